What follows belongs to an exercise in optimizing a design on an open flow for small area, a short achievable clock period and few clock cycles per item; a production flow would make more cautious choices.
At most, simulation tests tie the RTL to the original design; equivalence was not proved.
Order is by start time. A run may have started before the one above it ended, and the first run may already hold edits.
Not every run is shown, and edits may drop behaviour that the tests do not exercise.
No functional check of the RTL was part of runs 8 to 11, 19, 20, 22, 23, 25, 28, 30 to 32 and 39.
The clock port is modelled as an ideal driver; clocking choices that lean on that would not hold on a real chip.
No activity file was given, so power comes from the tool's default toggle rates.

==> flow/design.v <==
`default_nettype none
module wb_slave_register #(
    parameter ADDR_WIDTH = 16,
    parameter DATA_WIDTH = 32,
    parameter GRANULE = 8,
    parameter REGISTER_NUM = 16,
    parameter SEL_WIDTH = DATA_WIDTH / GRANULE
) (
    input wire rst_i,
    input wire clk_i,
    input wire [ADDR_WIDTH-1:0] adr_i,
    input wire [DATA_WIDTH-1:0] dat_i,
    output reg [DATA_WIDTH-1:0] dat_o,
    input wire [SEL_WIDTH-1:0] sel_i,
    input wire we_i,
    input wire stb_i,
    output wire ack_o,
    output wire err_o,
    input wire cyc_i
);
    localparam [1:0] STATE_IDLE = 2'd0;
    localparam [1:0] STATE_PROCESS = 2'd1;
    localparam [1:0] STATE_WAIT_FOR_PHASE_END = 2'd2;
    reg [DATA_WIDTH-1:0] register_value [0:REGISTER_NUM-1];
    reg [ADDR_WIDTH-1:0] r_adr_i;
    reg [DATA_WIDTH-1:0] r_dat_i;
    reg [SEL_WIDTH-1:0] r_sel_i;
    reg r_we_i;
    reg ack;
    reg err;
    reg [1:0] state;
    integer i;
    always @(posedge clk_i) begin
        if (rst_i) begin
            state <= STATE_IDLE;
            ack <= 1'h0;
            err <= 1'h0;
            for (i = 0; i < REGISTER_NUM; i = i + 1) begin
                register_value[i] <= {DATA_WIDTH{1'h0}};
            end
        end else begin
            case (state)
                STATE_IDLE: begin
                    if (stb_i) begin
                        state <= STATE_PROCESS;
                        r_sel_i <= sel_i;
                        r_adr_i <= adr_i;
                        r_we_i <= we_i;
                        ack <= 1'h0;
                        err <= 1'h0;
                        if (we_i) begin
                            r_dat_i <= dat_i;
                        end
                    end
                end
                STATE_PROCESS: begin
                    if (r_adr_i >= REGISTER_NUM) begin
                        err <= 1'h1;
                        ack <= 1'h0;
                    end else begin
                        for (i = 0; i < SEL_WIDTH; i = i + 1) begin
                            if (r_sel_i[i]) begin
                                if (r_we_i) begin
                                    register_value[r_adr_i][i*GRANULE+:GRANULE] <= r_dat_i[i*GRANULE+:GRANULE];
                                end else begin
                                    dat_o[i*GRANULE+:GRANULE] <= register_value[r_adr_i][i*GRANULE+:GRANULE];
                                end
                            end
                        end
                        ack <= 1'h1;
                        err <= 1'h0;
                    end
                    state <= STATE_WAIT_FOR_PHASE_END;
                end
                STATE_WAIT_FOR_PHASE_END: begin
                    if (~stb_i) begin
                        state <= STATE_IDLE;
                        ack <= 1'h0;
                        err <= 1'h0;
                    end
                end
                default: ;
            endcase
        end
    end
    assign ack_o = ack;
    assign err_o = err;
endmodule
==> flow/run.sh <==
#!/bin/bash
# synth_recipe.tcl (not shown) runs the flow's synth.tcl, then flattens the netlist and writes it again
# the make line also repeats each setting of config.mk as NAME=value (left out here)
make -C /OpenROAD-flow-scripts/flow DESIGN_CONFIG=/design/flow/config.mk WORK_HOME=/design/flow/orfs CLKGATE_MAP_FILE= SYNTH_SCRIPT=/design/flow/synth_recipe.tcl finish
==> flow/config.mk <==
export PLATFORM = sky130hd
export DESIGN_NAME = wb_slave_register
export DESIGN_NICKNAME = wb_slave_register
export VERILOG_FILES = /design/flow/design.v
export SDC_FILE = /design/flow/constraint.sdc
export NUM_CORES = 4
export LEC_CHECK = 0
export CAP_MARGIN = 20
export CORE_MARGIN = 2
export CORE_UTILIZATION = 40
export SLEW_MARGIN = 20
==> flow/constraint.sdc <==
create_clock -name core_clock -period 5.0 [get_ports {clk_i}]
set_input_delay 1.0000 -clock core_clock [delete_from_list [all_inputs] [get_ports {clk_i}]]
set_output_delay 1.0000 -clock core_clock [all_outputs]
set_load 0.01 [all_outputs]
==> results of run 1 <==
[worst paths after layout]
path | from | end | slack, ns | cells after the start
max | state[1] | register_value[2][6] | 1.46 | 6
max reg2reg | state[1] | register_value[2][6] | 1.46 | 6
min | err | err | 0.51 | 2
min reg2reg | err | err | 0.51 | 2
[flip-flops by register name, indices dropped and copies added (netlist names), named ones only]
name / cells
err: 1
r_sel_i: 4
r_adr_i: 16
r_dat_i: 32
register_value: 512
state: 2
r_we_i: 1
dat_o: 32
ack: 1
[layout make-up]
type / count / area, sq um
Fill cell: 5552 / 35200
Sequential cell: 605 / 18100
Multi-Input combinational cell: 931 / 8110
Clock buffer: 92 / 1830
Timing Repair Buffer: 119 / 1170
Tap cell: 864 / 1080
Clock inverter: 22 / 231
Inverter: 3 / 11.3
[critical path: stages (launching register included)]
cell and delay, ns:
dfxtp_1 0.34, inv_1 0.09, ha_1 0.24, nor2b_1 0.54
nand2_1 0.76, nor3_2 0.76, or2_1 0.46
[cells in the mapped netlist (2+ instances only)]
| library cell | n |
|---|---|
| edfxtp_1 | 597 |
| and2_1 | 514 |
| mux4_2 | 128 |
| clkbuf_1 | 70 |
| a22oi_1 | 64 |
| or2_2 | 46 |
| nand2_1 | 45 |
| nor3_2 | 43 |
| buf_2 | 20 |
| nor2_1 | 19 |
| or2_1 | 18 |
| nand3_1 | 11 |
| nor3_1 | 10 |
| dfxtp_1 | 8 |
| nor2b_1 | 8 |
| ha_1 | 4 |
| mux2_2 | 4 |
| inv_1 | 3 |
| nor4_4 | 3 |
| a211oi_1 | 2 |
| a21oi_1 | 2 |
| buf_1 | 2 |
| nand2b_1 | 2 |
| nand4_1 | 2 |
[power breakdown]
group / switching [mW] / total, mW / internal (mW) / leakage [nW]
sequential: 0.231 / 6.02 / 5.79 / 6.13
combinational: 0.694 / 1.26 / 0.570 / 3.56
clock: 1.91 / 4.72 / 2.81 / 1.01
[kinds of logic (layout without fill, tap and decap cells)]
| logic type | count (synthesis) | count (layout) | share of synthesized area [%] |
|---|---|---|---|
| AND/OR/NAND/NOR | 726 | 726 | 17.3 |
| AO/OA/AOI/OAI | 68 | 68 | 1.90 |
| flip-flops | 605 | 605 | 68.1 |
| adder cells (fa/ha/maj) | 4 | 4 | 0.189 |
| buffers and inverters | 95 | 236 | 1.44 |
| multiplexers | 133 | 133 | 11.1 |
[routing by layer]
metal	vias up	wire length [microns]	GRT usage (%)	part of all wire [%]
met5	-	41	0	0.066
met4	6	1470	5.95	2.4
li1	6306	-	-	-
met3	113	3660	3.24	5.9
met2	372	31500	31.8	51
met1	7064	25700	24.1	41
[metrics by stage]
step	hold WS (ns)	instance area [sq um]	std cells	power (mW)	utilization, %
2_1_floorplan	0.491	26500	1631	6.90	-
3_5_place_dp	0.507	28500	2522	7.42	43.3
5_1_grt	0.537	30500	2636	12.4	46.4
4_1_cts	0.520	30500	2636	12.1	46.4
3_3_place_gp	0.491	28400	2521	7.38	43.2
6_report	0.511	30500	2636	12.0	46.4
==> results.sh, run 1 <==
export IMPL_clk_pin_slew_ns=0.06
export IMPL_post_drt_wl_per_cell_microns=23.7
export IMPL_cts_path_max_buffers=3
export IMPL_ys_flop_type="edfxtp_1"
export IMPL_numPortBuffers=89
export IMPL_diodes=0
export IMPL_synth_area_leaders="edfxtp_1, and2_1, mux4_2"
export IMPL_fin_ws_ns=1.46
export IMPL_vias=13861
export IMPL_final_hold_violation_count=0
export IMPL_num_rows=94
export IMPL_grt_max_degree=71
export IMPL_antenna_found_initial=3
export IMPL_syn_avg_cell_area_sq_um=16.3
export IMPL_max_vdd_ir_drop_v=0.000250
export IMPL_synthArstFlopShare_pct=0
export IMPL_firstDrtPassIters=7
export IMPL_die_height_microns=262
export IMPL_drtAntennaViolNets=0
export IMPL_area_delta_synth_final_pct=15.0
export IMPL_design_core_area_sq_um=65700
export IMPL_clockRootBuffer="clkbuf_16"
export IMPL_max_freq_mhz=283
export IMPL_fin_crit_sh_pct=70.7
export IMPL_cts_hold_buffers=0
export IMPL_path_class="reg2reg"
export IMPL_cts_tree="yes"
export IMPL_syn_inst=1631
export IMPL_syn_num_nets=1692
export IMPL_cts_inserted_buffers=66
export IMPL_numClockSinks=605
export IMPL_dr_first_iter_drc_count=1110
export IMPL_initial_core_util_pct=40.4
export IMPL_htree_levels=3
export IMPL_worst_pin_slew_ns=1.12
export IMPL_synth_top_area_share_pct=67.5
export IMPL_place_gp_congestion=0.767
export IMPL_ios=91
export IMPL_worst_clock_skew_ns=0.0198
export IMPL_power_density_nw_per_um2=393
export IMPL_drc=0
export IMPL_grt_pass1_wl_microns=91400
export IMPL_maxCapViolations=0
export IMPL_preCtsSetupSlack_ns=1.11
export IMPL_tns_ns=0
export IMPL_fin_nets=1787
export IMPL_dpl_hpwl_microns=39100
export IMPL_fin_crit_ns=3.54
export IMPL_final_common_cell="edfxtp_1"
export IMPL_cp_max_fo=17
export IMPL_slew_violations=0
export IMPL_gr_total_overflow=0
export IMPL_synthesis_area_sq_um=26500
export IMPL_critPathCaptureType="register"
export IMPL_synth_edf_count=597
export IMPL_via_per_inst=5.26
export IMPL_startpoint_type="register"
export IMPL_slew_headroom_pct=24.7
export IMPL_cts_resized=0
export IMPL_yosys_warnings=1
export IMPL_synth_top_cell_by_area="edfxtp_1"
export IMPL_yosysSeqAreaShare_pct=68.1
export IMPL_min_path_type="reg2reg"
export IMPL_setup_viol=0
export IMPL_cts_setup_buffers=0
export IMPL_outcome="complete, no violations"
export IMPL_synth_seq_cells=605
export IMPL_wirelength_microns=62400
export IMPL_layout_common_cells="edfxtp_1, and2_1, mux4_2"
export IMPL_rsz0062_at_grt="no"
export IMPL_insertion_delay_ns=0.59
export IMPL_cp_data_arrival_time_ns=3.77
export IMPL_drive_gt1_share_pct=19.7
export IMPL_die_x_microns=262
export IMPL_dieArea_sq_um=68400
export IMPL_ys_types=30
export IMPL_first_global_vias=14633
export IMPL_cp_data_required_time_ns=5.24
export IMPL_grt_use_total_pct=18.6
export IMPL_p_leak_nw=10.7
Testbench counts, summed over its fixed seeds: cycles 19,192, items 4,800.
==> run 2, diff against run 1 <==
==> flow/design.v (replaced) <==
`default_nettype none
module wb_slave_register #(
    parameter ADDR_WIDTH = 16,
    parameter DATA_WIDTH = 32,
    parameter GRANULE = 8,
    parameter REGISTER_NUM = 16,
    parameter SEL_WIDTH = DATA_WIDTH / GRANULE
) (
    input wire rst_i,
    input wire clk_i,
    input wire [ADDR_WIDTH-1:0] adr_i,
    input wire [DATA_WIDTH-1:0] dat_i,
    output reg [DATA_WIDTH-1:0] dat_o,
    input wire [SEL_WIDTH-1:0] sel_i,
    input wire we_i,
    input wire stb_i,
    output wire ack_o,
    output wire err_o,
    input wire cyc_i
);
    reg [DATA_WIDTH-1:0] register_value [0:REGISTER_NUM-1];
    wire in_range = (adr_i < REGISTER_NUM);
    wire [3:0] idx = adr_i[3:0];
    assign ack_o = stb_i & in_range;
    assign err_o = stb_i & ~in_range;
    wire wr = stb_i & we_i & in_range;
    wire [DATA_WIDTH-1:0] wdata = dat_i & {DATA_WIDTH{~rst_i}};
    integer i, b;
    always @(posedge clk_i) begin
        for (i = 0; i < REGISTER_NUM; i = i + 1) begin
            for (b = 0; b < SEL_WIDTH; b = b + 1) begin
                if (rst_i | (wr & (idx == i) & sel_i[b])) begin
                    register_value[i][b*GRANULE+:GRANULE] <= wdata[b*GRANULE+:GRANULE];
                end
            end
        end
    end
    always @(*) begin
        dat_o = register_value[idx];
    end
endmodule
==> run 2 against run 1 <==
Fmax is 26% lower. Synthesized cell count shrank 21%. Global-route usage grew 6.4 points. Largest power group unchanged. Setup slack got worse by 1.2 ns. Critical path type is now in2out. Sequential power down 14%. Core utilization up 1.7 points. Final cell count down 16%. Highest routed layer is now met4.
==> results.sh, run 2 <==
export IMPL_area_delta_synth_final_pct=19.1
export IMPL_regMostFlops="register_value"
export IMPL_startpoint_type="input pin"
export IMPL_die_height_microns=231
export IMPL_syn_avg_cell_area_sq_um=16.0
export IMPL_initial_core_util_pct=40.4
export IMPL_numPortBuffers=89
export IMPL_critPathCaptureType="output port"
export IMPL_via_per_inst=6.02
export IMPL_maxCapViolations=0
export IMPL_htree_levels=2
export IMPL_dr_first_iter_drc_count=2012
export IMPL_total_power_mw=9.80
export IMPL_post_synth_top_count_cell="edfxtp_1"
export IMPL_fin_area_sq_um=24700
export IMPL_dieArea_sq_um=53600
export IMPL_grt_max_degree=97
export IMPL_synth_mux_area_share_pct=4.10
export IMPL_largest_reg_flops=512
export IMPL_synthArstFlopShare_pct=0
export IMPL_synth_top_cell_by_area="edfxtp_1"
export IMPL_tns_ns=0
export IMPL_netlist_top_cells_count="edfxtp_1, a22oi_1, nand2_1, o21bai_1, mux2i_1"
export IMPL_outcome="complete, no violations"
export IMPL_final_cells=2215
export IMPL_cp_data_arrival_time_ns=3.78
export IMPL_max_vdd_ir_drop_v=0.000231
export IMPL_cp_max_fo=28
export IMPL_cts_resized=0
export IMPL_ys_flop_type="edfxtp_1"
export IMPL_place_gp_congestion=0.891
export IMPL_synth_top_family_by_area="compound AO/OA/AOI/OAI gates"
export IMPL_cts_tree="yes"
export IMPL_synthSimpleGateAreaFrac_pct=5.18
export IMPL_whs_path_depth=2
export IMPL_worst_pin_slew_ns=1.13
export IMPL_ios=91
export IMPL_setup_viol=0
export IMPL_syn_inst=1292
export IMPL_dpl_hpwl_microns=43000
export IMPL_vias=13334
export IMPL_slew_headroom_pct=24.5
export IMPL_cts_path_max_buffers=3
export IMPL_cp_data_required_time_ns=4.00
export IMPL_die_x_microns=231
export IMPL_grt_use_total_pct=25.0
export IMPL_drive_gt1_share_pct=17.5
export IMPL_num_rows=83
export IMPL_synth_area_leaders="edfxtp_1, a22oi_1, mux2i_1"
export IMPL_rsz0062_at_grt="no"
export IMPL_synth_seq_cells=512
export IMPL_synth_xor_area_share_pct=0
export IMPL_synth_adder_area_share_pct=0
export IMPL_fin_crit_ns=4.78
export IMPL_synth_top_area_share_pct=74.3
export IMPL_yosys_warnings=2
export IMPL_numClockSinks=512
export IMPL_holdWs_ns=1.17
export IMPL_synth_compound_area_share_pct=13.8
export IMPL_fin_nets=1553
export IMPL_drtAntennaViolNets=0
export IMPL_firstDrtPassIters=6
export IMPL_synthesis_area_sq_um=20700
export IMPL_clk_pin_slew_ns=0.06
export IMPL_drc=0
export IMPL_synth_edf_count=512
export IMPL_postPlaceCellArea_sq_um=23100
export IMPL_design_core_area_sq_um=51200
export IMPL_final_hold_violation_count=0
export IMPL_yosysSeqAreaShare_pct=74.3
export IMPL_path_class="in2out"
export IMPL_syn_num_nets=1349
export IMPL_slew_violations=0
export IMPL_clockRootBuffer="clkbuf_16"
export IMPL_fin_crit_sh_pct=95.6
export IMPL_max_freq_mhz=209
export IMPL_ys_types=63
export IMPL_grt_pass1_wl_microns=93800
export IMPL_reg_top3="register_value (512)"
export IMPL_final_common_cell="edfxtp_1"
export IMPL_preCtsSetupSlack_ns=0.223
export IMPL_cts_setup_buffers=0
export IMPL_p_leak_nw=8.27
export IMPL_fin_util_pct=48.2
export IMPL_hold_end="register_value[4][8]"
export IMPL_gr_total_overflow=0
export IMPL_antenna_found_initial=1
export IMPL_first_global_vias=12768
export IMPL_placedCellCount=2121
export IMPL_wirelength_microns=67400
export IMPL_layout_common_cells="edfxtp_1, buf_4, clkdlybuf4s50_1"
export IMPL_cts_hold_buffers=0
export IMPL_post_drt_wl_per_cell_microns=30.4
export IMPL_cts_inserted_buffers=52
export IMPL_fin_ws_ns=0.218
export IMPL_hp_start="dat_i[8]"
export IMPL_min_path_type="in2reg"
export IMPL_power_density_nw_per_um2=397
[run 2: cell count changes in the layout (fill, tap and decap cells not counted), sizes merged, moves of 49 or more]
| cell | before | now |
|---|---|---|
| and2 | 514 | 6 |
| buf | 31 | 156 |
| mux4 | 128 | 4 |
| edfxtp | 597 | 512 |
| o21bai | 0 | 64 |
| or2 | 64 | 2 |
| mux2i | 1 | 50 |
[run 2: where the power goes]
group          switching (mW)  leakage, nW  internal (mW)
clock                    1.58        0.755           2.04
sequential             0.0847         4.93           5.10
combinational           0.616         2.58          0.377
[run 2: metal layers]
metal	GRT usage (%)	part of all wire, %	up-vias	wire length (microns)
li1	-	-	5622	-
met2	38.8	46	852	30700
met1	33.7	39	6695	26200
met5	0	0	-	0
met4	10.8	4.4	0	2950
met3	5.81	11	165	7600
[run 2: how the worst max path moves through the flow]
stage,from,endpoint,depth (start not counted)
after CTS,adr_i[0],dat_o[22],10
final,adr_i[0],dat_o[22],10
after global routing,adr_i[0],dat_o[22],10
after floorplan,adr_i[3],dat_o[23],7
after global placement,adr_i[0],dat_o[22],10
after detailed placement,adr_i[0],dat_o[22],10
[run 2: worst max-delay path: stages]
cell             delay (ns)
buf_4                  0.38
buf_4                  0.40
nor2_2                 0.06
buf_4                  0.24
a22oi_1                0.20
o22ai_1                0.11
a2111oi_0              0.57
buf_4                  0.22
a21oi_1                0.08
clkdlybuf4s50_1        0.49
[run 2: logic make-up after synthesis]
kind of cell | after synthesis
buffers and inverters | 96
AOI/OAI and AO/OA | 387
and+or+nand+nor | 220
DFF | 512
muxes | 77
[run 2: layout make-up]
| cell class | instances | area [sq um] |
|---|---|---|
| Timing Repair Buffer | 240 | 2050 |
| Antenna cell | 1 | 2.50 |
| Fill cell | 4385 | 26500 |
| Sequential cell | 512 | 15400 |
| Tap cell | 680 | 851 |
| Multi-Input combinational cell | 684 | 4810 |
| Clock inverter | 25 | 169 |
| Inverter | 6 | 25.0 |
| Clock buffer | 67 | 1380 |
Testbench counts for the RTL of run 2, summed over its fixed seeds: cycles 9,592, items 4,800.
==> run 3, diff against run 2 <==
--- a/flow/design.v
+++ b/flow/design.v
@@ -19,10 +19,10 @@
     input wire cyc_i
 );
     reg [DATA_WIDTH-1:0] register_value [0:REGISTER_NUM-1];
+    reg ack;
+    reg err;
     wire in_range = (adr_i < REGISTER_NUM);
     wire [3:0] idx = adr_i[3:0];
-    assign ack_o = stb_i & in_range;
-    assign err_o = stb_i & ~in_range;
     wire wr = stb_i & we_i & in_range;
     wire [DATA_WIDTH-1:0] wdata = dat_i & {DATA_WIDTH{~rst_i}};
     integer i, b;
@@ -35,7 +35,18 @@
             end
         end
     end
-    always @(*) begin
-        dat_o = register_value[idx];
+    always @(posedge clk_i) begin
+        if (rst_i) begin
+            ack <= 1'b0;
+            err <= 1'b0;
+        end else begin
+            ack <= stb_i & in_range & ~ack;
+            err <= stb_i & ~in_range & ~err;
+        end
     end
+    always @(posedge clk_i) begin
+        dat_o <= register_value[idx];
+    end
+    assign ack_o = ack;
+    assign err_o = err;
 endmodule
==> run 3 against run 2 <==
Still clean. Hold slack worse by 0.74 ns. Power up 11%. Sequential cell count up 34. Sequential share of layout area about the same. Design area up 4.4%. Global-route usage down 2.8 points. Core utilization down 0.22 points. Count of clock-buffer cells in the layout up 15. Combinational power down 9.0%. Non-clock buffer count down 51. Critical path type is now in2reg. Highest routed layer unchanged.
==> results.sh, run 3 <==
export IMPL_outcome="complete, no violations"
export IMPL_synth_seq_cells=546
export IMPL_final_hold_violation_count=0
export IMPL_fin_crit_ns=3.32
export IMPL_post_drt_wl_per_cell_microns=27.5
export IMPL_setup_viol=0
export IMPL_grt_use_total_pct=22.2
export IMPL_maxCapViolations=0
export IMPL_synth_top_cell_by_area="edfxtp_1"
export IMPL_die_height_microns=237
export IMPL_htree_levels=2
export IMPL_slew_violations=0
export IMPL_r2r_end="dat_o[29]"
export IMPL_cts_hold_buffers=0
export IMPL_dieArea_sq_um=56100
export IMPL_fin_nets=1591
export IMPL_fin_crit_sh_pct=66.4
export IMPL_final_common_cell="edfxtp_1"
export IMPL_internal_power_mw=8.41
export IMPL_max_vdd_ir_drop_v=0.000273
export IMPL_synth_top_area_share_pct=70.9
export IMPL_startpoint_type="input pin"
export IMPL_post_synth_top_count_cell="edfxtp_1"
export IMPL_ios=91
export IMPL_cts_tree="yes"
export IMPL_tns_ns=0
export IMPL_worst_clock_skew_ns=0.0150
export IMPL_place_gp_congestion=0.806
export IMPL_wirelength_microns=62700
export IMPL_path_class="in2reg"
export IMPL_initial_core_util_pct=40.4
export IMPL_reg2reg_from="register_value[9][29]"
export IMPL_reg_top3="register_value (512), dat_o (32)"
export IMPL_gr_total_overflow=0
export IMPL_num_rows=85
export IMPL_crit_buf_inv=1
export IMPL_regMostFlops="register_value"
export IMPL_worst_r2r_cell_count=4
export IMPL_yosys_warnings=2
export IMPL_cp_data_required_time_ns=5.23
export IMPL_seqPwrFrac_pct=50.9
export IMPL_p_clk_share_pct=40.7
export IMPL_antenna_found_initial=1
export IMPL_numPortBuffers=89
export IMPL_cp_max_fo=16
export IMPL_netlist_top_cells_count="edfxtp_1, a22o_1, clkbuf_1, o21bai_1, nand2_1"
export IMPL_syn_inst=1396
export IMPL_grt_pass1_wl_microns=89200
export IMPL_worstPathCellList="clkdlybuf4s50_1 > or4_4 > nor4_4 > nand2_2 > o21bai_2"
export IMPL_drtAntennaViolNets=0
export IMPL_critPathSlowestCell="o21bai_2"
export IMPL_drc=0
export IMPL_slew_headroom_pct=22.5
export IMPL_clockRootBuffer="clkbuf_16"
export IMPL_max_freq_mhz=301
export IMPL_cts_resized=0
export IMPL_critPathCaptureType="register"
export IMPL_dr_first_iter_drc_count=1517
export IMPL_rsz0062_at_grt="no"
export IMPL_synthesis_area_sq_um=21700
export IMPL_via_per_inst=5.87
export IMPL_first_global_vias=13151
export IMPL_yosysSeqAreaShare_pct=74.1
export IMPL_power_frac_comb_pct=8.3
export IMPL_grt_max_degree=98
export IMPL_layout_common_cells="edfxtp_1, buf_4, clkdlybuf4s50_1"
export IMPL_clk_pin_slew_ns=0.06
export IMPL_synth_edf_count=512
export IMPL_largest_reg_flops=512
export IMPL_cts_setup_buffers=0
export IMPL_firstDrtPassIters=6
export IMPL_cp_depth=5
export IMPL_area_delta_synth_final_pct=18.8
export IMPL_min_path_type="reg2reg"
export IMPL_netSwitchingPower_mw=2.42
export IMPL_ys_flop_type="edfxtp_1"
export IMPL_total_power_mw=10.8
export IMPL_drive_gt1_share_pct=16.2
export IMPL_die_x_microns=237
export IMPL_whs_path_depth=1
export IMPL_design_core_area_sq_um=53700
export IMPL_numClockSinks=546
export IMPL_insertion_delay_ns=0.61
export IMPL_vias=13379
export IMPL_critPathLaunch="adr_i[7]"
export IMPL_synthArstFlopShare_pct=0
export IMPL_cp_data_arrival_time_ns=3.55
export IMPL_ys_types=61
export IMPL_synth_area_leaders="edfxtp_1, a22o_1, dfxtp_1"
export IMPL_crit_end="register_value[0][28]"
export IMPL_cp_top_family="simple AND/OR/NAND/NOR gates"
export IMPL_cts_inserted_buffers=58
export IMPL_syn_avg_cell_area_sq_um=15.5
export IMPL_rrSetupSlack_ns=3.39
export IMPL_dpl_hpwl_microns=39000
export IMPL_power_density_nw_per_um2=421
export IMPL_worst_pin_slew_ns=1.16
export IMPL_critPathMaxStageDelay_ns=0.67
export IMPL_cts_path_max_buffers=3
export IMPL_syn_num_nets=1453
export IMPL_p_leak_nw=8.69
export IMPL_switching_share_pct=22.3
[run 3: cell count changes after synthesis, moves of 24 or more]
cell,before,now
clkbuf_1,26,66
mux2i_1,50,15
a2111oi_0,1,25
a22o_1,20,80
dfxtp_1,0,34
nand3b_1,1,48
a22oi_1,77,30
[run 3: logic make-up after synthesis]
family / Yosys count / share of synthesized area [%]
muxes: 18 / 0.848
buffers and inverters: 124 / 2.49
AOI/OAI and AO/OA: 404 / 14.1
and+or+nand+nor: 304 / 8.47
DFF: 546 / 74.1
[run 3: worst reg2reg max path, delay by kind of cell, from the launching register on]
kind	cells	cell delay [ns]
flip-flops	1	0.35
AND/OR/NAND/NOR	1	0.19
AO/OA/AOI/OAI	3	0.92
[run 3: per-layer routing]
layer / global-route usage (%) / share of wire, %
met1: 29.8 / 42
met2: 36.0 / 47
met3: 3.39 / 7.5
met4: 9.47 / 4.2
met5: 0 / 0
[run 3: per-stage QoR]
step | cell area [sq um] | hold slack, ns | util, % | instances | worst slack [ns]
2_1_floorplan | 21700 | 0.429 | - | 1396 | 1.91
3_3_place_gp | 23700 | 0.410 | 44.2 | 2170 | 1.07
3_5_place_dp | 23700 | 0.417 | 44.2 | 2170 | 1.09
4_1_cts | 25700 | 0.431 | 47.9 | 2278 | 1.72
5_1_grt | 25700 | 0.451 | 47.9 | 2278 | 1.64
6_report | 25700 | 0.429 | 47.9 | 2279 | 1.68
[run 3: final cells by class]
class | count | area [sq um]
inverters | 13 | 48.8
multi-input cells | 726 | 5140
clock inverters | 26 | 335
flip-flops and latches | 546 | 16100
diodes | 1 | 2.50
clock buffers | 82 | 1640
well taps | 696 | 871
repair buffers | 189 | 1650
fillers | 4573 | 28000
[run 3: worst min-delay path by stage]
stage | slack (ns) | end | start
2_1_floorplan | 0.43 | dat_o[25] | register_value[0][25]
3_3_place_gp | 0.41 | err | err
3_5_place_dp | 0.42 | ack | ack
4_1_cts | 0.43 | ack | ack
5_1_grt | 0.45 | err | err
6_report | 0.43 | err | err
[run 3: power by group through the flow]
stage	clock [mW]	sequential (mW)	combinational, mW
global route	4.66	5.55	0.957
detailed placement	0	5.61	0.901
global placement	0	5.60	0.891
CTS	4.48	5.52	0.905
finish	4.41	5.52	0.904
floorplan	0	5.60	0.432
Testbench counts for the RTL of run 3, summed over its fixed seeds: cycles 14,392, items 4,800.
==> run 4, diff against run 3 <==
--- a/flow/design.v
+++ b/flow/design.v
@@ -19,10 +19,10 @@
     input wire cyc_i
 );
     reg [DATA_WIDTH-1:0] register_value [0:REGISTER_NUM-1];
-    reg ack;
-    reg err;
     wire in_range = (adr_i < REGISTER_NUM);
     wire [3:0] idx = adr_i[3:0];
+    assign ack_o = stb_i & in_range;
+    assign err_o = stb_i & ~in_range;
     wire wr = stb_i & we_i & in_range;
     wire [DATA_WIDTH-1:0] wdata = dat_i & {DATA_WIDTH{~rst_i}};
     integer i, b;
@@ -35,18 +35,7 @@
             end
         end
     end
-    always @(posedge clk_i) begin
-        if (rst_i) begin
-            ack <= 1'b0;
-            err <= 1'b0;
-        end else begin
-            ack <= stb_i & in_range & ~ack;
-            err <= stb_i & ~in_range & ~err;
-        end
+    always @(*) begin
+        dat_o = register_value[idx];
     end
-    always @(posedge clk_i) begin
-        dat_o <= register_value[idx];
-    end
-    assign ack_o = ack;
-    assign err_o = err;
 endmodule
--- a/flow/config.mk
+++ b/flow/config.mk
@@ -7,5 +7,6 @@
 export LEC_CHECK = 0
 export CAP_MARGIN = 20
 export CORE_MARGIN = 2
-export CORE_UTILIZATION = 40
+export CORE_UTILIZATION = 60
+export SETUP_SLACK_MARGIN = 2.0
 export SLEW_MARGIN = 20
==> run 4 against run 3 <==
Still clean on timing, DRC and antenna. Synthesized cell count decreased by 7.4%. Core utilization grew 32 points. Critical path type is now in2out. Final cell count decreased by 6.2%. Largest cell class unchanged. Hold slack better by 0.83 ns.
==> results.sh, run 4 <==
export IMPL_outcome="complete, no violations"
export IMPL_max_freq_mhz=268
export IMPL_yosys_warnings=2
export IMPL_htree_levels=2
export IMPL_fin_nets=1706
export IMPL_p_leak_nw=9.75
export IMPL_startpoint_type="input pin"
export IMPL_ys_types=63
export IMPL_die_x_microns=190
export IMPL_grt_pass1_wl_microns=101000
export IMPL_cts_inserted_buffers=50
export IMPL_grt_use_total_pct=40.7
export IMPL_gr_total_overflow=0
export IMPL_ios=91
export IMPL_area_delta_synth_final_pct=32.9
export IMPL_num_rows=68
export IMPL_place_gp_congestion=0.898
export IMPL_drive_gt1_share_pct=35.7
export IMPL_drtAntennaViolNets=0
export IMPL_tns_ns=0
export IMPL_met1_usage_pct=55.1
export IMPL_rsz0062_at_grt="yes"
export IMPL_post_drt_wl_per_cell_microns=34.5
export IMPL_final_common_cell="edfxtp_1"
export IMPL_synth_area_leaders="edfxtp_1, a22oi_1, mux2i_1"
export IMPL_firstDrtPassIters=6
export IMPL_dieArea_sq_um=36000
export IMPL_via_per_inst=6.94
export IMPL_cts_hold_buffers=0
export IMPL_grt_use_met3_pct=12.3
export IMPL_die_height_microns=190
export IMPL_worst_pin_slew_ns=1.16
export IMPL_slew_headroom_pct=22.8
export IMPL_cp_data_arrival_time_ns=2.73
export IMPL_numPortBuffers=89
export IMPL_final_cells=2138
export IMPL_yosysSeqAreaShare_pct=74.3
export IMPL_ys_flop_type="edfxtp_1"
export IMPL_fin_ws_ns=1.27
export IMPL_vias=14829
export IMPL_maxCapViolations=0
export IMPL_seqPwrFrac_pct=51.5
export IMPL_synth_top_area_share_pct=74.3
export IMPL_total_power_mw=10.1
export IMPL_fin_crit_sh_pct=74.7
export IMPL_cts_path_max_buffers=3
export IMPL_slew_violations=0
export IMPL_clk_pin_slew_ns=0.07
export IMPL_netSwitchingPower_mw=2.39
export IMPL_numClockSinks=512
export IMPL_busiest_layer="met2"
export IMPL_initial_core_util_pct=60.4
export IMPL_layout_common_cells="edfxtp_1, buf_4, o21bai_1"
export IMPL_met2_usage_pct=61.2
export IMPL_reg_top3="register_value (512)"
export IMPL_synth_top_cell_by_area="edfxtp_1"
export IMPL_grt_max_degree=54
export IMPL_syn_inst=1292
export IMPL_final_hold_violation_count=0
export IMPL_diodes=0
export IMPL_cp_data_required_time_ns=4.00
export IMPL_cp_max_fo=7
export IMPL_path_class="in2out"
export IMPL_netlist_top_cells_count="edfxtp_1, a22oi_1, nand2_1, o21bai_1, mux2i_1"
export IMPL_largest_reg_flops=512
export IMPL_synth_edf_count=512
export IMPL_regMostFlops="register_value"
export IMPL_post_synth_top_count_cell="edfxtp_1"
export IMPL_first_global_vias=14056
export IMPL_power_frac_comb_pct=12.7
export IMPL_switching_share_pct=23.6
export IMPL_cts_tree="yes"
export IMPL_power_density_nw_per_um2=368
export IMPL_wirelength_microns=73800
export IMPL_min_path_type="in2reg"
export IMPL_syn_avg_cell_area_sq_um=16.0
export IMPL_preCtsSetupSlack_ns=0.366
export IMPL_syn_num_nets=1349
export IMPL_p_clk_share_pct=35.8
export IMPL_dpl_hpwl_microns=41500
export IMPL_max_vdd_ir_drop_v=0.000332
export IMPL_setup_viol=0
export IMPL_placedCellCount=1884
export IMPL_drc=0
export IMPL_internal_power_mw=7.73
export IMPL_fin_crit_ns=3.73
export IMPL_antenna_found_initial=1
export IMPL_synthArstFlopShare_pct=0
export IMPL_dr_first_iter_drc_count=2679
export IMPL_critPathCaptureType="output port"
export IMPL_clockRootBuffer="clkbuf_16"
export IMPL_synthesis_area_sq_um=20700
export IMPL_design_core_area_sq_um=34300
export IMPL_synth_seq_cells=512
run 4: cell count changes after synthesis, moves of 24 or more:
cell       delta
nand3b_1     -47
a2111oi_0    -24
clkbuf_1     -40
mux2i_1      +35
a22oi_1      +47
a22o_1       -60
dfxtp_1      -34
run 4: worst max-delay path, cell delays in order:
cell	delay, ns
buf_16	0.13
nor2b_4	0.16
buf_12	0.13
a22o_1	0.20
a222oi_1	0.42
o221ai_1	0.27
o22a_1	0.25
buf_2	0.15
run 4: cell families (layout without fill, tap and decap cells):
kind of cell,after synthesis,count (layout),synth area share (%)
AOI/OAI and AO/OA,387,387,13.8
and+or+nand+nor,220,222,5.18
muxes,77,77,4.10
DFF,512,512,74.3
buffers and inverters,96,485,2.67
run 4: cell type report:
cell class	count	area (sq um)
inverters	6	37.5
flip-flops and latches	512	15400
clock buffers	63	1360
fillers	1812	6780
well taps	455	569
clock inverters	23	178
repair buffers	393	4200
multi-input cells	686	5780
run 4: worst paths after layout:
check | from | endpoint | depth (start not counted)
worst min-delay path | rst_i | register_value[1][29] | 2
worst max-delay path | adr_i[3] | dat_o[23] | 8
run 4: layer usage:
metal / routed length, microns / vias up
met2: 33400 / 1294
met4: 3910 / 4
met5: 76 / -
met3: 10700 / 238
met1: 25800 / 7332
li1: - / 5961
run 4: power by group through the flow:
stage	Clock (mW)	Sequential (mW)	Combinational, mW
6_report	3.62	5.21	1.28
5_1_grt	3.78	5.23	1.31
4_1_cts	3.61	5.20	1.17
3_5_place_dp	0	5.28	0.987
3_3_place_gp	0	5.26	0.980
2_1_floorplan	0	5.25	0.538
run 4: metrics by stage:
stage	util, %	hold slack (ns)	instance area [sq um]
finish	80.2	1.26	27500
global route	80.2	1.28	27500
CTS	78.2	1.24	26800
detailed placement	67.0	1.85	23000
global placement	67.0	1.84	23000
floorplan	-	1.42	21200
run 4: timing repair:
action,CTS,global route
buffers inserted,117,36
cloned,13,2
endpoints found under the setup margin,37,34
resized for setup,345,103
hold endpoints to repair,0,0
pin swaps,83,56
Testbench counts for the RTL of run 4, summed over its fixed seeds: cycles 9,592, items 4,800.
==> run 5, diff against run 4 <==
--- a/flow/design.v
+++ b/flow/design.v
@@ -19,10 +19,10 @@
     input wire cyc_i
 );
     reg [DATA_WIDTH-1:0] register_value [0:REGISTER_NUM-1];
+    reg ack;
+    reg err;
     wire in_range = (adr_i < REGISTER_NUM);
     wire [3:0] idx = adr_i[3:0];
-    assign ack_o = stb_i & in_range;
-    assign err_o = stb_i & ~in_range;
     wire wr = stb_i & we_i & in_range;
     wire [DATA_WIDTH-1:0] wdata = dat_i & {DATA_WIDTH{~rst_i}};
     integer i, b;
@@ -35,7 +35,18 @@
             end
         end
     end
-    always @(*) begin
-        dat_o = register_value[idx];
+    always @(posedge clk_i) begin
+        if (rst_i) begin
+            ack <= 1'b0;
+            err <= 1'b0;
+        end else begin
+            ack <= stb_i & in_range & ~ack;
+            err <= stb_i & ~in_range & ~err;
+        end
     end
+    always @(posedge clk_i) begin
+        dat_o <= register_value[idx];
+    end
+    assign ack_o = ack;
+    assign err_o = err;
 endmodule
--- a/flow/config.mk
+++ b/flow/config.mk
@@ -8,5 +8,5 @@
 export CAP_MARGIN = 20
 export CORE_MARGIN = 2
 export CORE_UTILIZATION = 60
-export SETUP_SLACK_MARGIN = 2.0
+export SETUP_SLACK_MARGIN = 2.5
 export SLEW_MARGIN = 20
==> run 5 against run 4 <==
Sequential cell count increased by 34. First-iteration DRC count decreased by 45%. Largest cell class unchanged. Non-clock buffer count decreased by 187. Clock power increased by 8.0%. Wire length decreased by 20%.
==> results.sh, run 5 <==
export IMPL_synth_adder_area_share_pct=0
export IMPL_grt_use_met3_pct=4.56
export IMPL_busiest_layer="met2"
export IMPL_fin_crit_sh_pct=51.2
export IMPL_synth_compound_area_share_pct=14.1
export IMPL_final_cells=2053
export IMPL_setup_viol=0
export IMPL_cp_top_family="simple AND/OR/NAND/NOR gates"
export IMPL_gr_total_overflow=0
export IMPL_worst_clock_skew_ns=0.0152
export IMPL_synthArstFlopShare_pct=0
export IMPL_cts_inserted_buffers=53
export IMPL_fin_area_sq_um=26400
export IMPL_firstDrtPassIters=8
export IMPL_maxCapViolations=0
export IMPL_fin_crit_ns=2.56
export IMPL_synth_mux_area_share_pct=0.848
export IMPL_max_freq_mhz=391
export IMPL_yosys_warnings=2
export IMPL_reg_top3="register_value (512), dat_o (32)"
export IMPL_crit_buf_inv=4
export IMPL_vias=13564
export IMPL_worst_pin_slew_ns=1.18
export IMPL_place_gp_congestion=0.838
export IMPL_p_leak_nw=9.03
export IMPL_synthSimpleGateAreaFrac_pct=8.47
export IMPL_synth_seq_cells=546
export IMPL_met2_usage_pct=48.3
export IMPL_fillCellCount=2260
export IMPL_rsz0062_at_grt="yes"
export IMPL_ios=91
export IMPL_regMostFlops="register_value"
export IMPL_final_common_cell="edfxtp_1"
export IMPL_power_density_nw_per_um2=394
export IMPL_post_synth_top_count_cell="edfxtp_1"
export IMPL_preCtsSetupSlack_ns=0.794
export IMPL_area_delta_synth_final_pct=21.8
export IMPL_die_x_microns=194
export IMPL_total_power_mw=10.4
export IMPL_insertion_delay_ns=0.61
export IMPL_fin_ws_ns=2.44
export IMPL_slew_headroom_pct=21.2
export IMPL_critPathMaxStageDelay_ns=0.54
export IMPL_wirelength_microns=59000
export IMPL_ys_types=61
export IMPL_min_path_type="reg2reg"
export IMPL_tns_ns=0
export IMPL_design_core_area_sq_um=35600
export IMPL_seqPwrFrac_pct=53.0
export IMPL_outcome="complete, no violations"
export IMPL_drc=0
export IMPL_met1_usage_pct=44.9
export IMPL_grt_use_total_pct=31.2
export IMPL_post_drt_wl_per_cell_microns=28.8
export IMPL_num_rows=69
export IMPL_grt_pass1_wl_microns=86100
export IMPL_initial_core_util_pct=60.9
export IMPL_area_sequential_sq_um=16100
export IMPL_max_vdd_ir_drop_v=0.000300
export IMPL_critPathCaptureType="register"
export IMPL_critPathSlowestCell="or4_4"
export IMPL_placedCellCount=1904
export IMPL_yosysSeqAreaShare_pct=74.1
export IMPL_syn_num_nets=1453
export IMPL_internal_power_mw=8.09
export IMPL_netSwitchingPower_mw=2.31
export IMPL_cp_data_required_time_ns=5.31
export IMPL_dieArea_sq_um=37700
export IMPL_worstPathCellList="clkbuf_2 > or4_4 > nor4_4 > buf_12 > nand2_8 > buf_12 > o21bai_1 > buf_4"
export IMPL_cp_max_fo=8
export IMPL_holdWs_ns=0.409
export IMPL_cts_tree="yes"
export IMPL_fin_util_pct=74.3
export IMPL_grt_max_degree=72
export IMPL_clk_pin_slew_ns=0.06
export IMPL_largest_reg_flops=512
export IMPL_switching_share_pct=22.2
export IMPL_antenna_found_initial=0
export IMPL_rrSetupSlack_ns=3.37
export IMPL_synth_top_area_share_pct=70.9
export IMPL_cts_path_max_buffers=3
export IMPL_drtAntennaViolNets=0
export IMPL_fin_nets=1605
export IMPL_via_per_inst=6.61
export IMPL_die_height_microns=194
export IMPL_cpMostUsedCell="buf_12"
export IMPL_ys_flop_type="edfxtp_1"
export IMPL_cp_data_arrival_time_ns=2.87
export IMPL_syn_avg_cell_area_sq_um=15.5
export IMPL_synth_top_family_by_area="compound AO/OA/AOI/OAI gates"
export IMPL_synth_area_leaders="edfxtp_1, a22o_1, dfxtp_1"
export IMPL_multiInputGateArea_sq_um=5840
export IMPL_layout_common_cells="edfxtp_1, a22o_1, buf_4"
export IMPL_synthesis_area_sq_um=21700
export IMPL_clockRootBuffer="clkbuf_16"
export IMPL_synth_top_cell_by_area="edfxtp_1"
export IMPL_final_hold_violation_count=0
export IMPL_power_frac_comb_pct=9.3
export IMPL_synth_edf_count=512
export IMPL_numClockSinks=546
export IMPL_first_global_vias=13282
export IMPL_p_clk_share_pct=37.6
export IMPL_numPortBuffers=89
export IMPL_diodes=0
export IMPL_drive_gt1_share_pct=20.7
export IMPL_syn_inst=1396
export IMPL_postPlaceCellArea_sq_um=23600
export IMPL_htree_levels=2
export IMPL_startpoint_type="input pin"
export IMPL_slew_violations=0
export IMPL_path_class="in2reg"
export IMPL_dpl_hpwl_microns=36200
export IMPL_dr_first_iter_drc_count=1467
export IMPL_netlist_top_cells_count="edfxtp_1, a22o_1, clkbuf_1, o21bai_1, nand2_1"
export IMPL_synth_xor_area_share_pct=0
[run 5: cell types whose count changed after synthesis, moves of 15 or more]
cell       delta
mux2i_1      -35
a22oi_1      -47
o22ai_1      -22
nor2_1       -19
a21o_1       +16
and2_1       +15
a22o_1       +60
a21oi_1      +16
clkbuf_1     +40
a2111oi_0    +24
dfxtp_1      +34
nand3b_1     +47
nand3_1      +15
or3b_2       +19
[run 5: area by class of cell]
cell class,instances,share of cell area (%)
sequential,546,60.8
multi-input combinational,728,22.1
timing repair buffer,206,8.27
clock buffer,76,5.74
tap,461,2.18
clock inverter,23,0.720
inverter,13,0.185
[run 5: kinds of logic after synthesis]
| logic type | after synthesis |
|---|---|
| flip-flops | 546 |
| AO/OA/AOI/OAI | 404 |
| multiplexers | 18 |
| buffers and inverters | 124 |
| AND/OR/NAND/NOR | 304 |
[run 5: metal layers]
layer  share of wire (%)  routed length, microns
met1                  41                   24000
met2                  47                   27500
met3                 8.5                    5010
met4                 4.3                    2540
met5                   0                       0
[run 5: path summary, 6_finish.rpt]
check | from | endpoint | cells past startpoint
worst max-delay path | adr_i[11] | register_value[13][13] | 8
worst min-delay path | err | err | 1
worst max register to register | register_value[14][15] | dat_o[15] | 3
worst min register to register | err | err | 1
[run 5: timing repair]
item / in CTS / in global routing
resized for setup: 96 / 26
endpoints found under the hold margin: 0 / 0
setup buffers: 34 / 14
cloned: 2 / 0
endpoints found under the setup margin: 544 / 449
hold buffers: 0 / 0
pin swaps: 23 / 22
[run 5: power by group through the flow]
stage / Combinational, mW / Sequential (mW) / Clock [mW]
2_1_floorplan: 0.458 / 5.60 / 0
3_3_place_gp: 0.867 / 5.60 / 0
3_5_place_dp: 0.878 / 5.61 / 0
4_1_cts: 0.929 / 5.52 / 3.94
5_1_grt: 1.02 / 5.55 / 4.10
6_report: 0.971 / 5.52 / 3.91
Testbench counts for the RTL of run 5, summed over its fixed seeds: cycles 14,392, items 4,800.
==> run 6, diff against run 5 <==
--- a/flow/config.mk
+++ b/flow/config.mk
@@ -8,5 +8,5 @@
 export CAP_MARGIN = 20
 export CORE_MARGIN = 2
 export CORE_UTILIZATION = 60
-export SETUP_SLACK_MARGIN = 2.5
+export SETUP_SLACK_MARGIN = 3.0
 export SLEW_MARGIN = 20
==> run 6 against run 5 <==
Still clean. Non-clock buffer count rose by 57. Power rose by 4.9%. Core utilization rose by 5.7 points. Synthesized cell count did not move. Sequential cell count did not move. Global-route usage rose by 3.5 points. Register-to-register slack improved by 0.09 ns. Fmax fell by 3.6%. Sequential share of layout area fell by 4.2 points. Wire length rose by 15%. Combinational power rose by 19%. Setup slack got worse by 0.096 ns. Critical endpoint is now register_value[13][2]. Largest power group unchanged.
==> results.sh, run 6 <==
export IMPL_cts_path_max_buffers=3
export IMPL_critPathLaunch="adr_i[5]"
export IMPL_die_x_microns=194
export IMPL_p_leak_nw=9.96
export IMPL_cp_data_arrival_time_ns=2.94
export IMPL_fin_crit_sh_pct=53.1
export IMPL_insertion_delay_ns=0.61
export IMPL_min_path_type="reg2reg"
export IMPL_numClockSinks=546
export IMPL_fillCellCount=1869
export IMPL_layout_common_cells="edfxtp_1, a22o_1, o21bai_4, buf_4, clkbuf_16"
export IMPL_final_hold_violation_count=0
export IMPL_cp_depth=8
export IMPL_worst_pin_slew_ns=0.837
export IMPL_synth_xor_area_share_pct=0
export IMPL_slew_headroom_pct=43.9
export IMPL_drive_gt1_share_pct=32.5
export IMPL_rrSetupSlack_ns=3.46
export IMPL_final_cells=2115
export IMPL_synth_seq_cells=546
export IMPL_dpl_hpwl_microns=35600
export IMPL_yosysSeqAreaShare_pct=74.1
export IMPL_critPathSlowestCell="or4_4"
export IMPL_ys_types=61
export IMPL_tns_ns=0
export IMPL_vias=14490
export IMPL_final_common_cell="edfxtp_1"
export IMPL_gr_total_overflow=0
export IMPL_fin_util_pct=79.9
export IMPL_worst_clock_skew_ns=0.0192
export IMPL_regMostFlops="register_value"
export IMPL_synth_top_cell_by_area="edfxtp_1"
export IMPL_path_class="in2reg"
export IMPL_synthArstFlopShare_pct=0
export IMPL_reg_top3="register_value (512), dat_o (32)"
export IMPL_total_power_mw=10.9
export IMPL_synth_adder_area_share_pct=0
export IMPL_cp_max_fo=8
export IMPL_power_density_nw_per_um2=384
export IMPL_maxCapViolations=0
export IMPL_worstPathCellList="buf_6 > or4_4 > nor4_4 > buf_6 > buf_12 > nand2_8 > o21bai_1 > buf_4"
export IMPL_num_rows=69
export IMPL_cp_top_family="simple AND/OR/NAND/NOR gates"
export IMPL_cpMostUsedCell="buf_6"
export IMPL_synth_top_family_by_area="compound AO/OA/AOI/OAI gates"
export IMPL_design_core_area_sq_um=35600
export IMPL_synthesis_area_sq_um=21700
export IMPL_numPortBuffers=89
export IMPL_fin_area_sq_um=28400
export IMPL_antenna_found_initial=1
export IMPL_ys_flop_type="edfxtp_1"
export IMPL_wirelength_microns=67700
export IMPL_grt_max_degree=67
export IMPL_outcome="complete, no violations"
export IMPL_dr_first_iter_drc_count=2114
export IMPL_htree_levels=2
export IMPL_cts_inserted_buffers=53
export IMPL_area_delta_synth_final_pct=31.1
export IMPL_critPathCaptureType="register"
export IMPL_syn_avg_cell_area_sq_um=15.5
export IMPL_max_vdd_ir_drop_v=0.000388
export IMPL_fin_nets=1666
export IMPL_cp_data_required_time_ns=5.29
export IMPL_setup_viol=0
export IMPL_first_global_vias=13999
export IMPL_drc=0
export IMPL_r2r_end="dat_o[5]"
export IMPL_synth_edf_count=512
export IMPL_post_drt_wl_per_cell_microns=32.0
export IMPL_grt_use_total_pct=34.7
export IMPL_rsz0062_at_grt="yes"
export IMPL_place_gp_congestion=0.829
export IMPL_yosys_warnings=2
export IMPL_synth_mux_area_share_pct=0.848
export IMPL_placedCellCount=1889
export IMPL_critPathMaxStageDelay_ns=0.55
export IMPL_synth_top_area_share_pct=70.9
export IMPL_largest_reg_flops=512
export IMPL_diodes=0
export IMPL_crit_end="register_value[13][2]"
export IMPL_slew_violations=0
export IMPL_clk_pin_slew_ns=0.06
export IMPL_holdWs_ns=0.411
export IMPL_crit_buf_inv=4
export IMPL_clockRootBuffer="clkbuf_16"
export IMPL_worst_r2r_cell_count=3
export IMPL_syn_num_nets=1453
export IMPL_via_per_inst=6.85
export IMPL_grt_pass1_wl_microns=94500
export IMPL_netlist_top_cells_count="edfxtp_1, a22o_1, clkbuf_1, o21bai_1, nand2_1"
export IMPL_ios=91
export IMPL_drtAntennaViolNets=0
export IMPL_reg2reg_from="register_value[14][5]"
export IMPL_startpoint_type="input pin"
export IMPL_initial_core_util_pct=60.9
export IMPL_max_freq_mhz=376
export IMPL_dieArea_sq_um=37700
export IMPL_synth_compound_area_share_pct=14.1
export IMPL_cts_tree="yes"
export IMPL_postPlaceCellArea_sq_um=23800
export IMPL_preCtsSetupSlack_ns=0.808
export IMPL_synthSimpleGateAreaFrac_pct=8.47
export IMPL_fin_ws_ns=2.34
export IMPL_synth_area_leaders="edfxtp_1, a22o_1, dfxtp_1"
export IMPL_firstDrtPassIters=7
export IMPL_die_height_microns=194
export IMPL_fin_crit_ns=2.66
export IMPL_post_synth_top_count_cell="edfxtp_1"
export IMPL_syn_inst=1396
-- run 6: cell counts after synthesis --
Identical to the previous run, type by type.
-- run 6: per-layer routing --
metal | global-route usage [%] | vias to the layer above | routed length [microns] | share of wire (%)
met3 | 6.66 | 228 | 6930 | 10
met4 | 16.3 | 0 | 3520 | 5.2
met2 | 56.5 | 1016 | 32800 | 48
met5 | 0 | - | 0 | 0
met1 | 45.6 | 7215 | 24500 | 36
li1 | - | 6031 | - | -
-- run 6: final cells by class --
cell class	count	area [sq um]	share of cell area [%]
repair buffers	263	3330	11.7
multi-input cells	732	6560	23.1
clock inverters	29	353	1.24
flip-flops and latches	546	16100	56.5
inverters	13	48.8	0.172
well taps	461	577	2.03
clock buffers	71	1490	5.23
-- run 6: kinds of logic (layout without fill, tap and decap cells) --
group | after synthesis | in the layout
flops | 546 | 546
compound gates | 404 | 404
simple gates | 304 | 310
buf+inv | 124 | 376
mux | 18 | 18
-- run 6: worst register-to-register path, delay by kind of cell (launching register included) --
| kind | cells | cell delay (ns) |
|---|---|---|
| flip-flops | 1 | 0.36 |
| AO/OA/AOI/OAI | 3 | 1.02 |
-- run 6: how the worst min path moves through the flow --
| stage | start | endpoint | slack [ns] | cells after the start |
|---|---|---|---|---|
| after global routing | ack | ack | 0.43 | 1 |
| final | err | err | 0.41 | 1 |
| after floorplan | register_value[0][25] | dat_o[25] | 0.43 | 1 |
| after global placement | ack | ack | 0.41 | 1 |
| after CTS | err | err | 0.41 | 1 |
| after detailed placement | err | err | 0.41 | 1 |
-- run 6: power by group --
group	switching [mW]	total, mW	leakage, nW	internal (mW)
logic	0.646	1.16	3.83	0.519
clock network	1.71	4.21	0.909	2.50
registers	0.113	5.54	5.22	5.42
-- run 6: what timing repair did --
| action | 4_1_cts | 5_1_grt |
|---|---|---|
| hold buffers | 0 | 0 |
| setup buffers | 91 | 18 |
| gates cloned | 14 | 3 |
| setup endpoints to repair | 959 | 766 |
| resized for setup | 367 | 83 |
| endpoints found under the hold margin | 0 | 0 |
| pin swaps | 90 | 59 |
==> run 7, diff against run 6 <==
--- a/flow/design.v
+++ b/flow/design.v
@@ -19,10 +19,10 @@
     input wire cyc_i
 );
     reg [DATA_WIDTH-1:0] register_value [0:REGISTER_NUM-1];
-    reg ack;
-    reg err;
     wire in_range = (adr_i < REGISTER_NUM);
     wire [3:0] idx = adr_i[3:0];
+    assign ack_o = stb_i & in_range;
+    assign err_o = stb_i & ~in_range;
     wire wr = stb_i & we_i & in_range;
     wire [DATA_WIDTH-1:0] wdata = dat_i & {DATA_WIDTH{~rst_i}};
     integer i, b;
@@ -35,18 +35,7 @@
             end
         end
     end
-    always @(posedge clk_i) begin
-        if (rst_i) begin
-            ack <= 1'b0;
-            err <= 1'b0;
-        end else begin
-            ack <= stb_i & in_range & ~ack;
-            err <= stb_i & ~in_range & ~err;
-        end
+    always @(*) begin
+        dat_o = register_value[idx];
     end
-    always @(posedge clk_i) begin
-        dat_o <= register_value[idx];
-    end
-    assign ack_o = ack;
-    assign err_o = err;
 endmodule
--- a/flow/config.mk
+++ b/flow/config.mk
@@ -5,8 +5,9 @@
 export SDC_FILE = /design/flow/constraint.sdc
 export NUM_CORES = 4
 export LEC_CHECK = 0
+export ABC_CLOCK_PERIOD_IN_PS = 1000
 export CAP_MARGIN = 20
 export CORE_MARGIN = 2
 export CORE_UTILIZATION = 60
-export SETUP_SLACK_MARGIN = 3.0
+export SETUP_SLACK_MARGIN = 2.0
 export SLEW_MARGIN = 20
==> run 7 against run 6 <==
Highest routed layer is now met5. Via count up 2.3%. Largest power group unchanged. Still clean on timing, DRC and antenna. Design area fell by 3.2%. First-iteration DRC count rose by 27%.
==> results.sh, run 7 <==
export IMPL_outcome="complete, no violations"
export IMPL_synth_seq_cells=512
export IMPL_numClockSinks=512
export IMPL_cp_data_arrival_time_ns=2.73
export IMPL_critPathCaptureType="output port"
export IMPL_numPortBuffers=89
export IMPL_place_gp_congestion=0.898
export IMPL_fillCellCount=1812
export IMPL_post_synth_top_count_cell="edfxtp_1"
export IMPL_syn_inst=1292
export IMPL_synth_edf_count=512
export IMPL_rsz0062_at_grt="yes"
export IMPL_worst_pin_slew_ns=1.16
export IMPL_htree_levels=2
export IMPL_clockRootBuffer="clkbuf_16"
export IMPL_first_global_vias=14056
export IMPL_grt_pass1_wl_microns=101000
export IMPL_diodes=0
export IMPL_antenna_found_initial=1
export IMPL_cts_path_max_buffers=3
export IMPL_preCtsSetupSlack_ns=0.366
export IMPL_cts_tree="yes"
export IMPL_area_sequential_sq_um=15400
export IMPL_synth_top_area_share_pct=74.3
export IMPL_slew_headroom_pct=22.8
export IMPL_min_path_type="in2reg"
export IMPL_maxCapViolations=0
export IMPL_drtAntennaViolNets=0
export IMPL_fin_crit_sh_pct=74.7
export IMPL_grt_max_degree=54
export IMPL_power_density_nw_per_um2=368
export IMPL_slew_violations=0
export IMPL_drc=0
export IMPL_wirelength_microns=73800
export IMPL_area_delta_synth_final_pct=32.9
export IMPL_die_height_microns=190
export IMPL_ios=91
export IMPL_post_drt_wl_per_cell_microns=34.5
export IMPL_largest_reg_flops=512
export IMPL_clk_pin_slew_ns=0.07
export IMPL_final_common_cell="edfxtp_1"
export IMPL_fin_crit_ns=3.73
export IMPL_drive_gt1_share_pct=35.7
export IMPL_max_vdd_ir_drop_v=0.000332
export IMPL_syn_avg_cell_area_sq_um=16.0
export IMPL_dpl_hpwl_microns=41500
export IMPL_via_per_inst=6.94
export IMPL_regMostFlops="register_value"
export IMPL_p_leak_nw=9.75
export IMPL_fin_nets=1706
export IMPL_cp_max_fo=7
export IMPL_synthesis_area_sq_um=20700
export IMPL_critPathSlowestCell="a222oi_1"
export IMPL_netlist_top_cells_count="edfxtp_1, a22oi_1, nand2_1, o21bai_1, mux2i_1"
export IMPL_cp_data_required_time_ns=4.00
export IMPL_grt_use_total_pct=40.7
export IMPL_yosys_warnings=2
export IMPL_die_x_microns=190
export IMPL_holdWs_ns=1.26
export IMPL_syn_num_nets=1349
export IMPL_fin_ws_ns=1.27
export IMPL_whs_path_depth=2
export IMPL_synth_area_leaders="edfxtp_1, a22oi_1, mux2i_1"
export IMPL_layout_common_cells="edfxtp_1, buf_4, o21bai_1"
export IMPL_synth_top_cell_by_area="edfxtp_1"
export IMPL_num_rows=68
export IMPL_max_freq_mhz=268
export IMPL_setup_viol=0
export IMPL_ys_flop_type="edfxtp_1"
export IMPL_critPathMaxStageDelay_ns=0.42
export IMPL_startpoint_type="input pin"
export IMPL_dr_first_iter_drc_count=2679
export IMPL_path_class="in2out"
export IMPL_worstPathCellList="buf_16 > nor2b_4 > buf_12 > a22o_1 > a222oi_1 > o221ai_1 > o22a_1 > buf_2"
export IMPL_dieArea_sq_um=36000
export IMPL_firstDrtPassIters=6
export IMPL_multiInputGateArea_sq_um=5780
export IMPL_cts_inserted_buffers=50
export IMPL_vias=14829
export IMPL_ys_types=63
export IMPL_synthArstFlopShare_pct=0
export IMPL_gr_total_overflow=0
export IMPL_yosysSeqAreaShare_pct=74.3
export IMPL_reg_top3="register_value (512)"
export IMPL_design_core_area_sq_um=34300
export IMPL_initial_core_util_pct=60.4
export IMPL_final_hold_violation_count=0
export IMPL_tns_ns=0
-- run 7: cell count changes after synthesis, moves of 22 or more --
cell | before | now
clkbuf_1 | 66 | 26
a2111oi_0 | 25 | 1
dfxtp_1 | 34 | 0
a22o_1 | 80 | 20
a22oi_1 | 30 | 77
mux2i_1 | 15 | 50
o22ai_1 | 6 | 28
nand3b_1 | 48 | 1
-- run 7: worst paths after layout --
path     start               endpoint
min      rst_i  register_value[1][29]
max   adr_i[3]              dat_o[23]
-- run 7: timing repair --
| item | 4_1_cts | 5_1_grt |
|---|---|---|
| endpoints found under the hold margin | 0 | 0 |
| pin swaps | 83 | 56 |
| gates cloned | 13 | 2 |
| endpoints found under the setup margin | 37 | 34 |
| hold buffers | 0 | 0 |
| resized for setup | 345 | 103 |
| buffers inserted | 117 | 36 |
-- run 7: critical path: cells and delay by family --
family / cells / cell delay [ns]
buffers and inverters: 3 / 0.41
AND/OR/NAND/NOR: 1 / 0.16
AO/OA/AOI/OAI: 4 / 1.14
-- run 7: cell type report --
cell class,instances,share of cell area (%)
Clock buffer,63,4.96
Sequential cell,512,55.9
Timing Repair Buffer,393,15.3
Multi-Input combinational cell,686,21.0
Inverter,6,0.136
Tap cell,455,2.07
Clock inverter,23,0.646
-- run 7: routing by layer --
layer,track usage [%],vias up,wire [microns]
li1,-,5961,-
met1,55.1,7332,25800
met2,61.2,1294,33400
met3,12.3,238,10700
met4,19.4,4,3910
met5,0,-,76
-- run 7: per-stage QoR --
step	cell area [sq um]	util, %	total power [mW]	std cells
2_1_floorplan	21200	-	5.79	1292
3_3_place_gp	23000	67.0	6.24	1884
3_5_place_dp	23000	67.0	6.27	1884
4_1_cts	26800	78.2	9.98	2100
5_1_grt	27500	80.2	10.3	2138
6_report	27500	80.2	10.1	2138
-- run 7: cell families after synthesis --
group | count (synthesis) | synth area share (%)
compound gates | 387 | 13.8
buf+inv | 96 | 2.67
flops | 512 | 74.3
mux | 77 | 4.10
simple gates | 220 | 5.18
-- run 7: where the power goes --
group / internal, mW / leakage (nW) / switching (mW) / total, mW
sequential: 5.11 / 4.93 / 0.106 / 5.21
combinational: 0.553 / 4.06 / 0.729 / 1.28
clock: 2.07 / 0.756 / 1.56 / 3.62
Testbench counts for the RTL of run 7, summed over its fixed seeds: cycles 9,592, items 4,800.
==> run 8, diff against run 7 <==
--- a/flow/design.v
+++ b/flow/design.v
@@ -19,11 +19,11 @@
     input wire cyc_i
 );
     reg [DATA_WIDTH-1:0] register_value [0:REGISTER_NUM-1];
+    reg ack;
+    reg err;
     wire in_range = (adr_i < REGISTER_NUM);
     wire [3:0] idx = adr_i[3:0];
-    assign ack_o = stb_i & in_range;
-    assign err_o = stb_i & ~in_range;
-    wire wr = stb_i & we_i & in_range;
+    wire wr = ack & we_i;
     wire [DATA_WIDTH-1:0] wdata = dat_i & {DATA_WIDTH{~rst_i}};
     integer i, b;
     always @(posedge clk_i) begin
@@ -35,7 +35,18 @@
             end
         end
     end
-    always @(*) begin
-        dat_o = register_value[idx];
+    always @(posedge clk_i) begin
+        if (rst_i) begin
+            ack <= 1'b0;
+            err <= 1'b0;
+        end else begin
+            ack <= stb_i & in_range & ~ack;
+            err <= stb_i & ~in_range & ~err;
+        end
     end
+    always @(posedge clk_i) begin
+        dat_o <= register_value[idx];
+    end
+    assign ack_o = ack;
+    assign err_o = err;
 endmodule
--- a/flow/config.mk
+++ b/flow/config.mk
@@ -9,5 +9,5 @@
 export CAP_MARGIN = 20
 export CORE_MARGIN = 2
 export CORE_UTILIZATION = 60
-export SETUP_SLACK_MARGIN = 2.0
+export SETUP_SLACK_MARGIN = 2.5
 export SLEW_MARGIN = 20
==> run 8 against run 7 <==
First-iteration DRC count is 48% lower. Synthesized cell count rose by 5.7%. Count of clock-buffer cells in the layout rose by 13. Setup slack better by 1.2 ns. Sequential share of layout area up 8.4 points. Clock power is 5.8% higher. Core utilization is 10 points lower. Global-route usage down 11 points. Critical path type is now in2reg. Largest cell class unchanged.
==> results.sh, run 8 <==
export IMPL_cts_inserted_buffers=51
export IMPL_max_vdd_ir_drop_v=0.000297
export IMPL_fin_nets=1506
export IMPL_cts_tree="yes"
export IMPL_post_synth_top_count_cell="edfxtp_1"
export IMPL_slew_headroom_pct=25.0
export IMPL_firstDrtPassIters=5
export IMPL_synth_top_cell_by_area="edfxtp_1"
export IMPL_drive_gt1_share_pct=14.7
export IMPL_grt_pass1_wl_microns=82700
export IMPL_grt_max_degree=98
export IMPL_power_density_nw_per_um2=410
export IMPL_maxCapViolations=0
export IMPL_clockRootBuffer="clkbuf_16"
export IMPL_ys_flop_type="edfxtp_1"
export IMPL_fin_crit_sh_pct=49.8
export IMPL_busiest_layer="met2"
export IMPL_drtAntennaViolNets=0
export IMPL_fin_ws_ns=2.51
export IMPL_die_height_microns=194
export IMPL_dpl_hpwl_microns=33900
export IMPL_cp_data_arrival_time_ns=2.69
export IMPL_dieArea_sq_um=37700
export IMPL_final_common_cell="edfxtp_1"
export IMPL_reg_top3="register_value (512), dat_o (32)"
export IMPL_grt_use_total_pct=30.0
export IMPL_final_hold_violation_count=0
export IMPL_crit_buf_inv=1
export IMPL_slew_violations=0
export IMPL_rsz0062_at_grt="yes"
export IMPL_insertion_delay_ns=0.57
export IMPL_cp_top_family="buffers and inverters"
export IMPL_met2_usage_pct=46.5
export IMPL_first_global_vias=12686
export IMPL_synth_area_leaders="edfxtp_1, dfxtp_1, a22oi_1"
export IMPL_placedCellCount=1844
export IMPL_postPlaceCellArea_sq_um=22900
export IMPL_met1_usage_pct=42.8
export IMPL_preCtsSetupSlack_ns=1.16
export IMPL_gr_total_overflow=0
export IMPL_ys_types=67
export IMPL_antenna_found_initial=0
export IMPL_cp_data_required_time_ns=5.21
export IMPL_numPortBuffers=89
export IMPL_synth_edf_count=512
export IMPL_grt_use_met3_pct=6.58
export IMPL_htree_levels=2
export IMPL_initial_core_util_pct=61.1
export IMPL_cts_hold_buffers=0
export IMPL_syn_inst=1365
export IMPL_via_per_inst=6.65
export IMPL_p_leak_nw=8.62
export IMPL_diodes=0
export IMPL_layout_common_cells="edfxtp_1, a22oi_1, clkdlybuf4s50_1"
export IMPL_dr_first_iter_drc_count=1405
export IMPL_clk_pin_slew_ns=0.06
export IMPL_design_core_area_sq_um=35600
export IMPL_drc=0
export IMPL_worstPathCellList="clkdlybuf4s50_1 > and3_1 > a21o_1"
export IMPL_setup_viol=0
export IMPL_synthArstFlopShare_pct=0
export IMPL_synth_top_area_share_pct=70.8
export IMPL_netlist_top_cells_count="edfxtp_1, a22oi_1, a22o_1, buf_2, a21oi_1"
export IMPL_worst_pin_slew_ns=1.12
export IMPL_area_delta_synth_final_pct=15.0
export IMPL_cts_path_max_buffers=3
export IMPL_cp_max_fo=11
export IMPL_syn_num_nets=1422
export IMPL_min_path_type="reg2reg"
export IMPL_ios=91
export IMPL_final_cells=1952
export IMPL_startpoint_type="input pin"
export IMPL_path_class="in2reg"
export IMPL_place_gp_congestion=0.822
export IMPL_wirelength_microns=56800
export IMPL_numClockSinks=546
export IMPL_fin_crit_ns=2.49
export IMPL_max_freq_mhz=402
export IMPL_largest_reg_flops=512
export IMPL_vias=12986
export IMPL_outcome="complete, no violations"
export IMPL_synthesis_area_sq_um=21700
export IMPL_synth_seq_cells=546
export IMPL_critPathMaxStageDelay_ns=0.71
export IMPL_critPathSlowestCell="clkdlybuf4s50_1"
export IMPL_regMostFlops="register_value"
export IMPL_fin_area_sq_um=25000
export IMPL_total_power_mw=10.2
export IMPL_holdWs_ns=0.445
export IMPL_tns_ns=0
export IMPL_yosysSeqAreaShare_pct=73.9
export IMPL_critPathCaptureType="register"
export IMPL_die_x_microns=194
export IMPL_yosys_warnings=2
export IMPL_post_drt_wl_per_cell_microns=29.1
export IMPL_worst_clock_skew_ns=0.0121
export IMPL_fin_util_pct=70.2
export IMPL_syn_avg_cell_area_sq_um=15.9
export IMPL_num_rows=69
-- run 8: changes by cell type after synthesis, sizes merged, moves of 34 or more --
cell / before / now
a21o: 2 / 44
a22o: 20 / 54
dfxtp: 0 / 34
nand2: 65 / 22
nand3b: 1 / 45
o21bai: 64 / 20
-- run 8: cells by family after synthesis --
kind of cell	synth area share (%)
simple gates	7.58
flops	73.9
compound gates	13.6
buf+inv	3.24
mux	1.66
-- run 8: path summary, 6_finish.rpt --
path	end	start	slack (ns)	cells past startpoint
setup / recovery	register_value[7][16]	we_i	2.51	3
hold / removal	err	err	0.45	1
setup reg to reg	register_value[7][16]	ack	3.29	2
hold reg to reg	err	err	0.45	1
-- run 8: timing repair --
action	in CTS	in global routing
setup buffers	11	0
resized for setup	61	27
endpoints found under the setup margin	490	194
pin swaps	2	0
gates cloned	2	0
-- run 8: cell type report --
cell class,instances,area [sq um]
multi-input cells,692,5230
well taps,461,577
inverters,18,67.6
flip-flops and latches,546,16100
repair buffers,140,1380
clock inverters,19,164
fillers,2400,10600
clock buffers,76,1500
-- run 8: where the power goes --
group / internal, mW / switching [mW]
sequential: 5.42 / 0.101
clock: 2.23 / 1.60
combinational: 0.341 / 0.548
total: 7.99 / 2.25
-- run 8: layer usage --
metal  wire length [microns]  vias to the layer above
li1                        -                     5681
met1                   23000                     6519
met2                   26300                      686
met3                    5810                      100
met4                    1650                        0
met5                       0                        -
==> run 9, diff against run 8 <==
--- a/flow/config.mk
+++ b/flow/config.mk
@@ -9,5 +9,5 @@
 export CAP_MARGIN = 20
 export CORE_MARGIN = 2
 export CORE_UTILIZATION = 60
-export SETUP_SLACK_MARGIN = 2.5
+export SETUP_SLACK_MARGIN = 2.8
 export SLEW_MARGIN = 20
==> run 9 against run 8 <==
Largest power group unchanged. Wire length increased by 2.8%. Sequential share of layout area decreased by 2.3 points. Still clean on timing, DRC and antenna. Critical endpoint is now dat_o[15]. Register-to-register slack improved by 0.07 ns. Synthesized cell count unchanged. Hold slack got worse by 0.022 ns. Count of clock-buffer cells in the layout increased by 4.
==> results.sh, run 9 <==
export IMPL_ios=91
export IMPL_worstPathCellList="buf_16 > nor2_4 > buf_4 > a22o_1 > a2111oi_2 > a31oi_2"
export IMPL_min_path_type="reg2reg"
export IMPL_synth_top_area_share_pct=70.8
export IMPL_clk_pin_slew_ns=0.06
export IMPL_synthesis_area_sq_um=21700
export IMPL_max_vdd_ir_drop_v=0.000362
export IMPL_rsz0062_at_grt="yes"
export IMPL_htree_levels=2
export IMPL_synth_seq_cells=546
export IMPL_r2r_end="register_value[15][9]"
export IMPL_cp_max_fo=52
export IMPL_worst_r2r_cell_count=3
export IMPL_reg2reg_from="ack"
export IMPL_place_gp_congestion=0.824
export IMPL_post_drt_wl_per_cell_microns=29.8
export IMPL_netlist_top_cells_count="edfxtp_1, a22oi_1, a22o_1, buf_2, a21oi_1"
export IMPL_fin_nets=1518
export IMPL_outcome="complete, no violations"
export IMPL_numPortBuffers=89
export IMPL_maxCapViolations=0
export IMPL_final_common_cell="edfxtp_1"
export IMPL_crit_end="dat_o[15]"
export IMPL_post_synth_top_count_cell="edfxtp_1"
export IMPL_dr_first_iter_drc_count=1510
export IMPL_regMostFlops="register_value"
export IMPL_synthArstFlopShare_pct=0
export IMPL_fin_crit_sh_pct=44.5
export IMPL_critPathMaxStageDelay_ns=0.46
export IMPL_rrSetupSlack_ns=3.36
export IMPL_cts_path_max_buffers=3
export IMPL_p_leak_nw=8.92
export IMPL_dieArea_sq_um=37700
export IMPL_drtAntennaViolNets=0
export IMPL_synth_top_cell_by_area="edfxtp_1"
export IMPL_cts_inserted_buffers=53
export IMPL_total_power_mw=10.2
export IMPL_max_freq_mhz=450
export IMPL_die_x_microns=194
export IMPL_numClockSinks=546
export IMPL_gr_total_overflow=0
export IMPL_slew_violations=0
export IMPL_num_rows=69
export IMPL_drc=0
export IMPL_cts_tree="yes"
export IMPL_first_global_vias=13221
export IMPL_syn_avg_cell_area_sq_um=15.9
export IMPL_fin_crit_ns=2.22
export IMPL_firstDrtPassIters=5
export IMPL_worst_clock_skew_ns=0.0120
export IMPL_synth_edf_count=512
export IMPL_final_hold_violation_count=0
export IMPL_reg_top3="register_value (512), dat_o (32)"
export IMPL_insertion_delay_ns=0.59
export IMPL_drive_gt1_share_pct=20.6
export IMPL_wirelength_microns=58400
export IMPL_yosysSeqAreaShare_pct=73.9
export IMPL_power_density_nw_per_um2=395
export IMPL_whs_path_depth=1
export IMPL_clockRootBuffer="clkbuf_16"
export IMPL_critPathCaptureType="register"
export IMPL_tns_ns=0
export IMPL_grt_max_degree=82
export IMPL_diodes=0
export IMPL_vias=13185
export IMPL_initial_core_util_pct=61.1
export IMPL_holdWs_ns=0.423
export IMPL_fillCellCount=2248
export IMPL_via_per_inst=6.72
export IMPL_dpl_hpwl_microns=33400
export IMPL_critPathLaunch="adr_i[1]"
export IMPL_path_class="in2reg"
export IMPL_antenna_found_initial=0
export IMPL_largest_reg_flops=512
export IMPL_cp_data_arrival_time_ns=2.69
export IMPL_ys_types=67
export IMPL_area_delta_synth_final_pct=19.3
export IMPL_grt_pass1_wl_microns=85200
export IMPL_yosys_warnings=2
export IMPL_startpoint_type="input pin"
export IMPL_fin_area_sq_um=25900
export IMPL_synth_area_leaders="edfxtp_1, dfxtp_1, a22oi_1"
export IMPL_die_height_microns=194
export IMPL_syn_num_nets=1422
export IMPL_fin_ws_ns=2.78
export IMPL_slew_headroom_pct=25.4
export IMPL_syn_inst=1365
export IMPL_setup_viol=0
export IMPL_preCtsSetupSlack_ns=1.29
export IMPL_design_core_area_sq_um=35600
export IMPL_layout_common_cells="edfxtp_1, a22oi_1, a22o_1"
export IMPL_critPathSlowestCell="nor2_4"
export IMPL_cts_hold_buffers=0
export IMPL_ys_flop_type="edfxtp_1"
export IMPL_worst_pin_slew_ns=1.12
export IMPL_cp_data_required_time_ns=5.47
export IMPL_grt_use_total_pct=31.0
export IMPL_postPlaceCellArea_sq_um=23400
run 9: cell counts after synthesis:
No cell type changed its count.
run 9: per-layer routing:
metal	up-vias	global-route usage, %	routed length [microns]
li1	5699	-	-
met1	6678	44.1	23800
met2	693	48.3	27400
met3	115	6.24	5430
met4	0	11.2	1720
met5	-	0	0
run 9: power breakdown:
| part | switching, mW | internal [mW] | total, mW | leakage [nW] |
|---|---|---|---|---|
| combinational | 0.573 | 0.376 | 0.949 | 2.90 |
| clock | 1.63 | 2.16 | 3.78 | 0.798 |
| sequential | 0.0987 | 5.42 | 5.52 | 5.22 |
| total | 2.30 | 7.95 | 10.2 | 8.92 |
run 9: cell type report:
| cell class | instances | area [sq um] | area share, % |
|---|---|---|---|
| Clock buffer | 80 | 1540 | 5.93 |
| Clock inverter | 14 | 93.8 | 0.362 |
| Timing Repair Buffer | 151 | 1670 | 6.43 |
| Sequential cell | 546 | 16100 | 62.0 |
| Inverter | 18 | 67.6 | 0.261 |
| Multi-Input combinational cell | 691 | 5910 | 22.8 |
| Tap cell | 461 | 577 | 2.23 |
run 9: metrics by stage:
step	std cells	util [%]
2_1_floorplan	1365	-
3_3_place_gp	1826	65.9
3_5_place_dp	1826	65.9
4_1_cts	1954	72.2
5_1_grt	1961	72.9
6_report	1961	72.9
run 9: cell families (layout without fill, tap and decap cells):
family	count (synthesis)	count (layout)	share of synthesized area, %
compound gates	395	395	13.6
mux	35	35	1.66
buf+inv	129	263	3.24
simple gates	260	261	7.58
flops	546	546	73.9
run 9: worst min path at each step:
| stage | startpoint | endpoint | slack, ns |
|---|---|---|---|
| final | err | err | 0.42 |
| after global routing | err | err | 0.45 |
| after CTS | err | err | 0.43 |
| after detailed placement | err | err | 0.42 |
| after global placement | err | err | 0.41 |
| after floorplan | register_value[0][11] | dat_o[11] | 0.44 |
run 9: worst max-delay path: cells and delay by family:
kind | cells | cell delay [ns]
AOI/OAI and AO/OA | 3 | 0.63
buffers and inverters | 2 | 0.56
and+or+nand+nor | 1 | 0.46
run 9: repair_timing:
action / CTS / global route
resized for setup: 109 / 34
pin swaps: 9 / 7
buffers inserted: 30 / 7
setup endpoints to repair: 722 / 452
gates cloned: 4 / 0
==> run 10, diff against run 9 <==
--- a/flow/config.mk
+++ b/flow/config.mk
@@ -5,9 +5,8 @@
 export SDC_FILE = /design/flow/constraint.sdc
 export NUM_CORES = 4
 export LEC_CHECK = 0
-export ABC_CLOCK_PERIOD_IN_PS = 1000
 export CAP_MARGIN = 20
 export CORE_MARGIN = 2
 export CORE_UTILIZATION = 60
-export SETUP_SLACK_MARGIN = 2.8
+export SETUP_SLACK_MARGIN = 3.2
 export SLEW_MARGIN = 20
==> run 10 against run 9 <==
Still clean on timing, DRC and antenna. Setup slack better by 0.13 ns. Sequential share of layout area is 7.3 points lower. Wire length is 30% higher. Critical path depth is 5 lower. Design area is 14% higher. Largest cell class unchanged. Largest power group unchanged.
==> results.sh, run 10 <==
export IMPL_fin_ws_ns=2.90
export IMPL_internal_power_mw=8.26
export IMPL_rsz0062_at_grt="yes"
export IMPL_slew_violations=0
export IMPL_drive_gt1_share_pct=37.6
export IMPL_dieArea_sq_um=37700
export IMPL_numClockSinks=546
export IMPL_synth_edf_count=512
export IMPL_synthArstFlopShare_pct=0
export IMPL_wl_met2_microns=34800
export IMPL_clk_pin_slew_ns=0.07
export IMPL_syn_inst=1365
export IMPL_htree_levels=2
export IMPL_vias=15351
export IMPL_synth_area_leaders="edfxtp_1, dfxtp_1, a22oi_1"
export IMPL_die_x_microns=194
export IMPL_syn_num_nets=1422
export IMPL_crit_buf_inv=1
export IMPL_insertion_delay_ns=0.62
export IMPL_synth_seq_cells=546
export IMPL_die_height_microns=194
export IMPL_grt_max_degree=51
export IMPL_syn_avg_cell_area_sq_um=15.9
export IMPL_startpoint_type="register"
export IMPL_gr_total_overflow=0
export IMPL_fin_crit_ns=2.10
export IMPL_min_path_type="reg2reg"
export IMPL_worstPathCellList="buf_6"
export IMPL_layout_common_cells="edfxtp_1, buf_4, a22oi_1"
export IMPL_tns_ns=0
export IMPL_yosys_warnings=2
export IMPL_path_class="reg2out"
export IMPL_place_gp_congestion=0.805
export IMPL_post_synth_top_count_cell="edfxtp_1"
export IMPL_final_hold_violation_count=0
export IMPL_grt_pass1_wl_microns=102000
export IMPL_cp_data_arrival_time_ns=1.10
export IMPL_ys_types=67
export IMPL_critPathSlowestCell="dfxtp_2"
export IMPL_numPortBuffers=89
export IMPL_fin_crit_sh_pct=41.9
export IMPL_area_delta_synth_final_pct=35.5
export IMPL_postPlaceCellArea_sq_um=23700
export IMPL_p_clk_share_pct=36.5
export IMPL_synthesis_area_sq_um=21700
export IMPL_preCtsSetupSlack_ns=1.37
export IMPL_power_frac_comb_pct=12.4
export IMPL_wl_met3_microns=10500
export IMPL_cp_data_required_time_ns=4.00
export IMPL_reg_top3="register_value (512), dat_o (32)"
export IMPL_critPathMaxStageDelay_ns=0.36
export IMPL_ys_flop_type="edfxtp_1"
export IMPL_wl_met1_microns=26000
export IMPL_netSwitchingPower_mw=2.61
export IMPL_yosysSeqAreaShare_pct=73.9
export IMPL_outcome="complete, no violations"
export IMPL_largest_reg_flops=512
export IMPL_clockRootBuffer="clkbuf_16"
export IMPL_num_rows=69
export IMPL_final_common_cell="edfxtp_1"
export IMPL_design_core_area_sq_um=35600
export IMPL_critPathCaptureType="output port"
export IMPL_setup_viol=0
export IMPL_fin_nets=1685
export IMPL_wirelength_microns=76000
export IMPL_cts_tree="yes"
export IMPL_seqPwrFrac_pct=51.1
export IMPL_post_drt_wl_per_cell_microns=35.7
export IMPL_via_per_inst=7.20
export IMPL_synth_top_area_share_pct=70.8
export IMPL_ios=91
export IMPL_dr_first_iter_drc_count=2109
export IMPL_max_vdd_ir_drop_v=0.000344
export IMPL_worst_pin_slew_ns=0.792
export IMPL_slew_headroom_pct=47.0
export IMPL_firstDrtPassIters=6
export IMPL_synth_top_cell_by_area="edfxtp_1"
export IMPL_worst_clock_skew_ns=0.0228
export IMPL_total_power_mw=10.9
export IMPL_cp_top_family="flip-flops"
export IMPL_antenna_found_initial=2
export IMPL_maxCapViolations=0
export IMPL_switching_share_pct=24.0
export IMPL_cts_path_max_buffers=3
export IMPL_drtAntennaViolNets=0
export IMPL_dpl_hpwl_microns=33700
export IMPL_diodes=0
export IMPL_cts_inserted_buffers=54
export IMPL_netlist_top_cells_count="edfxtp_1, a22oi_1, a22o_1, buf_2, a21oi_1"
export IMPL_fin_area_sq_um=29400
export IMPL_top_layer="met5"
export IMPL_first_global_vias=14725
export IMPL_fin_util_pct=82.8
export IMPL_p_leak_nw=10.4
export IMPL_fillCellCount=1697
export IMPL_cp_max_fo=1
export IMPL_max_freq_mhz=477
export IMPL_regMostFlops="register_value"
export IMPL_drc=0
export IMPL_initial_core_util_pct=61.1
export IMPL_grt_use_total_pct=38.1
export IMPL_power_density_nw_per_um2=369
## run 10: cell types whose count changed in the layout (fill, tap and decap cells not counted), sizes merged, moves of 2 or more
cell,change
and2,+2
buf,+183
bufbuf,+5
clkbuf,-6
clkdlybuf4s15,-7
clkdlybuf4s50,-4
clkinv,+7
dlygate4sd2,-20
inv,+3
nand2b,+3
## run 10: final timing paths
kind,end,start,slack (ns),depth (start not counted)
setup / recovery,dat_o[15],dat_o[15],2.90,1
hold / removal,err,err,0.42,1
setup reg to reg,dat_o[1],register_value[15][1],3.37,4
hold reg to reg,err,err,0.42,1
## run 10: metrics by stage
stage,hold slack [ns],cells
2_1_floorplan,0.439,1365
3_3_place_gp,0.412,1828
3_5_place_dp,0.420,1828
4_1_cts,0.419,2094
5_1_grt,0.430,2132
6_report,0.421,2132
## run 10: cell families (layout without fill, tap and decap cells)
| logic type | Yosys count | in the layout | share of synthesized area [%] |
|---|---|---|---|
| and+or+nand+nor | 260 | 271 | 7.58 |
| muxes | 35 | 35 | 1.66 |
| DFF | 546 | 546 | 73.9 |
| buffers and inverters | 129 | 424 | 3.24 |
| AOI/OAI and AO/OA | 395 | 395 | 13.6 |
## run 10: area by class of cell
type / count / area [sq um] / area share [%]
timing repair buffer: 307 / 4160 / 14.1
tap: 461 / 577 / 1.96
clock buffer: 74 / 1520 / 5.16
multi-input combinational: 701 / 6850 / 23.3
inverter: 18 / 67.6 / 0.230
clock inverter: 25 / 183 / 0.621
sequential: 546 / 16100 / 54.6
## run 10: timing repair
item                                    4_1_cts  5_1_grt
hold buffers                                  0        0
gates cloned                                 33        6
endpoints found under the setup margin      878      590
buffers inserted                            134       32
pin swaps                                   106       87
resized for setup                           392      110
## run 10: layer usage
metal,vias up,global-route usage [%]
met4,2,20.7
met2,1346,59.0
li1,6082,-
met5,-,0
met3,324,10.3
met1,7597,49.3
## run 10: power by group through the flow
stage                     logic [mW]  clock network [mW]  registers (mW)
after floorplan                0.541                   0            5.60
after global placement         0.886                   0            5.59
after detailed placement       0.899                   0            5.61
after CTS                       1.20                3.90            5.52
after global routing            1.38                4.13            5.58
final                           1.35                3.96            5.55
==> run 11, diff against run 10 <==
--- a/flow/config.mk
+++ b/flow/config.mk
@@ -8,5 +8,5 @@
 export CAP_MARGIN = 20
 export CORE_MARGIN = 2
 export CORE_UTILIZATION = 60
-export SETUP_SLACK_MARGIN = 3.2
+export SETUP_SLACK_MARGIN = 3.0
 export SLEW_MARGIN = 20
==> run 11 against run 10 <==
Design area fell by 9.2%. Critical endpoint unchanged. Clock skew fell by 0.0014 ns. Final cell count fell by 6.2%. Largest power group unchanged. Register-to-register slack improved by 0.04 ns. Largest cell class unchanged.
==> results.sh, run 11 <==
export IMPL_first_global_vias=13524
export IMPL_antenna_found_initial=1
export IMPL_numClockSinks=546
export IMPL_layout_common_cells="edfxtp_1, a22oi_1, clkbuf_16"
export IMPL_cp_max_fo=1
export IMPL_drc=0
export IMPL_crit_buf_inv=1
export IMPL_worstPathCellList="buf_6"
export IMPL_synth_compound_area_share_pct=13.6
export IMPL_grt_max_degree=42
export IMPL_drtAntennaViolNets=0
export IMPL_wl_met3_microns=5790
export IMPL_fin_crit_ns=2.10
export IMPL_p_clk_share_pct=36.7
export IMPL_regMostFlops="register_value"
export IMPL_largest_reg_flops=512
export IMPL_initial_core_util_pct=61.1
export IMPL_yosysSeqAreaShare_pct=73.9
export IMPL_min_path_type="reg2reg"
export IMPL_critPathSlowestCell="dfxtp_4"
export IMPL_dieArea_sq_um=37700
export IMPL_ys_flop_type="edfxtp_1"
export IMPL_fillCellCount=2139
export IMPL_switching_share_pct=22.6
export IMPL_synthesis_area_sq_um=21700
export IMPL_syn_avg_cell_area_sq_um=15.9
export IMPL_reg_top3="register_value (512), dat_o (32)"
export IMPL_slew_headroom_pct=33.4
export IMPL_wl_met1_microns=24400
export IMPL_synth_seq_cells=546
export IMPL_clk_pin_slew_ns=0.06
export IMPL_syn_inst=1365
export IMPL_synth_top_cell_by_area="edfxtp_1"
export IMPL_insertion_delay_ns=0.61
export IMPL_num_rows=69
export IMPL_place_gp_congestion=0.799
export IMPL_slew_violations=0
export IMPL_cp_data_required_time_ns=4.00
export IMPL_ys_types=67
export IMPL_synth_top_area_share_pct=70.8
export IMPL_top_layer="met4"
export IMPL_synth_adder_area_share_pct=0
export IMPL_die_height_microns=194
export IMPL_power_density_nw_per_um2=388
export IMPL_yosys_warnings=2
export IMPL_clockRootBuffer="clkbuf_16"
export IMPL_ios=91
export IMPL_cts_path_max_buffers=3
export IMPL_path_class="reg2out"
export IMPL_grt_pass1_wl_microns=88700
export IMPL_final_common_cell="edfxtp_1"
export IMPL_fin_nets=1550
export IMPL_dr_first_iter_drc_count=1865
export IMPL_netlist_top_cells_count="edfxtp_1, a22oi_1, a22o_1, buf_2, a21oi_1"
export IMPL_grt_use_total_pct=32.5
export IMPL_die_x_microns=194
export IMPL_worst_pin_slew_ns=0.998
export IMPL_htree_levels=2
export IMPL_diodes=0
export IMPL_critPathMaxStageDelay_ns=0.39
export IMPL_cts_hold_buffers=0
export IMPL_vias=13560
export IMPL_syn_num_nets=1422
export IMPL_max_vdd_ir_drop_v=0.000308
export IMPL_setup_viol=0
export IMPL_startpoint_type="register"
export IMPL_internal_power_mw=8.04
export IMPL_postPlaceCellArea_sq_um=23600
export IMPL_gr_total_overflow=0
export IMPL_cts_tree="yes"
export IMPL_drive_gt1_share_pct=26.1
export IMPL_dpl_hpwl_microns=33400
export IMPL_critPathCaptureType="output port"
export IMPL_post_drt_wl_per_cell_microns=31.0
export IMPL_wirelength_microns=61900
export IMPL_synth_edf_count=512
export IMPL_outcome="complete, no violations"
export IMPL_synthSimpleGateAreaFrac_pct=7.58
export IMPL_fin_crit_sh_pct=42.1
export IMPL_post_synth_top_count_cell="edfxtp_1"
export IMPL_wl_met2_microns=29200
export IMPL_synthArstFlopShare_pct=0
export IMPL_synth_area_leaders="edfxtp_1, dfxtp_1, a22oi_1"
export IMPL_maxCapViolations=0
export IMPL_power_frac_comb_pct=10.0
export IMPL_p_leak_nw=9.26
export IMPL_synth_mux_area_share_pct=1.66
export IMPL_design_core_area_sq_um=35600
export IMPL_seqPwrFrac_pct=53.3
export IMPL_preCtsSetupSlack_ns=1.38
export IMPL_synth_xor_area_share_pct=0
export IMPL_synth_top_family_by_area="compound AO/OA/AOI/OAI gates"
export IMPL_cts_inserted_buffers=53
export IMPL_cp_data_arrival_time_ns=1.10
export IMPL_rsz0062_at_grt="yes"
export IMPL_max_freq_mhz=475
export IMPL_firstDrtPassIters=5
export IMPL_final_hold_violation_count=0
export IMPL_worst_clock_skew_ns=0.0213
export IMPL_fin_area_sq_um=26700
export IMPL_area_delta_synth_final_pct=23.1
export IMPL_netSwitchingPower_mw=2.35
export IMPL_fin_ws_ns=2.90
export IMPL_numPortBuffers=89
export IMPL_via_per_inst=6.78
export IMPL_tns_ns=0
export IMPL_cp_top_family="flip-flops"
## run 11: cell counts after synthesis
No cell type changed its count.
## run 11: metrics by stage
| step | hold WS [ns] | total power [mW] | util [%] | instances |
|---|---|---|---|---|
| 4_1_cts | 0.416 | 10.3 | 74.1 | 1982 |
| 2_1_floorplan | 0.439 | 6.14 | - | 1365 |
| 3_5_place_dp | 0.409 | 6.50 | 66.3 | 1829 |
| 6_report | 0.413 | 10.4 | 75.2 | 1999 |
| 5_1_grt | 0.428 | 10.7 | 75.2 | 1999 |
| 3_3_place_gp | 0.412 | 6.47 | 66.3 | 1829 |
## run 11: power groups by stage
stage                     registers [mW]  clock network (mW)  logic (mW)
after floorplan                     5.60                   0       0.535
after global placement              5.60                   0       0.874
after detailed placement            5.61                   0       0.889
after CTS                           5.52                3.82       0.988
after global routing                5.56                4.02        1.09
final                               5.53                3.81        1.04
## run 11: what timing repair did
action,4_1_cts,5_1_grt
hold endpoints to repair,0,0
setup buffers,43,13
gates resized for setup,261,43
gates cloned,10,4
endpoints found under the setup margin,796,406
pin swaps,22,16
## run 11: cell families after synthesis
logic type / count (synthesis)
compound gates: 395
mux: 35
simple gates: 260
buf+inv: 129
flops: 546
## run 11: path summary, 6_finish.rpt
path / startpoint / end / slack (ns) / cells past startpoint
setup / recovery: dat_o[15] / dat_o[15] / 2.90 / 1
hold / removal: err / err / 0.41 / 1
setup reg to reg: ack / register_value[10][18] / 3.41 / 3
hold reg to reg: err / err / 0.41 / 1
## run 11: routing by layer
layer	up-vias	track usage [%]
met3	150	5.71
li1	5786	-
met4	0	13.4
met5	-	0
met1	6848	45.9
met2	776	50.9
## run 11: final cells by class
class / instances / area, sq um / area share (%)
sequential: 546 / 16100 / 60.2
multi-input combinational: 694 / 6070 / 22.7
timing repair buffer: 180 / 2290 / 8.57
clock buffer: 79 / 1500 / 5.60
tap: 461 / 577 / 2.16
clock inverter: 21 / 150 / 0.562
inverter: 18 / 67.6 / 0.253
## run 11: worst register-to-register path: stages (launching register included)
cell      delay [ns]
dfxtp_4         0.35
buf_4           0.23
nand3_2         0.29
o21bai_4        0.40
==> run 12, diff against run 11 <==
--- a/flow/design.v
+++ b/flow/design.v
@@ -44,8 +44,19 @@
             err <= stb_i & ~in_range & ~err;
         end
     end
+    wire [REGISTER_NUM-1:0] rsel;
+    reg [DATA_WIDTH-1:0] rdata;
+    genvar g;
+    generate for (g = 0; g < REGISTER_NUM; g = g + 1) begin : dec
+        assign rsel[g] = (idx == g);
+    end endgenerate
+    always @(*) begin
+        rdata = {DATA_WIDTH{1'b0}};
+        for (i = 0; i < REGISTER_NUM; i = i + 1)
+            rdata = rdata | (register_value[i] & {DATA_WIDTH{rsel[i]}});
+    end
     always @(posedge clk_i) begin
-        dat_o <= register_value[idx];
+        dat_o <= rdata;
     end
     assign ack_o = ack;
     assign err_o = err;
--- a/flow/config.mk
+++ b/flow/config.mk
@@ -8,5 +8,5 @@
 export CAP_MARGIN = 20
 export CORE_MARGIN = 2
 export CORE_UTILIZATION = 60
-export SETUP_SLACK_MARGIN = 3.0
+export SETUP_SLACK_MARGIN = 2.9
 export SLEW_MARGIN = 20
==> run 12 against run 11 <==
Sequential cell count unchanged. Sequential power about the same. First-iteration DRC count decreased by 22%. Power decreased by 2.9%. Synthesized cell count decreased by 11%. Count of clock-buffer cells in the layout increased by 7. Via count decreased by 9.7%. Final cell count decreased by 9.6%. Critical endpoint is now register_value[0][23]. Highest routed layer unchanged.
==> results.sh, run 12 <==
export IMPL_outcome="complete, no violations"
export IMPL_maxCapViolations=0
export IMPL_syn_num_nets=1269
export IMPL_max_freq_mhz=472
export IMPL_synth_edf_count=512
export IMPL_cp_data_required_time_ns=5.25
export IMPL_synthArstFlopShare_pct=0
export IMPL_power_density_nw_per_um2=406
export IMPL_syn_avg_cell_area_sq_um=16.9
export IMPL_cts_inserted_buffers=52
export IMPL_fin_ws_ns=2.88
export IMPL_fin_util_pct=73.8
export IMPL_ios=91
export IMPL_htree_levels=2
export IMPL_post_synth_top_count_cell="edfxtp_1"
export IMPL_numClockSinks=546
export IMPL_p_leak_nw=8.41
export IMPL_cp_max_fo=13
export IMPL_place_gp_congestion=0.766
export IMPL_insertion_delay_ns=0.59
export IMPL_first_global_vias=12078
export IMPL_gr_total_overflow=0
export IMPL_worstPathCellList="dlygate4sd2_1 > buf_12 > buf_4 > nor4_4 > a21o_2"
export IMPL_synth_top_cell_by_area="edfxtp_1"
export IMPL_clockRootBuffer="clkbuf_16"
export IMPL_dieArea_sq_um=35700
export IMPL_fin_crit_ns=2.12
export IMPL_critPathSlowestCell="a21o_2"
export IMPL_dr_first_iter_drc_count=1447
export IMPL_crit_buf_inv=3
export IMPL_critPathMaxStageDelay_ns=0.42
export IMPL_diodes=0
export IMPL_worst_clock_skew_ns=0.00903
export IMPL_via_per_inst=6.77
export IMPL_min_path_type="reg2reg"
export IMPL_synthesis_area_sq_um=20500
export IMPL_path_class="in2reg"
export IMPL_layout_common_cells="edfxtp_1, a22oi_1, o22ai_1"
export IMPL_yosys_warnings=2
export IMPL_ys_types=28
export IMPL_drtAntennaViolNets=0
export IMPL_cts_path_max_buffers=3
export IMPL_largest_reg_flops=512
export IMPL_synth_top_area_share_pct=75.0
export IMPL_post_drt_wl_per_cell_microns=29.6
export IMPL_slew_headroom_pct=30.9
export IMPL_synth_seq_cells=546
export IMPL_drive_gt1_share_pct=28.7
export IMPL_tns_ns=0
export IMPL_startpoint_type="input pin"
export IMPL_cp_data_arrival_time_ns=2.37
export IMPL_ys_flop_type="edfxtp_1"
export IMPL_firstDrtPassIters=5
export IMPL_synth_area_leaders="edfxtp_1, a22oi_1, a221oi_1"
export IMPL_vias=12239
export IMPL_setup_viol=0
export IMPL_fin_nets=1376
export IMPL_rsz0062_at_grt="yes"
export IMPL_numPortBuffers=89
export IMPL_cp_top_family="buffers and inverters"
export IMPL_antenna_found_initial=0
export IMPL_max_vdd_ir_drop_v=0.000352
export IMPL_reg_top3="register_value (512), dat_o (32)"
export IMPL_design_core_area_sq_um=33600
export IMPL_grt_use_total_pct=30.5
export IMPL_fin_crit_sh_pct=42.4
export IMPL_netlist_top_cells_count="edfxtp_1, a22oi_1, a221oi_1, o22ai_1, clkbuf_1"
export IMPL_grt_pass1_wl_microns=78500
export IMPL_total_power_mw=10.1
export IMPL_regMostFlops="register_value"
export IMPL_die_height_microns=189
export IMPL_grt_max_degree=98
export IMPL_critPathCaptureType="register"
export IMPL_wirelength_microns=53500
export IMPL_num_rows=67
export IMPL_preCtsSetupSlack_ns=1.22
export IMPL_final_hold_violation_count=0
export IMPL_drc=0
export IMPL_yosysSeqAreaShare_pct=78.3
export IMPL_slew_violations=0
export IMPL_area_delta_synth_final_pct=21.1
export IMPL_syn_inst=1212
export IMPL_worst_pin_slew_ns=1.03
export IMPL_final_common_cell="edfxtp_1"
export IMPL_cts_tree="yes"
export IMPL_clk_pin_slew_ns=0.06
export IMPL_holdWs_ns=0.410
export IMPL_dpl_hpwl_microns=28600
export IMPL_die_x_microns=189
export IMPL_initial_core_util_pct=61.0
## run 12: cell types whose count changed in the layout (fill, tap and decap cells not counted), sizes merged, moves of 19 or more
| cell | before | now |
|---|---|---|
| mux2i | 26 | 0 |
| a31oi | 24 | 0 |
| a211o | 9 | 32 |
| nand3b | 45 | 0 |
| a22o | 54 | 0 |
| or3b | 19 | 0 |
| o22ai | 26 | 64 |
| buf | 121 | 97 |
| a21oi | 51 | 32 |
| nand3 | 27 | 5 |
| nand2 | 23 | 4 |
| a22oi | 85 | 160 |
| a221oi | 17 | 96 |
## run 12: logic make-up after synthesis
| kind of cell | after synthesis | share of synthesized area [%] |
|---|---|---|
| buf+inv | 103 | 2.31 |
| flops | 546 | 78.3 |
| simple gates | 115 | 2.94 |
| compound gates | 448 | 16.4 |
## run 12: cell type report
class	instances	area, sq um
clock inverters	9	45.0
flip-flops and latches	546	16100
multi-input cells	568	5150
fillers	2059	8790
clock buffers	86	1540
well taps	448	561
repair buffers	151	1470
## run 12: final timing paths
check / start / to / slack (ns) / depth (start not counted)
max: adr_i[2] / register_value[0][23] / 2.88 / 5
max reg2reg: ack / register_value[12][11] / 3.36 / 3
min: err / err / 0.41 / 1
min reg2reg: err / err / 0.41 / 1
## run 12: through the flow
| stage | area, sq um | cells |
|---|---|---|
| 2_1_floorplan | 21400 | 1212 |
| 3_3_place_gp | 22600 | 1678 |
| 3_5_place_dp | 22600 | 1678 |
| 4_1_cts | 24700 | 1808 |
| 5_1_grt | 24800 | 1808 |
| 6_report | 24800 | 1808 |
## run 12: timing repair
item	in CTS	in global routing
endpoints found under the hold margin	0	0
setup buffers	28	0
setup endpoints to repair	866	357
pin swaps	11	2
hold buffers	0	0
gates cloned	7	0
resized for setup	272	27
## run 12: power breakdown
group / switching, mW / internal [mW] / leakage (nW) / total, mW
clock: 1.59 / 2.09 / 0.775 / 3.68
combinational: 0.539 / 0.325 / 2.41 / 0.864
sequential: 0.120 / 5.42 / 5.22 / 5.54
total: 2.25 / 7.83 / 8.41 / 10.1
## run 12: routing by layer
layer,vias up,routed length (microns),global-route usage [%]
li1,5289,-,-
met1,6281,22100,43.9
met2,568,25700,48.5
met3,101,4210,5.18
met4,0,1510,9.53
met5,-,0,0
Testbench counts for the RTL of run 12, summed over its fixed seeds: cycles 14,392, items 4,800.
==> run 13, diff against run 12 <==
--- a/flow/config.mk
+++ b/flow/config.mk
@@ -8,5 +8,8 @@
 export CAP_MARGIN = 20
 export CORE_MARGIN = 2
 export CORE_UTILIZATION = 60
+export CTS_BUF_LIST = sky130_fd_sc_hd__clkbuf_8
+export CTS_CLUSTER_DIAMETER = 60
+export CTS_CLUSTER_SIZE = 16
 export SETUP_SLACK_MARGIN = 2.9
 export SLEW_MARGIN = 20
==> run 13 against run 12 <==
Highest routed layer unchanged. Setup slack got worse by 0.031 ns. Hold slack improved by 0.0052 ns. Still clean. Combinational power is 2% lower. Design area is 4.3% lower. Core utilization is 3.1 points lower. Clock power decreased by 42%. Area after synthesis unchanged.
==> results.sh, run 13 <==
export IMPL_path_class="in2reg"
export IMPL_yosysSeqAreaShare_pct=78.3
export IMPL_rsz0062_at_grt="yes"
export IMPL_initial_core_util_pct=61.0
export IMPL_synthArstFlopShare_pct=0
export IMPL_insertion_delay_ns=0.58
export IMPL_fin_area_sq_um=23800
export IMPL_cp_data_required_time_ns=5.24
export IMPL_slew_violations=0
export IMPL_numClockSinks=546
export IMPL_fin_crit_sh_pct=43.0
export IMPL_outcome="complete, no violations"
export IMPL_cts_inserted_buffers=40
export IMPL_min_path_type="reg2reg"
export IMPL_worst_pin_slew_ns=1.11
export IMPL_final_hold_violation_count=0
export IMPL_dpl_hpwl_microns=28600
export IMPL_max_vdd_ir_drop_v=0.000342
export IMPL_final_common_cell="edfxtp_1"
export IMPL_cts_tree="yes"
export IMPL_synth_edf_count=512
export IMPL_synth_top_cell_by_area="edfxtp_1"
export IMPL_worst_clock_skew_ns=0.0175
export IMPL_drtAntennaViolNets=0
export IMPL_cts_path_max_buffers=3
export IMPL_area_delta_synth_final_pct=16.0
export IMPL_place_gp_congestion=0.766
export IMPL_p_leak_nw=8.04
export IMPL_numPortBuffers=89
export IMPL_post_drt_wl_per_cell_microns=29.6
export IMPL_vias=12025
export IMPL_cp_max_fo=13
export IMPL_yosys_warnings=2
export IMPL_power_density_nw_per_um2=359
export IMPL_total_power_mw=8.52
export IMPL_dr_first_iter_drc_count=1494
export IMPL_fillCellCount=2202
export IMPL_num_rows=67
export IMPL_wirelength_microns=52800
export IMPL_design_core_area_sq_um=33600
export IMPL_firstDrtPassIters=5
export IMPL_antenna_found_initial=0
export IMPL_netlist_top_cells_count="edfxtp_1, a22oi_1, a221oi_1, o22ai_1, clkbuf_1"
export IMPL_synthesis_area_sq_um=20500
export IMPL_ios=91
export IMPL_via_per_inst=6.75
export IMPL_grt_pass1_wl_microns=77000
export IMPL_cp_data_arrival_time_ns=2.39
export IMPL_syn_inst=1212
export IMPL_synth_seq_cells=546
export IMPL_diodes=0
export IMPL_gr_total_overflow=0
export IMPL_post_synth_top_count_cell="edfxtp_1"
export IMPL_startpoint_type="input pin"
export IMPL_synth_top_area_share_pct=75.0
export IMPL_dieArea_sq_um=35700
export IMPL_ys_types=28
export IMPL_max_freq_mhz=465
export IMPL_reg_top3="register_value (512), dat_o (32)"
export IMPL_drive_gt1_share_pct=27.2
export IMPL_clockRootBuffer="clkbuf_8"
export IMPL_syn_num_nets=1269
export IMPL_postPlaceCellArea_sq_um=22600
export IMPL_tns_ns=0
export IMPL_fin_crit_ns=2.15
export IMPL_regMostFlops="register_value"
export IMPL_fin_util_pct=70.7
export IMPL_grt_use_total_pct=29.9
export IMPL_cts_hold_buffers=0
export IMPL_clk_pin_slew_ns=0.09
export IMPL_syn_avg_cell_area_sq_um=16.9
export IMPL_fin_nets=1361
export IMPL_slew_headroom_pct=26.0
export IMPL_critPathCaptureType="register"
export IMPL_drc=0
export IMPL_largest_reg_flops=512
export IMPL_htree_levels=2
export IMPL_die_x_microns=189
export IMPL_first_global_vias=11787
export IMPL_die_height_microns=189
export IMPL_ys_flop_type="edfxtp_1"
export IMPL_setup_viol=0
export IMPL_layout_common_cells="edfxtp_1, a22oi_1, o22ai_1"
export IMPL_synth_area_leaders="edfxtp_1, a22oi_1, a221oi_1"
export IMPL_maxCapViolations=0
export IMPL_grt_max_degree=98
-- run 13: cells by family (layout without fill, tap and decap cells) --
group | after synthesis | count (layout) | synth area share [%]
DFF | 546 | 546 | 78.3
and+or+nand+nor | 115 | 120 | 2.94
AOI/OAI and AO/OA | 448 | 448 | 16.4
buffers and inverters | 103 | 219 | 2.31
-- run 13: area by class of cell --
type	count	area (sq um)	area share [%]
timing repair buffer	148	1390	5.84
sequential	546	16100	67.6
tap	448	561	2.36
clock buffer	42	578	2.43
multi-input combinational	568	5060	21.3
clock inverter	29	113	0.474
-- run 13: what timing repair did --
action,CTS,global route
resized for setup,257,25
setup buffers,25,0
pin swaps,10,1
endpoints found under the setup margin,858,255
gates cloned,7,0
-- run 13: worst max-delay path, stage by stage --
cell and delay (ns):
dlygate4sd2_1 0.26, buf_12 0.15, nand2b_4 0.16, nor2_1 0.37, a21o_2 0.43
-- run 13: power breakdown --
group	switching, mW	leakage [nW]	internal, mW	total (mW)
clock network	1.36	0.452	0.787	2.14
logic	0.535	2.36	0.315	0.850
registers	0.118	5.22	5.41	5.53
total	2.01	8.04	6.51	8.52
-- run 13: final timing paths --
check / cells past startpoint / to / start / slack (ns)
worst max-delay path: 5 / register_value[9][7] / adr_i[2] / 2.85
worst min-delay path: 1 / err / err / 0.41
worst min register to register: 1 / err / err / 0.41
worst max register to register: 3 / register_value[0][17] / ack / 3.37
-- run 13: stage by stage --
step,hold slack (ns),setup WS [ns],std cells
after floorplan,0.465,2.76,1212
after global placement,0.406,1.21,1678
after detailed placement,0.426,1.22,1678
after CTS,0.417,2.84,1781
after global routing,0.438,2.87,1781
final,0.415,2.85,1781
-- run 13: routing by layer --
layer / global-route usage, % / wire length [microns] / up-vias
met2: 48.9 / 25700 / 586
li1: - / - / 5221
met4: 7.63 / 1270 / 0
met1: 42.3 / 21400 / 6154
met3: 5.18 / 4480 / 64
met5: 0 / 0 / -
==> run 14, diff against run 13 <==
--- a/flow/config.mk
+++ b/flow/config.mk
@@ -8,8 +8,8 @@
 export CAP_MARGIN = 20
 export CORE_MARGIN = 2
 export CORE_UTILIZATION = 60
-export CTS_BUF_LIST = sky130_fd_sc_hd__clkbuf_8
-export CTS_CLUSTER_DIAMETER = 60
-export CTS_CLUSTER_SIZE = 16
+export CTS_BUF_LIST = sky130_fd_sc_hd__clkbuf_4 sky130_fd_sc_hd__clkbuf_8
+export CTS_CLUSTER_DIAMETER = 50
+export CTS_CLUSTER_SIZE = 12
 export SETUP_SLACK_MARGIN = 2.9
 export SLEW_MARGIN = 20
==> run 14 against run 13 <==
Clock power up 24%. First-iteration DRC count down 6.5%. Register-to-register slack worse by 0.07 ns. Via count up 0.23%. Synthesized cell count unchanged. Sequential power about the same. Critical path type unchanged. Largest power group unchanged. Highest routed layer unchanged.
==> results.sh, run 14 <==
export IMPL_outcome="complete, no violations"
export IMPL_diodes=0
export IMPL_p_leak_nw=8.26
export IMPL_cp_data_required_time_ns=5.29
export IMPL_synth_adder_area_share_pct=0
export IMPL_place_gp_congestion=0.766
export IMPL_vias=12053
export IMPL_synth_top_cell_by_area="edfxtp_1"
export IMPL_max_vdd_ir_drop_v=0.000293
export IMPL_clk_pin_slew_ns=0.07
export IMPL_total_power_mw=9.08
export IMPL_yosys_warnings=2
export IMPL_cts_tree="yes"
export IMPL_rsz0062_at_grt="yes"
export IMPL_tns_ns=0
export IMPL_syn_num_nets=1269
export IMPL_design_core_area_sq_um=33600
export IMPL_dr_first_iter_drc_count=1397
export IMPL_cp_data_arrival_time_ns=2.39
export IMPL_setup_viol=0
export IMPL_cts_hold_buffers=0
export IMPL_critPathCaptureType="register"
export IMPL_drive_gt1_share_pct=30.5
export IMPL_netlist_top_cells_count="edfxtp_1, a22oi_1, a221oi_1, o22ai_1, clkbuf_1"
export IMPL_cts_path_max_buffers=3
export IMPL_initial_core_util_pct=61.0
export IMPL_post_synth_top_count_cell="edfxtp_1"
export IMPL_regMostFlops="register_value"
export IMPL_synth_edf_count=512
export IMPL_clockRootBuffer="clkbuf_8"
export IMPL_maxCapViolations=0
export IMPL_wl_met1_microns=21400
export IMPL_cp_max_fo=11
export IMPL_die_x_microns=189
export IMPL_post_drt_wl_per_cell_microns=29.2
export IMPL_synthArstFlopShare_pct=0
export IMPL_synthesis_area_sq_um=20500
export IMPL_via_per_inst=6.66
export IMPL_fin_crit_sh_pct=42.1
export IMPL_synth_top_area_share_pct=75.0
export IMPL_final_common_cell="edfxtp_1"
export IMPL_dieArea_sq_um=35700
export IMPL_reg_top3="register_value (512), dat_o (32)"
export IMPL_syn_inst=1212
export IMPL_gr_total_overflow=0
export IMPL_insertion_delay_ns=0.64
export IMPL_syn_avg_cell_area_sq_um=16.9
export IMPL_slew_headroom_pct=26.7
export IMPL_startpoint_type="input pin"
export IMPL_worstPathCellList="clkdlybuf4s50_1 > and3_2 > a21o_2"
export IMPL_synth_seq_cells=546
export IMPL_grt_pass1_wl_microns=77400
export IMPL_top_layer="met4"
export IMPL_fin_nets=1382
export IMPL_critPathMaxStageDelay_ns=0.56
export IMPL_yosysSeqAreaShare_pct=78.3
export IMPL_firstDrtPassIters=5
export IMPL_dpl_hpwl_microns=28600
export IMPL_wirelength_microns=52900
export IMPL_placedCellCount=1678
export IMPL_synth_xor_area_share_pct=0
export IMPL_holdWs_ns=0.427
export IMPL_synth_mux_area_share_pct=0
export IMPL_drtAntennaViolNets=0
export IMPL_synth_area_leaders="edfxtp_1, a22oi_1, a221oi_1"
export IMPL_antenna_found_initial=0
export IMPL_grt_use_total_pct=30.2
export IMPL_fin_util_pct=72.7
export IMPL_ys_flop_type="edfxtp_1"
export IMPL_critPathSlowestCell="clkdlybuf4s50_1"
export IMPL_die_height_microns=189
export IMPL_worst_clock_skew_ns=0.0220
export IMPL_fillCellCount=2103
export IMPL_slew_violations=0
export IMPL_wl_met3_microns=4410
export IMPL_drc=0
export IMPL_synthSimpleGateAreaFrac_pct=2.94
export IMPL_ys_types=28
export IMPL_final_cells=1810
export IMPL_numClockSinks=546
export IMPL_first_global_vias=11976
export IMPL_power_density_nw_per_um2=372
export IMPL_max_freq_mhz=476
export IMPL_synth_top_family_by_area="compound AO/OA/AOI/OAI gates"
export IMPL_synth_compound_area_share_pct=16.4
export IMPL_fin_crit_ns=2.10
export IMPL_grt_max_degree=98
export IMPL_num_rows=67
export IMPL_ios=91
export IMPL_numPortBuffers=89
export IMPL_htree_levels=2
export IMPL_area_delta_synth_final_pct=19.2
export IMPL_min_path_type="reg2reg"
export IMPL_path_class="in2reg"
export IMPL_layout_common_cells="edfxtp_1, a22oi_1, o22ai_1"
export IMPL_cts_inserted_buffers=51
export IMPL_wl_met2_microns=25700
export IMPL_worst_pin_slew_ns=1.10
export IMPL_largest_reg_flops=512
export IMPL_final_hold_violation_count=0
## run 14: cell counts after synthesis
No cell type changed its count.
## run 14: cell type report
class	instances	area (sq um)	share of cell area [%]
sequential	546	16100	65.9
multi-input combinational	567	5060	20.7
timing repair buffer	159	1720	7.04
clock buffer	88	992	4.06
tap	448	561	2.29
clock inverter	2	8.76	0.0359
## run 14: per-layer routing
metal / GRT usage (%) / vias to the layer above
li1: - / 5271
met1: 42.7 / 6130
met2: 48.4 / 575
met3: 5.35 / 77
met4: 10.2 / 0
met5: 0 / -
## run 14: path summary, 6_finish.rpt
| kind | start | endpoint | slack (ns) | cells past startpoint |
|---|---|---|---|---|
| setup / recovery | sel_i[0] | register_value[6][5] | 2.90 | 3 |
| hold / removal | err | err | 0.43 | 1 |
| setup reg to reg | ack | register_value[6][5] | 3.30 | 3 |
| hold reg to reg | err | err | 0.43 | 1 |
## run 14: timing repair
| action | CTS | global route |
|---|---|---|
| setup buffers | 24 | 11 |
| resized for setup | 264 | 45 |
| gates cloned | 7 | 0 |
| pin swaps | 8 | 9 |
| endpoints found under the setup margin | 683 | 316 |
## run 14: logic make-up (layout without fill, tap and decap cells)
logic type      count (synthesis)  count (layout)
buf+inv                       103             249
simple gates                  115             119
compound gates                448             448
flops                         546             546
## run 14: power breakdown
part	internal (mW)	switching (mW)	total, mW
Sequential	5.42	0.122	5.54
Combinational	0.358	0.534	0.892
Clock	1.24	1.41	2.65
Total	7.01	2.07	9.08
## run 14: critical path, delay by kind of cell
kind                   cells  cell delay [ns]
AOI/OAI and AO/OA          1             0.43
and+or+nand+nor            1             0.39
buffers and inverters      1             0.56
## run 14: through the flow
step                setup WS (ns)  instance area, sq um
finish                       2.90                 24400
global route                 2.87                 24400
CTS                          2.85                 24100
detailed placement           1.22                 22600
global placement             1.21                 22600
floorplan                    2.76                 21400
==> run 15, diff against run 14 <==
--- a/flow/config.mk
+++ b/flow/config.mk
@@ -11,5 +11,5 @@
 export CTS_BUF_LIST = sky130_fd_sc_hd__clkbuf_4 sky130_fd_sc_hd__clkbuf_8
 export CTS_CLUSTER_DIAMETER = 50
 export CTS_CLUSTER_SIZE = 12
-export SETUP_SLACK_MARGIN = 2.9
+export SETUP_SLACK_MARGIN = 3.05
 export SLEW_MARGIN = 20
==> run 15 against run 14 <==
Sequential power barely moved. Global-route usage fell by 0.90 points. Wire length fell by 1.7%. Count of clock-buffer cells in the layout rose by 5. Die area did not move. Critical path depth fell by 2. Register-to-register slack improved by 0.13 ns. Hold slack got worse by 0.0034 ns. Non-clock buffer count fell by 8.
==> results.sh, run 15 <==
export IMPL_firstDrtPassIters=5
export IMPL_ys_flop_type="edfxtp_1"
export IMPL_numClockSinks=546
export IMPL_design_core_area_sq_um=33600
export IMPL_grt_pass1_wl_microns=76300
export IMPL_regMostFlops="register_value"
export IMPL_final_hold_violation_count=0
export IMPL_max_freq_mhz=484
export IMPL_clockRootBuffer="clkbuf_8"
export IMPL_outcome="complete, no violations"
export IMPL_fin_ws_ns=2.93
export IMPL_numPortBuffers=89
export IMPL_p_leak_nw=8.24
export IMPL_fillCellCount=2090
export IMPL_cts_tree="yes"
export IMPL_max_vdd_ir_drop_v=0.000296
export IMPL_cts_inserted_buffers=52
export IMPL_num_rows=67
export IMPL_insertion_delay_ns=0.61
export IMPL_area_delta_synth_final_pct=19.5
export IMPL_cp_data_arrival_time_ns=1.07
export IMPL_path_class="reg2out"
export IMPL_vias=12056
export IMPL_syn_avg_cell_area_sq_um=16.9
export IMPL_fin_crit_sh_pct=41.3
export IMPL_ios=91
export IMPL_synthesis_area_sq_um=20500
export IMPL_critPathCaptureType="output port"
export IMPL_rrSetupSlack_ns=3.43
export IMPL_cp_data_required_time_ns=4.00
export IMPL_diodes=0
export IMPL_initial_core_util_pct=61.0
export IMPL_critPathMaxStageDelay_ns=0.35
export IMPL_rsz0062_at_grt="yes"
export IMPL_via_per_inst=6.66
export IMPL_min_path_type="reg2reg"
export IMPL_wirelength_microns=52000
export IMPL_tns_ns=0
export IMPL_worst_clock_skew_ns=0.0274
export IMPL_place_gp_congestion=0.800
export IMPL_reg_top3="register_value (512), dat_o (32)"
export IMPL_drtAntennaViolNets=0
export IMPL_holdWs_ns=0.423
export IMPL_antenna_found_initial=0
export IMPL_fin_nets=1376
export IMPL_synth_top_cell_by_area="edfxtp_1"
export IMPL_dieArea_sq_um=35700
export IMPL_area_sequential_sq_um=16100
export IMPL_final_cells=1809
export IMPL_crit_buf_inv=1
export IMPL_cts_hold_buffers=0
export IMPL_critPathSlowestCell="dfxtp_4"
export IMPL_dpl_hpwl_microns=28500
export IMPL_die_x_microns=189
export IMPL_fin_crit_ns=2.07
export IMPL_power_density_nw_per_um2=373
export IMPL_drc=0
export IMPL_htree_levels=2
export IMPL_setup_viol=0
export IMPL_synth_seq_cells=546
export IMPL_synth_area_leaders="edfxtp_1, a22oi_1, a221oi_1"
export IMPL_drive_gt1_share_pct=30.3
export IMPL_startpoint_type="register"
export IMPL_yosys_warnings=2
export IMPL_layout_common_cells="edfxtp_1, a22oi_1, o22ai_1"
export IMPL_multiInputGateArea_sq_um=5200
export IMPL_syn_inst=1212
export IMPL_preCtsSetupSlack_ns=1.04
export IMPL_post_drt_wl_per_cell_microns=28.8
export IMPL_dr_first_iter_drc_count=1319
export IMPL_gr_total_overflow=0
export IMPL_die_height_microns=189
export IMPL_synthArstFlopShare_pct=0
export IMPL_cp_top_family="flip-flops"
export IMPL_worst_pin_slew_ns=0.717
export IMPL_final_common_cell="edfxtp_1"
export IMPL_grt_max_degree=68
export IMPL_synth_edf_count=512
export IMPL_largest_reg_flops=512
export IMPL_slew_violations=0
export IMPL_slew_headroom_pct=52.0
export IMPL_netlist_top_cells_count="edfxtp_1, a22oi_1, a221oi_1, o22ai_1, clkbuf_1"
export IMPL_placedCellCount=1675
export IMPL_cts_path_max_buffers=3
export IMPL_maxCapViolations=0
export IMPL_grt_use_total_pct=29.3
export IMPL_yosysSeqAreaShare_pct=78.3
export IMPL_first_global_vias=11889
export IMPL_worstPathCellList="buf_6"
export IMPL_cp_max_fo=2
export IMPL_syn_num_nets=1269
export IMPL_total_power_mw=9.13
export IMPL_ys_types=28
export IMPL_post_synth_top_count_cell="edfxtp_1"
export IMPL_clk_pin_slew_ns=0.08
export IMPL_synth_top_area_share_pct=75.0
[run 15: cell counts after synthesis]
No cell type changed its count.
[run 15: final cells by class]
type | count | area share (%)
Sequential cell | 546 | 65.6
Tap cell | 448 | 2.29
Clock inverter | 3 | 0.0869
Multi-Input combinational cell | 568 | 21.3
Clock buffer | 93 | 4.23
Timing Repair Buffer | 151 | 6.50
[run 15: report_power, final]
group | total [mW] | internal [mW] | switching [mW] | leakage [nW]
logic | 0.876 | 0.346 | 0.530 | 2.43
clock network | 2.73 | 1.30 | 1.43 | 0.582
registers | 5.53 | 5.41 | 0.116 | 5.22
total | 9.13 | 7.06 | 2.07 | 8.24
[run 15: worst paths after layout]
check	depth (start not counted)	startpoint	endpoint
worst max-delay path	1	ack	ack_o
worst min-delay path	1	err	err
worst max register to register	3	ack	register_value[10][28]
worst min register to register	1	err	err
[run 15: what timing repair did]
| action | CTS | global route |
|---|---|---|
| setup endpoints to repair | 861 | 597 |
| setup buffers | 21 | 12 |
| gates resized for setup | 271 | 65 |
| gates cloned | 5 | 0 |
| pin swaps | 13 | 13 |
[run 15: kinds of logic after synthesis]
| kind of cell | synth area share (%) |
|---|---|
| buffers and inverters | 2.31 |
| AND/OR/NAND/NOR | 2.94 |
| AO/OA/AOI/OAI | 16.4 |
| flip-flops | 78.3 |
[run 15: metal layers]
layer,track usage (%),part of all wire [%],vias to the layer above,wire length [microns]
met4,9.74,3.0,2,1580
li1,-,-,5274,-
met1,41.9,41,6131,21500
met5,0,0.092,-,48
met2,46.6,48,545,25100
met3,4.99,7.3,104,3790
[run 15: through the flow]
stage | instance area, sq um | utilization [%]
floorplan | 21400 | -
global placement | 22500 | 67.0
detailed placement | 22500 | 67.0
CTS | 24000 | 71.5
global route | 24500 | 72.8
finish | 24500 | 72.8
==> run 16, diff against run 15 <==
--- a/flow/config.mk
+++ b/flow/config.mk
@@ -8,8 +8,8 @@
 export CAP_MARGIN = 20
 export CORE_MARGIN = 2
 export CORE_UTILIZATION = 60
-export CTS_BUF_LIST = sky130_fd_sc_hd__clkbuf_4 sky130_fd_sc_hd__clkbuf_8
-export CTS_CLUSTER_DIAMETER = 50
-export CTS_CLUSTER_SIZE = 12
+export CTS_BUF_LIST = sky130_fd_sc_hd__clkbuf_8
+export CTS_CLUSTER_DIAMETER = 60
+export CTS_CLUSTER_SIZE = 16
 export SETUP_SLACK_MARGIN = 3.05
 export SLEW_MARGIN = 20
==> run 16 against run 15 <==
Setup slack gained 0.023 ns. Via count grew 1.3%. Final cell count is essentially flat. Hold slack is essentially flat. Synthesized cell count is the same. Sequential share of layout area shrank 0.54 points. Register-to-register slack is essentially flat. Critical path type unchanged. Highest routed layer is now met4. Wire length grew 3.9%. Critical path depth is the same.
==> results.sh, run 16 <==
export IMPL_outcome="complete, no violations"
export IMPL_rsz0062_at_grt="yes"
export IMPL_crit_buf_inv=1
export IMPL_slew_headroom_pct=49.2
export IMPL_ys_types=28
export IMPL_power_density_nw_per_um2=348
export IMPL_yosys_warnings=2
export IMPL_cts_path_max_buffers=3
export IMPL_design_core_area_sq_um=33600
export IMPL_drive_gt1_share_pct=29.1
export IMPL_insertion_delay_ns=0.59
export IMPL_fin_ws_ns=2.96
export IMPL_area_delta_synth_final_pct=20.5
export IMPL_cp_data_arrival_time_ns=1.04
export IMPL_synth_edf_count=512
export IMPL_grt_pass1_wl_microns=76300
export IMPL_placedCellCount=1675
export IMPL_dr_first_iter_drc_count=1334
export IMPL_met1_usage_pct=41.6
export IMPL_layout_common_cells="edfxtp_1, a22oi_1, o22ai_1"
export IMPL_cp_max_fo=2
export IMPL_synth_seq_cells=546
export IMPL_synth_top_area_share_pct=75.0
export IMPL_clockRootBuffer="clkbuf_8"
export IMPL_busiest_layer="met2"
export IMPL_critPathMaxStageDelay_ns=0.36
export IMPL_synthesis_area_sq_um=20500
export IMPL_grt_max_degree=68
export IMPL_vias=12212
export IMPL_startpoint_type="register"
export IMPL_initial_core_util_pct=61.0
export IMPL_die_x_microns=189
export IMPL_met2_usage_pct=47.1
export IMPL_final_cells=1808
export IMPL_regMostFlops="register_value"
export IMPL_grt_use_met3_pct=5.42
export IMPL_syn_inst=1212
export IMPL_cts_hold_buffers=0
export IMPL_numPortBuffers=89
export IMPL_tns_ns=0
export IMPL_synth_top_cell_by_area="edfxtp_1"
export IMPL_htree_levels=2
export IMPL_preCtsSetupSlack_ns=1.04
export IMPL_firstDrtPassIters=6
export IMPL_final_hold_violation_count=0
export IMPL_worst_pin_slew_ns=0.758
export IMPL_max_vdd_ir_drop_v=0.000252
export IMPL_fin_crit_sh_pct=40.8
export IMPL_cp_top_family="flip-flops"
export IMPL_cts_tree="yes"
export IMPL_place_gp_congestion=0.800
export IMPL_p_leak_nw=8.33
export IMPL_yosysSeqAreaShare_pct=78.3
export IMPL_ios=91
export IMPL_maxCapViolations=0
export IMPL_post_synth_top_count_cell="edfxtp_1"
export IMPL_post_drt_wl_per_cell_microns=29.9
export IMPL_largest_reg_flops=512
export IMPL_cts_inserted_buffers=40
export IMPL_syn_avg_cell_area_sq_um=16.9
export IMPL_slew_violations=0
export IMPL_num_rows=67
export IMPL_clk_pin_slew_ns=0.09
export IMPL_drtAntennaViolNets=0
export IMPL_drc=0
export IMPL_syn_num_nets=1269
export IMPL_critPathSlowestCell="dfxtp_4"
export IMPL_grt_use_total_pct=29.4
export IMPL_reg_top3="register_value (512), dat_o (32)"
export IMPL_max_freq_mhz=490
export IMPL_gr_total_overflow=0
export IMPL_die_height_microns=189
export IMPL_cp_data_required_time_ns=4.00
export IMPL_via_per_inst=6.75
export IMPL_fin_nets=1387
export IMPL_setup_viol=0
export IMPL_numClockSinks=546
export IMPL_path_class="reg2out"
export IMPL_synthArstFlopShare_pct=0
export IMPL_antenna_found_initial=1
export IMPL_min_path_type="reg2reg"
export IMPL_ys_flop_type="edfxtp_1"
export IMPL_dieArea_sq_um=35700
export IMPL_fin_crit_ns=2.04
export IMPL_wirelength_microns=54000
export IMPL_worst_clock_skew_ns=0.0227
export IMPL_dpl_hpwl_microns=28500
export IMPL_critPathCaptureType="output port"
export IMPL_netlist_top_cells_count="edfxtp_1, a22oi_1, a221oi_1, o22ai_1, clkbuf_1"
export IMPL_fillCellCount=2025
export IMPL_final_common_cell="edfxtp_1"
export IMPL_worstPathCellList="buf_6"
export IMPL_synth_area_leaders="edfxtp_1, a22oi_1, a221oi_1"
export IMPL_first_global_vias=11813
==> run 16: kinds of logic after synthesis <==
kind of cell / after synthesis / share of synthesized area [%]
AOI/OAI and AO/OA: 448 / 16.4
and+or+nand+nor: 115 / 2.94
buffers and inverters: 103 / 2.31
DFF: 546 / 78.3
==> run 16: stage by stage <==
step                utilization (%)  instance area (sq um)  power, mW  hold WS (ns)
floorplan                         -                  21400       6.07         0.465
global placement               67.0                  22500       6.40         0.407
detailed placement             67.0                  22500       6.43         0.423
CTS                            71.3                  24000       8.53         0.426
global route                   73.5                  24700       8.87         0.440
finish                         73.5                  24700       8.60         0.423
==> run 16: path summary, 6_finish.rpt <==
| kind | from | end | slack, ns | cells past startpoint |
|---|---|---|---|---|
| hold / removal | err | err | 0.42 | 1 |
| hold reg to reg | err | err | 0.42 | 1 |
| setup reg to reg | ack | register_value[12][24] | 3.42 | 3 |
| setup / recovery | ack | ack_o | 2.96 | 1 |
==> run 16: layout make-up <==
| cell class | instances | area [sq um] | area share, % |
|---|---|---|---|
| timing repair buffer | 171 | 1920 | 7.79 |
| clock buffer | 42 | 578 | 2.34 |
| clock inverter | 29 | 113 | 0.456 |
| multi-input combinational | 571 | 5440 | 22.0 |
| sequential | 546 | 16100 | 65.1 |
| tap | 448 | 561 | 2.27 |
| antenna | 1 | 2.50 | 0.0101 |
==> run 16: timing repair <==
action,4_1_cts,5_1_grt
cloned,6,8
buffers inserted,29,18
pin swaps,15,8
gates resized for setup,306,63
setup endpoints to repair,989,378
==> run 16: where the power goes <==
group	leakage, nW	switching [mW]	internal (mW)	total, mW
Clock	0.452	1.35	0.787	2.13
Sequential	5.22	0.123	5.41	5.53
Combinational	2.65	0.554	0.378	0.932
==> run 16: per-layer routing <==
| layer | vias to the layer above | wire [microns] |
|---|---|---|
| li1 | 5291 | - |
| met1 | 6268 | 21900 |
| met2 | 555 | 26200 |
| met3 | 98 | 4320 |
| met4 | 0 | 1640 |
| met5 | - | 0 |
==> run 17, diff against run 16 <==
--- a/flow/config.mk
+++ b/flow/config.mk
@@ -7,7 +7,7 @@
 export LEC_CHECK = 0
 export CAP_MARGIN = 20
 export CORE_MARGIN = 2
-export CORE_UTILIZATION = 60
+export CORE_UTILIZATION = 75
 export CTS_BUF_LIST = sky130_fd_sc_hd__clkbuf_8
 export CTS_CLUSTER_DIAMETER = 60
 export CTS_CLUSTER_SIZE = 16
==> run 17 against run 16 <==
Register-to-register slack lost 0.11 ns. Sequential power grew 0.9%. Count of clock-buffer cells in the layout shrank 1. Critical endpoint unchanged. Fmax shrank 2.0%. Final cell count shrank 7.0%. Wire length grew 1.3%. Hold slack gained 0.00073 ns. Sequential share of layout area grew 1.3 points. Critical path type unchanged. Still clean. Core utilization grew 17 points. Critical path depth is the same. Die area shrank 20%. First-iteration DRC count grew 61%.
==> results.sh, run 17 <==
export IMPL_insertion_delay_ns=0.60
export IMPL_netlist_top_cells_count="edfxtp_1, a22oi_1, a221oi_1, o22ai_1, clkbuf_1"
export IMPL_num_rows=60
export IMPL_yosys_warnings=2
export IMPL_regMostFlops="register_value"
export IMPL_grt_pass1_wl_microns=71900
export IMPL_synth_edf_count=512
export IMPL_die_x_microns=169
export IMPL_layout_common_cells="edfxtp_1, a22oi_1, o22ai_1"
export IMPL_netSwitchingPower_mw=2.12
export IMPL_vias=12957
export IMPL_gr_total_overflow=0
export IMPL_power_frac_comb_pct=10.4
export IMPL_synth_xor_area_share_pct=0
export IMPL_hold_end="err"
export IMPL_drc=0
export IMPL_worst_pin_slew_ns=0.784
export IMPL_clk_pin_slew_ns=0.11
export IMPL_antenna_found_initial=0
export IMPL_reg_top3="register_value (512), dat_o (32)"
export IMPL_final_common_cell="edfxtp_1"
export IMPL_synth_adder_area_share_pct=0
export IMPL_fin_area_sq_um=24200
export IMPL_crit_buf_inv=1
export IMPL_synth_seq_cells=546
export IMPL_outcome="complete, no violations"
export IMPL_first_global_vias=12233
export IMPL_synth_mux_area_share_pct=0
export IMPL_postPlaceCellArea_sq_um=22400
export IMPL_cts_tree="yes"
export IMPL_wirelength_microns=54800
export IMPL_grt_max_degree=73
export IMPL_critPathCaptureType="output port"
export IMPL_diodes=0
export IMPL_synthesis_area_sq_um=20500
export IMPL_hp_start="err"
export IMPL_synth_top_cell_by_area="edfxtp_1"
export IMPL_largest_reg_flops=512
export IMPL_slew_headroom_pct=47.5
export IMPL_syn_avg_cell_area_sq_um=16.9
export IMPL_synth_top_family_by_area="compound AO/OA/AOI/OAI gates"
export IMPL_rsz0062_at_grt="yes"
export IMPL_seqPwrFrac_pct=64.3
export IMPL_drtAntennaViolNets=0
export IMPL_startpoint_type="register"
export IMPL_cts_inserted_buffers=40
export IMPL_final_hold_violation_count=0
export IMPL_yosysSeqAreaShare_pct=78.3
export IMPL_htree_levels=2
export IMPL_path_class="reg2out"
export IMPL_place_gp_congestion=0.826
export IMPL_clockRootBuffer="clkbuf_8"
export IMPL_drive_gt1_share_pct=29.6
export IMPL_power_density_nw_per_um2=358
export IMPL_post_synth_top_count_cell="edfxtp_1"
export IMPL_cts_hold_buffers=0
export IMPL_area_delta_synth_final_pct=18.1
export IMPL_worst_clock_skew_ns=0.0386
export IMPL_ys_flop_type="edfxtp_1"
export IMPL_fin_crit_sh_pct=41.7
export IMPL_ys_types=28
export IMPL_synthSimpleGateAreaFrac_pct=2.94
export IMPL_design_core_area_sq_um=26900
export IMPL_initial_core_util_pct=76.3
export IMPL_fin_nets=1367
export IMPL_max_vdd_ir_drop_v=0.000332
export IMPL_tns_ns=0
export IMPL_whs_path_depth=1
export IMPL_synth_compound_area_share_pct=16.4
export IMPL_rrSetupSlack_ns=3.31
export IMPL_via_per_inst=7.71
export IMPL_r2r_end="register_value[6][31]"
export IMPL_cp_top_family="flip-flops"
export IMPL_dpl_hpwl_microns=29000
export IMPL_grt_use_total_pct=33.8
export IMPL_critPathMaxStageDelay_ns=0.36
export IMPL_max_freq_mhz=480
export IMPL_maxCapViolations=0
export IMPL_slew_violations=0
export IMPL_reg2reg_from="ack"
export IMPL_fin_crit_ns=2.08
export IMPL_cp_max_fo=2
export IMPL_setup_viol=0
export IMPL_numPortBuffers=89
export IMPL_numClockSinks=546
export IMPL_synthArstFlopShare_pct=0
export IMPL_syn_inst=1212
export IMPL_dieArea_sq_um=28700
export IMPL_critPathSlowestCell="dfxtp_4"
export IMPL_p_clk_share_pct=25.3
export IMPL_fin_util_pct=90.1
export IMPL_die_height_microns=169
export IMPL_p_leak_nw=8.17
export IMPL_switching_share_pct=24.4
export IMPL_syn_num_nets=1269
export IMPL_min_path_type="reg2reg"
export IMPL_dr_first_iter_drc_count=2149
export IMPL_firstDrtPassIters=6
export IMPL_internal_power_mw=6.55
export IMPL_ios=91
export IMPL_worst_r2r_cell_count=3
export IMPL_synth_top_area_share_pct=75.0
export IMPL_worstPathCellList="buf_6"
export IMPL_synth_area_leaders="edfxtp_1, a22oi_1, a221oi_1"
export IMPL_cp_data_arrival_time_ns=1.08
export IMPL_cts_path_max_buffers=3
export IMPL_post_drt_wl_per_cell_microns=32.6
export IMPL_cp_data_required_time_ns=4.00
run 17: cell counts after synthesis:
Identical to the previous run, type by type.
run 17: cell families (layout without fill, tap and decap cells):
logic type             Yosys count  in the layout
flip-flops                     546            546
AO/OA/AOI/OAI                  448            448
AND/OR/NAND/NOR                115            119
buffers and inverters          103            227
run 17: final cells by class:
class | count | area, sq um
Timing Repair Buffer | 155 | 1600
Tap cell | 341 | 427
Fill cell | 938 | 2670
Sequential cell | 546 | 16100
Multi-Input combinational cell | 567 | 5400
Clock buffer | 41 | 564
Clock inverter | 31 | 136
run 17: power by group through the flow:
stage | Combinational [mW] | Sequential [mW] | Clock (mW)
detailed placement | 0.781 | 5.63 | 0
global placement | 0.755 | 5.60 | 0
finish | 0.902 | 5.58 | 2.19
global route | 0.940 | 5.59 | 2.32
CTS | 0.791 | 5.54 | 2.13
floorplan | 0.461 | 5.61 | 0
run 17: routing by layer:
metal / track usage (%) / up-vias / share of wire (%)
met1: 47.5 / 6416 / 35
li1: - / 5242 / -
met3: 5.88 / 191 / 11
met4: 10.0 / 0 / 3.7
met2: 56.1 / 1108 / 50
met5: 0 / - / 0
run 17: how the worst max path moves through the flow:
| stage | start | endpoint | depth (start not counted) |
|---|---|---|---|
| floorplan | adr_i[2] | register_value[11][16] | 4 |
| global placement | adr_i[2] | dat_o[17] | 6 |
| detailed placement | adr_i[2] | dat_o[25] | 6 |
| CTS | rst_i | register_value[13][21] | 3 |
| global route | ack | ack_o | 1 |
| finish | ack | ack_o | 1 |
run 17: per-stage QoR:
| stage | hold WS (ns) | power, mW | setup slack [ns] | std cells |
|---|---|---|---|---|
| finish | 0.424 | 8.67 | 2.92 | 1681 |
| floorplan | 0.465 | 6.07 | 2.86 | 1212 |
| global placement | 0.407 | 6.36 | 1.29 | 1570 |
| global route | 0.441 | 8.86 | 2.90 | 1681 |
| detailed placement | 0.414 | 6.41 | 1.18 | 1570 |
| CTS | 0.423 | 8.46 | 2.84 | 1654 |
run 17: what timing repair did:
| item | 4_1_cts | 5_1_grt |
|---|---|---|
| endpoints found under the setup margin | 1074 | 812 |
| buffers inserted | 9 | 19 |
| gates cloned | 3 | 7 |
| resized for setup | 271 | 104 |
| pin swaps | 5 | 11 |
==> run 18, diff against run 17 <==
==> flow/flow/run.sh (new file) <==
#!/bin/bash
# The standard layout, with the port buffers that buffer_ports inserts made
# from the smallest plain buffer instead of the delay buffer it picks by
# default; the resizer upsizes the ones on critical paths as usual.
set -euo pipefail
export BUFFER_PORTS_ARGS="-buffer_cell sky130_fd_sc_hd__buf_1"
bash standard.sh finish > standard_flow.log 2>&1
==> flow/standard.sh (new file) <==
#!/bin/bash
# synth_recipe.tcl (not shown) runs the flow's synth.tcl, then flattens the netlist and writes it again
# the make line also repeats each setting of config.mk as NAME=value (left out here)
make -C /OpenROAD-flow-scripts/flow DESIGN_CONFIG=/design/flow/config.mk WORK_HOME=/design/flow/orfs CLKGATE_MAP_FILE= SYNTH_SCRIPT=/design/flow/synth_recipe.tcl "${@:-finish}"
--- a/flow/config.mk
+++ b/flow/config.mk
@@ -7,7 +7,7 @@
 export LEC_CHECK = 0
 export CAP_MARGIN = 20
 export CORE_MARGIN = 2
-export CORE_UTILIZATION = 75
+export CORE_UTILIZATION = 60
 export CTS_BUF_LIST = sky130_fd_sc_hd__clkbuf_8
 export CTS_CLUSTER_DIAMETER = 60
 export CTS_CLUSTER_SIZE = 16
removed: flow/run.sh
==> run 18 against run 17 <==
Wire length increased by 11%. Critical path depth grew 9. Area after synthesis is the same. Synthesized cell count unchanged. Sequential share of layout area is 3.6 points lower. Sequential cell count unchanged. Via count rose by 0.38%. Count of clock-buffer cells in the layout increased by 2. Critical path type is now in2reg. Highest routed layer is now met5.
==> results.sh, run 18 <==
export IMPL_gr_total_overflow=0
export IMPL_slew_violations=0
export IMPL_place_gp_congestion=0.791
export IMPL_tns_ns=0
export IMPL_cp_data_required_time_ns=5.45
export IMPL_crit_buf_inv=6
export IMPL_drtAntennaViolNets=0
export IMPL_cts_inserted_buffers=40
export IMPL_synthArstFlopShare_pct=0
export IMPL_synth_area_leaders="edfxtp_1, a22oi_1, a221oi_1"
export IMPL_holdWs_ns=0.422
export IMPL_largest_reg_flops=512
export IMPL_netlist_top_cells_count="edfxtp_1, a22oi_1, a221oi_1, o22ai_1, clkbuf_1"
export IMPL_p_leak_nw=8.70
export IMPL_dpl_hpwl_microns=28400
export IMPL_antenna_found_initial=1
export IMPL_rsz0062_at_grt="yes"
export IMPL_fin_nets=1436
export IMPL_max_freq_mhz=473
export IMPL_grt_max_degree=60
export IMPL_clk_pin_slew_ns=0.09
export IMPL_layout_common_cells="edfxtp_1, a22oi_1, buf_4"
export IMPL_drc=0
export IMPL_ys_flop_type="edfxtp_1"
export IMPL_post_synth_top_count_cell="edfxtp_1"
export IMPL_design_core_area_sq_um=33600
export IMPL_reg2reg_from="ack"
export IMPL_cp_max_fo=8
export IMPL_numClockSinks=546
export IMPL_cp_top_family="buffers and inverters"
export IMPL_dieArea_sq_um=35700
export IMPL_diodes=0
export IMPL_critPathSlowestCell="a211o_1"
export IMPL_synth_edf_count=512
export IMPL_final_common_cell="edfxtp_1"
export IMPL_final_hold_violation_count=0
export IMPL_fin_crit_sh_pct=42.3
export IMPL_grt_pass1_wl_microns=82500
export IMPL_startpoint_type="input pin"
export IMPL_fin_crit_ns=2.12
export IMPL_grt_use_total_pct=32.5
export IMPL_via_per_inst=7.01
export IMPL_total_power_mw=8.84
export IMPL_clockRootBuffer="clkbuf_8"
export IMPL_regMostFlops="register_value"
export IMPL_fillCellCount=1909
export IMPL_drive_gt1_share_pct=35.5
export IMPL_critPathCaptureType="register"
export IMPL_area_delta_synth_final_pct=24.8
export IMPL_critPathMaxStageDelay_ns=0.32
export IMPL_synth_seq_cells=546
export IMPL_synth_top_area_share_pct=75.0
export IMPL_synth_top_cell_by_area="edfxtp_1"
export IMPL_htree_levels=2
export IMPL_first_global_vias=12171
export IMPL_area_sequential_sq_um=16100
export IMPL_cts_hold_buffers=0
export IMPL_syn_inst=1212
export IMPL_initial_core_util_pct=61.0
export IMPL_ios=91
export IMPL_critPathLaunch="adr_i[3]"
export IMPL_yosys_warnings=2
export IMPL_cts_path_max_buffers=3
export IMPL_max_vdd_ir_drop_v=0.000291
export IMPL_synthesis_area_sq_um=20500
export IMPL_syn_num_nets=1269
export IMPL_ys_types=28
export IMPL_hp_start="err"
export IMPL_min_path_type="reg2reg"
export IMPL_syn_avg_cell_area_sq_um=16.9
export IMPL_power_density_nw_per_um2=346
export IMPL_cp_data_arrival_time_ns=2.57
export IMPL_slew_headroom_pct=32.5
export IMPL_outcome="complete, no violations"
export IMPL_maxCapViolations=0
export IMPL_wirelength_microns=60700
export IMPL_post_drt_wl_per_cell_microns=32.7
export IMPL_insertion_delay_ns=0.59
export IMPL_vias=13006
export IMPL_cts_tree="yes"
export IMPL_reg_top3="register_value (512), dat_o (32)"
export IMPL_die_x_microns=189
export IMPL_worst_clock_skew_ns=0.0236
export IMPL_yosysSeqAreaShare_pct=78.3
export IMPL_path_class="in2reg"
export IMPL_num_rows=67
export IMPL_cpMostUsedCell="buf_12"
export IMPL_die_height_microns=189
export IMPL_numPortBuffers=89
export IMPL_worstPathCellList="buf_12 > buf_12 > buf_12 > nor2b_4 > buf_8 > buf_12 > buf_16 > a221oi_2 > nor2_1 > a211o_1"
export IMPL_firstDrtPassIters=7
export IMPL_multiInputGateArea_sq_um=5770
export IMPL_fin_util_pct=76.1
export IMPL_setup_viol=0
export IMPL_worst_pin_slew_ns=1.01
export IMPL_dr_first_iter_drc_count=1643
## run 18: cell counts after synthesis
No cell type changed its count.
## run 18: path summary, 6_finish.rpt
check | to | slack, ns | depth (start not counted)
setup reg to reg | register_value[3][18] | 3.32 | 3
hold reg to reg | err | 0.42 | 1
hold / removal | err | 0.42 | 1
setup / recovery | dat_o[24] | 2.88 | 10
## run 18: metrics by stage
stage	cells	cell area [sq um]	worst slack, ns
floorplan	1212	21400	2.86
global placement	1673	22000	1.56
detailed placement	1673	22000	1.56
CTS	1815	24400	2.94
global route	1855	25600	2.88
finish	1855	25600	2.88
## run 18: worst reg2reg max path: stages (launching register included)
cell and delay, ns:
dfxtp_4 0.36, buf_4 0.20, and3_2 0.42, a21o_2 0.37
## run 18: cell type report
| cell class | instances | share of cell area (%) |
|---|---|---|
| clock buffer | 43 | 2.31 |
| clock inverter | 27 | 0.514 |
| multi-input combinational | 570 | 22.6 |
| sequential | 546 | 62.8 |
| tap | 448 | 2.19 |
| timing repair buffer | 221 | 9.57 |
## run 18: timing repair
action,CTS,global route
gates resized for setup,224,106
cloned,25,9
endpoints found under the setup margin,1076,510
pin swaps,43,34
setup buffers,47,31
## run 18: cell families after synthesis
logic type             share of synthesized area (%)
AOI/OAI and AO/OA                               16.4
DFF                                             78.3
and+or+nand+nor                                 2.94
buffers and inverters                           2.31
## run 18: power by group
group	switching, mW	leakage [nW]	internal [mW]
clock network	1.39	0.457	0.853
logic	0.622	3.03	0.428
registers	0.137	5.22	5.41
## run 18: per-layer routing
| layer | part of all wire (%) | vias up | track usage [%] |
|---|---|---|---|
| li1 | - | 5389 | - |
| met1 | 39 | 6658 | 47.5 |
| met2 | 47 | 844 | 50.1 |
| met3 | 10 | 113 | 6.44 |
| met4 | 2.9 | 2 | 10.3 |
| met5 | 0.023 | - | 0 |
==> run 19, diff against run 18 <==
--- a/flow/design.v
+++ b/flow/design.v
@@ -23,13 +23,25 @@
     reg err;
     wire in_range = (adr_i < REGISTER_NUM);
     wire [3:0] idx = adr_i[3:0];
+    wire [REGISTER_NUM-1:0] rsel;
+    genvar g, gb;
+    generate for (g = 0; g < REGISTER_NUM; g = g + 1) begin : dec
+        assign rsel[g] = (idx == g);
+    end endgenerate
     wire wr = ack & we_i;
+    wire [REGISTER_NUM-1:0] wrow = rsel & {REGISTER_NUM{wr}};
+    wire [SEL_WIDTH-1:0] lane_en [0:REGISTER_NUM-1];
+    generate for (g = 0; g < REGISTER_NUM; g = g + 1) begin : wen
+        for (gb = 0; gb < SEL_WIDTH; gb = gb + 1) begin : lane
+            wbr_a21o u_en (.a1(wrow[g]), .a2(sel_i[gb]), .b1(rst_i), .y(lane_en[g][gb]));
+        end
+    end endgenerate
     wire [DATA_WIDTH-1:0] wdata = dat_i & {DATA_WIDTH{~rst_i}};
     integer i, b;
     always @(posedge clk_i) begin
         for (i = 0; i < REGISTER_NUM; i = i + 1) begin
             for (b = 0; b < SEL_WIDTH; b = b + 1) begin
-                if (rst_i | (wr & (idx == i) & sel_i[b])) begin
+                if (lane_en[i][b]) begin
                     register_value[i][b*GRANULE+:GRANULE] <= wdata[b*GRANULE+:GRANULE];
                 end
             end
@@ -44,20 +56,43 @@
             err <= stb_i & ~in_range & ~err;
         end
     end
-    wire [REGISTER_NUM-1:0] rsel;
-    reg [DATA_WIDTH-1:0] rdata;
-    genvar g;
-    generate for (g = 0; g < REGISTER_NUM; g = g + 1) begin : dec
-        assign rsel[g] = (idx == g);
+    wire [DATA_WIDTH-1:0] rdata;
+    generate for (gb = 0; gb < DATA_WIDTH; gb = gb + 1) begin : rmux
+        wire [5:0] t;
+        for (g = 0; g < 5; g = g + 1) begin : grp
+            wbr_aoi222 u_t (
+                .a1(register_value[3*g][gb]),   .a2(rsel[3*g]),
+                .b1(register_value[3*g+1][gb]), .b2(rsel[3*g+1]),
+                .c1(register_value[3*g+2][gb]), .c2(rsel[3*g+2]),
+                .y(t[g]));
+        end
+        wbr_nand2 u_t5 (.a(register_value[15][gb]), .b(rsel[15]), .y(t[5]));
+        wire n0, n1;
+        wbr_nand3 u_n0 (.a(t[0]), .b(t[1]), .c(t[2]), .y(n0));
+        wbr_nand3 u_n1 (.a(t[3]), .b(t[4]), .c(t[5]), .y(n1));
+        wbr_or2 u_o (.a(n0), .b(n1), .y(rdata[gb]));
     end endgenerate
-    always @(*) begin
-        rdata = {DATA_WIDTH{1'b0}};
-        for (i = 0; i < REGISTER_NUM; i = i + 1)
-            rdata = rdata | (register_value[i] & {DATA_WIDTH{rsel[i]}});
-    end
     always @(posedge clk_i) begin
         dat_o <= rdata;
     end
     assign ack_o = ack;
     assign err_o = err;
 endmodule
+module wbr_aoi222 (
+    input wire a1, input wire a2, input wire b1, input wire b2,
+    input wire c1, input wire c2, output wire y
+);
+    assign y = ~((a1 & a2) | (b1 & b2) | (c1 & c2));
+endmodule
+module wbr_nand2 (input wire a, input wire b, output wire y);
+    assign y = ~(a & b);
+endmodule
+module wbr_nand3 (input wire a, input wire b, input wire c, output wire y);
+    assign y = ~(a & b & c);
+endmodule
+module wbr_or2 (input wire a, input wire b, output wire y);
+    assign y = a | b;
+endmodule
+module wbr_a21o (input wire a1, input wire a2, input wire b1, output wire y);
+    assign y = (a1 & a2) | b1;
+endmodule
==> flow/run.sh (new file) <==
#!/bin/bash
# synth_recipe.tcl (not shown) runs the flow's synth.tcl, then flattens the netlist and writes it again
# the make line also repeats each setting of config.mk as NAME=value (left out here)
make -C /OpenROAD-flow-scripts/flow DESIGN_CONFIG=/design/flow/config.mk WORK_HOME=/design/flow/orfs CLKGATE_MAP_FILE= SYNTH_SCRIPT=/design/flow/synth_recipe.tcl finish
--- a/flow/config.mk
+++ b/flow/config.mk
@@ -13,3 +13,5 @@
 export CTS_CLUSTER_SIZE = 16
 export SETUP_SLACK_MARGIN = 3.05
 export SLEW_MARGIN = 20
+export SYNTH_HIERARCHICAL = 1
+export SYNTH_MINIMUM_KEEP_SIZE = 0
removed: flow/flow/run.sh
removed: flow/standard.sh
==> run 19 against run 18 <==
Count of clock-buffer cells in the layout is 2 lower. Critical path type unchanged. Die area is 5.8% lower. Setup slack worse by 0.064 ns. Wire length is 14% lower. Area after synthesis is 6.0% lower. Still clean. Hold slack better by 0.10 ns. Highest routed layer is now met4.
==> results.sh, run 19 <==
export IMPL_drtAntennaViolNets=0
export IMPL_design_core_area_sq_um=31600
export IMPL_antenna_found_initial=1
export IMPL_slew_headroom_pct=40.7
export IMPL_post_drt_wl_per_cell_microns=31.6
export IMPL_worstPathCellList="buf_12 > or2_4 > buf_6 > nor3_4 > buf_6 > buf_12 > a222oi_1 > nand3_1 > or2_1"
export IMPL_multiInputGateArea_sq_um=4110
export IMPL_critPathCaptureType="register"
export IMPL_rsz0062_at_grt="yes"
export IMPL_gr_total_overflow=0
export IMPL_crit_buf_inv=4
export IMPL_outcome="complete, no violations"
export IMPL_max_vdd_ir_drop_v=0.000272
export IMPL_synth_seq_cells=546
export IMPL_num_rows=65
export IMPL_via_per_inst=6.92
export IMPL_startpoint_type="input pin"
export IMPL_yosys_warnings=9
export IMPL_regMostFlops="register_value"
export IMPL_setup_viol=0
export IMPL_synth_top_cell_by_area="edfxtp_1"
export IMPL_synth_top_area_share_pct=79.8
export IMPL_drive_gt1_share_pct=28.4
export IMPL_cts_path_max_buffers=3
export IMPL_yosysSeqAreaShare_pct=83.3
export IMPL_ios=91
export IMPL_fin_crit_sh_pct=43.6
export IMPL_seqPwrFrac_pct=66.2
export IMPL_max_freq_mhz=459
export IMPL_dpl_hpwl_microns=26100
export IMPL_synth_edf_count=512
export IMPL_synthesis_area_sq_um=19300
export IMPL_die_x_microns=183
export IMPL_post_synth_top_count_cell="edfxtp_1"
export IMPL_cts_hold_buffers=0
export IMPL_numClockSinks=546
export IMPL_die_height_microns=183
export IMPL_cts_inserted_buffers=40
export IMPL_clockRootBuffer="clkbuf_8"
export IMPL_fin_nets=1290
export IMPL_whs_path_depth=2
export IMPL_internal_power_mw=6.48
export IMPL_synth_area_leaders="edfxtp_1, a222oi_1, dfxtp_1"
export IMPL_syn_inst=988
export IMPL_path_class="in2reg"
export IMPL_numPortBuffers=89
export IMPL_p_leak_nw=8.22
export IMPL_netlist_top_cells_count="edfxtp_1, a222oi_1, a21o_1, nand3_1"
export IMPL_layout_common_cells="edfxtp_1, a222oi_1, nand3_1"
export IMPL_clk_pin_slew_ns=0.10
export IMPL_switching_share_pct=22.3
export IMPL_area_delta_synth_final_pct=22.7
export IMPL_area_sequential_sq_um=16100
export IMPL_worst_r2r_cell_count=4
export IMPL_cp_data_arrival_time_ns=2.65
export IMPL_syn_num_nets=1045
export IMPL_fillCellCount=1866
export IMPL_insertion_delay_ns=0.58
export IMPL_critPathLaunch="adr_i[2]"
export IMPL_slew_violations=0
export IMPL_wirelength_microns=52500
export IMPL_worst_clock_skew_ns=0.0173
export IMPL_drc=0
export IMPL_rrSetupSlack_ns=3.13
export IMPL_critPathMaxStageDelay_ns=0.45
export IMPL_total_power_mw=8.34
export IMPL_firstDrtPassIters=7
export IMPL_first_global_vias=10962
export IMPL_final_common_cell="edfxtp_1"
export IMPL_vias=11501
export IMPL_dr_first_iter_drc_count=2205
export IMPL_grt_pass1_wl_microns=72600
export IMPL_cp_max_fo=6
export IMPL_tns_ns=0
export IMPL_cp_data_required_time_ns=5.47
export IMPL_power_frac_comb_pct=8.6
export IMPL_hold_end="err"
export IMPL_power_density_nw_per_um2=352
export IMPL_syn_avg_cell_area_sq_um=19.5
export IMPL_largest_reg_flops=512
export IMPL_cts_tree="yes"
export IMPL_cp_top_family="simple AND/OR/NAND/NOR gates"
export IMPL_fin_crit_ns=2.18
export IMPL_grt_max_degree=61
export IMPL_place_gp_congestion=0.813
export IMPL_final_hold_violation_count=0
export IMPL_critPathSlowestCell="a222oi_1"
export IMPL_p_clk_share_pct=25.2
export IMPL_ys_flop_type="edfxtp_1"
export IMPL_htree_levels=2
export IMPL_ys_types=23
export IMPL_grt_use_total_pct=30.4
export IMPL_worst_pin_slew_ns=0.887
export IMPL_dieArea_sq_um=33600
export IMPL_reg2reg_from="ack"
export IMPL_min_path_type="reg2reg"
export IMPL_hp_start="err"
export IMPL_initial_core_util_pct=61.1
export IMPL_netSwitchingPower_mw=1.86
export IMPL_maxCapViolations=0
export IMPL_synthArstFlopShare_pct=0
export IMPL_reg_top3="register_value (512), dat_o (32)"
export IMPL_r2r_end="register_value[0][3]"
## run 19: changes by cell type in the layout (fill, tap and decap cells not counted), sizes merged, moves of 30 or more
cell	before	now
a22oi	160	0
clkdlybuf4s50	0	45
o22ai	64	0
nand2	4	34
a221oi	96	0
a222oi	0	160
a211o	32	0
nand3	5	64
a21oi	32	0
buf	208	150
## run 19: worst min-delay path: cells and delay by family, from the launching register on
kind | cells | cell delay [ns]
AOI/OAI and AO/OA | 1 | 0.04
DFF | 1 | 0.35
and+or+nand+nor | 1 | 0.10
## run 19: power groups by stage
stage | clock network [mW] | logic, mW | registers (mW)
CTS | 2.13 | 0.675 | 5.51
finish | 2.10 | 0.717 | 5.52
floorplan | 0 | 0.270 | 5.61
global placement | 0 | 0.596 | 5.60
global route | 2.27 | 0.752 | 5.55
detailed placement | 0 | 0.604 | 5.62
## run 19: how the worst max path moves through the flow
stage | end | slack, ns | cells after the start
6_report | dat_o[9] | 2.82 | 9
3_5_place_dp | dat_o[24] | 1.21 | 7
2_1_floorplan | dat_o[0] | 2.59 | 6
5_1_grt | dat_o[17] | 2.84 | 10
4_1_cts | dat_o[21] | 2.94 | 1
3_3_place_gp | dat_o[29] | 1.20 | 7
## run 19: per-stage QoR
| stage | hold slack [ns] | worst slack (ns) | util (%) | instance area, sq um | cells |
|---|---|---|---|---|---|
| 2_1_floorplan | 0.512 | 2.59 | - | 19700 | 988 |
| 3_3_place_gp | 0.493 | 1.20 | 67.1 | 21200 | 1490 |
| 3_5_place_dp | 0.509 | 1.21 | 67.1 | 21200 | 1490 |
| 4_1_cts | 0.517 | 2.94 | 73.7 | 23300 | 1647 |
| 5_1_grt | 0.547 | 2.84 | 75.0 | 23700 | 1662 |
| 6_report | 0.522 | 2.82 | 75.0 | 23700 | 1662 |
## run 19: modules after synthesis (local to each module, per instance)
module             cells inside  copies in the design  flip-flops and latches
wbr_a21o                      1                    64                       0
wbr_nand3                     1                    64                       0
wbr_aoi222                    1                   160                       0
wbr_or2                       1                    32                       0
wbr_nand2                     1                    32                       0
wb_slave_register           636                     1                     546
## run 19: area by class of cell
| class | instances | area share (%) |
|---|---|---|
| antenna | 1 | 0.0106 |
| clock buffer | 41 | 2.39 |
| clock inverter | 27 | 0.460 |
| multi-input combinational | 442 | 17.4 |
| sequential | 546 | 68.0 |
| tap | 402 | 2.13 |
| timing repair buffer | 203 | 9.68 |
## run 19: per-layer routing
layer  share of wire (%)  vias to the layer above  GRT usage, %
li1                    -                     4819             -
met1                  39                     5829          44.0
met2                  46                      725          47.2
met3                  10                      128          5.06
met4                 4.3                        0          11.9
met5                   0                        -             0
## run 19: cell families (layout without fill, tap and decap cells)
logic type | Yosys count | after routing | share of synthesized area, %
buf+inv | 8 | 271 | 0.195
other cells | 0 | 1 | 0
simple gates | 209 | 217 | 5.66
compound gates | 225 | 225 | 10.8
flops | 546 | 546 | 83.3
## run 19: what timing repair did
item,CTS,global route
gates resized for setup,354,51
setup buffers,76,11
gates cloned,13,3
endpoints found under the setup margin,927,363
pin swaps,61,37
==> run 20, diff against run 19 <==
--- a/flow/design.v
+++ b/flow/design.v
@@ -25,9 +25,7 @@
     wire [3:0] idx = adr_i[3:0];
     wire [REGISTER_NUM-1:0] rsel;
     genvar g, gb;
-    generate for (g = 0; g < REGISTER_NUM; g = g + 1) begin : dec
-        assign rsel[g] = (idx == g);
-    end endgenerate
+    wbr_dec4 u_dec (.a(idx), .y(rsel));
     wire wr = ack & we_i;
     wire [REGISTER_NUM-1:0] wrow = rsel & {REGISTER_NUM{wr}};
     wire [SEL_WIDTH-1:0] lane_en [0:REGISTER_NUM-1];
@@ -78,6 +76,12 @@
     assign ack_o = ack;
     assign err_o = err;
 endmodule
+module wbr_dec4 (input wire [3:0] a, output wire [15:0] y);
+    genvar k;
+    generate for (k = 0; k < 16; k = k + 1) begin : d
+        assign y[k] = (a == k);
+    end endgenerate
+endmodule
 module wbr_aoi222 (
     input wire a1, input wire a2, input wire b1, input wire b2,
     input wire c1, input wire c2, output wire y
==> run 20 against run 19 <==
Area after synthesis is 0.82% higher. Via count down 0.37%. Setup slack improved by 0.087 ns. Critical path depth fell by 5. Die area rose by 0.80%. Clock skew up 0.00066 ns. Largest power group unchanged.
==> results.sh, run 20 <==
export IMPL_final_common_cell="edfxtp_1"
export IMPL_synth_top_cell_by_area="edfxtp_1"
export IMPL_final_hold_violation_count=0
export IMPL_drc=0
export IMPL_antenna_found_initial=1
export IMPL_yosysSeqAreaShare_pct=82.6
export IMPL_die_height_microns=184
export IMPL_initial_core_util_pct=61.3
export IMPL_fillCellCount=1891
export IMPL_post_drt_wl_per_cell_microns=32.7
export IMPL_synthesis_area_sq_um=19400
export IMPL_dpl_hpwl_microns=25400
export IMPL_yosys_warnings=9
export IMPL_reg_top3="register_value (512), dat_o (32)"
export IMPL_critPathCaptureType="register"
export IMPL_startpoint_type="input pin"
export IMPL_regMostFlops="register_value"
export IMPL_netlist_top_cells_count="edfxtp_1, a222oi_1, a21o_1, nand3_1, dfxtp_1"
export IMPL_reg2reg_from="ack"
export IMPL_cts_hold_buffers=0
export IMPL_syn_num_nets=1035
export IMPL_synth_area_leaders="edfxtp_1, a222oi_1, dfxtp_1"
export IMPL_fin_crit_ns=2.09
export IMPL_slew_headroom_pct=48.8
export IMPL_fin_crit_sh_pct=41.9
export IMPL_vias=11459
export IMPL_numClockSinks=546
export IMPL_die_x_microns=184
export IMPL_post_synth_top_count_cell="edfxtp_1"
export IMPL_cp_max_fo=8
export IMPL_ys_types=23
export IMPL_hp_start="err"
export IMPL_outcome="complete, no violations"
export IMPL_path_class="in2reg"
export IMPL_setup_viol=0
export IMPL_layout_common_cells="edfxtp_1, a222oi_1, nand3_1"
export IMPL_via_per_inst=7.02
export IMPL_dieArea_sq_um=33800
export IMPL_postPlaceCellArea_sq_um=21200
export IMPL_critPathLaunch="adr_i[3]"
export IMPL_slew_violations=0
export IMPL_cp_data_arrival_time_ns=2.36
export IMPL_largest_reg_flops=512
export IMPL_worst_clock_skew_ns=0.0179
export IMPL_syn_inst=978
export IMPL_gr_total_overflow=0
export IMPL_fin_area_sq_um=23500
export IMPL_power_density_nw_per_um2=356
export IMPL_synth_edf_count=512
export IMPL_insertion_delay_ns=0.59
export IMPL_grt_pass1_wl_microns=75100
export IMPL_dr_first_iter_drc_count=2200
export IMPL_numPortBuffers=89
export IMPL_area_sequential_sq_um=16100
export IMPL_worst_r2r_cell_count=3
export IMPL_maxCapViolations=0
export IMPL_rsz0062_at_grt="yes"
export IMPL_synth_seq_cells=546
export IMPL_drive_gt1_share_pct=26.3
export IMPL_synthArstFlopShare_pct=0
export IMPL_cts_path_max_buffers=3
export IMPL_design_core_area_sq_um=31700
export IMPL_ios=91
export IMPL_whs_path_depth=2
export IMPL_ys_flop_type="edfxtp_1"
export IMPL_clk_pin_slew_ns=0.09
export IMPL_area_delta_synth_final_pct=21.1
export IMPL_clockRootBuffer="clkbuf_8"
export IMPL_cts_inserted_buffers=40
export IMPL_r2r_end="register_value[7][22]"
export IMPL_drtAntennaViolNets=0
export IMPL_final_cells=1632
export IMPL_first_global_vias=10989
export IMPL_cts_tree="yes"
export IMPL_cp_data_required_time_ns=5.27
export IMPL_placedCellCount=1476
export IMPL_synth_top_area_share_pct=79.1
export IMPL_min_path_type="reg2reg"
export IMPL_max_vdd_ir_drop_v=0.000280
export IMPL_syn_avg_cell_area_sq_um=19.9
export IMPL_htree_levels=2
export IMPL_hold_end="err"
export IMPL_firstDrtPassIters=9
export IMPL_max_freq_mhz=478
export IMPL_worst_pin_slew_ns=0.768
export IMPL_grt_max_degree=62
export IMPL_multiInputGateArea_sq_um=3930
export IMPL_p_leak_nw=8.26
export IMPL_rrSetupSlack_ns=3.28
export IMPL_num_rows=65
export IMPL_place_gp_congestion=0.741
export IMPL_tns_ns=0
export IMPL_fin_nets=1260
export IMPL_grt_use_total_pct=31.6
export IMPL_wirelength_microns=53400
-- run 20: cell types whose count changed in the layout (fill, tap and decap cells not counted), moves of 9 or more --
cell / delta
nor2_4: -34
a21o_4: -15
and3_4: +10
buf_16: +14
buf_4: -18
buf_12: -11
buf_6: -11
and4bb_4: +9
a21o_2: +12
-- run 20: critical path, cell delays in order --
cell and delay [ns]:
buf_16 0.12, nor4b_4 0.61, and3_4 0.38, a21o_4 0.25
-- run 20: timing repair --
item,in CTS,in global routing
gates resized for setup,326,40
gates cloned,24,2
setup endpoints to repair,955,293
pin swaps,50,28
buffers inserted,51,10
-- run 20: worst max-delay path by stage --
stage,cells after the start,end
finish,4,register_value[2][0]
global route,4,register_value[2][0]
CTS,1,ack_o
detailed placement,5,register_value[5][29]
global placement,5,register_value[5][29]
floorplan,4,register_value[4][0]
-- run 20: area by class of cell --
cell class              instances  area share [%]
diodes                          1          0.0106
repair buffers                186            9.87
clock inverters                24           0.399
flip-flops and latches        546            68.3
well taps                     402            2.14
multi-input cells             429            16.7
clock buffers                  44            2.57
-- run 20: stage by stage --
step / setup WS, ns / util, % / hold WS (ns) / total power [mW]
finish: 2.91 / 74.2 / 0.504 / 8.37
global placement: 1.15 / 66.9 / 0.488 / 6.19
CTS: 2.95 / 73.5 / 0.508 / 8.35
detailed placement: 1.13 / 66.9 / 0.497 / 6.21
floorplan: 2.09 / - / 0.512 / 5.88
global route: 2.91 / 74.2 / 0.539 / 8.62
-- run 20: layer usage --
metal	vias up	part of all wire [%]	GRT usage (%)
li1	4794	-	-
met1	5819	39	46.0
met2	746	46	47.9
met3	100	11	7.27
met4	0	2.9	10.8
met5	-	0	0
-- run 20: Yosys stat by module (local to each module, per instance) --
module | cells | copies in the design | area, sq um
wbr_dec4 | 20 | 1 | 277
wbr_or2 | 1 | 32 | 6.26
wbr_aoi222 | 1 | 160 | 10.0
wbr_nand2 | 1 | 32 | 3.75
wbr_a21o | 1 | 64 | 7.51
wb_slave_register | 606 | 1 | 16400
wbr_nand3 | 1 | 64 | 5.00
-- run 20: cell families after synthesis --
| family | share of synthesized area, % |
|---|---|
| flip-flops | 82.6 |
| AND/OR/NAND/NOR | 6.27 |
| buffers and inverters | 0.348 |
| AO/OA/AOI/OAI | 10.7 |
-- run 20: power by group --
| part | internal (mW) | switching (mW) | total (mW) |
|---|---|---|---|
| Clock | 0.813 | 1.34 | 2.16 |
| Sequential | 5.41 | 0.103 | 5.52 |
| Combinational | 0.291 | 0.410 | 0.701 |
==> run 21, diff against run 20 <==
==> flow/design.v (replaced) <==
`default_nettype none
module wb_slave_register #(
    parameter ADDR_WIDTH = 16,
    parameter DATA_WIDTH = 32,
    parameter GRANULE = 8,
    parameter REGISTER_NUM = 16,
    parameter SEL_WIDTH = DATA_WIDTH / GRANULE
) (
    input wire rst_i,
    input wire clk_i,
    input wire [ADDR_WIDTH-1:0] adr_i,
    input wire [DATA_WIDTH-1:0] dat_i,
    output reg [DATA_WIDTH-1:0] dat_o,
    input wire [SEL_WIDTH-1:0] sel_i,
    input wire we_i,
    input wire stb_i,
    output wire ack_o,
    output wire err_o,
    input wire cyc_i
);
    reg [DATA_WIDTH-1:0] register_value [0:REGISTER_NUM-1];
    reg ack;
    reg err;
    wire in_range = (adr_i < REGISTER_NUM);
    wire [3:0] idx = adr_i[3:0];
    wire wr = ack & we_i;
    wire [DATA_WIDTH-1:0] wdata = dat_i & {DATA_WIDTH{~rst_i}};
    integer i, b;
    always @(posedge clk_i) begin
        for (i = 0; i < REGISTER_NUM; i = i + 1) begin
            for (b = 0; b < SEL_WIDTH; b = b + 1) begin
                if (rst_i | (wr & (idx == i) & sel_i[b])) begin
                    register_value[i][b*GRANULE+:GRANULE] <= wdata[b*GRANULE+:GRANULE];
                end
            end
        end
    end
    always @(posedge clk_i) begin
        if (rst_i) begin
            ack <= 1'b0;
            err <= 1'b0;
        end else begin
            ack <= stb_i & in_range & ~ack;
            err <= stb_i & ~in_range & ~err;
        end
    end
    wire [REGISTER_NUM-1:0] rsel;
    reg [DATA_WIDTH-1:0] rdata;
    genvar g;
    generate for (g = 0; g < REGISTER_NUM; g = g + 1) begin : dec
        assign rsel[g] = (idx == g);
    end endgenerate
    always @(*) begin
        rdata = {DATA_WIDTH{1'b0}};
        for (i = 0; i < REGISTER_NUM; i = i + 1)
            rdata = rdata | (register_value[i] & {DATA_WIDTH{rsel[i]}});
    end
    always @(posedge clk_i) begin
        dat_o <= rdata;
    end
    assign ack_o = ack;
    assign err_o = err;
endmodule
==> flow/config.mk (replaced) <==
export PLATFORM = sky130hd
export DESIGN_NAME = wb_slave_register
export DESIGN_NICKNAME = wb_slave_register
export VERILOG_FILES = /design/flow/design.v
export SDC_FILE = /design/flow/constraint.sdc
export NUM_CORES = 4
export LEC_CHECK = 0
export CAP_MARGIN = 20
export CORE_MARGIN = 2
export CORE_UTILIZATION = 60
export CTS_BUF_LIST = sky130_fd_sc_hd__clkbuf_16
export CTS_CLUSTER_DIAMETER = 80
export CTS_CLUSTER_SIZE = 32
export SETUP_SLACK_MARGIN = 3.05
export SLEW_MARGIN = 20
==> run 21 against run 20 <==
Count of clock-buffer cells in the layout fell by 21. Synthesized cell count rose by 24%. Clock power rose by 6%. Global-route usage fell by 2.5 points. Non-clock buffer count fell by 20. Register-to-register slack improved by 0.11 ns. Critical path depth fell by 3. Sequential share of layout area fell by 3.0 points. Via count rose by 6.6%. Combinational power rose by 32%. Die area rose by 5.4%. Sequential power barely moved. Critical path type is now reg2out.
==> results.sh, run 21 <==
export IMPL_power_density_nw_per_um2=355
export IMPL_post_synth_top_count_cell="edfxtp_1"
export IMPL_path_class="reg2out"
export IMPL_max_freq_mhz=487
export IMPL_antenna_found_initial=0
export IMPL_first_global_vias=11695
export IMPL_dieArea_sq_um=35700
export IMPL_setup_viol=0
export IMPL_synth_top_cell_by_area="edfxtp_1"
export IMPL_cp_top_family="flip-flops"
export IMPL_die_height_microns=189
export IMPL_final_hold_violation_count=0
export IMPL_slew_headroom_pct=50.8
export IMPL_largest_reg_flops=512
export IMPL_placedCellCount=1675
export IMPL_final_common_cell="edfxtp_1"
export IMPL_critPathSlowestCell="dfxtp_4"
export IMPL_cts_path_max_buffers=3
export IMPL_fin_ws_ns=2.95
export IMPL_syn_inst=1212
export IMPL_fin_crit_ns=2.05
export IMPL_synth_seq_cells=546
export IMPL_via_per_inst=6.90
export IMPL_netlist_top_cells_count="edfxtp_1, a22oi_1, a221oi_1, o22ai_1, clkbuf_1"
export IMPL_reg_top3="register_value (512), dat_o (32)"
export IMPL_gr_total_overflow=0
export IMPL_grt_use_total_pct=29.1
export IMPL_htree_levels=1
export IMPL_drtAntennaViolNets=0
export IMPL_layout_common_cells="edfxtp_1, a22oi_1, o22ai_1"
export IMPL_syn_avg_cell_area_sq_um=16.9
export IMPL_clockRootBuffer="clkbuf_16"
export IMPL_worst_clock_skew_ns=0.0357
export IMPL_min_path_type="reg2reg"
export IMPL_vias=12218
export IMPL_clk_pin_slew_ns=0.11
export IMPL_insertion_delay_ns=0.57
export IMPL_numClockSinks=546
export IMPL_rsz0062_at_grt="yes"
export IMPL_numPortBuffers=89
export IMPL_yosys_warnings=2
export IMPL_wirelength_microns=53600
export IMPL_synthesis_area_sq_um=20500
export IMPL_outcome="complete, no violations"
export IMPL_hp_start="err"
export IMPL_cts_inserted_buffers=22
export IMPL_final_cells=1772
export IMPL_num_rows=67
export IMPL_cp_data_required_time_ns=4.00
export IMPL_die_x_microns=189
export IMPL_critPathMaxStageDelay_ns=0.37
export IMPL_synth_edf_count=512
export IMPL_ys_types=28
export IMPL_cp_data_arrival_time_ns=1.05
export IMPL_syn_num_nets=1269
export IMPL_post_drt_wl_per_cell_microns=30.2
export IMPL_ios=91
export IMPL_preCtsSetupSlack_ns=1.04
export IMPL_worstPathCellList="buf_6"
export IMPL_dr_first_iter_drc_count=1458
export IMPL_p_leak_nw=8.23
export IMPL_fin_crit_sh_pct=41.1
export IMPL_fin_util_pct=73.2
export IMPL_dpl_hpwl_microns=28500
export IMPL_synth_top_area_share_pct=75.0
export IMPL_design_core_area_sq_um=33600
export IMPL_holdWs_ns=0.427
export IMPL_drc=0
export IMPL_max_vdd_ir_drop_v=0.000356
export IMPL_ys_flop_type="edfxtp_1"
export IMPL_synthArstFlopShare_pct=0
export IMPL_grt_pass1_wl_microns=76000
export IMPL_diodes=0
export IMPL_startpoint_type="register"
export IMPL_rrSetupSlack_ns=3.39
export IMPL_firstDrtPassIters=7
export IMPL_crit_buf_inv=1
export IMPL_worst_pin_slew_ns=0.734
export IMPL_cts_hold_buffers=0
export IMPL_reg2reg_from="ack"
export IMPL_cts_tree="yes"
export IMPL_maxCapViolations=0
export IMPL_slew_violations=0
export IMPL_area_delta_synth_final_pct=20.1
export IMPL_place_gp_congestion=0.800
export IMPL_synth_area_leaders="edfxtp_1, a22oi_1, a221oi_1"
export IMPL_tns_ns=0
export IMPL_grt_max_degree=68
export IMPL_cp_max_fo=2
export IMPL_drive_gt1_share_pct=28.6
export IMPL_critPathCaptureType="output port"
export IMPL_fin_nets=1365
export IMPL_initial_core_util_pct=61.0
export IMPL_regMostFlops="register_value"
export IMPL_yosysSeqAreaShare_pct=78.3
export IMPL_critPathLaunch="ack"
-- run 21: changes by cell type in the layout (fill, tap and decap cells not counted), sizes merged, moves of 21 or more --
| cell | delta |
|---|---|
| a211o | +32 |
| a21oi | +32 |
| clkbuf | -21 |
| nor2 | +38 |
| a222oi | -160 |
| buf | -21 |
| nand2 | -28 |
| nand3 | -59 |
| o22ai | +64 |
| a22oi | +160 |
| or2 | -24 |
| a221oi | +96 |
-- run 21: path summary, 6_finish.rpt --
| kind | endpoint | cells past startpoint |
|---|---|---|
| max | ack_o | 1 |
| min | err | 1 |
| max reg2reg | register_value[6][10] | 3 |
| min reg2reg | err | 1 |
-- run 21: what timing repair did --
action	4_1_cts	5_1_grt
gates cloned	6	9
setup buffers	30	12
pin swaps	17	8
gates resized for setup	310	64
endpoints found under the setup margin	1008	360
-- run 21: cells by family (layout without fill, tap and decap cells) --
group / after synthesis / after routing / synth area share, %
buf+inv: 103 / 206 / 2.31
simple gates: 115 / 124 / 2.94
compound gates: 448 / 448 / 16.4
flops: 546 / 546 / 78.3
-- run 21: cell type report --
type                    instances  area [sq um]
flip-flops and latches        546         16100
fillers                      2030          8990
multi-input cells             572          5410
repair buffers                166          1860
clock buffers                  23           576
well taps                     448           561
clock inverters                17           139
-- run 21: power breakdown --
part | switching (mW) | internal, mW | total (mW)
Combinational | 0.550 | 0.373 | 0.923
Clock | 1.35 | 0.925 | 2.28
Sequential | 0.121 | 5.41 | 5.53
Total | 2.02 | 6.71 | 8.73
-- run 21: metal layers --
layer	up-vias	GRT usage [%]	routed length, microns	part of all wire [%]
met3	94	4.53	4320	8.1
met4	0	7.96	1580	2.9
met5	-	0	0	0
met1	6264	41.6	21600	40
li1	5247	-	-	-
met2	613	47.4	26100	49
-- run 21: stage by stage --
step                      total power, mW  cell area (sq um)
after CTS                            8.68              24000
after detailed placement             6.43              22500
after floorplan                      6.07              21400
after global routing                 8.98              24600
after global placement               6.40              22500
final                                8.73              24600
Testbench counts for the RTL of run 21, summed over its fixed seeds: cycles 14,392, items 4,800.
==> run 22, diff against run 21 <==
--- a/flow/design.v
+++ b/flow/design.v
@@ -23,13 +23,24 @@
     reg err;
     wire in_range = (adr_i < REGISTER_NUM);
     wire [3:0] idx = adr_i[3:0];
+    wire [REGISTER_NUM-1:0] rsel;
+    genvar g, gb;
+    wbr_dec4 u_dec (.a(idx), .y(rsel));
     wire wr = ack & we_i;
+    wire [REGISTER_NUM-1:0] wrow;
+    wbr_wdec4 u_wdec (.a(idx), .en(wr), .y(wrow));
+    wire [SEL_WIDTH-1:0] lane_en [0:REGISTER_NUM-1];
+    generate for (g = 0; g < REGISTER_NUM; g = g + 1) begin : wen
+        for (gb = 0; gb < SEL_WIDTH; gb = gb + 1) begin : lane
+            wbr_a21o u_en (.a1(wrow[g]), .a2(sel_i[gb]), .b1(rst_i), .y(lane_en[g][gb]));
+        end
+    end endgenerate
     wire [DATA_WIDTH-1:0] wdata = dat_i & {DATA_WIDTH{~rst_i}};
     integer i, b;
     always @(posedge clk_i) begin
         for (i = 0; i < REGISTER_NUM; i = i + 1) begin
             for (b = 0; b < SEL_WIDTH; b = b + 1) begin
-                if (rst_i | (wr & (idx == i) & sel_i[b])) begin
+                if (lane_en[i][b]) begin
                     register_value[i][b*GRANULE+:GRANULE] <= wdata[b*GRANULE+:GRANULE];
                 end
             end
@@ -44,20 +55,55 @@
             err <= stb_i & ~in_range & ~err;
         end
     end
-    wire [REGISTER_NUM-1:0] rsel;
-    reg [DATA_WIDTH-1:0] rdata;
-    genvar g;
-    generate for (g = 0; g < REGISTER_NUM; g = g + 1) begin : dec
-        assign rsel[g] = (idx == g);
+    wire [DATA_WIDTH-1:0] rdata;
+    generate for (gb = 0; gb < DATA_WIDTH; gb = gb + 1) begin : rmux
+        wire [5:0] t;
+        for (g = 0; g < 5; g = g + 1) begin : grp
+            wbr_aoi222 u_t (
+                .a1(register_value[3*g][gb]),   .a2(rsel[3*g]),
+                .b1(register_value[3*g+1][gb]), .b2(rsel[3*g+1]),
+                .c1(register_value[3*g+2][gb]), .c2(rsel[3*g+2]),
+                .y(t[g]));
+        end
+        wbr_nand2 u_t5 (.a(register_value[15][gb]), .b(rsel[15]), .y(t[5]));
+        wire n0, n1;
+        wbr_nand3 u_n0 (.a(t[0]), .b(t[1]), .c(t[2]), .y(n0));
+        wbr_nand3 u_n1 (.a(t[3]), .b(t[4]), .c(t[5]), .y(n1));
+        wbr_or2 u_o (.a(n0), .b(n1), .y(rdata[gb]));
     end endgenerate
-    always @(*) begin
-        rdata = {DATA_WIDTH{1'b0}};
-        for (i = 0; i < REGISTER_NUM; i = i + 1)
-            rdata = rdata | (register_value[i] & {DATA_WIDTH{rsel[i]}});
-    end
     always @(posedge clk_i) begin
         dat_o <= rdata;
     end
     assign ack_o = ack;
     assign err_o = err;
 endmodule
+module wbr_dec4 (input wire [3:0] a, output wire [15:0] y);
+    genvar k;
+    generate for (k = 0; k < 16; k = k + 1) begin : d
+        assign y[k] = (a == k);
+    end endgenerate
+endmodule
+module wbr_wdec4 (input wire [3:0] a, input wire en, output wire [15:0] y);
+    genvar k;
+    generate for (k = 0; k < 16; k = k + 1) begin : d
+        assign y[k] = en & (a == k);
+    end endgenerate
+endmodule
+module wbr_aoi222 (
+    input wire a1, input wire a2, input wire b1, input wire b2,
+    input wire c1, input wire c2, output wire y
+);
+    assign y = ~((a1 & a2) | (b1 & b2) | (c1 & c2));
+endmodule
+module wbr_nand2 (input wire a, input wire b, output wire y);
+    assign y = ~(a & b);
+endmodule
+module wbr_nand3 (input wire a, input wire b, input wire c, output wire y);
+    assign y = ~(a & b & c);
+endmodule
+module wbr_or2 (input wire a, input wire b, output wire y);
+    assign y = a | b;
+endmodule
+module wbr_a21o (input wire a1, input wire a2, input wire b1, output wire y);
+    assign y = (a1 & a2) | b1;
+endmodule
--- a/flow/config.mk
+++ b/flow/config.mk
@@ -8,8 +8,10 @@
 export CAP_MARGIN = 20
 export CORE_MARGIN = 2
 export CORE_UTILIZATION = 60
-export CTS_BUF_LIST = sky130_fd_sc_hd__clkbuf_16
-export CTS_CLUSTER_DIAMETER = 80
-export CTS_CLUSTER_SIZE = 32
+export CTS_BUF_LIST = sky130_fd_sc_hd__clkbuf_8
+export CTS_CLUSTER_DIAMETER = 60
+export CTS_CLUSTER_SIZE = 16
 export SETUP_SLACK_MARGIN = 3.05
 export SLEW_MARGIN = 20
+export SYNTH_HIERARCHICAL = 1
+export SYNTH_MINIMUM_KEEP_SIZE = 0
==> run 22 against run 21 <==
Die area down 5.0%. Via count down 10%. Register-to-register slack worse by 0.34 ns. Critical endpoint is now dat_o[31]. Highest routed layer unchanged.
==> results.sh, run 22 <==
export IMPL_worst_r2r_cell_count=7
export IMPL_synthArstFlopShare_pct=0
export IMPL_fin_crit_ns=2.15
export IMPL_post_drt_wl_per_cell_microns=29.0
export IMPL_drive_gt1_share_pct=26.7
export IMPL_cts_inserted_buffers=40
export IMPL_outcome="complete, no violations"
export IMPL_min_path_type="reg2reg"
export IMPL_tns_ns=0
export IMPL_rrSetupSlack_ns=3.05
export IMPL_worst_clock_skew_ns=0.0187
export IMPL_via_per_inst=6.71
export IMPL_reg2reg_from="ack"
export IMPL_synthesis_area_sq_um=19400
export IMPL_grt_max_degree=56
export IMPL_worst_pin_slew_ns=0.874
export IMPL_slew_violations=0
export IMPL_cts_tree="yes"
export IMPL_synth_compound_area_share_pct=10.7
export IMPL_dieArea_sq_um=33900
export IMPL_drc=0
export IMPL_vias=10984
export IMPL_critPathCaptureType="register"
export IMPL_fin_nets=1261
export IMPL_cp_data_arrival_time_ns=2.62
export IMPL_fin_crit_sh_pct=43.0
export IMPL_wirelength_microns=47400
export IMPL_cts_path_max_buffers=3
export IMPL_netlist_top_cells_count="edfxtp_1, a222oi_1, nand3_1, a21o_1, dfxtp_1"
export IMPL_synthSimpleGateAreaFrac_pct=6.39
export IMPL_final_common_cell="edfxtp_1"
export IMPL_startpoint_type="input pin"
export IMPL_syn_avg_cell_area_sq_um=19.8
export IMPL_maxCapViolations=0
export IMPL_largest_reg_flops=512
export IMPL_synth_top_area_share_pct=79.1
export IMPL_grt_pass1_wl_microns=68800
export IMPL_layout_common_cells="edfxtp_1, a222oi_1, nand3_1"
export IMPL_fillCellCount=1854
export IMPL_final_hold_violation_count=0
export IMPL_placedCellCount=1491
export IMPL_numPortBuffers=89
export IMPL_syn_num_nets=1041
export IMPL_regMostFlops="register_value"
export IMPL_slew_headroom_pct=41.8
export IMPL_hold_end="dat_o[1]"
export IMPL_whs_path_depth=3
export IMPL_max_vdd_ir_drop_v=0.000334
export IMPL_htree_levels=2
export IMPL_yosysSeqAreaShare_pct=82.6
export IMPL_initial_core_util_pct=61.3
export IMPL_antenna_found_initial=1
export IMPL_insertion_delay_ns=0.58
export IMPL_dpl_hpwl_microns=26300
export IMPL_die_x_microns=184
export IMPL_total_power_mw=8.35
export IMPL_firstDrtPassIters=9
export IMPL_final_cells=1637
export IMPL_synth_edf_count=512
export IMPL_setup_viol=0
export IMPL_max_freq_mhz=466
export IMPL_synth_adder_area_share_pct=0
export IMPL_synth_top_family_by_area="compound AO/OA/AOI/OAI gates"
export IMPL_multiInputGateArea_sq_um=4100
export IMPL_numClockSinks=546
export IMPL_path_class="in2reg"
export IMPL_drtAntennaViolNets=0
export IMPL_synth_mux_area_share_pct=0
export IMPL_area_sequential_sq_um=16100
export IMPL_ys_flop_type="edfxtp_1"
export IMPL_r2r_end="register_value[11][30]"
export IMPL_grt_use_total_pct=28.3
export IMPL_place_gp_congestion=0.739
export IMPL_syn_inst=984
export IMPL_ios=91
export IMPL_clockRootBuffer="clkbuf_8"
export IMPL_yosys_warnings=9
export IMPL_ys_types=28
export IMPL_synth_xor_area_share_pct=0
export IMPL_design_core_area_sq_um=31700
export IMPL_gr_total_overflow=0
export IMPL_synth_seq_cells=546
export IMPL_rsz0062_at_grt="yes"
export IMPL_synth_top_cell_by_area="edfxtp_1"
export IMPL_reg_top3="register_value (512), dat_o (32)"
export IMPL_p_leak_nw=8.19
export IMPL_area_delta_synth_final_pct=21.0
export IMPL_die_height_microns=184
export IMPL_num_rows=65
export IMPL_cp_max_fo=7
export IMPL_hp_start="register_value[15][1]"
export IMPL_post_synth_top_count_cell="edfxtp_1"
export IMPL_dr_first_iter_drc_count=1649
export IMPL_clk_pin_slew_ns=0.10
export IMPL_first_global_vias=10742
export IMPL_cp_data_required_time_ns=5.47
export IMPL_synth_area_leaders="edfxtp_1, a222oi_1, dfxtp_1"
export IMPL_power_density_nw_per_um2=355
run 22: changes by cell type in the layout (fill, tap and decap cells not counted), sizes merged, moves of 23 or more:
| cell | previous run | this run |
|---|---|---|
| a222oi | 0 | 160 |
| a21oi | 32 | 0 |
| nand2 | 4 | 33 |
| or2 | 8 | 32 |
| buf | 111 | 134 |
| a22oi | 160 | 0 |
| o22ai | 64 | 0 |
| a211o | 32 | 0 |
| a221oi | 96 | 0 |
| nand3 | 5 | 65 |
| nor2 | 38 | 12 |
run 22: metrics by stage:
| step | cell area (sq um) | setup slack [ns] | util, % | hold WS [ns] |
|---|---|---|---|---|
| final | 23500 | 2.85 | 74.2 | 0.536 |
| after global routing | 23500 | 2.79 | 74.2 | 0.563 |
| after CTS | 23300 | 2.92 | 73.4 | 0.508 |
| after detailed placement | 21500 | 0.919 | 67.8 | 0.506 |
| after global placement | 21500 | 1.01 | 67.8 | 0.499 |
| after floorplan | 20000 | 2.49 | - | 0.510 |
run 22: final cells by class:
cell class | count | share of cell area [%]
diodes | 1 | 0.0106
well taps | 402 | 2.14
repair buffers | 183 | 9.04
flip-flops and latches | 546 | 68.4
clock inverters | 31 | 0.628
clock buffers | 41 | 2.40
multi-input cells | 433 | 17.4
run 22: cell families after synthesis:
logic type,count (synthesis)
AND/OR/NAND/NOR,206
AO/OA/AOI/OAI,225
buffers and inverters,7
flip-flops,546
run 22: Yosys stat by module (local to each module, per instance):
| module | cell area, sq um | cells inside | times used | flip-flops and latches |
|---|---|---|---|---|
| wbr_a21o | 7.51 | 1 | 64 | 0 |
| wbr_aoi222 | 10.0 | 1 | 160 | 0 |
| wbr_nand2 | 3.75 | 1 | 32 | 0 |
| wb_slave_register | 16300 | 589 | 1 | 546 |
| wbr_dec4 | 277 | 20 | 1 | 0 |
| wbr_nand3 | 5.00 | 1 | 64 | 0 |
| wbr_wdec4 | 118 | 23 | 1 | 0 |
| wbr_or2 | 6.26 | 1 | 32 | 0 |
run 22: report_power, final:
part	total, mW	internal [mW]	switching (mW)
clock network	2.15	0.825	1.32
registers	5.52	5.42	0.107
logic	0.682	0.291	0.391
run 22: per-layer routing:
layer	up-vias	GRT usage (%)	routed length, microns
li1	4789	-	-
met1	5586	40.2	19200
met2	519	46.7	23200
met3	90	3.27	3480
met4	0	9.09	1520
met5	-	0	0
run 22: timing repair:
| action | 4_1_cts | 5_1_grt |
|---|---|---|
| cloned | 11 | 0 |
| endpoints found under the setup margin | 914 | 393 |
| setup buffers | 52 | 10 |
| hold buffers | 0 | 0 |
| pin swaps | 66 | 49 |
| resized for setup | 315 | 52 |
run 22: worst max-delay path: stages:
cell and delay [ns]:
buf_12 0.09, buf_8 0.10, and4bb_4 0.23, buf_6 0.13, buf_12 0.12, buf_16 0.13
a222oi_1 0.38, nand3_1 0.17, or2_1 0.25
run 22: worst max-delay path by stage:
| stage | cells past startpoint | start | slack [ns] | endpoint |
|---|---|---|---|---|
| final | 9 | adr_i[3] | 2.85 | dat_o[31] |
| after global routing | 9 | adr_i[3] | 2.79 | dat_o[31] |
| after CTS | 6 | adr_i[2] | 2.92 | dat_o[5] |
| after detailed placement | 6 | adr_i[2] | 0.92 | dat_o[5] |
| after global placement | 6 | adr_i[2] | 1.01 | dat_o[5] |
| after floorplan | 5 | adr_i[2] | 2.49 | dat_o[10] |
==> run 23, diff against run 22 <==
--- a/flow/design.v
+++ b/flow/design.v
@@ -27,8 +27,7 @@
     genvar g, gb;
     wbr_dec4 u_dec (.a(idx), .y(rsel));
     wire wr = ack & we_i;
-    wire [REGISTER_NUM-1:0] wrow;
-    wbr_wdec4 u_wdec (.a(idx), .en(wr), .y(wrow));
+    wire [REGISTER_NUM-1:0] wrow = rsel & {REGISTER_NUM{wr}};
     wire [SEL_WIDTH-1:0] lane_en [0:REGISTER_NUM-1];
     generate for (g = 0; g < REGISTER_NUM; g = g + 1) begin : wen
         for (gb = 0; gb < SEL_WIDTH; gb = gb + 1) begin : lane
@@ -83,12 +82,6 @@
         assign y[k] = (a == k);
     end endgenerate
 endmodule
-module wbr_wdec4 (input wire [3:0] a, input wire en, output wire [15:0] y);
-    genvar k;
-    generate for (k = 0; k < 16; k = k + 1) begin : d
-        assign y[k] = en & (a == k);
-    end endgenerate
-endmodule
 module wbr_aoi222 (
     input wire a1, input wire a2, input wire b1, input wire b2,
     input wire c1, input wire c2, output wire y
==> flow/flow/run.sh (new file) <==
#!/bin/bash
# The standard layout, with one change after clock tree synthesis: the tree's
# root buffer, which drives only the few buffers of the tree's first level,
# is removed and the clock port drives those buffers directly. Every
# register's clock still goes through the same number of buffers of the
# tree, so the skew between registers is unchanged.
set -euo pipefail
res=orfs/results/${FLOW_PLATFORM}/wb_slave_register/base
bash standard.sh cts > flow_1_to_cts.log 2>&1
openroad -no_init -exit flow/unroot.tcl > flow_2_unroot.log 2>&1
bash standard.sh finish > flow_3_to_finish.log 2>&1
==> flow/flow/unroot.tcl (new file) <==
set odb_file orfs/results/$::env(FLOW_PLATFORM)/wb_slave_register/base/4_cts.odb
read_db $odb_file
set block [ord::get_db_block]
set clk_net [$block findNet clk_i]
set loads [$clk_net getITerms]
if {[llength $loads] != 1} {
  puts "clk_i drives [llength $loads] cell pins; nothing changed"
  exit 0
}
set root [[lindex $loads 0] getInst]
set master [[$root getMaster] getName]
if {![string match "sky130_fd_sc_hd__clkbuf_*" $master]} {
  puts "clk_i drives $master; nothing changed"
  exit 0
}
set out_net [[$root findITerm X] getNet]
set sinks {}
foreach it [$out_net getITerms] {
  if {[$it getInst] != $root} { lappend sinks $it }
}
if {[llength $sinks] > 4} {
  puts "root buffer drives [llength $sinks] pins; nothing changed"
  exit 0
}
puts "removing [$root getName] ($master), moving [llength $sinks] pins to clk_i"
foreach it $sinks {
  $it disconnect
  $it connect $clk_net
  puts "  [[$it getInst] getName]/[[$it getMTerm] getName]"
}
[$root findITerm A] disconnect
odb::dbInst_destroy $root
odb::dbNet_destroy $out_net
write_db $odb_file
puts "done"
==> flow/standard.sh (new file) <==
#!/bin/bash
# synth_recipe.tcl (not shown) runs the flow's synth.tcl, then flattens the netlist and writes it again
# the make line also repeats each setting of config.mk as NAME=value (left out here)
make -C /OpenROAD-flow-scripts/flow DESIGN_CONFIG=/design/flow/config.mk WORK_HOME=/design/flow/orfs CLKGATE_MAP_FILE= SYNTH_SCRIPT=/design/flow/synth_recipe.tcl "${@:-finish}"
removed: flow/run.sh
==> run 23 against run 22 <==
Wire length rose by 13%. Die area barely moved. Sequential share of layout area fell by 0.46 points. Still clean.
==> results.sh, run 23 <==
export IMPL_dr_first_iter_drc_count=2149
export IMPL_first_global_vias=10991
export IMPL_maxCapViolations=0
export IMPL_startpoint_type="input pin"
export IMPL_initial_core_util_pct=61.3
export IMPL_fin_crit_sh_pct=46.6
export IMPL_netlist_top_cells_count="edfxtp_1, a222oi_1, a21o_1, nand3_1, dfxtp_1"
export IMPL_antenna_found_initial=1
export IMPL_grt_use_total_pct=31.5
export IMPL_layout_common_cells="edfxtp_1, a222oi_1, nand3_1"
export IMPL_dieArea_sq_um=33800
export IMPL_insertion_delay_ns=0.41
export IMPL_synthArstFlopShare_pct=0
export IMPL_setup_viol=0
export IMPL_largest_reg_flops=512
export IMPL_final_cells=1634
export IMPL_slew_headroom_pct=54.0
export IMPL_ys_types=23
export IMPL_cts_tree="yes"
export IMPL_die_height_microns=184
export IMPL_drive_gt1_share_pct=26.5
export IMPL_fin_util_pct=74.6
export IMPL_worst_r2r_cell_count=3
export IMPL_synth_top_area_share_pct=79.1
export IMPL_path_class="in2reg"
export IMPL_hold_end="err"
export IMPL_power_frac_comb_pct=8.5
export IMPL_p_clk_share_pct=25.3
export IMPL_dpl_hpwl_microns=25400
export IMPL_reg2reg_from="register_value[0][19]"
export IMPL_via_per_inst=7.04
export IMPL_fin_nets=1262
export IMPL_die_x_microns=184
export IMPL_postPlaceCellArea_sq_um=21200
export IMPL_whs_path_depth=2
export IMPL_yosysSeqAreaShare_pct=82.6
export IMPL_fin_area_sq_um=23700
export IMPL_synthesis_area_sq_um=19400
export IMPL_slew_violations=0
export IMPL_htree_levels=2
export IMPL_final_hold_violation_count=0
export IMPL_syn_avg_cell_area_sq_um=19.9
export IMPL_switching_share_pct=22.0
export IMPL_synth_seq_cells=546
export IMPL_grt_pass1_wl_microns=75100
export IMPL_numClockSinks=546
export IMPL_cp_data_required_time_ns=5.30
export IMPL_rsz0062_at_grt="yes"
export IMPL_yosys_warnings=9
export IMPL_place_gp_congestion=0.741
export IMPL_drtAntennaViolNets=0
export IMPL_cts_hold_buffers=0
export IMPL_final_common_cell="edfxtp_1"
export IMPL_worst_clock_skew_ns=0.0184
export IMPL_internal_power_mw=6.50
export IMPL_post_synth_top_count_cell="edfxtp_1"
export IMPL_worst_pin_slew_ns=0.687
export IMPL_max_vdd_ir_drop_v=0.000282
export IMPL_area_delta_synth_final_pct=21.8
export IMPL_ios=91
export IMPL_gr_total_overflow=0
export IMPL_reg_top3="register_value (512), dat_o (32)"
export IMPL_hp_start="err"
export IMPL_cts_inserted_buffers=40
export IMPL_numPortBuffers=89
export IMPL_clockRootBuffer="clkbuf_8"
export IMPL_cp_max_fo=7
export IMPL_critPathCaptureType="register"
export IMPL_netSwitchingPower_mw=1.83
export IMPL_syn_inst=978
export IMPL_total_power_mw=8.33
export IMPL_cp_data_arrival_time_ns=2.63
export IMPL_vias=11505
export IMPL_num_rows=65
export IMPL_outcome="complete, no violations"
export IMPL_ys_flop_type="edfxtp_1"
export IMPL_placedCellCount=1476
export IMPL_power_density_nw_per_um2=352
export IMPL_synth_top_cell_by_area="edfxtp_1"
export IMPL_post_drt_wl_per_cell_microns=32.9
export IMPL_seqPwrFrac_pct=66.2
export IMPL_tns_ns=0
export IMPL_max_freq_mhz=429
export IMPL_fin_crit_ns=2.33
export IMPL_cts_path_max_buffers=3
export IMPL_grt_max_degree=62
export IMPL_p_leak_nw=8.30
export IMPL_regMostFlops="register_value"
export IMPL_rrSetupSlack_ns=3.39
export IMPL_clk_pin_slew_ns=0.10
export IMPL_firstDrtPassIters=8
export IMPL_wirelength_microns=53700
export IMPL_syn_num_nets=1035
export IMPL_synth_area_leaders="edfxtp_1, a222oi_1, dfxtp_1"
export IMPL_min_path_type="reg2reg"
export IMPL_drc=0
export IMPL_r2r_end="dat_o[19]"
export IMPL_synth_edf_count=512
export IMPL_design_core_area_sq_um=31700
## run 23: changes by cell type after synthesis, sizes merged, moves of 2 or more
cell / delta
and3: +16
clkbuf: +2
nand2b: -2
nand3b: -2
nor2: -12
nor3: -4
## run 23: how the worst max path moves through the flow
stage                        start                     to  slack [ns]
after floorplan           adr_i[3]   register_value[4][0]        2.09
after global placement    adr_i[0]  register_value[5][29]        1.15
after detailed placement  adr_i[0]  register_value[5][29]        1.13
after CTS                      ack                  ack_o        2.95
after global routing      adr_i[3]   register_value[2][0]        2.73
final                     adr_i[3]              dat_o[22]        2.67
## run 23: per-module statistics from Yosys (local to each module, per instance)
module,cells,copies in the design,flops+latches
wbr_a21o,1,64,0
wbr_nand2,1,32,0
wbr_dec4,20,1,0
wbr_aoi222,1,160,0
wb_slave_register,606,1,546
wbr_or2,1,32,0
wbr_nand3,1,64,0
## run 23: cell families after synthesis
logic type	synth area share, %
buffers and inverters	0.348
AOI/OAI and AO/OA	10.7
DFF	82.6
and+or+nand+nor	6.27
## run 23: metrics by stage
step	setup slack, ns	hold slack, ns
CTS	2.95	0.508
global route	2.73	0.539
global placement	1.15	0.488
floorplan	2.09	0.512
detailed placement	1.13	0.497
finish	2.67	0.504
## run 23: routing by layer
layer / global-route usage [%] / wire (microns) / part of all wire (%)
met4: 10.8 / 1770 / 3.3
met1: 46.0 / 20600 / 38
met3: 6.97 / 6410 / 12
met5: 0 / 0 / 0
met2: 47.9 / 25000 / 46
## run 23: what timing repair did
item,CTS,global route
setup buffers,51,13
gates cloned,24,2
setup endpoints to repair,955,769
pin swaps,50,33
gates resized for setup,326,68
## run 23: area by class of cell
class | count | area (sq um)
Clock buffer | 43 | 592
Antenna cell | 1 | 2.50
Fill cell | 1861 | 8060
Timing Repair Buffer | 189 | 2310
Tap cell | 402 | 503
Clock inverter | 24 | 93.8
Multi-Input combinational cell | 429 | 4100
Sequential cell | 546 | 16100
## run 23: critical path, stage by stage
cell and delay [ns]:
buf_16 0.10, and4bb_4 0.25, buf_12 0.14, buf_12 0.13, buf_4 0.13, a222oi_1 0.45, nand3_1 0.19, or2_1 0.24
## run 23: power groups by stage
stage          clock [mW]  combinational (mW)  sequential (mW)
3_3_place_gp            0               0.594             5.60
6_report             2.11               0.708             5.51
3_5_place_dp            0               0.599             5.62
4_1_cts              2.17               0.669             5.51
2_1_floorplan           0               0.271             5.61
5_1_grt              2.29               0.743             5.55
==> run 24, diff against run 23 <==
==> flow/design.v (replaced) <==
`default_nettype none
module wb_slave_register #(
    parameter ADDR_WIDTH = 16,
    parameter DATA_WIDTH = 32,
    parameter GRANULE = 8,
    parameter REGISTER_NUM = 16,
    parameter SEL_WIDTH = DATA_WIDTH / GRANULE
) (
    input wire rst_i,
    input wire clk_i,
    input wire [ADDR_WIDTH-1:0] adr_i,
    input wire [DATA_WIDTH-1:0] dat_i,
    output reg [DATA_WIDTH-1:0] dat_o,
    input wire [SEL_WIDTH-1:0] sel_i,
    input wire we_i,
    input wire stb_i,
    output wire ack_o,
    output wire err_o,
    input wire cyc_i
);
    reg [DATA_WIDTH-1:0] register_value [0:REGISTER_NUM-1];
    reg ack;
    reg err;
    wire in_range = (adr_i < REGISTER_NUM);
    wire [3:0] idx = adr_i[3:0];
    wire wr = ack & we_i;
    wire [DATA_WIDTH-1:0] wdata = dat_i & {DATA_WIDTH{~rst_i}};
    integer i, b;
    always @(posedge clk_i) begin
        for (i = 0; i < REGISTER_NUM; i = i + 1) begin
            for (b = 0; b < SEL_WIDTH; b = b + 1) begin
                if (rst_i | (wr & (idx == i) & sel_i[b])) begin
                    register_value[i][b*GRANULE+:GRANULE] <= wdata[b*GRANULE+:GRANULE];
                end
            end
        end
    end
    always @(posedge clk_i) begin
        if (rst_i) begin
            ack <= 1'b0;
            err <= 1'b0;
        end else begin
            ack <= stb_i & in_range & ~ack;
            err <= stb_i & ~in_range & ~err;
        end
    end
    wire [REGISTER_NUM-1:0] rsel;
    reg [DATA_WIDTH-1:0] rdata;
    genvar g;
    generate for (g = 0; g < REGISTER_NUM; g = g + 1) begin : dec
        assign rsel[g] = (idx == g);
    end endgenerate
    always @(*) begin
        rdata = {DATA_WIDTH{1'b0}};
        for (i = 0; i < REGISTER_NUM; i = i + 1)
            rdata = rdata | (register_value[i] & {DATA_WIDTH{rsel[i]}});
    end
    always @(posedge clk_i) begin
        dat_o <= rdata;
    end
    assign ack_o = ack;
    assign err_o = err;
endmodule
--- a/flow/config.mk
+++ b/flow/config.mk
@@ -13,5 +13,3 @@
 export CTS_CLUSTER_SIZE = 16
 export SETUP_SLACK_MARGIN = 3.05
 export SLEW_MARGIN = 20
-export SYNTH_HIERARCHICAL = 1
-export SYNTH_MINIMUM_KEEP_SIZE = 0
==> run 24 against run 23 <==
Still clean. Fmax is 9.8% higher. Critical path depth stayed put. Non-clock buffer count is 50 higher. Power is 5.7% higher. Global-route usage is 2.3 points lower. Wire length is 17% higher. Area after synthesis is 5.5% higher. Combinational power is about 60% higher. Critical endpoint is now dat_o[26]. Largest cell class unchanged. Largest power group unchanged.
==> results.sh, run 24 <==
export IMPL_outcome="complete, no violations"
export IMPL_holdWs_ns=0.427
export IMPL_initial_core_util_pct=61.0
export IMPL_grt_use_met3_pct=5.20
export IMPL_fin_area_sq_um=26500
export IMPL_antenna_found_initial=0
export IMPL_ios=91
export IMPL_fin_crit_sh_pct=42.4
export IMPL_synthesis_area_sq_um=20500
export IMPL_met1_usage_pct=41.8
export IMPL_rrSetupSlack_ns=3.39
export IMPL_synth_area_leaders="edfxtp_1, a22oi_1, a221oi_1"
export IMPL_cts_inserted_buffers=40
export IMPL_area_sequential_sq_um=16100
export IMPL_gr_total_overflow=0
export IMPL_layout_common_cells="edfxtp_1, a22oi_1, a221oi_2"
export IMPL_setup_viol=0
export IMPL_multiInputGateArea_sq_um=6180
export IMPL_firstDrtPassIters=6
export IMPL_num_rows=67
export IMPL_numPortBuffers=89
export IMPL_busiest_layer="met2"
export IMPL_dr_first_iter_drc_count=1697
export IMPL_ys_types=28
export IMPL_grt_max_degree=68
export IMPL_fin_nets=1454
export IMPL_syn_num_nets=1269
export IMPL_path_class="in2reg"
export IMPL_slew_headroom_pct=50.5
export IMPL_syn_avg_cell_area_sq_um=16.9
export IMPL_die_height_microns=189
export IMPL_diodes=0
export IMPL_cts_tree="yes"
export IMPL_yosysSeqAreaShare_pct=78.3
export IMPL_syn_inst=1212
export IMPL_drive_gt1_share_pct=38.4
export IMPL_grt_pass1_wl_microns=76200
export IMPL_cp_data_arrival_time_ns=2.46
export IMPL_critPathCaptureType="register"
export IMPL_preCtsSetupSlack_ns=1.04
export IMPL_yosys_warnings=2
export IMPL_wirelength_microns=62600
export IMPL_synth_top_area_share_pct=75.0
export IMPL_synthArstFlopShare_pct=0
export IMPL_maxCapViolations=0
export IMPL_worst_clock_skew_ns=0.0250
export IMPL_netlist_top_cells_count="edfxtp_1, a22oi_1, a221oi_1, o22ai_1, clkbuf_1"
export IMPL_regMostFlops="register_value"
export IMPL_area_delta_synth_final_pct=29.4
export IMPL_largest_reg_flops=512
export IMPL_min_path_type="reg2reg"
export IMPL_power_density_nw_per_um2=332
export IMPL_via_per_inst=7.06
export IMPL_cts_hold_buffers=0
export IMPL_dieArea_sq_um=35700
export IMPL_final_common_cell="edfxtp_1"
export IMPL_clk_pin_slew_ns=0.10
export IMPL_max_vdd_ir_drop_v=0.000253
export IMPL_synth_edf_count=512
export IMPL_cp_data_required_time_ns=5.34
export IMPL_clockRootBuffer="clkbuf_8"
export IMPL_htree_levels=2
export IMPL_rsz0062_at_grt="yes"
export IMPL_drc=0
export IMPL_final_hold_violation_count=0
export IMPL_max_freq_mhz=471
export IMPL_worst_pin_slew_ns=0.738
export IMPL_p_leak_nw=9.09
export IMPL_postPlaceCellArea_sq_um=22500
export IMPL_tns_ns=0
export IMPL_cp_max_fo=22
export IMPL_numClockSinks=546
export IMPL_place_gp_congestion=0.800
export IMPL_synth_top_cell_by_area="edfxtp_1"
export IMPL_cts_path_max_buffers=3
export IMPL_insertion_delay_ns=0.42
export IMPL_post_synth_top_count_cell="edfxtp_1"
export IMPL_reg_top3="register_value (512), dat_o (32)"
export IMPL_vias=13231
export IMPL_ys_flop_type="edfxtp_1"
export IMPL_dpl_hpwl_microns=28500
export IMPL_startpoint_type="input pin"
export IMPL_first_global_vias=11811
export IMPL_post_drt_wl_per_cell_microns=33.4
export IMPL_fillCellCount=1721
export IMPL_drtAntennaViolNets=0
export IMPL_met2_usage_pct=46.8
export IMPL_die_x_microns=189
export IMPL_synth_seq_cells=546
export IMPL_grt_use_total_pct=29.2
export IMPL_fin_util_pct=78.9
export IMPL_slew_violations=0
export IMPL_fin_ws_ns=2.88
export IMPL_fin_crit_ns=2.12
export IMPL_design_core_area_sq_um=33600
[run 24: layout make-up]
type	count	share of cell area, %
timing repair buffer	239	11.5
clock buffer	41	2.13
clock inverter	29	0.425
tap	448	2.11
sequential	546	60.6
multi-input combinational	571	23.3
[run 24: kinds of logic (layout without fill, tap and decap cells)]
kind of cell / Yosys count / after routing / synth area share, %
DFF: 546 / 546 / 78.3
AOI/OAI and AO/OA: 448 / 448 / 16.4
buffers and inverters: 103 / 309 / 2.31
and+or+nand+nor: 115 / 123 / 2.94
[run 24: critical path: stages]
cell,delay [ns]
buf_12,0.12
buf_12,0.13
buf_4,0.13
nor2b_2,0.21
buf_8,0.26
a22oi_1,0.11
o22ai_1,0.29
a211o_1,0.19
[run 24: power breakdown]
part,leakage [nW],switching [mW],internal [mW]
Clock,0.445,1.34,0.770
Combinational,3.42,0.645,0.481
Sequential,5.22,0.152,5.41
Total,9.09,2.14,6.67
[run 24: per-layer routing]
layer | share of wire (%) | vias to the layer above
li1 | - | 5427
met2 | 48 | 847
met3 | 9.4 | 153
met1 | 38 | 6804
met5 | 0 | -
met4 | 3.8 | 0
[run 24: path summary, 6_finish.rpt]
kind                            depth (start not counted)     start               endpoint
worst min-delay path                                    1       err                    err
worst max register to register                          3       ack  register_value[3][13]
worst max-delay path                                    8  adr_i[3]              dat_o[26]
worst min register to register                          1       err                    err
[run 24: timing repair]
action | CTS | global route
setup endpoints to repair | 989 | 778
gates resized for setup | 306 | 237
hold endpoints to repair | 0 | 0
buffers inserted | 29 | 59
pin swaps | 15 | 74
gates cloned | 6 | 35
[run 24: per-stage QoR]
step	instances	total power, mW
final	1874	8.81
after global routing	1874	9.04
after CTS	1781	8.53
after detailed placement	1675	6.43
after global placement	1675	6.40
after floorplan	1212	6.07
Testbench counts for the RTL of run 24, summed over its fixed seeds: cycles 14,392, items 4,800.
==> run 25, diff against run 24 <==
--- a/flow/design.v
+++ b/flow/design.v
@@ -23,13 +23,28 @@
     reg err;
     wire in_range = (adr_i < REGISTER_NUM);
     wire [3:0] idx = adr_i[3:0];
-    wire wr = ack & we_i;
+    wire [REGISTER_NUM-1:0] rsel;
+    genvar g, gb;
+    wbr_dec4 u_dec (.a(idx), .y(rsel));
+    reg [REGISTER_NUM-1:0] wrow;
+    wire wr_first = ~rst_i & stb_i & we_i & in_range & ~ack;
+    wire [REGISTER_NUM-1:0] wrow_d;
+    wbr_wdec4 u_wdec (.a(idx), .en(wr_first), .y(wrow_d));
+    always @(posedge clk_i) begin
+        wrow <= wrow_d;
+    end
+    wire [SEL_WIDTH-1:0] lane_en [0:REGISTER_NUM-1];
+    generate for (g = 0; g < REGISTER_NUM; g = g + 1) begin : wen
+        for (gb = 0; gb < SEL_WIDTH; gb = gb + 1) begin : lane
+            wbr_a21o u_en (.a1(wrow[g]), .a2(sel_i[gb]), .b1(rst_i), .y(lane_en[g][gb]));
+        end
+    end endgenerate
     wire [DATA_WIDTH-1:0] wdata = dat_i & {DATA_WIDTH{~rst_i}};
     integer i, b;
     always @(posedge clk_i) begin
         for (i = 0; i < REGISTER_NUM; i = i + 1) begin
             for (b = 0; b < SEL_WIDTH; b = b + 1) begin
-                if (rst_i | (wr & (idx == i) & sel_i[b])) begin
+                if (lane_en[i][b]) begin
                     register_value[i][b*GRANULE+:GRANULE] <= wdata[b*GRANULE+:GRANULE];
                 end
             end
@@ -44,20 +59,41 @@
             err <= stb_i & ~in_range & ~err;
         end
     end
-    wire [REGISTER_NUM-1:0] rsel;
-    reg [DATA_WIDTH-1:0] rdata;
-    genvar g;
-    generate for (g = 0; g < REGISTER_NUM; g = g + 1) begin : dec
-        assign rsel[g] = (idx == g);
+    wire [DATA_WIDTH-1:0] rdata;
+    generate for (gb = 0; gb < DATA_WIDTH; gb = gb + 1) begin : rmux
+        wire [REGISTER_NUM-1:0] col;
+        for (g = 0; g < REGISTER_NUM; g = g + 1) begin : c
+            assign col[g] = register_value[g][gb];
+        end
+        wire lo, hi;
+        wbr_mux8 u_lo (.d(col[7:0]), .s(rsel[7:0]), .y(lo));
+        wbr_mux8 u_hi (.d(col[15:8]), .s(rsel[15:8]), .y(hi));
+        wbr_or2 u_o (.a(lo), .b(hi), .y(rdata[gb]));
     end endgenerate
-    always @(*) begin
-        rdata = {DATA_WIDTH{1'b0}};
-        for (i = 0; i < REGISTER_NUM; i = i + 1)
-            rdata = rdata | (register_value[i] & {DATA_WIDTH{rsel[i]}});
-    end
     always @(posedge clk_i) begin
         dat_o <= rdata;
     end
     assign ack_o = ack;
     assign err_o = err;
 endmodule
+module wbr_dec4 (input wire [3:0] a, output wire [15:0] y);
+    genvar k;
+    generate for (k = 0; k < 16; k = k + 1) begin : d
+        assign y[k] = (a == k);
+    end endgenerate
+endmodule
+module wbr_wdec4 (input wire [3:0] a, input wire en, output wire [15:0] y);
+    genvar k;
+    generate for (k = 0; k < 16; k = k + 1) begin : d
+        assign y[k] = en & (a == k);
+    end endgenerate
+endmodule
+module wbr_mux8 (input wire [7:0] d, input wire [7:0] s, output wire y);
+    assign y = |(d & s);
+endmodule
+module wbr_or2 (input wire a, input wire b, output wire y);
+    assign y = a | b;
+endmodule
+module wbr_a21o (input wire a1, input wire a2, input wire b1, output wire y);
+    assign y = (a1 & a2) | b1;
+endmodule
==> flow/run.sh (new file) <==
#!/bin/bash
# synth_recipe.tcl (not shown) runs the flow's synth.tcl, then flattens the netlist and writes it again
# the make line also repeats each setting of config.mk as NAME=value (left out here)
make -C /OpenROAD-flow-scripts/flow DESIGN_CONFIG=/design/flow/config.mk WORK_HOME=/design/flow/orfs CLKGATE_MAP_FILE= SYNTH_SCRIPT=/design/flow/synth_recipe.tcl finish
--- a/flow/config.mk
+++ b/flow/config.mk
@@ -13,3 +13,5 @@
 export CTS_CLUSTER_SIZE = 16
 export SETUP_SLACK_MARGIN = 3.05
 export SLEW_MARGIN = 20
+export SYNTH_HIERARCHICAL = 1
+export SYNTH_MINIMUM_KEEP_SIZE = 0
removed: flow/flow/run.sh
removed: flow/flow/unroot.tcl
removed: flow/standard.sh
==> run 25 against run 24 <==
Clock power grew 5%. Still clean. Core utilization fell by 9.3 points. Non-clock buffer count decreased by 111. Combinational power fell by 47%. Largest cell class unchanged. Sequential share of layout area up 11 points. Synthesized cell count fell by 12%. Power decreased by 3.8%. Area after synthesis is 2.1% lower.
==> results.sh, run 25 <==
export IMPL_antenna_found_initial=4
export IMPL_drive_gt1_share_pct=20.4
export IMPL_via_per_inst=6.42
export IMPL_min_path_type="reg2reg"
export IMPL_num_rows=66
export IMPL_die_height_microns=187
export IMPL_syn_num_nets=1122
export IMPL_layout_common_cells="edfxtp_1, a22oi_1, nand4_1"
export IMPL_numPortBuffers=89
export IMPL_path_class="reg2out"
export IMPL_post_synth_top_count_cell="edfxtp_1"
export IMPL_power_density_nw_per_um2=371
export IMPL_reg_top3="register_value (512), dat_o (32), wrow (16)"
export IMPL_wirelength_microns=47800
export IMPL_htree_levels=2
export IMPL_max_vdd_ir_drop_v=0.000276
export IMPL_holdWs_ns=0.548
export IMPL_cts_path_max_buffers=3
export IMPL_dpl_hpwl_microns=26200
export IMPL_multiInputGateArea_sq_um=3870
export IMPL_cts_tree="yes"
export IMPL_die_x_microns=187
export IMPL_synth_edf_count=512
export IMPL_gr_total_overflow=0
export IMPL_cts_hold_buffers=0
export IMPL_numClockSinks=562
export IMPL_fin_crit_ns=2.09
export IMPL_critPathCaptureType="output port"
export IMPL_worstPathCellList="buf_6"
export IMPL_area_delta_synth_final_pct=13.6
export IMPL_maxCapViolations=0
export IMPL_area_sequential_sq_um=16400
export IMPL_regMostFlops="register_value"
export IMPL_clk_pin_slew_ns=0.10
export IMPL_ys_types=29
export IMPL_outcome="complete, no violations"
export IMPL_vias=10935
export IMPL_firstDrtPassIters=7
export IMPL_ys_flop_type="edfxtp_1"
export IMPL_design_core_area_sq_um=32800
export IMPL_fillCellCount=2227
export IMPL_yosysSeqAreaShare_pct=81.6
export IMPL_max_freq_mhz=477
export IMPL_grt_pass1_wl_microns=68200
export IMPL_synthesis_area_sq_um=20100
export IMPL_dieArea_sq_um=34900
export IMPL_final_common_cell="edfxtp_1"
export IMPL_dr_first_iter_drc_count=1068
export IMPL_synth_seq_cells=562
export IMPL_crit_buf_inv=1
export IMPL_insertion_delay_ns=0.60
export IMPL_fin_ws_ns=2.91
export IMPL_worst_pin_slew_ns=0.694
export IMPL_fin_nets=1287
export IMPL_cp_top_family="flip-flops"
export IMPL_critPathMaxStageDelay_ns=0.38
export IMPL_final_hold_violation_count=0
export IMPL_synth_top_area_share_pct=76.6
export IMPL_total_power_mw=8.47
export IMPL_grt_use_total_pct=27.0
export IMPL_slew_violations=0
export IMPL_slew_headroom_pct=53.5
export IMPL_grt_max_degree=57
export IMPL_startpoint_type="register"
export IMPL_setup_viol=0
export IMPL_cp_max_fo=3
export IMPL_synth_area_leaders="edfxtp_1, a22oi_1, dfxtp_1"
export IMPL_cts_inserted_buffers=41
export IMPL_ios=91
export IMPL_worst_clock_skew_ns=0.0259
export IMPL_preCtsSetupSlack_ns=1.10
export IMPL_place_gp_congestion=0.768
export IMPL_synth_top_cell_by_area="edfxtp_1"
export IMPL_netlist_top_cells_count="edfxtp_1, a22oi_1, a21o_1, nand4_1, dfxtp_1"
export IMPL_critPathSlowestCell="dfxtp_4"
export IMPL_synthArstFlopShare_pct=0
export IMPL_post_drt_wl_per_cell_microns=28.1
export IMPL_syn_inst=1065
export IMPL_drc=0
export IMPL_clockRootBuffer="clkbuf_8"
export IMPL_initial_core_util_pct=61.2
export IMPL_cp_data_required_time_ns=4.00
export IMPL_p_leak_nw=7.79
export IMPL_tns_ns=0
export IMPL_fin_crit_sh_pct=41.9
export IMPL_syn_avg_cell_area_sq_um=18.9
export IMPL_drtAntennaViolNets=0
export IMPL_rsz0062_at_grt="yes"
export IMPL_largest_reg_flops=512
export IMPL_first_global_vias=10584
export IMPL_cp_data_arrival_time_ns=1.09
export IMPL_yosys_warnings=9
export IMPL_fin_util_pct=69.6
run 25: cell count changes after synthesis, sizes merged, moves of 44 or more:
| cell | delta |
|---|---|
| a221oi | -96 |
| a22oi | +96 |
| buf | -44 |
| clkbuf | -52 |
| nand4 | +63 |
| o22ai | -64 |
run 25: cell type report:
cell class | instances | share of cell area, %
Timing Repair Buffer | 128 | 5.53
Antenna cell | 1 | 0.0110
Multi-Input combinational cell | 497 | 17.0
Tap cell | 442 | 2.42
Clock buffer | 44 | 2.65
Clock inverter | 30 | 0.532
Sequential cell | 562 | 71.9
run 25: cell families after synthesis:
logic type / count (synthesis) / share of synthesized area [%]
AND/OR/NAND/NOR: 175 / 6.14
AO/OA/AOI/OAI: 321 / 12.0
buffers and inverters: 7 / 0.280
flip-flops: 562 / 81.6
run 25: worst paths after layout:
| kind | start | endpoint | slack [ns] | depth (start not counted) |
|---|---|---|---|---|
| setup / recovery | ack | ack_o | 2.91 | 1 |
| hold / removal | err | err | 0.55 | 2 |
| setup reg to reg | ack | wrow[0] | 3.08 | 4 |
| hold reg to reg | err | err | 0.55 | 2 |
run 25: routing by layer:
layer  wire length [microns]  track usage [%]
met3                    3830             4.33
met5                       0                0
met1                   20100             39.0
met4                    1140             7.45
met2                   22700             43.4
run 25: what timing repair did:
action                                  CTS  global route
resized for setup                       307            57
buffers inserted                          6             8
pin swaps                                 7             6
gates cloned                              2             2
endpoints found under the setup margin  977           472
run 25: stage by stage:
step	cells	instance area [sq um]
after floorplan	1065	20100
after global placement	1611	21700
after detailed placement	1611	21700
after CTS	1693	22500
after global routing	1704	22800
final	1704	22800
run 25: power by group:
group | leakage, nW | internal [mW] | switching, mW
sequential | 5.35 | 5.54 | 0.103
clock | 0.467 | 0.823 | 1.40
combinational | 1.97 | 0.225 | 0.375
total | 7.79 | 6.59 | 1.88
run 25: Yosys stat by module, one instance, submodules excluded:
module	cell area, sq um	flip-flops and latches
wb_slave_register	16700	562
wbr_dec4	277	0
wbr_wdec4	118	0
wbr_mux8	36.3	0
wbr_a21o	7.51	0
wbr_or2	6.26	0
==> run 26, diff against run 25 <==
--- a/flow/design.v
+++ b/flow/design.v
@@ -26,13 +26,9 @@
     wire [REGISTER_NUM-1:0] rsel;
     genvar g, gb;
     wbr_dec4 u_dec (.a(idx), .y(rsel));
-    reg [REGISTER_NUM-1:0] wrow;
-    wire wr_first = ~rst_i & stb_i & we_i & in_range & ~ack;
-    wire [REGISTER_NUM-1:0] wrow_d;
-    wbr_wdec4 u_wdec (.a(idx), .en(wr_first), .y(wrow_d));
-    always @(posedge clk_i) begin
-        wrow <= wrow_d;
-    end
+    wire wr = ack & we_i;
+    wire [REGISTER_NUM-1:0] wrow;
+    wbr_wdec4 u_wdec (.a(idx), .en(wr), .y(wrow));
     wire [SEL_WIDTH-1:0] lane_en [0:REGISTER_NUM-1];
     generate for (g = 0; g < REGISTER_NUM; g = g + 1) begin : wen
         for (gb = 0; gb < SEL_WIDTH; gb = gb + 1) begin : lane
==> run 26 against run 25 <==
Still clean on timing, DRC and antenna. Sequential cell count shrank 16. Critical path depth is the same. Fmax grew 1.9%. Core utilization grew 2.0 points. Via count shrank 0.56%. Clock skew grew 0.0020 ns. Area after synthesis shrank 1.7%. Sequential power shrank 2%. Synthesized cell count shrank 1.6%. Die area shrank 1.7%. Count of clock-buffer cells in the layout shrank 1.
==> results.sh, run 26 <==
export IMPL_outcome="complete, no violations"
export IMPL_synth_top_area_share_pct=77.9
export IMPL_post_synth_top_count_cell="edfxtp_1"
export IMPL_synth_area_leaders="edfxtp_1, a22oi_1, dfxtp_1"
export IMPL_design_core_area_sq_um=32500
export IMPL_worst_pin_slew_ns=0.693
export IMPL_layout_common_cells="edfxtp_1, a22oi_1, nand4_1"
export IMPL_diodes=0
export IMPL_clk_pin_slew_ns=0.10
export IMPL_cts_path_max_buffers=3
export IMPL_firstDrtPassIters=5
export IMPL_die_x_microns=185
export IMPL_setup_viol=0
export IMPL_slew_violations=0
export IMPL_synthArstFlopShare_pct=0
export IMPL_power_frac_comb_pct=7.5
export IMPL_synth_compound_area_share_pct=12.2
export IMPL_cp_data_arrival_time_ns=1.06
export IMPL_die_height_microns=185
export IMPL_critPathCaptureType="output port"
export IMPL_initial_core_util_pct=60.8
export IMPL_netlist_top_cells_count="edfxtp_1, a22oi_1, a21o_1, nand4_1, dfxtp_1"
export IMPL_yosysSeqAreaShare_pct=81.4
export IMPL_cp_top_family="flip-flops"
export IMPL_synthSimpleGateAreaFrac_pct=6.10
export IMPL_drtAntennaViolNets=0
export IMPL_seqPwrFrac_pct=66.8
export IMPL_reg_top3="register_value (512), dat_o (32)"
export IMPL_fillCellCount=2050
export IMPL_min_path_type="reg2reg"
export IMPL_critPathLaunch="ack"
export IMPL_fin_crit_sh_pct=41.1
export IMPL_synth_edf_count=512
export IMPL_worst_clock_skew_ns=0.0279
export IMPL_gr_total_overflow=0
export IMPL_p_leak_nw=7.76
export IMPL_cp_max_fo=3
export IMPL_wirelength_microns=45900
export IMPL_synth_top_cell_by_area="edfxtp_1"
export IMPL_largest_reg_flops=512
export IMPL_dr_first_iter_drc_count=1156
export IMPL_area_delta_synth_final_pct=17.8
export IMPL_netSwitchingPower_mw=1.82
export IMPL_cts_hold_buffers=0
export IMPL_htree_levels=2
export IMPL_drive_gt1_share_pct=24.6
export IMPL_cp_data_required_time_ns=4.00
export IMPL_switching_share_pct=21.9
export IMPL_synthesis_area_sq_um=19700
export IMPL_p_clk_share_pct=25.7
export IMPL_place_gp_congestion=0.755
export IMPL_startpoint_type="register"
export IMPL_syn_inst=1048
export IMPL_hp_start="err"
export IMPL_max_vdd_ir_drop_v=0.000254
export IMPL_fin_nets=1289
export IMPL_vias=10874
export IMPL_synth_mux_area_share_pct=0
export IMPL_crit_buf_inv=1
export IMPL_grt_max_degree=64
export IMPL_synth_adder_area_share_pct=0
export IMPL_yosys_warnings=9
export IMPL_worstPathCellList="buf_6"
export IMPL_post_drt_wl_per_cell_microns=27.0
export IMPL_syn_num_nets=1105
export IMPL_numPortBuffers=89
export IMPL_dpl_hpwl_microns=25200
export IMPL_fin_crit_ns=2.06
export IMPL_max_freq_mhz=486
export IMPL_power_density_nw_per_um2=356
export IMPL_placedCellCount=1595
export IMPL_synth_seq_cells=546
export IMPL_fin_util_pct=71.6
export IMPL_reg2reg_from="ack"
export IMPL_antenna_found_initial=0
export IMPL_first_global_vias=10471
export IMPL_drc=0
export IMPL_syn_avg_cell_area_sq_um=18.8
export IMPL_synth_xor_area_share_pct=0
export IMPL_cts_tree="yes"
export IMPL_ys_types=29
export IMPL_insertion_delay_ns=0.58
export IMPL_final_common_cell="edfxtp_1"
export IMPL_dieArea_sq_um=34300
export IMPL_final_cells=1700
export IMPL_tns_ns=0
export IMPL_ys_flop_type="edfxtp_1"
export IMPL_num_rows=66
export IMPL_synth_top_family_by_area="compound AO/OA/AOI/OAI gates"
export IMPL_critPathSlowestCell="dfxtp_2"
export IMPL_slew_headroom_pct=53.6
export IMPL_rsz0062_at_grt="yes"
export IMPL_holdWs_ns=0.523
export IMPL_regMostFlops="register_value"
export IMPL_via_per_inst=6.40
export IMPL_internal_power_mw=6.45
export IMPL_cts_inserted_buffers=40
export IMPL_critPathMaxStageDelay_ns=0.37
export IMPL_clockRootBuffer="clkbuf_8"
export IMPL_maxCapViolations=0
export IMPL_numClockSinks=546
export IMPL_path_class="reg2out"
export IMPL_grt_use_total_pct=26.7
export IMPL_grt_pass1_wl_microns=65800
export IMPL_final_hold_violation_count=0
export IMPL_ios=91
run 26: cell count changes after synthesis, moves of 2 or more:
cell,change
dfxtp_1,-16
nor2b_1,-2
buf_2,+3
nor4_2,-2
and2b_1,+2
nor4_1,+3
or4_4,-2
clkbuf_1,-3
run 26: power by group through the flow:
stage	Combinational, mW	Sequential [mW]	Clock, mW
finish	0.622	5.52	2.13
global route	0.666	5.55	2.31
CTS	0.600	5.51	2.15
detailed placement	0.612	5.62	0
global placement	0.603	5.60	0
floorplan	0.276	5.61	0
run 26: cell families after synthesis:
kind of cell           count (synthesis)
buffers and inverters                  7
AO/OA/AOI/OAI                        321
flip-flops                           546
AND/OR/NAND/NOR                      174
run 26: final timing paths:
check / to / slack [ns] / cells after the start
hold reg to reg: err / 0.52 / 2
setup reg to reg: register_value[0][0] / 3.10 / 5
hold / removal: err / 0.52 / 2
setup / recovery: ack_o / 2.94 / 1
run 26: Yosys stat by module (local to each module, per instance):
module,copies in the design,cells
wb_slave_register,1,589
wbr_dec4,1,20
wbr_wdec4,1,23
wbr_mux8,64,5
wbr_a21o,64,1
wbr_or2,32,1
run 26: routing by layer:
layer	global-route usage [%]	share of wire (%)	vias up	wire (microns)
met5	0	0	-	0
met4	8.79	3.3	0	1510
met3	3.42	6.2	87	2830
met2	42.7	48	409	22000
met1	38.7	43	5550	19500
li1	-	-	4828	-
run 26: per-stage QoR:
step | area, sq um | power [mW] | setup WS, ns
floorplan | 20300 | 5.89 | 2.49
global placement | 21900 | 6.20 | 1.27
detailed placement | 21900 | 6.23 | 1.21
CTS | 22900 | 8.26 | 2.92
global route | 23200 | 8.53 | 2.90
finish | 23200 | 8.27 | 2.94
run 26: tightest hold or removal path, cell delays in order, from the launching register on:
cell	delay, ns
dfxtp_2	0.35
or3b_1	0.11
a31oi_1	0.04
run 26: final cells by class:
class / instances / area (sq um) / share of cell area, %
clock buffer: 43 / 592 / 2.55
clock inverter: 25 / 100 / 0.431
multi-input combinational: 496 / 4450 / 19.1
sequential: 546 / 16100 / 69.2
tap: 442 / 553 / 2.38
timing repair buffer: 148 / 1470 / 6.33
run 26: timing repair:
item                       in CTS  in global routing
gates resized for setup       255                 67
setup endpoints to repair     914                415
pin swaps                      14                  6
setup buffers                  27                  6
gates cloned                    2                  2
Testbench counts for the RTL of run 26, summed over its fixed seeds: cycles 14,392, items 4,800.
==> run 27, diff against run 26 <==
--- a/flow/config.mk
+++ b/flow/config.mk
@@ -9,8 +9,8 @@
 export CORE_MARGIN = 2
 export CORE_UTILIZATION = 60
 export CTS_BUF_LIST = sky130_fd_sc_hd__clkbuf_8
-export CTS_CLUSTER_DIAMETER = 60
-export CTS_CLUSTER_SIZE = 16
+export CTS_CLUSTER_DIAMETER = 70
+export CTS_CLUSTER_SIZE = 20
 export SETUP_SLACK_MARGIN = 3.05
 export SLEW_MARGIN = 20
 export SYNTH_HIERARCHICAL = 1
==> run 27 against run 26 <==
Largest power group unchanged. Combinational power decreased by 0.6%. Wire length decreased by 1.1%. Area after synthesis unchanged. Sequential share of layout area increased by 0.26 points. Power decreased by 1.2%. Sequential cell count unchanged. Count of clock-buffer cells in the layout decreased by 5. Largest cell class unchanged. Still clean on timing, DRC and antenna. First-iteration DRC count decreased by 13%.
==> results.sh, run 27 <==
export IMPL_cp_data_required_time_ns=4.00
export IMPL_die_height_microns=185
export IMPL_largest_reg_flops=512
export IMPL_max_vdd_ir_drop_v=0.000325
export IMPL_slew_violations=0
export IMPL_syn_avg_cell_area_sq_um=18.8
export IMPL_diodes=0
export IMPL_crit_end="ack_o"
export IMPL_grt_use_total_pct=26.5
export IMPL_gr_total_overflow=0
export IMPL_syn_inst=1048
export IMPL_cp_max_fo=3
export IMPL_worst_clock_skew_ns=0.0312
export IMPL_yosys_warnings=9
export IMPL_crit_buf_inv=1
export IMPL_rsz0062_at_grt="yes"
export IMPL_startpoint_type="register"
export IMPL_cp_data_arrival_time_ns=1.04
export IMPL_cts_inserted_buffers=34
export IMPL_synthArstFlopShare_pct=0
export IMPL_final_common_cell="edfxtp_1"
export IMPL_fin_area_sq_um=23100
export IMPL_numPortBuffers=89
export IMPL_numClockSinks=546
export IMPL_clk_pin_slew_ns=0.12
export IMPL_critPathLaunch="ack"
export IMPL_tns_ns=0
export IMPL_initial_core_util_pct=60.8
export IMPL_fin_nets=1277
export IMPL_placedCellCount=1595
export IMPL_insertion_delay_ns=0.56
export IMPL_maxCapViolations=0
export IMPL_ios=91
export IMPL_grt_pass1_wl_microns=65300
export IMPL_cp_depth=1
export IMPL_dieArea_sq_um=34300
export IMPL_wirelength_microns=45400
export IMPL_worstPathCellList="buf_6"
export IMPL_ys_types=29
export IMPL_p_leak_nw=7.69
export IMPL_drive_gt1_share_pct=24.4
export IMPL_syn_num_nets=1105
export IMPL_dr_first_iter_drc_count=1008
export IMPL_outcome="complete, no violations"
export IMPL_post_synth_top_count_cell="edfxtp_1"
export IMPL_fin_crit_ns=2.04
export IMPL_cp_top_family="flip-flops"
export IMPL_yosysSeqAreaShare_pct=81.4
export IMPL_critPathCaptureType="output port"
export IMPL_regMostFlops="register_value"
export IMPL_vias=10768
export IMPL_die_x_microns=185
export IMPL_worst_r2r_cell_count=7
export IMPL_area_delta_synth_final_pct=17.3
export IMPL_slew_headroom_pct=40.6
export IMPL_synth_seq_cells=546
export IMPL_path_class="reg2out"
export IMPL_grt_max_degree=64
export IMPL_drc=0
export IMPL_first_global_vias=10351
export IMPL_critPathSlowestCell="dfxtp_2"
export IMPL_layout_common_cells="edfxtp_1, a22oi_1, nand4_1"
export IMPL_min_path_type="reg2reg"
export IMPL_dpl_hpwl_microns=25200
export IMPL_via_per_inst=6.38
export IMPL_r2r_end="register_value[11][17]"
export IMPL_power_density_nw_per_um2=353
export IMPL_place_gp_congestion=0.755
export IMPL_synth_edf_count=512
export IMPL_design_core_area_sq_um=32500
export IMPL_synth_top_cell_by_area="edfxtp_1"
export IMPL_max_freq_mhz=489
export IMPL_num_rows=66
export IMPL_drtAntennaViolNets=0
export IMPL_reg2reg_from="ack"
export IMPL_cts_path_max_buffers=3
export IMPL_synth_area_leaders="edfxtp_1, a22oi_1, dfxtp_1"
export IMPL_rrSetupSlack_ns=3.09
export IMPL_whs_path_depth=2
export IMPL_firstDrtPassIters=5
export IMPL_final_hold_violation_count=0
export IMPL_critPathMaxStageDelay_ns=0.38
export IMPL_final_cells=1687
export IMPL_setup_viol=0
export IMPL_synthesis_area_sq_um=19700
export IMPL_total_power_mw=8.17
export IMPL_worst_pin_slew_ns=0.891
export IMPL_fin_crit_sh_pct=40.9
export IMPL_antenna_found_initial=0
export IMPL_htree_levels=2
export IMPL_post_drt_wl_per_cell_microns=26.9
export IMPL_synth_top_area_share_pct=77.9
export IMPL_postPlaceCellArea_sq_um=21900
export IMPL_cts_tree="yes"
export IMPL_reg_top3="register_value (512), dat_o (32)"
export IMPL_clockRootBuffer="clkbuf_8"
export IMPL_ys_flop_type="edfxtp_1"
export IMPL_netlist_top_cells_count="edfxtp_1, a22oi_1, a21o_1, nand4_1, dfxtp_1"
-- run 27: cell counts after synthesis --
Identical to the previous run, type by type.
-- run 27: cell families (layout without fill, tap and decap cells) --
logic type             after synthesis  after routing  synth area share (%)
DFF                                546            546                  81.4
AOI/OAI and AO/OA                  321            321                  12.2
and+or+nand+nor                    174            175                  6.10
buffers and inverters                7            203                 0.304
-- run 27: how the worst min path moves through the flow --
stage                               from       end  slack, ns
CTS                                  err       err       0.52
detailed placement                   err       err       0.50
finish                               err       err       0.53
floorplan           register_value[6][0]  dat_o[0]       0.52
global route                         err       err       0.55
global placement                     err       err       0.49
-- run 27: worst reg2reg max path, delay by kind of cell (launching register included) --
| kind | cells | cell delay [ns] |
|---|---|---|
| buffers and inverters | 3 | 0.47 |
| DFF | 1 | 0.38 |
| and+or+nand+nor | 3 | 0.55 |
| AOI/OAI and AO/OA | 1 | 0.20 |
-- run 27: final cells by class --
cell class / count / area, sq um
Timing Repair Buffer: 142 / 1410
Clock buffer: 38 / 523
Tap cell: 442 / 553
Multi-Input combinational cell: 496 / 4480
Sequential cell: 546 / 16100
Clock inverter: 23 / 114
Fill cell: 2056 / 9310
-- run 27: per-module statistics from Yosys, one instance, submodules excluded --
module             cells inside  copies in the design
wbr_mux8                      5                    64
wbr_dec4                     20                     1
wbr_wdec4                    23                     1
wbr_or2                       1                    32
wbr_a21o                      1                    64
wb_slave_register           589                     1
-- run 27: repair_timing --
action / 4_1_cts / 5_1_grt
hold buffers: 0 / 0
gates cloned: 2 / 0
gates resized for setup: 251 / 70
setup buffers: 24 / 5
hold endpoints to repair: 0 / 0
endpoints found under the setup margin: 914 / 414
pin swaps: 13 / 8
-- run 27: metrics by stage --
stage	hold WS (ns)	util, %	setup slack (ns)
3_5_place_dp	0.499	67.4	1.21
6_report	0.525	71.3	2.96
2_1_floorplan	0.519	-	2.49
5_1_grt	0.548	71.3	2.90
4_1_cts	0.515	70.3	2.92
3_3_place_gp	0.491	67.4	1.27
-- run 27: layer usage --
metal	routed length, microns	vias to the layer above	track usage, %
met2	22000	407	42.6
met3	2930	65	3.58
met1	19300	5489	38.5
met4	1170	0	7.97
li1	-	4807	-
met5	0	-	0
-- run 27: power breakdown --
| part | total [mW] | internal, mW | switching (mW) |
|---|---|---|---|
| Combinational | 0.618 | 0.239 | 0.379 |
| Clock | 2.03 | 0.726 | 1.31 |
| Sequential | 5.52 | 5.41 | 0.107 |
==> run 28, diff against run 27 <==
--- a/flow/design.v
+++ b/flow/design.v
@@ -26,9 +26,13 @@
     wire [REGISTER_NUM-1:0] rsel;
     genvar g, gb;
     wbr_dec4 u_dec (.a(idx), .y(rsel));
-    wire wr = ack & we_i;
-    wire [REGISTER_NUM-1:0] wrow;
-    wbr_wdec4 u_wdec (.a(idx), .en(wr), .y(wrow));
+    reg [REGISTER_NUM-1:0] wrow;
+    wire wr_first = ~rst_i & stb_i & we_i & in_range & ~ack;
+    wire [REGISTER_NUM-1:0] wrow_d;
+    wbr_wdec4 u_wdec (.a(idx), .en(wr_first), .y(wrow_d));
+    always @(posedge clk_i) begin
+        wrow <= wrow_d;
+    end
     wire [SEL_WIDTH-1:0] lane_en [0:REGISTER_NUM-1];
     generate for (g = 0; g < REGISTER_NUM; g = g + 1) begin : wen
         for (gb = 0; gb < SEL_WIDTH; gb = gb + 1) begin : lane
==> flow/flow/run.sh (new file) <==
#!/bin/bash
# The standard layout, with one change after clock tree synthesis: the tree's
# root buffer, which drives only the few buffers of the tree's first level,
# is removed and the clock port drives those buffers directly. Every
# register's clock still goes through the same number of buffers of the
# tree, so the skew between registers is unchanged.
set -euo pipefail
res=orfs/results/${FLOW_PLATFORM}/wb_slave_register/base
bash standard.sh cts > flow_1_to_cts.log 2>&1
openroad -no_init -exit flow/unroot.tcl > flow_2_unroot.log 2>&1
bash standard.sh finish > flow_3_to_finish.log 2>&1
==> flow/flow/unroot.tcl (new file) <==
set odb_file orfs/results/$::env(FLOW_PLATFORM)/wb_slave_register/base/4_cts.odb
read_db $odb_file
set block [ord::get_db_block]
set clk_net [$block findNet clk_i]
set loads [$clk_net getITerms]
if {[llength $loads] != 1} {
  puts "clk_i drives [llength $loads] cell pins; nothing changed"
  exit 0
}
set root [[lindex $loads 0] getInst]
set master [[$root getMaster] getName]
if {![string match "sky130_fd_sc_hd__clkbuf_*" $master]} {
  puts "clk_i drives $master; nothing changed"
  exit 0
}
set out_net [[$root findITerm X] getNet]
set sinks {}
foreach it [$out_net getITerms] {
  if {[$it getInst] != $root} { lappend sinks $it }
}
if {[llength $sinks] > 4} {
  puts "root buffer drives [llength $sinks] pins; nothing changed"
  exit 0
}
puts "removing [$root getName] ($master), moving [llength $sinks] pins to clk_i"
foreach it $sinks {
  $it disconnect
  $it connect $clk_net
  puts "  [[$it getInst] getName]/[[$it getMTerm] getName]"
}
[$root findITerm A] disconnect
odb::dbInst_destroy $root
odb::dbNet_destroy $out_net
write_db $odb_file
puts "done"
==> flow/standard.sh (new file) <==
#!/bin/bash
# synth_recipe.tcl (not shown) runs the flow's synth.tcl, then flattens the netlist and writes it again
# the make line also repeats each setting of config.mk as NAME=value (left out here)
make -C /OpenROAD-flow-scripts/flow DESIGN_CONFIG=/design/flow/config.mk WORK_HOME=/design/flow/orfs CLKGATE_MAP_FILE= SYNTH_SCRIPT=/design/flow/synth_recipe.tcl "${@:-finish}"
--- a/flow/config.mk
+++ b/flow/config.mk
@@ -9,9 +9,9 @@
 export CORE_MARGIN = 2
 export CORE_UTILIZATION = 60
 export CTS_BUF_LIST = sky130_fd_sc_hd__clkbuf_8
-export CTS_CLUSTER_DIAMETER = 70
-export CTS_CLUSTER_SIZE = 20
-export SETUP_SLACK_MARGIN = 3.05
+export CTS_CLUSTER_DIAMETER = 60
+export CTS_CLUSTER_SIZE = 16
+export SETUP_SLACK_MARGIN = 3.15
 export SLEW_MARGIN = 20
 export SYNTH_HIERARCHICAL = 1
 export SYNTH_MINIMUM_KEEP_SIZE = 0
removed: flow/run.sh
==> run 28 against run 27 <==
Core utilization rose by 1.7 points. Combinational power rose by 7.6%. Synthesized cell count rose by 1.6%. Critical endpoint is now wrow[8]. Largest power group unchanged.
==> results.sh, run 28 <==
export IMPL_synth_seq_cells=562
export IMPL_worst_pin_slew_ns=0.495
export IMPL_critPathCaptureType="register"
export IMPL_ys_flop_type="edfxtp_1"
export IMPL_holdWs_ns=0.520
export IMPL_antenna_found_initial=0
export IMPL_synth_edf_count=512
export IMPL_wirelength_microns=48200
export IMPL_clk_pin_slew_ns=0.09
export IMPL_num_rows=66
export IMPL_slew_violations=0
export IMPL_fin_util_pct=73.0
export IMPL_netlist_top_cells_count="edfxtp_1, a22oi_1, a21o_1, nand4_1, dfxtp_1"
export IMPL_grt_pass1_wl_microns=67600
export IMPL_syn_inst=1065
export IMPL_whs_path_depth=2
export IMPL_final_common_cell="edfxtp_1"
export IMPL_drc=0
export IMPL_firstDrtPassIters=5
export IMPL_grt_max_degree=68
export IMPL_ys_types=29
export IMPL_worst_r2r_cell_count=7
export IMPL_cts_hold_buffers=0
export IMPL_preCtsSetupSlack_ns=1.01
export IMPL_initial_core_util_pct=61.2
export IMPL_dr_first_iter_drc_count=1281
export IMPL_path_class="in2reg"
export IMPL_max_freq_mhz=437
export IMPL_synthArstFlopShare_pct=0
export IMPL_final_hold_violation_count=0
export IMPL_slew_headroom_pct=67.0
export IMPL_post_synth_top_count_cell="edfxtp_1"
export IMPL_grt_use_total_pct=26.2
export IMPL_critPathMaxStageDelay_ns=0.53
export IMPL_insertion_delay_ns=0.40
export IMPL_first_global_vias=10648
export IMPL_yosys_warnings=9
export IMPL_yosysSeqAreaShare_pct=81.6
export IMPL_die_height_microns=187
export IMPL_synth_top_cell_by_area="edfxtp_1"
export IMPL_power_density_nw_per_um2=352
export IMPL_fin_ws_ns=2.71
export IMPL_ios=91
export IMPL_outcome="complete, no violations"
export IMPL_fin_crit_sh_pct=45.7
export IMPL_critPathSlowestCell="or4_4"
export IMPL_crit_buf_inv=3
export IMPL_clockRootBuffer="clkbuf_8"
export IMPL_hold_end="err"
export IMPL_cp_data_arrival_time_ns=2.60
export IMPL_cp_top_family="simple AND/OR/NAND/NOR gates"
export IMPL_cts_path_max_buffers=3
export IMPL_numPortBuffers=89
export IMPL_design_core_area_sq_um=32800
export IMPL_synth_area_leaders="edfxtp_1, a22oi_1, dfxtp_1"
export IMPL_syn_num_nets=1122
export IMPL_regMostFlops="register_value"
export IMPL_tns_ns=0
export IMPL_dieArea_sq_um=34900
export IMPL_fin_nets=1321
export IMPL_vias=11232
export IMPL_synth_top_area_share_pct=76.6
export IMPL_syn_avg_cell_area_sq_um=18.9
export IMPL_cpMostUsedCell="buf_4"
export IMPL_worst_clock_skew_ns=0.0230
export IMPL_fin_crit_ns=2.29
export IMPL_critPathLaunch="adr_i[10]"
export IMPL_place_gp_congestion=0.866
export IMPL_drive_gt1_share_pct=28.0
export IMPL_dpl_hpwl_microns=26100
export IMPL_cts_tree="yes"
export IMPL_max_vdd_ir_drop_v=0.000270
export IMPL_post_drt_wl_per_cell_microns=27.8
export IMPL_maxCapViolations=0
export IMPL_largest_reg_flops=512
export IMPL_rsz0062_at_grt="yes"
export IMPL_startpoint_type="input pin"
export IMPL_cp_max_fo=4
export IMPL_drtAntennaViolNets=0
export IMPL_fillCellCount=2032
export IMPL_gr_total_overflow=0
export IMPL_layout_common_cells="edfxtp_1, a22oi_1, a22oi_2, nand4_1, clkbuf_8"
export IMPL_synthesis_area_sq_um=20100
export IMPL_via_per_inst=6.47
export IMPL_diodes=0
export IMPL_hp_start="err"
export IMPL_worstPathCellList="buf_2 > or4_4 > nor4_4 > buf_4 > buf_4 > nand3b_1 > nor3_2"
export IMPL_cp_data_required_time_ns=5.32
export IMPL_area_delta_synth_final_pct=19.2
export IMPL_r2r_end="wrow[8]"
export IMPL_cts_inserted_buffers=41
export IMPL_rrSetupSlack_ns=3.00
export IMPL_min_path_type="reg2reg"
export IMPL_numClockSinks=562
export IMPL_reg_top3="register_value (512), dat_o (32), wrow (16)"
export IMPL_p_leak_nw=8.20
export IMPL_htree_levels=2
export IMPL_die_x_microns=187
export IMPL_reg2reg_from="ack"
export IMPL_setup_viol=0
## run 28: metrics by stage
stage               power [mW]  instances  area, sq um
floorplan                 6.00       1065        20200
global placement          6.30       1610        21700
detailed placement        6.33       1610        21700
global route              8.70       1735        23900
finish                    8.42       1735        23900
CTS                       8.41       1708        22900
## run 28: timing repair
action                                  4_1_cts  5_1_grt
pin swaps                                    26       66
gates resized for setup                     301      204
gates cloned                                  7        8
endpoints found under the setup margin      898     1098
setup buffers                                19       20
## run 28: worst max path at each step
stage	end	depth (start not counted)
2_1_floorplan	dat_o[0]	5
3_3_place_gp	dat_o[29]	6
3_5_place_dp	dat_o[29]	6
4_1_cts	wrow[0]	6
5_1_grt	wrow[8]	7
6_report	wrow[8]	7
## run 28: cell families after synthesis
logic type	count (synthesis)	synth area share (%)
compound gates	321	12.0
buf+inv	7	0.280
flops	562	81.6
simple gates	175	6.14
## run 28: final cells by class
cell class,instances,area (sq um),share of cell area [%]
Sequential cell,562,16400,68.5
Clock inverter,31,129,0.539
Multi-Input combinational cell,498,4470,18.7
Timing Repair Buffer,162,1830,7.63
Clock buffer,40,551,2.30
Tap cell,442,553,2.31
## run 28: metal layers
metal	wire length, microns	share of wire [%]	GRT usage [%]
met3	3540	7.3	3.58
met1	20700	43	39.8
met2	22800	47	40.9
met5	0	0	0
met4	1160	2.4	6.26
## run 28: worst reg2reg max path, stage by stage (launching register included)
cell      delay [ns]
dfxtp_2         0.34
buf_4           0.13
or4bb_4         0.54
nor4_4          0.21
buf_4           0.18
buf_4           0.13
nand3b_1        0.20
nor3_2          0.19
## run 28: modules after synthesis (local to each module, per instance)
module             cells inside  flops+latches  times used
wb_slave_register           606            562           1
wbr_dec4                     20              0           1
wbr_wdec4                    23              0           1
wbr_mux8                      5              0          64
wbr_a21o                      1              0          64
wbr_or2                       1              0          32
## run 28: where the power goes
part | switching (mW) | total (mW) | internal [mW]
registers | 0.117 | 5.66 | 5.54
clock network | 1.34 | 2.10 | 0.760
logic | 0.392 | 0.665 | 0.273
total | 1.85 | 8.42 | 6.58
==> run 29, diff against run 28 <==
--- a/flow/design.v
+++ b/flow/design.v
@@ -26,13 +26,9 @@
     wire [REGISTER_NUM-1:0] rsel;
     genvar g, gb;
     wbr_dec4 u_dec (.a(idx), .y(rsel));
-    reg [REGISTER_NUM-1:0] wrow;
-    wire wr_first = ~rst_i & stb_i & we_i & in_range & ~ack;
-    wire [REGISTER_NUM-1:0] wrow_d;
-    wbr_wdec4 u_wdec (.a(idx), .en(wr_first), .y(wrow_d));
-    always @(posedge clk_i) begin
-        wrow <= wrow_d;
-    end
+    wire wr = ack & we_i;
+    wire [REGISTER_NUM-1:0] wrow;
+    wbr_wdec4 u_wdec (.a(idx), .en(wr), .y(wrow));
     wire [SEL_WIDTH-1:0] lane_en [0:REGISTER_NUM-1];
     generate for (g = 0; g < REGISTER_NUM; g = g + 1) begin : wen
         for (gb = 0; gb < SEL_WIDTH; gb = gb + 1) begin : lane
==> run 29 against run 28 <==
Die area fell by 1.7%. Design area increased by 4.0%. Synthesized cell count decreased by 1.6%. Critical path type unchanged. Largest power group unchanged.
==> results.sh, run 29 <==
export IMPL_vias=11612
export IMPL_final_common_cell="edfxtp_1"
export IMPL_firstDrtPassIters=5
export IMPL_regMostFlops="register_value"
export IMPL_fin_nets=1337
export IMPL_syn_avg_cell_area_sq_um=18.8
export IMPL_htree_levels=2
export IMPL_dr_first_iter_drc_count=1156
export IMPL_worst_pin_slew_ns=0.586
export IMPL_synth_top_family_by_area="compound AO/OA/AOI/OAI gates"
export IMPL_synth_edf_count=512
export IMPL_wirelength_microns=52300
export IMPL_ys_types=29
export IMPL_min_path_type="reg2reg"
export IMPL_startpoint_type="input pin"
export IMPL_cts_hold_buffers=0
export IMPL_yosys_warnings=9
export IMPL_numPortBuffers=89
export IMPL_p_leak_nw=8.35
export IMPL_cp_data_required_time_ns=5.10
export IMPL_area_delta_synth_final_pct=26.2
export IMPL_post_drt_wl_per_cell_microns=29.9
export IMPL_final_cells=1750
export IMPL_via_per_inst=6.64
export IMPL_synth_mux_area_share_pct=0
export IMPL_synthArstFlopShare_pct=0
export IMPL_diodes=0
export IMPL_power_density_nw_per_um2=336
export IMPL_netlist_top_cells_count="edfxtp_1, a22oi_1, a21o_1, nand4_1, dfxtp_1"
export IMPL_drtAntennaViolNets=0
export IMPL_ys_flop_type="edfxtp_1"
export IMPL_layout_common_cells="edfxtp_1, a22oi_1, a22oi_2"
export IMPL_holdWs_ns=0.515
export IMPL_tns_ns=0
export IMPL_numClockSinks=546
export IMPL_maxCapViolations=0
export IMPL_fillCellCount=1847
export IMPL_ios=91
export IMPL_path_class="in2reg"
export IMPL_largest_reg_flops=512
export IMPL_cts_tree="yes"
export IMPL_cp_max_fo=8
export IMPL_die_x_microns=185
export IMPL_first_global_vias=10777
export IMPL_worst_clock_skew_ns=0.0331
export IMPL_syn_inst=1048
export IMPL_slew_headroom_pct=60.9
export IMPL_synthSimpleGateAreaFrac_pct=6.10
export IMPL_clockRootBuffer="clkbuf_8"
export IMPL_synth_top_cell_by_area="edfxtp_1"
export IMPL_synth_xor_area_share_pct=0
export IMPL_drc=0
export IMPL_fin_crit_sh_pct=43.6
export IMPL_syn_num_nets=1105
export IMPL_cp_data_arrival_time_ns=2.28
export IMPL_insertion_delay_ns=0.42
export IMPL_multiInputGateArea_sq_um=5130
export IMPL_die_height_microns=185
export IMPL_num_rows=66
export IMPL_grt_max_degree=42
export IMPL_synthesis_area_sq_um=19700
export IMPL_place_gp_congestion=0.770
export IMPL_max_vdd_ir_drop_v=0.000281
export IMPL_synth_seq_cells=546
export IMPL_rsz0062_at_grt="yes"
export IMPL_cts_inserted_buffers=40
export IMPL_antenna_found_initial=0
export IMPL_initial_core_util_pct=60.8
export IMPL_area_sequential_sq_um=16100
export IMPL_post_synth_top_count_cell="edfxtp_1"
export IMPL_outcome="complete, no violations"
export IMPL_yosysSeqAreaShare_pct=81.4
export IMPL_clk_pin_slew_ns=0.09
export IMPL_design_core_area_sq_um=32500
export IMPL_gr_total_overflow=0
export IMPL_fin_crit_ns=2.18
export IMPL_max_freq_mhz=459
export IMPL_critPathCaptureType="register"
export IMPL_placedCellCount=1595
export IMPL_slew_violations=0
export IMPL_dieArea_sq_um=34300
export IMPL_reg_top3="register_value (512), dat_o (32)"
export IMPL_grt_use_total_pct=27.2
export IMPL_synth_top_area_share_pct=77.9
export IMPL_synth_compound_area_share_pct=12.2
export IMPL_drive_gt1_share_pct=35.0
export IMPL_synth_adder_area_share_pct=0
export IMPL_cts_path_max_buffers=3
export IMPL_synth_area_leaders="edfxtp_1, a22oi_1, dfxtp_1"
export IMPL_final_hold_violation_count=0
export IMPL_grt_pass1_wl_microns=66900
export IMPL_setup_viol=0
export IMPL_dpl_hpwl_microns=25000
run 29: changes by cell type in the layout (fill, tap and decap cells not counted), sizes merged, moves of 3 or more:
| cell | before | now |
|---|---|---|
| buf | 115 | 133 |
| dfxtp | 50 | 34 |
| clkdlybuf4s50 | 32 | 45 |
| inv | 30 | 23 |
| clkbuf | 53 | 56 |
| or4 | 3 | 0 |
run 29: cells by family after synthesis:
logic type,count (synthesis)
AO/OA/AOI/OAI,321
buffers and inverters,7
flip-flops,546
AND/OR/NAND/NOR,174
run 29: critical path, stage by stage:
cell and delay [ns]:
buf_6 0.06, and2_4 0.17, or3b_4 0.42, nor3_4 0.34
a21o_4 0.27
run 29: path summary, 6_finish.rpt:
kind / startpoint / slack, ns / cells after the start / end
setup / recovery: we_i / 2.82 / 5 / register_value[0][18]
hold / removal: err / 0.52 / 2 / err
setup reg to reg: ack / 2.99 / 5 / register_value[0][18]
hold reg to reg: err / 0.52 / 2 / err
run 29: metal layers:
metal / track usage, % / part of all wire, % / vias up
li1: - / - / 4949
met1: 38.5 / 40 / 5916
met2: 44.2 / 48 / 616
met3: 4.03 / 8.0 / 131
met4: 8.98 / 4.3 / 0
met5: 0 / 0 / -
run 29: metrics by stage:
step	instance area (sq um)	power (mW)	worst slack, ns	util (%)
floorplan	20400	5.89	2.49	-
global placement	21900	6.20	1.33	67.6
detailed placement	21900	6.23	1.39	67.6
CTS	23400	8.30	2.93	72.1
global route	24900	8.63	2.82	76.7
finish	24900	8.37	2.82	76.7
run 29: what timing repair did:
item,CTS,global route
buffers inserted,35,24
pin swaps,37,67
gates resized for setup,292,199
gates cloned,8,19
setup endpoints to repair,770,1002
run 29: layout make-up:
| class | instances | area share [%] |
|---|---|---|
| Multi-Input combinational cell | 497 | 20.6 |
| Clock inverter | 28 | 0.483 |
| Clock buffer | 41 | 2.27 |
| Tap cell | 442 | 2.22 |
| Sequential cell | 546 | 64.6 |
| Timing Repair Buffer | 196 | 9.84 |
run 29: per-module statistics from Yosys, one instance, submodules excluded:
module,flops+latches,cells inside,copies in the design,cell area [sq um]
wbr_or2,0,1,32,6.26
wb_slave_register,546,589,1,16300
wbr_wdec4,0,23,1,118
wbr_a21o,0,1,64,7.51
wbr_mux8,0,5,64,36.3
wbr_dec4,0,20,1,277
run 29: power breakdown:
group / internal [mW] / switching (mW)
Sequential: 5.42 / 0.128
Clock: 0.772 / 1.31
Combinational: 0.313 / 0.425
Testbench counts for the RTL of run 29, summed over its fixed seeds: cycles 14,392, items 4,800.
==> run 30, diff against run 29 <==
--- a/flow/design.v
+++ b/flow/design.v
@@ -21,14 +21,26 @@
     reg [DATA_WIDTH-1:0] register_value [0:REGISTER_NUM-1];
     reg ack;
     reg err;
-    wire in_range = (adr_i < REGISTER_NUM);
+    wire [2:0] hi_zero;
+    wbr_nor4 u_z0 (.a(adr_i[4]),  .b(adr_i[5]),  .c(adr_i[6]),  .d(adr_i[7]),  .y(hi_zero[0]));
+    wbr_nor4 u_z1 (.a(adr_i[8]),  .b(adr_i[9]),  .c(adr_i[10]), .d(adr_i[11]), .y(hi_zero[1]));
+    wbr_nor4 u_z2 (.a(adr_i[12]), .b(adr_i[13]), .c(adr_i[14]), .d(adr_i[15]), .y(hi_zero[2]));
+    wire in_range = &hi_zero;
     wire [3:0] idx = adr_i[3:0];
     wire [REGISTER_NUM-1:0] rsel;
     genvar g, gb;
     wbr_dec4 u_dec (.a(idx), .y(rsel));
-    wire wr = ack & we_i;
-    wire [REGISTER_NUM-1:0] wrow;
-    wbr_wdec4 u_wdec (.a(idx), .en(wr), .y(wrow));
+    reg [REGISTER_NUM-1:0] wrow;
+    wire wr_first = ~rst_i & stb_i & we_i & in_range & ~ack;
+    wire [REGISTER_NUM-1:0] wsel;
+    wire [REGISTER_NUM-1:0] wrow_d;
+    wbr_dec4 u_wdec (.a(idx), .y(wsel));
+    generate for (g = 0; g < REGISTER_NUM; g = g + 1) begin : wq
+        wbr_and2 u_w (.a(wsel[g]), .b(wr_first), .y(wrow_d[g]));
+    end endgenerate
+    always @(posedge clk_i) begin
+        wrow <= wrow_d;
+    end
     wire [SEL_WIDTH-1:0] lane_en [0:REGISTER_NUM-1];
     generate for (g = 0; g < REGISTER_NUM; g = g + 1) begin : wen
         for (gb = 0; gb < SEL_WIDTH; gb = gb + 1) begin : lane
@@ -78,11 +90,11 @@
         assign y[k] = (a == k);
     end endgenerate
 endmodule
-module wbr_wdec4 (input wire [3:0] a, input wire en, output wire [15:0] y);
-    genvar k;
-    generate for (k = 0; k < 16; k = k + 1) begin : d
-        assign y[k] = en & (a == k);
-    end endgenerate
+module wbr_nor4 (input wire a, input wire b, input wire c, input wire d, output wire y);
+    assign y = ~(a | b | c | d);
+endmodule
+module wbr_and2 (input wire a, input wire b, output wire y);
+    assign y = a & b;
 endmodule
 module wbr_mux8 (input wire [7:0] d, input wire [7:0] s, output wire y);
     assign y = |(d & s);
==> flow/run.sh (new file) <==
#!/bin/bash
# synth_recipe.tcl (not shown) runs the flow's synth.tcl, then flattens the netlist and writes it again
# the make line also repeats each setting of config.mk as NAME=value (left out here)
make -C /OpenROAD-flow-scripts/flow DESIGN_CONFIG=/design/flow/config.mk WORK_HOME=/design/flow/orfs CLKGATE_MAP_FILE= SYNTH_SCRIPT=/design/flow/synth_recipe.tcl finish
--- a/flow/config.mk
+++ b/flow/config.mk
@@ -11,7 +11,7 @@
 export CTS_BUF_LIST = sky130_fd_sc_hd__clkbuf_8
 export CTS_CLUSTER_DIAMETER = 60
 export CTS_CLUSTER_SIZE = 16
-export SETUP_SLACK_MARGIN = 3.15
+export SETUP_SLACK_MARGIN = 3.05
 export SLEW_MARGIN = 20
 export SYNTH_HIERARCHICAL = 1
 export SYNTH_MINIMUM_KEEP_SIZE = 0
removed: flow/flow/run.sh
removed: flow/flow/unroot.tcl
removed: flow/standard.sh
==> run 30 against run 29 <==
Setup slack better by 0.11 ns. Sequential power up 2%. Wire length down 8.0%. Global-route usage down 0.14 points. Sequential cell count up 16. Critical path type is now reg2out. Critical endpoint is now ack_o. Largest cell class unchanged. Highest routed layer unchanged.
==> results.sh, run 30 <==
export IMPL_yosysSeqAreaShare_pct=80.5
export IMPL_netlist_top_cells_count="edfxtp_1, a22oi_1, a21o_1, nand4_1, dfxtp_1"
export IMPL_rrSetupSlack_ns=3.69
export IMPL_post_synth_top_count_cell="edfxtp_1"
export IMPL_yosys_warnings=9
export IMPL_diodes=0
export IMPL_ys_types=22
export IMPL_setup_viol=0
export IMPL_fin_crit_ns=2.07
export IMPL_synthSimpleGateAreaFrac_pct=7.11
export IMPL_cp_data_arrival_time_ns=1.07
export IMPL_die_x_microns=188
export IMPL_r2r_end="register_value[2][28]"
export IMPL_wl_met3_microns=4210
export IMPL_wirelength_microns=48100
export IMPL_maxCapViolations=0
export IMPL_grt_pass1_wl_microns=69200
export IMPL_layout_common_cells="edfxtp_1, a22oi_1, nand4_1"
export IMPL_cts_hold_buffers=0
export IMPL_hp_start="err"
export IMPL_rsz0062_at_grt="yes"
export IMPL_reg2reg_from="wrow[2]"
export IMPL_ios=91
export IMPL_grt_use_total_pct=27.1
export IMPL_cp_max_fo=2
export IMPL_power_density_nw_per_um2=362
export IMPL_insertion_delay_ns=0.62
export IMPL_antenna_found_initial=0
export IMPL_cp_depth=1
export IMPL_max_vdd_ir_drop_v=0.000337
export IMPL_crit_buf_inv=1
export IMPL_syn_avg_cell_area_sq_um=18.9
export IMPL_fillCellCount=2138
export IMPL_via_per_inst=6.45
export IMPL_wl_met2_microns=23300
export IMPL_regMostFlops="register_value"
export IMPL_holdWs_ns=0.521
export IMPL_numClockSinks=562
export IMPL_cp_data_required_time_ns=4.00
export IMPL_final_common_cell="edfxtp_1"
export IMPL_critPathSlowestCell="dfxtp_4"
export IMPL_slew_headroom_pct=33.8
export IMPL_worst_r2r_cell_count=1
export IMPL_outcome="complete, no violations"
export IMPL_startpoint_type="register"
export IMPL_final_hold_violation_count=0
export IMPL_drtAntennaViolNets=0
export IMPL_num_rows=67
export IMPL_fin_area_sq_um=23500
export IMPL_synth_edf_count=512
export IMPL_firstDrtPassIters=5
export IMPL_cts_tree="yes"
export IMPL_largest_reg_flops=512
export IMPL_fin_nets=1305
export IMPL_gr_total_overflow=0
export IMPL_p_leak_nw=8.03
export IMPL_cts_path_max_buffers=3
export IMPL_synth_seq_cells=562
export IMPL_synthesis_area_sq_um=20300
export IMPL_final_cells=1726
export IMPL_die_height_microns=188
export IMPL_synth_top_cell_by_area="edfxtp_1"
export IMPL_syn_inst=1078
export IMPL_synth_top_family_by_area="compound AO/OA/AOI/OAI gates"
export IMPL_ys_flop_type="edfxtp_1"
export IMPL_wl_met1_microns=19900
export IMPL_clockRootBuffer="clkbuf_8"
export IMPL_max_freq_mhz=484
export IMPL_first_global_vias=10728
export IMPL_design_core_area_sq_um=33400
export IMPL_hold_end="err"
export IMPL_initial_core_util_pct=60.8
export IMPL_slew_violations=0
export IMPL_syn_num_nets=1135
export IMPL_reg_top3="register_value (512), dat_o (32), wrow (16)"
export IMPL_preCtsSetupSlack_ns=1.42
export IMPL_dieArea_sq_um=35400
export IMPL_dpl_hpwl_microns=25600
export IMPL_htree_levels=2
export IMPL_vias=11139
export IMPL_min_path_type="reg2reg"
export IMPL_worst_pin_slew_ns=0.992
export IMPL_grt_max_degree=98
export IMPL_critPathMaxStageDelay_ns=0.36
export IMPL_postPlaceCellArea_sq_um=21900
export IMPL_area_delta_synth_final_pct=15.8
export IMPL_fin_crit_sh_pct=41.4
export IMPL_synthArstFlopShare_pct=0
export IMPL_worstPathCellList="buf_6"
export IMPL_synth_top_area_share_pct=75.6
export IMPL_synth_adder_area_share_pct=0
export IMPL_synth_mux_area_share_pct=0
export IMPL_placedCellCount=1627
export IMPL_whs_path_depth=2
export IMPL_path_class="reg2out"
export IMPL_drc=0
export IMPL_place_gp_congestion=0.742
export IMPL_post_drt_wl_per_cell_microns=27.9
export IMPL_synth_compound_area_share_pct=11.8
export IMPL_top_layer="met4"
export IMPL_numPortBuffers=89
export IMPL_tns_ns=0
export IMPL_worst_clock_skew_ns=0.0310
export IMPL_cts_inserted_buffers=41
export IMPL_synth_area_leaders="edfxtp_1, a22oi_1, dfxtp_1"
export IMPL_multiInputGateArea_sq_um=4200
export IMPL_synth_xor_area_share_pct=0
export IMPL_cp_top_family="flip-flops"
export IMPL_critPathCaptureType="output port"
export IMPL_drive_gt1_share_pct=21.7
export IMPL_fin_ws_ns=2.93
export IMPL_fin_util_pct=70.4
export IMPL_area_sequential_sq_um=16400
export IMPL_total_power_mw=8.52
export IMPL_clk_pin_slew_ns=0.09
export IMPL_dr_first_iter_drc_count=993
[run 30: cell types whose count changed in the layout (fill, tap and decap cells not counted), moves of 19 or more]
| cell | change |
|---|---|
| buf_6 | -30 |
| a22oi_1 | +93 |
| dfxtp_1 | +19 |
| a22oi_2 | -93 |
| a21o_4 | -63 |
| nor2b_4 | -26 |
| a21o_2 | +51 |
| nor2b_2 | +26 |
[run 30: repair_timing]
action | CTS | global route
resized for setup | 319 | 44
cloned | 12 | 2
buffers inserted | 8 | 4
endpoints found under the setup margin | 1082 | 318
pin swaps | 15 | 13
[run 30: per-module statistics from Yosys, one instance, submodules excluded]
module,area [sq um],times used
wb_slave_register,16600,1
wbr_dec4,277,2
wbr_mux8,36.3,64
wbr_nor4,12.5,3
wbr_a21o,7.51,64
wbr_and2,6.26,16
wbr_or2,6.26,32
[run 30: how the worst max path moves through the flow]
stage,startpoint,endpoint,slack [ns]
after detailed placement,adr_i[1],dat_o[19],1.42
after global placement,adr_i[1],dat_o[19],1.41
after floorplan,adr_i[1],dat_o[0],2.49
after CTS,ack,ack_o,2.91
final,ack,ack_o,2.93
after global routing,ack,ack_o,2.89
[run 30: cell type report]
cell class,instances,area share [%]
Timing Repair Buffer,138,7.04
Clock buffer,43,2.51
Multi-Input combinational cell,504,17.8
Inverter,1,0.0159
Clock inverter,30,0.616
Tap cell,448,2.38
Sequential cell,562,69.6
[run 30: kinds of logic after synthesis]
group           after synthesis
compound gates              320
buf+inv                      12
flops                       562
simple gates                184
[run 30: per-layer routing]
metal | GRT usage [%] | up-vias
li1 | - | 4918
met5 | 0 | -
met4 | 6.18 | 0
met3 | 4.34 | 62
met1 | 39.8 | 5667
met2 | 43.6 | 492
[run 30: where the power goes]
group	switching [mW]	internal, mW
clock network	1.38	0.857
registers	0.103	5.54
logic	0.388	0.245
total	1.87	6.64
==> run 31, diff against run 30 <==
==> flow/flow/run.sh (new file) <==
#!/bin/bash
# The standard layout, with one change after clock tree synthesis: the tree's
# root buffer, which drives only the few buffers of the tree's first level,
# is removed and the clock port drives those buffers directly. Every
# register's clock still goes through the same number of buffers of the
# tree, so the skew between registers is unchanged.
set -euo pipefail
res=orfs/results/${FLOW_PLATFORM}/wb_slave_register/base
bash standard.sh cts > flow_1_to_cts.log 2>&1
openroad -no_init -exit flow/unroot.tcl > flow_2_unroot.log 2>&1
bash standard.sh finish > flow_3_to_finish.log 2>&1
==> flow/flow/unroot.tcl (new file) <==
set odb_file orfs/results/$::env(FLOW_PLATFORM)/wb_slave_register/base/4_cts.odb
read_db $odb_file
set block [ord::get_db_block]
set clk_net [$block findNet clk_i]
set loads [$clk_net getITerms]
if {[llength $loads] != 1} {
  puts "clk_i drives [llength $loads] cell pins; nothing changed"
  exit 0
}
set root [[lindex $loads 0] getInst]
set master [[$root getMaster] getName]
if {![string match "sky130_fd_sc_hd__clkbuf_*" $master]} {
  puts "clk_i drives $master; nothing changed"
  exit 0
}
set out_net [[$root findITerm X] getNet]
set sinks {}
foreach it [$out_net getITerms] {
  if {[$it getInst] != $root} { lappend sinks $it }
}
if {[llength $sinks] > 4} {
  puts "root buffer drives [llength $sinks] pins; nothing changed"
  exit 0
}
puts "removing [$root getName] ($master), moving [llength $sinks] pins to clk_i"
foreach it $sinks {
  $it disconnect
  $it connect $clk_net
  puts "  [[$it getInst] getName]/[[$it getMTerm] getName]"
}
[$root findITerm A] disconnect
odb::dbInst_destroy $root
odb::dbNet_destroy $out_net
write_db $odb_file
puts "done"
==> flow/standard.sh (new file) <==
#!/bin/bash
# synth_recipe.tcl (not shown) runs the flow's synth.tcl, then flattens the netlist and writes it again
# the make line also repeats each setting of config.mk as NAME=value (left out here)
make -C /OpenROAD-flow-scripts/flow DESIGN_CONFIG=/design/flow/config.mk WORK_HOME=/design/flow/orfs CLKGATE_MAP_FILE= SYNTH_SCRIPT=/design/flow/synth_recipe.tcl "${@:-finish}"
--- a/flow/config.mk
+++ b/flow/config.mk
@@ -11,7 +11,7 @@
 export CTS_BUF_LIST = sky130_fd_sc_hd__clkbuf_8
 export CTS_CLUSTER_DIAMETER = 60
 export CTS_CLUSTER_SIZE = 16
-export SETUP_SLACK_MARGIN = 3.05
+export SETUP_SLACK_MARGIN = 3.15
 export SLEW_MARGIN = 20
 export SYNTH_HIERARCHICAL = 1
 export SYNTH_MINIMUM_KEEP_SIZE = 0
removed: flow/run.sh
==> run 31 against run 30 <==
Largest power group unchanged. Area after synthesis did not move. Global-route usage fell by 0.13 points. First-iteration DRC count rose by 16%. Clock power fell by 5%. Die area did not move. Combinational power rose by 11%. Hold slack got worse by 0.086 ns. Critical path type is now in2reg. Still clean. Wire length rose by 6.6%.
==> results.sh, run 31 <==
export IMPL_outcome="complete, no violations"
export IMPL_max_vdd_ir_drop_v=0.000259
export IMPL_fin_crit_sh_pct=40.4
export IMPL_postPlaceCellArea_sq_um=22000
export IMPL_regMostFlops="register_value"
export IMPL_cts_path_max_buffers=3
export IMPL_first_global_vias=10932
export IMPL_min_path_type="reg2reg"
export IMPL_drtAntennaViolNets=0
export IMPL_switching_share_pct=22.2
export IMPL_worstPathCellList="buf_16 > buf_12 > and4b_4 > buf_12 > a22oi_2 > nand4_1 > or2_1"
export IMPL_yosys_warnings=9
export IMPL_whs_path_depth=1
export IMPL_largest_reg_flops=512
export IMPL_worst_clock_skew_ns=0.0177
export IMPL_vias=11516
export IMPL_crit_buf_inv=3
export IMPL_synth_seq_cells=562
export IMPL_synth_area_leaders="edfxtp_1, a22oi_1, dfxtp_1"
export IMPL_drive_gt1_share_pct=27.0
export IMPL_slew_violations=0
export IMPL_netlist_top_cells_count="edfxtp_1, a22oi_1, a21o_1, nand4_1, dfxtp_1"
export IMPL_final_hold_violation_count=0
export IMPL_clockRootBuffer="clkbuf_8"
export IMPL_tns_ns=0
export IMPL_cpMostUsedCell="buf_12"
export IMPL_die_height_microns=188
export IMPL_dieArea_sq_um=35400
export IMPL_layout_common_cells="edfxtp_1, a22oi_1, a22oi_2"
export IMPL_critPathMaxStageDelay_ns=0.27
export IMPL_fin_area_sq_um=24300
export IMPL_via_per_inst=6.57
export IMPL_rsz0062_at_grt="yes"
export IMPL_drc=0
export IMPL_worst_r2r_cell_count=1
export IMPL_ys_flop_type="edfxtp_1"
export IMPL_cts_tree="yes"
export IMPL_die_x_microns=188
export IMPL_dr_first_iter_drc_count=1152
export IMPL_insertion_delay_ns=0.40
export IMPL_grt_use_total_pct=27.0
export IMPL_antenna_found_initial=1
export IMPL_internal_power_mw=6.60
export IMPL_syn_inst=1078
export IMPL_yosysSeqAreaShare_pct=80.5
export IMPL_place_gp_congestion=0.756
export IMPL_cts_hold_buffers=0
export IMPL_cts_inserted_buffers=41
export IMPL_netSwitchingPower_mw=1.89
export IMPL_cp_data_required_time_ns=5.28
export IMPL_p_clk_share_pct=25.0
export IMPL_max_freq_mhz=495
export IMPL_worst_pin_slew_ns=0.573
export IMPL_synthArstFlopShare_pct=0
export IMPL_slew_headroom_pct=61.8
export IMPL_grt_pass1_wl_microns=69300
export IMPL_fillCellCount=2039
export IMPL_seqPwrFrac_pct=66.8
export IMPL_diodes=0
export IMPL_initial_core_util_pct=60.8
export IMPL_setup_viol=0
export IMPL_critPathSlowestCell="and4b_4"
export IMPL_cp_top_family="simple AND/OR/NAND/NOR gates"
export IMPL_path_class="in2reg"
export IMPL_ios=91
export IMPL_post_synth_top_count_cell="edfxtp_1"
export IMPL_numClockSinks=562
export IMPL_fin_crit_ns=2.02
export IMPL_p_leak_nw=8.44
export IMPL_area_delta_synth_final_pct=19.7
export IMPL_syn_avg_cell_area_sq_um=18.9
export IMPL_fin_util_pct=72.7
export IMPL_cp_max_fo=8
export IMPL_num_rows=67
export IMPL_design_core_area_sq_um=33400
export IMPL_reg_top3="register_value (512), dat_o (32), wrow (16)"
export IMPL_synth_edf_count=512
export IMPL_area_sequential_sq_um=16400
export IMPL_power_density_nw_per_um2=349
export IMPL_fin_nets=1333
export IMPL_syn_num_nets=1135
export IMPL_clk_pin_slew_ns=0.10
export IMPL_dpl_hpwl_microns=26600
export IMPL_critPathCaptureType="register"
export IMPL_startpoint_type="input pin"
export IMPL_post_drt_wl_per_cell_microns=29.3
export IMPL_synth_top_cell_by_area="edfxtp_1"
export IMPL_ys_types=22
export IMPL_power_frac_comb_pct=8.3
export IMPL_gr_total_overflow=0
export IMPL_maxCapViolations=0
export IMPL_cp_depth=7
export IMPL_firstDrtPassIters=5
export IMPL_cp_data_arrival_time_ns=2.31
export IMPL_htree_levels=2
export IMPL_wirelength_microns=51300
export IMPL_synthesis_area_sq_um=20300
export IMPL_synth_top_area_share_pct=75.6
export IMPL_numPortBuffers=89
export IMPL_grt_max_degree=66
export IMPL_final_common_cell="edfxtp_1"
export IMPL_multiInputGateArea_sq_um=4620
-- run 31: cell counts after synthesis --
No cell type changed its count.
-- run 31: kinds of logic after synthesis --
group	after synthesis	synth area share, %
AO/OA/AOI/OAI	320	11.8
flip-flops	562	80.5
buffers and inverters	12	0.535
AND/OR/NAND/NOR	184	7.11
-- run 31: worst paths after layout --
kind	from	to	slack, ns
worst min register to register	err	err	0.44
worst max-delay path	adr_i[2]	dat_o[0]	2.98
worst min-delay path	err	err	0.44
worst max register to register	wrow[10]	register_value[10][9]	3.58
-- run 31: cell type report --
type                    count  share of cell area, %
inverters                   1                 0.0154
clock buffers              40                   2.26
flip-flops and latches    562                   67.4
clock inverters            32                  0.525
repair buffers            166                   8.54
well taps                 448                   2.30
multi-input cells         505                   19.0
-- run 31: timing repair --
action | 4_1_cts | 5_1_grt
cloned | 10 | 14
endpoints found under the setup margin | 770 | 1072
pin swaps | 22 | 54
gates resized for setup | 300 | 179
setup buffers | 10 | 20
-- run 31: layer usage --
| metal | wire, microns | track usage [%] | up-vias |
|---|---|---|---|
| li1 | - | - | 4972 |
| met4 | 1450 | 9.87 | 2 |
| met3 | 4070 | 4.42 | 89 |
| met2 | 24900 | 42.5 | 539 |
| met1 | 20900 | 38.7 | 5914 |
| met5 | 17 | 0 | - |
-- run 31: power groups by stage --
| stage | Clock (mW) | Sequential (mW) | Combinational [mW] |
|---|---|---|---|
| CTS | 2.20 | 5.65 | 0.612 |
| detailed placement | 0 | 5.75 | 0.600 |
| floorplan | 0 | 5.74 | 0.272 |
| global placement | 0 | 5.73 | 0.593 |
| global route | 2.31 | 5.70 | 0.742 |
| finish | 2.12 | 5.66 | 0.701 |
-- run 31: Yosys stat by module, one instance, submodules excluded --
module / area [sq um] / flops+latches / copies in the design
wbr_dec4: 277 / 0 / 2
wbr_mux8: 36.3 / 0 / 64
wbr_nor4: 12.5 / 0 / 3
wbr_and2: 6.26 / 0 / 16
wbr_or2: 6.26 / 0 / 32
wb_slave_register: 16600 / 562 / 1
wbr_a21o: 7.51 / 0 / 64
-- run 31: metrics by stage --
step | power [mW] | hold WS (ns) | worst slack, ns | std cells
final | 8.48 | 0.435 | 2.98 | 1754
after floorplan | 6.01 | 0.465 | 2.49 | 1078
after CTS | 8.45 | 0.432 | 2.94 | 1721
after global placement | 6.32 | 0.410 | 1.19 | 1628
after global routing | 8.75 | 0.457 | 2.97 | 1754
after detailed placement | 6.35 | 0.423 | 1.15 | 1628
==> run 32, diff against run 31 <==
--- a/flow/design.v
+++ b/flow/design.v
@@ -73,10 +73,10 @@
         for (g = 0; g < REGISTER_NUM; g = g + 1) begin : c
             assign col[g] = register_value[g][gb];
         end
-        wire lo, hi;
-        wbr_mux8 u_lo (.d(col[7:0]), .s(rsel[7:0]), .y(lo));
-        wbr_mux8 u_hi (.d(col[15:8]), .s(rsel[15:8]), .y(hi));
-        wbr_or2 u_o (.a(lo), .b(hi), .y(rdata[gb]));
+        wire lo_n, hi_n;
+        wbr_mux8n u_lo (.d(col[7:0]), .s(rsel[7:0]), .y(lo_n));
+        wbr_mux8n u_hi (.d(col[15:8]), .s(rsel[15:8]), .y(hi_n));
+        wbr_nand2 u_o (.a(lo_n), .b(hi_n), .y(rdata[gb]));
     end endgenerate
     always @(posedge clk_i) begin
         dat_o <= rdata;
@@ -96,11 +96,11 @@
 module wbr_and2 (input wire a, input wire b, output wire y);
     assign y = a & b;
 endmodule
-module wbr_mux8 (input wire [7:0] d, input wire [7:0] s, output wire y);
-    assign y = |(d & s);
+module wbr_mux8n (input wire [7:0] d, input wire [7:0] s, output wire y);
+    assign y = ~|(d & s);
 endmodule
-module wbr_or2 (input wire a, input wire b, output wire y);
-    assign y = a | b;
+module wbr_nand2 (input wire a, input wire b, output wire y);
+    assign y = ~(a & b);
 endmodule
 module wbr_a21o (input wire a1, input wire a2, input wire b1, output wire y);
     assign y = (a1 & a2) | b1;
==> flow/flow/run.sh (replaced) <==
#!/bin/bash
# The standard layout, with one change at the end of clock tree synthesis
# (flow/post_cts.tcl, run through ORFS's POST_CTS_TCL hook): the tree's root
# buffer, which drives only the few buffers of the tree's first level, is
# removed and the clock port drives those buffers directly; timing is then
# repaired again as the CTS step does. Every register's clock still goes
# through the same number of buffers, so the skew between registers is
# unchanged.
set -euo pipefail
export POST_CTS_TCL="$PWD/flow/post_cts.tcl"
bash standard.sh finish > flow_standard.log 2>&1
==> flow/flow/post_cts.tcl (new file) <==
set block [ord::get_db_block]
set clk_net [$block findNet clk_i]
set loads [$clk_net getITerms]
set root ""
if {[llength $loads] == 1} {
  set root [[lindex $loads 0] getInst]
  if {![string match "sky130_fd_sc_hd__clkbuf_*" [[$root getMaster] getName]]} {
    set root ""
  }
}
if {$root != ""} {
  set out_net [[$root findITerm X] getNet]
  set sinks {}
  foreach it [$out_net getITerms] {
    if {[$it getInst] != $root} { lappend sinks $it }
  }
  if {[llength $sinks] <= 4} {
    puts "post_cts: removing [$root getName], moving [llength $sinks] pins to clk_i"
    foreach it $sinks {
      $it disconnect
      $it connect $clk_net
    }
    [$root findITerm A] disconnect
    odb::dbInst_destroy $root
    odb::dbNet_destroy $out_net
    estimate_parasitics -placement
    repair_timing_helper
    detailed_placement
    check_placement -verbose
  } else {
    puts "post_cts: root buffer drives [llength $sinks] pins; nothing changed"
  }
} else {
  puts "post_cts: clock port does not drive a single clock buffer; nothing changed"
}
removed: flow/flow/unroot.tcl
==> run 32 against run 31 <==
Core utilization is 1.7 points higher. Sequential cell count stayed put. Synthesized cell count stayed put. Setup slack worse by 0.015 ns. Global-route usage is 1.0 points higher. Sequential share of layout area is 1.6 points lower. Critical path depth is 2 higher. Critical path type unchanged. Critical endpoint is now dat_o[18]. Highest routed layer is now met4.
==> results.sh, run 32 <==
export IMPL_outcome="complete, no violations"
export IMPL_numClockSinks=562
export IMPL_cts_tree="yes"
export IMPL_insertion_delay_ns=0.42
export IMPL_critPathMaxStageDelay_ns=0.27
export IMPL_yosys_warnings=9
export IMPL_hp_start="err"
export IMPL_critPathCaptureType="register"
export IMPL_dieArea_sq_um=35500
export IMPL_holdWs_ns=0.443
export IMPL_fin_util_pct=74.4
export IMPL_clk_pin_slew_ns=0.10
export IMPL_numPortBuffers=89
export IMPL_path_class="in2reg"
export IMPL_syn_num_nets=1135
export IMPL_synthArstFlopShare_pct=0
export IMPL_cp_top_family="buffers and inverters"
export IMPL_syn_avg_cell_area_sq_um=18.9
export IMPL_design_core_area_sq_um=33500
export IMPL_diodes=0
export IMPL_total_power_mw=8.60
export IMPL_setup_viol=0
export IMPL_min_path_type="reg2reg"
export IMPL_critPathLaunch="adr_i[3]"
export IMPL_tns_ns=0
export IMPL_ys_flop_type="edfxtp_1"
export IMPL_initial_core_util_pct=60.9
export IMPL_firstDrtPassIters=5
export IMPL_p_leak_nw=8.52
export IMPL_synth_top_cell_by_area="edfxtp_1"
export IMPL_fin_crit_ns=2.04
export IMPL_area_delta_synth_final_pct=22.2
export IMPL_crit_buf_inv=5
export IMPL_drtAntennaViolNets=0
export IMPL_final_common_cell="edfxtp_1"
export IMPL_cp_max_fo=8
export IMPL_yosysSeqAreaShare_pct=80.2
export IMPL_wl_met3_microns=3480
export IMPL_wirelength_microns=51200
export IMPL_power_density_nw_per_um2=345
export IMPL_post_drt_wl_per_cell_microns=28.6
export IMPL_slew_headroom_pct=60.6
export IMPL_startpoint_type="input pin"
export IMPL_gr_total_overflow=0
export IMPL_netlist_top_cells_count="edfxtp_1, a22oi_1, and4_1, a21o_1, dfxtp_1"
export IMPL_max_freq_mhz=491
export IMPL_fin_nets=1367
export IMPL_wl_met1_microns=20500
export IMPL_worstPathCellList="buf_16 > buf_12 > nor4b_4 > buf_6 > buf_12 > buf_12 > a22oi_2 > and4_4 > nand2_1"
export IMPL_hold_end="err"
export IMPL_layout_common_cells="edfxtp_1, a22oi_1, a22oi_2"
export IMPL_grt_max_degree=38
export IMPL_synth_top_area_share_pct=75.3
export IMPL_dr_first_iter_drc_count=1025
export IMPL_wl_met2_microns=25800
export IMPL_fin_crit_sh_pct=40.7
export IMPL_drive_gt1_share_pct=31.0
export IMPL_place_gp_congestion=0.792
export IMPL_worst_pin_slew_ns=0.588
export IMPL_synth_area_leaders="edfxtp_1, a22oi_1, dfxtp_1"
export IMPL_antenna_found_initial=0
export IMPL_via_per_inst=6.45
export IMPL_top_layer="met4"
export IMPL_drc=0
export IMPL_reg2reg_from="ack"
export IMPL_grt_use_total_pct=28.0
export IMPL_worst_r2r_cell_count=6
export IMPL_cp_data_required_time_ns=5.34
export IMPL_synth_edf_count=512
export IMPL_die_height_microns=188
export IMPL_r2r_end="wrow[12]"
export IMPL_first_global_vias=11362
export IMPL_num_rows=67
export IMPL_maxCapViolations=0
export IMPL_rsz0062_at_grt="yes"
export IMPL_dpl_hpwl_microns=27300
export IMPL_worst_clock_skew_ns=0.0335
export IMPL_critPathSlowestCell="nor4b_4"
export IMPL_max_vdd_ir_drop_v=0.000282
export IMPL_die_x_microns=188
export IMPL_vias=11541
export IMPL_post_synth_top_count_cell="edfxtp_1"
export IMPL_reg_top3="register_value (512), dat_o (32), wrow (16)"
export IMPL_rrSetupSlack_ns=3.62
export IMPL_regMostFlops="register_value"
export IMPL_synthesis_area_sq_um=20400
export IMPL_ys_types=21
export IMPL_final_hold_violation_count=0
export IMPL_syn_inst=1078
export IMPL_largest_reg_flops=512
export IMPL_grt_pass1_wl_microns=72000
export IMPL_whs_path_depth=1
export IMPL_slew_violations=0
export IMPL_cpMostUsedCell="buf_12"
export IMPL_ios=91
export IMPL_synth_seq_cells=562
export IMPL_cp_data_arrival_time_ns=2.38
==> run 32: cells by family after synthesis <==
kind of cell	Yosys count	share of synthesized area (%)
buf+inv	12	0.533
compound gates	320	11.8
flops	562	80.2
simple gates	184	7.48
==> run 32: Yosys stat by module (local to each module, per instance) <==
module	copies in the design	area, sq um
wb_slave_register	1	16600
wbr_a21o	64	7.51
wbr_and2	16	6.26
wbr_dec4	2	277
wbr_mux8n	64	38.8
wbr_nand2	32	3.75
wbr_nor4	3	12.5
==> run 32: worst max-delay path by stage <==
stage	end	slack (ns)	cells after the start
global placement	dat_o[29]	1.22	6
detailed placement	dat_o[29]	1.19	6
global route	dat_o[18]	2.93	9
floorplan	dat_o[0]	2.44	5
finish	dat_o[18]	2.96	9
==> run 32: per-layer routing <==
metal  vias up  track usage (%)
li1       5033                -
met5         -                0
met4         0             8.86
met1      5914             37.7
met3        96             4.28
met2       498             47.5
==> run 32: power breakdown <==
| group | switching, mW | internal, mW |
|---|---|---|
| clock network | 1.36 | 0.841 |
| logic | 0.412 | 0.322 |
| registers | 0.120 | 5.54 |
| total | 1.89 | 6.71 |
==> run 32: metrics by stage <==
stage	worst slack, ns	cell area (sq um)	cells
floorplan	2.44	20500	1078
global placement	1.22	22100	1635
detailed placement	1.19	22100	1635
global route	2.93	24900	1788
finish	2.96	24900	1788
==> run 32: area by class of cell <==
class / count / area [sq um]
Sequential cell: 562 / 16400
Fill cell: 1976 / 8590
Multi-Input combinational cell: 505 / 4650
Timing Repair Buffer: 200 / 2610
Clock buffer: 42 / 578
Tap cell: 448 / 561
Clock inverter: 30 / 148
Inverter: 1 / 3.75
==> run 33, diff against run 32 <==
--- a/flow/design.v
+++ b/flow/design.v
@@ -21,26 +21,14 @@
     reg [DATA_WIDTH-1:0] register_value [0:REGISTER_NUM-1];
     reg ack;
     reg err;
-    wire [2:0] hi_zero;
-    wbr_nor4 u_z0 (.a(adr_i[4]),  .b(adr_i[5]),  .c(adr_i[6]),  .d(adr_i[7]),  .y(hi_zero[0]));
-    wbr_nor4 u_z1 (.a(adr_i[8]),  .b(adr_i[9]),  .c(adr_i[10]), .d(adr_i[11]), .y(hi_zero[1]));
-    wbr_nor4 u_z2 (.a(adr_i[12]), .b(adr_i[13]), .c(adr_i[14]), .d(adr_i[15]), .y(hi_zero[2]));
-    wire in_range = &hi_zero;
+    wire in_range = (adr_i < REGISTER_NUM);
     wire [3:0] idx = adr_i[3:0];
     wire [REGISTER_NUM-1:0] rsel;
     genvar g, gb;
     wbr_dec4 u_dec (.a(idx), .y(rsel));
-    reg [REGISTER_NUM-1:0] wrow;
-    wire wr_first = ~rst_i & stb_i & we_i & in_range & ~ack;
-    wire [REGISTER_NUM-1:0] wsel;
-    wire [REGISTER_NUM-1:0] wrow_d;
-    wbr_dec4 u_wdec (.a(idx), .y(wsel));
-    generate for (g = 0; g < REGISTER_NUM; g = g + 1) begin : wq
-        wbr_and2 u_w (.a(wsel[g]), .b(wr_first), .y(wrow_d[g]));
-    end endgenerate
-    always @(posedge clk_i) begin
-        wrow <= wrow_d;
-    end
+    wire wr = ack & we_i;
+    wire [REGISTER_NUM-1:0] wrow;
+    wbr_wdec4 u_wdec (.a(idx), .en(wr), .y(wrow));
     wire [SEL_WIDTH-1:0] lane_en [0:REGISTER_NUM-1];
     generate for (g = 0; g < REGISTER_NUM; g = g + 1) begin : wen
         for (gb = 0; gb < SEL_WIDTH; gb = gb + 1) begin : lane
@@ -90,11 +78,11 @@
         assign y[k] = (a == k);
     end endgenerate
 endmodule
-module wbr_nor4 (input wire a, input wire b, input wire c, input wire d, output wire y);
-    assign y = ~(a | b | c | d);
-endmodule
-module wbr_and2 (input wire a, input wire b, output wire y);
-    assign y = a & b;
+module wbr_wdec4 (input wire [3:0] a, input wire en, output wire [15:0] y);
+    genvar k;
+    generate for (k = 0; k < 16; k = k + 1) begin : d
+        assign y[k] = en & (a == k);
+    end endgenerate
 endmodule
 module wbr_mux8n (input wire [7:0] d, input wire [7:0] s, output wire y);
     assign y = ~|(d & s);
==> flow/run.sh (new file) <==
#!/bin/bash
# synth_recipe.tcl (not shown) runs the flow's synth.tcl, then flattens the netlist and writes it again
# the make line also repeats each setting of config.mk as NAME=value (left out here)
make -C /OpenROAD-flow-scripts/flow DESIGN_CONFIG=/design/flow/config.mk WORK_HOME=/design/flow/orfs CLKGATE_MAP_FILE= SYNTH_SCRIPT=/design/flow/synth_recipe.tcl finish
--- a/flow/config.mk
+++ b/flow/config.mk
@@ -11,7 +11,7 @@
 export CTS_BUF_LIST = sky130_fd_sc_hd__clkbuf_8
 export CTS_CLUSTER_DIAMETER = 60
 export CTS_CLUSTER_SIZE = 16
-export SETUP_SLACK_MARGIN = 3.15
+export SETUP_SLACK_MARGIN = 3.05
 export SLEW_MARGIN = 20
 export SYNTH_HIERARCHICAL = 1
 export SYNTH_MINIMUM_KEEP_SIZE = 0
removed: flow/flow/run.sh
removed: flow/flow/post_cts.tcl
removed: flow/standard.sh
==> run 33 against run 32 <==
Still clean. Combinational power decreased by 16%. Final cell count decreased by 5.3%. Via count down 7.1%. Critical path type is now reg2out. Critical endpoint is now dat_o[22].
==> results.sh, run 33 <==
export IMPL_drc=0
export IMPL_firstDrtPassIters=5
export IMPL_first_global_vias=10669
export IMPL_path_class="reg2out"
export IMPL_synth_top_cell_by_area="edfxtp_1"
export IMPL_fin_ws_ns=2.96
export IMPL_slew_violations=0
export IMPL_r2r_end="register_value[1][2]"
export IMPL_final_common_cell="edfxtp_1"
export IMPL_hp_start="err"
export IMPL_holdWs_ns=0.509
export IMPL_startpoint_type="register"
export IMPL_dpl_hpwl_microns=27100
export IMPL_fin_util_pct=70.8
export IMPL_regMostFlops="register_value"
export IMPL_design_core_area_sq_um=32500
export IMPL_antenna_found_initial=2
export IMPL_drive_gt1_share_pct=22.0
export IMPL_via_per_inst=6.33
export IMPL_worstPathCellList="buf_6"
export IMPL_critPathMaxStageDelay_ns=0.34
export IMPL_top_layer="met4"
export IMPL_max_freq_mhz=491
export IMPL_insertion_delay_ns=0.58
export IMPL_dieArea_sq_um=34500
export IMPL_outcome="complete, no violations"
export IMPL_gr_total_overflow=0
export IMPL_grt_pass1_wl_microns=66400
export IMPL_reg2reg_from="ack"
export IMPL_slew_headroom_pct=40.9
export IMPL_die_height_microns=186
export IMPL_grt_use_total_pct=26.7
export IMPL_largest_reg_flops=512
export IMPL_ios=91
export IMPL_whs_path_depth=2
export IMPL_wl_met1_microns=18500
export IMPL_numPortBuffers=89
export IMPL_grt_max_degree=71
export IMPL_vias=10719
export IMPL_post_synth_top_count_cell="edfxtp_1"
export IMPL_min_path_type="reg2reg"
export IMPL_wl_met3_microns=2930
export IMPL_die_x_microns=186
export IMPL_synth_area_leaders="edfxtp_1, a22oi_1, dfxtp_1"
export IMPL_initial_core_util_pct=60.9
export IMPL_yosys_warnings=9
export IMPL_post_drt_wl_per_cell_microns=26.6
export IMPL_total_power_mw=8.24
export IMPL_critPathCaptureType="output port"
export IMPL_area_delta_synth_final_pct=16.2
export IMPL_syn_num_nets=1105
export IMPL_crit_buf_inv=1
export IMPL_tns_ns=0
export IMPL_ys_types=27
export IMPL_critPathSlowestCell="dfxtp_2"
export IMPL_preCtsSetupSlack_ns=1.33
export IMPL_yosysSeqAreaShare_pct=81.1
export IMPL_layout_common_cells="edfxtp_1, a22oi_1, and4_1"
export IMPL_dr_first_iter_drc_count=1021
export IMPL_clk_pin_slew_ns=0.10
export IMPL_synth_top_area_share_pct=77.6
export IMPL_synth_edf_count=512
export IMPL_hold_end="err"
export IMPL_htree_levels=2
export IMPL_fin_nets=1276
export IMPL_num_rows=66
export IMPL_setup_viol=0
export IMPL_synth_seq_cells=546
export IMPL_numClockSinks=546
export IMPL_rrSetupSlack_ns=3.04
export IMPL_syn_inst=1048
export IMPL_drtAntennaViolNets=0
export IMPL_worst_clock_skew_ns=0.0245
export IMPL_power_density_nw_per_um2=358
export IMPL_cp_max_fo=1
export IMPL_wl_met2_microns=22700
export IMPL_cts_tree="yes"
export IMPL_ys_flop_type="edfxtp_1"
export IMPL_worst_pin_slew_ns=0.887
export IMPL_cp_top_family="flip-flops"
export IMPL_netlist_top_cells_count="edfxtp_1, a22oi_1, and4_1, a21o_1, dfxtp_1"
export IMPL_reg_top3="register_value (512), dat_o (32)"
export IMPL_clockRootBuffer="clkbuf_8"
export IMPL_worst_r2r_cell_count=6
export IMPL_wirelength_microns=45000
export IMPL_maxCapViolations=0
export IMPL_fin_crit_ns=2.04
export IMPL_cp_data_arrival_time_ns=1.04
export IMPL_cp_data_required_time_ns=4.00
export IMPL_synthesis_area_sq_um=19800
export IMPL_cts_inserted_buffers=40
export IMPL_p_leak_nw=7.53
export IMPL_synthArstFlopShare_pct=0
export IMPL_final_hold_violation_count=0
export IMPL_rsz0062_at_grt="yes"
export IMPL_syn_avg_cell_area_sq_um=18.9
export IMPL_place_gp_congestion=0.761
export IMPL_max_vdd_ir_drop_v=0.000307
export IMPL_fin_crit_sh_pct=40.7
export IMPL_cts_path_max_buffers=3
## run 33: cell count changes in the layout (fill, tap and decap cells not counted), sizes merged, moves of 6 or more
cell,change
and2,-15
clkdlybuf4s50,+13
nor2,+12
dfxtp,-16
clkbuf,-7
and4bb,-6
buf,-65
## run 33: layer usage
| layer | track usage, % | vias to the layer above |
|---|---|---|
| li1 | - | 4809 |
| met1 | 37.0 | 5439 |
| met2 | 45.3 | 401 |
| met3 | 3.38 | 70 |
| met4 | 7.21 | 0 |
| met5 | 0 | - |
## run 33: through the flow
stage          cells  instance area, sq um
2_1_floorplan   1048                 20400
3_3_place_gp    1605                 22000
3_5_place_dp    1605                 22000
4_1_cts         1692                 22900
5_1_grt         1694                 23000
6_report        1694                 23000
## run 33: cell families after synthesis
| logic type | synth area share, % |
|---|---|
| flip-flops | 81.1 |
| buffers and inverters | 0.303 |
| AND/OR/NAND/NOR | 6.47 |
| AO/OA/AOI/OAI | 12.2 |
## run 33: worst max-delay path by stage
stage               startpoint                    end  slack [ns]  cells past startpoint
global placement      adr_i[2]              dat_o[28]        1.37                      7
detailed placement    adr_i[2]  register_value[8][10]        1.33                      5
CTS                  dat_o[22]              dat_o[22]        2.93                      1
global route         dat_o[16]              dat_o[16]        2.92                      1
finish               dat_o[22]              dat_o[22]        2.96                      1
floorplan             adr_i[2]               dat_o[0]        2.44                      5
## run 33: power by group
part	internal, mW	leakage (nW)	switching (mW)
registers	5.42	5.22	0.104
clock network	0.777	0.452	1.33
logic	0.241	1.86	0.374
total	6.43	7.53	1.81
## run 33: area by class of cell
class | count | area [sq um]
Sequential cell | 546 | 16100
Fill cell | 2120 | 9510
Multi-Input combinational cell | 496 | 4390
Timing Repair Buffer | 135 | 1290
Clock buffer | 41 | 564
Tap cell | 442 | 553
Clock inverter | 32 | 138
Antenna cell | 2 | 5.00
## run 33: worst reg2reg max path, delay by kind of cell (launching register included)
family | cells | cell delay (ns)
AO/OA/AOI/OAI | 1 | 0.26
AND/OR/NAND/NOR | 3 | 0.80
flip-flops | 1 | 0.35
buffers and inverters | 2 | 0.24
## run 33: Yosys stat by module (local to each module, per instance)
module             flops+latches  times used
wb_slave_register            546           1
wbr_a21o                       0          64
wbr_dec4                       0           1
wbr_mux8n                      0          64
wbr_nand2                      0          32
wbr_wdec4                      0           1
## run 33: timing repair
action	in CTS	in global routing
endpoints found under the setup margin	1090	458
hold buffers	0	0
resized for setup	239	51
pin swaps	6	6
setup buffers	13	0
gates cloned	1	0
Testbench counts for the RTL of run 33, summed over its fixed seeds: cycles 14,392, items 4,800.
==> run 34, diff against run 33 <==
--- a/flow/config.mk
+++ b/flow/config.mk
@@ -11,7 +11,7 @@
 export CTS_BUF_LIST = sky130_fd_sc_hd__clkbuf_8
 export CTS_CLUSTER_DIAMETER = 60
 export CTS_CLUSTER_SIZE = 16
-export SETUP_SLACK_MARGIN = 3.05
+export SETUP_SLACK_MARGIN = 2.98
 export SLEW_MARGIN = 20
 export SYNTH_HIERARCHICAL = 1
 export SYNTH_MINIMUM_KEEP_SIZE = 0
==> run 34 against run 33 <==
Clock skew rose by 0.0024 ns. Hold slack got worse by 0.0056 ns. Wire length rose by 0.59%. First-iteration DRC count rose by 17%. Design area rose by 0.39%. Global-route usage rose by 0.13 points. Via count rose by 0.31%. Setup slack improved by 0.011 ns. Critical path type unchanged. Largest cell class unchanged.
==> results.sh, run 34 <==
export IMPL_outcome="complete, no violations"
export IMPL_die_x_microns=186
export IMPL_ys_types=27
export IMPL_tns_ns=0
export IMPL_htree_levels=2
export IMPL_ys_flop_type="edfxtp_1"
export IMPL_place_gp_congestion=0.752
export IMPL_cts_hold_buffers=0
export IMPL_num_rows=66
export IMPL_netSwitchingPower_mw=1.79
export IMPL_critPathCaptureType="output port"
export IMPL_worst_pin_slew_ns=0.944
export IMPL_insertion_delay_ns=0.58
export IMPL_setup_viol=0
export IMPL_numPortBuffers=89
export IMPL_cp_max_fo=1
export IMPL_grt_max_degree=53
export IMPL_design_core_area_sq_um=32500
export IMPL_rsz0062_at_grt="yes"
export IMPL_regMostFlops="register_value"
export IMPL_cts_inserted_buffers=40
export IMPL_synth_top_cell_by_area="edfxtp_1"
export IMPL_fin_nets=1280
export IMPL_ios=91
export IMPL_clk_pin_slew_ns=0.10
export IMPL_syn_num_nets=1105
export IMPL_largest_reg_flops=512
export IMPL_final_hold_violation_count=0
export IMPL_cp_data_arrival_time_ns=1.03
export IMPL_worst_clock_skew_ns=0.0269
export IMPL_area_delta_synth_final_pct=16.7
export IMPL_p_leak_nw=7.56
export IMPL_yosys_warnings=9
export IMPL_drc=0
export IMPL_max_freq_mhz=494
export IMPL_post_drt_wl_per_cell_microns=26.8
export IMPL_synthArstFlopShare_pct=0
export IMPL_firstDrtPassIters=5
export IMPL_syn_inst=1048
export IMPL_maxCapViolations=0
export IMPL_critPathSlowestCell="dfxtp_1"
export IMPL_yosysSeqAreaShare_pct=81.1
export IMPL_grt_use_total_pct=26.8
export IMPL_worst_r2r_cell_count=6
export IMPL_drive_gt1_share_pct=22.3
export IMPL_die_height_microns=186
export IMPL_post_synth_top_count_cell="edfxtp_1"
export IMPL_dieArea_sq_um=34500
export IMPL_dpl_hpwl_microns=26000
export IMPL_synth_seq_cells=546
export IMPL_fin_crit_sh_pct=40.5
export IMPL_cts_path_max_buffers=3
export IMPL_slew_violations=0
export IMPL_first_global_vias=10359
export IMPL_min_path_type="reg2reg"
export IMPL_synth_top_area_share_pct=77.6
export IMPL_antenna_found_initial=0
export IMPL_initial_core_util_pct=60.9
export IMPL_final_common_cell="edfxtp_1"
export IMPL_netlist_top_cells_count="edfxtp_1, a22oi_1, and4_1, a21o_1, dfxtp_1"
export IMPL_fillCellCount=2092
export IMPL_internal_power_mw=6.53
export IMPL_via_per_inst=6.36
export IMPL_grt_pass1_wl_microns=66000
export IMPL_synth_edf_count=512
export IMPL_dr_first_iter_drc_count=1193
export IMPL_cp_top_family="flip-flops"
export IMPL_numClockSinks=546
export IMPL_reg_top3="register_value (512), dat_o (32)"
export IMPL_max_vdd_ir_drop_v=0.000237
export IMPL_diodes=0
export IMPL_whs_path_depth=2
export IMPL_cts_tree="yes"
export IMPL_crit_buf_inv=1
export IMPL_startpoint_type="register"
export IMPL_total_power_mw=8.31
export IMPL_slew_headroom_pct=37.0
export IMPL_drtAntennaViolNets=0
export IMPL_power_frac_comb_pct=7.4
export IMPL_wirelength_microns=45300
export IMPL_clockRootBuffer="clkbuf_8"
export IMPL_critPathMaxStageDelay_ns=0.32
export IMPL_power_density_nw_per_um2=360
export IMPL_layout_common_cells="edfxtp_1, a22oi_1, and4_1"
export IMPL_worstPathCellList="buf_2"
export IMPL_synthesis_area_sq_um=19800
export IMPL_switching_share_pct=21.5
export IMPL_p_clk_share_pct=26.3
export IMPL_path_class="reg2out"
export IMPL_seqPwrFrac_pct=66.4
export IMPL_syn_avg_cell_area_sq_um=18.9
export IMPL_synth_area_leaders="edfxtp_1, a22oi_1, dfxtp_1"
export IMPL_gr_total_overflow=0
export IMPL_cp_depth=1
export IMPL_vias=10752
export IMPL_fin_crit_ns=2.03
export IMPL_cp_data_required_time_ns=4.00
run 34: layout make-up:
cell class	instances	area, sq um	area share [%]
clock buffer	41	564	2.44
clock inverter	27	155	0.671
multi-input combinational	496	4370	18.9
sequential	546	16100	69.5
tap	442	553	2.39
timing repair buffer	139	1400	6.04
run 34: metal layers:
layer | track usage, % | vias up | part of all wire, %
li1 | - | 4814 | -
met4 | 7.12 | 0 | 2.0
met3 | 3.60 | 55 | 7.4
met2 | 42.2 | 448 | 48
met5 | 0 | - | 0
met1 | 40.1 | 5435 | 42
run 34: cells by family (layout without fill, tap and decap cells):
kind of cell    count (synthesis)  after routing  synth area share (%)
simple gates                  174            175                  6.47
buf+inv                         7            207                 0.303
flops                         546            546                  81.1
compound gates                321            321                  12.2
run 34: worst paths after layout:
kind | start | to | slack, ns
worst max-delay path | dat_o[7] | dat_o[7] | 2.97
worst min-delay path | err | err | 0.50
worst max register to register | ack | register_value[3][18] | 3.05
worst min register to register | err | err | 0.50
run 34: worst min-delay path: stages (launching register included):
cell	delay, ns
dfxtp_2	0.34
or3b_1	0.10
a31oi_1	0.03
run 34: power by group through the flow:
stage | combinational [mW] | sequential, mW | clock [mW]
after global placement | 0.599 | 5.60 | 0
after floorplan | 0.271 | 5.61 | 0
after global routing | 0.660 | 5.55 | 2.38
final | 0.613 | 5.52 | 2.18
after CTS | 0.606 | 5.52 | 2.23
after detailed placement | 0.606 | 5.62 | 0
run 34: modules after synthesis, one instance, submodules excluded:
module	flip-flops and latches	cells inside	copies in the design	area (sq um)
wbr_mux8n	0	5	64	38.8
wbr_nand2	0	1	32	3.75
wbr_a21o	0	1	64	7.51
wb_slave_register	546	589	1	16300
wbr_dec4	0	20	1	277
wbr_wdec4	0	23	1	118
run 34: through the flow:
stage	utilization, %	hold slack, ns	setup slack, ns	instances	instance area, sq um
after floorplan	-	0.544	2.44	1048	20300
after global placement	67.2	0.486	1.19	1595	21900
after detailed placement	67.2	0.495	1.15	1595	21900
after CTS	70.7	0.508	2.94	1690	23000
after global routing	71.0	0.542	2.93	1691	23100
final	71.0	0.504	2.97	1691	23100
run 34: repair_timing:
| item | CTS | global route |
|---|---|---|
| endpoints found under the setup margin | 874 | 458 |
| cloned | 5 | 0 |
| gates resized for setup | 272 | 34 |
| pin swaps | 13 | 3 |
| setup buffers | 22 | 1 |
==> run 35, diff against run 34 <==
--- a/flow/design.v
+++ b/flow/design.v
@@ -21,14 +21,32 @@
     reg [DATA_WIDTH-1:0] register_value [0:REGISTER_NUM-1];
     reg ack;
     reg err;
-    wire in_range = (adr_i < REGISTER_NUM);
+    wire [2:0] hi_zero;
+    wbr_nor4 u_z0 (.a(adr_i[4]),  .b(adr_i[5]),  .c(adr_i[6]),  .d(adr_i[7]),  .y(hi_zero[0]));
+    wbr_nor4 u_z1 (.a(adr_i[8]),  .b(adr_i[9]),  .c(adr_i[10]), .d(adr_i[11]), .y(hi_zero[1]));
+    wbr_nor4 u_z2 (.a(adr_i[12]), .b(adr_i[13]), .c(adr_i[14]), .d(adr_i[15]), .y(hi_zero[2]));
+    wire in_range = &hi_zero;
     wire [3:0] idx = adr_i[3:0];
-    wire [REGISTER_NUM-1:0] rsel;
-    genvar g, gb;
-    wbr_dec4 u_dec (.a(idx), .y(rsel));
-    wire wr = ack & we_i;
-    wire [REGISTER_NUM-1:0] wrow;
-    wbr_wdec4 u_wdec (.a(idx), .en(wr), .y(wrow));
+    genvar g, gb, gq;
+    wire [3:0] pre_lo, pre_hi;
+    wbr_dec2 u_pre_lo (.a(idx[1:0]), .y(pre_lo));
+    wbr_dec2 u_pre_hi (.a(idx[3:2]), .y(pre_hi));
+    wire [REGISTER_NUM-1:0] rsel [0:3];
+    generate for (gq = 0; gq < 4; gq = gq + 1) begin : rdec
+        for (g = 0; g < REGISTER_NUM; g = g + 1) begin : line
+            wbr_and2 u_s (.a(pre_lo[g % 4]), .b(pre_hi[g / 4]), .y(rsel[gq][g]));
+        end
+    end endgenerate
+    reg [REGISTER_NUM-1:0] wrow;
+    wire wr_first = ~rst_i & stb_i & we_i & in_range & ~ack;
+    wire [REGISTER_NUM-1:0] wrow_d;
+    wire [REGISTER_NUM-1:0] wsel = rsel[0];
+    generate for (g = 0; g < REGISTER_NUM; g = g + 1) begin : wq
+        wbr_and2 u_w (.a(wsel[g]), .b(wr_first), .y(wrow_d[g]));
+    end endgenerate
+    always @(posedge clk_i) begin
+        wrow <= wrow_d;
+    end
     wire [SEL_WIDTH-1:0] lane_en [0:REGISTER_NUM-1];
     generate for (g = 0; g < REGISTER_NUM; g = g + 1) begin : wen
         for (gb = 0; gb < SEL_WIDTH; gb = gb + 1) begin : lane
@@ -62,8 +80,8 @@
             assign col[g] = register_value[g][gb];
         end
         wire lo_n, hi_n;
-        wbr_mux8n u_lo (.d(col[7:0]), .s(rsel[7:0]), .y(lo_n));
-        wbr_mux8n u_hi (.d(col[15:8]), .s(rsel[15:8]), .y(hi_n));
+        wbr_mux8n u_lo (.d(col[7:0]), .s(rsel[gb / 8][7:0]), .y(lo_n));
+        wbr_mux8n u_hi (.d(col[15:8]), .s(rsel[gb / 8][15:8]), .y(hi_n));
         wbr_nand2 u_o (.a(lo_n), .b(hi_n), .y(rdata[gb]));
     end endgenerate
     always @(posedge clk_i) begin
@@ -72,17 +90,17 @@
     assign ack_o = ack;
     assign err_o = err;
 endmodule
-module wbr_dec4 (input wire [3:0] a, output wire [15:0] y);
-    genvar k;
-    generate for (k = 0; k < 16; k = k + 1) begin : d
-        assign y[k] = (a == k);
-    end endgenerate
+module wbr_dec2 (input wire [1:0] a, output wire [3:0] y);
+    assign y[0] = (a == 2'd0);
+    assign y[1] = (a == 2'd1);
+    assign y[2] = (a == 2'd2);
+    assign y[3] = (a == 2'd3);
 endmodule
-module wbr_wdec4 (input wire [3:0] a, input wire en, output wire [15:0] y);
-    genvar k;
-    generate for (k = 0; k < 16; k = k + 1) begin : d
-        assign y[k] = en & (a == k);
-    end endgenerate
+module wbr_nor4 (input wire a, input wire b, input wire c, input wire d, output wire y);
+    assign y = ~(a | b | c | d);
+endmodule
+module wbr_and2 (input wire a, input wire b, output wire y);
+    assign y = a & b;
 endmodule
 module wbr_mux8n (input wire [7:0] d, input wire [7:0] s, output wire y);
     assign y = ~|(d & s);
==> flow/flow/run.sh (new file) <==
#!/bin/bash
# The standard layout, with one change at the end of clock tree synthesis
# (flow/post_cts.tcl, run through ORFS's POST_CTS_TCL hook): the tree's root
# buffer, which drives only the few buffers of the tree's first level, is
# removed and the clock port drives those buffers directly; timing is then
# repaired again as the CTS step does. Every register's clock still goes
# through the same number of buffers, so the skew between registers is
# unchanged.
set -euo pipefail
export POST_CTS_TCL="$PWD/flow/post_cts.tcl"
bash standard.sh finish > flow_standard.log 2>&1
==> flow/flow/post_cts.tcl (new file) <==
set block [ord::get_db_block]
set clk_net [$block findNet clk_i]
set loads [$clk_net getITerms]
set root ""
if {[llength $loads] == 1} {
  set root [[lindex $loads 0] getInst]
  if {![string match "sky130_fd_sc_hd__clkbuf_*" [[$root getMaster] getName]]} {
    set root ""
  }
}
if {$root != ""} {
  set out_net [[$root findITerm X] getNet]
  set sinks {}
  foreach it [$out_net getITerms] {
    if {[$it getInst] != $root} { lappend sinks $it }
  }
  if {[llength $sinks] <= 4} {
    puts "post_cts: removing [$root getName], moving [llength $sinks] pins to clk_i"
    foreach it $sinks {
      $it disconnect
      $it connect $clk_net
    }
    [$root findITerm A] disconnect
    odb::dbInst_destroy $root
    odb::dbNet_destroy $out_net
    estimate_parasitics -placement
    repair_timing_helper
    detailed_placement
    check_placement -verbose
  } else {
    puts "post_cts: root buffer drives [llength $sinks] pins; nothing changed"
  }
} else {
  puts "post_cts: clock port does not drive a single clock buffer; nothing changed"
}
==> flow/standard.sh (new file) <==
#!/bin/bash
# synth_recipe.tcl (not shown) runs the flow's synth.tcl, then flattens the netlist and writes it again
# the make line also repeats each setting of config.mk as NAME=value (left out here)
make -C /OpenROAD-flow-scripts/flow DESIGN_CONFIG=/design/flow/config.mk WORK_HOME=/design/flow/orfs CLKGATE_MAP_FILE= SYNTH_SCRIPT=/design/flow/synth_recipe.tcl "${@:-finish}"
--- a/flow/config.mk
+++ b/flow/config.mk
@@ -11,7 +11,7 @@
 export CTS_BUF_LIST = sky130_fd_sc_hd__clkbuf_8
 export CTS_CLUSTER_DIAMETER = 60
 export CTS_CLUSTER_SIZE = 16
-export SETUP_SLACK_MARGIN = 2.98
+export SETUP_SLACK_MARGIN = 3.15
 export SLEW_MARGIN = 20
 export SYNTH_HIERARCHICAL = 1
 export SYNTH_MINIMUM_KEEP_SIZE = 0
removed: flow/run.sh
==> run 35 against run 34 <==
Still clean on timing, DRC and antenna. Synthesized cell count rose by 5.9%. Global-route usage fell by 1.8 points. Wire length fell by 2.0%. Combinational power rose by 6.5%. Final cell count rose by 3.8%. Critical endpoint is now wrow[6]. Largest cell class unchanged. Highest routed layer unchanged.
==> results.sh, run 35 <==
export IMPL_netSwitchingPower_mw=1.87
export IMPL_layout_common_cells="edfxtp_1, a22oi_1, a22oi_2"
export IMPL_max_vdd_ir_drop_v=0.000308
export IMPL_holdWs_ns=0.515
export IMPL_design_core_area_sq_um=33400
export IMPL_die_x_microns=188
export IMPL_num_rows=67
export IMPL_grt_max_degree=61
export IMPL_numPortBuffers=89
export IMPL_yosys_warnings=9
export IMPL_area_delta_synth_final_pct=18.2
export IMPL_synth_top_area_share_pct=75.7
export IMPL_power_density_nw_per_um2=355
export IMPL_cp_max_fo=8
export IMPL_outcome="complete, no violations"
export IMPL_dieArea_sq_um=35300
export IMPL_p_clk_share_pct=25.8
export IMPL_critPathCaptureType="register"
export IMPL_place_gp_congestion=0.785
export IMPL_syn_avg_cell_area_sq_um=18.3
export IMPL_drive_gt1_share_pct=32.1
export IMPL_post_synth_top_count_cell="edfxtp_1"
export IMPL_dr_first_iter_drc_count=875
export IMPL_worst_r2r_cell_count=6
export IMPL_maxCapViolations=0
export IMPL_power_frac_comb_pct=7.7
export IMPL_fin_nets=1332
export IMPL_rrSetupSlack_ns=3.63
export IMPL_synth_area_leaders="edfxtp_1, a22oi_1, dfxtp_1"
export IMPL_rsz0062_at_grt="yes"
export IMPL_reg_top3="register_value (512), dat_o (32), wrow (16)"
export IMPL_worst_pin_slew_ns=0.586
export IMPL_reg2reg_from="ack"
export IMPL_syn_inst=1110
export IMPL_regMostFlops="register_value"
export IMPL_synth_top_cell_by_area="edfxtp_1"
export IMPL_wirelength_microns=44400
export IMPL_diodes=0
export IMPL_post_drt_wl_per_cell_microns=25.3
export IMPL_yosysSeqAreaShare_pct=80.6
export IMPL_synthesis_area_sq_um=20300
export IMPL_internal_power_mw=6.65
export IMPL_largest_reg_flops=512
export IMPL_grt_pass1_wl_microns=66700
export IMPL_ys_flop_type="edfxtp_1"
export IMPL_fin_crit_sh_pct=38.8
export IMPL_tns_ns=0
export IMPL_critPathLaunch="adr_i[15]"
export IMPL_slew_violations=0
export IMPL_switching_share_pct=22.0
export IMPL_min_path_type="reg2reg"
export IMPL_startpoint_type="input pin"
export IMPL_clk_pin_slew_ns=0.09
export IMPL_crit_end="wrow[6]"
export IMPL_final_hold_violation_count=0
export IMPL_numClockSinks=562
export IMPL_fillCellCount=2129
export IMPL_path_class="in2reg"
export IMPL_r2r_end="wrow[6]"
export IMPL_gr_total_overflow=0
export IMPL_syn_num_nets=1167
export IMPL_vias=10976
export IMPL_drc=0
export IMPL_p_leak_nw=8.09
export IMPL_drtAntennaViolNets=0
export IMPL_fin_util_pct=71.8
export IMPL_synth_seq_cells=562
export IMPL_max_freq_mhz=515
export IMPL_synthArstFlopShare_pct=0
export IMPL_cts_tree="yes"
export IMPL_insertion_delay_ns=0.43
export IMPL_slew_headroom_pct=60.8
export IMPL_fin_crit_ns=1.94
export IMPL_dpl_hpwl_microns=28100
export IMPL_synth_edf_count=512
export IMPL_seqPwrFrac_pct=66.5
export IMPL_via_per_inst=6.25
export IMPL_ios=91
export IMPL_setup_viol=0
export IMPL_die_height_microns=188
export IMPL_antenna_found_initial=0
export IMPL_ys_types=19
export IMPL_worst_clock_skew_ns=0.0408
export IMPL_cp_data_arrival_time_ns=2.28
export IMPL_first_global_vias=11128
export IMPL_final_common_cell="edfxtp_1"
export IMPL_netlist_top_cells_count="edfxtp_1, a22oi_1, and2_1, a21o_1, and4_1"
export IMPL_firstDrtPassIters=5
export IMPL_grt_use_total_pct=25.0
export IMPL_initial_core_util_pct=60.7
export IMPL_cp_data_required_time_ns=5.34
run 35: layer usage:
layer	share of wire, %	track usage, %
met1	43	35.8
met2	49	41.4
met3	6.4	4.02
met4	1.7	5.03
met5	0	0
run 35: worst min path at each step:
| stage | startpoint | to | slack, ns | cells after the start |
|---|---|---|---|---|
| 2_1_floorplan | err | err | 0.46 | 1 |
| 3_3_place_gp | err | err | 0.42 | 1 |
| 3_5_place_dp | err | err | 0.41 | 1 |
| 5_1_grt | err | err | 0.52 | 2 |
| 6_report | err | err | 0.52 | 2 |
run 35: power groups by stage:
stage | logic (mW) | registers [mW] | clock network (mW)
2_1_floorplan | 0.266 | 5.74 | 0
3_5_place_dp | 0.586 | 5.75 | 0
5_1_grt | 0.698 | 5.70 | 2.40
6_report | 0.653 | 5.67 | 2.20
3_3_place_gp | 0.576 | 5.73 | 0
run 35: through the flow:
stage	instance area (sq um)	setup slack (ns)	total power [mW]	instances
finish	24000	3.06	8.53	1756
global route	24000	3.04	8.81	1756
detailed placement	22000	1.90	6.33	1645
global placement	22000	1.92	6.31	1645
floorplan	20600	3.04	6.01	1110
run 35: final cells by class:
class                   instances  area, sq um  area share (%)
flip-flops and latches        562        16400            68.3
repair buffers                119         1240            5.16
multi-input cells             551         5070            21.1
well taps                     448          561            2.34
clock buffers                  42          578            2.41
inverters                       1         3.75          0.0156
clock inverters                33          159           0.662
run 35: kinds of logic (layout without fill, tap and decap cells):
family                 count (synthesis)  after routing  share of synthesized area [%]
AOI/OAI and AO/OA                    320            320                           11.8
buffers and inverters                  4            195                         0.0924
DFF                                  562            562                           80.6
and+or+nand+nor                      224            231                           7.47
run 35: critical path: stages:
cell and delay, ns:
buf_6 0.09, nor4_4 0.28, nand3_2 0.16, nor4_4 0.20, buf_4 0.19, buf_6 0.10
buf_12 0.11, and2_4 0.14
run 35: Yosys stat by module (local to each module, per instance):
module,flops+latches,cell area [sq um]
wb_slave_register,562,16600
wbr_a21o,0,7.51
wbr_and2,0,6.26
wbr_dec2,0,26.3
wbr_mux8n,0,38.8
wbr_nand2,0,3.75
wbr_nor4,0,12.5
Testbench counts for the RTL of run 35, summed over its fixed seeds: cycles 14,392, items 4,800.
==> run 36, diff against run 35 <==
--- a/flow/design.v
+++ b/flow/design.v
@@ -38,7 +38,7 @@
         end
     end endgenerate
     reg [REGISTER_NUM-1:0] wrow;
-    wire wr_first = ~rst_i & stb_i & we_i & in_range & ~ack;
+    wire wr_first = ~rst_i & stb_i & we_i & ~ack;
     wire [REGISTER_NUM-1:0] wrow_d;
     wire [REGISTER_NUM-1:0] wsel = rsel[0];
     generate for (g = 0; g < REGISTER_NUM; g = g + 1) begin : wq
@@ -47,10 +47,14 @@
     always @(posedge clk_i) begin
         wrow <= wrow_d;
     end
+    wire [REGISTER_NUM-1:0] wrow_ok;
+    generate for (g = 0; g < REGISTER_NUM; g = g + 1) begin : wok
+        wbr_and2 u_k (.a(wrow[g]), .b(ack), .y(wrow_ok[g]));
+    end endgenerate
     wire [SEL_WIDTH-1:0] lane_en [0:REGISTER_NUM-1];
     generate for (g = 0; g < REGISTER_NUM; g = g + 1) begin : wen
         for (gb = 0; gb < SEL_WIDTH; gb = gb + 1) begin : lane
-            wbr_a21o u_en (.a1(wrow[g]), .a2(sel_i[gb]), .b1(rst_i), .y(lane_en[g][gb]));
+            wbr_a21o u_en (.a1(wrow_ok[g]), .a2(sel_i[gb]), .b1(rst_i), .y(lane_en[g][gb]));
         end
     end endgenerate
     wire [DATA_WIDTH-1:0] wdata = dat_i & {DATA_WIDTH{~rst_i}};
==> flow/run.sh (new file) <==
#!/bin/bash
# synth_recipe.tcl (not shown) runs the flow's synth.tcl, then flattens the netlist and writes it again
# the make line also repeats each setting of config.mk as NAME=value (left out here)
make -C /OpenROAD-flow-scripts/flow DESIGN_CONFIG=/design/flow/config.mk WORK_HOME=/design/flow/orfs CLKGATE_MAP_FILE= SYNTH_SCRIPT=/design/flow/synth_recipe.tcl finish
--- a/flow/config.mk
+++ b/flow/config.mk
@@ -11,7 +11,7 @@
 export CTS_BUF_LIST = sky130_fd_sc_hd__clkbuf_8
 export CTS_CLUSTER_DIAMETER = 60
 export CTS_CLUSTER_SIZE = 16
-export SETUP_SLACK_MARGIN = 3.15
+export SETUP_SLACK_MARGIN = 3.05
 export SLEW_MARGIN = 20
 export SYNTH_HIERARCHICAL = 1
 export SYNTH_MINIMUM_KEEP_SIZE = 0
removed: flow/flow/run.sh
removed: flow/flow/post_cts.tcl
removed: flow/standard.sh
==> run 36 against run 35 <==
Clock skew shrank 0.017 ns. Hold slack improved by 0.084 ns. Sequential power about the same.
==> results.sh, run 36 <==
export IMPL_outcome="complete, no violations"
export IMPL_synth_area_leaders="edfxtp_1, a22oi_1, dfxtp_1"
export IMPL_setup_viol=0
export IMPL_slew_violations=0
export IMPL_synthArstFlopShare_pct=0
export IMPL_post_synth_top_count_cell="edfxtp_1"
export IMPL_syn_inst=1125
export IMPL_crit_end="ack_o"
export IMPL_numClockSinks=562
export IMPL_place_gp_congestion=0.765
export IMPL_largest_reg_flops=512
export IMPL_p_clk_share_pct=27.2
export IMPL_ys_types=19
export IMPL_startpoint_type="register"
export IMPL_syn_avg_cell_area_sq_um=18.2
export IMPL_dr_first_iter_drc_count=829
export IMPL_rrSetupSlack_ns=3.08
export IMPL_regMostFlops="register_value"
export IMPL_drive_gt1_share_pct=18.1
export IMPL_final_hold_violation_count=0
export IMPL_synth_edf_count=512
export IMPL_max_vdd_ir_drop_v=0.000287
export IMPL_layout_common_cells="edfxtp_1, a22oi_1, and4_1"
export IMPL_grt_use_total_pct=25.0
export IMPL_initial_core_util_pct=60.9
export IMPL_max_freq_mhz=466
export IMPL_synth_seq_cells=562
export IMPL_ys_flop_type="edfxtp_1"
export IMPL_fin_crit_sh_pct=43.0
export IMPL_netSwitchingPower_mw=1.84
export IMPL_rsz0062_at_grt="yes"
export IMPL_cp_data_arrival_time_ns=1.15
export IMPL_synth_top_cell_by_area="edfxtp_1"
export IMPL_switching_share_pct=21.5
export IMPL_reg_top3="register_value (512), dat_o (32), wrow (16)"
export IMPL_tns_ns=0
export IMPL_final_common_cell="edfxtp_1"
export IMPL_fin_nets=1332
export IMPL_firstDrtPassIters=5
export IMPL_fin_ws_ns=2.85
export IMPL_numPortBuffers=89
export IMPL_power_density_nw_per_um2=371
export IMPL_synth_top_area_share_pct=75.3
export IMPL_die_x_microns=188
export IMPL_antenna_found_initial=1
export IMPL_slew_headroom_pct=48.2
export IMPL_via_per_inst=6.19
export IMPL_internal_power_mw=6.73
export IMPL_insertion_delay_ns=0.57
export IMPL_cp_data_required_time_ns=4.00
export IMPL_cp_max_fo=2
export IMPL_reg2reg_from="ack"
export IMPL_multiInputGateArea_sq_um=4340
export IMPL_cts_path_max_buffers=3
export IMPL_worst_r2r_cell_count=4
export IMPL_seqPwrFrac_pct=65.9
export IMPL_worst_clock_skew_ns=0.0240
export IMPL_min_path_type="reg2reg"
export IMPL_design_core_area_sq_um=33500
export IMPL_first_global_vias=10890
export IMPL_cts_tree="yes"
export IMPL_dieArea_sq_um=35500
export IMPL_preCtsSetupSlack_ns=1.74
export IMPL_power_frac_comb_pct=6.8
export IMPL_netlist_top_cells_count="edfxtp_1, a22oi_1, and2_1, a21o_1, and4_1"
export IMPL_r2r_end="register_value[6][12]"
export IMPL_area_sequential_sq_um=16400
export IMPL_area_delta_synth_final_pct=13.2
export IMPL_yosys_warnings=9
export IMPL_die_height_microns=188
export IMPL_maxCapViolations=0
export IMPL_fin_crit_ns=2.15
export IMPL_num_rows=67
export IMPL_synthesis_area_sq_um=20400
export IMPL_diodes=0
export IMPL_htree_levels=2
export IMPL_cts_inserted_buffers=42
export IMPL_grt_pass1_wl_microns=66700
export IMPL_fillCellCount=2274
export IMPL_syn_num_nets=1182
export IMPL_drc=0
export IMPL_grt_max_degree=76
export IMPL_p_leak_nw=7.82
export IMPL_ios=91
export IMPL_critPathLaunch="ack"
export IMPL_vias=10866
export IMPL_clockRootBuffer="clkbuf_8"
export IMPL_post_drt_wl_per_cell_microns=25.0
export IMPL_yosysSeqAreaShare_pct=80.2
export IMPL_path_class="reg2out"
export IMPL_gr_total_overflow=0
export IMPL_wirelength_microns=43900
export IMPL_drtAntennaViolNets=0
export IMPL_clk_pin_slew_ns=0.10
export IMPL_critPathCaptureType="output port"
export IMPL_worst_pin_slew_ns=0.774
export IMPL_dpl_hpwl_microns=28200
run 36: final cells by class:
cell class / instances / area share, %
clock buffers: 46 / 2.74
flip-flops and latches: 562 / 70.9
multi-input cells: 564 / 18.8
clock inverters: 31 / 0.774
repair buffers: 105 / 4.36
well taps: 448 / 2.42
run 36: per-layer routing:
metal	share of wire [%]	global-route usage, %
met5	0	0
met1	42	34.9
met4	1.3	4.12
met2	50	42.7
met3	6.3	4.10
run 36: stage by stage:
stage / area (sq um) / utilization, % / hold WS, ns / total power [mW] / instances
floorplan: 20500 / - / 0.559 / 6.00 / 1125
global placement: 21900 / 65.4 / 0.586 / 6.30 / 1663
detailed placement: 21900 / 65.4 / 0.579 / 6.33 / 1663
CTS: 23000 / 68.7 / 0.602 / 8.62 / 1755
global route: 23100 / 69.0 / 0.640 / 8.89 / 1756
finish: 23100 / 69.0 / 0.599 / 8.58 / 1756
run 36: per-module statistics from Yosys (local to each module, per instance), excerpt:
module | area, sq um | copies in the design | cells inside | flip-flops and latches
wbr_nor4 | 12.5 | 3 | 1 | 0
wbr_dec2 | 26.3 | 2 | 4 | 0
wbr_mux8n | 38.8 | 64 | 5 | 0
wbr_a21o | 7.51 | 64 | 1 | 0
wbr_and2 | 6.26 | 96 | 1 | 0
wbr_nand2 | 3.75 | 32 | 1 | 0
run 36: cells by family (layout without fill, tap and decap cells):
logic type / after synthesis / in the layout / synth area share (%)
DFF: 562 / 562 / 80.2
AOI/OAI and AO/OA: 320 / 320 / 11.8
and+or+nand+nor: 240 / 244 / 7.94
buffers and inverters: 3 / 182 / 0.104
run 36: worst max-delay path: stages (launching register included):
cell     delay [ns]
dfxtp_2        0.34
buf_8          0.12
buf_6          0.11
run 36: power by group through the flow:
stage,clock network [mW],logic (mW),registers (mW)
floorplan,0,0.252,5.74
global placement,0,0.563,5.73
detailed placement,0,0.573,5.75
CTS,2.40,0.569,5.65
global route,2.56,0.632,5.69
finish,2.34,0.585,5.65
run 36: repair_timing:
item,CTS,global route
setup endpoints to repair,1010,256
resized for setup,266,37
hold buffers,0,0
pin swaps,8,0
gates cloned,4,0
setup buffers,11,1
run 36: how the worst min path moves through the flow:
stage | start | to | slack, ns | cells past startpoint
floorplan | register_value[9][0] | dat_o[0] | 0.56 | 3
global placement | register_value[9][25] | dat_o[25] | 0.59 | 3
detailed placement | register_value[9][25] | dat_o[25] | 0.58 | 3
CTS | register_value[9][25] | dat_o[25] | 0.60 | 3
global route | err | err | 0.64 | 2
finish | register_value[9][25] | dat_o[25] | 0.60 | 3
Testbench counts for the RTL of run 36, summed over its fixed seeds: cycles 14,392, items 4,800.
==> run 37, diff against run 36 <==
==> flow/flow/run.sh (new file) <==
#!/bin/bash
# The standard layout, with one change at the end of clock tree synthesis
# (flow/post_cts.tcl, run through ORFS's POST_CTS_TCL hook): the tree's root
# buffer, which drives only the few buffers of the tree's first level, is
# removed and the clock port drives those buffers directly; timing is then
# repaired again as the CTS step does. Every register's clock still goes
# through the same number of buffers, so the skew between registers is
# unchanged.
set -euo pipefail
export POST_CTS_TCL="$PWD/flow/post_cts.tcl"
bash standard.sh finish > flow_standard.log 2>&1
==> flow/flow/post_cts.tcl (new file) <==
set block [ord::get_db_block]
set clk_net [$block findNet clk_i]
set loads [$clk_net getITerms]
set root ""
if {[llength $loads] == 1} {
  set root [[lindex $loads 0] getInst]
  if {![string match "sky130_fd_sc_hd__clkbuf_*" [[$root getMaster] getName]]} {
    set root ""
  }
}
if {$root != ""} {
  set out_net [[$root findITerm X] getNet]
  set sinks {}
  foreach it [$out_net getITerms] {
    if {[$it getInst] != $root} { lappend sinks $it }
  }
  if {[llength $sinks] <= 4} {
    puts "post_cts: removing [$root getName], moving [llength $sinks] pins to clk_i"
    foreach it $sinks {
      $it disconnect
      $it connect $clk_net
    }
    [$root findITerm A] disconnect
    odb::dbInst_destroy $root
    odb::dbNet_destroy $out_net
    estimate_parasitics -placement
    repair_timing_helper
    detailed_placement
    check_placement -verbose
  } else {
    puts "post_cts: root buffer drives [llength $sinks] pins; nothing changed"
  }
} else {
  puts "post_cts: clock port does not drive a single clock buffer; nothing changed"
}
==> flow/standard.sh (new file) <==
#!/bin/bash
# synth_recipe.tcl (not shown) runs the flow's synth.tcl, then flattens the netlist and writes it again
# the make line also repeats each setting of config.mk as NAME=value (left out here)
make -C /OpenROAD-flow-scripts/flow DESIGN_CONFIG=/design/flow/config.mk WORK_HOME=/design/flow/orfs CLKGATE_MAP_FILE= SYNTH_SCRIPT=/design/flow/synth_recipe.tcl "${@:-finish}"
--- a/flow/config.mk
+++ b/flow/config.mk
@@ -11,7 +11,7 @@
 export CTS_BUF_LIST = sky130_fd_sc_hd__clkbuf_8
 export CTS_CLUSTER_DIAMETER = 60
 export CTS_CLUSTER_SIZE = 16
-export SETUP_SLACK_MARGIN = 3.05
+export SETUP_SLACK_MARGIN = 3.15
 export SLEW_MARGIN = 20
 export SYNTH_HIERARCHICAL = 1
 export SYNTH_MINIMUM_KEEP_SIZE = 0
removed: flow/run.sh
==> run 37 against run 36 <==
Core utilization up 2.3 points. Critical path depth up 6. First-iteration DRC count up 6.9%. Setup slack better by 0.23 ns. Area after synthesis unchanged. Global-route usage down 0.14 points. Non-clock buffer count up 6. Clock power down 8.5%. Largest power group unchanged.
==> results.sh, run 37 <==
export IMPL_outcome="complete, no violations"
export IMPL_post_synth_top_count_cell="edfxtp_1"
export IMPL_post_drt_wl_per_cell_microns=25.6
export IMPL_firstDrtPassIters=5
export IMPL_grt_use_total_pct=24.8
export IMPL_grt_pass1_wl_microns=66200
export IMPL_regMostFlops="register_value"
export IMPL_syn_num_nets=1182
export IMPL_ios=91
export IMPL_synth_edf_count=512
export IMPL_cp_max_fo=8
export IMPL_diodes=0
export IMPL_fin_nets=1339
export IMPL_max_vdd_ir_drop_v=0.000267
export IMPL_critPathCaptureType="register"
export IMPL_fin_crit_ns=1.91
export IMPL_via_per_inst=6.24
export IMPL_insertion_delay_ns=0.41
export IMPL_num_rows=67
export IMPL_reg_top3="register_value (512), dat_o (32), wrow (16)"
export IMPL_dpl_hpwl_microns=28700
export IMPL_drtAntennaViolNets=0
export IMPL_place_gp_congestion=0.767
export IMPL_slew_violations=0
export IMPL_wirelength_microns=45200
export IMPL_drive_gt1_share_pct=27.8
export IMPL_synthesis_area_sq_um=20400
export IMPL_layout_common_cells="edfxtp_1, a22oi_1, a22oi_2"
export IMPL_yosys_warnings=9
export IMPL_first_global_vias=11041
export IMPL_setup_viol=0
export IMPL_reg2reg_from="ack"
export IMPL_netlist_top_cells_count="edfxtp_1, a22oi_1, and2_1, a21o_1, and4_1"
export IMPL_antenna_found_initial=0
export IMPL_critPathLaunch="adr_i[3]"
export IMPL_maxCapViolations=0
export IMPL_tns_ns=0
export IMPL_path_class="in2reg"
export IMPL_grt_max_degree=73
export IMPL_numClockSinks=562
export IMPL_vias=10995
export IMPL_initial_core_util_pct=60.9
export IMPL_dr_first_iter_drc_count=886
export IMPL_worst_pin_slew_ns=0.562
export IMPL_cp_data_required_time_ns=5.28
export IMPL_min_path_type="reg2reg"
export IMPL_slew_headroom_pct=62.5
export IMPL_design_core_area_sq_um=33500
export IMPL_final_hold_violation_count=0
export IMPL_final_common_cell="edfxtp_1"
export IMPL_die_x_microns=188
export IMPL_p_leak_nw=8.09
export IMPL_gr_total_overflow=0
export IMPL_synthArstFlopShare_pct=0
export IMPL_syn_avg_cell_area_sq_um=18.2
export IMPL_dieArea_sq_um=35500
export IMPL_synth_top_area_share_pct=75.3
export IMPL_max_freq_mhz=522
export IMPL_numPortBuffers=89
export IMPL_power_density_nw_per_um2=354
export IMPL_ys_flop_type="edfxtp_1"
export IMPL_die_height_microns=188
export IMPL_cts_tree="yes"
export IMPL_syn_inst=1125
export IMPL_yosysSeqAreaShare_pct=80.2
export IMPL_fin_area_sq_um=23900
export IMPL_ys_types=19
export IMPL_synth_area_leaders="edfxtp_1, a22oi_1, dfxtp_1"
export IMPL_drc=0
export IMPL_postPlaceCellArea_sq_um=22100
export IMPL_fin_crit_sh_pct=38.3
export IMPL_worst_clock_skew_ns=0.0244
export IMPL_hp_start="err"
export IMPL_largest_reg_flops=512
export IMPL_cp_data_arrival_time_ns=2.20
export IMPL_synth_top_cell_by_area="edfxtp_1"
export IMPL_synth_seq_cells=562
export IMPL_rsz0062_at_grt="yes"
export IMPL_clk_pin_slew_ns=0.10
export IMPL_startpoint_type="input pin"
export IMPL_area_delta_synth_final_pct=17.0
run 37: final timing paths:
check                     endpoint  slack, ns  cells after the start
max                      dat_o[17]       3.09                      8
min reg2reg                    err       0.61                      2
min                            err       0.61                      2
max reg2reg  register_value[4][13]       3.20                      3
run 37: report_power, final:
part	total, mW	switching (mW)	internal [mW]
registers	5.67	0.124	5.54
logic	0.653	0.389	0.264
clock network	2.14	1.33	0.808
total	8.46	1.84	6.62
run 37: cell type report:
cell class | instances | area, sq um
clock buffers | 43 | 592
flip-flops and latches | 562 | 16400
repair buffers | 111 | 1160
well taps | 448 | 561
multi-input cells | 567 | 5050
clock inverters | 32 | 128
fillers | 2161 | 9640
run 37: metrics by stage:
step | setup WS (ns) | util [%] | power (mW) | hold slack (ns) | instances
2_1_floorplan | 3.12 | - | 6.01 | 0.559 | 1125
3_3_place_gp | 1.99 | 65.9 | 6.31 | 0.591 | 1663
3_5_place_dp | 1.98 | 65.9 | 6.34 | 0.593 | 1663
5_1_grt | 3.07 | 71.3 | 8.75 | 0.631 | 1763
6_report | 3.09 | 71.3 | 8.46 | 0.608 | 1763
run 37: cell families after synthesis:
kind of cell           synth area share, %
buffers and inverters                0.104
AOI/OAI and AO/OA                     11.8
DFF                                   80.2
and+or+nand+nor                       7.94
run 37: per-module statistics from Yosys, one instance, submodules excluded:
module	cells inside	copies in the design
wbr_dec2	4	2
wb_slave_register	602	1
wbr_nor4	1	3
wbr_mux8n	5	64
wbr_and2	1	96
wbr_a21o	1	64
wbr_nand2	1	32
run 37: routing by layer:
metal / routed length [microns] / GRT usage (%) / share of wire (%)
met1: 18700 / 34.4 / 41
met2: 23100 / 42.7 / 51
met3: 2820 / 3.74 / 6.2
met4: 651 / 4.84 / 1.4
met5: 0 / 0 / 0
run 37: worst max-delay path, stage by stage:
cell and delay, ns:
buf_8 0.11, nor2b_4 0.14, buf_12 0.13, buf_16 0.14
and2_4 0.18, a22oi_2 0.19, and4_1 0.23, nand2_1 0.08
==> run 38, diff against run 37 <==
--- a/flow/design.v
+++ b/flow/design.v
@@ -38,7 +38,7 @@
         end
     end endgenerate
     reg [REGISTER_NUM-1:0] wrow;
-    wire wr_first = ~rst_i & stb_i & we_i & ~ack;
+    wire wr_first = ~rst_i & stb_i & we_i & in_range & ~ack;
     wire [REGISTER_NUM-1:0] wrow_d;
     wire [REGISTER_NUM-1:0] wsel = rsel[0];
     generate for (g = 0; g < REGISTER_NUM; g = g + 1) begin : wq
@@ -47,14 +47,10 @@
     always @(posedge clk_i) begin
         wrow <= wrow_d;
     end
-    wire [REGISTER_NUM-1:0] wrow_ok;
-    generate for (g = 0; g < REGISTER_NUM; g = g + 1) begin : wok
-        wbr_and2 u_k (.a(wrow[g]), .b(ack), .y(wrow_ok[g]));
-    end endgenerate
     wire [SEL_WIDTH-1:0] lane_en [0:REGISTER_NUM-1];
     generate for (g = 0; g < REGISTER_NUM; g = g + 1) begin : wen
         for (gb = 0; gb < SEL_WIDTH; gb = gb + 1) begin : lane
-            wbr_a21o u_en (.a1(wrow_ok[g]), .a2(sel_i[gb]), .b1(rst_i), .y(lane_en[g][gb]));
+            wbr_a21o u_en (.a1(wrow[g]), .a2(sel_i[gb]), .b1(rst_i), .y(lane_en[g][gb]));
         end
     end endgenerate
     wire [DATA_WIDTH-1:0] wdata = dat_i & {DATA_WIDTH{~rst_i}};
==> flow/run.sh (new file) <==
#!/bin/bash
# synth_recipe.tcl (not shown) runs the flow's synth.tcl, then flattens the netlist and writes it again
# the make line also repeats each setting of config.mk as NAME=value (left out here)
make -C /OpenROAD-flow-scripts/flow DESIGN_CONFIG=/design/flow/config.mk WORK_HOME=/design/flow/orfs CLKGATE_MAP_FILE= SYNTH_SCRIPT=/design/flow/synth_recipe.tcl finish
--- a/flow/config.mk
+++ b/flow/config.mk
@@ -11,7 +11,7 @@
 export CTS_BUF_LIST = sky130_fd_sc_hd__clkbuf_8
 export CTS_CLUSTER_DIAMETER = 60
 export CTS_CLUSTER_SIZE = 16
-export SETUP_SLACK_MARGIN = 3.15
+export SETUP_SLACK_MARGIN = 3.05
 export SLEW_MARGIN = 20
 export SYNTH_HIERARCHICAL = 1
 export SYNTH_MINIMUM_KEEP_SIZE = 0
removed: flow/flow/run.sh
removed: flow/flow/post_cts.tcl
removed: flow/standard.sh
==> run 38 against run 37 <==
Die area decreased by 0.51%. Clock power about the same. Sequential cell count is the same. Synthesized cell count decreased by 1.3%. Non-clock buffer count grew 2. Design area shrank 3.8%. Setup slack got worse by 0.11 ns. Hold slack worse by 0.099 ns.
==> results.sh, run 38 <==
export IMPL_dieArea_sq_um=35300
export IMPL_crit_buf_inv=1
export IMPL_post_drt_wl_per_cell_microns=24.6
export IMPL_syn_inst=1110
export IMPL_path_class="reg2out"
export IMPL_multiInputGateArea_sq_um=4240
export IMPL_reg2reg_from="wrow[5]"
export IMPL_fin_nets=1323
export IMPL_cp_max_fo=1
export IMPL_p_clk_share_pct=25.8
export IMPL_clockRootBuffer="clkbuf_8"
export IMPL_drive_gt1_share_pct=17.9
export IMPL_synth_top_cell_by_area="edfxtp_1"
export IMPL_cts_path_max_buffers=3
export IMPL_worst_pin_slew_ns=0.771
export IMPL_numPortBuffers=89
export IMPL_fin_ws_ns=2.98
export IMPL_internal_power_mw=6.56
export IMPL_drtAntennaViolNets=0
export IMPL_switching_share_pct=21.9
export IMPL_synthArstFlopShare_pct=0
export IMPL_htree_levels=2
export IMPL_largest_reg_flops=512
export IMPL_insertion_delay_ns=0.58
export IMPL_slew_violations=0
export IMPL_worst_clock_skew_ns=0.0312
export IMPL_min_path_type="reg2reg"
export IMPL_netSwitchingPower_mw=1.84
export IMPL_dr_first_iter_drc_count=894
export IMPL_outcome="complete, no violations"
export IMPL_startpoint_type="register"
export IMPL_cts_hold_buffers=0
export IMPL_synth_top_area_share_pct=75.7
export IMPL_diodes=0
export IMPL_grt_use_total_pct=24.4
export IMPL_power_frac_comb_pct=6.9
export IMPL_regMostFlops="register_value"
export IMPL_maxCapViolations=0
export IMPL_fillCellCount=2276
export IMPL_cp_data_arrival_time_ns=1.02
export IMPL_post_synth_top_count_cell="edfxtp_1"
export IMPL_cp_top_family="flip-flops"
export IMPL_firstDrtPassIters=5
export IMPL_layout_common_cells="edfxtp_1, a22oi_1, and4_1, a21o_1, clkbuf_8"
export IMPL_postPlaceCellArea_sq_um=21900
export IMPL_dpl_hpwl_microns=28000
export IMPL_cts_tree="yes"
export IMPL_die_x_microns=188
export IMPL_area_delta_synth_final_pct=13.1
export IMPL_die_height_microns=188
export IMPL_hp_start="err"
export IMPL_seqPwrFrac_pct=67.3
export IMPL_critPathCaptureType="output port"
export IMPL_grt_pass1_wl_microns=64600
export IMPL_num_rows=67
export IMPL_ys_types=19
export IMPL_design_core_area_sq_um=33400
export IMPL_holdWs_ns=0.509
export IMPL_syn_num_nets=1167
export IMPL_setup_viol=0
export IMPL_syn_avg_cell_area_sq_um=18.3
export IMPL_worstPathCellList="buf_6"
export IMPL_power_density_nw_per_um2=365
export IMPL_final_hold_violation_count=0
export IMPL_ios=91
export IMPL_vias=10723
export IMPL_gr_total_overflow=0
export IMPL_final_common_cell="edfxtp_1"
export IMPL_drc=0
export IMPL_fin_crit_ns=2.02
export IMPL_yosys_warnings=9
export IMPL_ys_flop_type="edfxtp_1"
export IMPL_max_vdd_ir_drop_v=0.000306
export IMPL_critPathMaxStageDelay_ns=0.33
export IMPL_synthesis_area_sq_um=20300
export IMPL_cts_inserted_buffers=41
export IMPL_slew_headroom_pct=48.4
export IMPL_antenna_found_initial=0
export IMPL_synth_seq_cells=562
export IMPL_critPathLaunch="dat_o[13]"
export IMPL_reg_top3="register_value (512), dat_o (32), wrow (16)"
export IMPL_grt_max_degree=68
export IMPL_p_leak_nw=7.80
export IMPL_rsz0062_at_grt="yes"
export IMPL_cp_data_required_time_ns=4.00
export IMPL_numClockSinks=562
export IMPL_critPathSlowestCell="dfxtp_2"
export IMPL_netlist_top_cells_count="edfxtp_1, a22oi_1, and2_1, a21o_1, and4_1"
export IMPL_preCtsSetupSlack_ns=1.54
export IMPL_area_sequential_sq_um=16400
export IMPL_initial_core_util_pct=60.7
export IMPL_place_gp_congestion=0.745
export IMPL_tns_ns=0
export IMPL_fin_area_sq_um=23000
export IMPL_max_freq_mhz=494
export IMPL_yosysSeqAreaShare_pct=80.6
export IMPL_fin_crit_sh_pct=40.5
export IMPL_first_global_vias=10571
export IMPL_via_per_inst=6.15
export IMPL_synth_area_leaders="edfxtp_1, a22oi_1, dfxtp_1"
export IMPL_clk_pin_slew_ns=0.10
export IMPL_synth_edf_count=512
export IMPL_wirelength_microns=42900
==> run 38: changes by cell type after synthesis, sizes merged <==
cell	change
nor2	-1
nor4	+1
nor4bb	-1
nand2b	+1
nor3b	+1
and2	-16
nor4b	-1
nor3	+1
inv	+1
and3	-1
==> run 38: worst paths after layout <==
kind / end / slack, ns / cells after the start
max: dat_o[13] / 2.98 / 1
min: err / 0.51 / 2
max reg2reg: register_value[5][28] / 3.60 / 1
min reg2reg: err / 0.51 / 2
==> run 38: metrics by stage <==
step / total power, mW / std cells / utilization [%]
global placement: 6.30 / 1647 / 65.5
global route: 8.70 / 1744 / 68.7
floorplan: 6.00 / 1110 / -
finish: 8.39 / 1744 / 68.7
detailed placement: 6.33 / 1647 / 65.5
CTS: 8.42 / 1744 / 68.4
==> run 38: area by class of cell <==
type,count,share of cell area (%)
clock buffers,42,2.52
clock inverters,31,0.528
inverters,1,0.0163
multi-input cells,547,18.5
flip-flops and latches,562,71.4
well taps,448,2.44
repair buffers,113,4.68
==> run 38: repair_timing <==
| item | in CTS | in global routing |
|---|---|---|
| pin swaps | 9 | 2 |
| buffers inserted | 20 | 0 |
| endpoints found under the setup margin | 1037 | 140 |
| gates resized for setup | 233 | 37 |
| cloned | 4 | 0 |
==> run 38: kinds of logic after synthesis <==
logic type,Yosys count,synth area share (%)
AND/OR/NAND/NOR,224,7.47
buffers and inverters,4,0.0924
flip-flops,562,80.6
AO/OA/AOI/OAI,320,11.8
==> run 38: layer usage <==
metal | up-vias | global-route usage (%) | part of all wire [%]
li1 | 4937 | - | -
met1 | 5402 | 35.6 | 44
met2 | 320 | 39.7 | 48
met3 | 64 | 3.31 | 5.5
met4 | 0 | 5.84 | 1.9
met5 | - | 0 | 0
==> run 38: power groups by stage <==
stage	Sequential [mW]	Clock, mW	Combinational (mW)
2_1_floorplan	5.74	0	0.258
3_3_place_gp	5.73	0	0.569
3_5_place_dp	5.75	0	0.579
4_1_cts	5.64	2.21	0.571
5_1_grt	5.68	2.39	0.629
6_report	5.65	2.16	0.582
==> run 38: modules after synthesis (local to each module, per instance) <==
module,cell area [sq um],flops+latches,cells inside,copies in the design
wbr_a21o,7.51,0,1,64
wbr_nor4,12.5,0,1,3
wbr_mux8n,38.8,0,5,64
wbr_nand2,3.75,0,1,32
wbr_dec2,26.3,0,4,2
wbr_and2,6.26,0,1,80
wb_slave_register,16600,562,603,1
Testbench counts for the RTL of run 38, summed over its fixed seeds: cycles 14,392, items 4,800.
==> run 39, diff against run 38 <==
--- a/flow/design.v
+++ b/flow/design.v
@@ -76,12 +76,22 @@
     wire [DATA_WIDTH-1:0] rdata;
     generate for (gb = 0; gb < DATA_WIDTH; gb = gb + 1) begin : rmux
         wire [REGISTER_NUM-1:0] col;
+        wire [REGISTER_NUM-1:0] s = rsel[gb / 8];
         for (g = 0; g < REGISTER_NUM; g = g + 1) begin : c
             assign col[g] = register_value[g][gb];
         end
+        wire [5:0] t;
+        for (g = 0; g < 5; g = g + 1) begin : grp
+            wbr_aoi222 u_t (
+                .a1(col[3*g]),   .a2(s[3*g]),
+                .b1(col[3*g+1]), .b2(s[3*g+1]),
+                .c1(col[3*g+2]), .c2(s[3*g+2]),
+                .y(t[g]));
+        end
+        wbr_nand2 u_t5 (.a(col[15]), .b(s[15]), .y(t[5]));
         wire lo_n, hi_n;
-        wbr_mux8n u_lo (.d(col[7:0]), .s(rsel[gb / 8][7:0]), .y(lo_n));
-        wbr_mux8n u_hi (.d(col[15:8]), .s(rsel[gb / 8][15:8]), .y(hi_n));
+        wbr_and3 u_lo (.a(t[0]), .b(t[1]), .c(t[2]), .y(lo_n));
+        wbr_and3 u_hi (.a(t[3]), .b(t[4]), .c(t[5]), .y(hi_n));
         wbr_nand2 u_o (.a(lo_n), .b(hi_n), .y(rdata[gb]));
     end endgenerate
     always @(posedge clk_i) begin
@@ -102,8 +112,14 @@
 module wbr_and2 (input wire a, input wire b, output wire y);
     assign y = a & b;
 endmodule
-module wbr_mux8n (input wire [7:0] d, input wire [7:0] s, output wire y);
-    assign y = ~|(d & s);
+module wbr_aoi222 (
+    input wire a1, input wire a2, input wire b1, input wire b2,
+    input wire c1, input wire c2, output wire y
+);
+    assign y = ~((a1 & a2) | (b1 & b2) | (c1 & c2));
+endmodule
+module wbr_and3 (input wire a, input wire b, input wire c, output wire y);
+    assign y = a & b & c;
 endmodule
 module wbr_nand2 (input wire a, input wire b, output wire y);
     assign y = ~(a & b);
==> run 39 against run 38 <==
Still clean on timing, DRC and antenna. Clock power about the same. Power increased by 0.69%. First-iteration DRC count increased by 84%. Critical path type is now in2reg. Critical endpoint is now dat_o[3]. Largest cell class unchanged.
==> results.sh, run 39 <==
export IMPL_first_global_vias=10687
export IMPL_fin_nets=1268
export IMPL_syn_avg_cell_area_sq_um=19.1
export IMPL_worstPathCellList="buf_8 > and2b_4 > buf_12 > and2_4 > clkbuf_2 > a222oi_1 > and3_1 > nand2_2"
export IMPL_num_rows=66
export IMPL_worst_pin_slew_ns=0.806
export IMPL_post_drt_wl_per_cell_microns=27.3
export IMPL_drtAntennaViolNets=0
export IMPL_die_height_microns=186
export IMPL_slew_headroom_pct=46.3
export IMPL_synthArstFlopShare_pct=0
export IMPL_vias=10980
export IMPL_numPortBuffers=89
export IMPL_yosysSeqAreaShare_pct=82.1
export IMPL_insertion_delay_ns=0.59
export IMPL_synthesis_area_sq_um=20000
export IMPL_design_core_area_sq_um=32600
export IMPL_via_per_inst=6.52
export IMPL_grt_pass1_wl_microns=65700
export IMPL_ys_flop_type="edfxtp_1"
export IMPL_final_common_cell="edfxtp_1"
export IMPL_ys_types=19
export IMPL_multiInputGateArea_sq_um=3860
export IMPL_htree_levels=2
export IMPL_fillCellCount=2103
export IMPL_clk_pin_slew_ns=0.10
export IMPL_p_leak_nw=7.98
export IMPL_cp_max_fo=6
export IMPL_drc=0
export IMPL_synth_edf_count=512
export IMPL_ios=91
export IMPL_cp_data_arrival_time_ns=2.53
export IMPL_synth_seq_cells=562
export IMPL_power_density_nw_per_um2=372
export IMPL_holdWs_ns=0.421
export IMPL_diodes=0
export IMPL_cts_inserted_buffers=41
export IMPL_netlist_top_cells_count="edfxtp_1, a222oi_1, and2_1"
export IMPL_worst_clock_skew_ns=0.0217
export IMPL_placedCellCount=1581
export IMPL_critPathMaxStageDelay_ns=0.41
export IMPL_final_hold_violation_count=0
export IMPL_final_cells=1685
export IMPL_drive_gt1_share_pct=17.9
export IMPL_die_x_microns=186
export IMPL_regMostFlops="register_value"
export IMPL_setup_viol=0
export IMPL_dieArea_sq_um=34700
export IMPL_grt_use_total_pct=26.0
export IMPL_synth_area_leaders="edfxtp_1, a222oi_1, dfxtp_1"
export IMPL_area_sequential_sq_um=16400
export IMPL_layout_common_cells="edfxtp_1, a222oi_1, a21o_1"
export IMPL_startpoint_type="input pin"
export IMPL_antenna_found_initial=0
export IMPL_firstDrtPassIters=10
export IMPL_synth_top_area_share_pct=77.1
export IMPL_cts_tree="yes"
export IMPL_fin_ws_ns=2.93
export IMPL_cp_data_required_time_ns=5.46
export IMPL_dr_first_iter_drc_count=1643
export IMPL_max_vdd_ir_drop_v=0.000252
export IMPL_critPathCaptureType="register"
export IMPL_preCtsSetupSlack_ns=1.71
export IMPL_post_synth_top_count_cell="edfxtp_1"
export IMPL_yosys_warnings=9
export IMPL_gr_total_overflow=0
export IMPL_syn_inst=1046
export IMPL_outcome="complete, no violations"
export IMPL_tns_ns=0
export IMPL_fin_crit_sh_pct=41.4
export IMPL_min_path_type="reg2reg"
export IMPL_max_freq_mhz=483
export IMPL_maxCapViolations=0
export IMPL_syn_num_nets=1103
export IMPL_area_delta_synth_final_pct=13.9
export IMPL_rsz0062_at_grt="yes"
export IMPL_dpl_hpwl_microns=27000
export IMPL_largest_reg_flops=512
export IMPL_cts_path_max_buffers=3
export IMPL_critPathSlowestCell="a222oi_1"
export IMPL_place_gp_congestion=0.761
export IMPL_reg_top3="register_value (512), dat_o (32), wrow (16)"
export IMPL_grt_max_degree=73
export IMPL_clockRootBuffer="clkbuf_8"
export IMPL_numClockSinks=562
export IMPL_initial_core_util_pct=61.2
export IMPL_synth_top_cell_by_area="edfxtp_1"
export IMPL_path_class="in2reg"
export IMPL_slew_violations=0
export IMPL_wirelength_microns=46000
export IMPL_fin_crit_ns=2.07
[run 39: cell types whose count changed after synthesis]
cell / change
a222oi_1: +160
a22oi_1: -256
and3_1: +64
and4_1: -64
nand2_1: +32
[run 39: timing repair]
item,in CTS,in global routing
gates resized for setup,223,29
setup endpoints to repair,1010,120
hold buffers,0,0
setup buffers,19,6
pin swaps,25,22
gates cloned,3,1
[run 39: final cells by class]
cell class | instances | area share (%)
clock buffers | 44 | 2.66
multi-input cells | 484 | 17.0
clock inverters | 31 | 0.556
well taps | 442 | 2.43
flip-flops and latches | 562 | 72.1
inverters | 1 | 0.0165
repair buffers | 121 | 5.24
[run 39: through the flow]
step / cell area (sq um) / util, % / total power, mW
global route: 22700 / 69.7 / 8.75
finish: 22700 / 69.7 / 8.45
detailed placement: 21600 / 66.2 / 6.36
CTS: 22600 / 69.3 / 8.47
floorplan: 20100 / - / 6.01
global placement: 21600 / 66.2 / 6.34
[run 39: logic make-up after synthesis]
logic type | synth area share, %
DFF | 82.1
and+or+nand+nor | 7.40
AOI/OAI and AO/OA | 10.4
buffers and inverters | 0.0940
[run 39: power by group]
| group | switching [mW] | total [mW] | internal [mW] |
|---|---|---|---|
| logic | 0.393 | 0.633 | 0.240 |
| clock network | 1.35 | 2.17 | 0.824 |
| registers | 0.102 | 5.64 | 5.54 |
[run 39: final timing paths]
path | start | endpoint | slack, ns | cells after the start
min reg2reg | err | err | 0.42 | 1
max reg2reg | wrow[9] | register_value[9][27] | 3.56 | 1
min | err | err | 0.42 | 1
max | adr_i[0] | dat_o[3] | 2.93 | 8
[run 39: Yosys stat by module (local to each module, per instance)]
module	flip-flops and latches	times used	cells	cell area [sq um]
wbr_and3	0	64	1	6.26
wbr_nand2	0	64	1	3.75
wb_slave_register	562	1	603	16600
wbr_aoi222	0	160	1	10.0
wbr_and2	0	80	1	6.26
wbr_nor4	0	3	1	12.5
wbr_dec2	0	2	4	26.3
wbr_a21o	0	64	1	7.51
[run 39: critical path: cells and delay by family]
family	cells	cell delay (ns)
compound gates	1	0.41
buf+inv	3	0.39
simple gates	4	0.72
[run 39: metal layers]
layer  global-route usage (%)  part of all wire, %  vias to the layer above
met1                     37.0                   39                     5531
met5                        0                    0                        -
met3                     4.93                  9.4                       74
li1                         -                    -                     4829
met2                     41.2                   49                      546
met4                     8.55                  2.6                        0
==> run 40, diff against run 39 <==
==> flow/design.v: back to that of run 36 <==
==> flow/flow/run.sh (new file) <==
#!/bin/bash
# The standard layout, with one change at the end of clock tree synthesis
# (flow/post_cts.tcl, run through ORFS's POST_CTS_TCL hook): the tree's root
# buffer, which drives only the few buffers of the tree's first level, is
# removed and the clock port drives those buffers directly; timing is then
# repaired again as the CTS step does. Every register's clock still goes
# through the same number of buffers, so the skew between registers is
# unchanged.
set -euo pipefail
export POST_CTS_TCL="$PWD/flow/post_cts.tcl"
bash standard.sh finish > flow_standard.log 2>&1
==> flow/flow/post_cts.tcl (new file) <==
set block [ord::get_db_block]
set clk_net [$block findNet clk_i]
set loads [$clk_net getITerms]
set root ""
if {[llength $loads] == 1} {
  set root [[lindex $loads 0] getInst]
  if {![string match "sky130_fd_sc_hd__clkbuf_*" [[$root getMaster] getName]]} {
    set root ""
  }
}
if {$root != ""} {
  set out_net [[$root findITerm X] getNet]
  set sinks {}
  foreach it [$out_net getITerms] {
    if {[$it getInst] != $root} { lappend sinks $it }
  }
  if {[llength $sinks] <= 4} {
    puts "post_cts: removing [$root getName], moving [llength $sinks] pins to clk_i"
    foreach it $sinks {
      $it disconnect
      $it connect $clk_net
    }
    [$root findITerm A] disconnect
    odb::dbInst_destroy $root
    odb::dbNet_destroy $out_net
    estimate_parasitics -placement
    repair_timing_helper
    detailed_placement
    check_placement -verbose
  } else {
    puts "post_cts: root buffer drives [llength $sinks] pins; nothing changed"
  }
} else {
  puts "post_cts: clock port does not drive a single clock buffer; nothing changed"
}
==> flow/standard.sh (new file) <==
#!/bin/bash
# synth_recipe.tcl (not shown) runs the flow's synth.tcl, then flattens the netlist and writes it again
# the make line also repeats each setting of config.mk as NAME=value (left out here)
make -C /OpenROAD-flow-scripts/flow DESIGN_CONFIG=/design/flow/config.mk WORK_HOME=/design/flow/orfs CLKGATE_MAP_FILE= SYNTH_SCRIPT=/design/flow/synth_recipe.tcl "${@:-finish}"
--- a/flow/config.mk
+++ b/flow/config.mk
@@ -11,7 +11,7 @@
 export CTS_BUF_LIST = sky130_fd_sc_hd__clkbuf_8
 export CTS_CLUSTER_DIAMETER = 60
 export CTS_CLUSTER_SIZE = 16
-export SETUP_SLACK_MARGIN = 3.05
+export SETUP_SLACK_MARGIN = 3.1
 export SLEW_MARGIN = 20
 export SYNTH_HIERARCHICAL = 1
 export SYNTH_MINIMUM_KEEP_SIZE = 0
removed: flow/run.sh
==> run 40 against run 39 <==
Still clean. Critical path depth is 6 lower. Via count is 0.54% higher. Power up 0.32%. Hold slack better by 0.18 ns. Synthesized cell count up 7.6%. Design area is 4.6% higher. Global-route usage is 0.36 points lower. Sequential power about the same. Setup slack improved by 0.085 ns. Sequential share of layout area down 3.2 points. Count of clock-buffer cells in the layout rose by 1. Critical endpoint is now ack_o. Largest cell class unchanged.
==> results.sh, run 40 <==
export IMPL_multiInputGateArea_sq_um=4990
export IMPL_drtAntennaViolNets=0
export IMPL_post_synth_top_count_cell="edfxtp_1"
export IMPL_post_drt_wl_per_cell_microns=26.2
export IMPL_dr_first_iter_drc_count=921
export IMPL_die_x_microns=188
export IMPL_syn_avg_cell_area_sq_um=18.2
export IMPL_worst_clock_skew_ns=0.0324
export IMPL_antenna_found_initial=0
export IMPL_synth_edf_count=512
export IMPL_final_common_cell="edfxtp_1"
export IMPL_ios=91
export IMPL_yosysSeqAreaShare_pct=80.2
export IMPL_gr_total_overflow=0
export IMPL_layout_common_cells="edfxtp_1, a22oi_1, a22oi_2"
export IMPL_vias=11039
export IMPL_design_core_area_sq_um=33500
export IMPL_synthArstFlopShare_pct=0
export IMPL_preCtsSetupSlack_ns=1.87
export IMPL_fin_crit_ns=1.98
export IMPL_ys_flop_type="edfxtp_1"
export IMPL_numPortBuffers=89
export IMPL_p_leak_nw=8.02
export IMPL_drive_gt1_share_pct=27.4
export IMPL_fin_crit_sh_pct=39.7
export IMPL_critPathCaptureType="output port"
export IMPL_cts_tree="yes"
export IMPL_wirelength_microns=46300
export IMPL_yosys_warnings=9
export IMPL_drc=0
export IMPL_diodes=0
export IMPL_largest_reg_flops=512
export IMPL_dpl_hpwl_microns=28300
export IMPL_first_global_vias=11021
export IMPL_num_rows=67
export IMPL_worst_pin_slew_ns=0.621
export IMPL_rsz0062_at_grt="yes"
export IMPL_area_sequential_sq_um=16400
export IMPL_tns_ns=0
export IMPL_cp_max_fo=2
export IMPL_final_hold_violation_count=0
export IMPL_clk_pin_slew_ns=0.10
export IMPL_area_delta_synth_final_pct=16.5
export IMPL_netlist_top_cells_count="edfxtp_1, a22oi_1, and2_1, a21o_1, and4_1"
export IMPL_p_clk_share_pct=25.7
export IMPL_synthesis_area_sq_um=20400
export IMPL_slew_headroom_pct=58.4
export IMPL_slew_violations=0
export IMPL_cp_data_arrival_time_ns=0.98
export IMPL_seqPwrFrac_pct=66.8
export IMPL_fin_ws_ns=3.02
export IMPL_regMostFlops="register_value"
export IMPL_startpoint_type="register"
export IMPL_ys_types=19
export IMPL_setup_viol=0
export IMPL_die_height_microns=188
export IMPL_via_per_inst=6.25
export IMPL_place_gp_congestion=0.761
export IMPL_fin_nets=1346
export IMPL_synth_top_area_share_pct=75.3
export IMPL_firstDrtPassIters=5
export IMPL_syn_inst=1125
export IMPL_syn_num_nets=1182
export IMPL_max_freq_mhz=504
export IMPL_grt_max_degree=67
export IMPL_power_frac_comb_pct=7.5
export IMPL_grt_use_total_pct=25.6
export IMPL_power_density_nw_per_um2=356
export IMPL_outcome="complete, no violations"
export IMPL_numClockSinks=562
export IMPL_fin_util_pct=70.9
export IMPL_min_path_type="reg2reg"
export IMPL_reg_top3="register_value (512), dat_o (32), wrow (16)"
export IMPL_cp_data_required_time_ns=4.00
export IMPL_maxCapViolations=0
export IMPL_synth_seq_cells=562
export IMPL_fillCellCount=2214
export IMPL_path_class="reg2out"
export IMPL_internal_power_mw=6.63
export IMPL_netSwitchingPower_mw=1.85
export IMPL_max_vdd_ir_drop_v=0.000294
export IMPL_synth_top_cell_by_area="edfxtp_1"
export IMPL_synth_area_leaders="edfxtp_1, a22oi_1, dfxtp_1"
export IMPL_insertion_delay_ns=0.42
export IMPL_switching_share_pct=21.8
export IMPL_initial_core_util_pct=60.9
export IMPL_grt_pass1_wl_microns=67400
export IMPL_dieArea_sq_um=35500
run 40: changes by cell type after synthesis, sizes merged, moves of 16 or more:
cell,delta
nand2,-32
and3,-63
and4,+64
a222oi,-160
and2,+16
a22oi,+256
run 40: worst paths after layout:
path / from / end / slack (ns) / depth (start not counted)
max: ack / ack_o / 3.02 / 2
min: register_value[4][0] / dat_o[0] / 0.60 / 3
max reg2reg: ack / register_value[5][18] / 3.14 / 4
min reg2reg: register_value[4][0] / dat_o[0] / 0.60 / 3
run 40: modules after synthesis, one instance, submodules excluded:
module             area [sq um]  flip-flops and latches  times used  cells inside
wb_slave_register         16600                     562           1           602
wbr_mux8n                  38.8                       0          64             5
wbr_nand2                  3.75                       0          32             1
wbr_and2                   6.26                       0          96             1
wbr_a21o                   7.51                       0          64             1
wbr_nor4                   12.5                       0           3             1
wbr_dec2                   26.3                       0           2             4
run 40: power groups by stage:
stage | Sequential, mW | Clock [mW] | Combinational [mW]
3_3_place_gp | 5.73 | 0 | 0.575
3_5_place_dp | 5.75 | 0 | 0.584
2_1_floorplan | 5.74 | 0 | 0.258
5_1_grt | 5.69 | 2.39 | 0.682
6_report | 5.66 | 2.18 | 0.638
run 40: per-layer routing:
metal | vias to the layer above | wire length, microns | track usage (%)
met5 | - | 0 | 0
met4 | 0 | 918 | 5.86
met3 | 68 | 2920 | 3.39
met2 | 365 | 23800 | 44.8
met1 | 5611 | 18600 | 34.7
li1 | 4995 | - | -
run 40: layout make-up:
type,instances,share of cell area [%]
Clock buffer,45,2.60
Sequential cell,562,68.9
Tap cell,448,2.36
Multi-Input combinational cell,567,21.0
Clock inverter,27,0.458
Timing Repair Buffer,118,4.72
run 40: per-stage QoR:
step / instance area [sq um] / hold WS, ns / cells / total power, mW
after floorplan: 20500 / 0.559 / 1125 / 6.00
after global placement: 22000 / 0.579 / 1664 / 6.31
after detailed placement: 22000 / 0.588 / 1664 / 6.33
after global routing: 23800 / 0.638 / 1767 / 8.76
final: 23800 / 0.599 / 1767 / 8.48
run 40: kinds of logic after synthesis:
family                 count (synthesis)  synth area share (%)
DFF                                  562                  80.2
AOI/OAI and AO/OA                    320                  11.8
and+or+nand+nor                      240                  7.94
buffers and inverters                  3                 0.104
run 40: critical path, stage by stage (launching register included):
cell	delay [ns]
dfxtp_2	0.33
buf_6	0.13
buf_6	0.11
Testbench counts for the RTL of run 40, summed over its fixed seeds: cycles 14,392, items 4,800.
==> run 41, diff against run 40 <==
--- a/flow/config.mk
+++ b/flow/config.mk
@@ -7,11 +7,11 @@
 export LEC_CHECK = 0
 export CAP_MARGIN = 20
 export CORE_MARGIN = 2
-export CORE_UTILIZATION = 60
+export CORE_UTILIZATION = 70
 export CTS_BUF_LIST = sky130_fd_sc_hd__clkbuf_8
 export CTS_CLUSTER_DIAMETER = 60
 export CTS_CLUSTER_SIZE = 16
-export SETUP_SLACK_MARGIN = 3.1
+export SETUP_SLACK_MARGIN = 3.15
 export SLEW_MARGIN = 20
 export SYNTH_HIERARCHICAL = 1
 export SYNTH_MINIMUM_KEEP_SIZE = 0
==> run 41 against run 40 <==
Wire length increased by 1.8%. First-iteration DRC count increased by 60%. Die area decreased by 14%. Synthesized cell count unchanged. Hold slack improved by 0.020 ns. Highest routed layer unchanged. Core utilization increased by 12 points.
==> results.sh, run 41 <==
export IMPL_outcome="complete, no violations"
export IMPL_total_power_mw=8.49
export IMPL_dpl_hpwl_microns=28500
export IMPL_wirelength_microns=47100
export IMPL_rrSetupSlack_ns=3.18
export IMPL_cts_tree="yes"
export IMPL_antenna_found_initial=0
export IMPL_clk_pin_slew_ns=0.11
export IMPL_syn_avg_cell_area_sq_um=18.2
export IMPL_synth_area_leaders="edfxtp_1, a22oi_1, dfxtp_1"
export IMPL_whs_path_depth=3
export IMPL_p_leak_nw=8.11
export IMPL_ys_flop_type="edfxtp_1"
export IMPL_r2r_end="register_value[5][13]"
export IMPL_diodes=0
export IMPL_synth_top_cell_by_area="edfxtp_1"
export IMPL_cp_top_family="simple AND/OR/NAND/NOR gates"
export IMPL_setup_viol=0
export IMPL_maxCapViolations=0
export IMPL_startpoint_type="input pin"
export IMPL_synthArstFlopShare_pct=0
export IMPL_yosysSeqAreaShare_pct=80.2
export IMPL_synth_top_area_share_pct=75.3
export IMPL_fin_ws_ns=3.03
export IMPL_crit_buf_inv=3
export IMPL_reg_top3="register_value (512), dat_o (32), wrow (16)"
export IMPL_initial_core_util_pct=71.1
export IMPL_grt_use_total_pct=31.2
export IMPL_synth_edf_count=512
export IMPL_syn_inst=1125
export IMPL_dieArea_sq_um=30600
export IMPL_die_x_microns=175
export IMPL_numClockSinks=562
export IMPL_cp_data_arrival_time_ns=2.27
export IMPL_slew_violations=0
export IMPL_crit_end="dat_o[1]"
export IMPL_critPathSlowestCell="and4_1"
export IMPL_reg2reg_from="ack"
export IMPL_cp_depth=8
export IMPL_fin_crit_ns=1.97
export IMPL_drtAntennaViolNets=0
export IMPL_preCtsSetupSlack_ns=1.89
export IMPL_dr_first_iter_drc_count=1474
export IMPL_tns_ns=0
export IMPL_worst_r2r_cell_count=3
export IMPL_worstPathCellList="buf_12 > nor2b_4 > buf_12 > buf_12 > and2_4 > a22oi_1 > and4_1 > nand2_1"
export IMPL_vias=11511
export IMPL_fin_area_sq_um=23900
export IMPL_yosys_warnings=9
export IMPL_regMostFlops="register_value"
export IMPL_firstDrtPassIters=5
export IMPL_postPlaceCellArea_sq_um=22000
export IMPL_placedCellCount=1604
export IMPL_ios=91
export IMPL_holdWs_ns=0.619
export IMPL_grt_pass1_wl_microns=70000
export IMPL_fin_nets=1344
export IMPL_fin_crit_sh_pct=39.4
export IMPL_synth_seq_cells=562
export IMPL_gr_total_overflow=0
export IMPL_worst_clock_skew_ns=0.0221
export IMPL_min_path_type="reg2reg"
export IMPL_insertion_delay_ns=0.41
export IMPL_critPathMaxStageDelay_ns=0.26
export IMPL_post_drt_wl_per_cell_microns=27.7
export IMPL_layout_common_cells="edfxtp_1, a22oi_1, a22oi_2"
export IMPL_slew_headroom_pct=64.4
export IMPL_grt_max_degree=39
export IMPL_syn_num_nets=1182
export IMPL_cpMostUsedCell="buf_12"
export IMPL_cp_max_fo=6
export IMPL_final_cells=1701
export IMPL_num_rows=62
export IMPL_final_common_cell="edfxtp_1"
export IMPL_final_hold_violation_count=0
export IMPL_max_freq_mhz=507
export IMPL_largest_reg_flops=512
export IMPL_critPathLaunch="adr_i[1]"
export IMPL_via_per_inst=6.77
export IMPL_drc=0
export IMPL_cp_data_required_time_ns=5.30
export IMPL_power_density_nw_per_um2=355
export IMPL_numPortBuffers=89
export IMPL_ys_types=19
export IMPL_path_class="in2reg"
export IMPL_synthesis_area_sq_um=20400
export IMPL_post_synth_top_count_cell="edfxtp_1"
export IMPL_critPathCaptureType="register"
export IMPL_rsz0062_at_grt="yes"
export IMPL_first_global_vias=11445
export IMPL_design_core_area_sq_um=28700
export IMPL_drive_gt1_share_pct=28.8
export IMPL_fin_util_pct=83.3
export IMPL_max_vdd_ir_drop_v=0.000297
export IMPL_worst_pin_slew_ns=0.534
export IMPL_netlist_top_cells_count="edfxtp_1, a22oi_1, and2_1, a21o_1, and4_1"
export IMPL_place_gp_congestion=0.828
export IMPL_area_delta_synth_final_pct=17.1
export IMPL_die_height_microns=175
[run 41: cell count changes in the layout (fill, tap and decap cells not counted), moves of 9 or more]
cell	before	now
a21o_1	31	40
a22oi_2	83	99
dfxtp_1	44	34
and2_4	51	70
a22oi_1	173	157
buf_2	27	18
and2_2	17	4
dfxtp_2	5	14
[run 41: worst min-delay path by stage]
stage,startpoint,end,slack (ns)
floorplan,register_value[9][0],dat_o[0],0.56
global placement,register_value[1][7],dat_o[7],0.59
detailed placement,register_value[9][6],dat_o[6],0.60
global route,err,err,0.64
finish,register_value[9][6],dat_o[6],0.62
[run 41: metal layers]
metal | global-route usage (%) | part of all wire [%]
met3 | 4.53 | 9.3
met4 | 9.58 | 2.9
met5 | 0 | 0
met2 | 51.4 | 50
met1 | 44.5 | 38
[run 41: report_power, final]
part           switching, mW  total [mW]  internal [mW]  leakage (nW)
logic                  0.399       0.675          0.277          2.30
registers              0.134        5.68           5.55          5.35
clock network           1.31        2.14          0.821         0.460
[run 41: worst register-to-register path, cell delays in order, from the launching register on]
cell,delay [ns]
dfxtp_4,0.40
buf_4,0.24
and2_1,0.46
a21o_1,0.40
[run 41: logic make-up after synthesis]
kind of cell / count (synthesis) / synth area share [%]
buffers and inverters: 3 / 0.104
AOI/OAI and AO/OA: 320 / 11.8
DFF: 562 / 80.2
and+or+nand+nor: 240 / 7.94
[run 41: layout make-up]
cell class | instances | area, sq um
Tap cell | 384 | 480
Clock inverter | 28 | 114
Fill cell | 1403 | 4780
Multi-Input combinational cell | 566 | 5040
Timing Repair Buffer | 117 | 1280
Clock buffer | 44 | 606
Sequential cell | 562 | 16400
[run 41: Yosys stat by module (local to each module, per instance), excerpt]
module	cells inside	cell area [sq um]	copies in the design	flip-flops and latches
wbr_and2	1	6.26	96	0
wbr_nor4	1	12.5	3	0
wb_slave_register	602	16600	1	562
wbr_a21o	1	7.51	64	0
wbr_dec2	4	26.3	2	0
wbr_mux8n	5	38.8	64	0
==> run 42, diff against run 41 <==
--- a/flow/design.v
+++ b/flow/design.v
@@ -38,7 +38,7 @@
         end
     end endgenerate
     reg [REGISTER_NUM-1:0] wrow;
-    wire wr_first = ~rst_i & stb_i & we_i & ~ack;
+    wire wr_first = ~rst_i & stb_i & we_i & in_range & ~ack;
     wire [REGISTER_NUM-1:0] wrow_d;
     wire [REGISTER_NUM-1:0] wsel = rsel[0];
     generate for (g = 0; g < REGISTER_NUM; g = g + 1) begin : wq
@@ -47,14 +47,10 @@
     always @(posedge clk_i) begin
         wrow <= wrow_d;
     end
-    wire [REGISTER_NUM-1:0] wrow_ok;
-    generate for (g = 0; g < REGISTER_NUM; g = g + 1) begin : wok
-        wbr_and2 u_k (.a(wrow[g]), .b(ack), .y(wrow_ok[g]));
-    end endgenerate
     wire [SEL_WIDTH-1:0] lane_en [0:REGISTER_NUM-1];
     generate for (g = 0; g < REGISTER_NUM; g = g + 1) begin : wen
         for (gb = 0; gb < SEL_WIDTH; gb = gb + 1) begin : lane
-            wbr_a21o u_en (.a1(wrow_ok[g]), .a2(sel_i[gb]), .b1(rst_i), .y(lane_en[g][gb]));
+            wbr_a21o u_en (.a1(wrow[g]), .a2(sel_i[gb]), .b1(rst_i), .y(lane_en[g][gb]));
         end
     end endgenerate
     wire [DATA_WIDTH-1:0] wdata = dat_i & {DATA_WIDTH{~rst_i}};
==> flow/flow/run.sh (replaced) <==
#!/bin/bash
# The standard layout, with the port buffers that buffer_ports inserts made
# from a small plain buffer instead of the delay buffer it picks by default;
# the resizer upsizes the ones on critical paths as usual.
set -euo pipefail
export BUFFER_PORTS_ARGS="-buffer_cell sky130_fd_sc_hd__buf_2"
bash standard.sh finish > flow_standard.log 2>&1
--- a/flow/config.mk
+++ b/flow/config.mk
@@ -7,11 +7,11 @@
 export LEC_CHECK = 0
 export CAP_MARGIN = 20
 export CORE_MARGIN = 2
-export CORE_UTILIZATION = 70
+export CORE_UTILIZATION = 60
 export CTS_BUF_LIST = sky130_fd_sc_hd__clkbuf_8
 export CTS_CLUSTER_DIAMETER = 60
 export CTS_CLUSTER_SIZE = 16
-export SETUP_SLACK_MARGIN = 3.15
+export SETUP_SLACK_MARGIN = 3.05
 export SLEW_MARGIN = 20
 export SYNTH_HIERARCHICAL = 1
 export SYNTH_MINIMUM_KEEP_SIZE = 0
removed: flow/flow/post_cts.tcl
==> run 42 against run 41 <==
Still clean. Combinational power decreased by 17%. Die area increased by 16%. Power decreased by 1.6%. Final cell count increased by 1.9%. Clock power about the same. Global-route usage decreased by 6.6 points. Via count decreased by 7.3%. Clock skew increased by 0.012 ns. Synthesized cell count decreased by 1.3%. Sequential share of layout area increased by 4.2 points. Critical path type is now reg2out. Highest routed layer unchanged.
==> results.sh, run 42 <==
export IMPL_outcome="complete, no violations"
export IMPL_final_hold_violation_count=0
export IMPL_reg_top3="register_value (512), dat_o (32), wrow (16)"
export IMPL_cts_path_max_buffers=3
export IMPL_busiest_layer="met2"
export IMPL_grt_pass1_wl_microns=64700
export IMPL_grt_use_met3_pct=3.22
export IMPL_syn_num_nets=1167
export IMPL_layout_common_cells="edfxtp_1, a22oi_1, buf_2"
export IMPL_met1_usage_pct=35.9
export IMPL_regMostFlops="register_value"
export IMPL_insertion_delay_ns=0.60
export IMPL_slew_violations=0
export IMPL_grt_use_total_pct=24.6
export IMPL_via_per_inst=6.16
export IMPL_maxCapViolations=0
export IMPL_max_freq_mhz=489
export IMPL_min_path_type="reg2reg"
export IMPL_synthArstFlopShare_pct=0
export IMPL_max_vdd_ir_drop_v=0.000334
export IMPL_synth_edf_count=512
export IMPL_fin_crit_sh_pct=40.9
export IMPL_yosys_warnings=9
export IMPL_holdWs_ns=0.431
export IMPL_grt_max_degree=64
export IMPL_p_leak_nw=7.69
export IMPL_dieArea_sq_um=35300
export IMPL_whs_path_depth=1
export IMPL_cts_tree="yes"
export IMPL_tns_ns=0
export IMPL_cp_data_required_time_ns=4.00
export IMPL_place_gp_congestion=0.747
export IMPL_rrSetupSlack_ns=3.64
export IMPL_wirelength_microns=43100
export IMPL_diodes=0
export IMPL_netlist_top_cells_count="edfxtp_1, a22oi_1, and2_1, a21o_1, and4_1"
export IMPL_antenna_found_initial=0
export IMPL_post_synth_top_count_cell="edfxtp_1"
export IMPL_cp_max_fo=1
export IMPL_die_height_microns=188
export IMPL_ys_flop_type="edfxtp_1"
export IMPL_synth_top_area_share_pct=75.7
export IMPL_ios=91
export IMPL_cts_inserted_buffers=41
export IMPL_fin_nets=1315
export IMPL_gr_total_overflow=0
export IMPL_design_core_area_sq_um=33400
export IMPL_numPortBuffers=89
export IMPL_synthesis_area_sq_um=20300
export IMPL_worstPathCellList="buf_6"
export IMPL_yosysSeqAreaShare_pct=80.6
export IMPL_slew_headroom_pct=29.3
export IMPL_largest_reg_flops=512
export IMPL_ys_types=19
export IMPL_post_drt_wl_per_cell_microns=24.9
export IMPL_firstDrtPassIters=5
export IMPL_final_common_cell="edfxtp_1"
export IMPL_power_density_nw_per_um2=371
export IMPL_dpl_hpwl_microns=28200
export IMPL_rsz0062_at_grt="yes"
export IMPL_cp_data_arrival_time_ns=1.05
export IMPL_worst_pin_slew_ns=1.06
export IMPL_initial_core_util_pct=60.7
export IMPL_area_delta_synth_final_pct=11.0
export IMPL_syn_avg_cell_area_sq_um=18.3
export IMPL_cp_depth=1
export IMPL_drtAntennaViolNets=0
export IMPL_critPathMaxStageDelay_ns=0.34
export IMPL_worst_r2r_cell_count=1
export IMPL_syn_inst=1110
export IMPL_critPathSlowestCell="dfxtp_2"
export IMPL_critPathCaptureType="output port"
export IMPL_startpoint_type="register"
export IMPL_synth_top_cell_by_area="edfxtp_1"
export IMPL_worst_clock_skew_ns=0.0340
export IMPL_synth_area_leaders="edfxtp_1, a22oi_1, dfxtp_1"
export IMPL_htree_levels=2
export IMPL_die_x_microns=188
export IMPL_clk_pin_slew_ns=0.11
export IMPL_clockRootBuffer="clkbuf_8"
export IMPL_drive_gt1_share_pct=19.2
export IMPL_first_global_vias=10528
export IMPL_path_class="reg2out"
export IMPL_crit_buf_inv=1
export IMPL_vias=10676
export IMPL_met2_usage_pct=40.2
export IMPL_setup_viol=0
export IMPL_dr_first_iter_drc_count=843
export IMPL_synth_seq_cells=562
export IMPL_cp_top_family="flip-flops"
export IMPL_drc=0
export IMPL_num_rows=67
export IMPL_numClockSinks=562
export IMPL_fin_crit_ns=2.05
## run 42: timing repair
action                                  CTS  global route
resized for setup                        22            37
pin swaps                                 0             3
buffers inserted                          2             9
hold buffers                              0             0
endpoints found under the setup margin  722           370
## run 42: area by class of cell
| type | instances | area [sq um] |
|---|---|---|
| Clock inverter | 29 | 115 |
| Multi-Input combinational cell | 544 | 4140 |
| Tap cell | 448 | 561 |
| Inverter | 1 | 3.75 |
| Clock buffer | 42 | 578 |
| Timing Repair Buffer | 108 | 753 |
| Sequential cell | 562 | 16400 |
| Fill cell | 2289 | 10900 |
## run 42: metal layers
metal	wire, microns	part of all wire [%]	vias up
li1	-	-	4899
met1	19100	44	5443
met2	21200	49	282
met3	2050	4.7	52
met4	743	1.7	0
met5	0	0	-
## run 42: per-stage QoR
stage | instances | setup slack (ns) | util, % | power, mW | area, sq um
4_1_cts | 1725 | 2.90 | 66.7 | 8.38 | 22300
2_1_floorplan | 1110 | 3.04 | - | 6.00 | 20500
5_1_grt | 1734 | 2.90 | 67.4 | 8.67 | 22500
3_3_place_gp | 1652 | 2.05 | 64.3 | 6.24 | 21500
3_5_place_dp | 1652 | 2.04 | 64.3 | 6.27 | 21500
6_report | 1734 | 2.95 | 67.4 | 8.36 | 22500
## run 42: cells by family (layout without fill, tap and decap cells)
family | count (synthesis) | in the layout | synth area share (%)
AOI/OAI and AO/OA | 320 | 320 | 11.8
DFF | 562 | 562 | 80.6
buffers and inverters | 4 | 180 | 0.0924
and+or+nand+nor | 224 | 224 | 7.47
## run 42: path summary, 6_finish.rpt
check / from / to
worst max-delay path: dat_o[11] / dat_o[11]
worst min-delay path: err / err
worst max register to register: wrow[2] / register_value[2][14]
worst min register to register: err / err
## run 42: power breakdown
| group | internal, mW | switching, mW | total (mW) |
|---|---|---|---|
| registers | 5.54 | 0.104 | 5.65 |
| clock network | 0.790 | 1.36 | 2.15 |
| logic | 0.197 | 0.362 | 0.559 |
| total | 6.53 | 1.83 | 8.36 |
## run 42: Yosys stat by module (local to each module, per instance)
module	flops+latches	area, sq um	cells inside	times used
wb_slave_register	562	16600	603	1
wbr_a21o	0	7.51	1	64
wbr_and2	0	6.26	1	80
wbr_dec2	0	26.3	4	2
wbr_mux8n	0	38.8	5	64
wbr_nand2	0	3.75	1	32
wbr_nor4	0	12.5	1	3
Testbench counts for the RTL of run 42, summed over its fixed seeds: cycles 14,392, items 4,800.

## port drivers added, routing unchanged
The results above use ideal ports. As a check the final layouts listed here were re-extracted and re-timed, cells and wires unchanged. Step 1 sets driving cells, clkbuf_16 on the clock port and buf_2 on the other inputs (assumed; they add their load-dependent delay and slew). Step 2 adds t to the input delays and takes it off the output delays; t is the mean of the earliest and latest rising clock arrival at the registers after step 1. Input paths then give back, and output paths get back, about the clock's delay inside the block. Three values: no drivers, after step 1, after step 2; two values: the first two.
| run | shift t [ns] | setup slack, ns | hold slack, ns | latest minus earliest clock arrival (ns) |
|---|---|---|---|---|
| run 1 | 0.639 | 1.464 / 1.464 / 1.049 | 0.511 / 0.511 / 0.511 | 0.021 / 0.021 |
| run 2 | 0.643 | 0.218 / 0.186 / 0.186 | 1.167 / 1.137 / 1.780 | 0.018 / 0.018 |
| run 3 | 0.659 | 1.678 / 1.703 / 1.043 | 0.429 / 0.429 / 0.429 | 0.021 / 0.021 |
| run 4 | 0.642 | 1.265 / 0.924 / 0.924 | 1.262 / 1.229 / 1.549 | 0.029 / 0.030 |
| run 5 | 0.654 | 2.439 / 2.468 / 1.814 | 0.409 / 0.409 / 0.409 | 0.020 / 0.020 |
| run 6 | 0.651 | 2.344 / 2.368 / 1.717 | 0.411 / 0.411 / 0.411 | 0.030 / 0.030 |
| run 7 | 0.642 | 1.265 / 0.924 / 0.924 | 1.262 / 1.229 / 1.549 | 0.029 / 0.030 |
| run 8 | 0.621 | 2.512 / 2.444 / 1.823 | 0.445 / 0.445 / 0.445 | 0.016 / 0.016 |
| run 9 | 0.639 | 2.777 / 2.746 / 2.107 | 0.423 / 0.423 / 0.423 | 0.019 / 0.019 |
| run 10 | 0.675 | 2.903 / 2.797 / 2.122 | 0.421 / 0.421 / 0.421 | 0.033 / 0.032 |
| run 11 | 0.651 | 2.896 / 2.840 / 2.199 | 0.413 / 0.413 / 0.413 | 0.024 / 0.024 |
| run 12 | 0.635 | 2.880 / 2.891 / 2.276 | 0.410 / 0.410 / 0.410 | 0.015 / 0.015 |
| run 13 | 0.619 | 2.849 / 2.878 / 2.259 | 0.415 / 0.415 / 0.415 | 0.023 / 0.023 |
| run 14 | 0.677 | 2.897 / 2.869 / 2.232 | 0.427 / 0.427 / 0.427 | 0.022 / 0.022 |
| run 15 | 0.646 | 2.935 / 2.884 / 2.373 | 0.423 / 0.423 / 0.423 | 0.034 / 0.034 |
| run 16 | 0.622 | 2.958 / 2.905 / 2.364 | 0.423 / 0.423 / 0.423 | 0.038 / 0.038 |
| run 17 | 0.639 | 2.916 / 2.865 / 2.358 | 0.424 / 0.424 / 0.424 | 0.045 / 0.045 |
| run 18 | 0.628 | 2.884 / 2.866 / 2.238 | 0.422 / 0.422 / 0.422 | 0.028 / 0.028 |
| run 19 | 0.617 | 2.820 / 2.803 / 2.186 | 0.522 / 0.522 / 0.522 | 0.027 / 0.027 |
| run 20 | 0.623 | 2.907 / 2.704 / 2.082 | 0.504 / 0.504 / 0.504 | 0.025 / 0.025 |
| run 21 | 0.614 | 2.945 / 2.892 / 2.415 | 0.427 / 0.427 / 0.427 | 0.044 / 0.044 |
| run 22 | 0.625 | 2.852 / 2.816 / 2.191 | 0.536 / 0.536 / 0.536 | 0.028 / 0.028 |
| run 23 | 0.478 | 2.670 / 2.494 / 2.016 | 0.504 / 0.504 / 0.504 | 0.023 / 0.023 |
| run 24 | 0.484 | 2.879 / 2.815 / 2.331 | 0.427 / 0.427 / 0.427 | 0.033 / 0.033 |
| run 25 | 0.637 | 2.905 / 2.843 / 2.206 | 0.548 / 0.548 / 0.548 | 0.027 / 0.027 |
| run 26 | 0.615 | 2.944 / 2.896 / 2.378 | 0.523 / 0.523 / 0.523 | 0.028 / 0.029 |
| run 27 | 0.605 | 2.957 / 2.905 / 2.401 | 0.525 / 0.525 / 0.525 | 0.046 / 0.046 |
| run 28 | 0.465 | 2.714 / 2.722 / 2.257 | 0.520 / 0.520 / 0.520 | 0.027 / 0.027 |
| run 29 | 0.485 | 2.821 / 2.851 / 2.366 | 0.515 / 0.515 / 0.515 | 0.043 / 0.042 |
| run 30 | 0.652 | 2.932 / 2.881 / 2.372 | 0.521 / 0.521 / 0.521 | 0.039 / 0.038 |
| run 31 | 0.472 | 2.978 / 2.889 / 2.417 | 0.435 / 0.435 / 0.435 | 0.021 / 0.020 |
| run 32 | 0.480 | 2.963 / 2.974 / 2.494 | 0.443 / 0.443 / 0.443 | 0.038 / 0.038 |
| run 33 | 0.617 | 2.964 / 2.916 / 2.396 | 0.509 / 0.509 / 0.509 | 0.035 / 0.035 |
| run 34 | 0.615 | 2.975 / 2.926 / 2.405 | 0.504 / 0.504 / 0.504 | 0.033 / 0.033 |
| run 35 | 0.484 | 3.059 / 3.053 / 2.618 | 0.515 / 0.515 / 0.515 | 0.041 / 0.041 |
| run 36 | 0.615 | 2.852 / 2.800 / 2.498 | 0.599 / 0.599 / 0.599 | 0.030 / 0.030 |
| run 37 | 0.482 | 3.086 / 3.006 / 2.646 | 0.608 / 0.608 / 0.608 | 0.029 / 0.028 |
| run 38 | 0.616 | 2.976 / 2.924 / 2.473 | 0.509 / 0.509 / 0.509 | 0.033 / 0.034 |
| run 39 | 0.617 | 2.930 / 2.906 / 2.298 | 0.421 / 0.421 / 0.421 | 0.028 / 0.028 |
| run 40 | 0.486 | 3.015 / 2.937 / 2.617 | 0.599 / 0.599 / 0.599 | 0.032 / 0.033 |
| run 41 | 0.471 | 3.029 / 3.017 / 2.562 | 0.619 / 0.619 / 0.619 | 0.026 / 0.026 |
| run 42 | 0.633 | 2.955 / 2.906 / 2.476 | 0.431 / 0.431 / 0.431 | 0.043 / 0.042 |
After both steps setup and hold are still met in every run listed. The setup slack of run 20, which loses most, moves by -0.203 ns with the drivers and by -0.825 ns with both steps.
